What follows belongs to an exercise in optimizing a design on an open flow for small area, a short achievable clock period and few clock cycles; a production flow would make more cautious choices. RTL that was checked went through simulation tests only; none was proved equivalent to the original. Runs are listed by start time; runs that overlapped did not see each other's results, and the first one shown may already differ from the original design. Some runs may be left out. An edit can pass the tests and still lose a function that they never use. For runs 2 to 11, 16 to 18 and 24, only the layout was checked, not whether the RTL still works.

==> design/flow/design.v <==
module dividor_rtl #(parameter SIZE=16) 
		(
			input clk, rst, start,
			input [SIZE-1:0] a, b,
			output reg [SIZE-1:0] m,
			output reg [9:0] f,
			output reg done,
			output reg div0);
		localparam IDLE=3'b000;
		localparam READY=3'b001;
		localparam INVALID=3'b010;
		localparam ZERO=3'b011;
		localparam REAL=3'b100;
		localparam FRACTION=3'b101;
		localparam RESULT=3'b111;
		reg [SIZE-1:0] a_reg, a_next;
		reg [SIZE-1:0] b_reg, b_next;
		reg [SIZE+3:0] a_f_reg, a_f_next;
		reg [1:0] precision_reg, precision_next; 
		reg [SIZE-1:0] counter_real_reg, counter_real_next;
		reg [3:0] counter_fraction_reg, counter_fraction_next; 
		reg [3:0] memory_reg_3, memory_reg_2, memory_reg_1;
		reg [3:0] memory_next_3, memory_next_2, memory_next_1;
		reg [2:0] current_state, next_state;
		always @(posedge clk or posedge rst)
			if (rst) begin
				current_state<= IDLE;
				a_reg<=0;
				b_reg<=0;
				a_f_reg<=0;
				counter_real_reg<=0;
				counter_fraction_reg<=0;
				precision_reg<=0;
				memory_reg_3<=0;
				memory_reg_2<=0;
				memory_reg_1<=0;
			end	
			else begin
				current_state<= next_state;
				a_reg<=a_next;
				b_reg<=b_next;
				a_f_reg<=a_f_next;
				counter_real_reg<=counter_real_next;
				counter_fraction_reg<=counter_fraction_next;
				precision_reg<=precision_next;
				memory_reg_3<=memory_next_3;
				memory_reg_2<=memory_next_2;
				memory_reg_1<=memory_next_1;
			end
		reg store_en;
		reg [3:0] store_val;
		always@(*) begin
			a_next=a_reg;
			b_next=b_reg;
			a_f_next=a_f_reg;
			precision_next=precision_reg;
			counter_real_next=counter_real_reg;
			counter_fraction_next=counter_fraction_reg;
			memory_next_3=memory_reg_3;
			memory_next_2=memory_reg_2;
			memory_next_1=memory_reg_1;
			store_en=0;
			store_val=0;
			case(current_state)
				IDLE: 	begin
							if(start) begin
								next_state=READY;
								a_next=a;
								b_next=b;
							end
					  		else 
								next_state=IDLE;
						end		
				READY: 	begin
							counter_real_next=0;
							memory_next_3=0;
							memory_next_2=0;
							memory_next_1=0;
							if(b_reg==0)
								next_state=INVALID;
					   		else if (a_reg==0)
					   			next_state=ZERO;
					   		else if (a_reg<b_reg) begin
					    		next_state=FRACTION;
					    		a_f_next=a_reg*10;
					    		counter_fraction_next=0;
					    		precision_next=3;
					   		end
					   		else 
					    		next_state=REAL;
					    end		
				INVALID:	begin
						  		next_state=IDLE;
						 	end	    
				ZERO: 	begin
						  	next_state=IDLE;
					  	end
				REAL:	begin
							a_next=a_reg-b_reg;
							counter_real_next=counter_real_reg+1;
							if(a_next>=b_reg)
								next_state=REAL;
							else if (a_next==0)
								next_state=RESULT;
							else begin	
								next_state=FRACTION;
								a_f_next=a_next*10;
								counter_fraction_next=0;
								precision_next=3;	
					  	end	end
				FRACTION:	begin
								if(precision_reg>0) begin
									if(a_f_reg<b_reg) begin
										next_state=FRACTION;
										a_f_next=a_f_reg*10;
										store_en=1;
										store_val=counter_fraction_reg;
										precision_next=precision_reg-1;
										counter_fraction_next=0;
									end
									else begin
										a_f_next=a_f_reg-b_reg;
										counter_fraction_next=counter_fraction_reg+1;
										if(a_f_next>=b_reg)
											next_state=FRACTION;
										else if(a_f_next==0) begin		
											next_state=RESULT;
											store_en=1;
											store_val=counter_fraction_next;
										end
										else begin
											next_state=FRACTION;
											a_f_next=a_f_next*10;
											store_en=1;
											store_val=counter_fraction_next;
											precision_next=precision_reg-1;
											counter_fraction_next=0;
										end
									end
								end		
								else
										next_state=RESULT;	
							end	  	    
				default: next_state=IDLE;
			endcase
			if(store_en)
				case(precision_reg)
					2'd3: memory_next_3=store_val;
					2'd2: memory_next_2=store_val;
					2'd1: memory_next_1=store_val;
					default: ;
				endcase
		end	
			always@(*) 
				case(current_state)
					RESULT: begin m=counter_real_reg; f=memory_reg_3*100+memory_reg_2*10+memory_reg_1; done=1; div0=0; end
					ZERO: begin m=0; f=0; done=1; div0=0; end
					INVALID: begin m=0; f=0; done=1; div0=1; end
					default: begin m=0; f=0; done=0; div0=0; end
			endcase			
endmodule
==> design/flow/run.sh <==
#!/bin/bash
# synth_recipe.tcl (not shown) runs the flow's synth.tcl, then flattens the netlist and writes it again
# the make line also repeats each setting of config.mk as NAME=value (left out here)
make -C /OpenROAD-flow-scripts/flow DESIGN_CONFIG=/design/flow/config.mk WORK_HOME=/design/flow/orfs CLKGATE_MAP_FILE= SYNTH_SCRIPT=/design/flow/synth_recipe.tcl finish
==> design/flow/config.mk <==
export PLATFORM = sky130hd
export DESIGN_NAME = dividor_rtl
export DESIGN_NICKNAME = dividor_rtl
export VERILOG_FILES = /design/flow/design.v
export SDC_FILE = /design/flow/constraint.sdc
export NUM_CORES = 4
export LEC_CHECK = 0
export CAP_MARGIN = 20
export CORE_MARGIN = 2
export CORE_UTILIZATION = 40
export SLEW_MARGIN = 20
==> design/flow/constraint.sdc <==
create_clock -name core_clock -period 7.5 [get_ports {clk}]
set_input_delay 1.5000 -clock core_clock [delete_from_list [all_inputs] [get_ports {clk}]]
set_output_delay 1.5000 -clock core_clock [all_outputs]
set_load 0.01 [all_outputs]
==> metrics list, run 1 <==
- CTS saw 89 sinks.
- After synthesis the cells add up to approximately 11,000 µm².
- The clock reaches the later pin of the worst-skew pair after between 0.3 and 0.4 ns.
* Iteration-0 DRC count of the detailed router: about 670
- After global routing the overflow that remains totals 0.
* Hold violation count in the final report: 0
- Post-synth cell types: a little over 80
* Fraction of registers with async set/reset: 100.0%
* Cts hold-fix bufs: 0
- Critical path required time: between 7 and 8 ns
* Clk root buf: sky130_fd_sc_hd__clkbuf_16
- Based on the critical path, the design can be clocked at up to 170.2 MHz.
- Critical path destination: a_f_reg[3]$_DFFE_PP0P_
- Worst clock skew on the final layout: 0.008434 ns
* Crit. path cell count: 19
- In this run the worst setup path begins at a_f_reg[0]$_DFFE_PP0P_.
- Filler cell count: ~2,800
- In this run the core area contains 61 standard-cell rows.
- Counting flops and latches in the post-synthesis netlist gives 89.
- In this run, CTS created clock tree buffers numbering 9.
- Counting I/O delays and the setup requirement, the final critical path takes 5.876 ns.
* Area of combinational cells with multiple inputs: 8462 µm²
- Largest net degree at the start of global routing: 71
- Post-route clock period utilization: roughly 78%
* Initial standard-cell utilization of the core: between 40% and 50%
- Leading register cell type out of synthesis: sky130_fd_sc_hd__dfrtp_1
- Leading post-synthesis cells by cell area: sky130_fd_sc_hd__ha_1, sky130_fd_sc_hd__dfrtp_1, sky130_fd_sc_hd__a21oi_1, sky130_fd_sc_hd__o21ai_0, sky130_fd_sc_hd__nand2_1
- Synth area leader: sky130_fd_sc_hd__ha_1
- The register with the most flip-flops in the layout has 20 of them.
- Fraction of layout instances using a drive strength above 1: under 10%
- Prior to clock tree synthesis, the placed netlist has a worst setup slack of 1.698 ns.
- The share of the Yosys chip area taken by registers is 20.03%.
- Number of warning messages in the yosys log: 1
- After legalization and detailed placement, the total HPWL measured between 20,000 and 30,000 µm.
- Top-area cell type share of the netlist area: 23.74%
- In the routed design, unresolved DRC markers number 0.
- For this design the top-level I/O count stands at 63.
* Max Transition Viols Final: 0
- Maximum fanout along the worst path: 19
- Post-CTS setup buffer count: 0
- Once routing completed, OpenROAD measured the worst setup slack at 1.624 ns.
- Flop-to-flop setup slack: about 1.6 ns
* H-Tree Depth: 3
- IO buf count: 62
* Net Count, Synth: about 1,600
* Top cell family by delay on the critical path: compound AO/OA/AOI/OAI gates
* Final GP Congestion: between 0.9 and 1
- Cell type of the slowest stage on the worst timing path: sky130_fd_sc_hd__a2111oi_4
* Avg Inst Size Synth: between 8 and 9 µm²
- After clock tree synthesis, the clock-pin slew on the worst setup and hold paths is about 0.070 ns.
* Ant diodes: 0
* TritonCTS clock tree: yes
* Max Cap Viol: 0
- Arrival time worst endpoint: between 6 and 7 ns
- The first global-routing pass estimated 52,010 µm of wire.
- Endpoint class of the critical path: register
* Max_slew headroom: around a third
* WL per Instance: about 18 µm
* Routed wire length: approximately 33,000 µm
* Remaining number of nets flagged by the antenna check after routing: 0
- The floorplan step set the die width to between 150 and 200 µm.
- Hold Worst Slack: 0.4849 ns
* Hold Startpoint: counter_real_reg[15]$_DFFE_PP0P_
- The number of buffers and inverters on the critical path is 1.
* Sequential cell area in the final layout: ~2200 µm²
* Reg2reg end: a_f_reg[3]$_DFFE_PP0P_
- Synthesis produced approximately 1,300 cells.
* Total die area: approximately 29,000 µm²
- Via density per instance: ~5.7
- The total area inside the core boundary comes to about 28,000 µm².
- On the worst path, the slowest cell contributes a delay of slightly below 0.9 ns.
- Final sum of negative setup slack: 0 ns
- The path class of the tightest hold or removal check is reg -> reg.
- GR Util All Layers: about 23%
- Setup repair after global routing left no endpoint under its margin.
- The final route contains just over 10,000 vias.
- Number of resized instances in the post-cts repair step: 0
- Crit path cell chain: inv_1, ha_1, fa_1, nand2b_1, a21oi_1, o211ai_1, and3b_1, a21oi_1, xor2_1, ha_1, a21o_1, a211o_1, a211oi_1, nand3_1, a2111oi_4, nand2_8, mux2_1, a221oi_1, o21ai_1
* Result of the run: complete, no violations
* Number of cell instances on the worst register-to-register path: 19
- STA classifies the critical path startpoint as a register.
- The die is 170.7 µm tall.
- Initial antenna violation count: 0
- Worst slew pin tran: between 1 and 1.5 ns
* Number of global-route vias before repair: 9,696
- EDFF count, synth: 0
- Relative to the synthesized area, the layout overhead comes to 12.03%.
- The clock passes through at most 2 buffers.
- At the end of the flow, the number of nets in the layout was between 1,500 and 2,000.
- The startpoint identified for the worst register-to-register timing path is a_f_reg[0]$_DFFE_PP0P_.
- The first detailed-routing pass took 6 iterations.
- By startpoint and endpoint, the worst setup path is classified as reg -> reg.
* Count of endpoints failing setup in the final report: 0
==> cell type report <==
| type | instances | share of cell area (%) |
|---|---|---|
| clock buffers | 10 | 1.918 |
| clock inverters | 5 | 0.5122 |
| inverters | 71 | 2.149 |
| multi-input cells | 1141 | 67.92 |
| flip-flops and latches | 89 | 17.88 |
| well taps | 378 | 3.796 |
| repair buffers | 76 | 5.825 |
==> layer usage <==
layer / vias up / track usage [%] / wire (µm) / share of wire (%)
met1: 4808 / 30.38 / 15450 / 47
met2: 255 / 38.36 / 14970 / 46
met4: 0 / 6.615 / 815 / 2.5
met3: 52 / 3.516 / 1429 / 4.4
met5: - / 0 / 0 / 0
li1: 5058 / - / - / -
==> worst reg2reg max path, delay by kind of cell (launching register included) <==
kind / cells / cell delay, ns
fa+ha+maj: 3 / 0.94
simple gates: 4 / 0.91
flops: 1 / 0.52
buf+inv: 1 / 0.09
mux: 1 / 0.41
compound gates: 9 / 2.50
xor+xnor: 1 / 0.38
==> cells by family (layout without fill, tap and decap cells) <==
group	count (synthesis)	count (layout)	synth area share, %
compound gates	414	414	24.04
xor+xnor	83	83	6.537
fa+ha+maj	222	222	25.72
buf+inv	112	162	3.927
flops	89	89	20.03
mux	21	21	2.014
simple gates	401	401	17.73
==> worst min-delay path by stage <==
stage / end / slack, ns / cells past startpoint
floorplan: counter_real_reg[15]$_DFFE_PP0P_ / 0.45 / 1
global placement: counter_real_reg[15]$_DFFE_PP0P_ / 0.47 / 1
detailed placement: counter_real_reg[15]$_DFFE_PP0P_ / 0.47 / 1
CTS: counter_real_reg[15]$_DFFE_PP0P_ / 0.48 / 1
global route: counter_real_reg[15]$_DFFE_PP0P_ / 0.50 / 1
finish: counter_real_reg[15]$_DFFE_PP0P_ / 0.48 / 1
==> layout by cell type, fill, tap and decap left out, drive strengths merged, types with 8 or more instances in the layout <==
cell type | synthesis | layout
nand4 | 12 | 12
and3 | 11 | 11
o21a | 18 | 18
o31ai | 14 | 14
or3 | 10 | 10
mux2 | 11 | 11
a211oi | 13 | 13
o211ai | 11 | 11
mux2i | 10 | 10
clkdlybuf4s50 | 0 | 62
xnor2 | 47 | 47
nor4 | 10 | 10
nor2 | 74 | 74
nor3 | 28 | 28
buf | 8 | 14
or2 | 8 | 8
nand2 | 125 | 125
nand3 | 51 | 51
xor2 | 36 | 36
nor2b | 14 | 14
a22oi | 14 | 14
fa | 11 | 11
o21ai | 117 | 117
and2 | 25 | 25
a21o | 31 | 31
dfrtp | 89 | 89
a2111oi | 8 | 8
o21bai | 10 | 10
ha | 211 | 211
a31oi | 11 | 11
inv | 71 | 71
clkbuf | 33 | 10
nand2b | 14 | 14
a21oi | 104 | 104
==> metrics by stage <==
stage | util, % | area [µm²] | std cells
global placement | 44.12 | 12160 | 1755
global route | 45.22 | 12460 | 1770
detailed placement | 44.12 | 12160 | 1755
CTS | 45.22 | 12460 | 1770
finish | 45.22 | 12460 | 1770
floorplan | - | 11120 | 1342
==> synthesized netlist by cell type (all sizes together), types with 6 or more instances <==
library cell	instances
ha	211
nand2	125
o21ai	117
a21oi	104
dfrtp	89
nor2	74
inv	71
nand3	51
xnor2	47
xor2	36
clkbuf	33
a21o	31
nor3	28
and2	25
o21a	18
a22oi	14
nand2b	14
nor2b	14
o31ai	14
a211oi	13
nand4	12
a31oi	11
and3	11
fa	11
mux2	11
o211ai	11
mux2i	10
nor4	10
o21bai	10
or3	10
a2111oi	8
buf	8
or2	8
a211o	7
o22ai	7
a221oi	6
o31a	6
o41ai	6
Testbench counts, summed over its fixed seeds: cycles 1,204,431.
Power of run 1 is left out: the tool's default activity adds up to more than one toggle a clock period on the data nets, which glitch-free logic cannot reach.
==> inputs of run 2 (changes only) <==
==> design/flow/design.v (replaced) <==
module dividor_rtl #(parameter SIZE=16)
		(
			input clk, rst, start,
			input [SIZE-1:0] a, b,
			output [SIZE-1:0] m,
			output [9:0] f,
			output done,
			output div0);
		localparam IDLE = 3'd0;
		localparam INT  = 3'd1;
		localparam MUL  = 3'd2;
		localparam FRAC = 3'd3;
		localparam FIN  = 3'd4;
		reg [2:0] state;
		reg [2:0] cnt;           
		reg [15:0] b_r;
		reg [17:0] b3;           
		reg [15:0] p;            
		reg [15:0] q;            
		reg [9:0] fr;            
		integer i;
		reg [15:0] bs;           
		always @(*) begin
			bs[15] = 1'b0;
			for (i = 14; i >= 0; i = i - 1)
				bs[i] = bs[i+1] | b[i+1];
		end
		wire [8:0] z;
		genvar j;
		generate for (j = 0; j < 8; j = j + 1) begin : g_z
			wire [31:0] lim = ({16'd0, bs} << (2*j)) | ((32'd1 << (2*j)) - 32'd1);
			assign z[j] = ~|(a & ~lim[15:0]);
		end endgenerate
		assign z[8] = 1'b1;
		reg [3:0] nj;
		always @(*) begin
			nj = 4'd8;
			for (i = 7; i >= 0; i = i - 1)
				if (z[i]) nj = i;
		end
		wire [31:0] a_sh = {a, 16'd0} >> {nj, 1'b0};
		wire [1:0] in_bits = (state == INT) ? q[15:14] : fr[9:8];
		wire [17:0] t = {p, in_bits};
		wire [18:0] d1 = {1'b0, t} - {3'b0, b_r};
		wire [18:0] d2 = {1'b0, t} - {2'b0, b_r, 1'b0};
		wire [18:0] d3 = {1'b0, t} - {1'b0, b3};
		wire [1:0] qq = !d3[18] ? 2'd3 : !d2[18] ? 2'd2 : !d1[18] ? 2'd1 : 2'd0;
		wire [15:0] p_step = !d3[18] ? d3[15:0] : !d2[18] ? d2[15:0] : !d1[18] ? d1[15:0] : t[15:0];
		wire [25:0] n1000 = {p, 10'd0} - {6'd0, p, 4'd0} - {7'd0, p, 3'd0};
		always @(posedge clk or posedge rst)
			if (rst)
				state <= IDLE;
			else case (state)
				IDLE: if (start) state <= z[0] ? MUL : INT;
				INT:  if (cnt == 3'd0) state <= MUL;
				MUL:  state <= (p == 16'd0) ? FIN : FRAC;
				FRAC: if (cnt == 3'd0) state <= FIN;
				default: state <= IDLE;
			endcase
		always @(posedge clk) begin
			case (state)
				IDLE: begin
					b_r <= b;
					b3 <= {1'b0, b, 1'b0} + {2'b0, b};
					p <= a_sh[31:16];
					q <= a_sh[15:0];
					cnt <= nj[2:0] - 3'd1;
				end
				MUL: begin
					p <= n1000[25:10];
					cnt <= 3'd4;
				end
				default: begin
					p <= p_step;
					cnt <= cnt - 3'd1;
				end
			endcase
			if (state == INT)
				q <= {q[13:0], qq};
			if (state == MUL)
				fr <= n1000[9:0];
			else
				fr <= {fr[7:0], qq};
		end
		assign m = q;
		assign f = fr;
		assign done = (state == FIN);
		assign div0 = (b_r == 16'd0);
endmodule
--- a/design/flow/config.mk
+++ b/design/flow/config.mk
@@ -10,2 +10,3 @@
 export CORE_UTILIZATION = 40
+export SETUP_SLACK_MARGIN = 4.0
 export SLEW_MARGIN = 20
==> metrics list, run 2 <==
* Result of the run: complete, no violations (unchanged)
* Fraction of met2 tracks used by global routing: 41.35% (was 38.36%)
- Clk root buf: sky130_fd_sc_hd__clkbuf_16 (unchanged)
* Wire length of the first global-routing pass: 46,350 µm (was 52,010 µm)
- The remaining design rule violation count is 0 (unchanged).
- Largest registers in the final layout: b3: 18 flops, p: 16 flops, q: 16 flops
* Max Transition Viols Final: 0 (unchanged)
* Post-synth design cell area: 9079 µm² (was 11,120 µm²)
- Avg Inst Size Synth: 8.299 µm² (was 8.287 µm²)
* Fraction of layout instances using a drive strength above 1: 21.89% (was 3.736%)
- Endpoint class of the critical path: register (unchanged)
- The buffer depth of the longest clock path is 2 (unchanged).
- Leading post-synthesis cells by cell area: sky130_fd_sc_hd__edfxtp_1, sky130_fd_sc_hd__ha_1, sky130_fd_sc_hd__dfxtp_1, sky130_fd_sc_hd__mux2i_1, sky130_fd_sc_hd__xnor2_1 (was sky130_fd_sc_hd__ha_1, sky130_fd_sc_hd__dfrtp_1, sky130_fd_sc_hd__a21oi_1, sky130_fd_sc_hd__o21ai_0, sky130_fd_sc_hd__nand2_1).
* Setup Crit Path Kind: in -> reg (was reg -> reg)
- The first element of the critical path is b[9] (was a_f_reg[0]$_DFFE_PP0P_).
- Leading register cell type out of synthesis: sky130_fd_sc_hd__edfxtp_1 (was sky130_fd_sc_hd__dfrtp_1)
- Worst min-delay path class: reg -> reg (unchanged)
- Half-perimeter wire length of the detailed placement result: 22,140 µm (was 25,890 µm)
* Worst reg2reg path startpoint: state[0]$_DFFE_PP0P_ (was a_f_reg[0]$_DFFE_PP0P_)
- Most Frequent Cell on Critical Path: sky130_fd_sc_hd__buf_6
- The post-CTS clock slew at the launch and capture registers of the worst setup and hold paths is 0.07 ns (about the same).
- Ant diodes: 0 (unchanged)
- The kind of start point of the critical path was an input port (was register).
- The via count of the first global-routing pass came to 8,620 (was 9,696).
- The maximum clock rate was 245.7 MHz (was 170.2 MHz).
- The first-iteration detailed-routing DRC count was 705 (was 669).
* GR Util All Layers: 24.82% (was 22.86%)
- Crit path cell chain: buf_6, nor4_4, buf_4, buf_6, nand4_1, a31oi_2, a22oi_1, a221o_2, and2_4, mux2_4, a32o_1, a221o_1 (was inv_1, ha_1, fa_1, nand2b_1, a21oi_1, o211ai_1, and3b_1, a21oi_1, xor2_1, ha_1, a21o_1, a211o_1, a211oi_1, nand3_1, a2111oi_4, nand2_8, mux2_1, a221oi_1, o21ai_1)
- The first-pass iteration count of the detailed router was 5 (was 6).
- The I/O pin count came to 63 (unchanged).
- The post-detailed-route count of antenna-violating nets is 0 (unchanged).
* Final sum of negative setup slack: 0 ns (unchanged)
- Most numerous cell types in the synthesized netlist: sky130_fd_sc_hd__ha_1, sky130_fd_sc_hd__nand2_1, sky130_fd_sc_hd__inv_1 (was sky130_fd_sc_hd__ha_1, sky130_fd_sc_hd__nand2_1, sky130_fd_sc_hd__a21oi_1)
- The commonest non-fill, non-tap cell in the layout is sky130_fd_sc_hd__ha_1 (unchanged).
- Sequential cell area in the final layout: 2136 µm² (was 2227 µm²)
- The overall via count from detail_route came to 8,897 (was 10,173).
- The largest area contributor in the netlist is sky130_fd_sc_hd__edfxtp_1 (was sky130_fd_sc_hd__ha_1).
- Final GP Congestion: 0.9299 (was 0.9495)
- Largest register FFs: 18 (was 20)
- The met3 usage in global routing is 2.970% (was 3.516%).
* Post-layout minimum cycle time: 4.071 ns (was 5.876 ns)
- The number of warnings issued by yosys is 1 (unchanged).
- Max_slew headroom: 43.93% (was 31.64%)
* Synthesized instance count: 1,094 (was 1,342)
- Floorplan die height: 154.7 µm (was 170.7 µm)
- The count of flip-flops with a built-in enable after synthesis was 49 (was 0).
- Number of synthesized register bits: 81 (was 89)
* Hold Startpoint: fr[2]$_SDFF_PP0_ (was counter_real_reg[15]$_DFFE_PP0P_)
- Buffers and inverters on the worst path: 3 (was 1)
* Initial standard-cell utilization of the core: 40.47% (was 40.36%)
* Area of combinational cells with multiple inputs: 7393 µm² (was 8462 µm²)
- The data required time at the worst endpoint was 7.61 ns (was 7.73 ns).
- The family with the most delay on the worst path is compound AO/OA/AOI/OAI gates (unchanged).
- Dominant cell by count in the synthesized netlist: sky130_fd_sc_hd__ha_1 (unchanged)
- Cell type of the slowest stage on the worst timing path: sky130_fd_sc_hd__a221o_2 (was sky130_fd_sc_hd__a2111oi_4)
- TritonCTS clock tree: yes (unchanged)
- The setup violation total in the final timing report came to 0 (unchanged).
- Largest net degree at the start of global routing: 36 (was 71)
- IO buf count: 62 (unchanged)
- Cts hold-fix bufs: 0 (unchanged)
* Global-route track usage on met1: 32.98% (was 30.38%)
- The final standard cell area without fillers was 11,730 µm² (was 12,460 µm²).
* Worst slew pin tran: 0.8390 ns (was 1.023 ns)
- The final design utilization is 52.29% (was 45.22%).
- Most frequent cells in the layout: sky130_fd_sc_hd__ha_1, sky130_fd_sc_hd__nand2_1, sky130_fd_sc_hd__inv_1 (was sky130_fd_sc_hd__ha_1, sky130_fd_sc_hd__nand2_1, sky130_fd_sc_hd__a21oi_1)
- The number of fill cells is 2,030 (was 2,785).
- WL per Instance: 20.47 µm (was 18.46 µm)
* CTS Sinks: 81 (was 89)
- The CTS H-tree depth was 3 (unchanged).
- Fraction of the yosys area taken by sequential cells: 23.43% (was 20.03%)
- The total placed instance area was 10,070 µm² (was 12,160 µm²).
- The post-route fraction of the period consumed by the critical path is 54.28% (was 78.34%).
* Synth-to-layout area growth: 29.20% (was 12.03%)
- The routed via count divided by cell count came to 5.967 (was 5.747).
* Die width: 154.7 µm (was 170.7 µm)
- Top-area cell type share of the netlist area: 16.21% (was 23.74%)
- The number of max-cap violations was 0 (unchanged).
* Total die area: 23,920 µm² (was 29,150 µm²)
* Rows: 55 (was 61)
* Unrepaired setup endpoints after global routing: yes (was no)
- The TritonCTS buffer count was 9 (unchanged).
* Worst clock skew on the final layout: 0.01621 ns (was 0.008434 ns)
- The latest clock arrival within the worst-skew pair is 0.35 ns (was 0.36 ns).
* Arrival time worst endpoint: 4.18 ns (was 6.11 ns)
- The distinct cell type count of the synthesized netlist is 77 (was 83).
- Core outline area: 22,430 µm² (was 27,550 µm²)
* Net count of the finished layout: 1,350 (was 1,645)
- The worst-path maximum fanout came to 6 (was 19).
- Global routing's busiest layer: met2 (unchanged)
* Fraction of registers with async set/reset: 3.704% (was 100.0%)
- The total wire length after detailed routing came to 30,520 µm (was 32,670 µm).
- Initial antenna violation count: 0 (unchanged)
* Hold violation count in the final report: 0 (unchanged)
- The global route total overflow was 0 (unchanged).
* Net Count, Synth: 1,243 (was 1,599)
* CP max stage delay: 0.46 ns (was 0.88 ns)
==> run 2: cell count changes in the layout (fill, tap and decap cells not counted), sizes merged, moves of 22 or more <==
cell and delta:
clkdlybuf4s50 -31, o21ai -52, nand3 -32, inv +22, ha -110, buf +68, mux2i +35, a21oi -26
dfxtp +29, dfrtp -86, edfxtp +49, nand2 -31
==> run 2: repair_timing <==
action,4_1_cts,5_1_grt
setup endpoints to repair,50,42
cloned,5,0
pin swaps,40,32
setup buffers,45,12
resized for setup,282,60
==> run 2: cell families after synthesis <==
logic type,share of synthesized area [%]
flip-flops,23.43
adder cells (fa/ha/maj),16.79
buffers and inverters,5.237
AO/OA/AOI/OAI,23.62
XOR/XNOR,5.981
multiplexers,5.995
AND/OR/NAND/NOR,18.95
==> run 2: layout make-up <==
cell class	instances	area share (%)
well taps	285	3.040
clock inverters	6	0.4053
inverters	89	2.933
multi-input cells	895	63.03
repair buffers	125	10.35
clock buffers	10	2.037
flip-flops and latches	81	18.21
==> run 2: worst paths after layout <==
path / to / slack (ns) / cells after the start
worst max-delay path: q[13]$_DFFE_PP_ / 3.43 / 12
worst max register to register: p[0]$_DFF_P_ / 3.79 / 12
min in group asynchronous: state[0]$_DFFE_PP0P_ / 1.31 / 2
max in group asynchronous: state[2]$_DFFE_PP0P_ / 6.05 / 2
worst min-delay path: fr[4]$_DFF_P_ / 0.46 / 2
worst min register to register: fr[4]$_DFF_P_ / 0.46 / 2
==> run 2: metal layers <==
layer	up-vias	wire length, µm	share of wire [%]
li1	4261	-	-
met1	4215	13340	44
met2	332	14350	47
met3	89	1594	5.2
met4	0	1233	4.0
met5	-	0	0
==> run 2: metrics by stage <==
step	hold slack (ns)	cells	worst slack (ns)
final	0.4576	1491	3.429
after global routing	0.4901	1491	3.295
after CTS	0.4607	1479	3.495
after detailed placement	0.4434	1413	1.968
after global placement	0.4373	1413	1.969
after floorplan	0.4786	1094	3.314
==> run 2: tightest hold or removal path, cell delays in order, from the launching register on <==
cell and delay, ns:
sky130_fd_sc_hd__dfxtp_1 0.33, sky130_fd_sc_hd__nand2_1 0.05, sky130_fd_sc_hd__o21ai_0 0.05
Power of run 2 is not shown: the default activity estimate is doubtful for this run.
==> inputs of run 3 (changes only) <==
--- a/design/flow/design.v
+++ b/design/flow/design.v
@@ -20,2 +20,3 @@
 		reg [9:0] fr;            
+		reg [1:0] nb;            
 		integer i;
@@ -41,4 +42,3 @@
 		wire [31:0] a_sh = {a, 16'd0} >> {nj, 1'b0};
-		wire [1:0] in_bits = (state == INT) ? q[15:14] : fr[9:8];
-		wire [17:0] t = {p, in_bits};
+		wire [17:0] t = {p, nb};
 		wire [18:0] d1 = {1'b0, t} - {3'b0, b_r};
@@ -77,2 +77,8 @@
 			endcase
+			case (state)
+				IDLE: nb <= a_sh[15:14];
+				INT:  nb <= q[13:12];
+				MUL:  nb <= n1000[9:8];
+				default: nb <= fr[7:6];
+			endcase
 			if (state == INT)
==> metrics list, run 3 <==
* Post-route clock period utilization: 53.41% (was 54.28%)
- The kind of start point of the critical path is an input port (unchanged).
* Post-synthesis xor/xnor area fraction: 6.056% (was 5.981%)
- Maximum fanout along the worst path: 5 (was 6)
- The first-iteration detailed-routing DRC count is 896 (was 705).
* Critical path required time: 7.69 ns (was 7.61 ns)
- The number of standard cells after synthesis is 1,082 (was 1,094).
- Worst clock skew on the final layout: 0.01474 ns (was 0.01621 ns)
- The global-route wire length before repair is 47,440 µm (was 46,350 µm).
- The placer congestion estimate came to 0.9337 (was 0.9299).
- The remaining design rule violation count came to 0 (unchanged).
* Clock-pin slew reported for the worst setup and hold paths after clock tree synthesis: 0.07 ns (about the same)
* Initial antenna violation count: 0 (unchanged)
- Fraction of the yosys area taken by sequential cells: 23.78% (was 23.43%)
- The post-detailed-route count of antenna-violating nets was 0 (unchanged).
- The fraction of synthesized cell area taken by the top area cell type is 16.15% (was 16.21%).
- The netlist area before placement is 9111 µm² (was 9079 µm²).
- The buffer depth of the longest clock path is 2 (unchanged).
- Floorplan die height: 154.9 µm (was 154.7 µm)
- The total wire length after detailed routing came to 32,110 µm (was 30,520 µm).
- Worst min-delay path class: reg -> reg (unchanged)
* Most frequent cells in the layout: sky130_fd_sc_hd__ha_1, sky130_fd_sc_hd__nor2_1, sky130_fd_sc_hd__inv_1 (was sky130_fd_sc_hd__ha_1, sky130_fd_sc_hd__nand2_1, sky130_fd_sc_hd__inv_1)
- The synthesized area divided by synthesized cell count is 8.421 µm² (was 8.299 µm²).
* Number of buffers added by the clock tree synthesis step: 9 (unchanged)
- Arrival time worst endpoint: 4.20 ns (was 4.18 ns)
- The number of synthesized register bits came to 83 (was 81).
- The number of max-cap violations was 0 (unchanged).
* Leading register cell type out of synthesis: sky130_fd_sc_hd__edfxtp_1 (unchanged)
- EDFF count, synth: 49 (unchanged)
* Post-synth cell types: 83 (was 77)
* Leading post-synthesis cells by cell area: sky130_fd_sc_hd__edfxtp_1, sky130_fd_sc_hd__ha_1, sky130_fd_sc_hd__dfxtp_1, sky130_fd_sc_hd__a21oi_1, sky130_fd_sc_hd__o21ai_0 (was sky130_fd_sc_hd__edfxtp_1, sky130_fd_sc_hd__ha_1, sky130_fd_sc_hd__dfxtp_1, sky130_fd_sc_hd__mux2i_1, sky130_fd_sc_hd__xnor2_1)
* Synth-to-layout area growth: 30.38% (was 29.20%)
* Largest register FFs: 18 (unchanged)
- The fraction of the mapped netlist area in adder cells came to 16.73% (was 16.79%).
- Synth area leader: sky130_fd_sc_hd__edfxtp_1 (unchanged)
- The minimum clock period after layout is 4.006 ns (was 4.071 ns).
- The type of element capturing the critical path was a register (unchanged).
- The largest net degree at the start of global routing came to 38 (was 36).
- Fraction of layout instances using a drive strength above 1: 22.12% (was 21.89%)
- Ant diodes: 0 (unchanged)
* CP max stage delay: 0.49 ns (was 0.46 ns)
* Net count of the finished layout: 1,360 (was 1,350)
- Max_slew headroom: 33.18% (was 43.93%)
* WL per Instance: 21.39 µm (was 20.47 µm)
- The latest clock arrival within the worst-skew pair was 0.35 ns (about the same).
- Most common library cell in the layout ignoring fill and taps: sky130_fd_sc_hd__ha_1 (unchanged)
- Crit path cell chain: buf_12, inv_16, ha_4, or3b_4, nor4_4, buf_4, a32oi_4, buf_6, and2_4, or3_4, nor2_4, buf_6, a21oi_1, a21oi_1 (was buf_6, nor4_4, buf_4, buf_6, nand4_1, a31oi_2, a22oi_1, a221o_2, and2_4, mux2_4, a32o_1, a221o_1)
* Dominant combinational cell family by area after synthesis: compound AO/OA/AOI/OAI gates (unchanged)
- Core outline area: 22,500 µm² (was 22,430 µm²)
- Worst slew pin tran: 0.9998 ns (was 0.8390 ns)
* Multiplexer share of the synthesized area: 5.136% (was 5.995%)
- Net Count, Synth: 1,231 (was 1,243)
- The floorplan die area was 24,000 µm² (was 23,920 µm²).
- CTS Sinks: 83 (was 81)
- The number of endpoints with negative hold slack in the final report came to 0 (unchanged).
- The routed via count divided by cell count was 6.115 (was 5.967).
- The global-route total usage across every layer was 25.41% (was 24.82%).
* Via count: 9,178 (was 8,897)
* Half-perimeter wire length of the detailed placement result: 22,660 µm (was 22,140 µm)
* Die width: 154.9 µm (was 154.7 µm)
* Rows: 55 (unchanged)
- The TritonCTS clock tree is yes (unchanged).
- Largest registers in the final layout: b3: 18 flops, p: 16 flops, q: 16 flops (unchanged).
- The I/O pin count was 63 (unchanged).
- Fraction of registers with async set/reset: 3.614% (was 3.704%)
* Count of endpoints failing setup in the final report: 0 (unchanged)
- The number of warnings issued by yosys came to 1 (unchanged).
* Max Clock Freq: 249.6 MHz (was 245.7 MHz)
* Sum of overflow across all layers after global routing: 0 (unchanged)
* DRT Pass-1 Iters: 6 (was 5)
- Number of global-route vias before repair: 8,597 (was 8,620)
* Result of the run: complete, no violations (unchanged)
- Unrepaired setup endpoints after global routing: yes (unchanged)
* Post-Synth Simple-Gate Area: 16.67% (was 18.95%)
- Cell type of the slowest stage on the worst timing path: sky130_fd_sc_hd__or3_4 (was sky130_fd_sc_hd__a221o_2)
* Dominant cell by count in the synthesized netlist: sky130_fd_sc_hd__ha_1 (unchanged)
- The number of input and output port buffers inserted came to 62 (unchanged).
* H-Tree Depth: 3 (unchanged)
- Most numerous cell types in the synthesized netlist: sky130_fd_sc_hd__ha_1, sky130_fd_sc_hd__nor2_1, sky130_fd_sc_hd__inv_1 (was sky130_fd_sc_hd__ha_1, sky130_fd_sc_hd__nand2_1, sky130_fd_sc_hd__inv_1).
- Initial standard-cell utilization of the core: 40.49% (was 40.47%)
* Final sum of negative setup slack: 0 ns (unchanged)
* Complex-gate fraction of the synthesized area: 26.61% (was 23.62%)
- Setup Crit Path Kind: in -> reg (unchanged)
- Clk root buf: sky130_fd_sc_hd__clkbuf_16 (unchanged)
- Cts hold-fix bufs: 0 (unchanged)
* Max Transition Viols Final: 0 (unchanged)
-- run 3: changes by cell type after synthesis, moves of 8 or more --
cell and change:
sky130_fd_sc_hd__nand4_1 -8, sky130_fd_sc_hd__nor2_1 +17, sky130_fd_sc_hd__a22oi_1 -9, sky130_fd_sc_hd__o21a_1 +10, sky130_fd_sc_hd__xor2_1 +16, sky130_fd_sc_hd__o21ai_0 +12, sky130_fd_sc_hd__nand2_1 -27, sky130_fd_sc_hd__mux2i_1 -14
sky130_fd_sc_hd__xnor2_1 -15, sky130_fd_sc_hd__nor3b_1 -8
-- run 3: final cells by class --
| class | count | area, µm² |
|---|---|---|
| Fill cell | 2030 | 10620 |
| Sequential cell | 83 | 2181 |
| Inverter | 87 | 349.1 |
| Clock inverter | 3 | 22.52 |
| Multi-Input combinational cell | 886 | 7318 |
| Clock buffer | 13 | 307.8 |
| Tap cell | 285 | 356.6 |
| Timing Repair Buffer | 144 | 1344 |
-- run 3: path summary, 6_finish.rpt --
| kind | slack (ns) | cells after the start | end | from |
|---|---|---|---|---|
| setup reg to reg | 3.84 | 12 | p[12]$_DFF_P_ | p[7]$_DFF_P_ |
| hold reg to reg | 0.46 | 2 | fr[5]$_DFF_P_ | fr[3]$_DFF_P_ |
| setup / recovery | 3.49 | 14 | q[6]$_DFFE_PP_ | b[15] |
| hold / removal | 0.46 | 2 | fr[5]$_DFF_P_ | fr[3]$_DFF_P_ |
| max in group asynchronous | 6.08 | 2 | state[2]$_DFFE_PP0P_ | rst |
| min in group asynchronous | 1.30 | 2 | state[0]$_DFFE_PP0P_ | rst |
-- run 3: worst max-delay path: cells and delay by family --
kind / cells / cell delay (ns)
AOI/OAI and AO/OA: 3 / 0.31
adders and majority gates: 1 / 0.15
buffers and inverters: 5 / 0.66
and+or+nand+nor: 5 / 1.57
-- run 3: kinds of logic (layout without fill, tap and decap cells) --
kind of cell               count (synthesis)  in the layout
buffers and inverters                    116            247
adders and majority gates                114            114
AOI/OAI and AO/OA                        356            356
muxes                                     45             45
and+or+nand+nor                          305            308
xor gates and xnor gates                  63             63
DFF                                       83             83
-- run 3: repair_timing --
| action | CTS | global route |
|---|---|---|
| buffers inserted | 55 | 20 |
| resized for setup | 209 | 105 |
| endpoints found under the hold margin | 0 | 0 |
| gates cloned | 4 | 0 |
| pin swaps | 35 | 41 |
| endpoints found under the setup margin | 50 | 42 |
-- run 3: per-stage QoR --
stage                     hold WS, ns  instances  instance area, µm²  setup slack, ns  util, %
after floorplan                0.4827       1082                9208            3.365        -
after global placement         0.4322       1406               10100            1.961    44.87
after detailed placement       0.4535       1406               10100            1.839    44.87
after CTS                      0.4653       1481               11340            3.550    50.39
after global routing           0.4995       1501               11880            3.403    52.79
final                          0.4594       1501               11880            3.494    52.79
-- run 3: layer usage --
| layer | wire, µm | GRT usage [%] | up-vias |
|---|---|---|---|
| met2 | 14740 | 40.85 | 449 |
| met1 | 13910 | 35.06 | 4338 |
| met4 | 968 | 6.878 | 0 |
| li1 | - | - | 4314 |
| met5 | 0 | 0 | - |
| met3 | 2495 | 4.819 | 77 |
Power of run 3 is not shown: the default activity estimate is doubtful for this run.
==> inputs of run 4 (changes only) <==
--- a/design/flow/design.v
+++ b/design/flow/design.v
@@ -9,6 +9,7 @@
 		localparam IDLE = 3'd0;
-		localparam INT  = 3'd1;
-		localparam MUL  = 3'd2;
-		localparam FRAC = 3'd3;
-		localparam FIN  = 3'd4;
+		localparam PREP = 3'd1;
+		localparam INT  = 3'd2;
+		localparam MUL  = 3'd3;
+		localparam FRAC = 3'd4;
+		localparam FIN  = 3'd5;
 		reg [2:0] state;
@@ -21,9 +22,12 @@
 		reg [1:0] nb;            
-		integer i;
-		reg [15:0] bs;           
-		always @(*) begin
-			bs[15] = 1'b0;
-			for (i = 14; i >= 0; i = i - 1)
-				bs[i] = bs[i+1] | b[i+1];
-		end
+		function [15:0] below_lead(input [15:0] x);
+			integer k;
+			begin
+				below_lead[15] = 1'b0;
+				for (k = 14; k >= 0; k = k - 1)
+					below_lead[k] = below_lead[k+1] | x[k+1];
+			end
+		endfunction
+		wire a_short = ~|(a & ~below_lead(b));
+		wire [15:0] bs = below_lead(b_r);
 		wire [8:0] z;
@@ -32,5 +36,6 @@
 			wire [31:0] lim = ({16'd0, bs} << (2*j)) | ((32'd1 << (2*j)) - 32'd1);
-			assign z[j] = ~|(a & ~lim[15:0]);
+			assign z[j] = ~|(q & ~lim[15:0]);
 		end endgenerate
 		assign z[8] = 1'b1;
+		integer i;
 		reg [3:0] nj;
@@ -41,3 +46,3 @@
 		end
-		wire [31:0] a_sh = {a, 16'd0} >> {nj, 1'b0};
+		wire [31:0] a_sh = {q, 16'd0} >> {nj, 1'b0};
 		wire [17:0] t = {p, nb};
@@ -53,3 +58,4 @@
 			else case (state)
-				IDLE: if (start) state <= z[0] ? MUL : INT;
+				IDLE: if (start) state <= a_short ? MUL : PREP;
+				PREP: state <= INT;
 				INT:  if (cnt == 3'd0) state <= MUL;
@@ -64,2 +70,6 @@
 					b3 <= {1'b0, b, 1'b0} + {2'b0, b};
+					p <= a;
+					q <= a_short ? 16'd0 : a;
+				end
+				PREP: begin
 					p <= a_sh[31:16];
@@ -67,2 +77,7 @@
 					cnt <= nj[2:0] - 3'd1;
+				end
+				INT: begin
+					p <= p_step;
+					q <= {q[13:0], qq};
+					cnt <= cnt - 3'd1;
 				end
@@ -78,3 +93,3 @@
 			case (state)
-				IDLE: nb <= a_sh[15:14];
+				PREP: nb <= a_sh[15:14];
 				INT:  nb <= q[13:12];
@@ -83,4 +98,2 @@
 			endcase
-			if (state == INT)
-				q <= {q[13:0], qq};
 			if (state == MUL)
==> metrics list, run 4 <==
* Result of the run: complete, no violations (unchanged)
- The TritonCTS clock tree is yes (unchanged).
* Met3 demand-to-capacity share in global routing: 5.151% (was 4.819%)
* Synthesized instance count: 1,148 (was 1,082)
- The placer congestion estimate is 0.9802 (was 0.9337).
* Fraction of layout instances using a drive strength above 1: 16.35% (was 22.12%)
- The post-CTS clock slew at the launch and capture registers of the worst setup and hold paths came to 0.07 ns (about the same).
- The primary flip-flop cell chosen by synthesis mapping is sky130_fd_sc_hd__edfxtp_1 (unchanged).
- The post-route fraction of the period consumed by the critical path came to 46.58% (was 53.41%).
- Routed wire length: 35,480 µm (was 32,110 µm)
- The number of synthesized register bits came to 83 (unchanged).
- The most used routing layer is met2 (unchanged).
- The largest area contributor in the netlist is sky130_fd_sc_hd__edfxtp_1 (unchanged).
- The final routed wire length divided by cell count was 22.73 µm (was 21.39 µm).
* Max Clock Freq: 286.3 MHz (was 249.6 MHz)
- The initial antenna violation count was 0 (unchanged).
- IO buf count: 62 (unchanged)
- Wire length of the first global-routing pass: 52,720 µm (was 47,440 µm)
- H-Tree Depth: 3 (unchanged)
* Die width: 156.7 µm (was 154.9 µm)
* Unrepaired setup endpoints after global routing: yes (unchanged)
* CTS Sinks: 83 (unchanged)
* Clock network latency to the later pin of the worst-skew pair: 0.35 ns (about the same)
- The minimum clock period after layout is 3.493 ns (was 4.006 ns).
- The worst hold path class is reg -> reg (unchanged).
- The CTS root buffer was sky130_fd_sc_hd__clkbuf_16 (unchanged).
- The post-synthesis net count is 1,297 (was 1,231).
- The routed via count divided by cell count was 6.142 (was 6.115).
- Fraction of the yosys area taken by sequential cells: 23.55% (was 23.78%)
- Core outline area: 22,780 µm² (was 22,500 µm²)
* Fraction of met2 tracks used by global routing: 43.48% (was 40.85%)
- Boundary Pins: 63 (unchanged)
- The start point of the worst hold path is fr[2]$_SDFF_PP0_ (was fr[3]$_DFF_P_).
* Number of warning messages in the yosys log: 1 (unchanged)
- The final HPWL from detailed placement came to 26,450 µm (was 22,660 µm).
- Most frequent cells in the layout: sky130_fd_sc_hd__nor2_1, sky130_fd_sc_hd__ha_1, sky130_fd_sc_hd__a21oi_1 (was sky130_fd_sc_hd__ha_1, sky130_fd_sc_hd__nor2_1, sky130_fd_sc_hd__inv_1)
- The remaining design rule violation count is 0 (unchanged).
* Max Cap Viol: 0 (unchanged)
- Leading post-synthesis cells by cell area: sky130_fd_sc_hd__edfxtp_1, sky130_fd_sc_hd__ha_1, sky130_fd_sc_hd__dfxtp_1, sky130_fd_sc_hd__a21oi_1, sky130_fd_sc_hd__nor2_1 (was sky130_fd_sc_hd__edfxtp_1, sky130_fd_sc_hd__ha_1, sky130_fd_sc_hd__dfxtp_1, sky130_fd_sc_hd__a21oi_1, sky130_fd_sc_hd__o21ai_0).
* Net count of the finished layout: 1,392 (was 1,360)
- Most common library cell in the layout ignoring fill and taps: sky130_fd_sc_hd__nor2_1 (was sky130_fd_sc_hd__ha_1)
- The floorplan die area is 24,570 µm² (was 24,000 µm²).
* Crit start category: register (was input port)
* Number of buffers added by the clock tree synthesis step: 9 (unchanged)
- The first-pass iteration count of the detailed router was 6 (unchanged).
- Iteration-0 DRC count of the detailed router: 1,047 (was 896)
* Max_slew headroom: 32.91% (was 33.18%)
- The final-report max-slew violation count was 0 (unchanged).
- The placement row count was 55 (unchanged).
- Largest net degree at the start of global routing: 37 (was 38)
* Floorplan die height: 156.7 µm (was 154.9 µm)
* Hold violation count in the final report: 0 (unchanged)
- The critical path data arrival time was 1.99 ns (was 4.20 ns).
* Dominant cell by count in the synthesized netlist: sky130_fd_sc_hd__nor2_1 (was sky130_fd_sc_hd__ha_1)
- Critical path required time: 6.00 ns (was 7.69 ns)
* Hold Worst Slack: 0.4513 ns (was 0.4594 ns)
- Worst clock skew on the final layout: 0.01197 ns (was 0.01474 ns)
* Largest registers in the final layout: b3: 18 flops, p: 16 flops, q: 16 flops (unchanged)
- The worst-case register-to-register setup slack was 4.01 ns (was 3.84 ns).
- The type of element capturing the critical path is a primary output (was register).
- Final sum of negative setup slack: 0 ns (unchanged)
- Initial standard-cell utilization of the core: 40.97% (was 40.49%)
- The worst-path maximum fanout came to 2 (was 5).
- Number of global-route vias before repair: 8,882 (was 8,597)
- GR Util All Layers: 28.43% (was 25.41%)
* Top-area cell type share of the netlist area: 16.73% (was 16.15%)
* Worst setup path startpoint: b_r[9]$_DFFE_PP_ (was b[15])
* Largest register FFs: 18 (unchanged)
- The post-detailed-route count of antenna-violating nets is 0 (unchanged).
- Sum of overflow across all layers after global routing: 0 (unchanged)
* Synth-to-layout area growth: 23.59% (was 30.38%)
* EDFF count, synth: 52 (was 49)
- Worst slew pin tran: 1.000 ns (was 0.9998 ns)
- Avg Inst Size Synth: 8.128 µm² (was 8.421 µm²)
- The overall via count from detail_route was 9,588 (was 9,178).
* Worst reg2reg path startpoint: b_r[9]$_DFFE_PP_ (was p[7]$_DFF_P_)
- Post-synth cell types: 81 (was 83)
* Count of endpoints failing setup in the final report: 0 (unchanged)
* Setup Crit Path Kind: reg -> out (was in -> reg)
- Clock Tree Buf Depth: 2 (unchanged)
- Post-synth design cell area: 9331 µm² (was 9111 µm²)
- Global-route track usage on met1: 40.21% (was 35.06%)
- The diode insertion count for antenna repair was 0 (unchanged).
* Fraction of registers with async set/reset: 3.614% (unchanged)
- Most numerous cell types in the synthesized netlist: sky130_fd_sc_hd__nor2_1, sky130_fd_sc_hd__ha_1, sky130_fd_sc_hd__a21oi_1 (was sky130_fd_sc_hd__ha_1, sky130_fd_sc_hd__nor2_1, sky130_fd_sc_hd__inv_1).
## run 4: worst max-delay path: stages (launching register included)
cell and delay, ns:
sky130_fd_sc_hd__edfxtp_1 0.48, sky130_fd_sc_hd__buf_4 0.19, sky130_fd_sc_hd__nor4_4 0.36, sky130_fd_sc_hd__nand3_4 0.13, sky130_fd_sc_hd__nor2_4 0.12, sky130_fd_sc_hd__nand2_2 0.08, sky130_fd_sc_hd__nor2_2 0.15, sky130_fd_sc_hd__buf_2 0.15
## run 4: logic make-up after synthesis
family                   after synthesis  synth area share, %
AND/OR/NAND/NOR                      350                17.86
XOR/XNOR                              59                5.538
adder cells (fa/ha/maj)              114                16.33
buffers and inverters                126                5.457
AO/OA/AOI/OAI                        378                27.04
flip-flops                            83                23.55
multiplexers                          38                4.224
## run 4: timing repair
action	CTS	global route
hold buffers	0	0
setup endpoints to repair	48	41
buffers inserted	21	29
resized for setup	81	78
pin swaps	15	23
gates cloned	2	2
## run 4: cell type report
cell class	instances	area (µm²)
clock inverters	4	75.07
well taps	313	391.6
repair buffers	121	1084
multi-input cells	942	7174
fillers	2176	11250
inverters	86	337.8
flip-flops and latches	83	2233
clock buffers	12	236.5
## run 4: layer usage
layer,up-vias,share of wire [%]
li1,4434,-
met1,4546,43
met2,514,44
met3,94,9.7
met4,0,3.5
met5,-,0
## run 4: path summary, 6_finish.rpt
path                                        end  depth (start not counted)
setup / recovery                           div0                          7
hold / removal                    fr[4]$_DFF_P_                          2
setup reg to reg                 q[7]$_DFFE_PP_                         13
hold reg to reg                   fr[4]$_DFF_P_                          2
max in group asynchronous  state[0]$_DFFE_PP0P_                          2
min in group asynchronous  state[2]$_DFFE_PP0P_                          2
## run 4: through the flow
stage | setup WS, ns | util (%) | cells | instance area (µm²)
floorplan | 3.958 | - | 1148 | 9361
global placement | 3.149 | 45.08 | 1491 | 10270
detailed placement | 3.104 | 45.08 | 1491 | 10270
CTS | 3.915 | 48.33 | 1530 | 11010
global route | 3.947 | 50.63 | 1561 | 11530
finish | 4.007 | 50.63 | 1561 | 11530
Power of run 4 is not shown: default switching activity piles up to over one toggle a cycle in this logic, so the estimate is an artifact.
==> inputs of run 5 (changes only) <==
--- a/design/flow/design.v
+++ b/design/flow/design.v
@@ -53,3 +53,8 @@
 		wire [15:0] p_step = !d3[18] ? d3[15:0] : !d2[18] ? d2[15:0] : !d1[18] ? d1[15:0] : t[15:0];
-		wire [25:0] n1000 = {p, 10'd0} - {6'd0, p, 4'd0} - {7'd0, p, 3'd0};
+		wire [25:0] mx = {p, 10'd0};
+		wire [25:0] my = ~{6'd0, p, 4'd0};
+		wire [25:0] mz = ~{7'd0, p, 3'd0};
+		wire [25:0] ms = mx ^ my ^ mz;
+		wire [25:0] mc = (mx & my) | (mx & mz) | (my & mz);
+		wire [25:0] n1000 = ms + {mc[24:0], 1'b0} + 26'd2;
 		always @(posedge clk or posedge rst)
@@ -66,2 +71,3 @@
 		always @(posedge clk) begin
+			b3 <= {1'b0, b_r, 1'b0} + {2'b0, b_r};
 			case (state)
@@ -69,3 +75,2 @@
 					b_r <= b;
-					b3 <= {1'b0, b, 1'b0} + {2'b0, b};
 					p <= a;
==> metrics list, run 5 <==
- The worst-case setup margin in the final layout was 3.968 ns (was 4.007 ns).
- Die width: 156.8 µm (was 156.7 µm)
- Number of warning messages in the yosys log: 1 (unchanged)
- Core outline area: 22,780 µm² (unchanged)
* Post-layout minimum cycle time: 3.532 ns (was 3.493 ns)
- Most numerous cell types in the synthesized netlist: sky130_fd_sc_hd__ha_1, sky130_fd_sc_hd__nor2_1, sky130_fd_sc_hd__a21oi_1 (was sky130_fd_sc_hd__nor2_1, sky130_fd_sc_hd__ha_1, sky130_fd_sc_hd__a21oi_1).
- The number of input and output port buffers inserted came to 62 (unchanged).
* Fraction of registers with async set/reset: 3.571% (was 3.614%)
- The latest clock arrival within the worst-skew pair is 0.37 ns (was 0.35 ns).
- Number of buffers added by the clock tree synthesis step: 9 (unchanged)
- Most frequent cells in the layout: sky130_fd_sc_hd__ha_1, sky130_fd_sc_hd__nor2_1, sky130_fd_sc_hd__a21oi_1 (was sky130_fd_sc_hd__nor2_1, sky130_fd_sc_hd__ha_1, sky130_fd_sc_hd__a21oi_1)
- Rows: 55 (unchanged)
* Ant diodes: 0 (unchanged)
- The distinct cell type count of the synthesized netlist was 82 (was 81).
- Post-Synth Simple-Gate Area: 18.01% (was 17.86%)
* TritonCTS clock tree: yes (unchanged)
- The number of synthesized register bits came to 84 (was 83).
- The netlist area before placement is 9343 µm² (was 9331 µm²).
- The maximum clock rate is 283.1 MHz (was 286.3 MHz).
- The CTS H-tree depth came to 3 (unchanged).
* Hold violation count in the final report: 0 (unchanged)
- The via count of the first global-routing pass is 9,236 (was 8,882).
- Top-area cell type share of the netlist area: 16.61% (was 16.73%)
* Crit path cell chain: inv_2, ha_4, nor3b_4, buf_6, o211ai_1, a31oi_1, nor3_2, o211a_4, buf_4, nor4_2, nand2_1, o41ai_1, a311oi_2, nand3_1 (was buf_4, nor4_4, nand3_4, nor2_4, nand2_2, nor2_2, buf_2)
- The fraction of the mapped netlist area in adder cells was 19.61% (was 16.33%).
- Clk root buf: sky130_fd_sc_hd__clkbuf_16 (unchanged)
* Iteration-0 DRC count of the detailed router: 1,071 (was 1,047)
- Leading register cell type out of synthesis: sky130_fd_sc_hd__dfxtp_1 (was sky130_fd_sc_hd__edfxtp_1)
* Final sum of negative setup slack: 0 ns (unchanged)
- The number of flip-flops in the largest register came to 18 (unchanged).
* Cts hold-fix bufs: 0 (unchanged)
- Final std cells w/o fill: 1,599 (was 1,561)
- The number of clock sinks is 84 (was 83).
- Via density per instance: 6.163 (was 6.142)
- Complex-gate fraction of the synthesized area: 26.86% (was 27.04%)
* Dominant cell by count in the synthesized netlist: sky130_fd_sc_hd__ha_1 (was sky130_fd_sc_hd__nor2_1)
- Most common library cell in the layout ignoring fill and taps: sky130_fd_sc_hd__ha_1 (was sky130_fd_sc_hd__nor2_1)
- Buffers and inverters on the worst path: 3 (was 2)
- The share of the yosys chip area belonging to registers is 21.91% (was 23.55%).
- The critical path's largest stage delay is 0.70 ns (was 0.48 ns).
- Post-route clock period utilization: 47.09% (was 46.58%)
- The total wire length after detailed routing came to 36,020 µm (was 35,480 µm).
- The post-CTS clock slew at the launch and capture registers of the worst setup and hold paths was 0.08 ns (was 0.07 ns).
* Leading post-synthesis cells by cell area: sky130_fd_sc_hd__ha_1, sky130_fd_sc_hd__edfxtp_1, sky130_fd_sc_hd__dfxtp_1, sky130_fd_sc_hd__a21oi_1, sky130_fd_sc_hd__xnor2_1 (was sky130_fd_sc_hd__edfxtp_1, sky130_fd_sc_hd__ha_1, sky130_fd_sc_hd__dfxtp_1, sky130_fd_sc_hd__a21oi_1, sky130_fd_sc_hd__nor2_1)
* Max Transition Viols Final: 0 (unchanged)
- The type of element capturing the critical path is a register (was primary output).
- The first-pass iteration count of the detailed router is 8 (was 6).
- Half-perimeter wire length of the detailed placement result: 26,120 µm (was 26,450 µm)
- The overall via count from detail_route was 9,855 (was 9,588).
- Initial standard-cell utilization of the core: 41.02% (was 40.97%)
* Post-place setup slack: 3.098 ns (was 3.104 ns)
- Synth-to-layout area growth: 29.01% (was 23.59%)
* Max_slew headroom: 37.94% (was 32.91%)
- The largest net degree at the start of global routing was 31 (was 37).
- Cell type of the slowest stage on the worst timing path: sky130_fd_sc_hd__nor4_2 (was sky130_fd_sc_hd__edfxtp_1)
* Net Count, Synth: 1,332 (was 1,297)
- The initial antenna violation count is 0 (unchanged).
- Unrepaired setup endpoints after global routing: yes (unchanged).
- The floorplan die area is 24,600 µm² (was 24,570 µm²).
* Worst min-delay path class: reg -> reg (unchanged)
- The remaining design rule violation count was 0 (unchanged).
- The largest area contributor in the netlist is sky130_fd_sc_hd__ha_1 (was sky130_fd_sc_hd__edfxtp_1).
- The data required time at the worst endpoint came to 7.80 ns (was 6.00 ns).
- The global-route total usage across every layer was 28.16% (was 28.43%).
- The height of the chip is 156.8 µm (was 156.7 µm).
* Remaining number of nets flagged by the antenna check after routing: 0 (unchanged)
* Fraction of layout instances using a drive strength above 1: 19.21% (was 16.35%)
- Worst slew pin tran: 0.9299 ns (was 1.000 ns)
* Total placed instance area: 10,260 µm² (was 10,270 µm²)
- The number of standard cells after synthesis was 1,159 (was 1,148).
* EDFF count, synth: 35 (was 52)
- Final Instance Area: 12,050 µm² (was 11,530 µm²)
- The number of nets in the finished design is 1,454 (was 1,392).
* Avg Inst Size Synth: 8.061 µm² (was 8.128 µm²)
- The buffer depth of the longest clock path was 2 (unchanged).
- The global route total overflow is 0 (unchanged).
- The I/O pin count came to 63 (unchanged).
- Final GP Congestion: 1.003 (was 0.9802)
- Crit start category: register (unchanged)
- WL per Instance: 22.53 µm (was 22.73 µm)
* Setup Crit Path Kind: reg -> reg (was reg -> out)
- Dominant combinational cell family by area after synthesis: compound AO/OA/AOI/OAI gates (unchanged)
- The family with the most delay on the worst path was simple AND/OR/NAND/NOR gates (unchanged).
- Result of the run: complete, no violations (unchanged).
* Post-synthesis xor/xnor area fraction: 5.250% (was 5.538%)
- Multiplexer share of the synthesized area: 3.013% (was 4.224%)
* DP Cell Count: 1,506 (was 1,491)
* Arrival time worst endpoint: 3.83 ns (was 1.99 ns)
- The number of max-cap violations was 0 (unchanged).
- Maximum fanout along the worst path: 6 (was 2)
- The setup skew after layout was 0.01390 ns (was 0.01197 ns).
* Filler cell count: 2,122 (was 2,176)
- The setup violation total in the final timing report is 0 (unchanged).
* Wire length of the first global-routing pass: 52,470 µm (was 52,720 µm)
[run 5: cell types whose count changed in the layout (fill, tap and decap cells not counted), sizes merged, moves of 11 or more]
cell	previous run	this run
buf	64	83
clkdlybuf4s50	45	56
dfxtp	28	46
edfxtp	52	35
ha	101	124
nor2	118	103
[run 5: tightest hold or removal path: cells and delay by family (launching register included)]
family,cells,cell delay [ns]
flip-flops,1,0.32
AND/OR/NAND/NOR,2,0.10
[run 5: layer usage]
metal	track usage [%]	part of all wire, %	vias to the layer above
li1	-	-	4559
met1	37.89	42	4615
met5	0	0	-
met2	45.51	45	547
met3	4.652	8.3	134
met4	10.00	4.0	0
[run 5: per-stage QoR]
| step | util [%] | hold WS (ns) |
|---|---|---|
| after detailed placement | 45.05 | 0.4465 |
| final | 52.91 | 0.4653 |
| after CTS | 48.83 | 0.4685 |
| after global routing | 52.91 | 0.4921 |
| after global placement | 45.02 | 0.4470 |
| after floorplan | - | 0.4297 |
[run 5: area by class of cell]
class | count | area [µm²] | share of cell area (%)
Multi-Input combinational cell | 948 | 7520 | 62.39
Sequential cell | 84 | 2101 | 17.43
Timing Repair Buffer | 146 | 1356 | 11.25
Tap cell | 313 | 391.6 | 3.249
Inverter | 92 | 370.4 | 3.073
Clock buffer | 10 | 250.2 | 2.076
Clock inverter | 6 | 63.81 | 0.5294
[run 5: logic make-up after synthesis]
family                     count (synthesis)
AOI/OAI and AO/OA                        377
xor gates and xnor gates                  56
adders and majority gates                138
buffers and inverters                    128
DFF                                       84
muxes                                     28
and+or+nand+nor                          348
[run 5: final timing paths]
kind | start | end | slack (ns) | cells past startpoint
hold / removal | fr[4]$_DFF_P_ | fr[6]$_DFF_P_ | 0.47 | 2
min in group asynchronous | rst | state[1]$_DFFE_PP0P_ | 1.30 | 2
hold reg to reg | fr[4]$_DFF_P_ | fr[6]$_DFF_P_ | 0.47 | 2
max in group asynchronous | rst | state[0]$_DFFE_PP0P_ | 6.03 | 2
setup / recovery | b_r[15]$_DFFE_PP_ | p[6]$_DFF_P_ | 3.97 | 14
setup reg to reg | b_r[15]$_DFFE_PP_ | p[6]$_DFF_P_ | 3.97 | 14
[run 5: what timing repair did]
item | CTS | global route
buffers inserted | 28 | 46
cloned | 2 | 1
pin swaps | 8 | 34
gates resized for setup | 97 | 111
setup endpoints to repair | 45 | 39
Power of run 5 is left out for the same reason.
==> inputs of run 6 (changes only) <==
--- a/design/flow/design.v
+++ b/design/flow/design.v
@@ -30,4 +30,3 @@
 		endfunction
-		wire a_short = ~|(a & ~below_lead(b));
-		wire [15:0] bs = below_lead(b_r);
+		wire [15:0] bs = below_lead(b);
 		wire [8:0] z;
@@ -36,3 +35,3 @@
 			wire [31:0] lim = ({16'd0, bs} << (2*j)) | ((32'd1 << (2*j)) - 32'd1);
-			assign z[j] = ~|(q & ~lim[15:0]);
+			assign z[j] = ~|(a & ~lim[15:0]);
 		end endgenerate
@@ -46,3 +45,9 @@
 		end
-		wire [31:0] a_sh = {q, 16'd0} >> {nj, 1'b0};
+		reg [8:1] sh;            
+		reg [31:0] a_sh;
+		always @(*) begin
+			a_sh = 32'd0;
+			for (i = 1; i <= 8; i = i + 1)
+				if (sh[i]) a_sh = a_sh | ({q, 16'd0} >> (2*i));
+		end
 		wire [17:0] t = {p, nb};
@@ -63,3 +68,3 @@
 			else case (state)
-				IDLE: if (start) state <= a_short ? MUL : PREP;
+				IDLE: if (start) state <= z[0] ? MUL : PREP;
 				PREP: state <= INT;
@@ -76,3 +81,6 @@
 					p <= a;
-					q <= a_short ? 16'd0 : a;
+					q <= z[0] ? 16'd0 : a;
+					for (i = 1; i <= 8; i = i + 1)
+						sh[i] <= (nj == i);
+					cnt <= nj[2:0] - 3'd1;
 				end
@@ -81,3 +89,2 @@
 					q <= a_sh[15:0];
-					cnt <= nj[2:0] - 3'd1;
 				end
==> metrics list, run 6 <==
- The first-pass iteration count of the detailed router came to 8 (unchanged).
- The transition time at the pin with the least slew margin was 0.9034 ns (was 0.9299 ns).
- Post-detailed-route DRC marker count: 0 (unchanged)
- Cts hold-fix bufs: 0 (unchanged)
- The via count of the first global-routing pass is 8,880 (was 9,236).
- The overall via count from detail_route was 9,366 (was 9,855).
* Endpoint class of the critical path: register (unchanged)
- Fraction of the yosys area taken by sequential cells: 23.85% (was 21.91%)
- Critical path required time: 7.58 ns (was 7.80 ns)
* Unrepaired setup endpoints after global routing: yes (unchanged)
- Largest register FFs: 18 (unchanged)
- The global route total overflow came to 0 (unchanged).
- Synth area leader: sky130_fd_sc_hd__ha_1 (unchanged)
* Number of buffers added by the clock tree synthesis step: 9 (unchanged)
- Leading register cell type out of synthesis: sky130_fd_sc_hd__dfxtp_1 (unchanged)
* Hold Worst Slack: 0.4572 ns (was 0.4653 ns)
* Initial standard-cell utilization of the core: 40.86% (was 41.02%)
- Final sum of negative setup slack: 0 ns (unchanged)
- The routed via count divided by cell count was 6.004 (was 6.163).
- Remaining number of nets flagged by the antenna check after routing: 0 (unchanged)
- WL per Instance: 20.46 µm (was 22.53 µm)
- The CTS root buffer was sky130_fd_sc_hd__clkbuf_16 (unchanged).
* Max_slew headroom: 39.77% (was 37.94%)
* Initial antenna violation count: 0 (unchanged)
- The distinct cell type count of the synthesized netlist was 91 (was 82).
- The height of the chip was 158.8 µm (was 156.8 µm).
- The post-CTS clock slew at the launch and capture registers of the worst setup and hold paths was 0.07 ns (was 0.08 ns).
- CTS Sinks: 92 (was 84)
- Fraction of layout instances using a drive strength above 1: 17.41% (was 19.21%)
- Routed wire length: 31,920 µm (was 36,020 µm)
- The final HPWL from detailed placement came to 23,240 µm (was 26,120 µm).
- The I/O pin count came to 63 (unchanged).
- Most frequent cells in the layout: sky130_fd_sc_hd__ha_1, sky130_fd_sc_hd__nor2_1, sky130_fd_sc_hd__a21oi_1 (unchanged)
- Die width: 158.8 µm (was 156.8 µm)
- Max Clock Freq: 259.3 MHz (was 283.1 MHz)
- The global-route total usage across every layer was 24.51% (was 28.16%).
- The global-route wire length before repair is 49,490 µm (was 52,470 µm).
* Ant diodes: 0 (unchanged)
- The number of max-cap violations was 0 (unchanged).
- The TritonCTS clock tree is yes (unchanged).
* Net count of the finished layout: 1,408 (was 1,454)
- Dominant cell by count in the synthesized netlist: sky130_fd_sc_hd__ha_1 (unchanged)
* Rows: 56 (was 55)
* Final GP Congestion: 0.9004 (was 1.003)
- Fraction of registers with async set/reset: 3.261% (was 3.571%)
- Post-layout minimum cycle time: 3.857 ns (was 3.532 ns)
- The setup skew after layout came to 0.007388 ns (was 0.01390 ns).
- The worst hold path class is reg -> reg (unchanged).
* Count of endpoints failing setup in the final report: 0 (unchanged)
* Worst setup margin: 3.643 ns (was 3.968 ns)
* Cell type of the slowest stage on the worst timing path: sky130_fd_sc_hd__or4_4 (was sky130_fd_sc_hd__nor4_2)
- Most common library cell in the layout ignoring fill and taps: sky130_fd_sc_hd__ha_1 (unchanged)
- Post-route clock period utilization: 51.42% (was 47.09%)
* Iteration-0 DRC count of the detailed router: 755 (was 1,071)
* Crit path cell chain: buf_8, or4_4, nor4_4, and3_4, a21boi_2, o22ai_1, a22o_2, o21ai_2, a21oi_2, o221ai_2, ha_2, xnor2_2, nand2_1 (was inv_2, ha_4, nor3b_4, buf_6, o211ai_1, a31oi_1, nor3_2, o211a_4, buf_4, nor4_2, nand2_1, o41ai_1, a311oi_2, nand3_1)
- H-Tree Depth: 3 (unchanged)
- Leading post-synthesis cells by cell area: sky130_fd_sc_hd__ha_1, sky130_fd_sc_hd__edfxtp_1, sky130_fd_sc_hd__dfxtp_1, sky130_fd_sc_hd__a21oi_1, sky130_fd_sc_hd__nor2_1 (was sky130_fd_sc_hd__ha_1, sky130_fd_sc_hd__edfxtp_1, sky130_fd_sc_hd__dfxtp_1, sky130_fd_sc_hd__a21oi_1, sky130_fd_sc_hd__xnor2_1).
* Hold violation count in the final report: 0 (unchanged)
* CP max stage delay: 0.55 ns (was 0.70 ns)
* Net Count, Synth: 1,314 (was 1,332)
- Post-place setup slack: 2.761 ns (was 3.098 ns)
* Arrival time worst endpoint: 3.94 ns (was 3.83 ns)
- Synth-to-layout area growth: 23.17% (was 29.01%)
- Avg Inst Size Synth: 8.398 µm² (was 8.061 µm²)
* Clock Tree Buf Depth: 2 (unchanged)
- Result of the run: complete, no violations (unchanged)
- The kind of start point of the critical path was an input port (was register).
- The worst-path maximum fanout was 4 (was 6).
- Number of synthesized register bits: 92 (was 84)
- Clock network latency to the later pin of the worst-skew pair: 0.36 ns (was 0.37 ns)
- Post-synth design cell area: 9590 µm² (was 9343 µm²)
- Core outline area: 23,470 µm² (was 22,780 µm²)
- Max Transition Viols Final: 0 (unchanged)
- The number of warnings issued by yosys was 1 (unchanged).
- Setup Crit Path Kind: in -> reg (was reg -> reg)
- The floorplan die area is 25,230 µm² (was 24,600 µm²).
* IO buf count: 62 (unchanged)
- Most numerous cell types in the synthesized netlist: sky130_fd_sc_hd__ha_1, sky130_fd_sc_hd__nor2_1, sky130_fd_sc_hd__a21oi_1 (unchanged)
* Largest net degree at the start of global routing: 35 (was 31)
- The fraction of synthesized cell area taken by the top area cell type is 16.05% (was 16.61%).
- The count of flip-flops with a built-in enable after synthesis came to 43 (was 35).
- The number of standard cells after synthesis was 1,142 (was 1,159).
## run 6: layer usage
| metal | GRT usage [%] | part of all wire (%) | wire length [µm] | vias up |
|---|---|---|---|---|
| met5 | 0 | 0 | 0 | - |
| met4 | 8.674 | 3.0 | 972 | 0 |
| met3 | 2.377 | 5.8 | 1845 | 60 |
| met2 | 41.05 | 47 | 15150 | 331 |
| met1 | 32.90 | 44 | 13950 | 4520 |
| li1 | - | - | - | 4455 |
## run 6: final timing paths
check                            startpoint                    to  slack [ns]  depth (start not counted)
max in group asynchronous               rst  state[2]$_DFFE_PP0P_        6.01                          2
setup reg to reg              p[10]$_DFF_P_         p[15]$_DFF_P_        3.68                         14
hold reg to reg            fr[0]$_SDFF_PP0_      fr[2]$_SDFF_PP0_        0.46                          1
min in group asynchronous               rst  state[1]$_DFFE_PP0P_        1.33                          2
setup / recovery                       b[4]  cnt[2]$_SDFFCE_PP1N_        3.64                         13
hold / removal             fr[0]$_SDFF_PP0_      fr[2]$_SDFF_PP0_        0.46                          1
## run 6: logic make-up (layout without fill, tap and decap cells)
family | after synthesis | in the layout | share of synthesized area (%)
flip-flops | 92 | 92 | 23.85
adder cells (fa/ha/maj) | 137 | 137 | 18.97
buffers and inverters | 146 | 242 | 5.988
AO/OA/AOI/OAI | 397 | 400 | 29.12
AND/OR/NAND/NOR | 295 | 295 | 14.99
multiplexers | 16 | 16 | 1.696
XOR/XNOR | 59 | 59 | 5.388
## run 6: repair_timing
action | 4_1_cts | 5_1_grt
gates cloned | 2 | 2
resized for setup | 99 | 74
setup buffers | 30 | 30
endpoints found under the setup margin | 42 | 37
pin swaps | 24 | 43
## run 6: area by class of cell
type,instances,area [µm²]
multi-input combinational,907,7172
tap,319,399.1
clock inverter,7,98.84
fill,2219,11660
clock buffer,9,225.2
timing repair buffer,130,1204
inverter,96,381.6
sequential,92,2332
## run 6: worst max-delay path, delay by kind of cell
family                     cells  cell delay, ns
AOI/OAI and AO/OA              6            0.71
xor gates and xnor gates       1            0.14
adders and majority gates      1            0.20
buffers and inverters          1            0.10
and+or+nand+nor                4            1.29
## run 6: per-stage QoR
stage / instance area, µm² / instances / utilization [%]
6_report: 11810 / 1560 / 50.33
3_3_place_gp: 10510 / 1480 / 44.77
2_1_floorplan: 9639 / 1142 / -
3_5_place_dp: 10510 / 1480 / 44.79
4_1_cts: 11230 / 1528 / 47.84
5_1_grt: 11810 / 1560 / 50.33
Power of run 6 is left out for the same reason.
==> inputs of run 7 (changes only) <==
--- a/design/flow/design.v
+++ b/design/flow/design.v
@@ -22,2 +22,3 @@
 		reg [1:0] nb;            
+		reg short;               
 		function [15:0] below_lead(input [15:0] x);
@@ -81,3 +82,4 @@
 					p <= a;
-					q <= z[0] ? 16'd0 : a;
+					q <= a;
+					short <= z[0];
 					for (i = 1; i <= 8; i = i + 1)
@@ -115,3 +117,3 @@
 		end
-		assign m = q;
+		assign m = short ? 16'd0 : q;
 		assign f = fr;
==> metrics list, run 7 <==
- H-Tree Depth: 3 (unchanged)
- Most numerous cell types in the synthesized netlist: sky130_fd_sc_hd__ha_1, sky130_fd_sc_hd__nor2_1, sky130_fd_sc_hd__a21oi_1 (unchanged).
* Ant diodes: 0 (unchanged)
* Final sum of negative setup slack: 0 ns (unchanged)
* Fraction of the mapped netlist area in adder cells: 18.77% (was 18.97%)
- Cell type of the slowest stage on the worst timing path: sky130_fd_sc_hd__or4_4 (unchanged)
- Worst setup margin: 3.748 ns (was 3.643 ns)
- Synth-to-layout area growth: 20.41% (was 23.17%)
- Crit path cell chain: buf_4, or4_4, or3_4, nor3_4, nand2_1, o311a_1, a21bo_1, a31oi_4, mux2i_1, ha_2, xor2_1, nand2_1 (was buf_8, or4_4, nor4_4, and3_4, a21boi_2, o22ai_1, a22o_2, o21ai_2, a21oi_2, o221ai_2, ha_2, xnor2_2, nand2_1)
- Unrepaired setup endpoints after global routing: yes (unchanged).
- The share of the yosys chip area belonging to registers came to 23.91% (was 23.85%).
- The minimum clock period after layout was 3.752 ns (was 3.857 ns).
* Max Clock Freq: 266.5 MHz (was 259.3 MHz)
- Post-synthesis xor/xnor area fraction: 5.512% (was 5.388%)
* Max Cap Viol: 0 (unchanged)
- The placement row count is 56 (unchanged).
- Most Frequent Cell on Critical Path: sky130_fd_sc_hd__nand2_1
* Post-synth cell types: 83 (was 91)
* Post-place setup slack: 2.754 ns (was 2.761 ns)
- The share of final-layout standard cells stronger than drive strength 1 was 13.44% (was 17.41%).
- Synthesized instance count: 1,180 (was 1,142)
- The number of clock sinks is 93 (was 92).
* Worst slew pin tran: 1.071 ns (was 0.9034 ns)
- The buffers plus inverters on the worst setup path came to 1 (unchanged).
- The TritonCTS clock tree is yes (unchanged).
- Hold violation count in the final report: 0 (unchanged)
- The category of the most critical setup path is in -> reg (unchanged).
* EDFF count, synth: 44 (was 43)
* Clock Tree Buf Depth: 2 (unchanged)
- The post-synthesis net count came to 1,352 (was 1,314).
- Half-perimeter wire length of the detailed placement result: 23,960 µm (was 23,240 µm)
- Number of warning messages in the yosys log: 1 (unchanged)
- Wire length the detailed router placed on met1: 14,270 µm (was 13,950 µm)
- Post-synth design cell area: 9693 µm² (was 9590 µm²)
- The global-route wire length before repair is 49,540 µm (was 49,490 µm).
- The largest area contributor in the netlist was sky130_fd_sc_hd__ha_1 (unchanged).
- Result of the run: complete, no violations (unchanged)
- The via count of the first global-routing pass came to 8,767 (was 8,880).
* Dominant combinational cell family by area after synthesis: compound AO/OA/AOI/OAI gates (unchanged)
- Max_slew headroom: 28.35% (was 39.77%)
* Multiplexer share of the synthesized area: 0.8519% (was 1.696%)
- The TritonCTS buffer count was 9 (unchanged).
- The routed length on met2 is 14,880 µm (was 15,150 µm).
- The family with the most delay on the worst path is simple AND/OR/NAND/NOR gates (unchanged).
- Worst clock skew on the final layout: 0.01201 ns (was 0.007388 ns)
* Initial standard-cell utilization of the core: 41.05% (was 40.86%)
* Initial antenna violation count: 0 (unchanged)
* GR Util All Layers: 24.49% (was 24.51%)
- The final design utilization came to 49.43% (was 50.33%).
* Clk root buf: sky130_fd_sc_hd__clkbuf_16 (unchanged)
* Total die area: 25,490 µm² (was 25,230 µm²)
- The most numerous cell in the Yosys netlist is sky130_fd_sc_hd__ha_1 (unchanged).
* Post-Synth Simple-Gate Area: 16.11% (was 14.99%)
- Top-area cell type share of the netlist area: 15.88% (was 16.05%)
- Filler cell count: 2,290 (was 2,219)
* CP max stage delay: 0.49 ns (was 0.55 ns)
- Maximum fanout along the worst path: 7 (was 4)
* Iteration-0 DRC count of the detailed router: 753 (was 755)
- The setup violation total in the final timing report came to 0 (unchanged).
* Final GP Congestion: 0.9269 (was 0.9004)
- The final-report max-slew violation count came to 0 (unchanged).
* Endpoint class of the critical path: register (unchanged)
* Arrival time worst endpoint: 3.85 ns (was 3.94 ns)
- The overall via count from detail_route was 9,402 (was 9,366).
- The post-detailed-route count of antenna-violating nets was 0 (unchanged).
- Avg Inst Size Synth: 8.214 µm² (was 8.398 µm²)
* DRT Pass-1 Iters: 7 (was 8)
- The cell count of the worst hold path is 1 (unchanged).
- The worst reg2reg path depth was 13 (was 14).
- Largest net degree at the start of global routing: 41 (was 35)
* Sum of overflow across all layers after global routing: 0 (unchanged)
- WL per Instance: 20.73 µm (was 20.46 µm)
- Crit start category: input port (unchanged)
- The number of input and output port buffers inserted was 62 (unchanged).
- The count of hold-fix buffers inserted at cts was 0 (unchanged).
- The total wire length after detailed routing was 32,530 µm (was 31,920 µm).
- Boundary Pins: 63 (unchanged)
- The sum of met3 wire segment lengths after detailed routing is 1890 µm (was 1845 µm).
- Fraction of registers with async set/reset: 3.226% (was 3.261%)
- Largest register FFs: 18 (unchanged)
* Worst min-delay path class: reg -> reg (unchanged)
- Net count of the finished layout: 1,417 (was 1,408)
- Leading post-synthesis cells by cell area: sky130_fd_sc_hd__ha_1, sky130_fd_sc_hd__edfxtp_1, sky130_fd_sc_hd__dfxtp_1, sky130_fd_sc_hd__a21oi_1, sky130_fd_sc_hd__nor2_1 (unchanged)
- The latest clock arrival within the worst-skew pair came to 0.36 ns (about the same).
- The data required time at the worst endpoint was 7.59 ns (was 7.58 ns).
- Number of synthesized register bits: 93 (was 92)
- Flop-to-flop setup slack: 4.07 ns (was 3.68 ns)
- The path length in cells of the critical path came to 12 (was 13).
- The routed via count divided by cell count was 5.992 (was 6.004).
- Most frequent cells in the layout: sky130_fd_sc_hd__ha_1, sky130_fd_sc_hd__nor2_1, sky130_fd_sc_hd__a21oi_1 (unchanged).
- Leading register cell type out of synthesis: sky130_fd_sc_hd__dfxtp_1 (unchanged)
* Complex-gate fraction of the synthesized area: 29.04% (was 29.12%)
- Post-detailed-route DRC marker count: 0 (unchanged)
* Most common library cell in the layout ignoring fill and taps: sky130_fd_sc_hd__ha_1 (unchanged)
- The top routing layer in use was met4 (unchanged).
- The post-CTS clock slew at the launch and capture registers of the worst setup and hold paths was 0.07 ns (about the same).
* Post-route clock period utilization: 50.03% (was 51.42%)
* Die width: 159.7 µm (was 158.8 µm)
- The height of the chip came to 159.7 µm (was 158.8 µm).
* Core outline area: 23,610 µm² (was 23,470 µm²)
run 7: timing repair:
action,4_1_cts,5_1_grt
resized for setup,85,68
pin swaps,12,22
cloned,1,2
buffers inserted,20,15
endpoints found under the setup margin,32,24
run 7: path summary, 6_finish.rpt:
kind | end | start
max in group asynchronous | state[0]$_DFFE_PP0P_ | rst
min in group asynchronous | state[2]$_DFFE_PP0P_ | rst
min reg2reg | fr[2]$_SDFF_PP0_ | fr[0]$_SDFF_PP0_
max | cnt[2]$_SDFFCE_PP1N_ | b[5]
max reg2reg | p[14]$_DFF_P_ | p[14]$_DFF_P_
min | fr[2]$_SDFF_PP0_ | fr[0]$_SDFF_PP0_
run 7: worst register-to-register path: cells and delay by family (launching register included):
family | cells | cell delay (ns)
compound gates | 4 | 0.98
xor+xnor | 1 | 0.19
fa+ha+maj | 3 | 1.16
buf+inv | 1 | 0.10
flops | 1 | 0.39
simple gates | 4 | 0.50
run 7: logic make-up after synthesis:
kind of cell,Yosys count
AND/OR/NAND/NOR,317
buffers and inverters,148
AO/OA/AOI/OAI,416
adder cells (fa/ha/maj),137
flip-flops,93
multiplexers,8
XOR/XNOR,61
run 7: area by class of cell:
cell class	instances	area [µm²]	share of cell area [%]
inverters	94	360.3	3.087
flip-flops and latches	93	2365	20.26
clock buffers	9	225.2	1.930
multi-input cells	940	7191	61.61
repair buffers	107	1030	8.823
clock inverters	7	101.3	0.8684
well taps	319	399.1	3.420
run 7: metrics by stage:
stage | cell area, µm² | instances | hold slack [ns]
finish | 11670 | 1569 | 0.4711
global route | 11670 | 1569 | 0.5000
CTS | 11220 | 1552 | 0.4782
detailed placement | 10570 | 1515 | 0.4516
global placement | 10570 | 1515 | 0.4523
floorplan | 9701 | 1180 | 0.4297
run 7: per-layer routing:
| layer | vias up | track usage (%) |
|---|---|---|
| met5 | - | 0 |
| met4 | 0 | 9.876 |
| met3 | 81 | 2.831 |
| met2 | 399 | 40.36 |
| met1 | 4422 | 32.71 |
| li1 | 4500 | - |
Power of run 7 is left out for the same reason.
==> inputs of run 8 (changes only) <==
--- a/design/flow/design.v
+++ b/design/flow/design.v
@@ -24,7 +24,8 @@
 		function [15:0] below_lead(input [15:0] x);
-			integer k;
+			reg [15:0] s1, s2, s4;
 			begin
-				below_lead[15] = 1'b0;
-				for (k = 14; k >= 0; k = k - 1)
-					below_lead[k] = below_lead[k+1] | x[k+1];
+				s1 = x | (x >> 1);
+				s2 = s1 | (s1 >> 2);
+				s4 = s2 | (s2 >> 4);
+				below_lead = (s4 | (s4 >> 8)) >> 1;
 			end
@@ -40,8 +41,2 @@
 		integer i;
-		reg [3:0] nj;
-		always @(*) begin
-			nj = 4'd8;
-			for (i = 7; i >= 0; i = i - 1)
-				if (z[i]) nj = i;
-		end
 		reg [8:1] sh;            
@@ -59,8 +54,3 @@
 		wire [15:0] p_step = !d3[18] ? d3[15:0] : !d2[18] ? d2[15:0] : !d1[18] ? d1[15:0] : t[15:0];
-		wire [25:0] mx = {p, 10'd0};
-		wire [25:0] my = ~{6'd0, p, 4'd0};
-		wire [25:0] mz = ~{7'd0, p, 3'd0};
-		wire [25:0] ms = mx ^ my ^ mz;
-		wire [25:0] mc = (mx & my) | (mx & mz) | (my & mz);
-		wire [25:0] n1000 = ms + {mc[24:0], 1'b0} + 26'd2;
+		wire [25:0] n1000 = {p, 10'd0} - {6'd0, p, 4'd0} - {7'd0, p, 3'd0};
 		always @(posedge clk or posedge rst)
@@ -85,4 +75,3 @@
 					for (i = 1; i <= 8; i = i + 1)
-						sh[i] <= (nj == i);
-					cnt <= nj[2:0] - 3'd1;
+						sh[i] <= z[i] & ~z[i-1];
 				end
@@ -91,2 +80,3 @@
 					q <= a_sh[15:0];
+					cnt <= {sh[8] | sh[7] | sh[6] | sh[5], sh[8] | sh[7] | sh[4] | sh[3], sh[8] | sh[6] | sh[4] | sh[2]};
 				end
==> metrics list, run 8 <==
- Met3 demand-to-capacity share in global routing: 4.316% (was 2.831%)
- Net count of the finished layout: 1,418 (was 1,417)
- Number of warning messages in the yosys log: 1 (unchanged)
* Routed wire length: 32,730 µm (was 32,530 µm)
* Hold violation count in the final report: 0 (unchanged)
* Top-area cell type share of the netlist area: 14.19% (was 15.88%)
* Post-synth design cell area: 9963 µm² (was 9693 µm²)
* Max Cap Viol: 0 (unchanged)
- EDFF count, synth: 44 (unchanged)
- The data required time at the worst endpoint was 6.00 ns (was 7.59 ns).
* Max Transition Viols Final: 0 (unchanged)
* Number of buffers added by the clock tree synthesis step: 9 (unchanged)
- The initial core utilization was 40.85% (was 41.05%).
- The worst hold path class was reg -> reg (unchanged).
* Floorplan die height: 161.8 µm (was 159.7 µm)
- Arrival time worst endpoint: 1.96 ns (was 3.85 ns)
- Post-synthesis xor/xnor area fraction: 5.538% (was 5.512%)
* Filler cell count: 2,463 (was 2,290)
- Max Clock Freq: 288.7 MHz (was 266.5 MHz)
- CTS Sinks: 93 (unchanged)
* Boundary Pins: 63 (unchanged)
- The type of element capturing the critical path is a primary output (was register).
- Largest net degree at the start of global routing: 33 (was 41)
- Ant diodes: 0 (unchanged)
- Result of the run: complete, no violations (unchanged).
- The fraction of the mapped netlist area in adder cells came to 16.80% (was 18.77%).
- The placer congestion estimate came to 0.9101 (was 0.9269).
- Global-route track usage on met1: 32.49% (was 32.71%)
* Maximum fanout along the worst path: 3 (was 7)
- WL per Instance: 20.64 µm (was 20.73 µm)
* Post-route clock period utilization: 46.19% (was 50.03%)
* Post-layout minimum cycle time: 3.464 ns (was 3.752 ns)
- The share of synthesized flip-flops with an asynchronous set or reset came to 3.226% (unchanged).
* Sum of overflow across all layers after global routing: 0 (unchanged)
- The share of the yosys chip area belonging to registers is 23.26% (was 23.91%).
- The area of the core region was 24,390 µm² (was 23,610 µm²).
* Synth-to-layout area growth: 14.05% (was 20.41%)
- The commonest non-fill, non-tap cell in the layout is sky130_fd_sc_hd__ha_1 (unchanged).
- Dominant combinational cell family by area after synthesis: compound AO/OA/AOI/OAI gates (unchanged)
* Count of endpoints failing setup in the final report: 0 (unchanged)
* Clock-pin slew reported for the worst setup and hold paths after clock tree synthesis: 0.07 ns (about the same)
- Multiplexer share of the synthesized area: 2.411% (was 0.8519%)
- The largest area contributor in the netlist is sky130_fd_sc_hd__ha_1 (unchanged).
- The synthesized-area fraction occupied by and/or/nand/nor cells was 16.36% (was 16.11%).
- Remaining number of nets flagged by the antenna check after routing: 0 (unchanged)
- The number of synthesized register bits is 93 (unchanged).
* Via count: 9,711 (was 9,402)
- Max_slew headroom: 24.12% (was 28.35%)
* Number of global-route vias before repair: 9,196 (was 8,767)
- Largest register FFs: 18 (unchanged)
* Wire length of the first global-routing pass: 51,050 µm (was 49,540 µm)
- Via density per instance: 6.123 (was 5.992)
* TritonCTS clock tree: yes (unchanged)
* Net Count, Synth: 1,378 (was 1,352)
* Clock network latency to the later pin of the worst-skew pair: 0.36 ns (about the same)
* Half-perimeter wire length of the detailed placement result: 24,880 µm (was 23,960 µm)
* Crit start category: register (was input port)
- IO buf count: 62 (unchanged)
* DRT Pass-1 Iters: 7 (unchanged)
* Worst slew pin tran: 1.134 ns (was 1.071 ns)
- The setup skew after layout is 0.008165 ns (was 0.01201 ns).
- Initial antenna violation count: 0 (unchanged)
* Die width: 161.8 µm (was 159.7 µm)
- Global routing's busiest layer: met2 (unchanged)
- The CTS H-tree depth is 3 (unchanged).
- Iteration-0 DRC count of the detailed router: 685 (was 753)
* Post-synth cell types: 83 (unchanged)
- Dominant cell by count in the synthesized netlist: sky130_fd_sc_hd__ha_1 (unchanged)
- The synthesized area divided by synthesized cell count came to 8.187 µm² (was 8.214 µm²).
- Most frequent cells in the layout: sky130_fd_sc_hd__ha_1, sky130_fd_sc_hd__a21oi_1, sky130_fd_sc_hd__nor2_1 (was sky130_fd_sc_hd__ha_1, sky130_fd_sc_hd__nor2_1, sky130_fd_sc_hd__a21oi_1).
- Fraction of met2 tracks used by global routing: 40.50% (was 40.36%)
- Most numerous cell types in the synthesized netlist: sky130_fd_sc_hd__ha_1, sky130_fd_sc_hd__a21oi_1, sky130_fd_sc_hd__inv_1 (was sky130_fd_sc_hd__ha_1, sky130_fd_sc_hd__nor2_1, sky130_fd_sc_hd__a21oi_1)
- Leading post-synthesis cells by cell area: sky130_fd_sc_hd__ha_1, sky130_fd_sc_hd__edfxtp_1, sky130_fd_sc_hd__dfxtp_1, sky130_fd_sc_hd__a21oi_1, sky130_fd_sc_hd__xnor2_1 (was sky130_fd_sc_hd__ha_1, sky130_fd_sc_hd__edfxtp_1, sky130_fd_sc_hd__dfxtp_1, sky130_fd_sc_hd__a21oi_1, sky130_fd_sc_hd__nor2_1)
* Complex-gate fraction of the synthesized area: 29.56% (was 29.04%)
* Leading register cell type out of synthesis: sky130_fd_sc_hd__dfxtp_1 (unchanged)
- Final sum of negative setup slack: 0 ns (unchanged)
- Total die area: 26,190 µm² (was 25,490 µm²)
- The number of standard cells after synthesis was 1,217 (was 1,180).
* GR Util All Layers: 24.71% (was 24.49%)
- The buffer depth of the longest clock path came to 2 (unchanged).
- Fraction of layout instances using a drive strength above 1: 8.479% (was 13.44%)
- Setup Crit Path Kind: reg -> out (was in -> reg)
- The placement row count is 57 (was 56).
- The remaining design rule violation count came to 0 (unchanged).
- The count of hold-fix buffers inserted at cts is 0 (unchanged).
- The CTS root buffer is sky130_fd_sc_hd__clkbuf_16 (unchanged).
- Unrepaired setup endpoints after global routing: yes (unchanged)
==> run 8: worst paths after layout <==
| path | startpoint | to | slack (ns) | cells past startpoint |
|---|---|---|---|---|
| max in group asynchronous | rst | state[1]$_DFFE_PP0P_ | 5.95 | 2 |
| hold reg to reg | fr[2]$_SDFF_PP0_ | fr[4]$_DFF_P_ | 0.46 | 2 |
| hold / removal | fr[2]$_SDFF_PP0_ | fr[4]$_DFF_P_ | 0.46 | 2 |
| setup / recovery | b_r[13]$_DFFE_PP_ | div0 | 4.04 | 5 |
| setup reg to reg | p[8]$_DFF_P_ | p[7]$_DFF_P_ | 4.12 | 10 |
| min in group asynchronous | rst | state[0]$_DFFE_PP0P_ | 1.35 | 2 |
==> run 8: cell families (layout without fill, tap and decap cells) <==
family / Yosys count / after routing
DFF: 93 / 93
adders and majority gates: 126 / 126
and+or+nand+nor: 326 / 326
xor gates and xnor gates: 63 / 63
buffers and inverters: 157 / 202
AOI/OAI and AO/OA: 429 / 429
muxes: 23 / 23
==> run 8: stage by stage <==
step           instances  util, %  hold WS, ns  instance area [µm²]  setup slack [ns]
2_1_floorplan       1217        -       0.4297                 9963             4.076
3_3_place_gp        1547    44.26       0.4404                10800             3.429
3_5_place_dp        1547    44.26       0.4414                10800             3.390
4_1_cts             1572    46.00       0.4620                11220             3.986
5_1_grt             1586    46.59       0.4909                11360             3.983
6_report            1586    46.59       0.4567                11360             4.036
==> run 8: per-layer routing <==
layer | vias up | wire length (µm)
met5 | - | 0
met4 | 0 | 912
li1 | 4628 | -
met3 | 61 | 2354
met2 | 424 | 15210
met1 | 4598 | 14250
==> run 8: worst max-delay path, stage by stage (launching register included) <==
cell and delay [ns]:
sky130_fd_sc_hd__edfxtp_1 0.47, sky130_fd_sc_hd__inv_2 0.16, sky130_fd_sc_hd__ha_1 0.17, sky130_fd_sc_hd__nand4_1 0.10
sky130_fd_sc_hd__nor2_1 0.15, sky130_fd_sc_hd__clkdlybuf4s50_1 0.56
==> run 8: timing repair <==
action	in CTS	in global routing
buffers inserted	9	14
pin swaps	4	6
resized for setup	22	26
endpoints found under the setup margin	9	13
==> run 8: final cells by class <==
class | count | area (µm²) | area share [%]
flip-flops and latches | 93 | 2342 | 20.61
clock buffers | 10 | 229.0 | 2.015
clock inverters | 6 | 92.59 | 0.8148
well taps | 324 | 405.4 | 3.567
repair buffers | 92 | 843.3 | 7.421
inverters | 94 | 364.1 | 3.204
multi-input cells | 967 | 7087 | 62.37
Power of run 8 is left out for the same reason.
==> inputs of run 9 (changes only) <==
--- a/design/flow/design.v
+++ b/design/flow/design.v
@@ -68,2 +68,4 @@
 			b3 <= {1'b0, b_r, 1'b0} + {2'b0, b_r};
+			for (i = 1; i <= 8; i = i + 1)
+				sh[i] <= z[i] & ~z[i-1];
 			case (state)
@@ -74,4 +76,2 @@
 					short <= z[0];
-					for (i = 1; i <= 8; i = i + 1)
-						sh[i] <= z[i] & ~z[i-1];
 				end
==> metrics list, run 9 <==
- Most frequent cells in the layout: sky130_fd_sc_hd__ha_1, sky130_fd_sc_hd__nor2_1, sky130_fd_sc_hd__a21oi_1 (was sky130_fd_sc_hd__ha_1, sky130_fd_sc_hd__a21oi_1, sky130_fd_sc_hd__nor2_1).
* Worst clock skew on the final layout: 0.01732 ns (was 0.008165 ns)
- The routed via count divided by cell count is 5.941 (was 6.123).
- The final-report max-slew violation count came to 0 (unchanged).
- The overall via count from detail_route is 9,048 (was 9,711).
* Result of the run: complete, no violations (unchanged)
- The maximum clock rate came to 292.1 MHz (was 288.7 MHz).
* Avg Inst Size Synth: 8.089 µm² (was 8.187 µm²)
- Fraction of registers with async set/reset: 3.226% (unchanged)
* Reg2reg end: p[15]$_DFF_P_ (was p[7]$_DFF_P_)
- Core outline area: 23,400 µm² (was 24,390 µm²)
- The start point of the worst hold path is fr[2]$_SDFF_PP0_ (unchanged).
* Die width: 158.0 µm (was 161.8 µm)
* Routed wire length: 30,600 µm (was 32,730 µm)
- Net count of the finished layout: 1,360 (was 1,418)
* TritonCTS clock tree: yes (unchanged)
* Net Count, Synth: 1,334 (was 1,378)
- Fraction of layout instances using a drive strength above 1: 7.143% (was 8.479%)
- The global-route total usage across every layer is 24.71% (about the same).
* Crit start category: input port (was register)
* Initial standard-cell utilization of the core: 40.54% (was 40.85%)
* Ant diodes: 0 (unchanged)
- Clock network latency to the later pin of the worst-skew pair: 0.36 ns (about the same)
- The worst-path maximum fanout is 5 (was 3).
- Post-layout minimum cycle time: 3.424 ns (was 3.464 ns)
- The post-CTS clock slew at the launch and capture registers of the worst setup and hold paths came to 0.07 ns (about the same).
- Half-perimeter wire length of the detailed placement result: 23,070 µm (was 24,880 µm)
- IO buf count: 62 (unchanged)
* Remaining number of nets flagged by the antenna check after routing: 0 (unchanged)
* Boundary Pins: 63 (unchanged)
- CTS Sinks: 93 (unchanged)
- The TritonCTS buffer count is 9 (unchanged).
- Synth-to-layout area growth: 13.74% (was 14.05%)
* Worst reg2reg path startpoint: p[11]$_DFF_P_ (was p[8]$_DFF_P_)
- The largest net degree at the start of global routing came to 36 (was 33).
- The number of flip-flops in the largest register came to 18 (unchanged).
* Number of cell instances on the worst register-to-register path: 12 (was 10)
* H-Tree Depth: 3 (unchanged)
* Wire length of the first global-routing pass: 47,310 µm (was 51,050 µm)
- The CTS root buffer is sky130_fd_sc_hd__clkbuf_16 (unchanged).
- The commonest non-fill, non-tap cell in the layout is sky130_fd_sc_hd__ha_1 (unchanged).
* Hold violation count in the final report: 0 (unchanged)
* Leading post-synthesis cells by cell area: sky130_fd_sc_hd__ha_1, sky130_fd_sc_hd__dfxtp_1, sky130_fd_sc_hd__edfxtp_1, sky130_fd_sc_hd__a21oi_1, sky130_fd_sc_hd__nor2_1 (was sky130_fd_sc_hd__ha_1, sky130_fd_sc_hd__edfxtp_1, sky130_fd_sc_hd__dfxtp_1, sky130_fd_sc_hd__a21oi_1, sky130_fd_sc_hd__xnor2_1)
- Max Cap Viol: 0 (unchanged)
- Flop-to-flop setup slack: 4.16 ns (was 4.12 ns)
- Worst min-delay path class: reg -> reg (unchanged)
- Most numerous cell types in the synthesized netlist: sky130_fd_sc_hd__ha_1, sky130_fd_sc_hd__nor2_1, sky130_fd_sc_hd__a21oi_1 (was sky130_fd_sc_hd__ha_1, sky130_fd_sc_hd__a21oi_1, sky130_fd_sc_hd__inv_1).
* Number of global-route vias before repair: 8,632 (was 9,196)
- Initial antenna violation count: 0 (unchanged)
- The number of standard cells after synthesis was 1,173 (was 1,217).
- Clock Tree Buf Depth: 2 (unchanged)
- The type of element capturing the critical path is a register (was primary output).
- Number of synthesized register bits: 93 (unchanged)
* Rows: 56 (was 57)
- EDFF count, synth: 36 (was 44)
* Post-synth design cell area: 9488 µm² (was 9963 µm²)
* Final GP Congestion: 0.8752 (was 0.9101)
- Unrepaired setup endpoints after global routing: yes (unchanged)
* Floorplan die height: 158.0 µm (was 161.8 µm)
- The fraction of synthesized cell area taken by the top area cell type came to 14.90% (was 14.19%).
* Number of warning messages in the yosys log: 1 (unchanged)
- Final sum of negative setup slack: 0 ns (unchanged)
- The first-iteration detailed-routing DRC count was 664 (was 685).
* Leading register cell type out of synthesis: sky130_fd_sc_hd__dfxtp_1 (unchanged)
- The data required time at the worst endpoint came to 7.74 ns (was 6.00 ns).
* Hold Path Stages: 2 (unchanged)
- The category of the most critical setup path was in -> reg (was reg -> out).
* Cts hold-fix bufs: 0 (unchanged)
- DRT Pass-1 Iters: 5 (was 7)
- Post-detailed-route DRC marker count: 0 (unchanged)
* Dominant cell by count in the synthesized netlist: sky130_fd_sc_hd__ha_1 (unchanged)
- The largest area contributor in the netlist was sky130_fd_sc_hd__ha_1 (unchanged).
- Arrival time worst endpoint: 3.67 ns (was 1.96 ns)
- Worst slew pin tran: 0.8481 ns (was 1.134 ns)
- Max_slew headroom: 43.12% (was 24.12%)
- The global route total overflow is 0 (unchanged).
- Post-route clock period utilization: 45.65% (was 46.19%)
* Fraction of the yosys area taken by sequential cells: 23.58% (was 23.26%)
- The final routed wire length divided by cell count was 20.09 µm (was 20.64 µm).
* Total die area: 24,970 µm² (was 26,190 µm²)
- Count of endpoints failing setup in the final report: 0 (unchanged)
- The endpoint of the worst hold-timing path was fr[4]$_DFF_P_ (unchanged).
* Post-synth cell types: 79 (was 83)
==> run 9: logic make-up (layout without fill, tap and decap cells) <==
family	count (synthesis)	after routing	share of synthesized area (%)
AND/OR/NAND/NOR	328	328	16.95
adder cells (fa/ha/maj)	126	126	17.64
multiplexers	11	11	1.240
XOR/XNOR	65	65	6.000
flip-flops	93	93	23.58
AO/OA/AOI/OAI	401	402	28.59
buffers and inverters	149	179	6.000
==> run 9: layer usage <==
metal | GRT usage [%] | vias up | share of wire (%)
met5 | 0 | - | 0
met4 | 9.910 | 0 | 3.0
met3 | 3.723 | 54 | 6.0
met2 | 40.41 | 329 | 46
met1 | 32.69 | 4273 | 45
li1 | - | 4392 | -
==> run 9: worst max-delay path by stage <==
stage / cells after the start / end / startpoint
6_report: 8 / sh[7]$_DFF_P_ / b[14]
5_1_grt: 12 / p[0]$_DFF_P_ / b_r[0]$_DFFE_PP_
4_1_cts: 12 / p[13]$_DFF_P_ / p[8]$_DFF_P_
3_5_place_dp: 10 / state[1]$_DFFE_PP0P_ / b[14]
3_3_place_gp: 10 / state[1]$_DFFE_PP0P_ / b[14]
2_1_floorplan: 8 / sh[7]$_DFF_P_ / b[12]
==> run 9: timing repair <==
action	4_1_cts	5_1_grt
setup buffers	9	2
endpoints found under the setup margin	13	18
pin swaps	2	3
gates resized for setup	13	27
cloned	0	1
==> run 9: critical path, cell delays in order <==
cell and delay (ns):
sky130_fd_sc_hd__dlygate4sd2_1 0.29, sky130_fd_sc_hd__nor4_4 0.33, sky130_fd_sc_hd__nand2_2 0.08, sky130_fd_sc_hd__or3_4 0.36
sky130_fd_sc_hd__or3_4 0.44, sky130_fd_sc_hd__or3_4 0.36, sky130_fd_sc_hd__nor4_4 0.23, sky130_fd_sc_hd__nor2b_1 0.07
==> run 9: per-stage QoR <==
| step | hold WS (ns) | std cells | util, % | cell area (µm²) | setup WS, ns |
|---|---|---|---|---|---|
| after floorplan | 0.4297 | 1173 | - | 9488 | 4.091 |
| after global placement | 0.4399 | 1495 | 44.04 | 10310 | 3.420 |
| after detailed placement | 0.4433 | 1495 | 44.04 | 10310 | 3.381 |
| after CTS | 0.4607 | 1520 | 45.70 | 10690 | 4.016 |
| after global routing | 0.4955 | 1523 | 46.11 | 10790 | 3.949 |
| final | 0.4583 | 1523 | 46.11 | 10790 | 4.076 |
==> run 9: area by class of cell <==
type / count / area (µm²)
inverters: 83 / 319.1
clock buffers: 12 / 277.8
flip-flops and latches: 93 / 2248
multi-input cells: 932 / 6750
well taps: 319 / 399.1
clock inverters: 4 / 33.78
fillers: 2397 / 12610
repair buffers: 80 / 763.2
Power of run 9 is left out for the same reason.
==> inputs of run 10 (changes only) <==
--- a/design/flow/design.v
+++ b/design/flow/design.v
@@ -68,4 +68,2 @@
 			b3 <= {1'b0, b_r, 1'b0} + {2'b0, b_r};
-			for (i = 1; i <= 8; i = i + 1)
-				sh[i] <= z[i] & ~z[i-1];
 			case (state)
@@ -76,2 +74,4 @@
 					short <= z[0];
+					for (i = 1; i <= 8; i = i + 1)
+						sh[i] <= z[i] & ~z[i-1];
 				end
--- a/design/flow/config.mk
+++ b/design/flow/config.mk
@@ -7,2 +7,3 @@
 export LEC_CHECK = 0
+export ABC_AREA = 1
 export CAP_MARGIN = 20
==> metrics list, run 10 <==
- The routed via count divided by cell count came to 5.614 (was 5.941).
- The share of the yosys chip area belonging to registers is 21.60% (was 23.58%).
* Critical path required time: 6.00 ns (was 7.74 ns)
- The number of input and output port buffers inserted is 62 (unchanged).
* Synth area leader: sky130_fd_sc_hd__nand2_1 (was sky130_fd_sc_hd__ha_1)
- DRT Pass-1 Iters: 6 (was 5)
* Count of endpoints failing setup in the final report: 0 (unchanged)
- The category of the most critical setup path is reg -> out (was in -> reg).
* Fraction of registers with async set/reset: 3.226% (unchanged)
- The distinct cell type count of the synthesized netlist came to 64 (was 79).
* Floorplan die height: 167.8 µm (was 158.0 µm)
- The count of hold-fix buffers inserted at cts was 0 (unchanged).
- Max Clock Freq: 293.2 MHz (was 292.1 MHz)
- WL per Instance: 18.70 µm (was 20.09 µm)
- Top-area cell type share of the netlist area: 13.61% (was 14.90%)
- The most numerous cell in the Yosys netlist was sky130_fd_sc_hd__nand2_1 (was sky130_fd_sc_hd__ha_1).
- Clock network latency to the later pin of the worst-skew pair: 0.35 ns (was 0.36 ns)
- The first-iteration detailed-routing DRC count is 982 (was 664).
- The transition time at the pin with the least slew margin is 0.7899 ns (was 0.8481 ns).
- The number of fill cells came to 2,818 (was 2,397).
- Post-synth design cell area: 10,730 µm² (was 9488 µm²)
- Total die area: 28,150 µm² (was 24,970 µm²)
- The final-report max-slew violation count was 0 (unchanged).
* Most numerous cell types in the synthesized netlist: sky130_fd_sc_hd__nand2_1, sky130_fd_sc_hd__inv_1, sky130_fd_sc_hd__nor2_1 (was sky130_fd_sc_hd__ha_1, sky130_fd_sc_hd__nor2_1, sky130_fd_sc_hd__a21oi_1)
- Clock Tree Buf Depth: 2 (unchanged)
- The share of final-layout standard cells stronger than drive strength 1 is 7.255% (was 7.143%).
- H-Tree Depth: 3 (unchanged)
- The global-route total usage across every layer came to 26.37% (was 24.71%).
- The initial antenna violation count is 0 (unchanged).
- Worst clock skew on the final layout: 0.01326 ns (was 0.01732 ns)
- Arrival time worst endpoint: 1.91 ns (was 3.67 ns)
* Ant diodes: 0 (unchanged)
- Post-layout minimum cycle time: 3.410 ns (was 3.424 ns)
- The via count of the first global-routing pass is 10,582 (was 8,632).
* Max_slew headroom: 46.65% (was 43.12%)
* Final core occ: 45.80% (was 46.11%)
- The sum of met3 wire segment lengths after detailed routing is 2376 µm (was 1845 µm).
* Wire length the detailed router placed on met1: 17,060 µm (was 13,710 µm)
* Clock-pin slew reported for the worst setup and hold paths after clock tree synthesis: 0.07 ns (about the same)
* Final GP Congestion: 0.9373 (was 0.8752)
* Remaining number of nets flagged by the antenna check after routing: 0 (unchanged)
- The number of warnings issued by yosys is 1 (unchanged).
- The initial core utilization is 40.94% (was 40.54%).
- The kind of start point of the critical path is a register (was input port).
- The post-route fraction of the period consumed by the critical path was 45.47% (was 45.65%).
* Largest net degree at the start of global routing: 42 (was 36)
* Synthesized instance count: 1,591 (was 1,173)
- Unrepaired setup endpoints after global routing: no (was yes)
- The top routing layer in use is met4 (unchanged).
- The global-route wire length before repair was 57,830 µm (was 47,310 µm).
* Boundary Pins: 63 (unchanged)
- The global route total overflow was 0 (unchanged).
* Number of buffers added by the clock tree synthesis step: 9 (unchanged)
- Leading post-synthesis cells by cell area: sky130_fd_sc_hd__nand2_1, sky130_fd_sc_hd__ha_1, sky130_fd_sc_hd__edfxtp_1, sky130_fd_sc_hd__dfxtp_1, sky130_fd_sc_hd__inv_1 (was sky130_fd_sc_hd__ha_1, sky130_fd_sc_hd__dfxtp_1, sky130_fd_sc_hd__edfxtp_1, sky130_fd_sc_hd__a21oi_1, sky130_fd_sc_hd__nor2_1)
- The die span in x was 167.8 µm (was 158.0 µm).
- Hold violation count in the final report: 0 (unchanged)
- The synthesized area divided by synthesized cell count was 6.744 µm² (was 8.089 µm²).
- Most frequent cells in the layout: sky130_fd_sc_hd__nand2_1, sky130_fd_sc_hd__inv_1, sky130_fd_sc_hd__nor2_1 (was sky130_fd_sc_hd__ha_1, sky130_fd_sc_hd__nor2_1, sky130_fd_sc_hd__a21oi_1).
- Final Instance Area: 12,000 µm² (was 10,790 µm²)
- Result of the run: complete, no violations (unchanged).
- The setup TNS is 0 ns (unchanged).
* Leading register cell type out of synthesis: sky130_fd_sc_hd__dfxtp_1 (unchanged)
- The worst-path maximum fanout is 4 (was 5).
- The total wire length after detailed routing is 37,200 µm (was 30,600 µm).
* Half-perimeter wire length of the detailed placement result: 30,200 µm (was 23,070 µm)
- Endpoint class of the critical path: primary output (was register)
- Post-detailed-route DRC marker count: 0 (unchanged)
- The placement row count was 59 (was 56).
- Clk root buf: sky130_fd_sc_hd__clkbuf_16 (unchanged)
- Number of synthesized register bits: 93 (unchanged)
- The number of flip-flops in the largest register came to 18 (unchanged).
- TritonCTS clock tree: yes (unchanged)
- EDFF count, synth: 44 (was 36)
- Net Count, Synth: 1,752 (was 1,334)
* Net count of the finished layout: 1,810 (was 1,360)
- Met2 WL post-DR: 17,060 µm (was 14,130 µm)
* Worst min-delay path class: reg -> reg (unchanged)
* Max Cap Viol: 0 (unchanged)
* Most common library cell in the layout ignoring fill and taps: sky130_fd_sc_hd__nand2_1 (was sky130_fd_sc_hd__ha_1)
- The number of clock sinks is 93 (unchanged).
* Core outline area: 26,210 µm² (was 23,400 µm²)
- The area overhead of the layout relative to synthesis came to 11.86% (was 13.74%).
- The total placed instance area came to 11,640 µm² (was 10,310 µm²).
- The overall via count from detail_route came to 11,167 (was 9,048).
run 10: cell types whose count changed in the layout (fill, tap and decap cells not counted), moves of 17 or more:
cell                       previous run  this run
sky130_fd_sc_hd__a22oi_1             39         5
sky130_fd_sc_hd__nor2b_1             30         1
sky130_fd_sc_hd__nand2_1             75       389
sky130_fd_sc_hd__o22ai_1              7        39
sky130_fd_sc_hd__o221ai_1             1        18
sky130_fd_sc_hd__inv_1               74       209
sky130_fd_sc_hd__nand3_1             20       114
sky130_fd_sc_hd__inv_2                7        35
sky130_fd_sc_hd__xnor2_1             42        14
sky130_fd_sc_hd__a31oi_1             22         4
sky130_fd_sc_hd__nand4_1              7        36
run 10: layer usage:
metal	up-vias	track usage, %
met3	45	2.139
met5	-	0
li1	5478	-
met4	0	6.616
met2	405	43.75
met1	5239	37.17
run 10: final timing paths:
| kind | startpoint | cells past startpoint | slack (ns) | end |
|---|---|---|---|---|
| worst min register to register | fr[0]$_SDFF_PP0_ | 2 | 0.43 | fr[2]$_SDFF_PP0_ |
| worst max-delay path | b_r[1]$_DFFE_PP_ | 5 | 4.09 | div0 |
| min in group asynchronous | rst | 2 | 1.32 | state[2]$_DFFE_PP0P_ |
| worst max register to register | p[7]$_DFF_P_ | 14 | 4.35 | p[14]$_DFF_P_ |
| worst min-delay path | fr[0]$_SDFF_PP0_ | 2 | 0.43 | fr[2]$_SDFF_PP0_ |
| max in group asynchronous | rst | 2 | 6.03 | state[0]$_DFFE_PP0P_ |
run 10: through the flow:
step | setup WS [ns] | hold slack, ns | cells
after global routing | 4.005 | 0.4491 | 1989
after CTS | 4.004 | 0.4407 | 1982
after floorplan | 4.706 | 0.4297 | 1591
after detailed placement | 3.895 | 0.4308 | 1964
after global placement | 3.922 | 0.4281 | 1964
final | 4.090 | 0.4345 | 1989
run 10: layout make-up:
class	count	area (µm²)	area share, %
clock buffers	9	225.2	1.877
clock inverters	7	67.56	0.5630
inverters	251	947.2	7.892
multi-input cells	1221	7320	60.99
flip-flops and latches	93	2320	19.33
well taps	335	419.2	3.492
repair buffers	73	703.2	5.859
run 10: repair_timing:
action / CTS / global route
setup endpoints to repair: 1 / 5
gates resized for setup: 10 / 7
setup buffers: 2 / 7
endpoints found under the hold margin: 0 / 0
run 10: worst max-delay path, stage by stage, from the launching register on:
cell and delay [ns]:
sky130_fd_sc_hd__edfxtp_1 0.45, sky130_fd_sc_hd__inv_2 0.13, sky130_fd_sc_hd__ha_1 0.20, sky130_fd_sc_hd__nand4_1 0.11, sky130_fd_sc_hd__nor2_1 0.13, sky130_fd_sc_hd__clkdlybuf4s50_1 0.54
run 10: cells by family after synthesis:
group	count (synthesis)	synth area share, %
adders and majority gates	126	15.60
and+or+nand+nor	742	31.63
buffers and inverters	277	10.23
xor gates and xnor gates	45	3.673
AOI/OAI and AO/OA	308	17.27
DFF	93	21.60
Power of run 10 is left out for the same reason.
==> inputs of run 11 (changes only) <==
--- a/design/flow/design.v
+++ b/design/flow/design.v
@@ -8,8 +8,8 @@
 			output div0);
-		localparam IDLE = 3'd0;
-		localparam PREP = 3'd1;
-		localparam INT  = 3'd2;
-		localparam MUL  = 3'd3;
-		localparam FRAC = 3'd4;
-		localparam FIN  = 3'd5;
+		localparam IDLE  = 3'd0;
+		localparam FIRST = 3'd1;     
+		localparam INT   = 3'd2;
+		localparam MUL   = 3'd3;
+		localparam FRAC  = 3'd4;
+		localparam FIN   = 3'd5;
 		reg [2:0] state;
@@ -23,2 +23,4 @@
 		reg short;               
+		reg [8:1] sh;            
+		integer i;
 		function [15:0] below_lead(input [15:0] x);
@@ -40,4 +42,2 @@
 		assign z[8] = 1'b1;
-		integer i;
-		reg [8:1] sh;            
 		reg [31:0] a_sh;
@@ -55,2 +55,3 @@
 		wire [25:0] n1000 = {p, 10'd0} - {6'd0, p, 4'd0} - {7'd0, p, 3'd0};
+		wire mul_now = (state == MUL) || (state == FIRST && short);
 		always @(posedge clk or posedge rst)
@@ -59,7 +60,7 @@
 			else case (state)
-				IDLE: if (start) state <= z[0] ? MUL : PREP;
-				PREP: state <= INT;
-				INT:  if (cnt == 3'd0) state <= MUL;
-				MUL:  state <= (p == 16'd0) ? FIN : FRAC;
-				FRAC: if (cnt == 3'd0) state <= FIN;
+				IDLE:  if (start) state <= FIRST;
+				FIRST: state <= !short ? INT : (p == 16'd0) ? FIN : FRAC;
+				INT:   if (cnt == 3'd0) state <= MUL;
+				MUL:   state <= (p == 16'd0) ? FIN : FRAC;
+				FRAC:  if (cnt == 3'd0) state <= FIN;
 				default: state <= IDLE;
@@ -68,15 +69,12 @@
 			b3 <= {1'b0, b_r, 1'b0} + {2'b0, b_r};
+			for (i = 1; i <= 8; i = i + 1)
+				sh[i] <= z[i] & ~z[i-1];
+			if (state == IDLE) begin
+				b_r <= b;
+				short <= z[0];
+			end
 			case (state)
 				IDLE: begin
-					b_r <= b;
 					p <= a;
 					q <= a;
-					short <= z[0];
-					for (i = 1; i <= 8; i = i + 1)
-						sh[i] <= z[i] & ~z[i-1];
-				end
-				PREP: begin
-					p <= a_sh[31:16];
-					q <= a_sh[15:0];
-					cnt <= {sh[8] | sh[7] | sh[6] | sh[5], sh[8] | sh[7] | sh[4] | sh[3], sh[8] | sh[6] | sh[4] | sh[2]};
 				end
@@ -87,5 +85,11 @@
 				end
-				MUL: begin
-					p <= n1000[25:10];
-					cnt <= 3'd4;
+				FIRST, MUL: begin
+					if (mul_now) begin
+						p <= n1000[25:10];
+						cnt <= 3'd4;
+					end else begin
+						p <= a_sh[31:16];
+						q <= a_sh[15:0];
+						cnt <= {sh[8] | sh[7] | sh[6] | sh[5], sh[8] | sh[7] | sh[4] | sh[3], sh[8] | sh[6] | sh[4] | sh[2]};
+					end
 				end
@@ -96,9 +100,11 @@
 			endcase
-			case (state)
-				PREP: nb <= a_sh[15:14];
-				INT:  nb <= q[13:12];
-				MUL:  nb <= n1000[9:8];
-				default: nb <= fr[7:6];
-			endcase
-			if (state == MUL)
+			if (mul_now)
+				nb <= n1000[9:8];
+			else if (state == FIRST)
+				nb <= a_sh[15:14];
+			else if (state == INT)
+				nb <= q[13:12];
+			else
+				nb <= fr[7:6];
+			if (mul_now)
 				fr <= n1000[9:0];
--- a/design/flow/config.mk
+++ b/design/flow/config.mk
@@ -7,3 +7,2 @@
 export LEC_CHECK = 0
-export ABC_AREA = 1
 export CAP_MARGIN = 20
==> metrics list, run 11 <==
- Endpoint of the worst hold-timing path: fr[2]$_SDFF_PN0_ (was fr[2]$_SDFF_PP0_)
- Leading post-synthesis cells by cell area: sky130_fd_sc_hd__ha_1, sky130_fd_sc_hd__dfxtp_1, sky130_fd_sc_hd__edfxtp_1, sky130_fd_sc_hd__a21oi_1, sky130_fd_sc_hd__nor2_1 (was sky130_fd_sc_hd__nand2_1, sky130_fd_sc_hd__ha_1, sky130_fd_sc_hd__edfxtp_1, sky130_fd_sc_hd__dfxtp_1, sky130_fd_sc_hd__inv_1)
- The height of the chip is 160.8 µm (was 167.8 µm).
* Most common library cell in the layout ignoring fill and taps: sky130_fd_sc_hd__nor2_1 (was sky130_fd_sc_hd__nand2_1)
- The placement row count was 57 (was 59).
- EDFF count, synth: 36 (was 44)
* Post-Synth Simple-Gate Area: 15.97% (was 31.63%)
* Routed wire length: 32,280 µm (was 37,200 µm)
* Core outline area: 24,250 µm² (was 26,210 µm²)
- Remaining number of nets flagged by the antenna check after routing: 0 (unchanged)
- Hold Path Stages: 1 (was 2)
* WL per Instance: 20.39 µm (was 18.70 µm)
- The initial antenna violation count was 0 (unchanged).
* Multiplexer share of the synthesized area: 1.666% (was 0%)
- Most frequent cells in the layout: sky130_fd_sc_hd__nor2_1, sky130_fd_sc_hd__a21oi_1, sky130_fd_sc_hd__ha_1 (was sky130_fd_sc_hd__nand2_1, sky130_fd_sc_hd__inv_1, sky130_fd_sc_hd__nor2_1)
- The minimum clock period after layout came to 3.459 ns (was 3.410 ns).
* Clk root buf: sky130_fd_sc_hd__clkbuf_16 (unchanged)
* Number of global-route vias before repair: 9,203 (was 10,582)
- Synth-to-layout area growth: 13.18% (was 11.86%)
- The post-CTS clock slew at the launch and capture registers of the worst setup and hold paths came to 0.08 ns (was 0.07 ns).
* Net Count, Synth: 1,385 (was 1,752)
- Worst clock skew on the final layout: 0.01034 ns (was 0.01326 ns)
* Max_slew headroom: 28.90% (was 46.65%)
- Dominant cell by count in the synthesized netlist: sky130_fd_sc_hd__nor2_1 (was sky130_fd_sc_hd__nand2_1)
* Worst min-delay path class: reg -> reg (unchanged)
* Clock network latency to the later pin of the worst-skew pair: 0.35 ns (about the same)
- The number of max-cap violations was 0 (unchanged).
* Via count: 9,596 (was 11,167)
- Post-detailed-route DRC marker count: 0 (unchanged)
* Final sum of negative setup slack: 0 ns (unchanged)
- The number of nets in the finished design is 1,415 (was 1,810).
- Post-synth design cell area: 9838 µm² (was 10,730 µm²)
- The final HPWL from detailed placement is 24,750 µm (was 30,200 µm).
- Unrepaired setup endpoints after global routing: yes (was no).
- Final GP Congestion: 0.8958 (was 0.9373)
- Total die area: 25,870 µm² (was 28,150 µm²)
* Top-area cell type share of the netlist area: 14.37% (was 13.61%)
- Worst setup margin: 4.041 ns (was 4.090 ns)
* Post-synthesis xor/xnor area fraction: 4.896% (was 3.673%)
- Max Clock Freq: 289.1 MHz (was 293.2 MHz)
* Hold Startpoint: fr[0]$_SDFF_PN0_ (was fr[0]$_SDFF_PP0_)
- Complex-gate fraction of the synthesized area: 31.29% (was 17.27%)
- The data required time at the worst endpoint is 6.00 ns (about the same).
* Cts hold-fix bufs: 0 (unchanged)
- The post-layout instance count excluding filler cells is 1,583 (was 1,989).
* Boundary Pins: 63 (unchanged)
* Wire length of the first global-routing pass: 51,000 µm (was 57,830 µm)
- CTS Sinks: 93 (unchanged)
- The final-report max-slew violation count came to 0 (unchanged).
- The number of flip-flops in the largest register came to 18 (unchanged).
- The number of synthesized register bits was 93 (unchanged).
* Largest net degree at the start of global routing: 34 (was 42)
* Endpoint class of the critical path: primary output (unchanged)
- The number of endpoints with negative hold slack in the final report is 0 (unchanged).
- Worst slew pin tran: 1.059 ns (was 0.7899 ns)
- Leading register cell type out of synthesis: sky130_fd_sc_hd__dfxtp_1 (unchanged)
- The share of the yosys chip area belonging to registers came to 22.74% (was 21.60%).
- The initial core utilization is 40.57% (was 40.94%).
- DP Cell Count: 1,552 (was 1,964)
* Fraction of layout instances using a drive strength above 1: 7.307% (was 7.255%)
* Synth area leader: sky130_fd_sc_hd__ha_1 (was sky130_fd_sc_hd__nand2_1)
- Result of the run: complete, no violations (unchanged).
* Number of cell instances on the worst register-to-register path: 10 (was 14)
* Fraction of registers with async set/reset: 3.226% (unchanged)
- The routed via count divided by cell count is 6.062 (was 5.614).
- Number of buffers added by the clock tree synthesis step: 9 (unchanged)
- The dominant combinational cell family by area after synthesis was compound AO/OA/AOI/OAI gates (was simple AND/OR/NAND/NOR gates).
- Fraction of the mapped netlist area in adder cells: 17.02% (was 15.60%)
- Flop-to-flop setup slack: 4.13 ns (was 4.35 ns)
- The worst slack at placement came to 3.557 ns (was 3.895 ns).
- The kind of start point of the critical path is a register (unchanged).
- The post-route fraction of the period consumed by the critical path is 46.12% (was 45.47%).
- Count of endpoints failing setup in the final report: 0 (unchanged)
* Avg Inst Size Synth: 8.038 µm² (was 6.744 µm²)
- The category of the most critical setup path is reg -> out (unchanged).
- GR Util All Layers: 24.90% (was 26.37%)
- Number of warning messages in the yosys log: 1 (unchanged)
* Die width: 160.8 µm (was 167.8 µm)
- The reg-to-reg endpoint is p[15]$_DFF_P_ (was p[14]$_DFF_P_).
* IO buf count: 62 (unchanged)
* Sum of overflow across all layers after global routing: 0 (unchanged)
- Most numerous cell types in the synthesized netlist: sky130_fd_sc_hd__nor2_1, sky130_fd_sc_hd__a21oi_1, sky130_fd_sc_hd__ha_1 (was sky130_fd_sc_hd__nand2_1, sky130_fd_sc_hd__inv_1, sky130_fd_sc_hd__nor2_1).
* Ant diodes: 0 (unchanged)
* TritonCTS clock tree: yes (unchanged)
- The worst-path maximum fanout came to 19 (was 4).
* Post-synth cell types: 84 (was 64)
- Clock Tree Buf Depth: 2 (unchanged)
* Arrival time worst endpoint: 1.96 ns (was 1.91 ns)
- The CTS H-tree depth came to 3 (unchanged).
* Worst reg2reg path startpoint: p[15]$_DFF_P_ (was p[7]$_DFF_P_)
- The first-iteration detailed-routing DRC count came to 848 (was 982).
- The first-pass iteration count of the detailed router came to 6 (unchanged).
- Synthesized instance count: 1,224 (was 1,591)
-- run 11: changes by cell type after synthesis, moves of 24 or more --
cell,change
sky130_fd_sc_hd__xnor2_1,+24
sky130_fd_sc_hd__clkbuf_1,+49
sky130_fd_sc_hd__a22oi_1,+37
sky130_fd_sc_hd__nand2_1,-324
sky130_fd_sc_hd__nand3_1,-99
sky130_fd_sc_hd__inv_1,-130
sky130_fd_sc_hd__nor2b_1,+26
sky130_fd_sc_hd__o22ai_1,-27
sky130_fd_sc_hd__nand4_1,-28
-- run 11: worst max-delay path, stage by stage (launching register included) --
cell                              delay, ns
sky130_fd_sc_hd__dfrtp_1               0.82
sky130_fd_sc_hd__and3_1                0.25
sky130_fd_sc_hd__clkdlybuf4s50_1       0.53
-- run 11: cells by family (layout without fill, tap and decap cells) --
logic type,after synthesis,count (layout)
AO/OA/AOI/OAI,446,446
XOR/XNOR,55,55
adder cells (fa/ha/maj),126,126
buffers and inverters,160,195
flip-flops,93,93
multiplexers,16,16
AND/OR/NAND/NOR,328,328
-- run 11: layout make-up --
cell class / count / area, µm²
flip-flops and latches: 93 / 2250
multi-input cells: 971 / 7014
repair buffers: 84 / 813.3
clock buffers: 9 / 225.2
fillers: 2433 / 13110
well taps: 324 / 405.4
inverters: 95 / 364.1
clock inverters: 7 / 62.56
-- run 11: worst max-delay path by stage --
| stage | from | endpoint | slack [ns] | cells after the start |
|---|---|---|---|---|
| after CTS | state[1]$_DFFE_PP0P_ | done | 3.91 | 3 |
| after global placement | b[14] | short$_DFFE_PN_ | 3.67 | 8 |
| after floorplan | b[14] | short$_DFFE_PN_ | 4.34 | 7 |
| after global routing | state[2]$_DFFE_PP0P_ | done | 3.96 | 2 |
| final | state[2]$_DFFE_PP0P_ | done | 4.04 | 2 |
| after detailed placement | b[14] | short$_DFFE_PN_ | 3.56 | 8 |
-- run 11: timing repair --
| item | 4_1_cts | 5_1_grt |
|---|---|---|
| setup endpoints to repair | 8 | 16 |
| resized for setup | 7 | 19 |
| buffers inserted | 7 | 8 |
-- run 11: per-stage QoR --
stage,cell area (µm²),hold WS [ns],util [%]
finish,11130,0.4575,45.92
detailed placement,10650,0.4433,43.91
floorplan,9838,0.4297,-
global placement,10650,0.4375,43.91
CTS,10990,0.4614,45.34
global route,11130,0.5007,45.92
-- run 11: layer usage --
metal / vias to the layer above / global-route usage [%] / wire length, µm
met2: 405 / 40.60 / 14590
met3: 78 / 4.675 / 2457
met1: 4526 / 32.77 / 13910
met4: 0 / 9.537 / 1317
li1: 4587 / - / -
met5: - / 0 / 0
Power of run 11 is left out for the same reason.
==> inputs of run 12 (changes only) <==
--- a/design/flow/design.v
+++ b/design/flow/design.v
@@ -22,28 +22,17 @@
 		reg [1:0] nb;            
-		reg short;               
-		reg [8:1] sh;            
+		reg [4:0] la, lb;        
+		reg short_r;             
 		integer i;
-		function [15:0] below_lead(input [15:0] x);
-			reg [15:0] s1, s2, s4;
+		function [4:0] bitlen(input [15:0] x);
+			integer k;
 			begin
-				s1 = x | (x >> 1);
-				s2 = s1 | (s1 >> 2);
-				s4 = s2 | (s2 >> 4);
-				below_lead = (s4 | (s4 >> 8)) >> 1;
+				bitlen = 5'd0;
+				for (k = 0; k < 16; k = k + 1)
+					if (x[k]) bitlen = k + 1;
 			end
 		endfunction
-		wire [15:0] bs = below_lead(b);
-		wire [8:0] z;
-		genvar j;
-		generate for (j = 0; j < 8; j = j + 1) begin : g_z
-			wire [31:0] lim = ({16'd0, bs} << (2*j)) | ((32'd1 << (2*j)) - 32'd1);
-			assign z[j] = ~|(a & ~lim[15:0]);
-		end endgenerate
-		assign z[8] = 1'b1;
-		reg [31:0] a_sh;
-		always @(*) begin
-			a_sh = 32'd0;
-			for (i = 1; i <= 8; i = i + 1)
-				if (sh[i]) a_sh = a_sh | ({q, 16'd0} >> (2*i));
-		end
+		wire short = la < lb;
+		wire [4:0] dl = la - lb;             
+		wire [2:0] k = dl[3:1];              
+		wire [31:0] a_sh = {2'b00, q, 14'd0} >> {k, 1'b0};
 		wire [17:0] t = {p, nb};
@@ -69,8 +58,8 @@
 			b3 <= {1'b0, b_r, 1'b0} + {2'b0, b_r};
-			for (i = 1; i <= 8; i = i + 1)
-				sh[i] <= z[i] & ~z[i-1];
-			if (state == IDLE) begin
+			la <= bitlen(a);
+			lb <= bitlen(b);
+			if (state == IDLE)
 				b_r <= b;
-				short <= z[0];
-			end
+			if (state == FIRST)
+				short_r <= short;
 			case (state)
@@ -92,3 +81,3 @@
 						q <= a_sh[15:0];
-						cnt <= {sh[8] | sh[7] | sh[6] | sh[5], sh[8] | sh[7] | sh[4] | sh[3], sh[8] | sh[6] | sh[4] | sh[2]};
+						cnt <= k;
 					end
@@ -113,3 +102,3 @@
 		end
-		assign m = short ? 16'd0 : q;
+		assign m = short_r ? 16'd0 : q;
 		assign f = fr;
==> metrics list, run 12 <==
- Cts hold-fix bufs: 0 (unchanged)
* Synth-to-layout area growth: 14.99% (was 13.18%)
* Remaining number of nets flagged by the antenna check after routing: 0 (unchanged)
- The data required time at the worst endpoint came to 6.00 ns (about the same).
* Most frequent cells in the layout: sky130_fd_sc_hd__ha_1, sky130_fd_sc_hd__inv_1, sky130_fd_sc_hd__nor2_1, sky130_fd_sc_hd__nand2_1, sky130_fd_sc_hd__a21oi_1 (was sky130_fd_sc_hd__nor2_1, sky130_fd_sc_hd__a21oi_1, sky130_fd_sc_hd__ha_1)
- CTS Sinks: 95 (was 93)
- Worst setup margin: 4.092 ns (was 4.041 ns)
* Setup Crit Path Kind: reg -> out (unchanged)
- The fraction of synthesized cell area taken by the top area cell type was 15.67% (was 14.37%).
- The final routed wire length divided by cell count came to 19.61 µm (was 20.39 µm).
- Endpoint class of the critical path: primary output (unchanged)
- The remaining design rule violation count came to 0 (unchanged).
- The wire length on met1 came to 13,130 µm (was 13,910 µm).
- Cell type of the slowest stage on the worst timing path: sky130_fd_sc_hd__dfrtp_1 (unchanged)
* Total placed instance area: 10,300 µm² (was 10,650 µm²)
- Final sum of negative setup slack: 0 ns (unchanged)
* Final Instance Area: 10,740 µm² (was 11,130 µm²)
- Total die area: 24,590 µm² (was 25,870 µm²)
* Max Cap Viol: 0 (unchanged)
* Post-route clock period utilization: 45.44% (was 46.12%)
- Die width: 156.8 µm (was 160.8 µm)
- Floorplan die height: 156.8 µm (was 160.8 µm)
- Sum of overflow across all layers after global routing: 0 (unchanged)
* Via count: 8,570 (was 9,596)
- The worst slack at placement was 3.933 ns (was 3.557 ns).
* Uppermost metal layer occupied by signal nets: met4 (unchanged)
- The number of flip-flops in the largest register was 18 (unchanged).
* Fraction of registers with async set/reset: 3.158% (was 3.226%)
* TritonCTS clock tree: yes (unchanged)
- The critical path data arrival time is 1.91 ns (was 1.96 ns).
- The most numerous cell in the Yosys netlist was sky130_fd_sc_hd__ha_1 (was sky130_fd_sc_hd__nor2_1).
* H-Tree Depth: 3 (unchanged)
- The total wire length after detailed routing was 29,060 µm (was 32,280 µm).
* Worst slew pin tran: 1.034 ns (was 1.059 ns)
- The number of synthesized register bits was 95 (was 93).
- Boundary Pins: 63 (unchanged)
- Crit start category: register (unchanged)
- Maximum fanout along the worst path: 7 (was 19)
- Fraction of the yosys area taken by sequential cells: 24.38% (was 22.74%)
- Via density per instance: 5.783 (was 6.062)
- The endpoint of the worst hold-timing path is fr[6]$_DFF_P_ (was fr[2]$_SDFF_PN0_).
- Leading post-synthesis cells by cell area: sky130_fd_sc_hd__ha_1, sky130_fd_sc_hd__dfxtp_1, sky130_fd_sc_hd__edfxtp_1, sky130_fd_sc_hd__mux2i_1, sky130_fd_sc_hd__a21oi_1 (was sky130_fd_sc_hd__ha_1, sky130_fd_sc_hd__dfxtp_1, sky130_fd_sc_hd__edfxtp_1, sky130_fd_sc_hd__a21oi_1, sky130_fd_sc_hd__nor2_1).
- Result of the run: complete, no violations (unchanged)
- The number of standard cells after synthesis was 1,104 (was 1,224).
- Count of endpoints failing setup in the final report: 0 (unchanged)
- Number of buffers added by the clock tree synthesis step: 9 (unchanged)
- Largest net degree at the start of global routing: 33 (was 34)
- The netlist area before placement was 9341 µm² (was 9838 µm²).
- Hold violation count in the final report: 0 (unchanged)
- Avg Inst Size Synth: 8.461 µm² (was 8.038 µm²)
- The final-report max-slew violation count is 0 (unchanged).
- Unrepaired setup endpoints after global routing: no (was yes)
* Number of warning messages in the yosys log: 1 (unchanged)
* DRT Pass-1 Iters: 6 (unchanged)
- The distinct cell type count of the synthesized netlist was 73 (was 84).
* Synth area leader: sky130_fd_sc_hd__ha_1 (unchanged)
- Rows: 55 (was 57)
- Crit path cell chain: inv_1, and3_1, clkdlybuf4s50_1 (was and3_1, clkdlybuf4s50_1).
- The worst reg2reg path startpoint is p[13]$_DFF_P_ (was p[15]$_DFF_P_).
* Net count of the finished layout: 1,330 (was 1,415)
* Most common library cell in the layout ignoring fill and taps: sky130_fd_sc_hd__ha_1 (was sky130_fd_sc_hd__nor2_1)
- Reg2reg end: p[15]$_DFF_P_ (unchanged)
- Max_slew headroom: 30.66% (was 28.90%)
* Worst clock skew on the final layout: 0.01488 ns (was 0.01034 ns)
- The area of the core region is 22,780 µm² (was 24,250 µm²).
* Clock Tree Buf Depth: 2 (unchanged)
* Ant diodes: 0 (unchanged)
- The minimum clock period after layout came to 3.408 ns (was 3.459 ns).
- The CTS root buffer was sky130_fd_sc_hd__clkbuf_16 (unchanged).
- Final GP Congestion: 0.9159 (was 0.8958)
- Iteration-0 DRC count of the detailed router: 755 (was 848)
* Flop-to-flop setup slack: 4.16 ns (was 4.13 ns)
- The final HPWL from detailed placement is 23,160 µm (was 24,750 µm).
- The maximum clock rate was 293.4 MHz (was 289.1 MHz).
- The cell count of the worst hold path was 2 (was 1).
- The via count of the first global-routing pass was 8,162 (was 9,203).
- The count of flip-flops with a built-in enable after synthesis is 36 (unchanged).
- Wire length of the first global-routing pass: 45,570 µm (was 51,000 µm)
- Worst min-delay path class: reg -> reg (unchanged)
- CP max stage delay: 0.53 ns (was 0.82 ns)
- Initial antenna violation count: 0 (unchanged)
* Fraction of layout instances using a drive strength above 1: 6.843% (was 7.307%)
- The primary flip-flop cell chosen by synthesis mapping was sky130_fd_sc_hd__dfxtp_1 (unchanged).
- Met2 WL post-DR: 13,150 µm (was 14,590 µm)
- Number of cell instances on the worst register-to-register path: 11 (was 10)
- IO buf count: 62 (unchanged)
* Initial standard-cell utilization of the core: 41.01% (was 40.57%)
* Met3 wire length: 1859 µm (was 2457 µm)
* Clock-pin slew reported for the worst setup and hold paths after clock tree synthesis: 0.07 ns (was 0.08 ns)
- The global-route total usage across every layer was 24.19% (was 24.90%).
- Hold Startpoint: fr[4]$_DFF_P_ (was fr[0]$_SDFF_PN0_)
* Clock network latency to the later pin of the worst-skew pair: 0.37 ns (was 0.35 ns)
- Most numerous cell types in the synthesized netlist: sky130_fd_sc_hd__ha_1, sky130_fd_sc_hd__inv_1, sky130_fd_sc_hd__nand2_1, sky130_fd_sc_hd__nor2_1, sky130_fd_sc_hd__a21oi_1 (was sky130_fd_sc_hd__nor2_1, sky130_fd_sc_hd__a21oi_1, sky130_fd_sc_hd__ha_1).
* Net Count, Synth: 1,270 (was 1,385)
## run 12: how the worst max path moves through the flow
stage,from,endpoint,slack [ns],cells after the start
final,state[1]$_DFFE_PP0P_,done,4.09,3
after global routing,nb[1]$_DFF_P_,p[15]$_DFF_P_,3.99,11
after CTS,b_r[1]$_DFFE_PN_,div0,3.98,5
after detailed placement,b_r[1]$_DFFE_PN_,q[1]$_DFFE_PP_,3.93,10
after global placement,b_r[1]$_DFFE_PN_,q[1]$_DFFE_PP_,3.95,10
after floorplan,p[13]$_DFF_P_,p[15]$_DFF_P_,4.44,11
## run 12: stage by stage
stage | hold slack (ns) | cells | utilization (%)
after floorplan | 0.4297 | 1104 | -
after global placement | 0.4499 | 1456 | 45.21
after detailed placement | 0.4541 | 1456 | 45.21
after CTS | 0.4688 | 1473 | 46.66
after global routing | 0.5018 | 1482 | 47.16
final | 0.4651 | 1482 | 47.16
## run 12: cell type report
class | instances | area [µm²]
Clock buffer | 9 | 225.2
Timing Repair Buffer | 80 | 758.2
Clock inverter | 7 | 96.34
Inverter | 95 | 364.1
Multi-Input combinational cell | 883 | 6616
Fill cell | 2255 | 12040
Sequential cell | 95 | 2290
Tap cell | 313 | 391.6
## run 12: logic make-up (layout without fill, tap and decap cells)
kind of cell	after synthesis	after routing	share of synthesized area [%]
multiplexers	54	54	5.853
buffers and inverters	126	191	5.237
adder cells (fa/ha/maj)	131	131	18.67
flip-flops	95	95	24.38
AO/OA/AOI/OAI	326	326	24.23
XOR/XNOR	58	58	5.438
AND/OR/NAND/NOR	314	314	16.19
## run 12: worst max-delay path: cells and delay by family, from the launching register on
| kind | cells | cell delay, ns |
|---|---|---|
| buffers and inverters | 2 | 0.82 |
| flip-flops | 1 | 0.53 |
| AND/OR/NAND/NOR | 1 | 0.20 |
## run 12: timing repair
action	CTS	global route
buffers inserted	1	9
endpoints found under the setup margin	3	15
pin swaps	0	0
resized for setup	4	27
## run 12: metal layers
metal | GRT usage [%] | up-vias
met5 | 0 | -
met4 | 8.257 | 0
met3 | 4.652 | 49
met2 | 39.16 | 283
met1 | 32.23 | 4046
li1 | - | 4192
Testbench counts for the RTL of run 12, summed over its fixed seeds: cycles 15,606.
Power of run 12 is left out for the same reason.
==> inputs of run 13 (changes only) <==
--- a/design/flow/config.mk
+++ b/design/flow/config.mk
@@ -9,3 +9,3 @@
 export CORE_MARGIN = 2
-export CORE_UTILIZATION = 40
+export CORE_UTILIZATION = 60
 export SETUP_SLACK_MARGIN = 4.0
==> metrics list, run 13 <==
* Unrepaired setup endpoints after global routing: no (unchanged)
* Crit start category: register (unchanged)
* Crit path cell chain: inv_1, fa_1, ha_1, or3_1, o21ai_0, a21oi_1, and3_1, a2111oi_4, xnor2_1, a22o_1, a2111o_1 (was inv_1, and3_1, clkdlybuf4s50_1)
- The capture point of the worst path was p[15]$_DFF_P_ (was done).
- The commonest non-fill, non-tap cell in the layout is sky130_fd_sc_hd__ha_1 (unchanged).
- TritonCTS clock tree: yes (unchanged)
- The share of synthesized flip-flops with an asynchronous set or reset is 3.158% (unchanged).
- Net Count, Synth: 1,270 (unchanged)
- Most frequent cells in the layout: sky130_fd_sc_hd__ha_1, sky130_fd_sc_hd__inv_1, sky130_fd_sc_hd__nor2_1, sky130_fd_sc_hd__nand2_1, sky130_fd_sc_hd__a21oi_1 (unchanged)
* Worst setup path startpoint: p[15]$_DFF_P_ (was state[1]$_DFFE_PP0P_)
- The maximum clock rate came to 293.0 MHz (was 293.4 MHz).
- Result of the run: complete, no violations (unchanged)
- GR Util All Layers: 33.84% (was 24.19%)
- The number of standard cells after synthesis is 1,104 (unchanged).
- Critical path required time: 7.76 ns (was 6.00 ns)
- The number of endpoints with negative hold slack in the final report came to 0 (unchanged).
- The wire length on met1 is 12,130 µm (was 13,130 µm).
- Wire length of the first global-routing pass: 43,130 µm (was 45,570 µm)
* Crit. path cell count: 11 (was 3)
- Top-area cell type share of the netlist area: 15.67% (unchanged)
- Hold Worst Slack: 0.4605 ns (was 0.4651 ns)
- The worst-case register-to-register setup slack is 4.09 ns (was 4.16 ns).
* Via count: 8,791 (was 8,570)
- The die span in x came to 128.8 µm (was 156.8 µm).
* Setup Crit Path Kind: reg -> reg (was reg -> out)
* Synth area leader: sky130_fd_sc_hd__ha_1 (unchanged)
- The global route total overflow was 0 (unchanged).
- Largest register FFs: 18 (unchanged)
- Initial standard-cell utilization of the core: 61.45% (was 41.01%)
- Final GP Congestion: 0.9689 (was 0.9159)
- The diode insertion count for antenna repair came to 0 (unchanged).
- Endpoint class of the critical path: register (was primary output)
* DRT Pass-1 Iters: 6 (unchanged)
- Uppermost metal layer occupied by signal nets: met4 (unchanged)
* Fraction of layout instances using a drive strength above 1: 6.512% (was 6.843%)
- The via count of the first global-routing pass was 8,128 (was 8,162).
* Clock-pin slew reported for the worst setup and hold paths after clock tree synthesis: 0.08 ns (was 0.07 ns)
- Via density per instance: 6.488 (was 5.783)
- The CTS H-tree depth came to 3 (unchanged).
* Met3 wire length: 1784 µm (was 1859 µm)
- The routed length on met2 came to 12,930 µm (was 13,150 µm).
- Buffers and inverters on the worst path: 1 (was 2)
* Half-perimeter wire length of the detailed placement result: 22,260 µm (was 23,160 µm)
- The buffer depth of the longest clock path was 2 (unchanged).
- Leading register cell type out of synthesis: sky130_fd_sc_hd__dfxtp_1 (unchanged)
- Max Transition Viols Final: 0 (unchanged)
* Worst clock skew on the final layout: 0.01028 ns (was 0.01488 ns)
* Boundary Pins: 63 (unchanged)
- Rows: 45 (was 55)
- CTS Sinks: 95 (unchanged)
- The area of the core region came to 15,200 µm² (was 22,780 µm²).
- The number of fill cells is 1,282 (was 2,255).
* Dominant cell by count in the synthesized netlist: sky130_fd_sc_hd__ha_1 (unchanged)
- Top cell family by delay on the critical path: compound AO/OA/AOI/OAI gates (was buffers and inverters)
- Largest net degree at the start of global routing: 33 (unchanged)
- The number of synthesized register bits is 95 (unchanged).
- The count of flip-flops with a built-in enable after synthesis came to 36 (unchanged).
- Avg Inst Size Synth: 8.461 µm² (unchanged)
* Number of warning messages in the yosys log: 1 (unchanged)
* Clk root buf: sky130_fd_sc_hd__clkbuf_16 (unchanged)
- Synth-to-layout area growth: 12.86% (was 14.99%)
* Fraction of the yosys area taken by sequential cells: 24.38% (unchanged)
* Floorplan die height: 128.8 µm (was 156.8 µm)
- Final sum of negative setup slack: 0 ns (unchanged)
- Cell type of the slowest stage on the worst timing path: sky130_fd_sc_hd__dfxtp_1 (was sky130_fd_sc_hd__dfrtp_1)
* Remaining number of nets flagged by the antenna check after routing: 0 (unchanged)
* Maximum fanout along the worst path: 7 (unchanged)
- Post-synth cell types: 73 (unchanged)
- The placed cell count is 1,330 (was 1,456).
- The worst reg2reg path depth was 11 (unchanged).
- The post-route fraction of the period consumed by the critical path is 45.51% (was 45.44%).
* Initial antenna violation count: 0 (unchanged)
* Number of buffers added by the clock tree synthesis step: 9 (unchanged)
- The worst reg2reg path startpoint is p[15]$_DFF_P_ (was p[13]$_DFF_P_).
- Leading post-synthesis cells by cell area: sky130_fd_sc_hd__ha_1, sky130_fd_sc_hd__dfxtp_1, sky130_fd_sc_hd__edfxtp_1, sky130_fd_sc_hd__mux2i_1, sky130_fd_sc_hd__a21oi_1 (unchanged).
- Post-detailed-route DRC marker count: 0 (unchanged)
- Total die area: 16,580 µm² (was 24,590 µm²)
* Routed wire length: 28,250 µm (was 29,060 µm)
* Arrival time worst endpoint: 3.67 ns (was 1.91 ns)
- Worst slew pin tran: 0.9899 ns (was 1.034 ns)
- Final std cells w/o fill: 1,355 (was 1,482)
- Iteration-0 DRC count of the detailed router: 873 (was 755)
- The reg-to-reg endpoint is p[15]$_DFF_P_ (unchanged).
* Most numerous cell types in the synthesized netlist: sky130_fd_sc_hd__ha_1, sky130_fd_sc_hd__inv_1, sky130_fd_sc_hd__nand2_1, sky130_fd_sc_hd__nor2_1, sky130_fd_sc_hd__a21oi_1 (unchanged)
- The netlist area before placement came to 9341 µm² (unchanged).
- The tightest slew margin relative to the limit is 33.65% (was 30.66%).
* Post-layout minimum cycle time: 3.413 ns (was 3.408 ns)
- The number of input and output port buffers inserted came to 62 (unchanged).
* Count of endpoints failing setup in the final report: 0 (unchanged)
- The final routed wire length divided by cell count is 20.85 µm (was 19.61 µm).
- The worst hold path class is reg -> reg (unchanged).
- The number of nets in the finished design was 1,328 (was 1,330).
* Clock network latency to the later pin of the worst-skew pair: 0.37 ns (about the same)
* Final core occ: 69.35% (was 47.16%)
- The number of max-cap violations is 0 (unchanged).
- The critical path's largest stage delay came to 0.47 ns (was 0.53 ns).
-- run 13: cell counts after synthesis --
No cell type changed its count.
-- run 13: area by class of cell --
cell class                 count  area [µm²]  share of cell area, %
clock buffer                   9       225.2                  2.136
multi-input combinational    883        6620                  62.79
timing repair buffer          78       743.2                  7.050
clock inverter                 7       71.32                 0.6765
sequential                    95        2287                  21.69
inverter                      95       360.3                  3.418
tap                          188       235.2                  2.231
-- run 13: worst min-delay path by stage --
stage          depth (start not counted)              from  slack [ns]                to
6_report                               2     fr[3]$_DFF_P_        0.46     fr[5]$_DFF_P_
4_1_cts                                1  fr[0]$_SDFF_PN0_        0.46  fr[2]$_SDFF_PN0_
3_3_place_gp                           1  fr[0]$_SDFF_PN0_        0.44  fr[2]$_SDFF_PN0_
2_1_floorplan                          0  b_r[0]$_DFFE_PN_        0.43     b3[0]$_DFF_P_
5_1_grt                                1  fr[0]$_SDFF_PN0_        0.50  fr[2]$_SDFF_PN0_
3_5_place_dp                           1  fr[0]$_SDFF_PN0_        0.45  fr[2]$_SDFF_PN0_
-- run 13: repair_timing --
| action | 4_1_cts | 5_1_grt |
|---|---|---|
| gates cloned | 0 | 0 |
| endpoints found under the setup margin | 2 | 16 |
| gates resized for setup | 5 | 24 |
| hold buffers | 0 | 0 |
| setup buffers | 3 | 6 |
-- run 13: metal layers --
layer  up-vias  track usage, %
li1       4200               -
met1      4145           44.22
met2       381           55.18
met3        65           3.617
met4         0           18.22
met5         -               0
-- run 13: logic make-up (layout without fill, tap and decap cells) --
group	after synthesis	after routing	synth area share (%)
AO/OA/AOI/OAI	326	326	24.23
XOR/XNOR	58	58	5.438
adder cells (fa/ha/maj)	131	131	18.67
buffers and inverters	126	189	5.237
flip-flops	95	95	24.38
multiplexers	54	54	5.853
AND/OR/NAND/NOR	314	314	16.19
-- run 13: metrics by stage --
stage / worst slack [ns] / cell area (µm²)
floorplan: 4.436 / 9341
global placement: 4.015 / 10130
detailed placement: 3.994 / 10130
CTS: 4.003 / 10460
global route: 4.001 / 10540
finish: 4.087 / 10540
-- run 13: worst min-delay path: stages (launching register included) --
cell,delay [ns]
sky130_fd_sc_hd__dfxtp_1,0.33
sky130_fd_sc_hd__nand2_1,0.04
sky130_fd_sc_hd__o21ai_0,0.06
Power of run 13 is left out for the same reason.
==> inputs of run 14 (changes only) <==
--- a/design/flow/config.mk
+++ b/design/flow/config.mk
@@ -9,4 +9,4 @@
 export CORE_MARGIN = 2
-export CORE_UTILIZATION = 60
-export SETUP_SLACK_MARGIN = 4.0
+export CORE_UTILIZATION = 40
+export SETUP_SLACK_MARGIN = 4.6
 export SLEW_MARGIN = 20
==> metrics list, run 14 <==
- Result of the run: complete, no violations (unchanged)
- The endpoint of the worst hold-timing path is fr[4]$_DFF_P_ (was fr[5]$_DFF_P_).
- The I/O pin count is 63 (unchanged).
* Max Cap Viol: 0 (unchanged)
* Initial antenna violation count: 1 (was 0)
* Floorplan die height: 156.8 µm (was 128.8 µm)
* Critical path required time: 6.00 ns (was 7.76 ns)
* Fraction of the yosys area taken by sequential cells: 24.38% (unchanged)
* Number of buffers added by the clock tree synthesis step: 9 (unchanged)
* Clock-pin slew reported for the worst setup and hold paths after clock tree synthesis: 0.07 ns (was 0.08 ns)
- Filler cell count: 2,123 (was 1,282)
* Total die area: 24,590 µm² (was 16,580 µm²)
- Top-area cell type share of the netlist area: 15.67% (unchanged)
* Post-synth cell types: 73 (unchanged)
- Number of synthesized register bits: 95 (unchanged)
* GR Util All Layers: 25.71% (was 33.84%)
- The final design utilization came to 53.66% (was 69.35%).
* TritonCTS clock tree: yes (unchanged)
- Post-synth design cell area: 9341 µm² (unchanged)
* Met2 WL post-DR: 15,140 µm (was 12,930 µm)
- The buffer depth of the longest clock path is 2 (unchanged).
* Crit path cell chain: inv_2, buf_6, ha_4, nand4_1, nor2_1, buf_2 (was inv_1, fa_1, ha_1, or3_1, o21ai_0, a21oi_1, and3_1, a2111oi_4, xnor2_1, a22o_1, a2111o_1)
- Worst slew pin tran: 1.039 ns (was 0.9899 ns)
* Dominant cell by count in the synthesized netlist: sky130_fd_sc_hd__ha_1 (unchanged)
* Max_slew headroom: 30.36% (was 33.65%)
* Leading post-synthesis cells by cell area: sky130_fd_sc_hd__ha_1, sky130_fd_sc_hd__dfxtp_1, sky130_fd_sc_hd__edfxtp_1, sky130_fd_sc_hd__mux2i_1, sky130_fd_sc_hd__a21oi_1 (unchanged)
- Cts hold-fix bufs: 0 (unchanged)
* Post-route clock period utilization: 39.96% (was 45.51%)
- The post-detailed-route count of antenna-violating nets is 0 (unchanged).
- Most numerous cell types in the synthesized netlist: sky130_fd_sc_hd__ha_1, sky130_fd_sc_hd__inv_1, sky130_fd_sc_hd__nand2_1, sky130_fd_sc_hd__nor2_1, sky130_fd_sc_hd__a21oi_1 (unchanged).
- The global route total overflow came to 0 (unchanged).
- Max Clock Freq: 333.7 MHz (was 293.0 MHz)
- Number of warning messages in the yosys log: 1 (unchanged)
- Unrepaired setup endpoints after global routing: yes (was no)
* Crit start category: register (unchanged)
* Routed wire length: 32,020 µm (was 28,250 µm)
- Count of endpoints failing setup in the final report: 0 (unchanged)
* Wire length the detailed router placed on met1: 14,130 µm (was 12,130 µm)
* Most frequent cells in the layout: sky130_fd_sc_hd__ha_1, sky130_fd_sc_hd__nor2_1, sky130_fd_sc_hd__nand2_1, sky130_fd_sc_hd__buf_4, sky130_fd_sc_hd__inv_1 (was sky130_fd_sc_hd__ha_1, sky130_fd_sc_hd__inv_1, sky130_fd_sc_hd__nor2_1, sky130_fd_sc_hd__nand2_1, sky130_fd_sc_hd__a21oi_1)
* Avg Inst Size Synth: 8.461 µm² (unchanged)
- Synth-to-layout area growth: 30.85% (was 12.86%)
- Final sum of negative setup slack: 0 ns (unchanged)
- Setup Crit Path Kind: reg -> out (was reg -> reg)
- Most common library cell in the layout ignoring fill and taps: sky130_fd_sc_hd__ha_1 (unchanged)
- Via density per instance: 5.896 (was 6.488)
- Leading register cell type out of synthesis: sky130_fd_sc_hd__dfxtp_1 (unchanged)
- Post-detailed-route DRC marker count: 0 (unchanged)
* Hold Path Stages: 2 (unchanged)
* Max Transition Viols Final: 0 (unchanged)
- The via count of the first global-routing pass was 8,668 (was 8,128).
- Hold violation count in the final report: 0 (unchanged)
- The worst reg2reg path depth was 11 (unchanged).
- The initial core utilization was 41.01% (was 61.45%).
- The CTS root buffer is sky130_fd_sc_hd__clkbuf_16 (unchanged).
* CP max stage delay: 0.42 ns (was 0.47 ns)
- The start point of the worst hold path is fr[2]$_SDFF_PN0_ (was fr[3]$_DFF_P_).
- Final GP Congestion: 0.9687 (was 0.9689)
- The number of nets in the finished design came to 1,395 (was 1,328).
- Synth area leader: sky130_fd_sc_hd__ha_1 (unchanged)
- Uppermost metal layer occupied by signal nets: met5 (was met4)
* Die width: 156.8 µm (was 128.8 µm)
* Worst reg2reg path startpoint: p[10]$_DFF_P_ (was p[15]$_DFF_P_)
- Reg2reg end: p[15]$_DFF_P_ (unchanged)
- The worst hold path class is reg -> reg (unchanged).
- Iteration-0 DRC count of the detailed router: 868 (was 873)
- The count of flip-flops with a built-in enable after synthesis was 36 (unchanged).
* Endpoint class of the critical path: primary output (was register)
* Post-layout minimum cycle time: 2.997 ns (was 3.413 ns)
* Ant diodes: 0 (unchanged)
- Worst clock skew on the final layout: 0.01742 ns (was 0.01028 ns)
* Maximum fanout along the worst path: 2 (was 7)
- CTS Sinks: 95 (unchanged)
* Clock network latency to the later pin of the worst-skew pair: 0.37 ns (about the same)
* Via count: 9,121 (was 8,791)
* Met3 wire length: 1918 µm (was 1784 µm)
- The number of input and output port buffers inserted came to 62 (unchanged).
- The final HPWL from detailed placement came to 23,620 µm (was 22,260 µm).
* Synthesized instance count: 1,104 (unchanged)
- The share of synthesized flip-flops with an asynchronous set or reset is 3.158% (unchanged).
- The worst-case register-to-register setup slack is 4.51 ns (was 4.09 ns).
- WL per Instance: 20.70 µm (was 20.85 µm)
- The global-route wire length before repair is 48,520 µm (was 43,130 µm).
- Rows: 55 (was 45)
- The first-pass iteration count of the detailed router came to 5 (was 6).
* Cell type of the slowest stage on the worst timing path: sky130_fd_sc_hd__edfxtp_1 (was sky130_fd_sc_hd__dfxtp_1)
- The post-synthesis net count was 1,270 (unchanged).
* Largest register FFs: 18 (unchanged)
* Largest net degree at the start of global routing: 33 (unchanged)
- The CTS H-tree depth came to 3 (unchanged).
* Hold Worst Slack: 0.4598 ns (was 0.4605 ns)
* Fraction of layout instances using a drive strength above 1: 23.42% (was 6.512%)
- The critical path data arrival time was 1.50 ns (was 3.67 ns).
- The area of the core region came to 22,780 µm² (was 15,200 µm²).
==> run 14: cell counts after synthesis <==
No cell type changed its count.
==> run 14: metrics by stage <==
step / area (µm²) / cells / worst slack, ns
after global routing: 12220 / 1547 / 4.403
after detailed placement: 10340 / 1456 / 3.843
after CTS: 11660 / 1518 / 4.446
final: 12220 / 1547 / 4.503
after global placement: 10340 / 1456 / 3.835
after floorplan: 9385 / 1104 / 4.602
==> run 14: cells by family after synthesis <==
logic type	synth area share, %
buffers and inverters	5.237
multiplexers	5.853
AND/OR/NAND/NOR	16.19
AO/OA/AOI/OAI	24.23
flip-flops	24.38
XOR/XNOR	5.438
adder cells (fa/ha/maj)	18.67
==> run 14: area by class of cell <==
cell class | instances | area, µm² | share of cell area, %
Multi-Input combinational cell | 885 | 7523 | 61.55
Clock inverter | 5 | 65.06 | 0.5323
Timing Repair Buffer | 143 | 1277 | 10.45
Sequential cell | 95 | 2338 | 19.13
Clock buffer | 11 | 252.7 | 2.068
Tap cell | 313 | 391.6 | 3.204
Inverter | 95 | 374.1 | 3.061
==> run 14: critical path: cells and delay by family (launching register included) <==
family | cells | cell delay [ns]
flip-flops | 1 | 0.42
buffers and inverters | 3 | 0.37
AND/OR/NAND/NOR | 2 | 0.21
adder cells (fa/ha/maj) | 1 | 0.13
==> run 14: worst max-delay path by stage <==
stage | startpoint | to | slack (ns) | cells past startpoint
detailed placement | b_r[1]$_DFFE_PN_ | q[1]$_DFFE_PP_ | 3.84 | 10
floorplan | p[14]$_DFF_P_ | p[15]$_DFF_P_ | 4.60 | 11
global placement | b_r[1]$_DFFE_PN_ | q[1]$_DFFE_PP_ | 3.84 | 10
finish | b_r[1]$_DFFE_PN_ | div0 | 4.50 | 6
global route | b_r[1]$_DFFE_PN_ | div0 | 4.40 | 6
CTS | b_r[1]$_DFFE_PN_ | div0 | 4.45 | 6
==> run 14: repair_timing <==
item                       in CTS  in global routing
setup buffers                  44                 29
pin swaps                      38                 43
setup endpoints to repair      39                 45
gates resized for setup       206                 70
gates cloned                    2                  0
==> run 14: routing by layer <==
| layer | track usage (%) | vias to the layer above |
|---|---|---|
| li1 | - | 4341 |
| met4 | 9.174 | 2 |
| met3 | 4.209 | 55 |
| met5 | 0 | - |
| met2 | 42.11 | 353 |
| met1 | 34.15 | 4370 |
Power of run 14 is left out for the same reason.
==> inputs of run 15 (changes only) <==
--- a/design/flow/config.mk
+++ b/design/flow/config.mk
@@ -10,3 +10,3 @@
 export CORE_UTILIZATION = 40
-export SETUP_SLACK_MARGIN = 4.6
+export SETUP_SLACK_MARGIN = 5.0
 export SLEW_MARGIN = 20
==> metrics list, run 15 <==
- Result of the run: complete, no violations (unchanged)
* DRT Pass-1 Iters: 5 (unchanged)
- The multiplexer fraction of the synthesized cell area came to 5.853% (unchanged).
- Clk root buf: sky130_fd_sc_hd__clkbuf_16 (unchanged)
- The critical path data arrival time came to 3.26 ns (was 1.50 ns).
* Worst setup path startpoint: p[13]$_DFF_P_ (was b_r[1]$_DFFE_PN_)
- The TritonCTS buffer count is 9 (unchanged).
* WL per Instance: 20.92 µm (was 20.70 µm)
- Unrepaired setup endpoints after global routing: yes (unchanged)
- Dominant combinational cell family by area after synthesis: compound AO/OA/AOI/OAI gates (unchanged)
- Avg Inst Size Synth: 8.461 µm² (unchanged)
- The global route total overflow came to 0 (unchanged).
* Crit path cell chain: inv_4, fa_1, ha_4, and3_4, nand2_1, nor2_2, and3_1, a2111oi_4, xnor2_1, a22o_1, a2111o_1 (was inv_2, buf_6, ha_4, nand4_1, nor2_1, buf_2)
* Boundary Pins: 63 (unchanged)
- Floorplan die height: 156.8 µm (unchanged)
- The transition time at the pin with the least slew margin came to 0.9877 ns (was 1.039 ns).
* Flop-to-flop setup slack: 4.49 ns (was 4.51 ns)
- Hold Startpoint: fr[4]$_DFF_P_ (was fr[2]$_SDFF_PN0_)
- The number of endpoints with negative hold slack in the final report was 0 (unchanged).
* Net count of the finished layout: 1,441 (was 1,395)
- Max_slew headroom: 33.79% (was 30.36%)
- The post-detailed-route count of antenna-violating nets is 0 (unchanged).
- The share of synthesized flip-flops with an asynchronous set or reset came to 3.158% (unchanged).
- Final GP Congestion: 0.9937 (was 0.9687)
- The largest area contributor in the netlist is sky130_fd_sc_hd__ha_1 (unchanged).
- The number of warnings issued by yosys was 1 (unchanged).
- H-Tree Depth: 3 (unchanged)
- The family with the most delay on the worst path is compound AO/OA/AOI/OAI gates (was flip-flops).
- Net Count, Synth: 1,270 (unchanged)
- Largest register FFs: 18 (unchanged)
- Post-detailed-route DRC marker count: 0 (unchanged)
- Rows: 55 (unchanged)
* Post-synthesis xor/xnor area fraction: 5.438% (unchanged)
* Total die area: 24,590 µm² (unchanged)
* Count of endpoints failing setup in the final report: 0 (unchanged)
- Cell type of the slowest stage on the worst timing path: sky130_fd_sc_hd__fa_1 (was sky130_fd_sc_hd__edfxtp_1)
- Top-area cell type share of the netlist area: 15.67% (unchanged)
- Worst reg2reg path startpoint: p[13]$_DFF_P_ (was p[10]$_DFF_P_)
- The share of final-layout standard cells stronger than drive strength 1 is 32.03% (was 23.42%).
- The worst hold path class is reg -> reg (unchanged).
- Half-perimeter wire length of the detailed placement result: 23,850 µm (was 23,620 µm)
* Synthesized instance count: 1,104 (unchanged)
- Reg2reg end: p[15]$_DFF_P_ (unchanged)
- The netlist area before placement was 9341 µm² (unchanged).
* Hold Path Stages: 2 (unchanged)
- Most frequent cells in the layout: sky130_fd_sc_hd__buf_4, sky130_fd_sc_hd__ha_1, sky130_fd_sc_hd__nand2_1 (was sky130_fd_sc_hd__ha_1, sky130_fd_sc_hd__nor2_1, sky130_fd_sc_hd__nand2_1, sky130_fd_sc_hd__buf_4, sky130_fd_sc_hd__inv_1).
- The worst reg2reg path depth is 11 (unchanged).
* Via count: 9,281 (was 9,121)
- Wire length of the first global-routing pass: 49,770 µm (was 48,520 µm)
- The count of hold-fix buffers inserted at cts is 0 (unchanged).
- Maximum fanout along the worst path: 6 (was 2)
- Max Cap Viol: 0 (unchanged)
* Synth-to-layout area growth: 36.50% (was 30.85%)
- Most common library cell in the layout ignoring fill and taps: sky130_fd_sc_hd__buf_4 (was sky130_fd_sc_hd__ha_1)
- CP max stage delay: 0.55 ns (was 0.42 ns)
- Leading register cell type out of synthesis: sky130_fd_sc_hd__dfxtp_1 (unchanged)
* Complex-gate fraction of the synthesized area: 24.23% (unchanged)
- The data required time at the worst endpoint was 7.75 ns (was 6.00 ns).
- EDFF count, synth: 36 (unchanged)
* Clock network latency to the later pin of the worst-skew pair: 0.37 ns (about the same)
- Number of global-route vias before repair: 8,878 (was 8,668)
* CTS Sinks: 95 (unchanged)
* Endpoint class of the critical path: register (was primary output)
- Fraction of the yosys area taken by sequential cells: 24.38% (unchanged)
- The area of the core region came to 22,780 µm² (unchanged).
- Post-synth cell types: 73 (unchanged)
- Most numerous cell types in the synthesized netlist: sky130_fd_sc_hd__ha_1, sky130_fd_sc_hd__inv_1, sky130_fd_sc_hd__nand2_1, sky130_fd_sc_hd__nor2_1, sky130_fd_sc_hd__a21oi_1 (unchanged).
* Post-layout minimum cycle time: 3.012 ns (was 2.997 ns)
- IO buf count: 62 (unchanged)
- Via density per instance: 5.826 (was 5.896)
* Buffers and inverters on the worst path: 1 (was 3)
- Max Transition Viols Final: 0 (unchanged)
* Number of synthesized register bits: 95 (unchanged)
- Initial standard-cell utilization of the core: 41.01% (unchanged)
* Routed wire length: 33,320 µm (was 32,020 µm)
- The die span in x was 156.8 µm (unchanged).
- Clock Tree Buf Depth: 2 (unchanged)
* Fraction of the mapped netlist area in adder cells: 18.67% (unchanged)
* Largest net degree at the start of global routing: 33 (unchanged)
- Leading post-synthesis cells by cell area: sky130_fd_sc_hd__ha_1, sky130_fd_sc_hd__dfxtp_1, sky130_fd_sc_hd__edfxtp_1, sky130_fd_sc_hd__mux2i_1, sky130_fd_sc_hd__a21oi_1 (unchanged).
- The setup skew after layout is 0.01707 ns (was 0.01742 ns).
* Setup Crit Path Kind: reg -> reg (was reg -> out)
* Post-Synth Simple-Gate Area: 16.19% (unchanged)
- The kind of start point of the critical path was a register (unchanged).
* Final sum of negative setup slack: 0 ns (unchanged)
- The first-iteration detailed-routing DRC count is 590 (was 868).
- Post-route clock period utilization: 40.16% (was 39.96%)
- The endpoint of the worst hold-timing path is fr[6]$_DFF_P_ (was fr[4]$_DFF_P_).
- GR Util All Layers: 26.53% (was 25.71%)
- The most numerous cell in the Yosys netlist is sky130_fd_sc_hd__ha_1 (unchanged).
- The diode insertion count for antenna repair is 0 (unchanged).
- Initial antenna violation count: 0 (was 1)
- Clock-pin slew reported for the worst setup and hold paths after clock tree synthesis: 0.08 ns (was 0.07 ns)
* TritonCTS clock tree: yes (unchanged)
- Max Clock Freq: 332.0 MHz (was 333.7 MHz)
[run 15: cell counts after synthesis]
Identical to the previous run, type by type.
[run 15: repair_timing]
action	in CTS	in global routing
resized for setup	285	122
cloned	4	2
setup buffers	84	31
endpoints found under the setup margin	78	77
pin swaps	58	61
[run 15: layer usage]
layer | up-vias | wire length, µm | part of all wire, % | global-route usage (%)
li1 | 4427 | - | - | -
met1 | 4421 | 14280 | 43 | 34.86
met2 | 362 | 15540 | 47 | 43.21
met3 | 71 | 2198 | 6.6 | 4.403
met4 | 0 | 1309 | 3.9 | 10.88
met5 | - | 0 | 0 | 0
[run 15: area by class of cell]
| cell class | instances | area (µm²) |
|---|---|---|
| clock inverters | 7 | 60.06 |
| well taps | 313 | 391.6 |
| fillers | 2065 | 10030 |
| flip-flops and latches | 95 | 2347 |
| clock buffers | 9 | 225.2 |
| repair buffers | 188 | 1577 |
| multi-input cells | 886 | 7769 |
| inverters | 95 | 381.6 |
[run 15: how the worst max path moves through the flow]
stage	to	slack, ns	depth (start not counted)
finish	p[15]$_DFF_P_	4.49	11
global route	div0	4.43	5
CTS	div0	4.58	5
detailed placement	q[1]$_DFFE_PP_	3.99	10
global placement	q[1]$_DFFE_PP_	3.95	10
floorplan	p[15]$_DFF_P_	4.74	12
[run 15: metrics by stage]
step / hold slack (ns) / instance area [µm²] / cells / setup WS (ns) / utilization, %
final: 0.4487 / 12750 / 1593 / 4.488 / 55.98
after global routing: 0.4883 / 12750 / 1593 / 4.431 / 55.98
after CTS: 0.4543 / 12030 / 1560 / 4.576 / 52.82
after detailed placement: 0.4444 / 10450 / 1456 / 3.989 / 45.86
after global placement: 0.4441 / 10450 / 1456 / 3.953 / 45.86
after floorplan: 0.4312 / 9528 / 1104 / 4.739 / -
[run 15: logic make-up (layout without fill, tap and decap cells)]
family                     Yosys count  after routing
adders and majority gates          131            131
buffers and inverters              126            299
and+or+nand+nor                    314            317
AOI/OAI and AO/OA                  326            326
xor gates and xnor gates            58             58
DFF                                 95             95
muxes                               54             54
[run 15: worst min-delay path, stage by stage (launching register included)]
cell and delay (ns):
sky130_fd_sc_hd__dfxtp_1 0.32, sky130_fd_sc_hd__nand2_1 0.04, sky130_fd_sc_hd__o21ai_0 0.05
Power of run 15 is left out for the same reason.
==> inputs of run 16 (changes only) <==
--- a/design/flow/design.v
+++ b/design/flow/design.v
@@ -22,15 +22,19 @@
 		reg [1:0] nb;            
-		reg [4:0] la, lb;        
+		reg [3:0] la, lb;        
+		reg az;                  
 		reg short_r;             
 		integer i;
-		function [4:0] bitlen(input [15:0] x);
-			integer k;
+		function [3:0] lead(input [15:0] x);
 			begin
-				bitlen = 5'd0;
-				for (k = 0; k < 16; k = k + 1)
-					if (x[k]) bitlen = k + 1;
+				lead[3] = |x[15:8];
+				lead[2] = |x[15:12] | (~|x[15:8] & |x[7:4]);
+				lead[1] = |x[15:14] | (~|x[15:12] & |x[11:10]) | (~|x[15:8] & |x[7:6])
+				        | (~|x[15:4] & |x[3:2]);
+				lead[0] = x[15] | (~|x[15:14] & x[13]) | (~|x[15:12] & x[11])
+				        | (~|x[15:10] & x[9]) | (~|x[15:8] & x[7]) | (~|x[15:6] & x[5])
+				        | (~|x[15:4] & x[3]) | (~|x[15:2] & x[1]);
 			end
 		endfunction
-		wire short = la < lb;
-		wire [4:0] dl = la - lb;             
+		wire short = az || la < lb;
+		wire [3:0] dl = la - lb;             
 		wire [2:0] k = dl[3:1];              
@@ -58,4 +62,5 @@
 			b3 <= {1'b0, b_r, 1'b0} + {2'b0, b_r};
-			la <= bitlen(a);
-			lb <= bitlen(b);
+			la <= lead(a);
+			lb <= lead(b);
+			az <= ~|a;
 			if (state == IDLE)
--- a/design/flow/config.mk
+++ b/design/flow/config.mk
@@ -10,3 +10,3 @@
 export CORE_UTILIZATION = 40
-export SETUP_SLACK_MARGIN = 5.0
+export SETUP_SLACK_MARGIN = 4.3
 export SLEW_MARGIN = 20
==> metrics list, run 16 <==
- Result of the run: complete, no violations (unchanged).
- Number of warning messages in the yosys log: 1 (unchanged)
* Number of global-route vias before repair: 8,042 (was 8,878)
* Floorplan die height: 155.3 µm (was 156.8 µm)
* DP Cell Count: 1,411 (was 1,456)
* Number of cell instances on the worst register-to-register path: 12 (was 11)
- The die span in x came to 155.3 µm (was 156.8 µm).
* WL per Instance: 19.62 µm (was 20.92 µm)
- The category of the most critical setup path is reg -> reg (unchanged).
- The transition time at the pin with the least slew margin is 0.9600 ns (was 0.9877 ns).
* Critical path required time: 7.72 ns (was 7.75 ns)
* Max Transition Viols Final: 0 (unchanged)
- DRT Pass-1 Iters: 7 (was 5)
* Half-perimeter wire length of the detailed placement result: 22,470 µm (was 23,850 µm)
* Wire length of the first global-routing pass: 44,710 µm (was 49,770 µm)
* Complex-gate fraction of the synthesized area: 24.65% (was 24.23%)
- Largest net degree at the start of global routing: 29 (was 33)
- The placer congestion estimate is 0.8923 (was 0.9937).
- Crit path cell chain: clkinvlp_4, fa_1, inv_1, ha_4, nand2_4, or3_4, o211ai_2, a31oi_1, o21ai_2, xor2_2, a222oi_1, o211ai_1 (was inv_4, fa_1, ha_4, and3_4, nand2_1, nor2_2, and3_1, a2111oi_4, xnor2_1, a22o_1, a2111o_1).
* Cell type of the slowest stage on the worst timing path: sky130_fd_sc_hd__fa_1 (unchanged)
* Fraction of the mapped netlist area in adder cells: 18.91% (was 18.67%)
- Ant diodes: 0 (unchanged)
- The tightest slew margin relative to the limit was 35.99% (was 33.79%).
- The worst hold slack came to 0.4743 ns (was 0.4487 ns).
- Post-synth cell types: 78 (was 73)
- The count of hold-fix buffers inserted at cts was 0 (unchanged).
* TritonCTS clock tree: yes (unchanged)
- The setup TNS is 0 ns (unchanged).
- The number of input and output port buffers inserted is 62 (unchanged).
- Unrepaired setup endpoints after global routing: yes (unchanged).
- Post-synth design cell area: 9156 µm² (was 9341 µm²)
- Initial antenna violation count: 0 (unchanged)
- The synthesized-area fraction occupied by xor and xnor cells is 5.849% (was 5.438%).
- Avg Inst Size Synth: 8.431 µm² (was 8.461 µm²)
- The TritonCTS buffer count is 9 (unchanged).
* Fraction of layout instances using a drive strength above 1: 14.50% (was 32.03%)
- The post-route fraction of the period consumed by the critical path is 42.08% (was 40.16%).
* Total die area: 24,120 µm² (was 24,590 µm²)
- The endpoint of the worst hold-timing path was fr[4]$_DFF_P_ (was fr[6]$_DFF_P_).
- The I/O pin count came to 63 (unchanged).
- Largest register FFs: 18 (unchanged)
* Post-Synth Simple-Gate Area: 15.81% (was 16.19%)
- Core outline area: 22,570 µm² (was 22,780 µm²)
* Most frequent cells in the layout: sky130_fd_sc_hd__ha_1, sky130_fd_sc_hd__nor2_1, sky130_fd_sc_hd__nand2_1 (was sky130_fd_sc_hd__buf_4, sky130_fd_sc_hd__ha_1, sky130_fd_sc_hd__nand2_1)
* Hold Startpoint: fr[2]$_SDFF_PN0_ (was fr[4]$_DFF_P_)
- The share of synthesized flip-flops with an asynchronous set or reset came to 3.191% (was 3.158%).
* Clk root buf: sky130_fd_sc_hd__clkbuf_16 (unchanged)
- The cell count of the worst hold path was 2 (unchanged).
* Top-area cell type share of the netlist area: 15.85% (was 15.67%)
- The worst-case register-to-register setup slack was 4.34 ns (was 4.49 ns).
- Hold violation count in the final report: 0 (unchanged)
- The type of element capturing the critical path is a register (unchanged).
- The maximum clock rate is 316.9 MHz (was 332.0 MHz).
- The CTS H-tree depth is 3 (unchanged).
* Sum of overflow across all layers after global routing: 0 (unchanged)
* Clock-pin slew reported for the worst setup and hold paths after clock tree synthesis: 0.08 ns (about the same)
* Initial standard-cell utilization of the core: 40.57% (was 41.01%)
- The post-detailed-route count of antenna-violating nets was 0 (unchanged).
* Maximum fanout along the worst path: 5 (was 6)
- Number of synthesized register bits: 94 (was 95)
- The routed via count divided by cell count came to 5.760 (was 5.826).
- The reg-to-reg endpoint is p[6]$_DFF_P_ (was p[15]$_DFF_P_).
* Worst min-delay path class: reg -> reg (unchanged)
- The critical path data arrival time came to 3.38 ns (was 3.26 ns).
- Count of endpoints failing setup in the final report: 0 (unchanged)
- Synthesized instance count: 1,086 (was 1,104)
- Net count of the finished layout: 1,346 (was 1,441)
* CTS Sinks: 94 (was 95)
* EDFF count, synth: 36 (unchanged)
- The global-route total usage across every layer came to 23.64% (was 26.53%).
- Leading post-synthesis cells by cell area: sky130_fd_sc_hd__ha_1, sky130_fd_sc_hd__dfxtp_1, sky130_fd_sc_hd__edfxtp_1, sky130_fd_sc_hd__mux2i_1, sky130_fd_sc_hd__o21ai_0 (was sky130_fd_sc_hd__ha_1, sky130_fd_sc_hd__dfxtp_1, sky130_fd_sc_hd__edfxtp_1, sky130_fd_sc_hd__mux2i_1, sky130_fd_sc_hd__a21oi_1).
- The number of fill cells was 2,208 (was 2,065).
* Dominant cell by count in the synthesized netlist: sky130_fd_sc_hd__ha_1 (unchanged)
* Rows: 55 (unchanged)
- Worst reg2reg path startpoint: p[0]$_DFF_P_ (was p[13]$_DFF_P_)
- The buffer depth of the longest clock path is 2 (unchanged).
- The largest area contributor in the netlist was sky130_fd_sc_hd__ha_1 (unchanged).
* Synth-to-layout area growth: 20.98% (was 36.50%)
* Most numerous cell types in the synthesized netlist: sky130_fd_sc_hd__ha_1, sky130_fd_sc_hd__inv_1, sky130_fd_sc_hd__nor2_1 (was sky130_fd_sc_hd__ha_1, sky130_fd_sc_hd__inv_1, sky130_fd_sc_hd__nand2_1, sky130_fd_sc_hd__nor2_1, sky130_fd_sc_hd__a21oi_1)
* Iteration-0 DRC count of the detailed router: 644 (was 590)
- Clock network latency to the later pin of the worst-skew pair: 0.36 ns (was 0.37 ns)
- The commonest non-fill, non-tap cell in the layout is sky130_fd_sc_hd__ha_1 (was sky130_fd_sc_hd__buf_4).
* Leading register cell type out of synthesis: sky130_fd_sc_hd__dfxtp_1 (unchanged)
- Crit start category: register (unchanged)
- Routed wire length: 28,860 µm (was 33,320 µm)
- The critical path's largest stage delay came to 0.49 ns (was 0.55 ns).
* Dominant combinational cell family by area after synthesis: compound AO/OA/AOI/OAI gates (unchanged)
* Post-layout minimum cycle time: 3.156 ns (was 3.012 ns)
- Post-detailed-route DRC marker count: 0 (unchanged)
- Fraction of the yosys area taken by sequential cells: 24.65% (was 24.38%)
- Net Count, Synth: 1,251 (was 1,270)
- Max Cap Viol: 0 (unchanged)
- The overall via count from detail_route is 8,473 (was 9,281).
- Worst clock skew on the final layout: 0.009257 ns (was 0.01707 ns)
* Final Instance Area: 11,080 µm² (was 12,750 µm²)
- Total placed instance area: 10,070 µm² (was 10,450 µm²)
* Final std cells w/o fill: 1,471 (was 1,593)
- The multiplexer fraction of the synthesized cell area is 4.974% (was 5.853%).
run 16: kinds of logic after synthesis:
kind of cell / after synthesis
AO/OA/AOI/OAI: 336
multiplexers: 45
flip-flops: 94
buffers and inverters: 119
adder cells (fa/ha/maj): 130
AND/OR/NAND/NOR: 303
XOR/XNOR: 59
run 16: final cells by class:
| cell class | instances | area (µm²) | share of cell area, % |
|---|---|---|---|
| repair buffers | 113 | 1044 | 9.421 |
| clock inverters | 6 | 93.84 | 0.8472 |
| inverters | 90 | 352.8 | 3.185 |
| flip-flops and latches | 94 | 2311 | 20.86 |
| clock buffers | 10 | 229.0 | 2.067 |
| well taps | 285 | 356.6 | 3.219 |
| multi-input cells | 873 | 6690 | 60.40 |
run 16: worst max-delay path by stage:
stage | slack (ns) | start | cells past startpoint | end
floorplan | 4.42 | p[0]$_DFF_P_ | 13 | p[11]$_DFF_P_
global placement | 3.87 | p[0]$_DFF_P_ | 12 | p[6]$_DFF_P_
detailed placement | 3.81 | p[0]$_DFF_P_ | 12 | p[6]$_DFF_P_
CTS | 4.23 | p[7]$_DFF_P_ | 11 | p[6]$_DFF_P_
global route | 4.23 | p[0]$_DFF_P_ | 12 | p[6]$_DFF_P_
finish | 4.34 | p[0]$_DFF_P_ | 12 | p[6]$_DFF_P_
run 16: per-stage QoR:
| stage | setup WS, ns | utilization [%] |
|---|---|---|
| global route | 4.232 | 49.07 |
| CTS | 4.228 | 46.75 |
| floorplan | 4.421 | - |
| global placement | 3.871 | 44.61 |
| finish | 4.344 | 49.07 |
| detailed placement | 3.812 | 44.61 |
run 16: repair_timing:
item | in CTS | in global routing
setup buffers | 11 | 33
resized for setup | 39 | 73
setup endpoints to repair | 37 | 22
pin swaps | 4 | 22
run 16: worst max-delay path, delay by kind of cell, from the launching register on:
| kind | cells | cell delay, ns |
|---|---|---|
| AOI/OAI and AO/OA | 5 | 1.09 |
| xor gates and xnor gates | 1 | 0.14 |
| adders and majority gates | 2 | 0.80 |
| buffers and inverters | 2 | 0.18 |
| DFF | 1 | 0.38 |
| and+or+nand+nor | 2 | 0.43 |
run 16: metal layers:
metal / up-vias / global-route usage (%) / share of wire [%]
met2: 248 / 38.05 / 45
met3: 37 / 3.593 / 5.6
li1: 4178 / - / -
met1: 4010 / 32.78 / 46
met5: - / 0 / 0
met4: 0 / 7.165 / 2.6
Power of run 16 is left out for the same reason.
==> inputs of run 17 (changes only) <==
--- a/design/flow/config.mk
+++ b/design/flow/config.mk
@@ -10,3 +10,3 @@
 export CORE_UTILIZATION = 40
-export SETUP_SLACK_MARGIN = 4.3
+export SETUP_SLACK_MARGIN = 4.4
 export SLEW_MARGIN = 20
==> metrics list, run 17 <==
- The met3 usage in global routing is 3.733% (was 3.593%).
- The TritonCTS clock tree is yes (unchanged).
- Global routing's busiest layer: met2 (unchanged)
- Fraction of the yosys area taken by sequential cells: 24.65% (unchanged)
- Final sum of negative setup slack: 0 ns (unchanged)
- The post-detailed-route count of antenna-violating nets was 0 (unchanged).
- EDFF count, synth: 36 (unchanged)
- The netlist area before placement came to 9156 µm² (unchanged).
- The most numerous cell in the Yosys netlist is sky130_fd_sc_hd__ha_1 (unchanged).
- The number of synthesized register bits was 94 (unchanged).
- Leading register cell type out of synthesis: sky130_fd_sc_hd__dfxtp_1 (unchanged)
* Post-layout minimum cycle time: 3.181 ns (was 3.156 ns)
* Clock network latency to the later pin of the worst-skew pair: 0.36 ns (about the same)
* Clk root buf: sky130_fd_sc_hd__clkbuf_16 (unchanged)
* Sum of overflow across all layers after global routing: 0 (unchanged)
- The CTS H-tree depth was 3 (unchanged).
- The maximum clock rate was 314.4 MHz (was 316.9 MHz).
- Worst clock skew on the final layout: 0.008477 ns (was 0.009257 ns)
* Post-route clock period utilization: 42.41% (was 42.08%)
- The synthesized area divided by synthesized cell count is 8.431 µm² (unchanged).
- The type of element capturing the critical path was a register (unchanged).
- Crit path cell chain: clkinvlp_4, fa_1, inv_2, ha_4, nand2_4, or3_4, o211ai_2, a31oi_1, o21ai_2, xor2_2, a222oi_1, o211ai_1 (was clkinvlp_4, fa_1, inv_1, ha_4, nand2_4, or3_4, o211ai_2, a31oi_1, o21ai_2, xor2_2, a222oi_1, o211ai_1).
- The area of the core region is 22,570 µm² (unchanged).
- Worst setup margin: 4.319 ns (was 4.344 ns)
* Synth area leader: sky130_fd_sc_hd__ha_1 (unchanged)
- Maximum fanout along the worst path: 5 (unchanged)
- Unrepaired setup endpoints after global routing: yes (unchanged).
- Number of global-route vias before repair: 8,156 (was 8,042)
- The transition time at the pin with the least slew margin came to 0.9595 ns (was 0.9600 ns).
* Arrival time worst endpoint: 3.39 ns (was 3.38 ns)
- The I/O pin count was 63 (unchanged).
- The commonest non-fill, non-tap cell in the layout is sky130_fd_sc_hd__ha_1 (unchanged).
* Wire length of the first global-routing pass: 45,200 µm (was 44,710 µm)
- DRT Pass-1 Iters: 6 (was 7)
- The number of clock sinks is 94 (unchanged).
- The initial core utilization came to 40.57% (unchanged).
- Number of warning messages in the yosys log: 1 (unchanged)
- Clock-pin slew reported for the worst setup and hold paths after clock tree synthesis: 0.08 ns (about the same)
- WL per Instance: 19.79 µm (was 19.62 µm)
* Ant diodes: 0 (unchanged)
* Critical path required time: 7.71 ns (was 7.72 ns)
* Post-synth cell types: 78 (unchanged)
- CP max stage delay: 0.53 ns (was 0.49 ns)
* Synth-to-layout area growth: 22.11% (was 20.98%)
- The total wire length after detailed routing was 29,150 µm (was 28,860 µm).
- Hold violation count in the final report: 0 (unchanged)
- Clock Tree Buf Depth: 2 (unchanged)
- The overall via count from detail_route was 8,510 (was 8,473).
* Max Cap Viol: 0 (unchanged)
* Rows: 55 (unchanged)
- The number of standard cells after synthesis is 1,086 (unchanged).
* Top-area cell type share of the netlist area: 15.85% (unchanged)
- The final HPWL from detailed placement came to 22,470 µm (unchanged).
- Max_slew headroom: 36.03% (was 35.99%)
- Max Transition Viols Final: 0 (unchanged)
- The number of flip-flops in the largest register came to 18 (unchanged).
- The family with the most delay on the worst path is compound AO/OA/AOI/OAI gates (unchanged).
* Worst min-delay path class: reg -> reg (unchanged)
- The cell at the slowest stage of the critical path is sky130_fd_sc_hd__fa_1 (unchanged).
- The TritonCTS buffer count is 9 (unchanged).
* Setup Crit Path Kind: reg -> reg (unchanged)
* Fraction of layout instances using a drive strength above 1: 15.91% (was 14.50%)
- The largest net degree at the start of global routing is 29 (unchanged).
* Via density per instance: 5.777 (was 5.760)
* Leading post-synthesis cells by cell area: sky130_fd_sc_hd__ha_1, sky130_fd_sc_hd__dfxtp_1, sky130_fd_sc_hd__edfxtp_1, sky130_fd_sc_hd__mux2i_1, sky130_fd_sc_hd__o21ai_0 (unchanged)
- Result of the run: complete, no violations (unchanged).
- Most numerous cell types in the synthesized netlist: sky130_fd_sc_hd__ha_1, sky130_fd_sc_hd__inv_1, sky130_fd_sc_hd__nor2_1 (unchanged)
* Buffers and inverters on the worst path: 2 (unchanged)
- Net count of the finished layout: 1,348 (was 1,346)
* Net Count, Synth: 1,251 (unchanged)
* Total placed instance area: 10,070 µm² (unchanged)
- IO buf count: 62 (unchanged)
- Die width: 155.3 µm (unchanged)
- The floorplan die area came to 24,120 µm² (unchanged).
- The initial antenna violation count came to 0 (unchanged).
- The share of synthesized flip-flops with an asynchronous set or reset was 3.191% (unchanged).
- Final Instance Area: 11,180 µm² (was 11,080 µm²)
- Most frequent cells in the layout: sky130_fd_sc_hd__ha_1, sky130_fd_sc_hd__nor2_1, sky130_fd_sc_hd__nand2_1 (unchanged)
- GR Util All Layers: 23.87% (was 23.64%)
- Crit start category: register (unchanged)
- The placer congestion estimate was 0.8923 (unchanged).
- The global routing met2 resource utilization was 38.48% (was 38.05%).
- The worst slack at placement is 3.812 ns (unchanged).
* Iteration-0 DRC count of the detailed router: 591 (was 644)
* Hold Worst Slack: 0.4736 ns (was 0.4743 ns)
- The setup violation total in the final timing report was 0 (unchanged).
- The height of the chip was 155.3 µm (unchanged).
- The met1 track utilization from global routing came to 32.82% (was 32.78%).
- Post-detailed-route DRC marker count: 0 (unchanged)
==> run 17: area by class of cell <==
type | instances | area (µm²)
timing repair buffer | 115 | 1071
inverter | 90 | 345.3
clock inverter | 6 | 93.84
clock buffer | 10 | 229.0
fill | 2189 | 11390
tap | 285 | 356.6
sequential | 94 | 2306
multi-input combinational | 873 | 6779
==> run 17: stage by stage <==
| step | instances | utilization, % |
|---|---|---|
| floorplan | 1086 | - |
| global placement | 1411 | 44.61 |
| detailed placement | 1411 | 44.61 |
| CTS | 1447 | 47.60 |
| global route | 1473 | 49.53 |
| finish | 1473 | 49.53 |
==> run 17: worst reg2reg max path: stages, from the launching register on <==
cell,delay (ns)
sky130_fd_sc_hd__dfxtp_4,0.39
sky130_fd_sc_hd__clkinvlp_4,0.12
sky130_fd_sc_hd__fa_1,0.53
sky130_fd_sc_hd__inv_2,0.05
sky130_fd_sc_hd__ha_4,0.30
sky130_fd_sc_hd__nand2_4,0.06
sky130_fd_sc_hd__or3_4,0.39
sky130_fd_sc_hd__o211ai_2,0.17
sky130_fd_sc_hd__a31oi_1,0.12
sky130_fd_sc_hd__o21ai_2,0.24
sky130_fd_sc_hd__xor2_2,0.13
sky130_fd_sc_hd__a222oi_1,0.37
sky130_fd_sc_hd__o211ai_1,0.16
==> run 17: worst paths after layout <==
check / from / endpoint / slack, ns / cells after the start
setup / recovery: p[0]$_DFF_P_ / p[6]$_DFF_P_ / 4.32 / 12
hold / removal: fr[2]$_SDFF_PN0_ / fr[4]$_DFF_P_ / 0.47 / 2
setup reg to reg: p[0]$_DFF_P_ / p[6]$_DFF_P_ / 4.32 / 12
hold reg to reg: fr[2]$_SDFF_PN0_ / fr[4]$_DFF_P_ / 0.47 / 2
max in group asynchronous: rst / state[1]$_DFFE_PP0P_ / 6.05 / 2
min in group asynchronous: rst / state[2]$_DFFE_PP0P_ / 1.31 / 2
==> run 17: repair_timing <==
action,4_1_cts,5_1_grt
resized for setup,80,70
hold buffers,0,0
hold endpoints to repair,0,0
endpoints found under the setup margin,39,31
pin swaps,11,38
setup buffers,20,26
==> run 17: per-layer routing <==
layer	vias up	share of wire, %
met5	-	0
met4	0	2.8
met3	39	6.7
met2	295	45
met1	4003	45
li1	4173	-
==> run 17: logic make-up after synthesis <==
group	Yosys count	synth area share, %
adders and majority gates	130	18.91
AOI/OAI and AO/OA	336	24.65
DFF	94	24.65
xor gates and xnor gates	59	5.849
buffers and inverters	119	5.152
muxes	45	4.974
and+or+nand+nor	303	15.81
Power of run 17 is left out for the same reason.
==> inputs of run 18 (changes only) <==
--- a/design/flow/config.mk
+++ b/design/flow/config.mk
@@ -7,6 +7,6 @@
 export LEC_CHECK = 0
-export CAP_MARGIN = 20
+export CAP_MARGIN = 0
 export CORE_MARGIN = 2
 export CORE_UTILIZATION = 40
-export SETUP_SLACK_MARGIN = 4.4
-export SLEW_MARGIN = 20
+export SETUP_SLACK_MARGIN = 4.3
+export SLEW_MARGIN = 0
==> metrics list, run 18 <==
- The number of input and output port buffers inserted is 62 (unchanged).
- The number of flip-flops in the largest register is 18 (unchanged).
* Final sum of negative setup slack: 0 ns (unchanged)
* Cell type of the slowest stage on the worst timing path: sky130_fd_sc_hd__fa_1 (unchanged)
- The minimum clock period after layout is 3.156 ns (was 3.181 ns).
- The global-route total usage across every layer came to 23.64% (was 23.87%).
- Crit path cell chain: clkinvlp_4, fa_1, inv_1, ha_4, nand2_4, or3_4, o211ai_2, a31oi_1, o21ai_2, xor2_2, a222oi_1, o211ai_1 (was clkinvlp_4, fa_1, inv_2, ha_4, nand2_4, or3_4, o211ai_2, a31oi_1, o21ai_2, xor2_2, a222oi_1, o211ai_1)
- The number of endpoints with negative hold slack in the final report is 0 (unchanged).
- The number of clock sinks came to 94 (unchanged).
* Synth-to-layout area growth: 20.98% (was 22.11%)
- Number of global-route vias before repair: 8,042 (was 8,156)
- CP max stage delay: 0.49 ns (was 0.53 ns)
* Synthesized instance count: 1,086 (unchanged)
- Synth area leader: sky130_fd_sc_hd__ha_1 (unchanged)
- Result of the run: complete, no violations (unchanged)
* Maximum fanout along the worst path: 5 (unchanged)
- Most numerous cell types in the synthesized netlist: sky130_fd_sc_hd__ha_1, sky130_fd_sc_hd__inv_1, sky130_fd_sc_hd__nor2_1 (unchanged).
- Net Count, Synth: 1,251 (unchanged)
- The category of the most critical setup path was reg -> reg (unchanged).
- The number of max-cap violations came to 0 (unchanged).
* Crit start category: register (unchanged)
- The setup violation total in the final timing report was 0 (unchanged).
- Leading post-synthesis cells by cell area: sky130_fd_sc_hd__ha_1, sky130_fd_sc_hd__dfxtp_1, sky130_fd_sc_hd__edfxtp_1, sky130_fd_sc_hd__mux2i_1, sky130_fd_sc_hd__o21ai_0 (unchanged)
- The most numerous cell in the Yosys netlist was sky130_fd_sc_hd__ha_1 (unchanged).
* Fraction of registers with async set/reset: 3.191% (unchanged)
- Fraction of the yosys area taken by sequential cells: 24.65% (unchanged)
* Post-synth cell types: 78 (unchanged)
- The first-iteration detailed-routing DRC count came to 644 (was 591).
* Remaining number of nets flagged by the antenna check after routing: 0 (unchanged)
* TritonCTS clock tree: yes (unchanged)
- The initial antenna violation count came to 0 (unchanged).
- The global route total overflow was 0 (unchanged).
- The setup skew after layout was 0.009257 ns (was 0.008477 ns).
- The worst hold path class is reg -> reg (unchanged).
* Post-detailed-route DRC marker count: 0 (unchanged)
- The buffer depth of the longest clock path was 2 (unchanged).
- The final HPWL from detailed placement came to 22,470 µm (unchanged).
* Clock network latency to the later pin of the worst-skew pair: 0.36 ns (about the same)
- The critical path data arrival time is 3.38 ns (was 3.39 ns).
- The initial core utilization came to 40.57% (unchanged).
- Filler cell count: 2,208 (was 2,189)
* Avg Inst Size Synth: 8.431 µm² (unchanged)
* Ant diodes: 0 (unchanged)
- The share of final-layout standard cells stronger than drive strength 1 is 14.50% (was 15.91%).
* Total placed instance area: 10,070 µm² (unchanged)
* Floorplan die height: 155.3 µm (unchanged)
- The final design utilization is 49.07% (was 49.53%).
* Net count of the finished layout: 1,346 (was 1,348)
* Max_slew headroom: 35.99% (was 36.03%)
* Die width: 155.3 µm (unchanged)
* Number of synthesized register bits: 94 (unchanged)
- The type of element capturing the critical path is a register (unchanged).
- The area of the core region was 22,570 µm² (unchanged).
- The data required time at the worst endpoint is 7.72 ns (was 7.71 ns).
- Via density per instance: 5.760 (was 5.777)
- The post-CTS clock slew at the launch and capture registers of the worst setup and hold paths was 0.08 ns (about the same).
- Final GP Congestion: 0.8923 (unchanged)
* Most common library cell in the layout ignoring fill and taps: sky130_fd_sc_hd__ha_1 (unchanged)
* Buffers and inverters on the worst path: 2 (unchanged)
- The family with the most delay on the worst path was compound AO/OA/AOI/OAI gates (unchanged).
* Boundary Pins: 63 (unchanged)
* Rows: 55 (unchanged)
- The CTS H-tree depth came to 3 (unchanged).
- Leading register cell type out of synthesis: sky130_fd_sc_hd__dfxtp_1 (unchanged)
- Total die area: 24,120 µm² (unchanged)
- Largest net degree at the start of global routing: 29 (unchanged)
- Most frequent cells in the layout: sky130_fd_sc_hd__ha_1, sky130_fd_sc_hd__nor2_1, sky130_fd_sc_hd__nand2_1 (unchanged)
* WL per Instance: 19.62 µm (was 19.79 µm)
* Number of warning messages in the yosys log: 1 (unchanged)
- Number of buffers added by the clock tree synthesis step: 9 (unchanged)
- The global-route wire length before repair was 44,710 µm (was 45,200 µm).
- The transition time at the pin with the least slew margin came to 0.9600 ns (was 0.9595 ns).
- Top-area cell type share of the netlist area: 15.85% (unchanged)
- The maximum clock rate is 316.9 MHz (was 314.4 MHz).
- Unrepaired setup endpoints after global routing: yes (unchanged).
* Routed wire length: 28,860 µm (was 29,150 µm)
- DRT Pass-1 Iters: 7 (was 6)
* Final Instance Area: 11,080 µm² (was 11,180 µm²)
* Clk root buf: sky130_fd_sc_hd__clkbuf_16 (unchanged)
- Post-synth design cell area: 9156 µm² (unchanged)
- Max Transition Viols Final: 0 (unchanged)
- Post-route clock period utilization: 42.08% (was 42.41%)
* Via count: 8,473 (was 8,510)
- EDFF count, synth: 36 (unchanged)
==> run 18: cell counts after synthesis <==
No cell type changed its count.
==> run 18: final timing paths <==
check | to | slack (ns) | cells after the start | startpoint
max | p[6]$_DFF_P_ | 4.34 | 12 | p[0]$_DFF_P_
max in group asynchronous | state[1]$_DFFE_PP0P_ | 6.05 | 2 | rst
max reg2reg | p[6]$_DFF_P_ | 4.34 | 12 | p[0]$_DFF_P_
min in group asynchronous | state[2]$_DFFE_PP0P_ | 1.30 | 2 | rst
min | fr[4]$_DFF_P_ | 0.47 | 2 | fr[2]$_SDFF_PN0_
min reg2reg | fr[4]$_DFF_P_ | 0.47 | 2 | fr[2]$_SDFF_PN0_
==> run 18: metal layers <==
metal,wire length (µm),global-route usage (%)
met5,0,0
met4,742,7.165
met3,1612,3.593
met2,13100,38.05
met1,13400,32.78
==> run 18: kinds of logic (layout without fill, tap and decap cells) <==
logic type                 after synthesis  count (layout)  share of synthesized area (%)
AOI/OAI and AO/OA                      336             336                          24.65
and+or+nand+nor                        303             303                          15.81
adders and majority gates              130             130                          18.91
buffers and inverters                  119             219                          5.152
DFF                                     94              94                          24.65
xor gates and xnor gates                59              59                          5.849
muxes                                   45              45                          4.974
==> run 18: layout make-up <==
| class | instances | area [µm²] | area share [%] |
|---|---|---|---|
| Clock inverter | 6 | 93.84 | 0.8472 |
| Tap cell | 285 | 356.6 | 3.219 |
| Multi-Input combinational cell | 873 | 6690 | 60.40 |
| Clock buffer | 10 | 229.0 | 2.067 |
| Sequential cell | 94 | 2311 | 20.86 |
| Inverter | 90 | 352.8 | 3.185 |
| Timing Repair Buffer | 113 | 1044 | 9.421 |
==> run 18: metrics by stage <==
step                hold WS (ns)  cells  setup WS, ns
floorplan                 0.4297   1086         4.421
detailed placement        0.4538   1411         3.812
CTS                       0.4698   1438         4.228
global route              0.4777   1471         4.232
global placement          0.4444   1411         3.871
finish                    0.4743   1471         4.344
==> run 18: what timing repair did <==
action | 4_1_cts | 5_1_grt
hold buffers | 0 | 0
setup buffers | 11 | 33
hold endpoints to repair | 0 | 0
pin swaps | 4 | 22
endpoints found under the setup margin | 37 | 22
resized for setup | 39 | 73
==> run 18: worst reg2reg max path, stage by stage (launching register included) <==
cell and delay, ns:
sky130_fd_sc_hd__dfxtp_4 0.38, sky130_fd_sc_hd__clkinvlp_4 0.11, sky130_fd_sc_hd__fa_1 0.49, sky130_fd_sc_hd__inv_1 0.07, sky130_fd_sc_hd__ha_4 0.31, sky130_fd_sc_hd__nand2_4 0.06
sky130_fd_sc_hd__or3_4 0.37, sky130_fd_sc_hd__o211ai_2 0.20, sky130_fd_sc_hd__a31oi_1 0.12, sky130_fd_sc_hd__o21ai_2 0.26, sky130_fd_sc_hd__xor2_2 0.14, sky130_fd_sc_hd__a222oi_1 0.36
sky130_fd_sc_hd__o211ai_1 0.15
Power of run 18 is left out for the same reason.
==> inputs of run 19 (changes only) <==
--- a/design/flow/design.v
+++ b/design/flow/design.v
@@ -23,3 +23,2 @@
 		reg [3:0] la, lb;        
-		reg az;                  
 		reg short_r;             
@@ -37,2 +36,3 @@
 		endfunction
+		wire az = la == 4'd0 && !q[0];      
 		wire short = az || la < lb;
@@ -64,3 +64,2 @@
 			lb <= lead(b);
-			az <= ~|a;
 			if (state == IDLE)
--- a/design/flow/config.mk
+++ b/design/flow/config.mk
@@ -7,3 +7,3 @@
 export LEC_CHECK = 0
-export CAP_MARGIN = 0
+export CAP_MARGIN = 20
 export CORE_MARGIN = 2
@@ -11,2 +11,2 @@
 export SETUP_SLACK_MARGIN = 4.3
-export SLEW_MARGIN = 0
+export SLEW_MARGIN = 20
==> metrics list, run 19 <==
- Most frequent cells in the layout: sky130_fd_sc_hd__ha_1, sky130_fd_sc_hd__nor2_1, sky130_fd_sc_hd__nand2_1 (unchanged)
- Post-synth design cell area: 9059 µm² (was 9156 µm²)
- The kind of start point of the critical path is a register (unchanged).
* Critical path required time: 7.78 ns (was 7.72 ns)
* Fraction of the yosys area taken by sequential cells: 24.70% (was 24.65%)
- DRT Pass-1 Iters: 6 (was 7)
- Net count of the finished layout: 1,305 (was 1,346)
* Leading post-synthesis cells by cell area: sky130_fd_sc_hd__ha_1, sky130_fd_sc_hd__dfxtp_1, sky130_fd_sc_hd__edfxtp_1, sky130_fd_sc_hd__mux2i_1, sky130_fd_sc_hd__a21oi_1 (was sky130_fd_sc_hd__ha_1, sky130_fd_sc_hd__dfxtp_1, sky130_fd_sc_hd__edfxtp_1, sky130_fd_sc_hd__mux2i_1, sky130_fd_sc_hd__o21ai_0)
* WL per Instance: 19.61 µm (was 19.62 µm)
- Half-perimeter wire length of the detailed placement result: 21,870 µm (was 22,470 µm)
* Total die area: 23,870 µm² (was 24,120 µm²)
- The category of the most critical setup path is reg -> reg (unchanged).
* Largest net degree at the start of global routing: 35 (was 29)
* Sum of overflow across all layers after global routing: 0 (unchanged)
- Via count: 8,340 (was 8,473)
* CP max stage delay: 0.53 ns (was 0.49 ns)
- The number of flip-flops in the largest register came to 18 (unchanged).
- Post-route clock period utilization: 42.06% (was 42.08%)
- The placement row count was 55 (unchanged).
- Maximum fanout along the worst path: 7 (was 5)
* Clock-pin slew reported for the worst setup and hold paths after clock tree synthesis: 0.08 ns (about the same)
* H-Tree Depth: 3 (unchanged)
- The number of endpoints with negative hold slack in the final report was 0 (unchanged).
- The TritonCTS clock tree is yes (unchanged).
* Clock Tree Buf Depth: 2 (unchanged)
- Iteration-0 DRC count of the detailed router: 807 (was 644)
* Total placed instance area: 9981 µm² (was 10,070 µm²)
- The share of synthesized flip-flops with an asynchronous set or reset came to 3.226% (was 3.191%).
* Crit path cell chain: inv_1, fa_1, ha_2, a21o_1, a21o_1, a211oi_1, o31ai_1, o21ai_1, buf_4, buf_4, xnor2_1, nand2_1, o211ai_1 (was clkinvlp_4, fa_1, inv_1, ha_4, nand2_4, or3_4, o211ai_2, a31oi_1, o21ai_2, xor2_2, a222oi_1, o211ai_1)
- Final GP Congestion: 0.9207 (was 0.8923)
- Clock network latency to the later pin of the worst-skew pair: 0.36 ns (about the same)
- Post-detailed-route DRC marker count: 0 (unchanged)
- The most numerous cell in the Yosys netlist is sky130_fd_sc_hd__ha_1 (unchanged).
- The area overhead of the layout relative to synthesis was 17.27% (was 20.98%).
* Final sum of negative setup slack: 0 ns (unchanged)
* Remaining number of nets flagged by the antenna check after routing: 0 (unchanged)
- Top-area cell type share of the netlist area: 16.02% (was 15.85%)
* Worst clock skew on the final layout: 0.007427 ns (was 0.009257 ns)
- Synthesized instance count: 1,062 (was 1,086)
- Core outline area: 22,430 µm² (was 22,570 µm²)
- Clk root buf: sky130_fd_sc_hd__clkbuf_16 (unchanged)
- Post-place setup slack: 3.920 ns (was 3.812 ns)
- The total wire length after detailed routing was 28,050 µm (was 28,860 µm).
- The number of max-cap violations is 0 (unchanged).
* Post-layout minimum cycle time: 3.155 ns (was 3.156 ns)
* Boundary Pins: 63 (unchanged)
- The initial antenna violation count was 0 (unchanged).
- Count of endpoints failing setup in the final report: 0 (unchanged)
- The count of hold-fix buffers inserted at cts was 0 (unchanged).
* Worst min-delay path class: reg -> reg (unchanged)
- Endpoint class of the critical path: register (unchanged)
* Floorplan die height: 154.5 µm (was 155.3 µm)
* Post-synth cell types: 79 (was 78)
- The critical path data arrival time is 3.44 ns (was 3.38 ns).
* Number of global-route vias before repair: 7,972 (was 8,042)
* Number of synthesized register bits: 93 (was 94)
- The final-report max-slew violation count is 0 (unchanged).
- Ant diodes: 0 (unchanged)
- The number of fill cells came to 2,175 (was 2,208).
- The number of warnings issued by yosys came to 1 (unchanged).
* Worst setup margin: 4.345 ns (was 4.344 ns)
- The commonest non-fill, non-tap cell in the layout is sky130_fd_sc_hd__ha_1 (unchanged).
- Number of buffers added by the clock tree synthesis step: 9 (unchanged)
* Fraction of layout instances using a drive strength above 1: 10.92% (was 14.50%)
- The global-route wire length before repair is 44,070 µm (was 44,710 µm).
* Max Clock Freq: 317.0 MHz (was 316.9 MHz)
* Most numerous cell types in the synthesized netlist: sky130_fd_sc_hd__ha_1, sky130_fd_sc_hd__nor2_1, sky130_fd_sc_hd__inv_1 (was sky130_fd_sc_hd__ha_1, sky130_fd_sc_hd__inv_1, sky130_fd_sc_hd__nor2_1)
- The cell at the slowest stage of the critical path was sky130_fd_sc_hd__fa_1 (unchanged).
* Synth area leader: sky130_fd_sc_hd__ha_1 (unchanged)
- Final Instance Area: 10,620 µm² (was 11,080 µm²)
* Leading register cell type out of synthesis: sky130_fd_sc_hd__dfxtp_1 (unchanged)
* IO buf count: 62 (unchanged)
- Die width: 154.5 µm (was 155.3 µm)
* Via density per instance: 5.832 (was 5.760)
- Max_slew headroom: 33.59% (was 35.99%)
- The transition time at the pin with the least slew margin was 0.9907 ns (was 0.9600 ns).
- The initial core utilization was 40.38% (was 40.57%).
* Result of the run: complete, no violations (unchanged)
- CTS Sinks: 93 (was 94)
- The synthesized area divided by synthesized cell count is 8.530 µm² (was 8.431 µm²).
- Net Count, Synth: 1,227 (was 1,251)
* GR Util All Layers: 23.62% (was 23.64%)
- The count of flip-flops with a built-in enable after synthesis is 36 (unchanged).
- Final core occ: 47.35% (was 49.07%)
- Unrepaired setup endpoints after global routing: yes (unchanged).
[run 19: cell types whose count changed after synthesis, moves of 4 or more]
cell and delta:
sky130_fd_sc_hd__or3_1 -4, sky130_fd_sc_hd__o21ai_0 -51, sky130_fd_sc_hd__and3_1 +4, sky130_fd_sc_hd__clkbuf_1 +4
sky130_fd_sc_hd__inv_1 -4, sky130_fd_sc_hd__o21a_1 -10, sky130_fd_sc_hd__o21ai_1 +34, sky130_fd_sc_hd__a31oi_1 +4
sky130_fd_sc_hd__nand3_1 -4, sky130_fd_sc_hd__a211oi_2 +4, sky130_fd_sc_hd__xor2_1 +8, sky130_fd_sc_hd__nor4_1 -8
[run 19: path summary, 6_finish.rpt]
| kind | cells past startpoint | to | slack (ns) | startpoint |
|---|---|---|---|---|
| setup / recovery | 13 | p[11]$_DFF_P_ | 4.35 | p[10]$_DFF_P_ |
| hold / removal | 2 | fr[4]$_DFF_P_ | 0.46 | fr[2]$_SDFF_PN0_ |
| setup reg to reg | 13 | p[11]$_DFF_P_ | 4.35 | p[10]$_DFF_P_ |
| hold reg to reg | 2 | fr[4]$_DFF_P_ | 0.46 | fr[2]$_SDFF_PN0_ |
| max in group asynchronous | 2 | state[0]$_DFFE_PP0P_ | 6.06 | rst |
| min in group asynchronous | 2 | state[1]$_DFFE_PP0P_ | 1.30 | rst |
[run 19: kinds of logic (layout without fill, tap and decap cells)]
kind of cell | Yosys count | count (layout) | share of synthesized area [%]
compound gates | 319 | 320 | 24.23
simple gates | 298 | 298 | 15.86
fa+ha+maj | 130 | 130 | 19.12
buf+inv | 114 | 196 | 4.958
flops | 93 | 93 | 24.70
xor+xnor | 64 | 64 | 6.271
mux | 44 | 44 | 4.876
[run 19: per-stage QoR]
step	hold slack [ns]	cells
after floorplan	0.4297	1062
after global placement	0.4410	1388
after detailed placement	0.4455	1388
after CTS	0.4583	1416
after global routing	0.4709	1430
final	0.4561	1430
[run 19: final cells by class]
type                    instances  area [µm²]  area share (%)
clock buffers                  10       229.0           2.155
multi-input cells             856        6529           61.46
well taps                     285       356.6           3.357
inverters                      86       325.3           3.062
flip-flops and latches         93        2270           21.37
repair buffers                 94       859.6           8.092
clock inverters                 6       53.80          0.5065
[run 19: routing by layer]
layer	vias to the layer above	wire length, µm	track usage (%)
li1	4037	-	-
met1	3919	12540	32.23
met2	329	12800	38.58
met3	55	1866	3.530
met4	0	843	7.451
met5	-	0	0
[run 19: worst max-delay path, delay by kind of cell (launching register included)]
family,cells,cell delay [ns]
compound gates,6,1.25
xor+xnor,1,0.11
fa+ha+maj,2,0.85
buf+inv,3,0.40
flops,1,0.39
simple gates,1,0.08
[run 19: timing repair]
item / CTS / global route
resized for setup: 25 / 40
pin swaps: 3 / 13
setup endpoints to repair: 43 / 21
buffers inserted: 11 / 14
cloned: 1 / 0
Testbench counts for the RTL of run 19, summed over its fixed seeds: cycles 15,606.
Power of run 19 is left out for the same reason.
==> inputs of run 20 (changes only) <==
--- a/design/flow/design.v
+++ b/design/flow/design.v
@@ -22,19 +22,15 @@
 		reg [1:0] nb;            
-		reg [3:0] la, lb;        
+		reg [4:0] la, lb;        
 		reg short_r;             
 		integer i;
-		function [3:0] lead(input [15:0] x);
+		function [4:0] bitlen(input [15:0] x);
+			integer k;
 			begin
-				lead[3] = |x[15:8];
-				lead[2] = |x[15:12] | (~|x[15:8] & |x[7:4]);
-				lead[1] = |x[15:14] | (~|x[15:12] & |x[11:10]) | (~|x[15:8] & |x[7:6])
-				        | (~|x[15:4] & |x[3:2]);
-				lead[0] = x[15] | (~|x[15:14] & x[13]) | (~|x[15:12] & x[11])
-				        | (~|x[15:10] & x[9]) | (~|x[15:8] & x[7]) | (~|x[15:6] & x[5])
-				        | (~|x[15:4] & x[3]) | (~|x[15:2] & x[1]);
+				bitlen = 5'd0;
+				for (k = 0; k < 16; k = k + 1)
+					if (x[k]) bitlen = k + 1;
 			end
 		endfunction
-		wire az = la == 4'd0 && !q[0];      
-		wire short = az || la < lb;
-		wire [3:0] dl = la - lb;             
+		wire short = la < lb;
+		wire [4:0] dl = la - lb;             
 		wire [2:0] k = dl[3:1];              
@@ -62,4 +58,4 @@
 			b3 <= {1'b0, b_r, 1'b0} + {2'b0, b_r};
-			la <= lead(a);
-			lb <= lead(b);
+			la <= bitlen(a);
+			lb <= bitlen(b);
 			if (state == IDLE)
==> metrics list, run 20 <==
* Routed wire length: 29,570 µm (was 28,050 µm)
- Max_slew headroom: 29.81% (was 33.59%)
* Boundary Pins: 63 (unchanged)
* Clk root buf: sky130_fd_sc_hd__clkbuf_16 (unchanged)
- The area used by multi-input combinational logic came to 6780 µm² (was 6529 µm²).
- Ant diodes: 0 (unchanged)
- The share of synthesized flip-flops with an asynchronous set or reset came to 3.158% (was 3.226%).
- The number of warnings issued by yosys was 1 (unchanged).
- The remaining design rule violation count came to 0 (unchanged).
- Most numerous cell types in the synthesized netlist: sky130_fd_sc_hd__ha_1, sky130_fd_sc_hd__inv_1, sky130_fd_sc_hd__nand2_1, sky130_fd_sc_hd__nor2_1, sky130_fd_sc_hd__a21oi_1 (was sky130_fd_sc_hd__ha_1, sky130_fd_sc_hd__nor2_1, sky130_fd_sc_hd__inv_1)
- Via count: 8,669 (was 8,340)
* Fraction of layout instances using a drive strength above 1: 11.83% (was 10.92%)
* TritonCTS clock tree: yes (unchanged)
- Result of the run: complete, no violations (unchanged).
* Dominant cell by count in the synthesized netlist: sky130_fd_sc_hd__ha_1 (unchanged)
- Maximum fanout along the worst path: 5 (was 7)
- Wire length of the first global-routing pass: 46,020 µm (was 44,070 µm)
* Worst clock skew on the final layout: 0.01721 ns (was 0.007427 ns)
- Leading post-synthesis cells by cell area: sky130_fd_sc_hd__ha_1, sky130_fd_sc_hd__dfxtp_1, sky130_fd_sc_hd__edfxtp_1, sky130_fd_sc_hd__mux2i_1, sky130_fd_sc_hd__a21oi_1 (unchanged).
* Clock network latency to the later pin of the worst-skew pair: 0.38 ns (was 0.36 ns)
* Sum of overflow across all layers after global routing: 0 (unchanged)
* Most frequent cells in the layout: sky130_fd_sc_hd__ha_1, sky130_fd_sc_hd__inv_1, sky130_fd_sc_hd__nand2_1 (was sky130_fd_sc_hd__ha_1, sky130_fd_sc_hd__nor2_1, sky130_fd_sc_hd__nand2_1)
- The post-CTS clock slew at the launch and capture registers of the worst setup and hold paths came to 0.08 ns (about the same).
- Global-route track usage on met1: 32.42% (was 32.23%)
* Max Transition Viols Final: 0 (unchanged)
- The global-route total usage across every layer was 24.40% (was 23.62%).
- Critical path required time: 7.76 ns (was 7.78 ns)
* Synthesized instance count: 1,104 (was 1,062)
- Sequential cell area in the final layout: 2321 µm² (was 2270 µm²)
- Max Cap Viol: 0 (unchanged)
- Final sum of negative setup slack: 0 ns (unchanged)
- Hold violation count in the final report: 0 (unchanged)
- Final GP Congestion: 0.9159 (was 0.9207)
- Via density per instance: 5.795 (was 5.832)
- The die span in x is 156.8 µm (was 154.5 µm).
- DRT Pass-1 Iters: 5 (was 6)
- The height of the chip came to 156.8 µm (was 154.5 µm).
- Worst min-delay path class: reg -> reg (unchanged)
- The number of clock sinks is 95 (was 93).
- The final design utilization is 48.58% (was 47.35%).
- Worst slew pin tran: 1.047 ns (was 0.9907 ns)
- The met3 usage in global routing is 4.625% (was 3.530%).
* Net Count, Synth: 1,270 (was 1,227)
- Rows: 55 (unchanged)
* Core outline area: 22,780 µm² (was 22,430 µm²)
- Clock Tree Buf Depth: 2 (unchanged)
* Filler cell count: 2,227 (was 2,175)
- Synth-to-layout area growth: 18.46% (was 17.27%)
- The largest net degree at the start of global routing was 33 (was 35).
- Global routing's busiest layer: met2 (unchanged)
- Leading register cell type out of synthesis: sky130_fd_sc_hd__dfxtp_1 (unchanged)
- Number of global-route vias before repair: 8,266 (was 7,972)
- Crit start category: register (unchanged)
- The number of nets in the finished design is 1,344 (was 1,305).
- Synth area leader: sky130_fd_sc_hd__ha_1 (unchanged)
- The number of input and output port buffers inserted is 62 (unchanged).
- Post-layout minimum cycle time: 3.137 ns (was 3.155 ns)
* Post-synth cell types: 73 (was 79)
- Post-synth design cell area: 9341 µm² (was 9059 µm²)
* Number of buffers added by the clock tree synthesis step: 9 (unchanged)
- The global routing met2 resource utilization came to 39.68% (was 38.58%).
- The category of the most critical setup path is reg -> reg (unchanged).
* Most common library cell in the layout ignoring fill and taps: sky130_fd_sc_hd__ha_1 (unchanged)
* Avg Inst Size Synth: 8.461 µm² (was 8.530 µm²)
* H-Tree Depth: 3 (unchanged)
- The type of element capturing the critical path is a register (unchanged).
- WL per Instance: 19.77 µm (was 19.61 µm)
- Remaining number of nets flagged by the antenna check after routing: 0 (unchanged)
- Largest register FFs: 18 (unchanged)
- The initial antenna violation count is 0 (unchanged).
- Unrepaired setup endpoints after global routing: yes (unchanged).
- Arrival time worst endpoint: 3.39 ns (was 3.44 ns)
- The initial core utilization came to 41.01% (was 40.38%).
- The first-iteration detailed-routing DRC count came to 661 (was 807).
- Top-area cell type share of the netlist area: 15.67% (was 16.02%)
- The floorplan die area is 24,590 µm² (was 23,870 µm²).
* EDFF count, synth: 36 (unchanged)
- Half-perimeter wire length of the detailed placement result: 23,160 µm (was 21,870 µm)
- Post-route clock period utilization: 41.82% (was 42.06%)
- The maximum clock rate is 318.8 MHz (was 317.0 MHz).
- The share of the yosys chip area belonging to registers was 24.38% (was 24.70%).
- Number of synthesized register bits: 95 (was 93)
- Count of endpoints failing setup in the final report: 0 (unchanged)
run 20: layout make-up:
cell class / count / share of cell area [%]
Sequential cell: 95 / 20.97
Clock inverter: 7 / 0.8706
Clock buffer: 9 / 2.035
Multi-Input combinational cell: 883 / 61.27
Inverter: 95 / 3.347
Tap cell: 313 / 3.539
Timing Repair Buffer: 94 / 7.960
run 20: final timing paths:
check / slack, ns / start / cells past startpoint / end
worst max-delay path: 4.36 / b_r[0]$_DFFE_PN_ / 10 / p[15]$_DFF_P_
worst min register to register: 0.47 / fr[4]$_DFF_P_ / 2 / fr[6]$_DFF_P_
min in group asynchronous: 1.30 / rst / 2 / state[2]$_DFFE_PP0P_
worst max register to register: 4.36 / b_r[0]$_DFFE_PN_ / 10 / p[15]$_DFF_P_
max in group asynchronous: 6.06 / rst / 2 / state[1]$_DFFE_PP0P_
worst min-delay path: 0.47 / fr[4]$_DFF_P_ / 2 / fr[6]$_DFF_P_
run 20: kinds of logic (layout without fill, tap and decap cells):
family	count (synthesis)	count (layout)	share of synthesized area (%)
muxes	54	54	5.853
and+or+nand+nor	314	314	16.19
adders and majority gates	131	131	18.67
DFF	95	95	24.38
buffers and inverters	126	205	5.237
xor gates and xnor gates	58	58	5.438
AOI/OAI and AO/OA	326	326	24.23
run 20: critical path, stage by stage (launching register included):
cell and delay, ns:
sky130_fd_sc_hd__edfxtp_1 0.52, sky130_fd_sc_hd__ha_1 0.30, sky130_fd_sc_hd__fa_1 0.45, sky130_fd_sc_hd__nor2b_2 0.21, sky130_fd_sc_hd__o31ai_4 0.10, sky130_fd_sc_hd__a2111oi_2 0.41
sky130_fd_sc_hd__o31a_1 0.22, sky130_fd_sc_hd__o21ai_0 0.14, sky130_fd_sc_hd__mux2i_1 0.20, sky130_fd_sc_hd__a211oi_1 0.09, sky130_fd_sc_hd__a2111o_1 0.38
run 20: what timing repair did:
action                                  CTS  global route
setup buffers                            10            14
gates resized for setup                  47            47
endpoints found under the setup margin   38            20
cloned                                    0             0
pin swaps                                 0             6
endpoints found under the hold margin     0             0
hold buffers                              0             0
run 20: per-layer routing:
layer | routed length [µm] | part of all wire, %
met3 | 1958 | 6.6
met4 | 811 | 2.7
met1 | 13160 | 44
met2 | 13640 | 46
met5 | 0 | 0
run 20: through the flow:
stage                     area, µm²  hold slack (ns)  setup WS [ns]  instances
after CTS                     10800           0.4688          4.305       1482
final                         11070           0.4651          4.363       1496
after global placement        10300           0.4499          3.953       1456
after floorplan                9341           0.4297          4.436       1104
after global routing          11070           0.5018          4.227       1496
after detailed placement      10300           0.4541          3.933       1456
Testbench counts for the RTL of run 20, summed over its fixed seeds: cycles 15,606.
Power of run 20 is left out for the same reason.
==> inputs of run 21 (changes only) <==
--- a/design/flow/design.v
+++ b/design/flow/design.v
@@ -22,15 +22,19 @@
 		reg [1:0] nb;            
-		reg [4:0] la, lb;        
+		reg [3:0] la, lb;        
 		reg short_r;             
 		integer i;
-		function [4:0] bitlen(input [15:0] x);
-			integer k;
+		function [3:0] lead(input [15:0] x);
 			begin
-				bitlen = 5'd0;
-				for (k = 0; k < 16; k = k + 1)
-					if (x[k]) bitlen = k + 1;
+				lead[3] = |x[15:8];
+				lead[2] = |x[15:12] | (~|x[15:8] & |x[7:4]);
+				lead[1] = |x[15:14] | (~|x[15:12] & |x[11:10]) | (~|x[15:8] & |x[7:6])
+				        | (~|x[15:4] & |x[3:2]);
+				lead[0] = x[15] | (~|x[15:14] & x[13]) | (~|x[15:12] & x[11])
+				        | (~|x[15:10] & x[9]) | (~|x[15:8] & x[7]) | (~|x[15:6] & x[5])
+				        | (~|x[15:4] & x[3]) | (~|x[15:2] & x[1]);
 			end
 		endfunction
-		wire short = la < lb;
-		wire [4:0] dl = la - lb;             
+		wire az = la == 4'd0 && !q[0];      
+		wire short = az || la < lb;
+		wire [3:0] dl = la - lb;             
 		wire [2:0] k = dl[3:1];              
@@ -58,4 +62,4 @@
 			b3 <= {1'b0, b_r, 1'b0} + {2'b0, b_r};
-			la <= bitlen(a);
-			lb <= bitlen(b);
+			la <= lead(a);
+			lb <= lead(b);
 			if (state == IDLE)
--- a/design/flow/config.mk
+++ b/design/flow/config.mk
@@ -10,3 +10,3 @@
 export CORE_UTILIZATION = 40
-export SETUP_SLACK_MARGIN = 4.3
+export SETUP_SLACK_MARGIN = 4.2
 export SLEW_MARGIN = 20
==> metrics list, run 21 <==
- Result of the run: complete, no violations (unchanged).
- Net count of the finished layout: 1,291 (was 1,344)
- Final Instance Area: 10,430 µm² (was 11,070 µm²)
- The post-CTS clock slew at the launch and capture registers of the worst setup and hold paths came to 0.08 ns (about the same).
- The type of element capturing the critical path was a register (unchanged).
- Crit path cell chain: buf_4, ha_1, nor2b_1, o31a_1, o21ai_1, a21boi_1, a21o_2, and2_2, a222oi_1, o221ai_1 (was ha_1, fa_1, nor2b_2, o31ai_4, a2111oi_2, o31a_1, o21ai_0, mux2i_1, a211oi_1, a2111o_1)
- Cell type of the slowest stage on the worst timing path: sky130_fd_sc_hd__a222oi_1 (was sky130_fd_sc_hd__edfxtp_1)
- The worst hold slack is 0.4549 ns (was 0.4651 ns).
- Crit start category: register (unchanged)
- The cell count of the worst hold path is 2 (unchanged).
- The area of the core region came to 22,430 µm² (was 22,780 µm²).
- The via count of the first global-routing pass is 7,959 (was 8,266).
- The TritonCTS buffer count is 9 (unchanged).
* Max Transition Viols Final: 0 (unchanged)
- The fraction of synthesized cell area taken by the top area cell type is 16.02% (was 15.67%).
* Most frequent cells in the layout: sky130_fd_sc_hd__ha_1, sky130_fd_sc_hd__nor2_1, sky130_fd_sc_hd__inv_1 (was sky130_fd_sc_hd__ha_1, sky130_fd_sc_hd__inv_1, sky130_fd_sc_hd__nand2_1)
- The share of the yosys chip area belonging to registers came to 24.70% (was 24.38%).
* Sum of overflow across all layers after global routing: 0 (unchanged)
- Post-route clock period utilization: 43.35% (was 41.82%)
- Fraction of layout instances using a drive strength above 1: 8.046% (was 11.83%)
* Worst clock skew on the final layout: 0.008045 ns (was 0.01721 ns)
* Worst slew pin tran: 1.029 ns (was 1.047 ns)
* Total die area: 23,870 µm² (was 24,590 µm²)
- Post-detailed-route DRC marker count: 0 (unchanged)
- The number of synthesized register bits came to 93 (was 95).
* Crit. path cell count: 10 (unchanged)
- Unrepaired setup endpoints after global routing: yes (unchanged).
- Initial standard-cell utilization of the core: 40.38% (was 41.01%)
- Max_slew headroom: 30.88% (was 29.81%)
* Floorplan die height: 154.5 µm (was 156.8 µm)
- The overall via count from detail_route was 8,227 (was 8,669).
- The die span in x came to 154.5 µm (was 156.8 µm).
- Worst setup path startpoint: p[0]$_DFF_P_ (was b_r[0]$_DFFE_PN_)
* Most numerous cell types in the synthesized netlist: sky130_fd_sc_hd__ha_1, sky130_fd_sc_hd__nor2_1, sky130_fd_sc_hd__inv_1 (was sky130_fd_sc_hd__ha_1, sky130_fd_sc_hd__inv_1, sky130_fd_sc_hd__nand2_1, sky130_fd_sc_hd__nor2_1, sky130_fd_sc_hd__a21oi_1)
- The final HPWL from detailed placement came to 21,870 µm (was 23,160 µm).
- The commonest non-fill, non-tap cell in the layout is sky130_fd_sc_hd__ha_1 (unchanged).
- The total wire length after detailed routing came to 27,950 µm (was 29,570 µm).
* Flop-to-flop setup slack: 4.25 ns (was 4.36 ns)
- The minimum clock period after layout is 3.251 ns (was 3.137 ns).
- Worst min-delay path class: reg -> reg (unchanged)
- The count of flip-flops with a built-in enable after synthesis came to 36 (unchanged).
- Met3 demand-to-capacity share in global routing: 3.474% (was 4.625%)
- The area overhead of the layout relative to synthesis is 15.12% (was 18.46%).
- Worst reg2reg path startpoint: p[0]$_DFF_P_ (was b_r[0]$_DFFE_PN_)
* Buffers and inverters on the worst path: 1 (was 0)
- Final core occ: 46.49% (was 48.58%)
- The number of standard cells after synthesis came to 1,062 (was 1,104).
- The placer congestion estimate is 0.9207 (was 0.9159).
- The number of fill cells was 2,189 (was 2,227).
* Avg Inst Size Synth: 8.530 µm² (was 8.461 µm²)
- The number of max-cap violations is 0 (unchanged).
* Final sum of negative setup slack: 0 ns (unchanged)
* Fraction of met2 tracks used by global routing: 38.37% (was 39.68%)
- Critical path required time: 7.70 ns (was 7.76 ns)
- The maximum clock rate was 307.6 MHz (was 318.8 MHz).
* Arrival time worst endpoint: 3.45 ns (was 3.39 ns)
- The CTS H-tree depth is 3 (unchanged).
* Net Count, Synth: 1,227 (was 1,270)
- CTS Sinks: 93 (was 95)
* Endpoint of the worst hold-timing path: fr[6]$_DFF_P_ (unchanged)
* Dominant cell by count in the synthesized netlist: sky130_fd_sc_hd__ha_1 (unchanged)
- The count of hold-fix buffers inserted at cts came to 0 (unchanged).
- The routed via count divided by cell count was 5.810 (was 5.795).
- Leading register cell type out of synthesis: sky130_fd_sc_hd__dfxtp_1 (unchanged)
- Hold Startpoint: fr[4]$_DFF_P_ (unchanged)
- Leading post-synthesis cells by cell area: sky130_fd_sc_hd__ha_1, sky130_fd_sc_hd__dfxtp_1, sky130_fd_sc_hd__edfxtp_1, sky130_fd_sc_hd__mux2i_1, sky130_fd_sc_hd__a21oi_1 (unchanged)
* DRT Pass-1 Iters: 6 (was 5)
- The largest area contributor in the netlist was sky130_fd_sc_hd__ha_1 (unchanged).
* Rows: 55 (unchanged)
* Fraction of registers with async set/reset: 3.226% (was 3.158%)
- The category of the most critical setup path is reg -> reg (unchanged).
- CP max stage delay: 0.55 ns (was 0.52 ns)
- The diode insertion count for antenna repair was 0 (unchanged).
- The worst-path maximum fanout came to 8 (was 5).
- Wire length of the first global-routing pass: 43,940 µm (was 46,020 µm)
- Largest register FFs: 18 (unchanged)
- The CTS root buffer was sky130_fd_sc_hd__clkbuf_16 (unchanged).
* Iteration-0 DRC count of the detailed router: 738 (was 661)
* Count of endpoints failing setup in the final report: 0 (unchanged)
* Top cell family by delay on the critical path: compound AO/OA/AOI/OAI gates (unchanged)
- Post-synth design cell area: 9059 µm² (was 9341 µm²)
- Number of cell instances on the worst register-to-register path: 10 (unchanged)
- Post-synth cell types: 79 (was 73)
- IO buf count: 62 (unchanged)
- The global-route total usage across every layer came to 23.56% (was 24.40%).
- The most used routing layer is met2 (unchanged).
* Initial antenna violation count: 0 (unchanged)
- The met1 track utilization from global routing is 32.16% (was 32.42%).
- Clock Tree Buf Depth: 2 (unchanged)
* TritonCTS clock tree: yes (unchanged)
- Total placed instance area: 9981 µm² (was 10,300 µm²)
- Remaining number of nets flagged by the antenna check after routing: 0 (unchanged)
* Number of warning messages in the yosys log: 1 (unchanged)
* Reg2reg end: p[9]$_DFF_P_ (was p[15]$_DFF_P_)
- Hold violation count in the final report: 0 (unchanged)
- The final routed wire length divided by cell count was 19.74 µm (was 19.77 µm).
- The latest clock arrival within the worst-skew pair is 0.36 ns (was 0.38 ns).
- The largest net degree at the start of global routing was 35 (was 33).
* Boundary Pins: 63 (unchanged)
==> run 21: cell count changes after synthesis, sizes merged, moves of 10 or more <==
cell | before | now
o21a | 23 | 13
nand3 | 24 | 13
nor2 | 76 | 88
nor3 | 42 | 24
o21ai | 59 | 71
==> run 21: what timing repair did <==
item	4_1_cts	5_1_grt
pin swaps	1	4
cloned	1	0
setup endpoints to repair	14	43
resized for setup	12	27
endpoints found under the hold margin	0	0
setup buffers	7	4
==> run 21: per-layer routing <==
layer | share of wire, % | vias to the layer above | wire length (µm)
met5 | 0 | - | 0
met4 | 2.8 | 0 | 770
met3 | 6.3 | 46 | 1758
met2 | 46 | 300 | 12790
met1 | 45 | 3882 | 12630
li1 | - | 3999 | -
==> run 21: how the worst max path moves through the flow <==
stage	to	slack, ns
after floorplan	p[13]$_DFF_P_	4.32
after global placement	p[13]$_DFF_P_	3.98
after detailed placement	p[13]$_DFF_P_	3.92
after CTS	p[13]$_DFF_P_	4.17
after global routing	p[14]$_DFF_P_	4.16
final	p[9]$_DFF_P_	4.25
==> run 21: cells by family (layout without fill, tap and decap cells) <==
logic type	Yosys count	in the layout	share of synthesized area, %
compound gates	319	320	24.23
xor+xnor	64	64	6.271
fa+ha+maj	130	130	19.12
buf+inv	114	182	4.958
flops	93	93	24.70
mux	44	44	4.876
simple gates	298	298	15.86
==> run 21: tightest hold or removal path, stage by stage, from the launching register on <==
cell and delay [ns]:
sky130_fd_sc_hd__dfxtp_1 0.31, sky130_fd_sc_hd__nand2_1 0.05, sky130_fd_sc_hd__o21ai_1 0.05
==> run 21: final cells by class <==
type                       instances  area [µm²]  area share, %
clock inverter                     6       53.80         0.5159
tap                              285       356.6          3.419
clock buffer                      10       229.0          2.196
multi-input combinational        856        6447          61.82
inverter                          86       325.3          3.119
sequential                        93        2262          21.69
timing repair buffer              80       754.5          7.235
==> run 21: per-stage QoR <==
step                      cells  setup WS, ns
final                      1416         4.249
after global routing       1416         4.160
after CTS                  1412         4.172
after detailed placement   1388         3.920
after global placement     1388         3.979
after floorplan            1062         4.322
Testbench counts for the RTL of run 21, summed over its fixed seeds: cycles 15,606.
Power of run 21 is left out for the same reason.
==> inputs of run 22 (changes only) <==
--- a/design/flow/config.mk
+++ b/design/flow/config.mk
@@ -10,3 +10,3 @@
 export CORE_UTILIZATION = 40
-export SETUP_SLACK_MARGIN = 4.2
+export SETUP_SLACK_MARGIN = 4.45
 export SLEW_MARGIN = 20
==> metrics list, run 22 <==
* Die width: 154.5 µm (unchanged)
* Endpoint class of the critical path: register (unchanged)
* Rows: 55 (unchanged)
* Count of endpoints failing setup in the final report: 0 (unchanged)
* Synth area leader: sky130_fd_sc_hd__ha_1 (unchanged)
* Max_slew headroom: 33.71% (was 30.88%)
- The diode insertion count for antenna repair is 0 (unchanged).
- Number of buffers added by the clock tree synthesis step: 9 (unchanged)
* Buffers and inverters on the worst path: 1 (unchanged)
- The start point of the worst hold path is fr[2]$_SDFF_PN0_ (was fr[4]$_DFF_P_).
- Clock network latency to the later pin of the worst-skew pair: 0.36 ns (about the same)
- Unrepaired setup endpoints after global routing: yes (unchanged).
* Worst setup path startpoint: p[10]$_DFF_P_ (was p[0]$_DFF_P_)
- The transition time at the pin with the least slew margin was 0.9873 ns (was 1.029 ns).
* Cell type of the slowest stage on the worst timing path: sky130_fd_sc_hd__fa_1 (was sky130_fd_sc_hd__a222oi_1)
* Arrival time worst endpoint: 3.28 ns (was 3.45 ns)
- IO buf count: 62 (unchanged)
* Sum of overflow across all layers after global routing: 0 (unchanged)
- The fraction of synthesized cell area taken by the top area cell type is 16.02% (unchanged).
* Wire length of the first global-routing pass: 44,660 µm (was 43,940 µm)
* Largest register FFs: 18 (unchanged)
* Most numerous cell types in the synthesized netlist: sky130_fd_sc_hd__ha_1, sky130_fd_sc_hd__nor2_1, sky130_fd_sc_hd__inv_1 (unchanged)
* EDFF count, synth: 36 (unchanged)
- Leading register cell type out of synthesis: sky130_fd_sc_hd__dfxtp_1 (unchanged)
- The post-CTS clock slew at the launch and capture registers of the worst setup and hold paths was 0.07 ns (was 0.08 ns).
- Post-detailed-route DRC marker count: 0 (unchanged)
- Max Clock Freq: 329.3 MHz (was 307.6 MHz)
- The final-report max-slew violation count came to 0 (unchanged).
- H-Tree Depth: 3 (unchanged)
* Core outline area: 22,430 µm² (unchanged)
- Fraction of registers with async set/reset: 3.226% (unchanged)
- The data required time at the worst endpoint came to 7.74 ns (was 7.70 ns).
- The kind of start point of the critical path was a register (unchanged).
* Remaining number of nets flagged by the antenna check after routing: 0 (unchanged)
- The floorplan die area is 23,870 µm² (unchanged).
* Number of warning messages in the yosys log: 1 (unchanged)
- The family with the most delay on the worst path is compound AO/OA/AOI/OAI gates (unchanged).
* Synth-to-layout area growth: 21.49% (was 15.12%)
- Most frequent cells in the layout: sky130_fd_sc_hd__ha_1, sky130_fd_sc_hd__nor2_1, sky130_fd_sc_hd__nand2_1 (was sky130_fd_sc_hd__ha_1, sky130_fd_sc_hd__nor2_1, sky130_fd_sc_hd__inv_1)
- Via density per instance: 5.833 (was 5.810)
* Iteration-0 DRC count of the detailed router: 749 (was 738)
- Number of synthesized register bits: 93 (unchanged)
- Fraction of the yosys area taken by sequential cells: 24.70% (unchanged)
- The largest net degree at the start of global routing is 35 (unchanged).
- CTS Sinks: 93 (unchanged)
- Half-perimeter wire length of the detailed placement result: 22,040 µm (was 21,870 µm)
- Maximum fanout along the worst path: 7 (was 8)
- The category of the most critical setup path was reg -> reg (unchanged).
- The post-synthesis net count is 1,227 (unchanged).
- The minimum clock period after layout came to 3.037 ns (was 3.251 ns).
- Leading post-synthesis cells by cell area: sky130_fd_sc_hd__ha_1, sky130_fd_sc_hd__dfxtp_1, sky130_fd_sc_hd__edfxtp_1, sky130_fd_sc_hd__mux2i_1, sky130_fd_sc_hd__a21oi_1 (unchanged)
* Net count of the finished layout: 1,326 (was 1,291)
* Initial standard-cell utilization of the core: 40.38% (unchanged)
- The setup skew after layout was 0.01121 ns (was 0.008045 ns).
* Synthesized instance count: 1,062 (unchanged)
- The most numerous cell type found on the critical path is sky130_fd_sc_hd__a21o_1.
- Number of global-route vias before repair: 7,997 (was 7,959)
* Final GP Congestion: 0.9451 (was 0.9207)
- GR Util All Layers: 24.14% (was 23.56%)
* Via count: 8,463 (was 8,227)
* Fraction of layout instances using a drive strength above 1: 16.21% (was 8.046%)
* Cts hold-fix bufs: 0 (unchanged)
* Clock Tree Buf Depth: 2 (unchanged)
- The synthesized area divided by synthesized cell count is 8.530 µm² (unchanged).
* Final sum of negative setup slack: 0 ns (unchanged)
- Post-place setup slack: 3.845 ns (was 3.920 ns)
- The critical path's largest stage delay was 0.53 ns (was 0.55 ns).
- The final routed wire length divided by cell count is 20.00 µm (was 19.74 µm).
- Worst reg2reg path startpoint: p[10]$_DFF_P_ (was p[0]$_DFF_P_)
- Most common library cell in the layout ignoring fill and taps: sky130_fd_sc_hd__ha_1 (unchanged)
- The number of endpoints with negative hold slack in the final report came to 0 (unchanged).
- The height of the chip is 154.5 µm (unchanged).
- Result of the run: complete, no violations (unchanged)
* Post-synth cell types: 79 (unchanged)
- Max Cap Viol: 0 (unchanged)
- The TritonCTS clock tree is yes (unchanged).
* Clk root buf: sky130_fd_sc_hd__clkbuf_16 (unchanged)
* DRT Pass-1 Iters: 5 (was 6)
- The most numerous cell in the Yosys netlist was sky130_fd_sc_hd__ha_1 (unchanged).
- The worst hold path class is reg -> reg (unchanged).
- The initial antenna violation count came to 0 (unchanged).
* Crit path cell chain: inv_2, fa_1, ha_2, a21o_1, a21o_1, a211oi_2, o31ai_2, xor2_1, a222oi_1, o221a_1, o21ai_1 (was buf_4, ha_1, nor2b_1, o31a_1, o21ai_1, a21boi_1, a21o_2, and2_2, a222oi_1, o221ai_1)
- The worst-case setup margin in the final layout is 4.463 ns (was 4.249 ns).
- Routed wire length: 29,020 µm (was 27,950 µm)
- The netlist area before placement was 9059 µm² (unchanged).
- The I/O pin count is 63 (unchanged).
* Post-route clock period utilization: 40.50% (was 43.35%)
run 22: cells by family after synthesis:
family	count (synthesis)	share of synthesized area (%)
muxes	44	4.876
DFF	93	24.70
and+or+nand+nor	298	15.86
adders and majority gates	130	19.12
xor gates and xnor gates	64	6.271
buffers and inverters	114	4.958
AOI/OAI and AO/OA	319	24.23
run 22: final timing paths:
path                            cells past startpoint  slack, ns                   end
worst min-delay path                                2       0.45         fr[4]$_DFF_P_
worst min register to register                      2       0.45         fr[4]$_DFF_P_
max in group asynchronous                           2       6.06  state[0]$_DFFE_PP0P_
worst max register to register                     11       4.46          p[7]$_DFF_P_
worst max-delay path                               11       4.46          p[7]$_DFF_P_
min in group asynchronous                           2       1.30  state[2]$_DFFE_PP0P_
run 22: cell type report:
class                      instances  area [µm²]
inverter                          86       332.8
sequential                        93        2287
timing repair buffer             115        1032
multi-input combinational        856        6700
clock buffer                      10       229.0
fill                            2164       11430
tap                              285       356.6
clock inverter                     6       67.56
run 22: tightest hold or removal path, cell delays in order (launching register included):
cell,delay (ns)
sky130_fd_sc_hd__dfxtp_1,0.32
sky130_fd_sc_hd__nand2_1,0.05
sky130_fd_sc_hd__nand2_1,0.04
run 22: routing by layer:
metal	global-route usage [%]	routed length, µm
met2	39.33	13250
met4	9.480	1018
met3	3.923	1821
met5	0	0
met1	32.08	12930
run 22: repair_timing:
item	CTS	global route
endpoints found under the setup margin	57	24
buffers inserted	30	18
cloned	1	0
pin swaps	15	36
endpoints found under the hold margin	0	0
resized for setup	69	70
run 22: through the flow:
stage	hold slack [ns]	instances	util, %	cell area (µm²)
floorplan	0.4297	1062	-	9072
global placement	0.4401	1386	44.48	9980
detailed placement	0.4476	1386	44.48	9980
CTS	0.4580	1433	47.36	10630
global route	0.5003	1451	49.06	11010
finish	0.4533	1451	49.06	11010
Power of run 22 is left out for the same reason.
==> inputs of run 23 (changes only) <==
--- a/design/flow/config.mk
+++ b/design/flow/config.mk
@@ -9,4 +9,4 @@
 export CORE_MARGIN = 2
-export CORE_UTILIZATION = 40
-export SETUP_SLACK_MARGIN = 4.45
+export CORE_UTILIZATION = 30
+export SETUP_SLACK_MARGIN = 4.3
 export SLEW_MARGIN = 20
==> metrics list, run 23 <==
- Result of the run: complete, no violations (unchanged)
* Largest net degree at the start of global routing: 35 (unchanged)
- Number of buffers added by the clock tree synthesis step: 9 (unchanged)
* Max_slew headroom: 37.55% (was 33.71%)
- The final routed wire length divided by cell count came to 18.51 µm (was 20.00 µm).
- Clk root buf: sky130_fd_sc_hd__clkbuf_16 (unchanged)
* Setup Crit Path Kind: reg -> reg (unchanged)
* Post-layout minimum cycle time: 3.179 ns (was 3.037 ns)
- The routed via count divided by cell count is 5.412 (was 5.833).
- Flop-to-flop setup slack: 4.32 ns (was 4.46 ns)
- H-Tree Depth: 3 (unchanged)
- The area overhead of the layout relative to synthesis is 19.81% (was 21.49%).
- Max Cap Viol: 0 (unchanged)
- The worst hold path class was reg -> reg (unchanged).
- Rows: 63 (was 55)
- The setup skew after layout came to 0.01587 ns (was 0.01121 ns).
* Via count: 8,329 (was 8,463)
- Most frequent cells in the layout: sky130_fd_sc_hd__ha_1, sky130_fd_sc_hd__nor2_1, sky130_fd_sc_hd__nand2_1 (unchanged)
* Wire length of the first global-routing pass: 44,130 µm (was 44,660 µm)
- The diode insertion count for antenna repair was 0 (unchanged).
- Leading post-synthesis cells by cell area: sky130_fd_sc_hd__ha_1, sky130_fd_sc_hd__dfxtp_1, sky130_fd_sc_hd__edfxtp_1, sky130_fd_sc_hd__mux2i_1, sky130_fd_sc_hd__a21oi_1 (unchanged).
- Net Count, Synth: 1,227 (unchanged)
- The share of the yosys chip area belonging to registers is 24.70% (unchanged).
* Post-detailed-route DRC marker count: 0 (unchanged)
* CTS Sinks: 93 (unchanged)
* Crit path cell chain: inv_1, ha_1, fa_1, nor2b_1, o31a_1, o21ai_2, a21boi_1, a21o_2, nor2_2, nand2_1, or3_1, o211ai_1 (was inv_2, fa_1, ha_2, a21o_1, a21o_1, a211oi_2, o31ai_2, xor2_1, a222oi_1, o221a_1, o21ai_1)
- Half-perimeter wire length of the detailed placement result: 22,250 µm (was 22,040 µm)
- Crit. path cell count: 12 (was 11)
* Avg Inst Size Synth: 8.530 µm² (unchanged)
- Post-synth cell types: 79 (unchanged)
- Critical path required time: 7.78 ns (was 7.74 ns)
* Synth area leader: sky130_fd_sc_hd__ha_1 (unchanged)
- Largest register FFs: 18 (unchanged)
* Most numerous cell types in the synthesized netlist: sky130_fd_sc_hd__ha_1, sky130_fd_sc_hd__nor2_1, sky130_fd_sc_hd__inv_1 (unchanged)
- The setup TNS was 0 ns (unchanged).
- Cell type of the slowest stage on the worst timing path: sky130_fd_sc_hd__nor2_2 (was sky130_fd_sc_hd__fa_1)
- Endpoint class of the critical path: register (unchanged)
- The initial core utilization is 30.48% (was 40.38%).
- The I/O pin count was 63 (unchanged).
- The first element of the critical path was nb[0]$_DFF_P_ (was p[10]$_DFF_P_).
- Synthesized instance count: 1,062 (unchanged)
- Iteration-0 DRC count of the detailed router: 645 (was 749)
- Fraction of registers with async set/reset: 3.226% (unchanged)
- Buffers and inverters on the worst path: 1 (unchanged)
- Leading register cell type out of synthesis: sky130_fd_sc_hd__dfxtp_1 (unchanged)
- The transition time at the pin with the least slew margin was 0.9317 ns (was 0.9873 ns).
- The buffer depth of the longest clock path came to 2 (unchanged).
* Count of endpoints failing setup in the final report: 0 (unchanged)
- The number of nets in the finished design was 1,309 (was 1,326).
- Number of global-route vias before repair: 7,861 (was 7,997)
* Dominant cell by count in the synthesized netlist: sky130_fd_sc_hd__ha_1 (unchanged)
* Fraction of layout instances using a drive strength above 1: 11.75% (was 16.21%)
- The commonest non-fill, non-tap cell in the layout was sky130_fd_sc_hd__ha_1 (unchanged).
* Unrepaired setup endpoints after global routing: yes (unchanged)
- Final GP Congestion: 0.9909 (was 0.9451)
* Die width: 177.8 µm (was 154.5 µm)
* Clock network latency to the later pin of the worst-skew pair: 0.36 ns (about the same)
- The post-route fraction of the period consumed by the critical path was 42.39% (was 40.50%).
- The count of flip-flops with a built-in enable after synthesis is 36 (unchanged).
* Clock-pin slew reported for the worst setup and hold paths after clock tree synthesis: 0.09 ns (was 0.07 ns)
- Hold Startpoint: fr[2]$_SDFF_PN0_ (unchanged)
- Floorplan die height: 177.8 µm (was 154.5 µm)
* Max Clock Freq: 314.6 MHz (was 329.3 MHz)
- Post-synth design cell area: 9059 µm² (unchanged)
* Number of cell instances on the worst register-to-register path: 12 (was 11)
- The reg-to-reg endpoint is p[12]$_DFF_P_ (was p[7]$_DFF_P_).
* Endpoint of the worst hold-timing path: fr[4]$_DFF_P_ (unchanged)
- The fraction of synthesized cell area taken by the top area cell type is 16.02% (unchanged).
- The final-report max-slew violation count is 0 (unchanged).
- The post-detailed-route count of antenna-violating nets is 0 (unchanged).
- Hold Path Stages: 2 (unchanged)
- The TritonCTS clock tree is yes (unchanged).
- Crit start category: register (unchanged)
- DRT Pass-1 Iters: 5 (unchanged)
- Number of warning messages in the yosys log: 1 (unchanged)
- The area of the core region was 29,720 µm² (was 22,430 µm²).
- The worst-path maximum fanout came to 8 (was 7).
- Top cell family by delay on the critical path: simple AND/OR/NAND/NOR gates (was compound AO/OA/AOI/OAI gates)
- The number of input and output port buffers inserted is 62 (unchanged).
- Routed wire length: 28,490 µm (was 29,020 µm)
- Initial antenna violation count: 0 (unchanged)
* CP max stage delay: 0.42 ns (was 0.53 ns)
- Arrival time worst endpoint: 3.46 ns (was 3.28 ns)
- Number of synthesized register bits: 93 (unchanged)
- Total die area: 31,600 µm² (was 23,870 µm²)
- GR Util All Layers: 18.13% (was 24.14%)
- The worst reg2reg path startpoint is nb[0]$_DFF_P_ (was p[10]$_DFF_P_).
- Hold violation count in the final report: 0 (unchanged)
* Sum of overflow across all layers after global routing: 0 (unchanged)
## run 23: cell counts after synthesis
No cell type changed its count.
## run 23: layer usage
layer / vias up / share of wire (%) / track usage (%)
met5: - / 0 / 0
met4: 0 / 3.0 / 6.421
met3: 39 / 6.4 / 1.971
met2: 297 / 45 / 29.17
met1: 3930 / 46 / 25.08
li1: 4063 / - / -
## run 23: cells by family (layout without fill, tap and decap cells)
| family | count (synthesis) | in the layout | synth area share, % |
|---|---|---|---|
| AOI/OAI and AO/OA | 319 | 320 | 24.23 |
| and+or+nand+nor | 298 | 298 | 15.86 |
| adders and majority gates | 130 | 130 | 19.12 |
| buffers and inverters | 114 | 200 | 4.958 |
| DFF | 93 | 93 | 24.70 |
| xor gates and xnor gates | 64 | 64 | 6.271 |
| muxes | 44 | 44 | 4.876 |
## run 23: how the worst max path moves through the flow
stage	end	slack, ns
4_1_cts	p[14]$_DFF_P_	4.26
6_report	p[12]$_DFF_P_	4.32
5_1_grt	p[12]$_DFF_P_	4.14
3_5_place_dp	p[13]$_DFF_P_	3.94
3_3_place_gp	p[10]$_DFF_P_	4.00
2_1_floorplan	p[13]$_DFF_P_	4.32
## run 23: cell type report
class | instances | area (µm²)
Clock buffer | 9 | 225.2
Clock inverter | 7 | 66.31
Fill cell | 3033 | 18860
Inverter | 86 | 326.6
Multi-Input combinational cell | 856 | 6560
Sequential cell | 93 | 2273
Tap cell | 390 | 488.0
Timing Repair Buffer | 98 | 913.4
## run 23: repair_timing
action	CTS	global route
endpoints found under the setup margin	36	39
gates resized for setup	30	43
setup buffers	10	21
hold buffers	0	0
cloned	1	0
pin swaps	3	14
## run 23: worst register-to-register path: stages, from the launching register on
cell and delay, ns:
sky130_fd_sc_hd__dfxtp_1 0.34, sky130_fd_sc_hd__inv_1 0.10, sky130_fd_sc_hd__ha_1 0.19, sky130_fd_sc_hd__fa_1 0.22, sky130_fd_sc_hd__nor2b_1 0.07, sky130_fd_sc_hd__o31a_1 0.33
sky130_fd_sc_hd__o21ai_2 0.23, sky130_fd_sc_hd__a21boi_1 0.15, sky130_fd_sc_hd__a21o_2 0.31, sky130_fd_sc_hd__nor2_2 0.42, sky130_fd_sc_hd__nand2_1 0.26, sky130_fd_sc_hd__or3_1 0.39
sky130_fd_sc_hd__o211ai_1 0.09
## run 23: per-stage QoR
stage	instance area (µm²)	setup WS, ns	std cells	util (%)	hold slack [ns]
3_3_place_gp	10100	3.997	1491	33.98	0.4480
3_5_place_dp	10100	3.936	1491	33.98	0.4444
5_1_grt	10850	4.142	1539	36.52	0.4839
4_1_cts	10550	4.259	1518	35.49	0.4553
6_report	10850	4.321	1539	36.52	0.4510
2_1_floorplan	9059	4.322	1062	-	0.4297
Power of run 23 is left out for the same reason.
==> inputs of run 24 (changes only) <==
--- a/design/flow/design.v
+++ b/design/flow/design.v
@@ -23,3 +23,2 @@
 		reg [3:0] la, lb;        
-		reg short_r;             
 		integer i;
@@ -66,4 +65,2 @@
 				b_r <= b;
-			if (state == FIRST)
-				short_r <= short;
 			case (state)
@@ -72,2 +69,3 @@
 					q <= a;
+					cnt <= cnt - 3'd1;
 				end
@@ -82,2 +80,4 @@
 						cnt <= 3'd4;
+						if (state == FIRST)
+							q <= 16'd0;
 					end else begin
@@ -106,3 +106,3 @@
 		end
-		assign m = short_r ? 16'd0 : q;
+		assign m = q;
 		assign f = fr;
--- a/design/flow/config.mk
+++ b/design/flow/config.mk
@@ -9,3 +9,3 @@
 export CORE_MARGIN = 2
-export CORE_UTILIZATION = 30
+export CORE_UTILIZATION = 40
 export SETUP_SLACK_MARGIN = 4.3
==> metrics list, run 24 <==
- Result of the run: complete, no violations (unchanged)
- EDFF count, synth: 32 (was 36)
- The final design utilization came to 47.51% (was 36.52%).
- The global-route wire length before repair came to 44,670 µm (was 44,130 µm).
* Worst min-delay path class: reg -> reg (unchanged)
- Max Cap Viol: 0 (unchanged)
- Crit start category: register (unchanged)
* Largest net degree at the start of global routing: 35 (unchanged)
- The minimum clock period after layout is 3.180 ns (was 3.179 ns).
* Die width: 155.6 µm (was 177.8 µm)
- Hold violation count in the final report: 0 (unchanged)
- The area of the core region was 22,570 µm² (was 29,720 µm²).
* Total die area: 24,210 µm² (was 31,600 µm²)
- Clock-pin slew reported for the worst setup and hold paths after clock tree synthesis: 0.07 ns (was 0.09 ns)
* Top-area cell type share of the netlist area: 15.79% (was 16.02%)
- IO buf count: 62 (unchanged)
* DP Cell Count: 1,401 (was 1,491)
* Boundary Pins: 63 (unchanged)
* Final sum of negative setup slack: 0 ns (unchanged)
* Most frequent cells in the layout: sky130_fd_sc_hd__ha_1, sky130_fd_sc_hd__inv_1, sky130_fd_sc_hd__a21oi_1 (was sky130_fd_sc_hd__ha_1, sky130_fd_sc_hd__nor2_1, sky130_fd_sc_hd__nand2_1)
- Rows: 55 (was 63)
- The tightest slew margin relative to the limit came to 22.77% (was 37.55%).
* Synth area leader: sky130_fd_sc_hd__ha_1 (unchanged)
- Final GP Congestion: 0.9236 (was 0.9909)
* Synth-to-layout area growth: 16.65% (was 19.81%)
* H-Tree Depth: 3 (unchanged)
* Number of buffers added by the clock tree synthesis step: 9 (unchanged)
- Initial antenna violation count: 0 (unchanged)
- Leading post-synthesis cells by cell area: sky130_fd_sc_hd__ha_1, sky130_fd_sc_hd__dfxtp_1, sky130_fd_sc_hd__edfxtp_1, sky130_fd_sc_hd__mux2i_1, sky130_fd_sc_hd__xnor2_1 (was sky130_fd_sc_hd__ha_1, sky130_fd_sc_hd__dfxtp_1, sky130_fd_sc_hd__edfxtp_1, sky130_fd_sc_hd__mux2i_1, sky130_fd_sc_hd__a21oi_1)
- Worst slew pin tran: 1.154 ns (was 0.9317 ns)
- The CTS root buffer is sky130_fd_sc_hd__clkbuf_16 (unchanged).
- Clock network latency to the later pin of the worst-skew pair: 0.36 ns (about the same)
- Routed wire length: 28,520 µm (was 28,490 µm)
- Count of endpoints failing setup in the final report: 0 (unchanged)
- The number of synthesized register bits came to 92 (was 93).
- The worst-path maximum fanout is 7 (was 8).
* Clock Tree Buf Depth: 2 (unchanged)
* Initial standard-cell utilization of the core: 40.73% (was 30.48%)
* TritonCTS clock tree: yes (unchanged)
* Synthesized instance count: 1,078 (was 1,062)
- The number of warnings issued by yosys is 1 (unchanged).
- Most numerous cell types in the synthesized netlist: sky130_fd_sc_hd__ha_1, sky130_fd_sc_hd__inv_1, sky130_fd_sc_hd__a21oi_1 (was sky130_fd_sc_hd__ha_1, sky130_fd_sc_hd__nor2_1, sky130_fd_sc_hd__inv_1)
- The overall via count from detail_route came to 8,513 (was 8,329).
- Avg Inst Size Synth: 8.527 µm² (was 8.530 µm²)
* Setup Crit Path Kind: reg -> reg (unchanged)
* Net Count, Synth: 1,243 (was 1,227)
* Number of global-route vias before repair: 8,107 (was 7,861)
- Arrival time worst endpoint: 3.42 ns (was 3.46 ns)
* Post-route clock period utilization: 42.40% (was 42.39%)
- DRT Pass-1 Iters: 6 (was 5)
- The worst hold slack came to 0.4572 ns (was 0.4510 ns).
* Via density per instance: 5.924 (was 5.412)
- Worst clock skew on the final layout: 0.007455 ns (was 0.01587 ns)
- Floorplan die height: 155.6 µm (was 177.8 µm)
- Dominant cell by count in the synthesized netlist: sky130_fd_sc_hd__ha_1 (unchanged)
- The post-layout instance count excluding filler cells is 1,437 (was 1,539).
- The maximum clock rate came to 314.5 MHz (was 314.6 MHz).
- Endpoint class of the critical path: register (unchanged)
- The share of final-layout standard cells stronger than drive strength 1 is 10.24% (was 11.75%).
* WL per Instance: 19.85 µm (was 18.51 µm)
- The post-detailed-route count of antenna-violating nets is 0 (unchanged).
* Largest register FFs: 18 (unchanged)
- Flop-to-flop setup slack: 4.32 ns (about the same)
- The first-iteration detailed-routing DRC count is 730 (was 645).
- The final HPWL from detailed placement came to 22,480 µm (was 22,250 µm).
- The global route total overflow is 0 (unchanged).
* Post-synth design cell area: 9193 µm² (was 9059 µm²)
* Leading register cell type out of synthesis: sky130_fd_sc_hd__dfxtp_1 (unchanged)
- Critical path required time: 7.74 ns (was 7.78 ns)
- Fraction of the yosys area taken by sequential cells: 23.68% (was 24.70%)
- The number of nets in the finished design was 1,312 (was 1,309).
- Max Transition Viols Final: 0 (unchanged)
- Post-detailed-route DRC marker count: 0 (unchanged)
* Unrepaired setup endpoints after global routing: yes (unchanged)
* Post-synth cell types: 78 (was 79)
- CTS Sinks: 92 (was 93)
- Fraction of registers with async set/reset: 3.261% (was 3.226%)
- The diode insertion count for antenna repair was 0 (unchanged).
* GR Util All Layers: 23.92% (was 18.13%)
- The commonest non-fill, non-tap cell in the layout was sky130_fd_sc_hd__ha_1 (unchanged).
## run 24: path summary, 6_finish.rpt
kind,from,end,depth (start not counted)
max in group asynchronous,rst,state[0]$_DFFE_PP0P_,2
setup / recovery,p[2]$_DFF_P_,p[2]$_DFF_P_,11
setup reg to reg,p[2]$_DFF_P_,p[2]$_DFF_P_,11
hold / removal,fr[3]$_DFF_P_,fr[5]$_DFF_P_,2
min in group asynchronous,rst,state[1]$_DFFE_PP0P_,2
hold reg to reg,fr[3]$_DFF_P_,fr[5]$_DFF_P_,2
## run 24: timing repair
item,CTS,global route
gates resized for setup,12,45
endpoints found under the setup margin,19,21
hold endpoints to repair,0,0
setup buffers,6,14
hold buffers,0,0
pin swaps,1,2
## run 24: final cells by class
| type | instances | area (µm²) |
|---|---|---|
| clock buffers | 12 | 279.0 |
| clock inverters | 4 | 27.53 |
| fillers | 2241 | 11850 |
| inverters | 93 | 356.6 |
| multi-input cells | 860 | 6639 |
| flip-flops and latches | 92 | 2203 |
| well taps | 285 | 356.6 |
| repair buffers | 91 | 860.8 |
## run 24: cells by family after synthesis
group | Yosys count | synth area share (%)
buffers and inverters | 126 | 5.376
AOI/OAI and AO/OA | 328 | 24.40
and+or+nand+nor | 275 | 14.71
xor gates and xnor gates | 65 | 6.193
muxes | 62 | 6.792
adders and majority gates | 130 | 18.84
DFF | 92 | 23.68
## run 24: critical path: stages (launching register included)
cell and delay (ns):
sky130_fd_sc_hd__dfxtp_2 0.44, sky130_fd_sc_hd__inv_1 0.14, sky130_fd_sc_hd__ha_1 0.32, sky130_fd_sc_hd__ha_1 0.23, sky130_fd_sc_hd__or3_1 0.38, sky130_fd_sc_hd__o2bb2ai_1 0.22, sky130_fd_sc_hd__o21a_1 0.24, sky130_fd_sc_hd__a21oi_2 0.12
sky130_fd_sc_hd__xnor2_1 0.36, sky130_fd_sc_hd__o221ai_1 0.33, sky130_fd_sc_hd__a21oi_1 0.20, sky130_fd_sc_hd__o21ai_1 0.08
## run 24: layer usage
metal / wire length, µm / GRT usage (%)
met1: 12820 / 33.11
met2: 12740 / 37.59
met3: 2112 / 4.167
met4: 854 / 8.388
met5: 0 / 0
## run 24: metrics by stage
step | area [µm²] | worst slack, ns
finish | 10720 | 4.320
global route | 10720 | 4.260
CTS | 10490 | 3.939
detailed placement | 10110 | 3.883
global placement | 10110 | 3.949
floorplan | 9193 | 4.705
Power of run 24 is left out for the same reason.
==> inputs of run 25 (changes only) <==
--- a/design/flow/design.v
+++ b/design/flow/design.v
@@ -23,2 +23,3 @@
 		reg [3:0] la, lb;        
+		reg short_r;             
 		integer i;
@@ -65,2 +66,4 @@
 				b_r <= b;
+			if (state == FIRST)
+				short_r <= short;
 			case (state)
@@ -69,3 +72,2 @@
 					q <= a;
-					cnt <= cnt - 3'd1;
 				end
@@ -80,4 +82,2 @@
 						cnt <= 3'd4;
-						if (state == FIRST)
-							q <= 16'd0;
 					end else begin
@@ -106,3 +106,3 @@
 		end
-		assign m = q;
+		assign m = short_r ? 16'd0 : q;
 		assign f = fr;
==> design/flow/flow/run.sh (new file) <==
#!/bin/bash
# The standard layout flow, with the port buffers made from buf_2 cells
# instead of the default delay-buffer cells. Every input and output port
# still gets its own buffer.
set -e
export BUFFER_PORTS_ARGS="-buffer_cell sky130_fd_sc_hd__buf_2"
bash standard.sh > standard.log 2>&1
==> design/flow/standard.sh (new file) <==
#!/bin/bash
# synth_recipe.tcl (not shown) runs the flow's synth.tcl, then flattens the netlist and writes it again
# the make line also repeats each setting of config.mk as NAME=value (left out here)
make -C /OpenROAD-flow-scripts/flow DESIGN_CONFIG=/design/flow/config.mk WORK_HOME=/design/flow/orfs CLKGATE_MAP_FILE= SYNTH_SCRIPT=/design/flow/synth_recipe.tcl "${@:-finish}"
--- a/design/flow/config.mk
+++ b/design/flow/config.mk
@@ -10,3 +10,3 @@
 export CORE_UTILIZATION = 40
-export SETUP_SLACK_MARGIN = 4.3
+export SETUP_SLACK_MARGIN = 4.7
 export SLEW_MARGIN = 20
removed: design/flow/run.sh
==> metrics list, run 25 <==
- The type of element capturing the critical path is a register (unchanged).
* Clock-pin slew reported for the worst setup and hold paths after clock tree synthesis: 0.08 ns (was 0.07 ns)
- Post-detailed-route DRC marker count: 0 (unchanged)
- The area of the core region was 22,430 µm² (was 22,570 µm²).
- Filler cell count: 2,008 (was 2,241)
- The diode insertion count for antenna repair is 0 (unchanged).
- Worst reg2reg path startpoint: p[0]$_DFF_P_ (was p[2]$_DFF_P_)
* Floorplan die height: 154.5 µm (was 155.6 µm)
* TritonCTS clock tree: yes (unchanged)
- Net Count, Synth: 1,227 (was 1,243)
- Remaining number of nets flagged by the antenna check after routing: 0 (unchanged)
* Max Clock Freq: 324.3 MHz (was 314.5 MHz)
* Synth-to-layout area growth: 30.99% (was 16.65%)
- The sequential cell area in the final layout came to 2296 µm² (was 2203 µm²).
- Complex-gate fraction of the synthesized area: 24.23% (was 24.40%)
- Post-synth design cell area: 9059 µm² (was 9193 µm²)
- Initial antenna violation count: 0 (unchanged)
- The number of nets in the finished design was 1,388 (was 1,312).
- The family with the most delay on the worst path is compound AO/OA/AOI/OAI gates (unchanged).
- The latest clock arrival within the worst-skew pair is 0.37 ns (was 0.36 ns).
* GR Util All Layers: 24.62% (was 23.92%)
- EDFF count, synth: 36 (was 32)
- Via density per instance: 5.835 (was 5.924)
* Critical path destination: p[8]$_DFF_P_ (was p[2]$_DFF_P_)
- The final standard cell area without fillers was 11,870 µm² (was 10,720 µm²).
- The minimum clock period after layout is 3.084 ns (was 3.180 ns).
- Unrepaired setup endpoints after global routing: yes (unchanged)
- The primary flip-flop cell chosen by synthesis mapping was sky130_fd_sc_hd__dfxtp_1 (unchanged).
- The share of synthesized flip-flops with an asynchronous set or reset came to 3.226% (was 3.261%).
* Wire length of the first global-routing pass: 45,810 µm (was 44,670 µm)
- The synthesized area divided by synthesized cell count came to 8.530 µm² (was 8.527 µm²).
- Worst slew pin tran: 0.8859 ns (was 1.154 ns)
* Largest net degree at the start of global routing: 35 (unchanged)
* Sum of overflow across all layers after global routing: 0 (unchanged)
* Total placed instance area: 9714 µm² (was 10,110 µm²)
- Routed wire length: 30,960 µm (was 28,520 µm)
- The critical path data arrival time is 3.27 ns (was 3.42 ns).
- The placement row count was 55 (unchanged).
- Most numerous cell types in the synthesized netlist: sky130_fd_sc_hd__ha_1, sky130_fd_sc_hd__nor2_1, sky130_fd_sc_hd__inv_1 (was sky130_fd_sc_hd__ha_1, sky130_fd_sc_hd__inv_1, sky130_fd_sc_hd__a21oi_1)
- Final core occ: 52.89% (was 47.51%)
* Post-synth cell types: 79 (was 78)
* Worst setup path startpoint: p[0]$_DFF_P_ (was p[2]$_DFF_P_)
- Crit start category: register (unchanged)
* Largest register FFs: 18 (unchanged)
* Number of synthesized register bits: 93 (was 92)
- The placer congestion estimate came to 0.9558 (was 0.9236).
- Crit path cell chain: buf_4, buf_6, ha_4, nor2b_4, o31a_1, o21ai_2, a21boi_2, a21o_4, and2_4, a222oi_1, o211ai_1 (was inv_1, ha_1, ha_1, or3_1, o2bb2ai_1, o21a_1, a21oi_2, xnor2_1, o221ai_1, a21oi_1, o21ai_1).
- Leading post-synthesis cells by cell area: sky130_fd_sc_hd__ha_1, sky130_fd_sc_hd__dfxtp_1, sky130_fd_sc_hd__edfxtp_1, sky130_fd_sc_hd__mux2i_1, sky130_fd_sc_hd__a21oi_1 (was sky130_fd_sc_hd__ha_1, sky130_fd_sc_hd__dfxtp_1, sky130_fd_sc_hd__edfxtp_1, sky130_fd_sc_hd__mux2i_1, sky130_fd_sc_hd__xnor2_1)
- IO buf count: 62 (unchanged)
- The number of clock sinks was 93 (was 92).
- The number of standard cells after synthesis came to 1,062 (was 1,078).
* Number of cell instances on the worst register-to-register path: 11 (unchanged)
* Most common library cell in the layout ignoring fill and taps: sky130_fd_sc_hd__buf_4 (was sky130_fd_sc_hd__ha_1)
- The path length in cells of the critical path came to 11 (unchanged).
* H-Tree Depth: 3 (unchanged)
- The floorplan die area came to 23,870 µm² (was 24,210 µm²).
- The reg-to-reg endpoint was p[8]$_DFF_P_ (was p[2]$_DFF_P_).
- The share of the yosys chip area belonging to registers was 24.70% (was 23.68%).
- Boundary Pins: 63 (unchanged)
- Multiplexer share of the synthesized area: 4.876% (was 6.792%)
- Worst min-delay path class: reg -> reg (unchanged)
- The synthesized-area fraction occupied by xor and xnor cells came to 6.271% (was 6.193%).
- Final sum of negative setup slack: 0 ns (unchanged)
- Post-Synth Simple-Gate Area: 15.86% (was 14.71%)
- The area used by multi-input combinational logic came to 7266 µm² (was 6639 µm²).
* Dominant combinational cell family by area after synthesis: compound AO/OA/AOI/OAI gates (unchanged)
- Cell type of the slowest stage on the worst timing path: sky130_fd_sc_hd__a222oi_1 (was sky130_fd_sc_hd__dfxtp_2)
- The critical path's largest stage delay is 0.56 ns (was 0.44 ns).
- Number of global-route vias before repair: 8,379 (was 8,107)
- Critical path required time: 7.68 ns (was 7.74 ns)
- The fraction of synthesized cell area taken by the top area cell type is 16.02% (was 15.79%).
- The fraction of the mapped netlist area in adder cells came to 19.12% (was 18.84%).
- The share of final-layout standard cells stronger than drive strength 1 is 31.60% (was 10.24%).
- The number of warnings issued by yosys was 1 (unchanged).
* Cts hold-fix bufs: 0 (unchanged)
- Max_slew headroom: 40.62% (was 22.77%)
- Worst clock skew on the final layout: 0.01537 ns (was 0.007455 ns)
- WL per Instance: 20.46 µm (was 19.85 µm)
- Result of the run: complete, no violations (unchanged).
- The final-report max-slew violation count came to 0 (unchanged).
- Hold Worst Slack: 0.4461 ns (was 0.4572 ns)
- Flop-to-flop setup slack: 4.42 ns (was 4.32 ns)
- The final HPWL from detailed placement was 21,950 µm (was 22,480 µm).
- Initial standard-cell utilization of the core: 40.38% (was 40.73%)
- Count of endpoints failing setup in the final report: 0 (unchanged)
- Die width: 154.5 µm (was 155.6 µm)
- The most numerous cell in the Yosys netlist is sky130_fd_sc_hd__ha_1 (unchanged).
- The number of max-cap violations was 0 (unchanged).
- Synth area leader: sky130_fd_sc_hd__ha_1 (unchanged)
- Most frequent cells in the layout: sky130_fd_sc_hd__buf_4, sky130_fd_sc_hd__ha_1, sky130_fd_sc_hd__nor2_1 (was sky130_fd_sc_hd__ha_1, sky130_fd_sc_hd__inv_1, sky130_fd_sc_hd__a21oi_1).
* Iteration-0 DRC count of the detailed router: 780 (was 730)
- The number of endpoints with negative hold slack in the final report was 0 (unchanged).
- The TritonCTS buffer count was 9 (unchanged).
- The first-pass iteration count of the detailed router was 5 (was 6).
* Buffers and inverters on the worst path: 2 (was 1)
- The CTS root buffer is sky130_fd_sc_hd__clkbuf_16 (unchanged).
* Maximum fanout along the worst path: 5 (was 7)
* Setup Crit Path Kind: reg -> reg (unchanged)
- The buffer depth of the longest clock path is 2 (unchanged).
- Post-route clock period utilization: 41.12% (was 42.40%)
- The overall via count from detail_route came to 8,828 (was 8,513).
-- run 25: cells by family after synthesis --
group                      Yosys count
AOI/OAI and AO/OA                  319
and+or+nand+nor                    298
adders and majority gates          130
buffers and inverters              114
DFF                                 93
xor gates and xnor gates            64
muxes                               44
-- run 25: worst reg2reg max path: stages (launching register included) --
cell,delay [ns]
sky130_fd_sc_hd__dfxtp_4,0.37
sky130_fd_sc_hd__buf_4,0.15
sky130_fd_sc_hd__buf_6,0.12
sky130_fd_sc_hd__ha_4,0.24
sky130_fd_sc_hd__nor2b_4,0.13
sky130_fd_sc_hd__o31a_1,0.29
sky130_fd_sc_hd__o21ai_2,0.23
sky130_fd_sc_hd__a21boi_2,0.12
sky130_fd_sc_hd__a21o_4,0.27
sky130_fd_sc_hd__and2_4,0.17
sky130_fd_sc_hd__a222oi_1,0.56
sky130_fd_sc_hd__o211ai_1,0.26
-- run 25: worst min path at each step --
| stage | cells past startpoint | slack (ns) | startpoint | endpoint |
|---|---|---|---|---|
| floorplan | 0 | 0.43 | b_r[0]$_DFFE_PN_ | b3[0]$_DFF_P_ |
| global placement | 2 | 0.44 | fr[2]$_SDFF_PN0_ | fr[4]$_DFF_P_ |
| detailed placement | 2 | 0.44 | fr[2]$_SDFF_PN0_ | fr[4]$_DFF_P_ |
| CTS | 2 | 0.45 | fr[2]$_SDFF_PN0_ | fr[4]$_DFF_P_ |
| global route | 2 | 0.48 | fr[2]$_SDFF_PN0_ | fr[4]$_DFF_P_ |
| finish | 2 | 0.45 | fr[2]$_SDFF_PN0_ | fr[4]$_DFF_P_ |
-- run 25: area by class of cell --
cell class,instances,area share (%)
multi-input cells,857,61.23
flip-flops and latches,93,19.35
repair buffers,176,10.92
well taps,285,3.005
inverters,86,2.857
clock buffers,9,1.898
clock inverters,7,0.7381
-- run 25: metrics by stage --
stage | worst slack, ns | std cells
floorplan | 4.666 | 1062
CTS | 4.498 | 1475
global route | 4.389 | 1513
detailed placement | 3.944 | 1387
global placement | 4.067 | 1387
finish | 4.416 | 1513
-- run 25: per-layer routing --
metal	wire length (µm)	track usage [%]
met5	0	0
met4	1034	8.642
met3	1946	2.858
met2	14580	40.97
met1	13400	33.12
-- run 25: repair_timing --
action | CTS | global route
resized for setup | 137 | 92
pin swaps | 51 | 64
gates cloned | 2 | 1
buffers inserted | 70 | 37
endpoints found under the setup margin | 61 | 43
Testbench counts for the RTL of run 25, summed over its fixed seeds: cycles 15,606.
Power of run 25 is left out for the same reason.
==> inputs of run 26 (changes only) <==
--- a/design/flow/config.mk
+++ b/design/flow/config.mk
@@ -10,3 +10,3 @@
 export CORE_UTILIZATION = 40
-export SETUP_SLACK_MARGIN = 4.7
+export SETUP_SLACK_MARGIN = 4.5
 export SLEW_MARGIN = 20
==> metrics list, run 26 <==
- Met3 wire length: 1962 µm (was 1946 µm)
* Final GP Congestion: 0.9521 (was 0.9558)
- Most frequent cells in the layout: sky130_fd_sc_hd__ha_1, sky130_fd_sc_hd__nor2_1, sky130_fd_sc_hd__nand2_1 (was sky130_fd_sc_hd__buf_4, sky130_fd_sc_hd__ha_1, sky130_fd_sc_hd__nor2_1).
- WL per Instance: 19.58 µm (was 20.46 µm)
- Max Clock Freq: 332.0 MHz (was 324.3 MHz)
- Number of global-route vias before repair: 8,082 (was 8,379)
* TritonCTS clock tree: yes (unchanged)
- Critical path required time: 7.72 ns (was 7.68 ns)
* Max Transition Viols Final: 0 (unchanged)
- The final HPWL from detailed placement came to 21,660 µm (was 21,950 µm).
- Ant diodes: 0 (unchanged)
* Cell type of the slowest stage on the worst timing path: sky130_fd_sc_hd__fa_1 (was sky130_fd_sc_hd__a222oi_1)
- H-Tree Depth: 3 (unchanged)
- The TritonCTS buffer count is 9 (unchanged).
- Max Cap Viol: 0 (unchanged)
* Number of warning messages in the yosys log: 1 (unchanged)
- Synthesized instance count: 1,062 (unchanged)
- Clock network latency to the later pin of the worst-skew pair: 0.36 ns (was 0.37 ns)
- The number of nets in the finished design came to 1,341 (was 1,388).
- The I/O pin count is 63 (unchanged).
* Floorplan die height: 154.5 µm (unchanged)
* Wire length the detailed router placed on met1: 12,570 µm (was 13,400 µm)
- The first-iteration detailed-routing DRC count came to 714 (was 780).
- Maximum fanout along the worst path: 5 (unchanged)
* Result of the run: complete, no violations (unchanged)
- Unrepaired setup endpoints after global routing: yes (unchanged)
- Via count: 8,472 (was 8,828)
- Initial antenna violation count: 0 (unchanged)
* Post-synth cell types: 79 (unchanged)
* Clock Tree Buf Depth: 2 (unchanged)
* Sum of overflow across all layers after global routing: 0 (unchanged)
- The share of final-layout standard cells stronger than drive strength 1 was 23.20% (was 31.60%).
- Leading register cell type out of synthesis: sky130_fd_sc_hd__dfxtp_1 (unchanged)
* Top-area cell type share of the netlist area: 16.02% (unchanged)
* Max_slew headroom: 36.60% (was 40.62%)
- Clock-pin slew reported for the worst setup and hold paths after clock tree synthesis: 0.07 ns (was 0.08 ns)
- Dominant cell by count in the synthesized netlist: sky130_fd_sc_hd__ha_1 (unchanged)
* Arrival time worst endpoint: 3.24 ns (was 3.27 ns)
- Remaining number of nets flagged by the antenna check after routing: 0 (unchanged)
* EDFF count, synth: 36 (unchanged)
- Net Count, Synth: 1,227 (unchanged)
- The first-pass iteration count of the detailed router came to 6 (was 5).
* Setup Crit Path Kind: reg -> reg (unchanged)
* Met2 WL post-DR: 12,730 µm (was 14,580 µm)
* Post-route clock period utilization: 40.16% (was 41.12%)
* Die width: 154.5 µm (unchanged)
- The number of flip-flops in the largest register came to 18 (unchanged).
* Crit path cell chain: clkinvlp_4, fa_1, inv_2, ha_4, and2_4, a311o_1, a31oi_4, a21oi_4, a221o_1, a211oi_2, o21ai_1, xnor2_1, o21ai_1 (was buf_4, buf_6, ha_4, nor2b_4, o31a_1, o21ai_2, a21boi_2, a21o_4, and2_4, a222oi_1, o211ai_1)
- Endpoint class of the critical path: register (unchanged)
- Initial standard-cell utilization of the core: 40.38% (unchanged)
- The netlist area before placement was 9059 µm² (unchanged).
- The transition time at the pin with the least slew margin is 0.9458 ns (was 0.8859 ns).
- Total placed instance area: 9669 µm² (was 9714 µm²)
- The floorplan die area is 23,870 µm² (unchanged).
* Hold violation count in the final report: 0 (unchanged)
* Leading post-synthesis cells by cell area: sky130_fd_sc_hd__ha_1, sky130_fd_sc_hd__dfxtp_1, sky130_fd_sc_hd__edfxtp_1, sky130_fd_sc_hd__mux2i_1, sky130_fd_sc_hd__a21oi_1 (unchanged)
- The area overhead of the layout relative to synthesis is 20.07% (was 30.99%).
* Core outline area: 22,430 µm² (unchanged)
* Cts hold-fix bufs: 0 (unchanged)
- Number of synthesized register bits: 93 (unchanged)
- Fraction of the yosys area taken by sequential cells: 24.70% (unchanged)
- The routed via count divided by cell count is 5.779 (was 5.835).
- Post-layout minimum cycle time: 3.012 ns (was 3.084 ns)
* CP max stage delay: 0.51 ns (was 0.56 ns)
* CTS Sinks: 93 (unchanged)
- Worst clock skew on the final layout: 0.009829 ns (was 0.01537 ns)
- The setup violation total in the final timing report is 0 (unchanged).
- Wire length of the first global-routing pass: 44,110 µm (was 45,810 µm)
* Largest net degree at the start of global routing: 35 (unchanged)
- The setup TNS was 0 ns (unchanged).
- Routed wire length: 28,700 µm (was 30,960 µm)
- Synth area leader: sky130_fd_sc_hd__ha_1 (unchanged)
- The commonest non-fill, non-tap cell in the layout is sky130_fd_sc_hd__ha_1 (was sky130_fd_sc_hd__buf_4).
- The share of synthesized flip-flops with an asynchronous set or reset came to 3.226% (unchanged).
- The placement row count came to 55 (unchanged).
- Uppermost metal layer occupied by signal nets: met4 (unchanged)
- The number of input and output port buffers inserted came to 62 (unchanged).
- The synthesized area divided by synthesized cell count came to 8.530 µm² (unchanged).
- Worst min-delay path class: reg -> reg (unchanged)
- GR Util All Layers: 23.52% (was 24.62%)
* Final Instance Area: 10,880 µm² (was 11,870 µm²)
* Clk root buf: sky130_fd_sc_hd__clkbuf_16 (unchanged)
* Post-detailed-route DRC marker count: 0 (unchanged)
- Most numerous cell types in the synthesized netlist: sky130_fd_sc_hd__ha_1, sky130_fd_sc_hd__nor2_1, sky130_fd_sc_hd__inv_1 (unchanged)
* Crit start category: register (unchanged)
- Most Frequent Cell on Critical Path: sky130_fd_sc_hd__o21ai_1
[run 26: cell counts after synthesis]
Identical to the previous run, type by type.
[run 26: repair_timing]
item,in CTS,in global routing
setup buffers,21,41
pin swaps,17,29
gates cloned,1,1
gates resized for setup,63,71
endpoints found under the setup margin,39,25
[run 26: stage by stage]
step	utilization [%]	hold WS, ns	std cells	setup slack, ns
3_3_place_gp	43.10	0.4359	1386	4.016
5_1_grt	48.48	0.4802	1466	4.356
3_5_place_dp	43.10	0.4350	1386	3.937
4_1_cts	45.81	0.4467	1424	4.361
6_report	48.48	0.4406	1466	4.488
2_1_floorplan	-	0.4297	1062	4.520
[run 26: cell type report]
cell class,count,area (µm²)
clock inverters,6,45.04
repair buffers,129,833.3
fillers,2156,11560
inverters,86,332.8
well taps,285,356.6
flip-flops and latches,93,2286
multi-input cells,857,6794
clock buffers,10,229.0
[run 26: cells by family after synthesis]
kind of cell / after synthesis / synth area share (%)
AO/OA/AOI/OAI: 319 / 24.23
AND/OR/NAND/NOR: 298 / 15.86
adder cells (fa/ha/maj): 130 / 19.12
buffers and inverters: 114 / 4.958
flip-flops: 93 / 24.70
XOR/XNOR: 64 / 6.271
multiplexers: 44 / 4.876
[run 26: worst paths after layout]
path / startpoint / end / slack (ns) / depth (start not counted)
max reg2reg: p[0]$_DFF_P_ / p[13]$_DFF_P_ / 4.49 / 13
min reg2reg: fr[2]$_SDFF_PN0_ / fr[4]$_DFF_P_ / 0.44 / 2
max: p[0]$_DFF_P_ / p[13]$_DFF_P_ / 4.49 / 13
max in group asynchronous: rst / state[1]$_DFFE_PP0P_ / 6.39 / 2
min in group asynchronous: rst / state[2]$_DFFE_PP0P_ / 0.99 / 2
min: fr[2]$_SDFF_PN0_ / fr[4]$_DFF_P_ / 0.44 / 2
[run 26: per-layer routing]
metal  vias up  global-route usage (%)
met4         0                   10.23
met2       309                   37.61
met5         -                       0
met3        80                   4.035
li1       4128                       -
met1      3955                   31.29
[run 26: worst max-delay path: cells and delay by family (launching register included)]
family | cells | cell delay [ns]
and+or+nand+nor | 1 | 0.13
adders and majority gates | 2 | 0.76
buffers and inverters | 2 | 0.17
AOI/OAI and AO/OA | 7 | 1.28
DFF | 1 | 0.37
xor gates and xnor gates | 1 | 0.16
Power of run 26 is left out for the same reason.
==> inputs of run 27 (changes only) <==
--- a/design/flow/config.mk
+++ b/design/flow/config.mk
@@ -10,3 +10,3 @@
 export CORE_UTILIZATION = 40
-export SETUP_SLACK_MARGIN = 4.5
+export SETUP_SLACK_MARGIN = 4.3
 export SLEW_MARGIN = 20
==> metrics list, run 27 <==
* Floorplan die height: 154.5 µm (unchanged)
- The post-synthesis net count was 1,227 (unchanged).
- Routed wire length: 27,660 µm (was 28,700 µm)
* Number of warning messages in the yosys log: 1 (unchanged)
- The I/O pin count is 63 (unchanged).
- The worst-case setup margin in the final layout was 4.358 ns (was 4.488 ns).
- Hold Path Stages: 2 (unchanged)
- Avg Inst Size Synth: 8.530 µm² (unchanged)
- The critical path's largest stage delay is 0.45 ns (was 0.51 ns).
- The cell at the slowest stage of the critical path is sky130_fd_sc_hd__fa_1 (unchanged).
* Via count: 8,148 (was 8,472)
- Post-synth design cell area: 9059 µm² (unchanged)
* Crit path cell chain: inv_1, fa_1, ha_1, a21oi_2, o21ai_1, a31oi_1, o21ai_1, a21oi_1, o21ai_1, xnor2_1, a221oi_2, o211ai_1 (was clkinvlp_4, fa_1, inv_2, ha_4, and2_4, a311o_1, a31oi_4, a21oi_4, a221o_1, a211oi_2, o21ai_1, xnor2_1, o21ai_1)
- The maximum clock rate came to 318.3 MHz (was 332.0 MHz).
- TritonCTS clock tree: yes (unchanged)
* Most common library cell in the layout ignoring fill and taps: sky130_fd_sc_hd__ha_1 (unchanged)
- The diode insertion count for antenna repair came to 0 (unchanged).
- Top-area cell type share of the netlist area: 16.02% (unchanged)
- The final-report max-slew violation count is 0 (unchanged).
* Unrepaired setup endpoints after global routing: yes (unchanged)
- The worst hold path class is reg -> reg (unchanged).
- The number of flip-flops in the largest register came to 18 (unchanged).
* Clock-pin slew reported for the worst setup and hold paths after clock tree synthesis: 0.08 ns (was 0.07 ns)
* Most frequent cells in the layout: sky130_fd_sc_hd__ha_1, sky130_fd_sc_hd__nor2_1, sky130_fd_sc_hd__nand2_1, sky130_fd_sc_hd__inv_1, sky130_fd_sc_hd__a21oi_1 (was sky130_fd_sc_hd__ha_1, sky130_fd_sc_hd__nor2_1, sky130_fd_sc_hd__nand2_1)
- Synth-to-layout area growth: 13.14% (was 20.07%)
* EDFF count, synth: 36 (unchanged)
- The worst hold slack is 0.4467 ns (was 0.4406 ns).
- Critical path required time: 7.73 ns (was 7.72 ns)
- The family with the most delay on the worst path is compound AO/OA/AOI/OAI gates (unchanged).
- The number of clock sinks is 93 (unchanged).
- The number of standard cells after synthesis is 1,062 (unchanged).
- Fraction of the yosys area taken by sequential cells: 24.70% (unchanged)
- The number of endpoints with negative hold slack in the final report is 0 (unchanged).
- The area of the core region was 22,430 µm² (unchanged).
- Max Cap Viol: 0 (unchanged)
- The critical path data arrival time came to 3.37 ns (was 3.24 ns).
* Number of synthesized register bits: 93 (unchanged)
* Rows: 55 (unchanged)
- The tightest slew margin relative to the limit is 28.05% (was 36.60%).
- The initial antenna violation count is 0 (unchanged).
* Sum of overflow across all layers after global routing: 0 (unchanged)
* Net count of the finished layout: 1,294 (was 1,341)
* Number of cell instances on the worst register-to-register path: 12 (was 13)
- The number of input and output port buffers inserted is 62 (unchanged).
- The TritonCTS buffer count came to 9 (unchanged).
- The remaining design rule violation count is 0 (unchanged).
- The worst slack at placement was 3.924 ns (was 3.937 ns).
* Post-route clock period utilization: 41.89% (was 40.16%)
* Iteration-0 DRC count of the detailed router: 662 (was 714)
- The CTS H-tree depth was 3 (unchanged).
- Endpoint class of the critical path: register (unchanged)
- Dominant cell by count in the synthesized netlist: sky130_fd_sc_hd__ha_1 (unchanged)
- Post-layout minimum cycle time: 3.142 ns (was 3.012 ns)
- The primary flip-flop cell chosen by synthesis mapping was sky130_fd_sc_hd__dfxtp_1 (unchanged).
- The setup TNS was 0 ns (unchanged).
* Initial standard-cell utilization of the core: 40.38% (unchanged)
- Clk root buf: sky130_fd_sc_hd__clkbuf_16 (unchanged)
* Clock Tree Buf Depth: 2 (unchanged)
- The distinct cell type count of the synthesized netlist is 79 (unchanged).
- Count of endpoints failing setup in the final report: 0 (unchanged)
* Synth area leader: sky130_fd_sc_hd__ha_1 (unchanged)
- The final routed wire length divided by cell count is 19.49 µm (was 19.58 µm).
- The latest clock arrival within the worst-skew pair was 0.36 ns (about the same).
- The global-route wire length before repair came to 42,880 µm (was 44,110 µm).
- The transition time at the pin with the least slew margin came to 1.072 ns (was 0.9458 ns).
- Most numerous cell types in the synthesized netlist: sky130_fd_sc_hd__ha_1, sky130_fd_sc_hd__nor2_1, sky130_fd_sc_hd__inv_1 (unchanged)
- The kind of start point of the critical path is a register (unchanged).
- The cell seen most often among critical-path stages was sky130_fd_sc_hd__o21ai_1 (unchanged).
* Half-perimeter wire length of the detailed placement result: 21,540 µm (was 21,660 µm)
- The first-pass iteration count of the detailed router was 6 (unchanged).
- The floorplan die area was 23,870 µm² (unchanged).
- The category of the most critical setup path was reg -> reg (unchanged).
- Leading post-synthesis cells by cell area: sky130_fd_sc_hd__ha_1, sky130_fd_sc_hd__dfxtp_1, sky130_fd_sc_hd__edfxtp_1, sky130_fd_sc_hd__mux2i_1, sky130_fd_sc_hd__a21oi_1 (unchanged).
* Crit. path cell count: 12 (was 13)
* Buffers and inverters on the worst path: 1 (was 2)
- The global-route total usage across every layer is 23.00% (was 23.52%).
- The worst-path maximum fanout came to 5 (unchanged).
* Die width: 154.5 µm (unchanged)
- The placer congestion estimate came to 0.9237 (was 0.9521).
- The setup skew after layout is 0.008977 ns (was 0.009829 ns).
- Fraction of layout instances using a drive strength above 1: 15.08% (was 23.20%)
- Cts hold-fix bufs: 0 (unchanged)
- Largest net degree at the start of global routing: 35 (unchanged)
- The via count of the first global-routing pass was 7,820 (was 8,082).
* Via density per instance: 5.742 (was 5.779)
- Remaining number of nets flagged by the antenna check after routing: 0 (unchanged)
* Fraction of registers with async set/reset: 3.226% (unchanged)
* Result of the run: complete, no violations (unchanged)
## run 27: worst register-to-register path, delay by kind of cell (launching register included)
family / cells / cell delay, ns
AOI/OAI and AO/OA: 8 / 1.43
xor gates and xnor gates: 1 / 0.17
adders and majority gates: 2 / 0.85
buffers and inverters: 1 / 0.15
DFF: 1 / 0.41
## run 27: stage by stage
step | cell area (µm²) | util, % | std cells
3_5_place_dp | 9671 | 43.11 | 1388
3_3_place_gp | 9671 | 43.11 | 1388
5_1_grt | 10250 | 45.68 | 1419
2_1_floorplan | 9059 | - | 1062
4_1_cts | 10050 | 44.79 | 1412
6_report | 10250 | 45.68 | 1419
## run 27: cell type report
cell class / count / area, µm²
inverters: 86 / 322.8
multi-input cells: 856 / 6549
repair buffers: 83 / 484.2
clock inverters: 6 / 51.30
well taps: 285 / 356.6
clock buffers: 10 / 229.0
fillers: 2260 / 12190
flip-flops and latches: 93 / 2256
## run 27: timing repair
action / 4_1_cts / 5_1_grt
buffers inserted: 7 / 7
gates resized for setup: 15 / 42
pin swaps: 3 / 13
gates cloned: 1 / 0
endpoints found under the setup margin: 36 / 20
## run 27: path summary, 6_finish.rpt
kind / start / end / slack [ns]
setup / recovery: p[8]$_DFF_P_ / p[12]$_DFF_P_ / 4.36
hold / removal: fr[2]$_SDFF_PN0_ / fr[4]$_DFF_P_ / 0.45
setup reg to reg: p[8]$_DFF_P_ / p[12]$_DFF_P_ / 4.36
hold reg to reg: fr[2]$_SDFF_PN0_ / fr[4]$_DFF_P_ / 0.45
max in group asynchronous: rst / state[0]$_DFFE_PP0P_ / 6.38
min in group asynchronous: rst / state[1]$_DFFE_PP0P_ / 0.99
## run 27: metal layers
layer	global-route usage, %	share of wire [%]	up-vias
met1	31.14	45	3769
met2	36.54	45	301
li1	-	-	4032
met4	8.422	3.3	0
met3	4.427	6.3	46
met5	0	0	-
## run 27: cell families after synthesis
family          count (synthesis)  share of synthesized area, %
compound gates                319                         24.23
xor+xnor                       64                         6.271
fa+ha+maj                     130                         19.12
buf+inv                       114                         4.958
flops                          93                         24.70
mux                            44                         4.876
simple gates                  298                         15.86
Power of run 27 is left out for the same reason.
==> inputs of run 28 (changes only) <==
--- a/design/flow/design.v
+++ b/design/flow/design.v
@@ -45,4 +45,9 @@
 		wire [18:0] d3 = {1'b0, t} - {1'b0, b3};
-		wire [1:0] qq = !d3[18] ? 2'd3 : !d2[18] ? 2'd2 : !d1[18] ? 2'd1 : 2'd0;
-		wire [15:0] p_step = !d3[18] ? d3[15:0] : !d2[18] ? d2[15:0] : !d1[18] ? d1[15:0] : t[15:0];
+		wire s3 = !d3[18];
+		wire s2 = d3[18] && !d2[18];
+		wire s1 = d2[18] && !d1[18];
+		wire s0 = d1[18];
+		wire [1:0] qq = {!d2[18], s3 | s1};
+		wire [15:0] p_step = ({16{s3}} & d3[15:0]) | ({16{s2}} & d2[15:0])
+		                   | ({16{s1}} & d1[15:0]) | ({16{s0}} & t[15:0]);
 		wire [25:0] n1000 = {p, 10'd0} - {6'd0, p, 4'd0} - {7'd0, p, 3'd0};
==> metrics list, run 28 <==
- Post-synth design cell area: 9188 µm² (was 9059 µm²)
- Critical path required time: 6.00 ns (was 7.73 ns)
* Clock Tree Buf Depth: 2 (unchanged)
- Largest register FFs: 18 (unchanged)
- Ant diodes: 0 (unchanged)
* Most numerous cell types in the synthesized netlist: sky130_fd_sc_hd__ha_1, sky130_fd_sc_hd__inv_1, sky130_fd_sc_hd__nor2_1 (was sky130_fd_sc_hd__ha_1, sky130_fd_sc_hd__nor2_1, sky130_fd_sc_hd__inv_1)
- The largest net degree at the start of global routing came to 35 (unchanged).
- The number of synthesized register bits is 93 (unchanged).
- The synthesized-area fraction occupied by xor and xnor cells is 6.087% (was 6.271%).
* Worst slew pin tran: 0.9744 ns (was 1.072 ns)
* Leading post-synthesis cells by cell area: sky130_fd_sc_hd__ha_1, sky130_fd_sc_hd__dfxtp_1, sky130_fd_sc_hd__edfxtp_1, sky130_fd_sc_hd__mux2i_1, sky130_fd_sc_hd__xnor2_1 (was sky130_fd_sc_hd__ha_1, sky130_fd_sc_hd__dfxtp_1, sky130_fd_sc_hd__edfxtp_1, sky130_fd_sc_hd__mux2i_1, sky130_fd_sc_hd__a21oi_1)
- The first-iteration detailed-routing DRC count came to 689 (was 662).
- The synthesized area divided by synthesized cell count is 8.390 µm² (was 8.530 µm²).
- Hold violation count in the final report: 0 (unchanged)
- The placer congestion estimate was 0.9695 (was 0.9237).
- WL per Instance: 19.16 µm (was 19.49 µm)
- The die span in x is 155.6 µm (was 154.5 µm).
- Max Transition Viols Final: 0 (unchanged)
- The global-route total usage across every layer was 22.86% (was 23.00%).
* Max Clock Freq: 326.7 MHz (was 318.3 MHz)
- The global route total overflow is 0 (unchanged).
- Total die area: 24,200 µm² (was 23,870 µm²)
- CP max stage delay: 0.45 ns (about the same)
- The area of the core region was 22,570 µm² (was 22,430 µm²).
- Multiplexer share of the synthesized area: 4.140% (was 4.876%)
* Max Cap Viol: 0 (unchanged)
- DRT Pass-1 Iters: 6 (unchanged)
- The fraction of synthesized cell area taken by the top area cell type was 15.66% (was 16.02%).
* CTS Sinks: 93 (unchanged)
* TritonCTS clock tree: yes (unchanged)
* Routed wire length: 27,690 µm (was 27,660 µm)
- Filler cell count: 2,222 (was 2,260)
* Buffers and inverters on the worst path: 2 (was 1)
- The remaining design rule violation count came to 0 (unchanged).
* Count of endpoints failing setup in the final report: 0 (unchanged)
* Number of global-route vias before repair: 7,979 (was 7,820)
- The share of synthesized flip-flops with an asynchronous set or reset is 3.226% (unchanged).
- Remaining number of nets flagged by the antenna check after routing: 0 (unchanged)
- H-Tree Depth: 3 (unchanged)
- Dominant combinational cell family by area after synthesis: compound AO/OA/AOI/OAI gates (unchanged)
* Top cell family by delay on the critical path: flip-flops (was compound AO/OA/AOI/OAI gates)
- Number of warning messages in the yosys log: 1 (unchanged)
- Maximum fanout along the worst path: 4 (was 5)
- The initial antenna violation count is 0 (unchanged).
- Complex-gate fraction of the synthesized area: 24.70% (was 24.23%)
- The overall via count from detail_route is 8,480 (was 8,148).
- Dominant cell by count in the synthesized netlist: sky130_fd_sc_hd__ha_1 (unchanged)
- Net count of the finished layout: 1,319 (was 1,294)
- Post-route clock period utilization: 40.81% (was 41.89%)
- IO buf count: 62 (unchanged)
* Post-Synth Simple-Gate Area: 16.91% (was 15.86%)
- The share of final-layout standard cells stronger than drive strength 1 was 12.93% (was 15.08%).
- The largest area contributor in the netlist is sky130_fd_sc_hd__ha_1 (unchanged).
- The commonest non-fill, non-tap cell in the layout is sky130_fd_sc_hd__ha_1 (unchanged).
- Worst min-delay path class: reg -> reg (unchanged)
- Floorplan die height: 155.6 µm (was 154.5 µm)
* Clock network latency to the later pin of the worst-skew pair: 0.36 ns (about the same)
- Crit path cell chain: inv_2, ha_1, nand4_1, nor2_1, buf_2 (was inv_1, fa_1, ha_1, a21oi_2, o21ai_1, a31oi_1, o21ai_1, a21oi_1, o21ai_1, xnor2_1, a221oi_2, o211ai_1)
- The TritonCTS buffer count is 9 (unchanged).
* Boundary Pins: 63 (unchanged)
- The critical path data arrival time was 1.56 ns (was 3.37 ns).
- Crit start category: register (unchanged)
- The cell at the slowest stage of the critical path was sky130_fd_sc_hd__edfxtp_1 (was sky130_fd_sc_hd__fa_1).
- The count of flip-flops with a built-in enable after synthesis is 36 (unchanged).
- The global-route wire length before repair came to 43,640 µm (was 42,880 µm).
- Synth-to-layout area growth: 12.24% (was 13.14%)
* Post-layout minimum cycle time: 3.061 ns (was 3.142 ns)
* Rows: 55 (unchanged)
* Fraction of the yosys area taken by sequential cells: 24.35% (was 24.70%)
- The final HPWL from detailed placement is 22,130 µm (was 21,540 µm).
- The type of element capturing the critical path was a primary output (was register).
- Leading register cell type out of synthesis: sky130_fd_sc_hd__dfxtp_1 (unchanged)
* Max_slew headroom: 35.03% (was 28.05%)
- The category of the most critical setup path is reg -> out (was reg -> reg).
* Net Count, Synth: 1,259 (was 1,227)
* Synthesized instance count: 1,095 (was 1,062)
- Unrepaired setup endpoints after global routing: yes (unchanged).
* Via density per instance: 5.869 (was 5.742)
* Post-synth cell types: 78 (was 79)
- The setup skew after layout is 0.01955 ns (was 0.008977 ns).
- Clock-pin slew reported for the worst setup and hold paths after clock tree synthesis: 0.07 ns (was 0.08 ns)
- The fraction of the mapped netlist area in adder cells is 18.71% (was 19.12%).
- Result of the run: complete, no violations (unchanged).
- The setup TNS is 0 ns (unchanged).
- The initial core utilization is 40.70% (was 40.38%).
- Most frequent cells in the layout: sky130_fd_sc_hd__ha_1, sky130_fd_sc_hd__inv_1, sky130_fd_sc_hd__nand2_1 (was sky130_fd_sc_hd__ha_1, sky130_fd_sc_hd__nor2_1, sky130_fd_sc_hd__nand2_1, sky130_fd_sc_hd__inv_1, sky130_fd_sc_hd__a21oi_1).
* Clk root buf: sky130_fd_sc_hd__clkbuf_16 (unchanged)
run 28: path summary, 6_finish.rpt:
path,cells past startpoint,end,from,slack [ns]
worst max-delay path,5,div0,b_r[15]$_DFFE_PN_,4.44
worst min-delay path,2,fr[4]$_DFF_P_,fr[2]$_SDFF_PN0_,0.45
worst max register to register,11,p[4]$_DFF_P_,b_r[14]$_DFFE_PN_,4.44
worst min register to register,2,fr[4]$_DFF_P_,fr[2]$_SDFF_PN0_,0.45
max in group asynchronous,2,state[0]$_DFFE_PP0P_,rst,6.38
min in group asynchronous,2,state[1]$_DFFE_PP0P_,rst,1.00
run 28: kinds of logic (layout without fill, tap and decap cells):
kind of cell | count (synthesis) | after routing
AO/OA/AOI/OAI | 331 | 331
XOR/XNOR | 63 | 63
adder cells (fa/ha/maj) | 129 | 129
buffers and inverters | 120 | 185
flip-flops | 93 | 93
multiplexers | 38 | 38
AND/OR/NAND/NOR | 321 | 321
run 28: routing by layer:
| metal | up-vias | part of all wire [%] | global-route usage (%) |
|---|---|---|---|
| met3 | 39 | 5.4 | 3.972 |
| li1 | 4160 | - | - |
| met1 | 4017 | 46 | 31.15 |
| met4 | 0 | 2.6 | 6.684 |
| met2 | 264 | 46 | 37.21 |
| met5 | - | 0 | 0 |
run 28: metrics by stage:
stage	utilization, %	instances	setup slack (ns)	hold WS [ns]	cell area, µm²
floorplan	-	1095	4.398	0.4297	9188
global placement	43.42	1420	4.003	0.4371	9801
detailed placement	43.42	1420	3.917	0.4433	9801
CTS	45.08	1440	4.255	0.4600	10180
global route	45.69	1445	4.263	0.4930	10310
finish	45.69	1445	4.439	0.4543	10310
run 28: tightest hold or removal path: cells and delay by family (launching register included):
| family | cells | cell delay, ns |
|---|---|---|
| compound gates | 1 | 0.05 |
| flops | 1 | 0.33 |
| simple gates | 1 | 0.04 |
run 28: what timing repair did:
action,CTS,global route
buffers inserted,4,5
hold buffers,0,0
pin swaps,3,2
setup endpoints to repair,19,20
resized for setup,17,31
run 28: area by class of cell:
cell class	instances	area, µm²	share of cell area (%)
clock inverters	5	40.04	0.3883
repair buffers	81	452.9	4.392
multi-input cells	882	6619	64.18
well taps	285	356.6	3.458
flip-flops and latches	93	2256	21.88
clock buffers	11	254.0	2.463
inverters	88	334.1	3.239
Testbench counts for the RTL of run 28, summed over its fixed seeds: cycles 15,606.
Power of run 28 is left out for the same reason.
==> inputs of run 29 (changes only) <==
==> design/flow/run.sh (new file) <==
#!/bin/bash
# synth_recipe.tcl (not shown) runs the flow's synth.tcl, then flattens the netlist and writes it again
# the make line also repeats each setting of config.mk as NAME=value (left out here)
make -C /OpenROAD-flow-scripts/flow DESIGN_CONFIG=/design/flow/config.mk WORK_HOME=/design/flow/orfs CLKGATE_MAP_FILE= SYNTH_SCRIPT=/design/flow/synth_recipe.tcl finish
removed: design/flow/flow/run.sh
removed: design/flow/standard.sh
==> metrics list, run 29 <==
* Post-synth cell types: 78 (unchanged)
* Number of warning messages in the yosys log: 1 (unchanged)
- Hold Startpoint: fr[2]$_SDFF_PN0_ (unchanged)
- Global routing's busiest layer: met2 (unchanged)
- The critical path data arrival time came to 3.39 ns (was 1.56 ns).
- The fraction of synthesized cell area taken by the top area cell type was 15.66% (unchanged).
* Clk root buf: sky130_fd_sc_hd__clkbuf_16 (unchanged)
- Number of synthesized register bits: 93 (unchanged)
- The area overhead of the layout relative to synthesis came to 16.94% (was 12.24%).
- The worst-case setup margin in the final layout is 4.339 ns (was 4.439 ns).
* Fraction of the yosys area taken by sequential cells: 24.35% (unchanged)
- Global-route track usage on met1: 31.62% (was 31.15%)
- The total wire length after detailed routing is 28,300 µm (was 27,690 µm).
- The first-iteration detailed-routing DRC count is 810 (was 689).
- Final sum of negative setup slack: 0 ns (unchanged)
- Crit path cell chain: clkinvlp_4, fa_1, inv_1, ha_2, nand3_1, a2111o_1, a21oi_1, o21ai_2, o31ai_2, xor2_1, a222oi_1, o21ai_2 (was inv_2, ha_1, nand4_1, nor2_1, buf_2).
- Boundary Pins: 63 (unchanged)
- The share of synthesized flip-flops with an asynchronous set or reset is 3.226% (unchanged).
* Reg2reg end: p[9]$_DFF_P_ (was p[4]$_DFF_P_)
- The tightest slew margin relative to the limit was 34.40% (was 35.03%).
- The dominant combinational cell family by area after synthesis is compound AO/OA/AOI/OAI gates (unchanged).
- Unrepaired setup endpoints after global routing: yes (unchanged).
- Die width: 155.6 µm (unchanged)
* Critical path required time: 7.73 ns (was 6.00 ns)
- The worst-path maximum fanout was 9 (was 4).
* Most numerous cell types in the synthesized netlist: sky130_fd_sc_hd__ha_1, sky130_fd_sc_hd__inv_1, sky130_fd_sc_hd__nor2_1 (unchanged)
- Leading post-synthesis cells by cell area: sky130_fd_sc_hd__ha_1, sky130_fd_sc_hd__dfxtp_1, sky130_fd_sc_hd__edfxtp_1, sky130_fd_sc_hd__mux2i_1, sky130_fd_sc_hd__xnor2_1 (unchanged).
- The diode insertion count for antenna repair is 0 (unchanged).
- The synthesized-area fraction occupied by and/or/nand/nor cells was 16.91% (unchanged).
- Initial antenna violation count: 0 (unchanged)
* Net Count, Synth: 1,259 (unchanged)
* Wire length of the first global-routing pass: 44,140 µm (was 43,640 µm)
- The overall via count from detail_route was 8,503 (was 8,480).
- The number of standard cells after synthesis is 1,095 (unchanged).
* Post-route clock period utilization: 42.14% (was 40.81%)
- The post-CTS clock slew at the launch and capture registers of the worst setup and hold paths is 0.07 ns (about the same).
* GR Util All Layers: 23.55% (was 22.86%)
- The TritonCTS clock tree is yes (unchanged).
- Remaining number of nets flagged by the antenna check after routing: 0 (unchanged)
- Endpoint of the worst hold-timing path: fr[4]$_DFF_P_ (unchanged)
- The placer congestion estimate came to 0.9006 (was 0.9695).
- Most Frequent Cell on Critical Path: sky130_fd_sc_hd__o21ai_2
- The share of final-layout standard cells stronger than drive strength 1 is 9.200% (was 12.93%).
- Most frequent cells in the layout: sky130_fd_sc_hd__ha_1, sky130_fd_sc_hd__nand2_1, sky130_fd_sc_hd__nor2_1 (was sky130_fd_sc_hd__ha_1, sky130_fd_sc_hd__inv_1, sky130_fd_sc_hd__nand2_1)
- Number of global-route vias before repair: 8,111 (was 7,979)
- The critical path's largest stage delay is 0.48 ns (was 0.45 ns).
- The initial core utilization is 40.70% (unchanged).
* Number of buffers added by the clock tree synthesis step: 9 (unchanged)
- Max Transition Viols Final: 0 (unchanged)
- Crit start category: register (unchanged)
- DRT Pass-1 Iters: 5 (was 6)
- The remaining design rule violation count is 0 (unchanged).
* Core outline area: 22,570 µm² (unchanged)
- The floorplan die area is 24,200 µm² (unchanged).
- Clock network latency to the later pin of the worst-skew pair: 0.36 ns (about the same)
- The primary flip-flop cell chosen by synthesis mapping is sky130_fd_sc_hd__dfxtp_1 (unchanged).
* Worst reg2reg path startpoint: p[0]$_DFF_P_ (was b_r[14]$_DFFE_PN_)
- The global routing met2 resource utilization is 37.80% (was 37.21%).
- The final HPWL from detailed placement came to 22,560 µm (was 22,130 µm).
- CTS Sinks: 93 (unchanged)
* Flop-to-flop setup slack: 4.34 ns (was 4.44 ns)
- Hold Path Stages: 2 (unchanged)
- The largest area contributor in the netlist is sky130_fd_sc_hd__ha_1 (unchanged).
- The type of element capturing the critical path is a register (was primary output).
* Multiplexer share of the synthesized area: 4.140% (unchanged)
- The most numerous cell in the Yosys netlist is sky130_fd_sc_hd__ha_1 (unchanged).
- The buffer depth of the longest clock path was 2 (unchanged).
- The CTS H-tree depth is 3 (unchanged).
* Sum of overflow across all layers after global routing: 0 (unchanged)
- The area fraction in compound gates after synthesis was 24.70% (unchanged).
* Net count of the finished layout: 1,322 (was 1,319)
* Floorplan die height: 155.6 µm (unchanged)
* Count of endpoints failing setup in the final report: 0 (unchanged)
- The placement row count was 55 (unchanged).
- The routed via count divided by cell count came to 5.872 (was 5.869).
* Post-place setup slack: 3.868 ns (was 3.917 ns)
* Met3 demand-to-capacity share in global routing: 4.583% (was 3.972%)
* Cell type of the slowest stage on the worst timing path: sky130_fd_sc_hd__fa_1 (was sky130_fd_sc_hd__edfxtp_1)
* Buffers and inverters on the worst path: 2 (unchanged)
* Result of the run: complete, no violations (unchanged)
* Max Cap Viol: 0 (unchanged)
- The netlist area before placement is 9188 µm² (unchanged).
- The transition time at the pin with the least slew margin came to 0.9804 ns (was 0.9744 ns).
- Top cell family by delay on the critical path: compound AO/OA/AOI/OAI gates (was flip-flops)
- Largest register FFs: 18 (unchanged)
- The fraction of the mapped netlist area in adder cells came to 18.71% (unchanged).
- Max Clock Freq: 316.4 MHz (was 326.7 MHz)
- The synthesized area divided by synthesized cell count was 8.390 µm² (unchanged).
- Cts hold-fix bufs: 0 (unchanged)
- The worst reg2reg path depth was 12 (was 11).
- EDFF count, synth: 36 (unchanged)
- Largest net degree at the start of global routing: 35 (unchanged)
- Worst min-delay path class: reg -> reg (unchanged)
- The commonest non-fill, non-tap cell in the layout was sky130_fd_sc_hd__ha_1 (unchanged).
* Post-layout minimum cycle time: 3.161 ns (was 3.061 ns)
* Post-synthesis xor/xnor area fraction: 6.087% (unchanged)
- The category of the most critical setup path was reg -> reg (was reg -> out).
- The final routed wire length divided by cell count is 19.54 µm (was 19.16 µm).
* Worst clock skew on the final layout: 0.01238 ns (was 0.01955 ns)
* Hold violation count in the final report: 0 (unchanged)
* IO buf count: 62 (unchanged)
run 29: per-stage QoR:
stage | cells | util, % | hold WS, ns | area (µm²)
2_1_floorplan | 1095 | - | 0.4297 | 9188
3_3_place_gp | 1419 | 44.76 | 0.4428 | 10100
3_5_place_dp | 1419 | 44.76 | 0.4508 | 10100
4_1_cts | 1442 | 46.78 | 0.4678 | 10560
5_1_grt | 1448 | 47.60 | 0.5091 | 10740
6_report | 1448 | 47.60 | 0.4574 | 10740
run 29: cells by family after synthesis:
group,after synthesis
compound gates,331
xor+xnor,63
fa+ha+maj,129
buf+inv,120
flops,93
mux,38
simple gates,321
run 29: final cells by class:
class	instances	area, µm²
Inverter	88	337.8
Clock buffer	10	229.0
Multi-Input combinational cell	882	6641
Fill cell	2197	11830
Clock inverter	6	118.9
Sequential cell	93	2265
Tap cell	285	356.6
Timing Repair Buffer	84	795.8
run 29: repair_timing:
item / CTS / global route
resized for setup: 25 / 43
endpoints found under the setup margin: 35 / 22
buffers inserted: 7 / 6
pin swaps: 3 / 3
hold endpoints to repair: 0 / 0
run 29: how the worst max path moves through the flow:
stage	start	end	slack, ns	cells after the start
6_report	p[0]$_DFF_P_	p[9]$_DFF_P_	4.34	12
5_1_grt	p[0]$_DFF_P_	p[9]$_DFF_P_	4.19	12
4_1_cts	b_r[15]$_DFFE_PN_	div0	4.27	5
3_5_place_dp	b_r[1]$_DFFE_PN_	p[5]$_DFF_P_	3.87	10
3_3_place_gp	p[0]$_DFF_P_	p[9]$_DFF_P_	3.86	12
2_1_floorplan	p[0]$_DFF_P_	p[9]$_DFF_P_	4.40	13
run 29: worst min-delay path, cell delays in order (launching register included):
cell,delay (ns)
sky130_fd_sc_hd__dfxtp_1,0.33
sky130_fd_sc_hd__nand2_1,0.04
sky130_fd_sc_hd__o21ai_0,0.06
run 29: per-layer routing:
metal  routed length (µm)  up-vias
met5                    0        -
li1                     -     4170
met1                12820     3997
met4                  793        0
met2                12860      292
met3                 1828       44
Power of run 29 is left out for the same reason.
==> inputs of run 30 (changes only) <==
==> design/flow/flow/run.sh (new file) <==
#!/bin/bash
# The standard layout flow, with the port buffers made from buf_2 cells
# instead of the default delay-buffer cells. Every input and output port
# still gets its own buffer.
set -e
export BUFFER_PORTS_ARGS="-buffer_cell sky130_fd_sc_hd__buf_2"
bash standard.sh > standard.log 2>&1
==> design/flow/standard.sh (new file) <==
#!/bin/bash
# synth_recipe.tcl (not shown) runs the flow's synth.tcl, then flattens the netlist and writes it again
# the make line also repeats each setting of config.mk as NAME=value (left out here)
make -C /OpenROAD-flow-scripts/flow DESIGN_CONFIG=/design/flow/config.mk WORK_HOME=/design/flow/orfs CLKGATE_MAP_FILE= SYNTH_SCRIPT=/design/flow/synth_recipe.tcl "${@:-finish}"
--- a/design/flow/config.mk
+++ b/design/flow/config.mk
@@ -10,3 +10,3 @@
 export CORE_UTILIZATION = 40
-export SETUP_SLACK_MARGIN = 4.3
+export SETUP_SLACK_MARGIN = 4.4
 export SLEW_MARGIN = 20
removed: design/flow/run.sh
==> metrics list, run 30 <==
* Result of the run: complete, no violations (unchanged)
- Max Transition Viols Final: 0 (unchanged)
- The largest net degree at the start of global routing was 35 (unchanged).
- The TritonCTS buffer count was 9 (unchanged).
- The worst reg2reg path startpoint is b_r[14]$_DFFE_PN_ (was p[0]$_DFF_P_).
* Max_slew headroom: 33.93% (was 34.40%)
- EDFF count, synth: 36 (unchanged)
* Unrepaired setup endpoints after global routing: yes (unchanged)
* Worst slew pin tran: 0.9890 ns (was 0.9804 ns)
- The share of final-layout standard cells stronger than drive strength 1 came to 15.35% (was 9.200%).
* Most frequent cells in the layout: sky130_fd_sc_hd__ha_1, sky130_fd_sc_hd__inv_1, sky130_fd_sc_hd__nand2_1 (was sky130_fd_sc_hd__ha_1, sky130_fd_sc_hd__nand2_1, sky130_fd_sc_hd__nor2_1)
* Synthesized instance count: 1,095 (unchanged)
* Post-route clock period utilization: 40.97% (was 42.14%)
* Sum of overflow across all layers after global routing: 0 (unchanged)
- Final GP Congestion: 0.9593 (was 0.9006)
* Dominant cell by count in the synthesized netlist: sky130_fd_sc_hd__ha_1 (unchanged)
- Reg2reg end: p[12]$_DFF_P_ (was p[9]$_DFF_P_)
- Avg Inst Size Synth: 8.390 µm² (unchanged)
- Crit path cell chain: inv_2, buf_4, ha_4, nand4_1, nor2_1, buf_2 (was clkinvlp_4, fa_1, inv_1, ha_2, nand3_1, a2111o_1, a21oi_1, o21ai_2, o31ai_2, xor2_1, a222oi_1, o21ai_2)
- Total die area: 24,200 µm² (unchanged)
- Post-synth design cell area: 9188 µm² (unchanged)
- Fraction of registers with async set/reset: 3.226% (unchanged)
- The initial antenna violation count is 0 (unchanged).
- The number of clock sinks is 93 (unchanged).
- The CTS root buffer is sky130_fd_sc_hd__clkbuf_16 (unchanged).
- Top-area cell type share of the netlist area: 15.66% (unchanged)
* Cell type of the slowest stage on the worst timing path: sky130_fd_sc_hd__edfxtp_1 (was sky130_fd_sc_hd__fa_1)
- The number of max-cap violations is 0 (unchanged).
- Synth-to-layout area growth: 14.39% (was 16.94%)
- Endpoint class of the critical path: primary output (was register)
- Die width: 155.6 µm (unchanged)
* Worst min-delay path class: reg -> reg (unchanged)
- The post-synthesis net count came to 1,259 (unchanged).
- Rows: 55 (unchanged)
- The first-pass iteration count of the detailed router was 5 (unchanged).
- The family with the most delay on the worst path was buffers and inverters (was compound AO/OA/AOI/OAI gates).
- The setup TNS was 0 ns (unchanged).
- Flop-to-flop setup slack: 4.47 ns (was 4.34 ns)
- IO buf count: 62 (unchanged)
- Synth area leader: sky130_fd_sc_hd__ha_1 (unchanged)
- Clock-pin slew reported for the worst setup and hold paths after clock tree synthesis: 0.07 ns (about the same)
- The critical path data arrival time was 1.57 ns (was 3.39 ns).
- Most numerous cell types in the synthesized netlist: sky130_fd_sc_hd__ha_1, sky130_fd_sc_hd__inv_1, sky130_fd_sc_hd__nor2_1 (unchanged)
* Leading register cell type out of synthesis: sky130_fd_sc_hd__dfxtp_1 (unchanged)
* Cts hold-fix bufs: 0 (unchanged)
- The number of synthesized register bits came to 93 (unchanged).
- The diode insertion count for antenna repair was 0 (unchanged).
* TritonCTS clock tree: yes (unchanged)
- Core outline area: 22,570 µm² (unchanged)
- The CTS H-tree depth came to 3 (unchanged).
* Max Clock Freq: 325.5 MHz (was 316.4 MHz)
- Initial standard-cell utilization of the core: 40.70% (unchanged)
* Worst clock skew on the final layout: 0.01609 ns (was 0.01238 ns)
- The global-route total usage across every layer is 23.07% (was 23.55%).
- The remaining design rule violation count came to 0 (unchanged).
* Iteration-0 DRC count of the detailed router: 666 (was 810)
- Setup Crit Path Kind: reg -> out (was reg -> reg)
* Hold Startpoint: fr[3]$_DFF_P_ (was fr[2]$_SDFF_PN0_)
- The global-route wire length before repair was 43,880 µm (was 44,140 µm).
- Leading post-synthesis cells by cell area: sky130_fd_sc_hd__ha_1, sky130_fd_sc_hd__dfxtp_1, sky130_fd_sc_hd__edfxtp_1, sky130_fd_sc_hd__mux2i_1, sky130_fd_sc_hd__xnor2_1 (unchanged).
- The final routed wire length divided by cell count was 19.28 µm (was 19.54 µm).
* Number of cell instances on the worst register-to-register path: 10 (was 12)
* Net count of the finished layout: 1,325 (was 1,322)
- Post-synth cell types: 78 (unchanged)
- Clock Tree Buf Depth: 2 (unchanged)
- Filler cell count: 2,235 (was 2,197)
- The number of warnings issued by yosys is 1 (unchanged).
- Critical path required time: 6.00 ns (was 7.73 ns)
- Buffers and inverters on the worst path: 3 (was 2)
- Count of endpoints failing setup in the final report: 0 (unchanged)
* Clock network latency to the later pin of the worst-skew pair: 0.36 ns (about the same)
* Post-layout minimum cycle time: 3.072 ns (was 3.161 ns)
- Half-perimeter wire length of the detailed placement result: 21,950 µm (was 22,560 µm)
- The worst hold slack was 0.4556 ns (was 0.4574 ns).
- The kind of start point of the critical path is a register (unchanged).
- Endpoint of the worst hold-timing path: fr[5]$_DFF_P_ (was fr[4]$_DFF_P_)
- Via count: 8,498 (was 8,503)
- The I/O pin count was 63 (unchanged).
- Remaining number of nets flagged by the antenna check after routing: 0 (unchanged)
- Most common library cell in the layout ignoring fill and taps: sky130_fd_sc_hd__ha_1 (unchanged)
- The share of the yosys chip area belonging to registers was 24.35% (unchanged).
- The total wire length after detailed routing was 27,970 µm (was 28,300 µm).
- Final core occ: 46.56% (was 47.60%)
* Floorplan die height: 155.6 µm (unchanged)
- The via count of the first global-routing pass came to 7,989 (was 8,111).
- Hold violation count in the final report: 0 (unchanged)
- The number of flip-flops in the largest register was 18 (unchanged).
- Via density per instance: 5.857 (was 5.872)
* CP max stage delay: 0.41 ns (was 0.48 ns)
- Maximum fanout along the worst path: 3 (was 9)
- The cell count of the worst hold path is 2 (unchanged).
-- run 30: cell counts after synthesis --
No cell type changed its count.
-- run 30: per-stage QoR --
step	std cells	setup WS (ns)	cell area, µm²
floorplan	1095	4.509	9189
global placement	1416	4.054	9772
detailed placement	1416	3.992	9772
CTS	1439	4.401	10230
global route	1451	4.325	10510
finish	1451	4.428	10510
-- run 30: cells by family after synthesis --
group,after synthesis,synth area share [%]
AO/OA/AOI/OAI,331,24.70
AND/OR/NAND/NOR,321,16.91
XOR/XNOR,63,6.087
adder cells (fa/ha/maj),129,18.71
buffers and inverters,120,5.093
flip-flops,93,24.35
multiplexers,38,4.140
-- run 30: area by class of cell --
type                       count  area (µm²)  share of cell area, %
clock buffer                  10       229.0                  2.179
multi-input combinational    882        6731                  64.05
inverter                      88       341.6                  3.250
timing repair buffer          87       510.5                  4.857
sequential                    93        2271                  21.61
tap                          285       356.6                  3.393
clock inverter                 6       70.07                 0.6667
-- run 30: how the worst max path moves through the flow --
| stage | start | to | slack [ns] | cells past startpoint |
|---|---|---|---|---|
| floorplan | p[0]$_DFF_P_ | p[9]$_DFF_P_ | 4.51 | 13 |
| global placement | b_r[1]$_DFFE_PN_ | p[5]$_DFF_P_ | 4.05 | 10 |
| detailed placement | b_r[1]$_DFFE_PN_ | p[5]$_DFF_P_ | 3.99 | 10 |
| CTS | la[0]$_DFF_P_ | p[0]$_DFF_P_ | 4.40 | 10 |
| global route | b_r[14]$_DFFE_PN_ | p[12]$_DFF_P_ | 4.33 | 10 |
| finish | b_r[14]$_DFFE_PN_ | div0 | 4.43 | 6 |
-- run 30: per-layer routing --
metal / vias up / wire length, µm / track usage (%)
met5: - / 0 / 0
li1: 4182 / - / -
met2: 296 / 12650 / 36.30
met1: 3984 / 12870 / 32.29
met4: 0 / 773 / 8.126
met3: 36 / 1683 / 3.389
-- run 30: what timing repair did --
action | in CTS | in global routing
buffers inserted | 7 | 12
resized for setup | 36 | 46
pin swaps | 4 | 13
setup endpoints to repair | 20 | 23
-- run 30: tightest hold or removal path, cell delays in order, from the launching register on --
cell                      delay (ns)
sky130_fd_sc_hd__dfxtp_1        0.33
sky130_fd_sc_hd__nand2_1        0.04
sky130_fd_sc_hd__o21ai_0        0.05
Power of run 30 is left out for the same reason.
==> inputs of run 31 (changes only) <==
==> design/flow/flow/run.sh (replaced) <==
#!/bin/bash
# The standard layout flow, with two changes:
#  - the port buffers are buf_2 cells instead of the default delay-buffer
#    cells (every input and output port still gets its own buffer);
#  - synthesis and floorplan run without the extra setup margin, so that
#    gates are sized for timing only once placement gives wire estimates.
set -e
export BUFFER_PORTS_ARGS="-buffer_cell sky130_fd_sc_hd__buf_2"
sed 's/SETUP_SLACK_MARGIN=[0-9.]*/SETUP_SLACK_MARGIN=0/' standard.sh > standard_nomargin.sh
bash standard_nomargin.sh floorplan > standard_floorplan.log 2>&1
bash standard.sh > standard.log 2>&1
--- a/design/flow/config.mk
+++ b/design/flow/config.mk
@@ -10,3 +10,3 @@
 export CORE_UTILIZATION = 40
-export SETUP_SLACK_MARGIN = 4.4
+export SETUP_SLACK_MARGIN = 4.3
 export SLEW_MARGIN = 20
==> metrics list, run 31 <==
- The height of the chip was 155.6 µm (unchanged).
- The distinct cell type count of the synthesized netlist came to 78 (unchanged).
- Worst slew pin tran: 0.9744 ns (was 0.9890 ns)
- The area fraction in compound gates after synthesis is 24.70% (unchanged).
* Synthesized instance count: 1,095 (unchanged)
* Clock-pin slew reported for the worst setup and hold paths after clock tree synthesis: 0.07 ns (about the same)
* GR Util All Layers: 22.86% (was 23.07%)
* Arrival time worst endpoint: 1.56 ns (was 1.57 ns)
- The dominant combinational cell family by area after synthesis is compound AO/OA/AOI/OAI gates (unchanged).
* Count of endpoints failing setup in the final report: 0 (unchanged)
- The buffer depth of the longest clock path came to 2 (unchanged).
- Dominant cell by count in the synthesized netlist: sky130_fd_sc_hd__ha_1 (unchanged)
* Largest net degree at the start of global routing: 35 (unchanged)
- The CTS H-tree depth is 3 (unchanged).
* Post-synthesis xor/xnor area fraction: 6.087% (unchanged)
* Half-perimeter wire length of the detailed placement result: 22,130 µm (was 21,950 µm)
- The worst slack at placement is 3.917 ns (was 3.992 ns).
- The initial core utilization was 40.70% (unchanged).
* Top-area cell type share of the netlist area: 15.66% (unchanged)
* Total die area: 24,200 µm² (unchanged)
- The worst reg2reg path depth is 11 (was 10).
- The via count of the first global-routing pass is 7,979 (was 7,989).
- The netlist area before placement was 9188 µm² (unchanged).
- TritonCTS clock tree: yes (unchanged)
* Cts hold-fix bufs: 0 (unchanged)
- Worst setup margin: 4.439 ns (was 4.428 ns)
* Via count: 8,480 (was 8,498)
* Worst min-delay path class: reg -> reg (unchanged)
- Leading post-synthesis cells by cell area: sky130_fd_sc_hd__ha_1, sky130_fd_sc_hd__dfxtp_1, sky130_fd_sc_hd__edfxtp_1, sky130_fd_sc_hd__mux2i_1, sky130_fd_sc_hd__xnor2_1 (unchanged).
- Number of buffers added by the clock tree synthesis step: 9 (unchanged)
- The share of synthesized flip-flops with an asynchronous set or reset came to 3.226% (unchanged).
- The diode insertion count for antenna repair was 0 (unchanged).
- EDFF count, synth: 36 (unchanged)
- The total wire length after detailed routing is 27,690 µm (was 27,970 µm).
* Fraction of the mapped netlist area in adder cells: 18.71% (unchanged)
* IO buf count: 62 (unchanged)
* Reg2reg end: p[4]$_DFF_P_ (was p[12]$_DFF_P_)
* Net count of the finished layout: 1,319 (was 1,325)
- The buffers plus inverters on the worst setup path came to 2 (was 3).
* Synth area leader: sky130_fd_sc_hd__ha_1 (unchanged)
- The maximum clock rate came to 326.7 MHz (was 325.5 MHz).
* Crit start category: register (unchanged)
- Remaining number of nets flagged by the antenna check after routing: 0 (unchanged)
- Unrepaired setup endpoints after global routing: yes (unchanged).
- Boundary Pins: 63 (unchanged)
- The share of the yosys chip area belonging to registers was 24.35% (unchanged).
- The number of max-cap violations was 0 (unchanged).
- Setup Crit Path Kind: reg -> out (unchanged)
* Hold violation count in the final report: 0 (unchanged)
* Net Count, Synth: 1,259 (unchanged)
- The first element of the critical path is b_r[15]$_DFFE_PN_ (was b_r[14]$_DFFE_PN_).
* Post-route clock period utilization: 40.81% (was 40.97%)
- Final core occ: 45.69% (was 46.56%)
- Worst reg2reg path startpoint: b_r[14]$_DFFE_PN_ (unchanged)
* CTS Sinks: 93 (unchanged)
* Wire length of the first global-routing pass: 43,640 µm (was 43,880 µm)
* Avg Inst Size Synth: 8.390 µm² (unchanged)
- Final std cells w/o fill: 1,445 (was 1,451)
- The remaining design rule violation count is 0 (unchanged).
- Critical path required time: 6.00 ns (about the same)
- Largest register FFs: 18 (unchanged)
- Result of the run: complete, no violations (unchanged).
- DRT Pass-1 Iters: 6 (was 5)
* Rows: 55 (unchanged)
- Number of warning messages in the yosys log: 1 (unchanged)
- The die span in x was 155.6 µm (unchanged).
- The synthesized-area fraction occupied by and/or/nand/nor cells came to 16.91% (unchanged).
- The placer congestion estimate is 0.9695 (was 0.9593).
* Number of synthesized register bits: 93 (unchanged)
- Most numerous cell types in the synthesized netlist: sky130_fd_sc_hd__ha_1, sky130_fd_sc_hd__inv_1, sky130_fd_sc_hd__nor2_1 (unchanged)
- Final sum of negative setup slack: 0 ns (unchanged)
* Via density per instance: 5.869 (was 5.857)
* Iteration-0 DRC count of the detailed router: 689 (was 666)
* Flop-to-flop setup slack: 4.44 ns (was 4.47 ns)
- Post-layout minimum cycle time: 3.061 ns (was 3.072 ns)
- Most frequent cells in the layout: sky130_fd_sc_hd__ha_1, sky130_fd_sc_hd__inv_1, sky130_fd_sc_hd__nand2_1 (unchanged)
- The commonest non-fill, non-tap cell in the layout is sky130_fd_sc_hd__ha_1 (unchanged).
- Initial antenna violation count: 0 (unchanged)
- Synth-to-layout area growth: 12.24% (was 14.39%)
- Crit path cell chain: inv_2, ha_1, nand4_1, nor2_1, buf_2 (was inv_2, buf_4, ha_4, nand4_1, nor2_1, buf_2)
- Multiplexer share of the synthesized area: 4.140% (unchanged)
- Max_slew headroom: 35.03% (was 33.93%)
- The latest clock arrival within the worst-skew pair is 0.36 ns (about the same).
* Leading register cell type out of synthesis: sky130_fd_sc_hd__dfxtp_1 (unchanged)
- Cell type of the slowest stage on the worst timing path: sky130_fd_sc_hd__edfxtp_1 (unchanged)
- DP Cell Count: 1,420 (was 1,416)
* Worst clock skew on the final layout: 0.01955 ns (was 0.01609 ns)
* Top cell family by delay on the critical path: flip-flops (was buffers and inverters)
- The global route total overflow was 0 (unchanged).
- The path length in cells of the critical path was 5 (was 6).
- Max Transition Viols Final: 0 (unchanged)
- The share of final-layout standard cells stronger than drive strength 1 was 12.93% (was 15.35%).
- Core outline area: 22,570 µm² (unchanged)
- Critical path destination: div0 (unchanged)
- The worst-path maximum fanout was 4 (was 3).
- Endpoint class of the critical path: primary output (unchanged)
- Clk root buf: sky130_fd_sc_hd__clkbuf_16 (unchanged)
* WL per Instance: 19.16 µm (was 19.28 µm)
- CP max stage delay: 0.45 ns (was 0.41 ns)
run 31: cell counts after synthesis:
No cell type changed its count.
run 31: logic make-up (layout without fill, tap and decap cells):
kind of cell / Yosys count / count (layout)
AND/OR/NAND/NOR: 321 / 321
buffers and inverters: 120 / 185
AO/OA/AOI/OAI: 331 / 331
multiplexers: 38 / 38
adder cells (fa/ha/maj): 129 / 129
flip-flops: 93 / 93
XOR/XNOR: 63 / 63
run 31: final cells by class:
type                    count  area (µm²)
inverters                  88       334.1
clock inverters             5       40.04
well taps                 285       356.6
repair buffers             81       452.9
clock buffers              11       254.0
flip-flops and latches     93        2256
multi-input cells         882        6619
fillers                  2222       12260
run 31: worst min path at each step:
stage | depth (start not counted) | slack [ns] | end | from
6_report | 2 | 0.45 | fr[4]$_DFF_P_ | fr[2]$_SDFF_PN0_
5_1_grt | 2 | 0.49 | fr[6]$_DFF_P_ | fr[4]$_DFF_P_
4_1_cts | 2 | 0.46 | fr[4]$_DFF_P_ | fr[2]$_SDFF_PN0_
3_5_place_dp | 2 | 0.44 | fr[4]$_DFF_P_ | fr[2]$_SDFF_PN0_
3_3_place_gp | 2 | 0.44 | fr[4]$_DFF_P_ | fr[2]$_SDFF_PN0_
2_1_floorplan | 0 | 0.43 | b3[0]$_DFF_P_ | b_r[0]$_DFFE_PN_
run 31: repair_timing:
item	4_1_cts	5_1_grt
resized for setup	17	31
setup endpoints to repair	19	20
pin swaps	3	2
setup buffers	4	5
run 31: metal layers:
| metal | vias to the layer above | global-route usage [%] | routed length [µm] |
|---|---|---|---|
| li1 | 4160 | - | - |
| met1 | 4017 | 31.15 | 12850 |
| met2 | 264 | 37.21 | 12640 |
| met3 | 39 | 3.972 | 1486 |
| met4 | 0 | 6.684 | 715 |
| met5 | - | 0 | 0 |
run 31: metrics by stage:
stage	hold WS, ns	cell area, µm²
after global routing	0.4930	10310
after floorplan	0.4297	9188
after CTS	0.4600	10180
after detailed placement	0.4433	9801
final	0.4543	10310
after global placement	0.4371	9801
run 31: worst min-delay path, delay by kind of cell (launching register included):
| family | cells | cell delay (ns) |
|---|---|---|
| compound gates | 1 | 0.05 |
| flops | 1 | 0.33 |
| simple gates | 1 | 0.04 |
Power of run 31 is left out for the same reason.
==> inputs of run 32 (changes only) <==
==> design/flow/flow/run.sh (replaced) <==
#!/bin/bash
# The standard layout flow, with the port buffers made from buf_2 cells
# instead of the default delay-buffer cells. Every input and output port
# still gets its own buffer.
set -e
export BUFFER_PORTS_ARGS="-buffer_cell sky130_fd_sc_hd__buf_2"
bash standard.sh > standard.log 2>&1
--- a/design/flow/config.mk
+++ b/design/flow/config.mk
@@ -9,3 +9,3 @@
 export CORE_MARGIN = 2
-export CORE_UTILIZATION = 40
+export CORE_UTILIZATION = 45
 export SETUP_SLACK_MARGIN = 4.3
==> metrics list, run 32 <==
- Number of buffers added by the clock tree synthesis step: 9 (unchanged)
- The sequential cell area in the final layout came to 2265 µm² (was 2256 µm²).
- Sum of overflow across all layers after global routing: 0 (unchanged)
- The area used by multi-input combinational logic was 6753 µm² (was 6619 µm²).
- Post-layout minimum cycle time: 3.390 ns (was 3.061 ns)
- The post-CTS clock slew at the launch and capture registers of the worst setup and hold paths was 0.07 ns (about the same).
* Worst clock skew on the final layout: 0.01702 ns (was 0.01955 ns)
* Top-area cell type share of the netlist area: 15.66% (unchanged)
- Die width: 146.9 µm (was 155.6 µm)
- The number of max-cap violations was 0 (unchanged).
* Iteration-0 DRC count of the detailed router: 653 (was 689)
- The floorplan die area was 21,580 µm² (was 24,200 µm²).
- H-Tree Depth: 3 (unchanged)
- TritonCTS clock tree: yes (unchanged)
- Unrepaired setup endpoints after global routing: yes (unchanged)
- Post-synth design cell area: 9188 µm² (unchanged)
- The worst slack at placement came to 3.841 ns (was 3.917 ns).
* Fraction of the yosys area taken by sequential cells: 24.35% (unchanged)
- Crit path cell chain: nand2b_1, fa_1, xor2_2, mux2i_1, mux2i_1, mux2i_1, nand2_1, a31o_2 (was inv_2, ha_1, nand4_1, nor2_1, buf_2).
- IO buf count: 62 (unchanged)
* Global-route track usage on met1: 33.98% (was 31.15%)
- The most numerous cell in the Yosys netlist was sky130_fd_sc_hd__ha_1 (unchanged).
* Number of warning messages in the yosys log: 1 (unchanged)
* Most numerous cell types in the synthesized netlist: sky130_fd_sc_hd__ha_1, sky130_fd_sc_hd__inv_1, sky130_fd_sc_hd__nor2_1 (unchanged)
* Clock Tree Buf Depth: 2 (unchanged)
* Initial antenna violation count: 0 (unchanged)
- Synthesized instance count: 1,095 (unchanged)
- Met3 demand-to-capacity share in global routing: 4.658% (was 3.972%)
* Synth-to-layout area growth: 14.67% (was 12.24%)
* Fraction of layout instances using a drive strength above 1: 15.26% (was 12.93%)
- The global-route total usage across every layer came to 25.06% (was 22.86%).
- The data required time at the worst endpoint came to 7.74 ns (was 6.00 ns).
- Crit start category: register (unchanged)
- Max Clock Freq: 295.0 MHz (was 326.7 MHz)
* Ant diodes: 0 (unchanged)
- DRT Pass-1 Iters: 8 (was 6)
- By instance count, the cell type seen most on the critical path is sky130_fd_sc_hd__mux2i_1.
- The placer congestion estimate came to 0.9188 (was 0.9695).
- The distinct cell type count of the synthesized netlist came to 78 (unchanged).
* Clock network latency to the later pin of the worst-skew pair: 0.36 ns (about the same)
* Worst slew pin tran: 1.138 ns (was 0.9744 ns)
- Rows: 52 (was 55)
- The number of endpoints with negative hold slack in the final report is 0 (unchanged).
- Leading post-synthesis cells by cell area: sky130_fd_sc_hd__ha_1, sky130_fd_sc_hd__dfxtp_1, sky130_fd_sc_hd__edfxtp_1, sky130_fd_sc_hd__mux2i_1, sky130_fd_sc_hd__xnor2_1 (unchanged).
- The remaining design rule violation count is 0 (unchanged).
* Largest net degree at the start of global routing: 35 (unchanged)
- The height of the chip came to 146.9 µm (was 155.6 µm).
- Global routing's busiest layer: met2 (unchanged)
- The routed via count divided by cell count was 5.841 (was 5.869).
* Cell type of the slowest stage on the worst timing path: sky130_fd_sc_hd__xor2_2 (was sky130_fd_sc_hd__edfxtp_1)
- Fraction of met2 tracks used by global routing: 39.65% (was 37.21%)
* Boundary Pins: 63 (unchanged)
- Final sum of negative setup slack: 0 ns (unchanged)
* Maximum fanout along the worst path: 18 (was 4)
* WL per Instance: 18.92 µm (was 19.16 µm)
- The count of flip-flops with a built-in enable after synthesis came to 36 (unchanged).
- The number of flip-flops in the largest register is 18 (unchanged).
- Remaining number of nets flagged by the antenna check after routing: 0 (unchanged)
- The initial core utilization is 45.70% (was 40.70%).
- Worst min-delay path class: reg -> reg (unchanged)
- The total wire length after detailed routing came to 27,310 µm (was 27,690 µm).
* Max_slew headroom: 24.07% (was 35.03%)
* Post-route clock period utilization: 45.20% (was 40.81%)
* Clk root buf: sky130_fd_sc_hd__clkbuf_16 (unchanged)
* Net count of the finished layout: 1,332 (was 1,319)
- Net Count, Synth: 1,259 (unchanged)
- The final HPWL from detailed placement is 21,570 µm (was 22,130 µm).
* Number of synthesized register bits: 93 (unchanged)
* Via count: 8,428 (was 8,480)
- The area of the core region was 20,100 µm² (was 22,570 µm²).
- The final-report max-slew violation count came to 0 (unchanged).
- The number of fill cells was 1,891 (was 2,222).
- CP max stage delay: 0.90 ns (was 0.45 ns)
- Synth area leader: sky130_fd_sc_hd__ha_1 (unchanged)
- The worst-case setup margin in the final layout came to 4.110 ns (was 4.439 ns).
- The commonest non-fill, non-tap cell in the layout was sky130_fd_sc_hd__ha_1 (unchanged).
- The via count of the first global-routing pass is 8,014 (was 7,979).
- The category of the most critical setup path is reg -> reg (was reg -> out).
* DP Cell Count: 1,403 (was 1,420)
- Final std cells w/o fill: 1,443 (was 1,445)
- Endpoint class of the critical path: register (was primary output)
- The share of synthesized flip-flops with an asynchronous set or reset came to 3.226% (unchanged).
- Result of the run: complete, no violations (unchanged).
* Most frequent cells in the layout: sky130_fd_sc_hd__ha_1, sky130_fd_sc_hd__inv_1, sky130_fd_sc_hd__nand2_1 (unchanged)
* CTS Sinks: 93 (unchanged)
- The global-route wire length before repair was 42,520 µm (was 43,640 µm).
* Leading register cell type out of synthesis: sky130_fd_sc_hd__dfxtp_1 (unchanged)
- Count of endpoints failing setup in the final report: 0 (unchanged)
- Arrival time worst endpoint: 3.63 ns (was 1.56 ns)
- The synthesized area divided by synthesized cell count is 8.390 µm² (unchanged).
-- run 32: area by class of cell --
type | count | share of cell area [%]
timing repair buffer | 94 | 5.297
tap | 270 | 3.207
multi-input combinational | 882 | 64.10
sequential | 93 | 21.50
clock buffer | 10 | 2.173
inverter | 88 | 3.278
clock inverter | 6 | 0.4513
-- run 32: worst paths after layout --
check                      slack, ns                    to           from  depth (start not counted)
max in group asynchronous       6.39  state[1]$_DFFE_PP0P_            rst                          2
min reg2reg                     0.45         fr[5]$_DFF_P_  fr[3]$_DFF_P_                          2
min                             0.45         fr[5]$_DFF_P_  fr[3]$_DFF_P_                          2
max reg2reg                     4.11         nb[0]$_DFF_P_  la[0]$_DFF_P_                          8
min in group asynchronous       0.99  state[2]$_DFFE_PP0P_            rst                          2
max                             4.11         nb[0]$_DFF_P_  la[0]$_DFF_P_                          8
-- run 32: through the flow --
step | area [µm²] | hold slack (ns) | utilization [%]
floorplan | 9188 | 0.4297 | -
global placement | 9767 | 0.4374 | 48.58
detailed placement | 9767 | 0.4356 | 48.58
CTS | 10110 | 0.4525 | 50.29
global route | 10540 | 0.4693 | 52.40
finish | 10540 | 0.4475 | 52.40
-- run 32: routing by layer --
| layer | wire, µm | part of all wire [%] |
|---|---|---|
| met4 | 897 | 3.3 |
| met3 | 1792 | 6.6 |
| met2 | 12150 | 45 |
| met5 | 0 | 0 |
| met1 | 12460 | 46 |
-- run 32: kinds of logic (layout without fill, tap and decap cells) --
family,after synthesis,after routing,share of synthesized area [%]
AOI/OAI and AO/OA,331,331,24.70
xor gates and xnor gates,63,63,6.087
adders and majority gates,129,129,18.71
buffers and inverters,120,198,5.093
DFF,93,93,24.35
muxes,38,38,4.140
and+or+nand+nor,321,321,16.91
-- run 32: critical path, delay by kind of cell (launching register included) --
kind	cells	cell delay, ns
fa+ha+maj	1	0.46
flops	1	0.31
xor+xnor	1	0.90
simple gates	2	0.28
mux	3	1.04
compound gates	1	0.28
-- run 32: timing repair --
action	in CTS	in global routing
pin swaps	1	12
setup endpoints to repair	19	23
buffers inserted	2	22
hold buffers	0	0
resized for setup	19	55
Power of run 32 is left out for the same reason.
==> inputs of run 33 (changes only) <==
==> design/flow/flow/run.sh (replaced) <==
#!/bin/bash
# The standard layout flow, with the port buffers made from buf_4 cells
# instead of the default delay-buffer cells. Every input and output port
# still gets its own buffer.
set -e
export BUFFER_PORTS_ARGS="-buffer_cell sky130_fd_sc_hd__buf_4"
bash standard.sh > standard.log 2>&1
--- a/design/flow/config.mk
+++ b/design/flow/config.mk
@@ -9,3 +9,3 @@
 export CORE_MARGIN = 2
-export CORE_UTILIZATION = 45
+export CORE_UTILIZATION = 40
 export SETUP_SLACK_MARGIN = 4.3
==> metrics list, run 33 <==
- Synth-to-layout area growth: 14.35% (was 14.67%)
- Total die area: 24,200 µm² (was 21,580 µm²)
* Clock Tree Buf Depth: 2 (unchanged)
- The setup TNS was 0 ns (unchanged).
- Endpoint class of the critical path: register (unchanged)
- Clk root buf: sky130_fd_sc_hd__clkbuf_16 (unchanged)
- Critical path destination: q[0]$_DFFE_PP_ (was nb[0]$_DFF_P_)
- The remaining design rule violation count came to 0 (unchanged).
- The number of input and output port buffers inserted is 62 (unchanged).
- Synth area leader: sky130_fd_sc_hd__ha_1 (unchanged)
- The post-detailed-route count of antenna-violating nets came to 0 (unchanged).
* Via density per instance: 5.896 (was 5.841)
* Max Clock Freq: 320.3 MHz (was 295.0 MHz)
* Number of cell instances on the worst register-to-register path: 10 (was 8)
* Setup Crit Path Kind: reg -> reg (unchanged)
* Rows: 55 (was 52)
- Final Instance Area: 10,510 µm² (was 10,540 µm²)
- Worst clock skew on the final layout: 0.01334 ns (was 0.01702 ns)
* Max Transition Viols Final: 0 (unchanged)
- The kind of start point of the critical path is a register (unchanged).
- Post-place setup slack: 3.900 ns (was 3.841 ns)
- Via count: 8,532 (was 8,428)
- Largest net degree at the start of global routing: 35 (unchanged)
- The final HPWL from detailed placement was 22,470 µm (was 21,570 µm).
- The latest clock arrival within the worst-skew pair was 0.36 ns (about the same).
- DRT Pass-1 Iters: 6 (was 8)
* Number of global-route vias before repair: 8,121 (was 8,014)
- Core outline area: 22,570 µm² (was 20,100 µm²)
* Flop-to-flop setup slack: 4.38 ns (was 4.11 ns)
* Max Cap Viol: 0 (unchanged)
- Critical path required time: 7.67 ns (was 7.74 ns)
* EDFF count, synth: 36 (unchanged)
- The TritonCTS buffer count was 9 (unchanged).
- TritonCTS clock tree: yes (unchanged)
- Most numerous cell types in the synthesized netlist: sky130_fd_sc_hd__ha_1, sky130_fd_sc_hd__inv_1, sky130_fd_sc_hd__nor2_1 (unchanged)
* H-Tree Depth: 3 (unchanged)
- Top-area cell type share of the netlist area: 15.66% (unchanged)
* Die width: 155.6 µm (was 146.9 µm)
- Number of synthesized register bits: 93 (unchanged)
- The primary flip-flop cell chosen by synthesis mapping is sky130_fd_sc_hd__dfxtp_1 (unchanged).
* Dominant cell by count in the synthesized netlist: sky130_fd_sc_hd__ha_1 (unchanged)
- The global-route wire length before repair was 44,020 µm (was 42,520 µm).
* Worst setup margin: 4.378 ns (was 4.110 ns)
- Most common library cell in the layout ignoring fill and taps: sky130_fd_sc_hd__ha_1 (unchanged)
* Net Count, Synth: 1,259 (unchanged)
- The share of final-layout standard cells stronger than drive strength 1 is 13.77% (was 15.26%).
* Arrival time worst endpoint: 3.29 ns (was 3.63 ns)
* Count of endpoints failing setup in the final report: 0 (unchanged)
- Synthesized instance count: 1,095 (unchanged)
* Worst setup path startpoint: b_r[14]$_DFFE_PN_ (was la[0]$_DFF_P_)
* Cts hold-fix bufs: 0 (unchanged)
* Iteration-0 DRC count of the detailed router: 582 (was 653)
- The number of fill cells is 2,218 (was 1,891).
* Max_slew headroom: 37.31% (was 24.07%)
- Final GP Congestion: 0.9288 (was 0.9188)
- The reg-to-reg endpoint is q[0]$_DFFE_PP_ (was nb[0]$_DFF_P_).
* Maximum fanout along the worst path: 13 (was 18)
- Worst min-delay path class: reg -> reg (unchanged)
- Unrepaired setup endpoints after global routing: yes (unchanged)
- The distinct cell type count of the synthesized netlist is 78 (unchanged).
* Most frequent cells in the layout: sky130_fd_sc_hd__ha_1, sky130_fd_sc_hd__inv_1, sky130_fd_sc_hd__buf_4 (was sky130_fd_sc_hd__ha_1, sky130_fd_sc_hd__inv_1, sky130_fd_sc_hd__nand2_1)
- Sum of overflow across all layers after global routing: 0 (unchanged)
- Initial standard-cell utilization of the core: 40.70% (was 45.70%)
- The number of clock sinks came to 93 (unchanged).
- Ant diodes: 0 (unchanged)
- Clock-pin slew reported for the worst setup and hold paths after clock tree synthesis: 0.08 ns (was 0.07 ns)
- Fraction of the yosys area taken by sequential cells: 24.35% (unchanged)
* Initial antenna violation count: 0 (unchanged)
- WL per Instance: 19.53 µm (was 18.92 µm)
* Number of warning messages in the yosys log: 1 (unchanged)
- The minimum clock period after layout came to 3.122 ns (was 3.390 ns).
- Floorplan die height: 155.6 µm (was 146.9 µm)
- Total placed instance area: 9948 µm² (was 9767 µm²)
- GR Util All Layers: 23.23% (was 25.06%)
- Largest register FFs: 18 (unchanged)
- The I/O pin count came to 63 (unchanged).
* Post-synth design cell area: 9188 µm² (unchanged)
- Routed wire length: 28,260 µm (was 27,310 µm)
- The number of endpoints with negative hold slack in the final report is 0 (unchanged).
* Leading post-synthesis cells by cell area: sky130_fd_sc_hd__ha_1, sky130_fd_sc_hd__dfxtp_1, sky130_fd_sc_hd__edfxtp_1, sky130_fd_sc_hd__mux2i_1, sky130_fd_sc_hd__xnor2_1 (unchanged)
- Fraction of registers with async set/reset: 3.226% (unchanged)
- Result of the run: complete, no violations (unchanged).
* Area of combinational cells with multiple inputs: 6631 µm² (was 6753 µm²)
- The sequential cell area in the final layout is 2260 µm² (was 2265 µm²).
* Worst slew pin tran: 0.9385 ns (was 1.138 ns)
* Avg Inst Size Synth: 8.390 µm² (unchanged)
- Worst reg2reg path startpoint: b_r[14]$_DFFE_PN_ (was la[0]$_DFF_P_)
- The number of nets in the finished design was 1,321 (was 1,332).
- Post-route clock period utilization: 41.62% (was 45.20%)
-- run 33: cell counts after synthesis --
Identical to the previous run, type by type.
-- run 33: layout make-up --
| type | count | share of cell area (%) |
|---|---|---|
| Multi-Input combinational cell | 882 | 63.12 |
| Sequential cell | 93 | 21.51 |
| Timing Repair Buffer | 83 | 5.966 |
| Tap cell | 285 | 3.394 |
| Inverter | 88 | 3.215 |
| Clock buffer | 9 | 2.144 |
| Clock inverter | 7 | 0.6550 |
-- run 33: routing by layer --
layer,track usage [%],up-vias,wire length (µm)
li1,-,4169,-
met1,31.60,4013,12830
met2,37.15,303,12650
met3,3.556,47,1787
met4,9.000,0,990
met5,0,-,0
-- run 33: worst min path at each step --
stage                      from             to  slack (ns)  depth (start not counted)
2_1_floorplan  b_r[0]$_DFFE_PN_  b3[0]$_DFF_P_        0.43                          0
5_1_grt           fr[3]$_DFF_P_  fr[5]$_DFF_P_        0.48                          2
6_report       fr[2]$_SDFF_PN0_  fr[4]$_DFF_P_        0.46                          2
3_5_place_dp   fr[2]$_SDFF_PN0_  fr[4]$_DFF_P_        0.45                          2
3_3_place_gp      fr[3]$_DFF_P_  fr[5]$_DFF_P_        0.44                          2
4_1_cts        fr[2]$_SDFF_PN0_  fr[4]$_DFF_P_        0.47                          2
-- run 33: logic make-up (layout without fill, tap and decap cells) --
logic type | count (synthesis) | after routing | synth area share (%)
XOR/XNOR | 63 | 63 | 6.087
AND/OR/NAND/NOR | 321 | 321 | 16.91
flip-flops | 93 | 93 | 24.35
buffers and inverters | 120 | 187 | 5.093
adder cells (fa/ha/maj) | 129 | 129 | 18.71
multiplexers | 38 | 38 | 4.140
AO/OA/AOI/OAI | 331 | 331 | 24.70
-- run 33: through the flow --
step,utilization [%],instances,hold WS [ns]
CTS,45.77,1437,0.4657
global placement,44.07,1419,0.4412
floorplan,-,1095,0.4297
finish,46.55,1447,0.4564
global route,46.55,1447,0.4843
detailed placement,44.07,1419,0.4472
-- run 33: timing repair --
item | 4_1_cts | 5_1_grt
hold endpoints to repair | 0 | 0
pin swaps | 2 | 7
setup buffers | 2 | 10
cloned | 0 | 0
setup endpoints to repair | 19 | 21
gates resized for setup | 19 | 37
-- run 33: worst max-delay path: stages (launching register included) --
cell                       delay, ns
sky130_fd_sc_hd__edfxtp_1       0.46
sky130_fd_sc_hd__inv_2          0.13
sky130_fd_sc_hd__ha_1           0.27
sky130_fd_sc_hd__a21o_1         0.19
sky130_fd_sc_hd__a211o_1        0.31
sky130_fd_sc_hd__or4b_1         0.54
sky130_fd_sc_hd__a211oi_4       0.24
sky130_fd_sc_hd__nor2_4         0.15
sky130_fd_sc_hd__nor2_4         0.28
sky130_fd_sc_hd__nor2_1         0.11
sky130_fd_sc_hd__o221ai_1       0.23
Power of run 33 is left out for the same reason.

-- what the ideal ports hide --
Ports are ideal in the flow. The routed layouts listed here were re-timed in OpenROAD. Step 1 sets driving cells, clkbuf_16 on the clock port and buf_2 on the other inputs (assumed; they add their load-dependent delay and slew). Step 2, shift: input delay + t, output delay - t, t = (earliest + latest rising clock arrival at the registers) / 2. This alone moves slack from input paths to output paths. a / b / c = no drivers / after step 1 / after step 2; a / b = the first two.
run	t, ns	setup slack, ns	slew at the worst register clock pin (ns)	pins driven straight from the clock port
run 1	0.402	1.624 / 1.624 / 1.624	0.07 / 0.07	1
run 2	0.391	3.429 / 3.424 / 3.033	0.07 / 0.07	1
run 3	0.394	3.494 / 3.491 / 3.098	0.07 / 0.07	1
run 4	0.395	4.007 / 3.959 / 3.682	0.07 / 0.07	1
run 5	0.409	3.968 / 3.968 / 3.697	0.08 / 0.08	1
run 6	0.398	3.643 / 3.647 / 3.249	0.07 / 0.07	1
run 7	0.401	3.748 / 3.752 / 3.351	0.08 / 0.08	1
run 8	0.403	4.036 / 3.988 / 3.717	0.07 / 0.07	1
run 9	0.401	4.076 / 4.071 / 3.698	0.08 / 0.08	1
run 10	0.396	4.090 / 4.041 / 3.816	0.08 / 0.08	1
run 11	0.398	4.041 / 3.993 / 3.750	0.08 / 0.08	1
run 12	0.408	4.092 / 4.046 / 4.157	0.08 / 0.08	1
run 13	0.406	4.087 / 4.087 / 4.087	0.08 / 0.08	1
run 14	0.407	4.503 / 4.456 / 4.322	0.08 / 0.08	1
run 15	0.403	4.488 / 4.486 / 4.488	0.08 / 0.08	1
run 16	0.401	4.344 / 4.328 / 4.239	0.08 / 0.08	1
run 17	0.399	4.319 / 4.319 / 4.259	0.08 / 0.08	1
run 18	0.401	4.344 / 4.328 / 4.239	0.08 / 0.08	1
run 19	0.403	4.345 / 4.335 / 4.264	0.08 / 0.08	1
run 20	0.411	4.363 / 4.352 / 4.214	0.08 / 0.08	1
run 21	0.402	4.249 / 4.249 / 4.249	0.08 / 0.08	1
run 22	0.404	4.463 / 4.426 / 4.311	0.08 / 0.08	1
run 23	0.404	4.321 / 4.321 / 4.242	0.09 / 0.09	1
run 24	0.399	4.320 / 4.320 / 4.320	0.07 / 0.07	1
run 25	0.406	4.416 / 4.416 / 4.416	0.09 / 0.09	1
run 26	0.404	4.488 / 4.488 / 4.488	0.08 / 0.08	1
run 27	0.400	4.358 / 4.355 / 4.358	0.08 / 0.08	1
run 28	0.397	4.439 / 4.394 / 4.443	0.08 / 0.08	1
run 29	0.405	4.339 / 4.322 / 4.131	0.07 / 0.07	1
run 30	0.396	4.428 / 4.379 / 4.473	0.08 / 0.08	1
run 31	0.397	4.439 / 4.394 / 4.443	0.08 / 0.08	1
run 32	0.398	4.110 / 4.110 / 4.110	0.08 / 0.08	1
run 33	0.399	4.378 / 4.370 / 4.378	0.08 / 0.08	1
After both steps setup and hold are still met in every run listed. The setup slack of run 7, which loses most, moves by +0.004 ns with the drivers and by -0.397 ns with both steps.
